Background: an optimization exercise with open tools, aiming at small area, a short achievable clock period and few clock cycles. Do not read the settings as production practice. At most, simulation tests tie the RTL to the original design; equivalence was not proved. Runs are listed by start time; runs that overlapped did not see each other's results, and the first one shown may already differ from the original design. Not every run is shown, and edits may drop behaviour that the tests do not exercise. The RTL of runs 2 to 8, 11 to 15, 17 and 18 was laid out without a check of its function. Power is estimated from default activity; no workload was simulated.

--- flow/run.sh ---
#!/bin/bash
# synth_recipe.tcl (not shown) runs the flow's synth.tcl, then flattens the netlist and writes it again
# the make line also repeats each setting of config.mk as NAME=value (left out here)
make -C /OpenROAD-flow-scripts/flow DESIGN_CONFIG=/design/flow/config.mk WORK_HOME=/design/flow/orfs CLKGATE_MAP_FILE= SYNTH_SCRIPT=/design/flow/synth_recipe.tcl finish
--- flow/config.mk ---
export PLATFORM = sky130hd
export DESIGN_NAME = engine
export DESIGN_NICKNAME = engine
export VERILOG_FILES = /design/flow/design.v
export SDC_FILE = /design/flow/constraint.sdc
export NUM_CORES = 4
export LEC_CHECK = 0
export CAP_MARGIN = 20
export CORE_MARGIN = 2
export CORE_UTILIZATION = 40
export SLEW_MARGIN = 20
--- flow/constraint.sdc ---
create_clock -name core_clock -period 11.0 [get_ports {clk}]
set_input_delay 2.2000 -clock core_clock [delete_from_list [all_inputs] [get_ports {clk}]]
set_output_delay 2.2000 -clock core_clock [all_outputs]
set_load 0.01 [all_outputs]
--- flow/design.v ---
`timescale 1 ns / 1 ps
module generic_register_chain #(
   parameter                  DATA_WIDTH     = 32,
   parameter                  CHAIN_LENGTH   = 1
) (
   input                      clk,
   input                      rst,
   input    [DATA_WIDTH-1:0]  data_in,
   output   [DATA_WIDTH-1:0]  data_out
);
   wire  [DATA_WIDTH-1:0]     chain [0:CHAIN_LENGTH];
   assign chain[CHAIN_LENGTH] = data_in;
   genvar i;
   generate
      for (i = CHAIN_LENGTH-1; i >= 0; i = i - 1) begin : REGS
         generic_register #(
            .DATA_WIDTH       (DATA_WIDTH)
         ) REG_I (
            .clk              (clk),
            .rst              (rst),
            .data_in          (chain[i+1]),
            .data_out         (chain[i])
         );
      end
   endgenerate
   assign data_out = chain[0];
endmodule
module generic_register #(
   parameter                  DATA_WIDTH     = 32
) (
   input                      clk,
   input                      rst,
   input    [DATA_WIDTH-1:0]  data_in,
   output   [DATA_WIDTH-1:0]  data_out
);
   reg   [DATA_WIDTH-1:0]     data_s;
   always @(posedge clk)
   begin
      if (rst == 1'd1)
         data_s <= {DATA_WIDTH{1'b0}};
      else
         data_s <= data_in;
   end
   assign data_out = data_s;
endmodule
`timescale 1 ns / 1 ps
module generic_fifo #(
   parameter                  DATA_WIDTH  = 8,
   parameter                  DATA_DEPTH  = 32,
   parameter                  AFULL_POS   = 24
) (
   input                      clk,
   input                      rst,
   output                     afull_out,
   input                      write_en_in,
   input    [DATA_WIDTH-1:0]  data_in,
   output                     empty_out,
   input                      read_en_in,
   output   [DATA_WIDTH-1:0]  data_out
);
   localparam                 PW = $clog2(DATA_DEPTH);
   reg   [DATA_WIDTH-1:0]     memory_s [0:DATA_DEPTH-1];
   reg   [PW-1:0]             push_pointer_s;
   reg   [PW-1:0]             pop_pointer_s;
   wire                       empty_s;
   wire                       afull_s;
   always @(posedge clk)
   begin
      if (rst == 1'd1) begin
         push_pointer_s <= {PW{1'b0}};
      end else if (write_en_in == 1'd1) begin
         memory_s[push_pointer_s] <= data_in;
         if (push_pointer_s >= DATA_DEPTH-1)
            push_pointer_s <= {PW{1'b0}};
         else
            push_pointer_s <= push_pointer_s + 1'd1;
      end
   end
   always @(posedge clk)
   begin
      if (rst == 1'd1) begin
         pop_pointer_s <= {PW{1'b0}};
      end else if (read_en_in == 1'd1 && empty_s == 1'd0) begin
         if (pop_pointer_s >= DATA_DEPTH-1)
            pop_pointer_s <= {PW{1'b0}};
         else
            pop_pointer_s <= pop_pointer_s + 1'd1;
      end
   end
   assign empty_s = (push_pointer_s == pop_pointer_s);
   assign afull_s = ((push_pointer_s > pop_pointer_s) &&
                     ({1'b0, push_pointer_s} - {1'b0, pop_pointer_s} > AFULL_POS)) ||
                    ((push_pointer_s < pop_pointer_s) &&
                     (DATA_DEPTH - 1 - pop_pointer_s + push_pointer_s > AFULL_POS));
   assign empty_out  = empty_s;
   assign afull_out  = afull_s;
   assign data_out   = memory_s[pop_pointer_s];
endmodule
`timescale 1 ns / 1 ps
module fifo_64x512 (
   input                      clk,
   input                      rst,
   input    [63:0]            din,
   input                      wr_en,
   input                      rd_en,
   output   [63:0]            dout,
   output                     full,
   output                     empty,
   output                     prog_full
);
   localparam                 DEPTH       = 16;
   localparam                 PROG_FULL   = 12;
   reg   [63:0]               memory_s [0:DEPTH-1];
   reg   [3:0]                push_pointer_s;
   reg   [3:0]                pop_pointer_s;
   reg   [4:0]                count_s;
   wire                       push_s = wr_en && !full;
   wire                       pop_s  = rd_en && !empty;
   always @(posedge clk)
   begin
      if (push_s)
         memory_s[push_pointer_s] <= din;
   end
   always @(posedge clk)
   begin
      if (rst == 1'd1) begin
         push_pointer_s <= 4'd0;
         pop_pointer_s  <= 4'd0;
         count_s        <= 5'd0;
      end else begin
         if (push_s)
            push_pointer_s <= push_pointer_s + 4'd1;
         if (pop_s)
            pop_pointer_s  <= pop_pointer_s + 4'd1;
         count_s <= count_s + {4'd0, push_s} - {4'd0, pop_s};
      end
   end
   assign dout       = memory_s[pop_pointer_s];
   assign full       = (count_s == DEPTH);
   assign empty      = (count_s == 5'd0);
   assign prog_full  = (count_s >= PROG_FULL);
endmodule
`timescale 1 ns / 1 ps
module mul_48 (
   input                      clk,
   input    [47:0]            a,
   input    [47:0]            b,
   output   [47:0]            p
);
   reg   [47:0]               p_s;
   always @(posedge clk)
   begin
      p_s <= a * b;
   end
   assign p = p_s;
endmodule
`timescale 1 ns / 1 ps
module generic_counter (
   input                      clk,
   input                      rst,
   output                     done,
   input    [63:0]            start_in,
   input    [63:0]            end_in,
   input    [63:0]            step_in,
   input                      read_in,
   output   [63:0]            count_out
);
   reg   [63:0]               counter_s;
   always @(posedge clk)
   begin
      if (rst == 'd1)
         counter_s <= start_in;
      else if (read_in == 'd1)
         counter_s <= counter_s + step_in;
   end
   assign count_out = counter_s;
   assign done = counter_s >= end_in;
endmodule
`timescale 1 ns / 1 ps
module outstanding_requests (
   input                      clk,
   input                      rst,
   output                     done,
   input                      rq_vld_in,
   input                      rs_vld_in
);
   reg   [63:0]               rq_count_s;
   reg   [63:0]               rs_count_s;
   always @(posedge clk)
   begin
      if (rst == 1)              rq_count_s <= 64'd0;
      else if (rq_vld_in == 1)   rq_count_s <= rq_count_s + 64'd1;
      if (rst == 1)              rs_count_s <= 64'd0;
      else if (rs_vld_in == 1)   rs_count_s <= rs_count_s + 64'd1;
   end
   assign done = (rq_count_s == rs_count_s);
endmodule
`timescale 1 ns / 1 ps
module hash_function (
   input                      clk,
   input                      rst,
   input                      valid_in,
   input    [63:0]            data_in,
   output                     valid_out,
   output   [63:0]            data_out
);
   wire  [47:0]               prime_0_s = 48'h00001E698F65;
   wire  [47:0]               prime_1_s = 48'h000024820C8D;
   wire  [47:0]               data_in_0_s;
   wire  [47:0]               data_in_1_s;
   wire  [47:0]               mul_0_s;
   wire  [47:0]               mul_1_s;
   wire  [47:0]               add_s;
   reg                        valid_out_s;
   assign data_in_0_s = {16'd0, data_in[63:32]};
   assign data_in_1_s = {16'd0, data_in[31:0]};
   mul_48 MUL_0 (
      .clk                    (clk),
      .a                      (prime_0_s),
      .b                      (data_in_0_s),
      .p                      (mul_0_s)
   );
   mul_48 MUL_1 (
      .clk                    (clk),
      .a                      (prime_1_s),
      .b                      (data_in_1_s),
      .p                      (mul_1_s)
   );
   assign add_s = mul_0_s + mul_1_s;
   always @(posedge clk)
   begin
      if (rst == 1'd1) begin
         valid_out_s <= 1'd0;
      end else begin
         valid_out_s <= valid_in;
      end
   end
   assign valid_out  = valid_out_s;
   assign data_out   = {33'd0, add_s[30:0]};
endmodule
`timescale 1 ns / 1 ps
module sync_2_fifo (
   input                      clk,
   input                      rst,
   output   [1:0]             afull_out,
   input    [1:0]             write_en_in,
   input    [63:0]            data_1_in,
   input    [63:0]            data_0_in,
   output                     empty_out,
   input                      read_en_in,
   output   [63:0]            data_1_out,
   output   [63:0]            data_0_out
);
   wire  [1:0]                fifo_empty_s;
   fifo_64x512 FIFO_0 (
      .clk                    (clk),
      .rst                    (rst),
      .din                    (data_0_in),
      .wr_en                  (write_en_in[0]),
      .rd_en                  (read_en_in),
      .dout                   (data_0_out),
      .full                   (),
      .empty                  (fifo_empty_s[0]),
      .prog_full              (afull_out[0])
   );
   fifo_64x512 FIFO_1 (
      .clk                    (clk),
      .rst                    (rst),
      .din                    (data_1_in),
      .wr_en                  (write_en_in[1]),
      .rd_en                  (read_en_in),
      .dout                   (data_1_out),
      .full                   (),
      .empty                  (fifo_empty_s[1]),
      .prog_full              (afull_out[1])
   );
   assign empty_out = (fifo_empty_s != 2'd0);
endmodule
`timescale 1 ns / 1 ps
module stream_rows (
   input                clk,
   input                rst,
   output               done,
   input    [63:0]      num_rows_in,
   input    [63:0]      rows_size_in,   
   input    [63:0]      row_start_in,   
   input    [63:0]      row_skip_in,    
   output               output_empty_out,
   input                output_read_en_in,
   output   [63:0]      output_value_out,
   input                row_rq_stall_in,
   output               row_rq_vld_out,
   output   [47:0]      row_rq_vadr_out,
   output               row_rs_stall_out,
   input                row_rs_vld_in,
   input    [63:0]      row_rs_data_in
);
   wire                       curr_row_done_s;
   reg   [7:0]                curr_row_done_hold_s;
   wire                       curr_row_read_en_s;
   wire  [63:0]               curr_row_data_out_s;
   wire                       req_fifo_afull_s;
   wire                       req_fifo_empty_s;
   wire  [47:0]               row_base_address_s;
   wire                       mem_rq_vld_s;
   wire  [47:0]               mem_rq_addr_s;
   wire                       mem_rq_out_done_s;
   wire                       row_fifo_empty_s;
   generic_counter CURR_ROW (
      .clk                    (clk),
      .rst                    (rst),
      .done                   (curr_row_done_s),
      .start_in               (row_start_in),
      .end_in                 (num_rows_in),
      .step_in                (row_skip_in),
      .read_in                (curr_row_read_en_s),
      .count_out              (curr_row_data_out_s)
   );
   assign curr_row_read_en_s = !rst && !req_fifo_afull_s && !curr_row_done_s;
   always @(posedge clk)
   begin
      curr_row_done_hold_s <= {curr_row_done_hold_s[6:0], curr_row_done_s};
   end
   wire                       curr_row_read_en_reg;
   wire  [47:0]               curr_row_data_out_reg;
   wire  [47:0]               curr_row_size_out_reg;
   generic_register_chain #(
      .DATA_WIDTH             (1),
      .CHAIN_LENGTH           (6)
   ) RE_CHAIN (
      .clk                    (clk),
      .rst                    (rst),
      .data_in                (curr_row_read_en_s),
      .data_out               (curr_row_read_en_reg)
   );
   generic_register_chain #(
      .DATA_WIDTH             (48),
      .CHAIN_LENGTH           (5)
   ) DATA_CHAIN (
      .clk                    (clk),
      .rst                    (rst),
      .data_in                (curr_row_data_out_s[47:0]),
      .data_out               (curr_row_data_out_reg)
   );
   mul_48 ROW_BASE (
      .clk                    (clk),
      .a                      (curr_row_data_out_reg),
      .b                      (rows_size_in[47:0]),
      .p                      (row_base_address_s)
   );
   generic_fifo #(
      .DATA_WIDTH             (48),
      .DATA_DEPTH             (32),
      .AFULL_POS              (12)
   ) REQ_FIFO (
      .clk                    (clk),
      .rst                    (rst),
      .afull_out              (req_fifo_afull_s),
      .write_en_in            (curr_row_read_en_reg),
      .data_in                ({3'd0, row_base_address_s[47:3]}),
      .empty_out              (req_fifo_empty_s),
      .read_en_in             (mem_rq_vld_s),
      .data_out               (mem_rq_addr_s)
   );
   assign mem_rq_vld_s = !req_fifo_empty_s && !row_rq_stall_in;
   outstanding_requests MEM_RQ_OUT (
      .clk                    (clk),
      .rst                    (rst),
      .done                   (mem_rq_out_done_s),
      .rq_vld_in              (mem_rq_vld_s),
      .rs_vld_in              (row_rs_vld_in)
   );
   assign row_rq_vld_out      = mem_rq_vld_s;
   assign row_rq_vadr_out     = mem_rq_addr_s;
   generic_fifo #(
      .DATA_WIDTH             (64),
      .DATA_DEPTH             (32),
      .AFULL_POS              (24)
   ) ROW_FIFO (
      .clk                    (clk),
      .rst                    (rst),
      .afull_out              (row_rs_stall_out),
      .write_en_in            (row_rs_vld_in),
      .data_in                (row_rs_data_in),
      .empty_out              (row_fifo_empty_s),
      .read_en_in             (output_read_en_in),
      .data_out               (output_value_out)
   );
   assign output_empty_out = row_fifo_empty_s;
   assign done = (curr_row_done_hold_s == 8'hFF) && req_fifo_empty_s && 
                  mem_rq_out_done_s && row_fifo_empty_s;
endmodule
`timescale 1 ns / 1 ps
module build_phase(
   input                      clk,
   input                      rst,
   output                     done,
   input    [63:0]            row_start_in,
   input    [63:0]            row_skip_in,
   input    [63:0]            hash_table_mask,
   output                     row_afull_out,
   input                      row_write_en_in,
   input    [63:0]            row_value_in,
   input                      ll_afull_in,
   output                     ll_write_en_out,
   output   [47:0]            ll_address_out,
   output   [63:0]            ll_payload_out,
   input                      ht_rq_afull_in,
   output                     ht_rq_read_en_out, 
   output   [47:0]            ht_rq_address_out,
   output   [63:0]            ht_rq_data_out,
   output                     ht_rs_afull_out,
   input                      ht_rs_write_en_in,
   input    [63:0]            ht_rs_data_in,
   input                      ll_update_afull_in,
   output                     ll_update_write_en_out,
   output   [47:0]            ll_update_addr_out,
   output   [63:0]            ll_update_data_out,
   input                      ll_rs_write_en_in
);
   wire                       hash_valid_s;
   wire  [63:0]               hash_data_out_s;
   wire  [63:0]               hash_masked_value_s;
   wire  [1:0]                phase_1_fifo_afull_s;
   wire                       phase_1_fifo_empty_s;
   wire  [63:0]               phase_1_fifo_payload_s;
   wire  [63:0]               phase_1_fifo_hash_value_s;
   wire                       phase_1_fifo_read_en_s;
   hash_function HASH (
      .clk                    (clk),
      .rst                    (rst),
      .valid_in               (row_write_en_in),
      .data_in                ({32'd0, row_value_in[63:32]}),
      .valid_out              (hash_valid_s),
      .data_out               (hash_data_out_s)
   );
   assign hash_masked_value_s = hash_data_out_s & hash_table_mask;
   sync_2_fifo PHASE_1_FIFO (
      .clk                    (clk),
      .rst                    (rst),
      .afull_out              (phase_1_fifo_afull_s),
      .write_en_in            ({row_write_en_in, hash_valid_s}),
      .data_1_in              (row_value_in),
      .data_0_in              (hash_masked_value_s),
      .empty_out              (phase_1_fifo_empty_s),
      .read_en_in             (phase_1_fifo_read_en_s),
      .data_1_out             (phase_1_fifo_payload_s),
      .data_0_out             (phase_1_fifo_hash_value_s)
   );
   assign row_afull_out = (phase_1_fifo_afull_s != 2'd0);
   reg   [63:0]               phase_2_addr_count_s;
   wire                       outstanding_ht_rq_done_s;
   assign phase_1_fifo_read_en_s = !phase_1_fifo_empty_s && !ll_afull_in && !ht_rq_afull_in;
   always @(posedge clk)
   begin
      if (rst == 1'd1)
         phase_2_addr_count_s <= row_start_in;
      else if (phase_1_fifo_read_en_s)
         phase_2_addr_count_s <= phase_2_addr_count_s + row_skip_in;
   end
   assign ll_write_en_out     = phase_1_fifo_read_en_s;
   assign ll_address_out      = phase_2_addr_count_s[47:0] * 48'd2;
   assign ll_payload_out      = phase_1_fifo_payload_s;
   assign ht_rq_read_en_out   = phase_1_fifo_read_en_s;
   assign ht_rq_address_out   = phase_1_fifo_hash_value_s[47:0];
   assign ht_rq_data_out      = phase_2_addr_count_s;
   outstanding_requests OUTSTANDING_HT_REQ (
      .clk                    (clk),
      .rst                    (rst),
      .done                   (outstanding_ht_rq_done_s),
      .rq_vld_in              (phase_1_fifo_read_en_s),
      .rs_vld_in              (ht_rs_write_en_in)
   );
   wire                       phase_3_fifo_empty_s;
   wire                       phase_3_fifo_read_en_s;
   wire  [63:0]               phase_3_fifo_data_out_s;
   reg   [63:0]               phase_3_addr_count_s;
   wire                       outstanding_ll_rq_done_s;
   fifo_64x512 PHASE_3_FIFO (
      .clk                    (clk),
      .rst                    (rst),
      .din                    (ht_rs_data_in),
      .wr_en                  (ht_rs_write_en_in),
      .rd_en                  (phase_3_fifo_read_en_s),
      .dout                   (phase_3_fifo_data_out_s),
      .full                   (),
      .empty                  (phase_3_fifo_empty_s),
      .prog_full              (ht_rs_afull_out)
   );
   assign phase_3_fifo_read_en_s = !phase_3_fifo_empty_s && !ll_update_afull_in;
   always @(posedge clk)
   begin
      if (rst == 1'd1)
         phase_3_addr_count_s <= row_start_in;
      else if (phase_3_fifo_read_en_s)
         phase_3_addr_count_s <= phase_3_addr_count_s + row_skip_in;
   end
   assign ll_update_write_en_out = phase_3_fifo_read_en_s;
   assign ll_update_addr_out     = (phase_3_addr_count_s[47:0] * 48'd2) + 48'd1;
   assign ll_update_data_out     = phase_3_fifo_data_out_s;
   outstanding_requests OUTSTANDING_LL_REQ (
      .clk                    (clk),
      .rst                    (rst),
      .done                   (outstanding_ll_rq_done_s),
      .rq_vld_in              (phase_3_fifo_read_en_s),
      .rs_vld_in              (ll_rs_write_en_in)
   );
   assign done = phase_1_fifo_empty_s && !hash_valid_s && outstanding_ht_rq_done_s &&
                 phase_3_fifo_empty_s && outstanding_ll_rq_done_s;
endmodule 
`timescale 1 ns / 1 ps
module engine (
   input                      clk,
   input                      rst,
   output                     done,
   input    [63:0]            num_rows_in,
   input    [63:0]            rows_size_in,   
   input    [63:0]            row_start_in,   
   input    [63:0]            row_skip_in,    
   input    [63:0]            hash_table_mask,
   input                      row_rq_stall_in,
   output                     row_rq_vld_out,
   output   [47:0]            row_rq_vadr_out,
   output                     row_rs_stall_out,
   input                      row_rs_vld_in,
   input    [63:0]            row_rs_data_in,
   input                      ll_afull_in,
   output                     ll_write_en_out,
   output   [47:0]            ll_address_out,
   output   [63:0]            ll_payload_out,
   input                      ht_rq_afull_in,
   output                     ht_rq_read_en_out, 
   output   [47:0]            ht_rq_address_out,
   output   [63:0]            ht_rq_data_out,
   output                     ht_rs_afull_out,
   input                      ht_rs_write_en_in,
   input    [63:0]            ht_rs_data_in,
   input                      ll_update_afull_in,
   output                     ll_update_write_en_out,
   output   [47:0]            ll_update_addr_out,
   output   [63:0]            ll_update_data_out,
   input                      ll_rs_write_en_in
);
   wire                       rows_done_s;
   wire                       rows_output_empty_s;
   wire  [63:0]               rows_output_value_s;
   wire                       rows_read_en_s;
   wire                       build_done_s;
   wire                       build_row_afull_s;
   stream_rows ROWS (
      .clk                    (clk),
      .rst                    (rst),
      .done                   (rows_done_s),
      .num_rows_in            (num_rows_in),
      .rows_size_in           (rows_size_in),
      .row_start_in           (row_start_in),
      .row_skip_in            (row_skip_in),
      .output_empty_out       (rows_output_empty_s),
      .output_read_en_in      (rows_read_en_s),
      .output_value_out       (rows_output_value_s),
      .row_rq_stall_in        (row_rq_stall_in),
      .row_rq_vld_out         (row_rq_vld_out),
      .row_rq_vadr_out        (row_rq_vadr_out),
      .row_rs_stall_out       (row_rs_stall_out),
      .row_rs_vld_in          (row_rs_vld_in),
      .row_rs_data_in         (row_rs_data_in)
   );
   assign rows_read_en_s = !rows_output_empty_s && !build_row_afull_s;
   build_phase BUILD (
      .clk                    (clk),
      .rst                    (rst),
      .done                   (build_done_s),
      .row_start_in           (row_start_in),
      .row_skip_in            (row_skip_in),
      .hash_table_mask        (hash_table_mask),
      .row_afull_out          (build_row_afull_s),
      .row_write_en_in        (rows_read_en_s),
      .row_value_in           (rows_output_value_s),
      .ll_afull_in            (ll_afull_in),
      .ll_write_en_out        (ll_write_en_out),
      .ll_address_out         (ll_address_out),
      .ll_payload_out         (ll_payload_out),
      .ht_rq_afull_in         (ht_rq_afull_in),
      .ht_rq_read_en_out      (ht_rq_read_en_out), 
      .ht_rq_address_out      (ht_rq_address_out),
      .ht_rq_data_out         (ht_rq_data_out),
      .ht_rs_afull_out        (ht_rs_afull_out),
      .ht_rs_write_en_in      (ht_rs_write_en_in),
      .ht_rs_data_in          (ht_rs_data_in),
      .ll_update_afull_in     (ll_update_afull_in),
      .ll_update_write_en_out (ll_update_write_en_out),
      .ll_update_addr_out     (ll_update_addr_out),
      .ll_update_data_out     (ll_update_data_out),
      .ll_rs_write_en_in      (ll_rs_write_en_in)
   );
   assign done = rows_done_s && build_done_s;
endmodule
==> results of run 1 <==
power breakdown:
group	leakage, nW	switching, mW	total [mW]	internal, mW
clock network	11.1	10.5	23.8	13.3
logic	49.0	15.7	28.0	12.3
registers	63.1	1.12	32.4	31.2
cell type report:
class / instances / area, um^2 / share of cell area, %
diodes: 72 / 180.2 / 0.04962
clock buffers: 914 / 18920 / 5.212
clock inverters: 384 / 3965 / 1.092
inverters: 1611 / 6047 / 1.665
multi-input cells: 9277 / 107200 / 29.52
flip-flops and latches: 7003 / 202400 / 55.74
well taps: 10528 / 13170 / 3.628
repair buffers: 1166 / 11230 / 3.092
per-layer routing:
metal | vias up | routed length [um] | part of all wire, % | global-route usage (%)
met1 | 91310 | 373100 | 43 | 30.54
met5 | - | 216 | 0.025 | 0
met2 | 5830 | 418500 | 48 | 34.53
met3 | 1191 | 61590 | 7.0 | 3.545
li1 | 72299 | - | - | -
met4 | 32 | 23670 | 2.7 | 5.377
kinds of logic after synthesis:
logic type,Yosys count,share of synthesized area [%]
AO/OA/AOI/OAI,1279,2.517
buffers and inverters,2524,3.103
other,2,0.002358
AND/OR/NAND/NOR,3410,5.367
multiplexers,2015,13.74
flip-flops,7003,63.54
adder cells (fa/ha/maj),1778,9.591
XOR/XNOR,773,2.140
cells in the mapped netlist, types with 15 or more instances:
library cell | count | area [um^2]
nor2b_1 | 289 | 1808
a211oi_1 | 22 | 165.2
nand3b_1 | 15 | 112.6
dfxtp_1 | 796 | 15940
and3_1 | 75 | 469.2
nand3_1 | 172 | 860.8
buf_4 | 72 | 540.5
buf_1 | 118 | 442.9
fa_1 | 1105 | 22120
edfxtp_1 | 6207 | 186400
a221oi_1 | 36 | 315.3
clkbuf_1 | 655 | 2459
and2_1 | 694 | 4342
o22ai_1 | 49 | 306.5
nand4_1 | 143 | 894.6
mux2_2 | 96 | 1081
o21a_1 | 40 | 300.3
or3_1 | 91 | 569.3
a21oi_1 | 347 | 1737
o21bai_1 | 40 | 300.3
o31ai_1 | 24 | 180.2
xnor2_1 | 429 | 3757
xor2_1 | 340 | 2978
nor3_1 | 100 | 500.5
mux2i_1 | 43 | 430.4
buf_2 | 59 | 295.3
nand2b_1 | 49 | 306.5
o211ai_1 | 16 | 120.1
or2_2 | 15 | 93.84
nor4_1 | 53 | 331.6
ha_1 | 673 | 8421
inv_1 | 1608 | 6036
and4_1 | 34 | 297.8
nor2_1 | 659 | 2474
mux4_2 | 1876 | 42250
nand2_1 | 984 | 3694
o21ai_0 | 351 | 1757
a31oi_1 | 37 | 231.5
a21o_1 | 181 | 1359
through the flow:
step                power, mW  utilization (%)
floorplan               52.08                -
global placement        60.73            42.86
detailed placement      61.04            42.87
CTS                     84.86            45.75
global route            88.82            45.78
finish                  84.17            45.79
final timing paths:
path         cells after the start                                   end
max                             30         ROWS.ROW_BASE.p_s[47]$_DFF_P_
min                              0  ROWS.curr_row_done_hold_s[7]$_DFF_P_
max reg2reg                     25      BUILD.HASH.MUL_1.p_s[27]$_DFF_P_
min reg2reg                      0  ROWS.curr_row_done_hold_s[7]$_DFF_P_
critical path: cells and delay by family:
family | cells | cell delay [ps]
AO/OA/AOI/OAI | 6 | 1590
adder cells (fa/ha/maj) | 10 | 4390
XOR/XNOR | 1 | 140
buffers and inverters | 8 | 1350
AND/OR/NAND/NOR | 5 | 1020
state kept, by name, indices dropped and copies added (netlist names), 6 cells and up, named ones only:
name                                 count
BUILD.HASH.MUL_1.p_s                    31
BUILD.OUTSTANDING_HT_REQ.rq_count_s     64
BUILD.OUTSTANDING_HT_REQ.rs_count_s     64
BUILD.OUTSTANDING_LL_REQ.rq_count_s     64
BUILD.OUTSTANDING_LL_REQ.rs_count_s     64
BUILD.PHASE_1_FIFO.FIFO_0.memory_s     496
BUILD.PHASE_1_FIFO.FIFO_1.memory_s    1024
BUILD.PHASE_3_FIFO.memory_s           1024
BUILD.phase_2_addr_count_s              64
BUILD.phase_3_addr_count_s              47
ROWS.CURR_ROW.counter_s                 64
ROWS.DATA_CHAIN.REGS.REG_I.data_s      240
ROWS.MEM_RQ_OUT.rq_count_s              64
ROWS.MEM_RQ_OUT.rs_count_s              64
ROWS.REQ_FIFO.memory_s                1440
ROWS.RE_CHAIN.REGS.REG_I.data_s          6
ROWS.ROW_BASE.p_s                       45
ROWS.ROW_FIFO.memory_s                2048
ROWS.curr_row_done_hold_s                8
==> impl_metrics.env, run 1 <==
export IMPL_status="complete, no violations"
export IMPL_period_share_pct=88.90
export IMPL_grt_antenna_before_repair=110
export IMPL_setup_reg_to_reg_worst_slack_ps=1810
export IMPL_clock_tree_root_cell="clkbuf_16"
export IMPL_fin_cells=30955
export IMPL_detail_route_vias_per_cell=5.513
export IMPL_synthesis_area_mm2=0.3184
export IMPL_rsz0062_at_grt="false"
export IMPL_core_rowCount=327
export IMPL_fraction_of_final_layout_cells_sized_beyond_drive_strength_1_pct=17.54
export IMPL_hpwlAfterDp_mm=551.8
export IMPL_ant_nets=0
export IMPL_tritoncts_num_sinks=7003
export IMPL_critPathArrivalTime_ps=10730
export IMPL_stdcell_area_mm2=0.3631
export IMPL_grt_usage_pct=21.42
export IMPL_fillCellCount=67812
export IMPL_via_count_of_the_first_global_routing_pass=171924
export IMPL_cts_resized_gates=0
export IMPL_dr_first_iter_drc_count=18160
export IMPL_hold_ws_ps=353.6
export IMPL_largest_net_degree_at_the_start_of_global_routing=167
export IMPL_setup_tns_ps=0
export IMPL_detailedRoute_firstPassIterationCount=8
export IMPL_setup_repair_bufs_after_cts=0
export IMPL_max_freq_ghz=0.1023
export IMPL_critPathMaxFanout=18
export IMPL_critical_path_slowest_cell="clkdlybuf4s50_1"
export IMPL_synth_cell_types=92
export IMPL_max_stage_delay_ps=740
export IMPL_syn_instance_count=18784
export IMPL_floorplan_die_width_um=896.2
export IMPL_maxCapViolations=0
export IMPL_cp_startpoint="rows_size_in[5]"
export IMPL_drc_errors=0
export IMPL_floorplan_io_pins=848
export IMPL_source_of_the_worst_hold_timing_path="ROWS.curr_row_done_hold_s[6]$_DFF_P_"
export IMPL_number_of_failing_hold_endpoints_at_the_final_stage=0
export IMPL_ys_dominant_reg_cell="edfxtp_1"
export IMPL_syn_to_final_growth_pct=14.03
export IMPL_final_critical_path_setup_slack_ps=1221
export IMPL_critical_path_class="input pin to register"
export IMPL_timing_worst_slew_pin_value_ps=1193
export IMPL_synth_edff_count=6207
export IMPL_htree_num_levels=6
export IMPL_final_cell_mix="6207 x edfxtp_1, 1876 x mux4_2, 1607 x inv_1, 1105 x fa_1, 984 x nand2_1"
export IMPL_final_common_cell="edfxtp_1"
export IMPL_overflow=0
export IMPL_place_congestion=0.9497
export IMPL_clk_path_buf_depth=4
export IMPL_cts_reportedPaths_clkPinSlew_ps=60
export IMPL_place_inst=29577
export IMPL_drt_wl_total_mm=877.1
export IMPL_grt_pass1_wl_mm=1252
export IMPL_synth_avg_cell_area_um2=16.95
export IMPL_core_region_area_mm2=0.7929
export IMPL_numCtsBuffers=714
export IMPL_critPathRequiredTime_ps=11950
export IMPL_p_per_area_mw_per_mm2=231.8
export IMPL_hold_path_class="register to register"
export IMPL_fin_nets=22008
export IMPL_start_util_pct=40.16
export IMPL_setup_worst_path_start_class="input pin"
export IMPL_cellLeakagePower_nw=123.2
export IMPL_place_port_buffers=776
export IMPL_setup_viol=0
export IMPL_insertion_delay_ps=1170
export IMPL_synthArstFlopShare_pct=0
export IMPL_clock_skew_ps=106.5
export IMPL_detail_route_wl_per_cell_um=28.33
export IMPL_postSynthRegisterBits=7003
export IMPL_floorplan_die_height_um=896.2
export IMPL_route_vias_total=170662
export IMPL_postCtsHoldBufs=0
export IMPL_design_die_area_mm2=0.8032
export IMPL_synth_sequential_area_ratio_pct=63.54
export IMPL_max_slew_margin_rel_pct=20.25
export IMPL_dpl_cell_area_mm2=0.3399
export IMPL_final_period_minus_worst_setup_slack_ps=9779
export IMPL_critical_path_endpoint_type="register"
export IMPL_vdd_ir_drop_worst_v=0.002089
export IMPL_worst_slack_at_placement_ps=234.3
export IMPL_drv_slew=0
export IMPL_cts_tree="built"
export IMPL_worst_path_most_repeated_cell="fa_1"
export IMPL_synthesis_yosys_warnings=13
Testbench counts, summed over its fixed seeds: cycles 12,407.
==> run 2, diff against run 1 <==
==> flow/design.v (replaced) <==
`timescale 1 ns / 1 ps
module engine (
   input                      clk,
   input                      rst,
   output                     done,
   input    [63:0]            num_rows_in,
   input    [63:0]            rows_size_in,
   input    [63:0]            row_start_in,
   input    [63:0]            row_skip_in,
   input    [63:0]            hash_table_mask,
   input                      row_rq_stall_in,
   output                     row_rq_vld_out,
   output   [47:0]            row_rq_vadr_out,
   output                     row_rs_stall_out,
   input                      row_rs_vld_in,
   input    [63:0]            row_rs_data_in,
   input                      ll_afull_in,
   output                     ll_write_en_out,
   output   [47:0]            ll_address_out,
   output   [63:0]            ll_payload_out,
   input                      ht_rq_afull_in,
   output                     ht_rq_read_en_out,
   output   [47:0]            ht_rq_address_out,
   output   [63:0]            ht_rq_data_out,
   output                     ht_rs_afull_out,
   input                      ht_rs_write_en_in,
   input    [63:0]            ht_rs_data_in,
   input                      ll_update_afull_in,
   output                     ll_update_write_en_out,
   output   [47:0]            ll_update_addr_out,
   output   [63:0]            ll_update_data_out,
   input                      ll_rs_write_en_in
);
   wire  [47:0]               size_s = rows_size_in[47:0];
   wire  [47:0]               ss_s   = row_start_in[47:0] | row_skip_in[47:0];
   reg   [5:0]                msb_s;
   integer                    j;
   always @* begin
      msb_s = 6'd0;
      for (j = 0; j < 48; j = j + 1)
         if (ss_s[j]) msb_s = j[5:0];
   end
   reg   [63:0]               idx_a;       
   reg                        more_a;      
   reg   [47:0]               badr_a;      
   reg   [47:0]               step_a;      
   reg   [5:0]                bit_a;       
   reg                        init_a;      
   wire                       start_bit_s = row_start_in[bit_a];
   wire                       skip_bit_s  = row_skip_in[bit_a];
   wire                       rq_s        = init_a && more_a && !row_rq_stall_in;
   wire  [63:0]               idx_a_nx    = idx_a + row_skip_in;
   wire  [47:0]               badr_op_a   = init_a ? badr_a : {badr_a[46:0], 1'b0};
   wire  [47:0]               badr_op_b   = init_a ? step_a : (start_bit_s ? size_s : 48'd0);
   wire  [47:0]               badr_sum    = badr_op_a + badr_op_b;
   always @(posedge clk) begin
      if (rst) begin
         idx_a  <= row_start_in;
         more_a <= row_start_in < num_rows_in;
         badr_a <= row_start_in[msb_s] ? size_s : 48'd0;
         step_a <= row_skip_in[msb_s]  ? size_s : 48'd0;
         bit_a  <= msb_s - 6'd1;
         init_a <= (msb_s == 6'd0);
      end else begin
         if (!init_a) begin
            badr_a <= badr_sum;
            step_a <= {step_a[46:0], 1'b0} + (skip_bit_s ? size_s : 48'd0);
            bit_a  <= bit_a - 6'd1;
            init_a <= (bit_a == 6'd0);
         end else if (rq_s) begin
            badr_a <= badr_sum;
         end
         if (rq_s) begin
            idx_a  <= idx_a_nx;
            more_a <= idx_a_nx < num_rows_in;
         end
      end
   end
   assign row_rq_vld_out  = rq_s;
   assign row_rq_vadr_out = {3'd0, badr_a[47:3]};
   wire  [31:0]               key_s  = row_rs_data_in[63:32];
   wire  [31:0]               prod_s = 32'h24820C8D * key_s;
   wire  [30:0]               hash_s = prod_s[30:0];
   reg                        lv0, lv1;
   reg   [63:0]               ld0, ld1;
   wire                       ll_fire = lv0 && !ll_afull_in;
   reg                        hv0, hv1;
   reg   [30:0]               hd0, hd1;
   wire                       ht_fire = hv0 && !ht_rq_afull_in;
   wire                       push_s  = row_rs_vld_in;
   always @(posedge clk) begin
      if (ll_fire) begin
         ld0 <= lv1 ? ld1 : row_rs_data_in;
         if (lv1) ld1 <= row_rs_data_in;
      end else if (push_s) begin
         if (!lv0) ld0 <= row_rs_data_in;
         else      ld1 <= row_rs_data_in;
      end
      if (ht_fire) begin
         hd0 <= hv1 ? hd1 : hash_s;
         if (hv1) hd1 <= hash_s;
      end else if (push_s) begin
         if (!hv0) hd0 <= hash_s;
         else      hd1 <= hash_s;
      end
   end
   reg                        lv0_nx, lv1_nx, hv0_nx, hv1_nx;
   always @* begin
      if (ll_fire) begin
         lv0_nx = lv1 || push_s;
         lv1_nx = lv1 && push_s;
      end else begin
         lv0_nx = lv0 || push_s;
         lv1_nx = lv1 || (lv0 && push_s);
      end
      if (ht_fire) begin
         hv0_nx = hv1 || push_s;
         hv1_nx = hv1 && push_s;
      end else begin
         hv0_nx = hv0 || push_s;
         hv1_nx = hv1 || (hv0 && push_s);
      end
   end
   reg                        row_stall_r;
   always @(posedge clk) begin
      if (rst) begin
         lv0 <= 1'b0; lv1 <= 1'b0; hv0 <= 1'b0; hv1 <= 1'b0;
         row_stall_r <= 1'b0;
      end else begin
         lv0 <= lv0_nx; lv1 <= lv1_nx; hv0 <= hv0_nx; hv1 <= hv1_nx;
         row_stall_r <= lv1_nx || hv1_nx;
      end
   end
   assign row_rs_stall_out = row_stall_r;
   reg   [46:0]               idx_l;       
   reg   [63:0]               idx_h;       
   always @(posedge clk) begin
      if (rst) begin
         idx_l <= row_start_in[46:0];
         idx_h <= row_start_in;
      end else begin
         if (ll_fire) idx_l <= idx_l + row_skip_in[46:0];
         if (ht_fire) idx_h <= idx_h + row_skip_in;
      end
   end
   assign ll_write_en_out    = ll_fire;
   assign ll_address_out     = {idx_l, 1'b0};
   assign ll_payload_out     = ld0;
   assign ht_rq_read_en_out  = ht_fire;
   assign ht_rq_address_out  = {17'd0, hd0 & hash_table_mask[30:0]};
   assign ht_rq_data_out     = idx_h;
   reg                        uv0;
   reg   [63:0]               ud0;
   wire                       u_vld   = uv0 || ht_rs_write_en_in;
   wire                       u_fire  = u_vld && !ll_update_afull_in;
   reg   [46:0]               idx_u;
   reg                        ht_afull_r;
   wire                       uv0_nx  = u_vld && !u_fire;
   always @(posedge clk) begin
      if (!uv0) ud0 <= ht_rs_data_in;
      if (rst) begin
         uv0        <= 1'b0;
         ht_afull_r <= 1'b0;
         idx_u      <= row_start_in[46:0];
      end else begin
         uv0        <= uv0_nx;
         ht_afull_r <= uv0_nx;
         if (u_fire) idx_u <= idx_u + row_skip_in[46:0];
      end
   end
   assign ht_rs_afull_out        = ht_afull_r;
   assign ll_update_write_en_out = u_fire;
   assign ll_update_addr_out     = {idx_u, 1'b1};
   assign ll_update_data_out     = uv0 ? ud0 : ht_rs_data_in;
   reg   [15:0]               inflight;
   always @(posedge clk) begin
      if (rst)
         inflight <= 16'd0;
      else if (rq_s && !ll_rs_write_en_in)
         inflight <= inflight + 16'd1;
      else if (!rq_s && ll_rs_write_en_in)
         inflight <= inflight - 16'd1;
   end
   assign done = !more_a && (inflight == 16'd0 ||
                             (inflight == 16'd1 && ll_rs_write_en_in));
endmodule
==> impl_metrics.env, run 2 <==
export IMPL_vdd_ir_drop_worst_v=0.0002046
export IMPL_crit_chain="clkdlybuf4s50_1 > mux4_2 > mux4_2 > mux4_2 > nand2_1 > o21ai_0 > ha_1 > a211oi_1 > o2111ai_1 > nand4bb_1 > a31oi_1 > a21oi_1 > o21ai_1 > a211oi_1 > o31ai_1 > o31ai_1 > a311o_1 > a31oi_1 > mux2i_1 > a221o_1"
export IMPL_tritoncts_num_sinks=602
export IMPL_place_port_buffers=776
export IMPL_final_common_cell="clkdlybuf4s50_1"
export IMPL_critical_path_class="input pin to register"
export IMPL_critical_path_slowest_cell="o31ai_1"
export IMPL_final_core_util_pct=49.70
export IMPL_start_util_pct=40.21
export IMPL_cts_resized_gates=0
export IMPL_detail_route_wl_per_cell_um=23.21
export IMPL_met2_length_mm=80.38
export IMPL_power_clock_fraction_pct=19.3
export IMPL_cts_tree="built"
export IMPL_critical_path_endpoint_type="register"
export IMPL_area_share_of_the_leading_cell_type_in_the_synthesized_netlist_pct=30.24
export IMPL_drv_slew=0
export IMPL_core_region_area_mm2=0.1272
export IMPL_fin_cells=7658
export IMPL_synth_area_leader_cell="edfxtp_1"
export IMPL_synth_edff_count=515
export IMPL_leading_post_synthesis_cells_by_cell_area="edfxtp_1 30%, ha_1 15%, mux2_2 4.8%"
export IMPL_setup_viol=0
export IMPL_setup_worst_path_start_class="input pin"
export IMPL_largest_net_degree_at_the_start_of_global_routing=82
export IMPL_hold_path_class="register to register"
export IMPL_seq_power_share_pct=26.9
export IMPL_cp_buffers_inverters=1
export IMPL_number_of_failing_hold_endpoints_at_the_final_stage=0
export IMPL_syn_to_final_growth_pct=23.59
export IMPL_synth_avg_cell_area_um2=9.898
export IMPL_status="complete, no violations"
export IMPL_insertion_delay_ps=690
export IMPL_synthesis_area_mm2=0.05115
export IMPL_critPathMaxFanout=23
export IMPL_clk_path_buf_depth=3
export IMPL_drt_wl_total_mm=177.7
export IMPL_wl_met3_mm=15.07
export IMPL_max_slew_margin_rel_pct=26.17
export IMPL_core_rowCount=131
export IMPL_timing_worst_slew_pin_value_ps=1107
export IMPL_design_die_area_mm2=0.1307
export IMPL_final_period_minus_worst_setup_slack_ps=8744
export IMPL_maxCapViolations=0
export IMPL_cts_reportedPaths_clkPinSlew_ps=60
export IMPL_report_power_total_mw=13.42
export IMPL_floorplan_die_width_um=361.6
export IMPL_worst_path_most_repeated_cell="mux4_2"
export IMPL_grt_pass1_wl_mm=264.6
export IMPL_fin_nets=7084
export IMPL_maxUsedRoutingLayer="met5"
export IMPL_fraction_of_final_layout_cells_sized_beyond_drive_strength_1_pct=8.806
export IMPL_numCtsBuffers=78
export IMPL_max_stage_delay_ps=790
export IMPL_final_critical_path_setup_slack_ps=2256
export IMPL_synth_cell_types=88
export IMPL_met1_length_mm=76.32
export IMPL_clock_skew_ps=36.13
export IMPL_syn_instance_count=5167
export IMPL_clock_tree_root_cell="clkbuf_16"
export IMPL_synthesis_yosys_warnings=1
export IMPL_rsz0062_at_grt="false"
export IMPL_cellLeakagePower_nw=26.98
export IMPL_floorplan_io_pins=848
export IMPL_grt_usage_pct=26.49
export IMPL_critPathArrivalTime_ps=9160
export IMPL_route_vias_total=42950
export IMPL_max_freq_ghz=0.1144
export IMPL_setup_reg_to_reg_worst_slack_ps=3580
export IMPL_htree_num_levels=3
export IMPL_dr_first_iter_drc_count=3089
export IMPL_ys_dominant_reg_cell="edfxtp_1"
export IMPL_sw_frac_of_total_pct=38.46
export IMPL_worst_slack_at_placement_ps=1662
export IMPL_drc_errors=0
export IMPL_synth_commonest_cells="604 x ha_1, 515 x edfxtp_1, 423 x nand2_1"
export IMPL_detail_route_vias_per_cell=5.609
export IMPL_p_per_area_mw_per_mm2=212.3
export IMPL_grt_antenna_before_repair=65
export IMPL_synthArstFlopShare_pct=0
export IMPL_detailedRoute_firstPassIterationCount=6
export IMPL_floorplan_die_height_um=361.6
export IMPL_via_count_of_the_first_global_routing_pass=42511
export IMPL_place_inst=7494
export IMPL_ant_nets=0
export IMPL_critPathRequiredTime_ps=11420
export IMPL_postCtsHoldBufs=0
export IMPL_overflow=0
export IMPL_power_share_combinational_pct=53.8
export IMPL_crit_family="compound AO/OA/AOI/OAI gates"
export IMPL_setup_repair_bufs_after_cts=0
export IMPL_period_share_pct=79.49
export IMPL_setup_tns_ps=0
export IMPL_final_cell_mix="775 x clkdlybuf4s50_1, 604 x ha_1, 515 x edfxtp_1, 418 x nand2_1, 390 x inv_1"
export IMPL_place_congestion=0.9312
export IMPL_switching_power_mw=5.162
export IMPL_postSynthRegisterBits=602
export IMPL_hpwlAfterDp_mm=138.3
export IMPL_intPower_mw=8.258
export IMPL_yosysMostFrequentCell="ha_1"
export IMPL_synth_sequential_area_ratio_pct=33.64
==> run 2: cell types whose count changed after synthesis, moves of 561 or more <==
cell,previous run,this run
fa_1,1105,110
clkbuf_1,655,93
mux4_2,1876,42
dfxtp_1,796,87
and2_1,694,95
inv_1,1608,392
nand2_1,984,423
edfxtp_1,6207,515
==> run 2: metal layers <==
layer  up-vias  GRT usage, %
met3       309         7.371
met1     20729         34.65
li1      20466             -
met2      1372         42.43
met4        74         8.186
met5         -             0
==> run 2: layout make-up <==
type,instances,area [um^2]
diodes,23,57.56
clock buffers,97,2064
clock inverters,43,439.2
fillers,11779,63980
inverters,392,1476
multi-input cells,3993,31570
flip-flops and latches,602,17210
well taps,1662,2079
repair buffers,846,8310
==> run 2: power by group through the flow <==
stage | Clock (mW) | Sequential (mW) | Combinational [mW]
6_report | 2.59 | 3.61 | 7.22
5_1_grt | 2.72 | 3.67 | 8.07
4_1_cts | 2.66 | 3.61 | 7.23
3_5_place_dp | 0 | 3.65 | 7.17
3_3_place_gp | 0 | 3.65 | 7.05
2_1_floorplan | 0 | 3.59 | 5.22
==> run 2: cells by family after synthesis <==
logic type / synth area share, %
mux: 7.107
simple gates: 11.66
buf+inv: 4.981
compound gates: 17.73
fa+ha+maj: 19.08
xor+xnor: 5.788
other cells: 0.01468
flops: 33.64
==> run 2: path summary, 6_finish.rpt <==
| path | from | endpoint | depth (start not counted) |
|---|---|---|---|
| worst max register to register | bit_a[0]$_DFFE_PP_ | badr_a[47]$_DFFE_PP_ | 20 |
| worst max-delay path | row_start_in[47] | badr_a[47]$_DFFE_PP_ | 20 |
| worst min-delay path | ud0[46]$_DFF_P_ | ud0[46]$_DFF_P_ | 1 |
| worst min register to register | ud0[46]$_DFF_P_ | ud0[46]$_DFF_P_ | 1 |
==> run 2: per-stage QoR <==
step                      hold WS (ps)  area [um^2]
after global placement           453.5        60620
after detailed placement         457.3        60620
after floorplan                  467.2        51220
after CTS                        473.3        63120
final                            470.5        63210
after global routing             484.8        63180
==> run 3, diff against run 2 <==
--- a/flow/design.v
+++ b/flow/design.v
@@ -81,54 +81,38 @@
    wire  [31:0]               key_s  = row_rs_data_in[63:32];
    wire  [31:0]               prod_s = 32'h24820C8D * key_s;
    wire  [30:0]               hash_s = prod_s[30:0];
-   reg                        lv0, lv1;
-   reg   [63:0]               ld0, ld1;
-   wire                       ll_fire = lv0 && !ll_afull_in;
-   reg                        hv0, hv1;
-   reg   [30:0]               hd0, hd1;
+   wire                       push_s = row_rs_vld_in;
+   reg                        lv0;
+   reg   [63:0]               ld0;
+   wire                       ll_fire = (lv0 || push_s) && !ll_afull_in;
+   wire                       lv0_nx  = (lv0 || push_s) && !ll_fire;
+   always @(posedge clk)
+      if (!lv0) ld0 <= row_rs_data_in;
+   reg                        hv0, hv1, hv2;
+   reg   [30:0]               hd0, hd1, hd2;
    wire                       ht_fire = hv0 && !ht_rq_afull_in;
-   wire                       push_s  = row_rs_vld_in;
    always @(posedge clk) begin
-      if (ll_fire) begin
-         ld0 <= lv1 ? ld1 : row_rs_data_in;
-         if (lv1) ld1 <= row_rs_data_in;
-      end else if (push_s) begin
-         if (!lv0) ld0 <= row_rs_data_in;
-         else      ld1 <= row_rs_data_in;
-      end
       if (ht_fire) begin
          hd0 <= hv1 ? hd1 : hash_s;
-         if (hv1) hd1 <= hash_s;
+         hd1 <= hv2 ? hd2 : hash_s;
+         hd2 <= hash_s;
       end else if (push_s) begin
-         if (!hv0) hd0 <= hash_s;
-         else      hd1 <= hash_s;
+         if (!hv0)      hd0 <= hash_s;
+         else if (!hv1) hd1 <= hash_s;
+         else           hd2 <= hash_s;
       end
    end
-   reg                        lv0_nx, lv1_nx, hv0_nx, hv1_nx;
-   always @* begin
-      if (ll_fire) begin
-         lv0_nx = lv1 || push_s;
-         lv1_nx = lv1 && push_s;
-      end else begin
-         lv0_nx = lv0 || push_s;
-         lv1_nx = lv1 || (lv0 && push_s);
-      end
-      if (ht_fire) begin
-         hv0_nx = hv1 || push_s;
-         hv1_nx = hv1 && push_s;
-      end else begin
-         hv0_nx = hv0 || push_s;
-         hv1_nx = hv1 || (hv0 && push_s);
-      end
-   end
+   wire                       hv0_nx = ht_fire ? (hv1 || push_s) : (hv0 || push_s);
+   wire                       hv1_nx = ht_fire ? (hv2 || (hv1 && push_s)) : (hv1 || (hv0 && push_s));
+   wire                       hv2_nx = ht_fire ? (hv2 && push_s) : (hv2 || (hv1 && push_s));
    reg                        row_stall_r;
    always @(posedge clk) begin
       if (rst) begin
-         lv0 <= 1'b0; lv1 <= 1'b0; hv0 <= 1'b0; hv1 <= 1'b0;
+         lv0 <= 1'b0; hv0 <= 1'b0; hv1 <= 1'b0; hv2 <= 1'b0;
          row_stall_r <= 1'b0;
       end else begin
-         lv0 <= lv0_nx; lv1 <= lv1_nx; hv0 <= hv0_nx; hv1 <= hv1_nx;
-         row_stall_r <= lv1_nx || hv1_nx;
+         lv0 <= lv0_nx; hv0 <= hv0_nx; hv1 <= hv1_nx; hv2 <= hv2_nx;
+         row_stall_r <= lv0_nx || hv2_nx;
       end
    end
    assign row_rs_stall_out = row_stall_r;
@@ -145,7 +129,7 @@
    end
    assign ll_write_en_out    = ll_fire;
    assign ll_address_out     = {idx_l, 1'b0};
-   assign ll_payload_out     = ld0;
+   assign ll_payload_out     = lv0 ? ld0 : row_rs_data_in;
    assign ht_rq_read_en_out  = ht_fire;
    assign ht_rq_address_out  = {17'd0, hd0 & hash_table_mask[30:0]};
    assign ht_rq_data_out     = idx_h;
--- a/flow/config.mk
+++ b/flow/config.mk
@@ -5,7 +5,9 @@
 export SDC_FILE = /design/flow/constraint.sdc
 export NUM_CORES = 4
 export LEC_CHECK = 0
+export ABC_CLOCK_PERIOD_IN_PS = 5000
 export CAP_MARGIN = 20
 export CORE_MARGIN = 2
 export CORE_UTILIZATION = 40
+export SETUP_SLACK_MARGIN = 5
 export SLEW_MARGIN = 20
==> impl_metrics.env, run 3 <==
export IMPL_status="complete, no violations"
export IMPL_syn_instance_count=5397
export IMPL_dr_first_iter_drc_count=3947
export IMPL_route_vias_total=45692
export IMPL_synthesis_yosys_warnings=1
export IMPL_report_power_total_mw=16.83
export IMPL_clock_tree_root_cell="clkbuf_16"
export IMPL_synth_cell_types=112
export IMPL_hold_path_class="register to register"
export IMPL_place_inst=7664
export IMPL_synth_commonest_cells="604 x ha_1, 462 x nand2_1, 418 x edfxtp_1"
export IMPL_final_period_minus_worst_setup_slack_ps=7198
export IMPL_grt_antenna_before_repair=84
export IMPL_max_stage_delay_ps=580
export IMPL_critPathMaxFanout=7
export IMPL_timing_worst_slew_pin_value_ps=991.7
export IMPL_drt_wl_total_mm=196.9
export IMPL_critPathArrivalTime_ps=7610
export IMPL_detail_route_vias_per_cell=5.669
export IMPL_numCtsBuffers=76
export IMPL_switching_power_mw=7.012
export IMPL_final_cell_mix="623 x clkdlybuf4s50_1, 518 x ha_1, 437 x nand2_1, 418 x edfxtp_1, 347 x o21ai_0"
export IMPL_hpwlAfterDp_mm=149.0
export IMPL_yosysMostFrequentCell="ha_1"
export IMPL_synthesis_area_mm2=0.05070
export IMPL_dpl_cell_area_mm2=0.06062
export IMPL_largest_net_degree_at_the_start_of_global_routing=83
export IMPL_fillCellCount=11454
export IMPL_htree_num_levels=3
export IMPL_synth_edff_count=418
export IMPL_final_core_util_pct=53.09
export IMPL_cellLeakagePower_nw=28.36
export IMPL_area_share_of_the_leading_cell_type_in_the_synthesized_netlist_pct=24.76
export IMPL_drc_errors=0
export IMPL_period_share_pct=65.44
export IMPL_cts_reportedPaths_clkPinSlew_ps=50
export IMPL_final_common_cell="clkdlybuf4s50_1"
export IMPL_fin_nets=7461
export IMPL_final_critical_path_setup_slack_ps=3802
export IMPL_start_util_pct=40.33
export IMPL_rsz0062_at_grt="true"
export IMPL_critPathRequiredTime_ps=11410
export IMPL_leading_post_synthesis_cells_by_cell_area="edfxtp_1 25%, ha_1 15%, dfxtp_1 6.0%"
export IMPL_clk_path_buf_depth=3
export IMPL_seq_power_share_pct=21.8
export IMPL_setup_worst_path_start_class="input pin"
export IMPL_regToRegEndpoint="badr_a[35]$_DFFE_PP_"
export IMPL_worst_slack_at_placement_ps=2135
export IMPL_power_share_combinational_pct=62.9
export IMPL_setup_viol=0
export IMPL_critical_path_class="input pin to register"
export IMPL_p_per_area_mw_per_mm2=252.1
export IMPL_postCtsHoldBufs=0
export IMPL_floorplan_die_height_um=360.0
export IMPL_cell_count_of_the_worst_hold_path=1
export IMPL_place_port_buffers=776
export IMPL_via_count_of_the_first_global_routing_pass=44411
export IMPL_syn_to_final_growth_pct=31.64
export IMPL_tritoncts_num_sinks=569
export IMPL_core_rowCount=130
export IMPL_crit_chain="buf_6 > ha_4 > inv_2 > fa_2 > inv_2 > ha_4 > fa_1 > ha_4 > fa_1 > fa_1 > fa_1 > ha_4 > or3_4 > buf_6 > buf_6 > nand2b_4 > o211ai_1 > a41oi_2 > a21o_1 > a21oi_2 > xor2_2 > o21ai_1"
export IMPL_detailedRoute_firstPassIterationCount=7
export IMPL_max_slew_margin_rel_pct=33.89
export IMPL_ys_dominant_reg_cell="edfxtp_1"
export IMPL_postSynthRegisterBits=569
export IMPL_drv_slew=0
export IMPL_setup_tns_ps=0
export IMPL_sw_frac_of_total_pct=41.67
export IMPL_synth_sequential_area_ratio_pct=30.72
export IMPL_number_of_failing_hold_endpoints_at_the_final_stage=0
export IMPL_core_region_area_mm2=0.1257
export IMPL_max_freq_ghz=0.1389
export IMPL_r2r_start="bit_a[0]$_DFFE_PP_"
export IMPL_synth_area_leader_cell="edfxtp_1"
export IMPL_worstHoldEndpoint="ud0[15]$_DFF_P_"
export IMPL_vdd_ir_drop_worst_v=0.0003151
export IMPL_ant_nets=0
export IMPL_place_congestion=0.9406
export IMPL_cts_tree="built"
export IMPL_overflow=0
export IMPL_design_die_area_mm2=0.1296
export IMPL_source_of_the_worst_hold_timing_path="ud0[15]$_DFF_P_"
export IMPL_rr_worst_depth=21
export IMPL_stdcell_area_mm2=0.06675
export IMPL_fraction_of_final_layout_cells_sized_beyond_drive_strength_1_pct=19.15
export IMPL_critical_path_endpoint_type="register"
export IMPL_fin_cells=8060
export IMPL_detail_route_wl_per_cell_um=24.43
export IMPL_floorplan_die_width_um=360.0
export IMPL_clock_skew_ps=43.32
export IMPL_critical_path_slowest_cell="fa_1"
export IMPL_insertion_delay_ps=700
export IMPL_maxCapViolations=0
export IMPL_synth_avg_cell_area_um2=9.395
export IMPL_setup_reg_to_reg_worst_slack_ps=4470
export IMPL_floorplan_io_pins=848
export IMPL_synthArstFlopShare_pct=0
export IMPL_intPower_mw=9.816
export IMPL_hold_ws_ps=471.2
export IMPL_grt_usage_pct=29.15
export IMPL_power_clock_fraction_pct=15.3
export IMPL_grt_pass1_wl_mm=286.1
## run 3: cell count changes after synthesis, sizes merged, moves of 19 or more
cell and delta:
dfxtp +64, clkbuf +27, inv -25, nor2 +95, nand2 +40, edfxtp -97
o22ai -19, a21oi +31, mux2 -39, o21ai +49, mux2i +27
## run 3: final cells by class
| type | count | area, um^2 | share of cell area, % |
|---|---|---|---|
| antenna | 61 | 152.6 | 0.2287 |
| clock buffer | 101 | 2171 | 3.252 |
| clock inverter | 36 | 316.6 | 0.4743 |
| inverter | 368 | 1394 | 2.088 |
| multi-input combinational | 4248 | 35430 | 53.08 |
| sequential | 569 | 15590 | 23.35 |
| tap | 1650 | 2064 | 3.093 |
| timing repair buffer | 1027 | 9630 | 14.43 |
## run 3: kinds of logic (layout without fill, tap and decap cells)
logic type | Yosys count | in the layout | share of synthesized area [%]
compound gates | 1501 | 1501 | 19.01
simple gates | 1410 | 1410 | 13.36
fa+ha+maj | 714 | 714 | 19.25
buf+inv | 600 | 1532 | 5.066
flops | 569 | 569 | 30.72
xor+xnor | 328 | 328 | 5.666
mux | 273 | 273 | 6.924
other cells | 2 | 83 | 0.01481
## run 3: critical path, delay by kind of cell
family / cells / cell delay (ps)
XOR/XNOR: 1 / 300
AO/OA/AOI/OAI: 5 / 860
adder cells (fa/ha/maj): 9 / 3260
buffers and inverters: 5 / 490
AND/OR/NAND/NOR: 2 / 480
## run 3: worst max path at each step
stage                            start           endpoint  slack (ps)
finish              row_rs_data_in[40]  hd0[29]$_DFFE_PP_        3800
global placement    row_rs_data_in[34]  hd0[30]$_DFFE_PP_        2190
global route        row_rs_data_in[39]  hd0[29]$_DFFE_PP_        3710
CTS                 row_rs_data_in[39]  hd0[30]$_DFFE_PP_        3830
floorplan           row_rs_data_in[40]  hd0[30]$_DFFE_PP_        3690
detailed placement  row_rs_data_in[34]  hd0[30]$_DFFE_PP_        2140
## run 3: metal layers
layer  vias to the layer above  wire, um  global-route usage (%)  part of all wire [%]
met5                         -        59                       0                 0.030
met4                        10      8471                   13.31                   4.3
met3                       358     12550                   5.000                   6.4
met2                      1642     93960                   48.17                    48
met1                     22127     81900                   37.12                    42
li1                      21555         -                       -                     -
## run 3: repair_timing
item | in CTS | in global routing
resized for setup | 992 | 187
cloned | 6 | 1
pin swaps | 187 | 158
setup endpoints to repair | 235 | 153
buffers inserted | 136 | 55
## run 3: power by group through the flow
stage / Clock, mW / Combinational [mW] / Sequential, mW
final: 2.57 / 10.6 / 3.67
after global routing: 2.68 / 11.5 / 3.73
after CTS: 2.61 / 9.81 / 3.68
after detailed placement: 0 / 8.45 / 3.71
after global placement: 0 / 8.33 / 3.70
after floorplan: 0 / 6.10 / 3.60
==> run 4, diff against run 3 <==
--- a/flow/design.v
+++ b/flow/design.v
@@ -40,47 +40,56 @@
       for (j = 0; j < 48; j = j + 1)
          if (ss_s[j]) msb_s = j[5:0];
    end
-   reg   [63:0]               idx_a;       
-   reg                        more_a;      
+   reg   [5:0]                bit_a;       
+   reg                        took_a;      
+   reg                        last_a;      
+   reg                        sbit_a, kbit_a;
+   reg                        init_a;      
    reg   [47:0]               badr_a;      
    reg   [47:0]               step_a;      
-   reg   [5:0]                bit_a;       
-   reg                        init_a;      
-   wire                       start_bit_s = row_start_in[bit_a];
-   wire                       skip_bit_s  = row_skip_in[bit_a];
-   wire                       rq_s        = init_a && more_a && !row_rq_stall_in;
-   wire  [63:0]               idx_a_nx    = idx_a + row_skip_in;
-   wire  [47:0]               badr_op_a   = init_a ? badr_a : {badr_a[46:0], 1'b0};
-   wire  [47:0]               badr_op_b   = init_a ? step_a : (start_bit_s ? size_s : 48'd0);
-   wire  [47:0]               badr_sum    = badr_op_a + badr_op_b;
+   reg   [63:0]               idx_a;
+   reg                        more_a;
+   reg                        primed_a;
+   wire                       rq_s       = init_a && more_a && !row_rq_stall_in;
+   wire  [47:0]               badr_op_a  = init_a ? badr_a : {badr_a[46:0], 1'b0};
+   wire  [47:0]               badr_op_b  = init_a ? step_a : (sbit_a ? size_s : 48'd0);
+   wire  [47:0]               badr_sum   = badr_op_a + badr_op_b;
    always @(posedge clk) begin
       if (rst) begin
-         idx_a  <= row_start_in;
-         more_a <= row_start_in < num_rows_in;
-         badr_a <= row_start_in[msb_s] ? size_s : 48'd0;
-         step_a <= row_skip_in[msb_s]  ? size_s : 48'd0;
-         bit_a  <= msb_s - 6'd1;
-         init_a <= (msb_s == 6'd0);
-      end else begin
-         if (!init_a) begin
+         bit_a    <= msb_s;
+         took_a   <= 1'b0;
+         last_a   <= 1'b0;
+         init_a   <= 1'b0;
+         badr_a   <= 48'd0;
+         step_a   <= 48'd0;
+      end else if (!init_a) begin
+         sbit_a   <= row_start_in[bit_a];
+         kbit_a   <= row_skip_in[bit_a];
+         last_a   <= (bit_a == 6'd0);
+         bit_a    <= bit_a - 6'd1;
+         took_a   <= 1'b1;
+         if (took_a) begin
             badr_a <= badr_sum;
-            step_a <= {step_a[46:0], 1'b0} + (skip_bit_s ? size_s : 48'd0);
-            bit_a  <= bit_a - 6'd1;
-            init_a <= (bit_a == 6'd0);
-         end else if (rq_s) begin
-            badr_a <= badr_sum;
+            step_a <= {step_a[46:0], 1'b0} + (kbit_a ? size_s : 48'd0);
+            init_a <= last_a;
          end
-         if (rq_s) begin
-            idx_a  <= idx_a_nx;
-            more_a <= idx_a_nx < num_rows_in;
-         end
+      end else if (rq_s) begin
+         badr_a   <= badr_sum;
+      end
+   end
+   always @(posedge clk) begin
+      if (rst) begin
+         idx_a    <= row_start_in;
+         more_a   <= 1'b0;
+         primed_a <= 1'b0;
+      end else if (!primed_a || rq_s) begin
+         idx_a    <= idx_a + row_skip_in;
+         more_a   <= idx_a < num_rows_in;
+         primed_a <= 1'b1;
       end
    end
    assign row_rq_vld_out  = rq_s;
    assign row_rq_vadr_out = {3'd0, badr_a[47:3]};
-   wire  [31:0]               key_s  = row_rs_data_in[63:32];
-   wire  [31:0]               prod_s = 32'h24820C8D * key_s;
-   wire  [30:0]               hash_s = prod_s[30:0];
    wire                       push_s = row_rs_vld_in;
    reg                        lv0;
    reg   [63:0]               ld0;
@@ -88,6 +97,12 @@
    wire                       lv0_nx  = (lv0 || push_s) && !ll_fire;
    always @(posedge clk)
       if (!lv0) ld0 <= row_rs_data_in;
+   reg                        kv;
+   reg   [31:0]               kd;
+   always @(posedge clk)
+      if (push_s) kd <= row_rs_data_in[63:32];
+   wire  [31:0]               prod_s = 32'h24820C8D * kd;
+   wire  [30:0]               hash_s = prod_s[30:0] & hash_table_mask[30:0];
    reg                        hv0, hv1, hv2;
    reg   [30:0]               hd0, hd1, hd2;
    wire                       ht_fire = hv0 && !ht_rq_afull_in;
@@ -96,23 +111,23 @@
          hd0 <= hv1 ? hd1 : hash_s;
          hd1 <= hv2 ? hd2 : hash_s;
          hd2 <= hash_s;
-      end else if (push_s) begin
+      end else if (kv) begin
          if (!hv0)      hd0 <= hash_s;
          else if (!hv1) hd1 <= hash_s;
          else           hd2 <= hash_s;
       end
    end
-   wire                       hv0_nx = ht_fire ? (hv1 || push_s) : (hv0 || push_s);
-   wire                       hv1_nx = ht_fire ? (hv2 || (hv1 && push_s)) : (hv1 || (hv0 && push_s));
-   wire                       hv2_nx = ht_fire ? (hv2 && push_s) : (hv2 || (hv1 && push_s));
+   wire                       hv0_nx = ht_fire ? (hv1 || kv) : (hv0 || kv);
+   wire                       hv1_nx = ht_fire ? (hv2 || (hv1 && kv)) : (hv1 || (hv0 && kv));
+   wire                       hv2_nx = ht_fire ? (hv2 && kv) : (hv2 || (hv1 && kv));
    reg                        row_stall_r;
    always @(posedge clk) begin
       if (rst) begin
-         lv0 <= 1'b0; hv0 <= 1'b0; hv1 <= 1'b0; hv2 <= 1'b0;
+         lv0 <= 1'b0; kv <= 1'b0; hv0 <= 1'b0; hv1 <= 1'b0; hv2 <= 1'b0;
          row_stall_r <= 1'b0;
       end else begin
-         lv0 <= lv0_nx; hv0 <= hv0_nx; hv1 <= hv1_nx; hv2 <= hv2_nx;
-         row_stall_r <= lv0_nx || hv2_nx;
+         lv0 <= lv0_nx; kv <= push_s; hv0 <= hv0_nx; hv1 <= hv1_nx; hv2 <= hv2_nx;
+         row_stall_r <= lv0_nx || hv2_nx || (hv1_nx && push_s);
       end
    end
    assign row_rs_stall_out = row_stall_r;
@@ -131,15 +146,15 @@
    assign ll_address_out     = {idx_l, 1'b0};
    assign ll_payload_out     = lv0 ? ld0 : row_rs_data_in;
    assign ht_rq_read_en_out  = ht_fire;
-   assign ht_rq_address_out  = {17'd0, hd0 & hash_table_mask[30:0]};
+   assign ht_rq_address_out  = {17'd0, hd0};
    assign ht_rq_data_out     = idx_h;
    reg                        uv0;
    reg   [63:0]               ud0;
    wire                       u_vld   = uv0 || ht_rs_write_en_in;
    wire                       u_fire  = u_vld && !ll_update_afull_in;
+   wire                       uv0_nx  = u_vld && !u_fire;
    reg   [46:0]               idx_u;
    reg                        ht_afull_r;
-   wire                       uv0_nx  = u_vld && !u_fire;
    always @(posedge clk) begin
       if (!uv0) ud0 <= ht_rs_data_in;
       if (rst) begin
@@ -165,6 +180,6 @@
       else if (!rq_s && ll_rs_write_en_in)
          inflight <= inflight - 16'd1;
    end
-   assign done = !more_a && (inflight == 16'd0 ||
-                             (inflight == 16'd1 && ll_rs_write_en_in));
+   assign done = primed_a && !more_a &&
+                 (inflight == 16'd0 || (inflight == 16'd1 && ll_rs_write_en_in));
 endmodule
==> impl_metrics.env, run 4 <==
export IMPL_status="complete, no violations"
export IMPL_timing_worst_slew_pin_value_ps=1081
export IMPL_numCtsBuffers=78
export IMPL_synth_cell_types=96
export IMPL_setup_tns_ps=0
export IMPL_ys_dominant_reg_cell="edfxtp_1"
export IMPL_final_period_minus_worst_setup_slack_ps=5984
export IMPL_ant_nets=0
export IMPL_start_util_pct=40.34
export IMPL_detailedRoute_firstPassIterationCount=6
export IMPL_hold_ws_ps=467.9
export IMPL_synth_sequential_area_ratio_pct=31.39
export IMPL_area_share_of_the_leading_cell_type_in_the_synthesized_netlist_pct=21.29
export IMPL_tritoncts_num_sinks=606
export IMPL_synth_area_leader_cell="edfxtp_1"
export IMPL_yosysMostFrequentCell="ha_1"
export IMPL_synthesis_area_mm2=0.04993
export IMPL_final_critical_path_setup_slack_ps=5016
export IMPL_overflow=0
export IMPL_largest_net_degree_at_the_start_of_global_routing=150
export IMPL_critPathArrivalTime_ps=6420
export IMPL_critPathMaxFanout=7
export IMPL_fin_nets=7283
export IMPL_cts_tree="built"
export IMPL_setup_viol=0
export IMPL_place_port_buffers=776
export IMPL_syn_to_final_growth_pct=25.95
export IMPL_critical_path_class="input pin to register"
export IMPL_cellLeakagePower_nw=26.62
export IMPL_p_per_area_mw_per_mm2=264.8
export IMPL_syn_instance_count=5439
export IMPL_max_freq_ghz=0.1671
export IMPL_grt_pass1_wl_mm=270.4
export IMPL_clock_tree_root_cell="clkbuf_16"
export IMPL_dr_first_iter_drc_count=3637
export IMPL_htree_num_levels=3
export IMPL_route_vias_total=44552
export IMPL_hpwlAfterDp_mm=143.3
export IMPL_detail_route_vias_per_cell=5.647
export IMPL_design_die_area_mm2=0.1277
export IMPL_rsz0062_at_grt="true"
export IMPL_core_region_area_mm2=0.1238
export IMPL_leading_post_synthesis_cells_by_cell_area="edfxtp_1 21%, ha_1 14%, dfxtp_1 10%"
export IMPL_drt_wl_total_mm=183.3
export IMPL_grt_antenna_before_repair=41
export IMPL_setup_worst_path_start_class="input pin"
export IMPL_clk_path_buf_depth=3
export IMPL_via_count_of_the_first_global_routing_pass=43457
export IMPL_worst_slack_at_placement_ps=4127
export IMPL_floorplan_die_width_um=357.3
export IMPL_insertion_delay_ps=700
export IMPL_final_common_cell="clkdlybuf4s50_1"
export IMPL_drc_errors=0
export IMPL_synthArstFlopShare_pct=0
export IMPL_drv_slew=0
export IMPL_hold_path_class="register to register"
export IMPL_period_share_pct=54.40
export IMPL_synth_edff_count=354
export IMPL_critPathRequiredTime_ps=11440
export IMPL_postCtsHoldBufs=0
export IMPL_synth_commonest_cells="542 x ha_1, 484 x inv_1, 445 x nand2_1"
export IMPL_max_slew_margin_rel_pct=27.95
export IMPL_maxCapViolations=0
export IMPL_critical_path_endpoint_type="register"
export IMPL_floorplan_io_pins=848
export IMPL_grt_usage_pct=27.83
export IMPL_report_power_total_mw=16.65
export IMPL_final_core_util_pct=50.80
export IMPL_core_rowCount=129
export IMPL_place_congestion=0.9714
export IMPL_vdd_ir_drop_worst_v=0.0004603
export IMPL_detail_route_wl_per_cell_um=23.23
export IMPL_postSynthRegisterBits=606
export IMPL_clock_skew_ps=28.02
export IMPL_synthesis_yosys_warnings=1
export IMPL_number_of_failing_hold_endpoints_at_the_final_stage=0
export IMPL_fraction_of_final_layout_cells_sized_beyond_drive_strength_1_pct=10.40
export IMPL_synth_avg_cell_area_um2=9.181
export IMPL_cts_reportedPaths_clkPinSlew_ps=60
export IMPL_final_cell_mix="773 x clkdlybuf4s50_1, 511 x ha_1, 451 x inv_1, 441 x nand2_1, 421 x a21oi_1"
export IMPL_floorplan_die_height_um=357.3
run 4: metrics by stage:
step	instances	area [um^2]
finish	7890	62890
global route	7881	62870
CTS	7855	62320
detailed placement	7663	59000
global placement	7663	59000
floorplan	5459	50020
run 4: area by class of cell:
type                            instances  area [um^2]
Multi-Input combinational cell       4127        32160
Clock inverter                         37        324.1
Inverter                              484         1823
Antenna cell                           14        35.03
Clock buffer                          108         2265
Sequential cell                       606        15690
Timing Repair Buffer                  877         8544
Fill cell                           11476        60910
Tap cell                             1637         2048
run 4: metal layers:
metal	track usage, %	share of wire [%]	vias up
met3	6.617	8.2	337
met1	36.36	42	21383
li1	-	-	21225
met4	10.16	3.7	48
met5	0	0.16	-
met2	44.71	46	1559
run 4: where the power goes:
| part | switching (mW) | internal [mW] | total (mW) |
|---|---|---|---|
| clock | 1.11 | 1.52 | 2.63 |
| sequential | 0.307 | 3.15 | 3.45 |
| combinational | 5.66 | 4.91 | 10.6 |
run 4: critical path, stage by stage:
cell             delay, ps
clkdlybuf4s50_1        590
ha_1                   450
o21ai_0                140
o21ai_1                320
a311oi_2               230
a22oi_1                530
o21bai_1               210
o21ai_2                460
a311oi_1               300
o41ai_2                600
nor2_1                 110
a211o_1                260
run 4: kinds of logic (layout without fill, tap and decap cells):
| kind of cell | count (synthesis) | after routing | synth area share (%) |
|---|---|---|---|
| XOR/XNOR | 303 | 303 | 5.315 |
| AO/OA/AOI/OAI | 1613 | 1613 | 20.68 |
| adder cells (fa/ha/maj) | 652 | 652 | 17.99 |
| buffers and inverters | 726 | 1506 | 5.979 |
| multiplexers | 234 | 234 | 6.194 |
| AND/OR/NAND/NOR | 1303 | 1303 | 12.44 |
| other | 2 | 36 | 0.01504 |
| flip-flops | 606 | 606 | 31.39 |
run 4: path summary, 6_finish.rpt:
kind	startpoint	slack, ps	endpoint	depth (start not counted)
max	row_skip_in[2]	5020	idx_h[51]$_DFFE_PP_	12
min	badr_a[0]$_SDFFE_PP0P_	470	badr_a[0]$_SDFFE_PP0P_	2
min reg2reg	badr_a[0]$_SDFFE_PP0P_	470	badr_a[0]$_SDFFE_PP0P_	2
max reg2reg	kd[10]$_DFFE_PP_	5030	hd0[26]$_DFFE_PP_	25
run 4: timing repair:
item / 4_1_cts / 5_1_grt
resized for setup: 67 / 81
pin swaps: 64 / 74
endpoints found under the setup margin: 48 / 53
buffers inserted: 47 / 21
gates cloned: 0 / 0
endpoints found under the hold margin: 0 / 0
==> run 5, diff against run 4 <==
--- a/flow/design.v
+++ b/flow/design.v
@@ -41,12 +41,14 @@
          if (ss_s[j]) msb_s = j[5:0];
    end
    reg   [5:0]                bit_a;       
-   reg                        took_a;      
    reg                        last_a;      
    reg                        sbit_a, kbit_a;
    reg                        init_a;      
    reg   [47:0]               badr_a;      
    reg   [47:0]               step_a;      
+   wire  [5:0]                sel_a      = rst ? msb_s : bit_a;
+   wire                       sbit_s     = row_start_in[sel_a];
+   wire                       kbit_s     = row_skip_in[sel_a];
    reg   [63:0]               idx_a;
    reg                        more_a;
    reg                        primed_a;
@@ -55,24 +57,20 @@
    wire  [47:0]               badr_op_b  = init_a ? step_a : (sbit_a ? size_s : 48'd0);
    wire  [47:0]               badr_sum   = badr_op_a + badr_op_b;
    always @(posedge clk) begin
+      if (rst || !init_a) begin
+         sbit_a   <= sbit_s;
+         kbit_a   <= kbit_s;
+         last_a   <= (sel_a == 6'd0);
+         bit_a    <= sel_a - 6'd1;
+      end
       if (rst) begin
-         bit_a    <= msb_s;
-         took_a   <= 1'b0;
-         last_a   <= 1'b0;
          init_a   <= 1'b0;
          badr_a   <= 48'd0;
          step_a   <= 48'd0;
       end else if (!init_a) begin
-         sbit_a   <= row_start_in[bit_a];
-         kbit_a   <= row_skip_in[bit_a];
-         last_a   <= (bit_a == 6'd0);
-         bit_a    <= bit_a - 6'd1;
-         took_a   <= 1'b1;
-         if (took_a) begin
-            badr_a <= badr_sum;
-            step_a <= {step_a[46:0], 1'b0} + (kbit_a ? size_s : 48'd0);
-            init_a <= last_a;
-         end
+         badr_a   <= badr_sum;
+         step_a   <= {step_a[46:0], 1'b0} + (kbit_a ? size_s : 48'd0);
+         init_a   <= last_a;
       end else if (rq_s) begin
          badr_a   <= badr_sum;
       end
@@ -99,35 +97,34 @@
       if (!lv0) ld0 <= row_rs_data_in;
    reg                        kv;
    reg   [31:0]               kd;
+   reg                        hv0, hv1;
+   reg   [30:0]               hd0, hd1;
+   wire                       ht_fire = hv0 && !ht_rq_afull_in;
+   wire                       k_move  = kv && (!hv1 || ht_fire);
    always @(posedge clk)
       if (push_s) kd <= row_rs_data_in[63:32];
    wire  [31:0]               prod_s = 32'h24820C8D * kd;
    wire  [30:0]               hash_s = prod_s[30:0] & hash_table_mask[30:0];
-   reg                        hv0, hv1, hv2;
-   reg   [30:0]               hd0, hd1, hd2;
-   wire                       ht_fire = hv0 && !ht_rq_afull_in;
    always @(posedge clk) begin
       if (ht_fire) begin
          hd0 <= hv1 ? hd1 : hash_s;
-         hd1 <= hv2 ? hd2 : hash_s;
-         hd2 <= hash_s;
+         hd1 <= hash_s;
       end else if (kv) begin
          if (!hv0)      hd0 <= hash_s;
          else if (!hv1) hd1 <= hash_s;
-         else           hd2 <= hash_s;
       end
    end
    wire                       hv0_nx = ht_fire ? (hv1 || kv) : (hv0 || kv);
-   wire                       hv1_nx = ht_fire ? (hv2 || (hv1 && kv)) : (hv1 || (hv0 && kv));
-   wire                       hv2_nx = ht_fire ? (hv2 && kv) : (hv2 || (hv1 && kv));
+   wire                       hv1_nx = ht_fire ? (hv1 && kv) : (hv1 || (hv0 && kv));
+   wire                       kv_nx  = push_s || (kv && !k_move);
    reg                        row_stall_r;
    always @(posedge clk) begin
       if (rst) begin
-         lv0 <= 1'b0; kv <= 1'b0; hv0 <= 1'b0; hv1 <= 1'b0; hv2 <= 1'b0;
+         lv0 <= 1'b0; kv <= 1'b0; hv0 <= 1'b0; hv1 <= 1'b0;
          row_stall_r <= 1'b0;
       end else begin
-         lv0 <= lv0_nx; kv <= push_s; hv0 <= hv0_nx; hv1 <= hv1_nx; hv2 <= hv2_nx;
-         row_stall_r <= lv0_nx || hv2_nx || (hv1_nx && push_s);
+         lv0 <= lv0_nx; kv <= kv_nx; hv0 <= hv0_nx; hv1 <= hv1_nx;
+         row_stall_r <= lv0_nx || (kv_nx && hv1_nx);
       end
    end
    assign row_rs_stall_out = row_stall_r;
==> flow/flow/run.sh (new file) <==
#!/bin/bash
# Layout: the standard flow (standard.sh: the standard synthesis, then
# ORFS floorplan to finish at the design's clock and constraints), with two
# changes to how the layout is optimised:
#  - the port buffers that buffer_ports inserts are buf_1 cells;
#  - repair_timing works towards a larger setup margin.
# make's full output goes to standard_finish.log in this folder.
set -uo pipefail
bash standard.sh \
   "BUFFER_PORTS_ARGS=-buffer_cell sky130_fd_sc_hd__buf_1" \
   SETUP_SLACK_MARGIN=6.0 \
   finish > standard_finish.log 2>&1
status=$?
tail -5 standard_finish.log
exit $status
==> flow/standard.sh (new file) <==
#!/bin/bash
# synth_recipe.tcl (not shown) runs the flow's synth.tcl, then flattens the netlist and writes it again
# the make line also repeats each setting of config.mk as NAME=value (left out here)
make -C /OpenROAD-flow-scripts/flow DESIGN_CONFIG=/design/flow/config.mk WORK_HOME=/design/flow/orfs CLKGATE_MAP_FILE= SYNTH_SCRIPT=/design/flow/synth_recipe.tcl "${@:-finish}"
--- a/flow/config.mk
+++ b/flow/config.mk
@@ -9,5 +9,4 @@
 export CAP_MARGIN = 20
 export CORE_MARGIN = 2
 export CORE_UTILIZATION = 40
-export SETUP_SLACK_MARGIN = 5
 export SLEW_MARGIN = 20
removed: flow/run.sh
==> impl_metrics.env, run 5 <==
export IMPL_setup_tns_ps=0
export IMPL_tritoncts_num_sinks=573
export IMPL_final_common_cell="buf_1"
export IMPL_clock_tree_root_cell="clkbuf_16"
export IMPL_multiInputGateArea_mm2=0.03288
export IMPL_htree_num_levels=3
export IMPL_synth_area_leader_cell="edfxtp_1"
export IMPL_syn_instance_count=5277
export IMPL_grt_usage_pct=26.93
export IMPL_intPower_mw=8.990
export IMPL_p_per_area_mw_per_mm2=273.2
export IMPL_synth_commonest_cells="542 x ha_1, 478 x nand2_1, 461 x inv_1"
export IMPL_leading_post_synthesis_cells_by_cell_area="edfxtp_1 20%, ha_1 14%, dfxtp_1 10%"
export IMPL_postSynthRegisterBits=573
export IMPL_core_region_area_mm2=0.1182
export IMPL_core_rowCount=126
export IMPL_hpwlAfterDp_mm=132.7
export IMPL_synth_avg_cell_area_um2=9.057
export IMPL_synth_sequential_area_ratio_pct=30.79
export IMPL_setup_worst_path_start_class="register"
export IMPL_floorplan_die_height_um=349.7
export IMPL_synthArstFlopShare_pct=0
export IMPL_period_share_pct=55.58
export IMPL_critPathMaxFanout=4
export IMPL_place_port_buffers=776
export IMPL_fraction_of_final_layout_cells_sized_beyond_drive_strength_1_pct=14.61
export IMPL_sw_frac_of_total_pct=43.63
export IMPL_overflow=0
export IMPL_postCtsHoldBufs=0
export IMPL_start_util_pct=40.42
export IMPL_setup_viol=0
export IMPL_final_critical_path_setup_slack_ps=4886
export IMPL_cellLeakagePower_nw=24.70
export IMPL_via_count_of_the_first_global_routing_pass=41489
export IMPL_critical_path_class="register to register"
export IMPL_insertion_delay_ps=670
export IMPL_route_vias_total=43039
export IMPL_grt_pass1_wl_mm=252.9
export IMPL_drc_errors=0
export IMPL_drt_wl_total_mm=172.1
export IMPL_grt_antenna_before_repair=27
export IMPL_critical_path_slowest_cell="fa_1"
export IMPL_switching_power_mw=6.958
export IMPL_worst_slack_at_placement_ps=3873
export IMPL_synthesis_area_mm2=0.04779
export IMPL_hold_path_class="register to register"
export IMPL_floorplan_die_width_um=349.7
export IMPL_vdd_ir_drop_worst_v=0.0004844
export IMPL_cts_reportedPaths_clkPinSlew_ps=60
export IMPL_critical_path_endpoint_type="register"
export IMPL_maxCapViolations=0
export IMPL_clock_skew_ps=19.78
export IMPL_final_period_minus_worst_setup_slack_ps=6114
export IMPL_cts_tree="built"
export IMPL_final_cell_mix="723 x buf_1, 486 x ha_1, 467 x nand2_1, 426 x inv_1, 363 x o21ai_0"
export IMPL_detailedRoute_firstPassIterationCount=5
export IMPL_drv_slew=0
export IMPL_power_clock_fraction_pct=15.9
export IMPL_number_of_failing_hold_endpoints_at_the_final_stage=0
export IMPL_numCtsBuffers=74
export IMPL_max_slew_margin_rel_pct=32.34
export IMPL_detail_route_vias_per_cell=5.579
export IMPL_place_congestion=0.9454
export IMPL_power_share_combinational_pct=62.9
export IMPL_design_die_area_mm2=0.1223
export IMPL_dr_first_iter_drc_count=3065
export IMPL_largest_net_degree_at_the_start_of_global_routing=162
export IMPL_ys_dominant_reg_cell="edfxtp_1"
export IMPL_critPathRequiredTime_ps=11410
export IMPL_critPathArrivalTime_ps=6530
export IMPL_yosysMostFrequentCell="ha_1"
export IMPL_synth_edff_count=324
export IMPL_ant_nets=0
export IMPL_status="complete, no violations"
export IMPL_max_freq_ghz=0.1636
export IMPL_fillCellCount=11216
export IMPL_area_sequential_mm2=0.01472
export IMPL_synthesis_yosys_warnings=1
export IMPL_max_stage_delay_ps=560
export IMPL_detail_route_wl_per_cell_um=22.31
export IMPL_seq_power_share_pct=21.2
export IMPL_floorplan_io_pins=848
export IMPL_setup_reg_to_reg_worst_slack_ps=4890
export IMPL_syn_to_final_growth_pct=22.14
export IMPL_fin_nets=7215
export IMPL_timing_worst_slew_pin_value_ps=1015
export IMPL_worst_path_most_repeated_cell="inv_2"
export IMPL_rsz0062_at_grt="true"
export IMPL_clk_path_buf_depth=3
export IMPL_area_share_of_the_leading_cell_type_in_the_synthesized_netlist_pct=20.36
export IMPL_synth_cell_types=99
[run 5: changes by cell type in the layout (fill, tap and decap cells not counted), moves of 21 or more]
cell	delta
a211oi_1	-53
a21oi_1	-66
a31oi_1	-22
buf_1	+723
buf_2	+26
buf_4	+36
buf_6	+21
clkdlybuf4s50_1	-773
edfxtp_1	-30
ha_1	-25
inv_1	-25
mux2i_1	+38
mux4_2	-42
nand2_1	+26
[run 5: power by group through the flow]
stage               clock, mW  combinational [mW]  sequential [mW]
floorplan                   0                6.24             3.34
global placement            0                8.05             3.41
detailed placement          0                8.17             3.42
CTS                      2.59                9.13             3.37
global route             2.67                11.0             3.43
finish                   2.54                10.0             3.37
[run 5: worst paths after layout]
kind / startpoint / to / cells after the start
min: ld0[30]$_DFF_P_ / ld0[30]$_DFF_P_ / 1
max: kd[5]$_DFFE_PP_ / hd1[30]$_DFFE_PP_ / 27
min reg2reg: ld0[30]$_DFF_P_ / ld0[30]$_DFF_P_ / 1
max reg2reg: kd[5]$_DFFE_PP_ / hd1[30]$_DFFE_PP_ / 27
[run 5: what timing repair did]
| item | 4_1_cts | 5_1_grt |
|---|---|---|
| endpoints found under the setup margin | 197 | 105 |
| setup buffers | 70 | 62 |
| pin swaps | 116 | 158 |
| cloned | 3 | 1 |
| resized for setup | 262 | 233 |
[run 5: cells by family after synthesis]
logic type | after synthesis | share of synthesized area [%]
adders and majority gates | 652 | 18.80
xor gates and xnor gates | 321 | 5.883
DFF | 573 | 30.79
buffers and inverters | 673 | 5.843
and+or+nand+nor | 1322 | 13.15
muxes | 234 | 5.380
AOI/OAI and AO/OA | 1500 | 20.15
other | 2 | 0.01571
[run 5: critical path, delay by kind of cell (launching register included)]
kind,cells,cell delay [ps]
adders and majority gates,9,3030
DFF,1,550
xor gates and xnor gates,1,220
AOI/OAI and AO/OA,11,1710
buffers and inverters,6,350
[run 5: cell type report]
class	count	share of cell area, %
diodes	12	0.05144
clock buffers	91	3.385
clock inverters	45	0.8424
inverters	463	3.020
multi-input cells	4053	56.33
flip-flops and latches	573	25.22
well taps	1536	3.292
repair buffers	941	7.858
[run 5: metrics by stage]
stage | hold WS, ps | power [mW] | utilization (%) | cell area (um^2) | cells
5_1_grt | 480.5 | 17.13 | 49.34 | 58340 | 7703
3_5_place_dp | 456.9 | 11.59 | 44.33 | 52420 | 7426
6_report | 466.1 | 15.95 | 49.37 | 58370 | 7714
3_3_place_gp | 451.2 | 11.46 | 44.33 | 52420 | 7426
4_1_cts | 469.8 | 15.09 | 47.88 | 56610 | 7635
2_1_floorplan | 427.9 | 9.580 | - | 48340 | 5297
[run 5: per-layer routing]
layer  global-route usage, %  share of wire, %  vias to the layer above  routed length, um
met4                   10.49               4.0                       32               6811
met3                   6.309               7.3                      359              12640
met5                       0              0.12                        -                212
li1                        -                 -                    20665                  -
met1                   34.60                43                    20609              73490
met2                   43.70                46                     1374              78940
==> run 6, diff against run 5 <==
==> flow/run.sh (new file) <==
#!/bin/bash
# synth_recipe.tcl (not shown) runs the flow's synth.tcl, then flattens the netlist and writes it again
# the make line also repeats each setting of config.mk as NAME=value (left out here)
make -C /OpenROAD-flow-scripts/flow DESIGN_CONFIG=/design/flow/config.mk WORK_HOME=/design/flow/orfs CLKGATE_MAP_FILE= SYNTH_SCRIPT=/design/flow/synth_recipe.tcl finish
--- a/flow/config.mk
+++ b/flow/config.mk
@@ -9,4 +9,5 @@
 export CAP_MARGIN = 20
 export CORE_MARGIN = 2
 export CORE_UTILIZATION = 40
+export SETUP_SLACK_MARGIN = 5
 export SLEW_MARGIN = 20
removed: flow/flow/run.sh
removed: flow/standard.sh
==> impl_metrics.env, run 6 <==
export IMPL_timing_worst_slew_pin_value_ps=1034
export IMPL_overflow=0
export IMPL_detailedRoute_firstPassIterationCount=6
export IMPL_fin_nets=7122
export IMPL_critical_path_endpoint_type="register"
export IMPL_place_congestion=0.9425
export IMPL_hold_path_class="register to register"
export IMPL_cellLeakagePower_nw=25.86
export IMPL_ys_dominant_reg_cell="edfxtp_1"
export IMPL_vdd_ir_drop_worst_v=0.0003370
export IMPL_setup_viol=0
export IMPL_fraction_of_final_layout_cells_sized_beyond_drive_strength_1_pct=8.892
export IMPL_max_stage_delay_ps=580
export IMPL_critPathArrivalTime_ps=6680
export IMPL_design_die_area_mm2=0.1223
export IMPL_rr_worst_depth=27
export IMPL_insertion_delay_ps=680
export IMPL_dr_first_iter_drc_count=2909
export IMPL_crit_family="adder cells"
export IMPL_synth_avg_cell_area_um2=9.057
export IMPL_yosysMostFrequentCell="ha_1"
export IMPL_critPathMaxFanout=5
export IMPL_route_vias_total=42555
export IMPL_drt_wl_total_mm=173.3
export IMPL_htree_num_levels=3
export IMPL_leading_post_synthesis_cells_by_cell_area="edfxtp_1 20%, ha_1 14%, dfxtp_1 10%"
export IMPL_detail_route_wl_per_cell_um=22.75
export IMPL_start_util_pct=40.42
export IMPL_postSynthRegisterBits=573
export IMPL_synthesis_area_mm2=0.04779
export IMPL_number_of_failing_hold_endpoints_at_the_final_stage=0
export IMPL_area_share_of_the_leading_cell_type_in_the_synthesized_netlist_pct=20.36
export IMPL_setup_reg_to_reg_worst_slack_ps=4740
export IMPL_cp_buffers_inverters=6
export IMPL_clk_path_buf_depth=3
export IMPL_grt_antenna_before_repair=45
export IMPL_max_slew_margin_rel_pct=29.28
export IMPL_p_per_area_mw_per_mm2=255.6
export IMPL_place_port_buffers=776
export IMPL_clock_tree_root_cell="clkbuf_16"
export IMPL_rsz0062_at_grt="true"
export IMPL_tritoncts_num_sinks=573
export IMPL_maxCapViolations=0
export IMPL_synth_edff_count=324
export IMPL_grt_pass1_wl_mm=254.5
export IMPL_synthArstFlopShare_pct=0
export IMPL_critical_path_cell_count=27
export IMPL_setup_worst_path_start_class="register"
export IMPL_period_share_pct=56.93
export IMPL_drc_errors=0
export IMPL_cts_tree="built"
export IMPL_floorplan_die_width_um=349.7
export IMPL_critical_path_endpoint="hd1[30]$_DFFE_PP_"
export IMPL_status="complete, no violations"
export IMPL_detail_route_vias_per_cell=5.585
export IMPL_synth_area_leader_cell="edfxtp_1"
export IMPL_critical_path_slowest_cell="fa_1"
export IMPL_max_freq_ghz=0.1597
export IMPL_floorplan_die_height_um=349.7
export IMPL_syn_instance_count=5277
export IMPL_ant_nets=0
export IMPL_critPathRequiredTime_ps=11410
export IMPL_floorplan_io_pins=848
export IMPL_synth_sequential_area_ratio_pct=30.79
export IMPL_clock_skew_ps=37.01
export IMPL_regToRegEndpoint="hd1[30]$_DFFE_PP_"
export IMPL_r2r_start="kd[5]$_DFFE_PP_"
export IMPL_fillCellCount=11015
export IMPL_final_core_util_pct=50.96
export IMPL_final_cell_mix="765 x clkdlybuf4s50_1, 530 x ha_1, 473 x nand2_1, 441 x inv_1, 404 x o21ai_0"
export IMPL_numCtsBuffers=75
export IMPL_via_count_of_the_first_global_routing_pass=41211
export IMPL_cp_startpoint="kd[5]$_DFFE_PP_"
export IMPL_final_period_minus_worst_setup_slack_ps=6263
export IMPL_syn_to_final_growth_pct=26.08
export IMPL_largest_net_degree_at_the_start_of_global_routing=99
export IMPL_synthesis_yosys_warnings=1
export IMPL_hpwlAfterDp_mm=136.0
export IMPL_cts_reportedPaths_clkPinSlew_ps=60
export IMPL_drv_slew=0
export IMPL_critical_path_class="register to register"
export IMPL_core_rowCount=126
export IMPL_synth_commonest_cells="542 x ha_1, 478 x nand2_1, 461 x inv_1"
export IMPL_final_common_cell="clkdlybuf4s50_1"
export IMPL_core_region_area_mm2=0.1182
export IMPL_setup_tns_ps=0
export IMPL_grt_usage_pct=27.29
export IMPL_synth_cell_types=99
export IMPL_worst_path_most_repeated_cell="inv_2"
-- run 6: cell counts after synthesis --
No cell type changed its count.
-- run 6: routing by layer --
layer	vias up	routed length (um)	GRT usage (%)
met1	20287	72310	34.33
met5	-	374	0
met3	356	15230	7.867
met4	56	5823	8.893
met2	1403	79580	44.83
li1	20453	-	-
-- run 6: worst min-delay path, stage by stage, from the launching register on --
cell     delay, ps
dfxtp_1        320
nand2_1         60
a21oi_1         50
-- run 6: report_power, final --
group	switching (mW)	internal [mW]	total (mW)
Sequential	0.369	3.00	3.37
Clock	1.06	1.37	2.43
Combinational	5.16	4.45	9.60
Total	6.58	8.82	15.4
-- run 6: how the worst min path moves through the flow --
stage	cells after the start	slack [ps]	endpoint	from
after global placement	1	450	ld0[19]$_DFF_P_	ld0[19]$_DFF_P_
after CTS	1	470	ld0[11]$_DFF_P_	ld0[11]$_DFF_P_
after global routing	1	480	ld0[55]$_DFF_P_	ld0[55]$_DFF_P_
final	2	470	badr_a[0]$_SDFFE_PP0P_	badr_a[0]$_SDFFE_PP0P_
after floorplan	2	430	init_a$_SDFF_PP0_	last_a$_DFFE_PP_
after detailed placement	1	460	ud0[13]$_DFF_P_	ud0[13]$_DFF_P_
-- run 6: cell type report --
cell class,count,area (um^2),share of cell area (%)
repair buffers,847,8449,14.02
inverters,463,1744,2.895
flip-flops and latches,573,14720,24.43
well taps,1536,1922,3.189
clock inverters,26,239.0,0.3966
clock buffers,111,2125,3.526
multi-input cells,4053,31030,51.49
diodes,11,27.53,0.04568
-- run 6: repair_timing --
action / 4_1_cts / 5_1_grt
gates resized for setup: 92 / 68
endpoints found under the setup margin: 70 / 63
setup buffers: 31 / 11
cloned: 2 / 1
pin swaps: 59 / 44
hold buffers: 0 / 0
-- run 6: per-stage QoR --
step | total power [mW] | std cells | worst slack (ps) | hold slack [ps] | area (um^2)
2_1_floorplan | 9.307 | 5297 | 4993 | 427.9 | 47900
3_3_place_gp | 11.57 | 7423 | 3614 | 453.9 | 56810
3_5_place_dp | 11.70 | 7423 | 3682 | 457.3 | 56810
4_1_cts | 15.00 | 7593 | 4766 | 471.3 | 59780
5_1_grt | 16.56 | 7612 | 4557 | 483.1 | 60240
6_report | 15.40 | 7620 | 4737 | 468.1 | 60260
-- run 6: kinds of logic after synthesis --
family,share of synthesized area [%]
flops,30.79
fa+ha+maj,18.80
buf+inv,5.843
other cells,0.01571
compound gates,20.15
simple gates,13.15
xor+xnor,5.883
mux,5.380
==> run 7, diff against run 6 <==
--- a/flow/design.v
+++ b/flow/design.v
@@ -1,4 +1,314 @@
 `timescale 1 ns / 1 ps
+module bk_add #(
+   parameter                  W = 64
+) (
+   input    [W-1:0]           a,
+   input    [W-1:0]           b,
+   input                      ci,
+   output   [W-1:0]           s
+);
+   localparam                 L = $clog2(W);
+   reg   [W-1:0]              g, p, gg, pp;
+   integer                    i, k;
+   always @* begin
+      p  = a ^ b;
+      g  = a & b;
+      gg = g;
+      pp = p;
+      gg[0] = g[0] | (p[0] & ci);
+      for (k = 0; k < L; k = k + 1) begin
+         for (i = (2 << k) - 1; i < W; i = i + (2 << k)) begin
+            gg[i] = gg[i] | (pp[i] & gg[i - (1 << k)]);
+            pp[i] = pp[i] & pp[i - (1 << k)];
+         end
+      end
+      for (k = L - 2; k >= 0; k = k - 1) begin
+         for (i = (3 << k) - 1; i < W; i = i + (2 << k)) begin
+            gg[i] = gg[i] | (pp[i] & gg[i - (1 << k)]);
+            pp[i] = pp[i] & pp[i - (1 << k)];
+         end
+      end
+   end
+   assign s = p ^ {gg[W-2:0], ci};
+endmodule
+module bk_lt #(
+   parameter                  W = 64
+) (
+   input    [W-1:0]           a,
+   input    [W-1:0]           b,
+   output                     lt
+);
+   localparam                 L = $clog2(W);
+   reg   [W-1:0]              gg, pp;
+   integer                    i, k;
+   always @* begin
+      pp = a ^ ~b;
+      gg = a & ~b;
+      gg[0] = gg[0] | pp[0];
+      for (k = 0; k < L; k = k + 1) begin
+         for (i = (2 << k) - 1; i < W; i = i + (2 << k)) begin
+            gg[i] = gg[i] | (pp[i] & gg[i - (1 << k)]);
+            pp[i] = pp[i] & pp[i - (1 << k)];
+         end
+      end
+   end
+   assign lt = !gg[W-1];
+endmodule
+`timescale 1 ns / 1 ps
+module hash31 (
+   input    [31:0]            k,
+   output   [30:0]            h
+);
+   wire t1, t2, t3, t4, t5, t6, t7, t8, t9, t10, t11, t12, t13, t14, t15, t16, t17, t18, t19, t20, t21, t22, t23, t24, t25, t26, t27, t28, t29, t30, t31, t32, t33, t34, t35, t36, t37, t38, t39, t40, t41, t42, t43, t44, t45, t46, t47, t48, t49, t50, t51, t52, t53, t54, t55, t56, t57, t58, t59, t60, t61, t62, t63, t64, t65, t66, t67, t68, t69, t70, t71, t72, t73, t74, t75, t76, t77, t78, t79, t80, t81, t82, t83, t84, t85, t86, t87, t88, t89, t90, t91, t92, t93, t94, t95, t96, t97, t98, t99, t100, t101, t102, t103, t104, t105, t106, t107, t108, t109, t110, t111, t112, t113, t114, t115, t116, t117, t118, t119, t120, t121, t122, t123, t124, t125, t126, t127, t128, t129, t130, t131, t132, t133, t134, t135, t136, t137, t138, t139, t140, t141, t142, t143, t144, t145, t146, t147, t148, t149, t150, t151, t152, t153, t154, t155, t156, t157, t158, t159, t160, t161, t162, t163, t164, t165, t166, t167, t168, t169, t170, t171, t172, t173, t174, t175, t176, t177, t178, t179, t180, t181, t182, t183, t184, t185, t186, t187, t188, t189, t190, t191, t192, t193, t194, t195, t196, t197, t198, t199, t200, t201, t202, t203, t204, t205, t206, t207, t208, t209, t210, t211, t212, t213, t214, t215, t216, t217, t218, t219, t220, t221, t222, t223, t224, t225, t226, t227, t228, t229, t230, t231, t232, t233, t234, t235, t236, t237, t238, t239, t240, t241, t242, t243, t244;
+   assign t1 = k[29] ^ k[27];
+   assign t2 = k[29] & k[27];
+   assign t3 = k[30] ^ k[28] ^ k[27];
+   assign t4 = (k[30] & k[28]) | (k[30] & k[27]) | (k[28] & k[27]);
+   assign t5 = k[17] ^ k[15];
+   assign t6 = k[17] & k[15];
+   assign t7 = k[18] ^ k[16] ^ k[15];
+   assign t8 = (k[18] & k[16]) | (k[18] & k[15]) | (k[16] & k[15]);
+   assign t9 = k[19] ^ k[17] ^ k[16];
+   assign t10 = (k[19] & k[17]) | (k[19] & k[16]) | (k[17] & k[16]);
+   assign t11 = k[20] ^ k[18] ^ k[17];
+   assign t12 = (k[20] & k[18]) | (k[20] & k[17]) | (k[18] & k[17]);
+   assign t13 = k[21] ^ k[19] ^ k[18];
+   assign t14 = (k[21] & k[19]) | (k[21] & k[18]) | (k[19] & k[18]);
+   assign t15 = k[22] ^ k[20] ^ k[19];
+   assign t16 = (k[22] & k[20]) | (k[22] & k[19]) | (k[20] & k[19]);
+   assign t17 = k[23] ^ k[21] ^ k[20];
+   assign t18 = (k[23] & k[21]) | (k[23] & k[20]) | (k[21] & k[20]);
+   assign t19 = k[16] ^ k[13];
+   assign t20 = k[16] & k[13];
+   assign t21 = k[24] ^ k[22] ^ k[21];
+   assign t22 = (k[24] & k[22]) | (k[24] & k[21]) | (k[22] & k[21]);
+   assign t23 = k[17] ^ k[14] ^ k[13];
+   assign t24 = (k[17] & k[14]) | (k[17] & k[13]) | (k[14] & k[13]);
+   assign t25 = k[25] ^ k[23] ^ k[22];
+   assign t26 = (k[25] & k[23]) | (k[25] & k[22]) | (k[23] & k[22]);
+   assign t27 = k[18] ^ k[15] ^ k[14];
+   assign t28 = (k[18] & k[15]) | (k[18] & k[14]) | (k[15] & k[14]);
+   assign t29 = k[26] ^ k[24] ^ k[23];
+   assign t30 = (k[26] & k[24]) | (k[26] & k[23]) | (k[24] & k[23]);
+   assign t31 = k[19] ^ k[16] ^ k[15];
+   assign t32 = (k[19] & k[16]) | (k[19] & k[15]) | (k[16] & k[15]);
+   assign t33 = k[9] ^ k[3];
+   assign t34 = k[9] & k[3];
+   assign t35 = k[27] ^ k[25] ^ k[24];
+   assign t36 = (k[27] & k[25]) | (k[27] & k[24]) | (k[25] & k[24]);
+   assign t37 = k[20] ^ k[17] ^ k[16];
+   assign t38 = (k[20] & k[17]) | (k[20] & k[16]) | (k[17] & k[16]);
+   assign t39 = k[10] ^ k[4] ^ k[1];
+   assign t40 = (k[10] & k[4]) | (k[10] & k[1]) | (k[4] & k[1]);
+   assign t41 = k[28] ^ k[26] ^ k[25];
+   assign t42 = (k[28] & k[26]) | (k[28] & k[25]) | (k[26] & k[25]);
+   assign t43 = k[21] ^ k[18] ^ k[17];
+   assign t44 = (k[21] & k[18]) | (k[21] & k[17]) | (k[18] & k[17]);
+   assign t45 = k[11] ^ k[5] ^ k[2];
+   assign t46 = (k[11] & k[5]) | (k[11] & k[2]) | (k[5] & k[2]);
+   assign t47 = t1 ^ k[26] ^ k[22];
+   assign t48 = (t1 & k[26]) | (t1 & k[22]) | (k[26] & k[22]);
+   assign t49 = k[19] ^ k[18] ^ k[12];
+   assign t50 = (k[19] & k[18]) | (k[19] & k[12]) | (k[18] & k[12]);
+   assign t51 = k[6] ^ k[3] ^ k[0];
+   assign t52 = (k[6] & k[3]) | (k[6] & k[0]) | (k[3] & k[0]);
+   assign t53 = t2 ^ t3 ^ k[23];
+   assign t54 = (t2 & t3) | (t2 & k[23]) | (t3 & k[23]);
+   assign t55 = k[20] ^ k[19] ^ k[13];
+   assign t56 = (k[20] & k[19]) | (k[20] & k[13]) | (k[19] & k[13]);
+   assign t57 = k[7] ^ k[4] ^ k[1];
+   assign t58 = (k[7] & k[4]) | (k[7] & k[1]) | (k[4] & k[1]);
+   assign t59 = k[10] ^ k[8];
+   assign t60 = k[10] & k[8];
+   assign t61 = k[11] ^ k[9] ^ k[8];
+   assign t62 = (k[11] & k[9]) | (k[11] & k[8]) | (k[9] & k[8]);
+   assign t63 = k[4] ^ k[1];
+   assign t64 = k[4] & k[1];
+   assign t65 = k[12] ^ k[10] ^ k[9];
+   assign t66 = (k[12] & k[10]) | (k[12] & k[9]) | (k[10] & k[9]);
+   assign t67 = k[5] ^ k[2] ^ k[1];
+   assign t68 = (k[5] & k[2]) | (k[5] & k[1]) | (k[2] & k[1]);
+   assign t69 = k[13] ^ k[11] ^ k[10];
+   assign t70 = (k[13] & k[11]) | (k[13] & k[10]) | (k[11] & k[10]);
+   assign t71 = k[6] ^ k[3] ^ k[2];
+   assign t72 = (k[6] & k[3]) | (k[6] & k[2]) | (k[3] & k[2]);
+   assign t73 = k[14] ^ k[12] ^ k[11];
+   assign t74 = (k[14] & k[12]) | (k[14] & k[11]) | (k[12] & k[11]);
+   assign t75 = k[7] ^ k[4] ^ k[3];
+   assign t76 = (k[7] & k[4]) | (k[7] & k[3]) | (k[4] & k[3]);
+   assign t77 = k[15] ^ k[13] ^ k[12];
+   assign t78 = (k[15] & k[13]) | (k[15] & k[12]) | (k[13] & k[12]);
+   assign t79 = k[8] ^ k[5] ^ k[4];
+   assign t80 = (k[8] & k[5]) | (k[8] & k[4]) | (k[5] & k[4]);
+   assign t81 = k[16] ^ k[14] ^ k[13];
+   assign t82 = (k[16] & k[14]) | (k[16] & k[13]) | (k[14] & k[13]);
+   assign t83 = k[9] ^ k[6] ^ k[5];
+   assign t84 = (k[9] & k[6]) | (k[9] & k[5]) | (k[6] & k[5]);
+   assign t85 = t5 ^ k[14] ^ k[10];
+   assign t86 = (t5 & k[14]) | (t5 & k[10]) | (k[14] & k[10]);
+   assign t87 = k[7] ^ k[6] ^ k[0];
+   assign t88 = (k[7] & k[6]) | (k[7] & k[0]) | (k[6] & k[0]);
+   assign t89 = t6 ^ t7 ^ k[11];
+   assign t90 = (t6 & t7) | (t6 & k[11]) | (t7 & k[11]);
+   assign t91 = k[8] ^ k[7] ^ k[1];
+   assign t92 = (k[8] & k[7]) | (k[8] & k[1]) | (k[7] & k[1]);
+   assign t93 = t8 ^ t9 ^ k[12];
+   assign t94 = (t8 & t9) | (t8 & k[12]) | (t9 & k[12]);
+   assign t95 = k[9] ^ k[8] ^ k[2];
+   assign t96 = (k[9] & k[8]) | (k[9] & k[2]) | (k[8] & k[2]);
+   assign t97 = t10 ^ t11 ^ k[13];
+   assign t98 = (t10 & t11) | (t10 & k[13]) | (t11 & k[13]);
+   assign t99 = k[10] ^ k[9] ^ k[3];
+   assign t100 = (k[10] & k[9]) | (k[10] & k[3]) | (k[9] & k[3]);
+   assign t101 = t12 ^ t13 ^ k[14];
+   assign t102 = (t12 & t13) | (t12 & k[14]) | (t13 & k[14]);
+   assign t103 = k[11] ^ k[10] ^ k[4];
+   assign t104 = (k[11] & k[10]) | (k[11] & k[4]) | (k[10] & k[4]);
+   assign t105 = t14 ^ t15 ^ k[15];
+   assign t106 = (t14 & t15) | (t14 & k[15]) | (t15 & k[15]);
+   assign t107 = k[12] ^ k[11] ^ k[5];
+   assign t108 = (k[12] & k[11]) | (k[12] & k[5]) | (k[11] & k[5]);
+   assign t109 = t16 ^ t17 ^ t19;
+   assign t110 = (t16 & t17) | (t16 & t19) | (t17 & t19);
+   assign t111 = k[12] ^ k[6] ^ k[0];
+   assign t112 = (k[12] & k[6]) | (k[12] & k[0]) | (k[6] & k[0]);
+   assign t113 = t18 ^ t20 ^ t21;
+   assign t114 = (t18 & t20) | (t18 & t21) | (t20 & t21);
+   assign t115 = t23 ^ k[7] ^ k[1];
+   assign t116 = (t23 & k[7]) | (t23 & k[1]) | (k[7] & k[1]);
+   assign t117 = t22 ^ t24 ^ t25;
+   assign t118 = (t22 & t24) | (t22 & t25) | (t24 & t25);
+   assign t119 = t27 ^ k[8] ^ k[2];
+   assign t120 = (t27 & k[8]) | (t27 & k[2]) | (k[8] & k[2]);
+   assign t121 = t26 ^ t28 ^ t29;
+   assign t122 = (t26 & t28) | (t26 & t29) | (t28 & t29);
+   assign t123 = t31 ^ t33 ^ k[0];
+   assign t124 = (t31 & t33) | (t31 & k[0]) | (t33 & k[0]);
+   assign t125 = t30 ^ t32 ^ t34;
+   assign t126 = (t30 & t32) | (t30 & t34) | (t32 & t34);
+   assign t127 = t35 ^ t37 ^ t39;
+   assign t128 = (t35 & t37) | (t35 & t39) | (t37 & t39);
+   assign t129 = t36 ^ t38 ^ t40;
+   assign t130 = (t36 & t38) | (t36 & t40) | (t38 & t40);
+   assign t131 = t41 ^ t43 ^ t45;
+   assign t132 = (t41 & t43) | (t41 & t45) | (t43 & t45);
+   assign t133 = t42 ^ t44 ^ t46;
+   assign t134 = (t42 & t44) | (t42 & t46) | (t44 & t46);
+   assign t135 = t47 ^ t49 ^ t51;
+   assign t136 = (t47 & t49) | (t47 & t51) | (t49 & t51);
+   assign t137 = t48 ^ t50 ^ t52;
+   assign t138 = (t48 & t50) | (t48 & t52) | (t50 & t52);
+   assign t139 = t53 ^ t55 ^ t57;
+   assign t140 = (t53 & t55) | (t53 & t57) | (t55 & t57);
+   assign t141 = k[7] ^ k[5];
+   assign t142 = k[7] & k[5];
+   assign t143 = k[8] ^ k[6] ^ k[5];
+   assign t144 = (k[8] & k[6]) | (k[8] & k[5]) | (k[6] & k[5]);
+   assign t145 = k[9] ^ k[7] ^ k[6];
+   assign t146 = (k[9] & k[7]) | (k[9] & k[6]) | (k[7] & k[6]);
+   assign t147 = t59 ^ k[7] ^ k[3];
+   assign t148 = (t59 & k[7]) | (t59 & k[3]) | (k[7] & k[3]);
+   assign t149 = t60 ^ t61 ^ t63;
+   assign t150 = (t60 & t61) | (t60 & t63) | (t61 & t63);
+   assign t151 = t62 ^ t64 ^ t65;
+   assign t152 = (t62 & t64) | (t62 & t65) | (t64 & t65);
+   assign t153 = t66 ^ t68 ^ t69;
+   assign t154 = (t66 & t68) | (t66 & t69) | (t68 & t69);
+   assign t155 = t70 ^ t72 ^ t73;
+   assign t156 = (t70 & t72) | (t70 & t73) | (t72 & t73);
+   assign t157 = t74 ^ t76 ^ t77;
+   assign t158 = (t74 & t76) | (t74 & t77) | (t76 & t77);
+   assign t159 = t78 ^ t80 ^ t81;
+   assign t160 = (t78 & t80) | (t78 & t81) | (t80 & t81);
+   assign t161 = t82 ^ t84 ^ t85;
+   assign t162 = (t82 & t84) | (t82 & t85) | (t84 & t85);
+   assign t163 = t86 ^ t88 ^ t89;
+   assign t164 = (t86 & t88) | (t86 & t89) | (t88 & t89);
+   assign t165 = t90 ^ t92 ^ t93;
+   assign t166 = (t90 & t92) | (t90 & t93) | (t92 & t93);
+   assign t167 = t94 ^ t96 ^ t97;
+   assign t168 = (t94 & t96) | (t94 & t97) | (t96 & t97);
+   assign t169 = t98 ^ t100 ^ t101;
+   assign t170 = (t98 & t100) | (t98 & t101) | (t100 & t101);
+   assign t171 = t102 ^ t104 ^ t105;
+   assign t172 = (t102 & t104) | (t102 & t105) | (t104 & t105);
+   assign t173 = t106 ^ t108 ^ t109;
+   assign t174 = (t106 & t108) | (t106 & t109) | (t108 & t109);
+   assign t175 = t110 ^ t112 ^ t113;
+   assign t176 = (t110 & t112) | (t110 & t113) | (t112 & t113);
+   assign t177 = t114 ^ t116 ^ t117;
+   assign t178 = (t114 & t116) | (t114 & t117) | (t116 & t117);
+   assign t179 = t118 ^ t120 ^ t121;
+   assign t180 = (t118 & t120) | (t118 & t121) | (t120 & t121);
+   assign t181 = t122 ^ t124 ^ t125;
+   assign t182 = (t122 & t124) | (t122 & t125) | (t124 & t125);
+   assign t183 = t126 ^ t128 ^ t129;
+   assign t184 = (t126 & t128) | (t126 & t129) | (t128 & t129);
+   assign t185 = t130 ^ t132 ^ t133;
+   assign t186 = (t130 & t132) | (t130 & t133) | (t132 & t133);
+   assign t187 = t134 ^ t136 ^ t137;
+   assign t188 = (t134 & t136) | (t134 & t137) | (t136 & t137);
+   assign t189 = k[3] ^ k[1];
+   assign t190 = k[3] & k[1];
+   assign t191 = k[4] ^ k[2] ^ k[1];
+   assign t192 = (k[4] & k[2]) | (k[4] & k[1]) | (k[2] & k[1]);
+   assign t193 = k[5] ^ k[3] ^ k[2];
+   assign t194 = (k[5] & k[3]) | (k[5] & k[2]) | (k[3] & k[2]);
+   assign t195 = k[6] ^ k[4] ^ k[3];
+   assign t196 = (k[6] & k[4]) | (k[6] & k[3]) | (k[4] & k[3]);
+   assign t197 = t141 ^ k[4] ^ k[0];
+   assign t198 = (t141 & k[4]) | (t141 & k[0]) | (k[4] & k[0]);
+   assign t199 = t142 ^ t143 ^ k[1];
+   assign t200 = (t142 & t143) | (t142 & k[1]) | (t143 & k[1]);
+   assign t201 = t144 ^ t145 ^ k[2];
+   assign t202 = (t144 & t145) | (t144 & k[2]) | (t145 & k[2]);
+   assign t203 = t146 ^ t147 ^ k[0];
+   assign t204 = (t146 & t147) | (t146 & k[0]) | (t147 & k[0]);
+   assign t205 = t148 ^ t149 ^ k[0];
+   assign t206 = (t148 & t149) | (t148 & k[0]) | (t149 & k[0]);
+   assign t207 = t150 ^ t151 ^ t67;
+   assign t208 = (t150 & t151) | (t150 & t67) | (t151 & t67);
+   assign t209 = t152 ^ t153 ^ t71;
+   assign t210 = (t152 & t153) | (t152 & t71) | (t153 & t71);
+   assign t211 = t154 ^ t155 ^ t75;
+   assign t212 = (t154 & t155) | (t154 & t75) | (t155 & t75);
+   assign t213 = t156 ^ t157 ^ t79;
+   assign t214 = (t156 & t157) | (t156 & t79) | (t157 & t79);
+   assign t215 = t158 ^ t159 ^ t83;
+   assign t216 = (t158 & t159) | (t158 & t83) | (t159 & t83);
+   assign t217 = t160 ^ t161 ^ t87;
+   assign t218 = (t160 & t161) | (t160 & t87) | (t161 & t87);
+   assign t219 = t162 ^ t163 ^ t91;
+   assign t220 = (t162 & t163) | (t162 & t91) | (t163 & t91);
+   assign t221 = t164 ^ t165 ^ t95;
+   assign t222 = (t164 & t165) | (t164 & t95) | (t165 & t95);
+   assign t223 = t166 ^ t167 ^ t99;
+   assign t224 = (t166 & t167) | (t166 & t99) | (t167 & t99);
+   assign t225 = t168 ^ t169 ^ t103;
+   assign t226 = (t168 & t169) | (t168 & t103) | (t169 & t103);
+   assign t227 = t170 ^ t171 ^ t107;
+   assign t228 = (t170 & t171) | (t170 & t107) | (t171 & t107);
+   assign t229 = t172 ^ t173 ^ t111;
+   assign t230 = (t172 & t173) | (t172 & t111) | (t173 & t111);
+   assign t231 = t174 ^ t175 ^ t115;
+   assign t232 = (t174 & t175) | (t174 & t115) | (t175 & t115);
+   assign t233 = t176 ^ t177 ^ t119;
+   assign t234 = (t176 & t177) | (t176 & t119) | (t177 & t119);
+   assign t235 = t178 ^ t179 ^ t123;
+   assign t236 = (t178 & t179) | (t178 & t123) | (t179 & t123);
+   assign t237 = t180 ^ t181 ^ t127;
+   assign t238 = (t180 & t181) | (t180 & t127) | (t181 & t127);
+   assign t239 = t182 ^ t183 ^ t131;
+   assign t240 = (t182 & t183) | (t182 & t131) | (t183 & t131);
+   assign t241 = t184 ^ t185 ^ t135;
+   assign t242 = (t184 & t185) | (t184 & t135) | (t185 & t135);
+   assign t243 = t186 ^ t187 ^ t139;
+   assign t244 = (t186 & t187) | (t186 & t139) | (t187 & t139);
+   wire  [30:0]               ra = {t242, t240, t238, t236, t234, t232, t230, t228, t226, t224, t222, t220, t218, t216, t214, t212, t210, t208, t206, t204, t202, t200, t198, t196, t194, t192, t190, t189, k[2], k[1], k[0]};
+   wire  [30:0]               rb = {t243, t241, t239, t237, t235, t233, t231, t229, t227, t225, t223, t221, t219, t217, t215, t213, t211, t209, t207, t205, t203, t201, t199, t197, t195, t193, t191, k[0], k[0], 1'b0, 1'b0};
+   bk_add #(.W(31)) ADD (.a(ra), .b(rb), .ci(1'b0), .s(h));
+endmodule
+`timescale 1 ns / 1 ps
 module engine (
    input                      clk,
    input                      rst,
@@ -55,7 +365,11 @@
    wire                       rq_s       = init_a && more_a && !row_rq_stall_in;
    wire  [47:0]               badr_op_a  = init_a ? badr_a : {badr_a[46:0], 1'b0};
    wire  [47:0]               badr_op_b  = init_a ? step_a : (sbit_a ? size_s : 48'd0);
-   wire  [47:0]               badr_sum   = badr_op_a + badr_op_b;
+   wire  [47:0]               badr_sum;
+   wire  [47:0]               step_sum;
+   bk_add #(.W(48)) BADR_ADD (.a(badr_op_a), .b(badr_op_b), .ci(1'b0), .s(badr_sum));
+   bk_add #(.W(48)) STEP_ADD (.a({step_a[46:0], 1'b0}), .b(kbit_a ? size_s : 48'd0),
+                              .ci(1'b0), .s(step_sum));
    always @(posedge clk) begin
       if (rst || !init_a) begin
          sbit_a   <= sbit_s;
@@ -69,20 +383,24 @@
          step_a   <= 48'd0;
       end else if (!init_a) begin
          badr_a   <= badr_sum;
-         step_a   <= {step_a[46:0], 1'b0} + (kbit_a ? size_s : 48'd0);
+         step_a   <= step_sum;
          init_a   <= last_a;
       end else if (rq_s) begin
          badr_a   <= badr_sum;
       end
    end
+   wire  [63:0]               idx_a_sum;
+   wire                       idx_a_lt;
+   bk_add #(.W(64)) IDXA_ADD (.a(idx_a), .b(row_skip_in), .ci(1'b0), .s(idx_a_sum));
+   bk_lt  #(.W(64)) IDXA_LT  (.a(idx_a), .b(num_rows_in), .lt(idx_a_lt));
    always @(posedge clk) begin
       if (rst) begin
          idx_a    <= row_start_in;
          more_a   <= 1'b0;
          primed_a <= 1'b0;
       end else if (!primed_a || rq_s) begin
-         idx_a    <= idx_a + row_skip_in;
-         more_a   <= idx_a < num_rows_in;
+         idx_a    <= idx_a_sum;
+         more_a   <= idx_a_lt;
          primed_a <= 1'b1;
       end
    end
@@ -103,8 +421,9 @@
    wire                       k_move  = kv && (!hv1 || ht_fire);
    always @(posedge clk)
       if (push_s) kd <= row_rs_data_in[63:32];
-   wire  [31:0]               prod_s = 32'h24820C8D * kd;
-   wire  [30:0]               hash_s = prod_s[30:0] & hash_table_mask[30:0];
+   wire  [30:0]               prod_s;
+   hash31 HASH (.k(kd), .h(prod_s));
+   wire  [30:0]               hash_s = prod_s & hash_table_mask[30:0];
    always @(posedge clk) begin
       if (ht_fire) begin
          hd0 <= hv1 ? hd1 : hash_s;
@@ -130,13 +449,17 @@
    assign row_rs_stall_out = row_stall_r;
    reg   [46:0]               idx_l;       
    reg   [63:0]               idx_h;       
+   wire  [46:0]               idx_l_sum;
+   wire  [63:0]               idx_h_sum;
+   bk_add #(.W(47)) IDXL_ADD (.a(idx_l), .b(row_skip_in[46:0]), .ci(1'b0), .s(idx_l_sum));
+   bk_add #(.W(64)) IDXH_ADD (.a(idx_h), .b(row_skip_in), .ci(1'b0), .s(idx_h_sum));
    always @(posedge clk) begin
       if (rst) begin
          idx_l <= row_start_in[46:0];
          idx_h <= row_start_in;
       end else begin
-         if (ll_fire) idx_l <= idx_l + row_skip_in[46:0];
-         if (ht_fire) idx_h <= idx_h + row_skip_in;
+         if (ll_fire) idx_l <= idx_l_sum;
+         if (ht_fire) idx_h <= idx_h_sum;
       end
    end
    assign ll_write_en_out    = ll_fire;
@@ -152,6 +475,8 @@
    wire                       uv0_nx  = u_vld && !u_fire;
    reg   [46:0]               idx_u;
    reg                        ht_afull_r;
+   wire  [46:0]               idx_u_sum;
+   bk_add #(.W(47)) IDXU_ADD (.a(idx_u), .b(row_skip_in[46:0]), .ci(1'b0), .s(idx_u_sum));
    always @(posedge clk) begin
       if (!uv0) ud0 <= ht_rs_data_in;
       if (rst) begin
@@ -161,7 +486,7 @@
       end else begin
          uv0        <= uv0_nx;
          ht_afull_r <= uv0_nx;
-         if (u_fire) idx_u <= idx_u + row_skip_in[46:0];
+         if (u_fire) idx_u <= idx_u_sum;
       end
    end
    assign ht_rs_afull_out        = ht_afull_r;
==> impl_metrics.env, run 7 <==
export IMPL_status="complete, no violations"
export IMPL_grt_antenna_before_repair=52
export IMPL_tritoncts_num_sinks=573
export IMPL_area_sequential_mm2=0.01472
export IMPL_place_congestion=0.9061
export IMPL_drt_wl_total_mm=146.5
export IMPL_synthArstFlopShare_pct=0
export IMPL_period_share_pct=54.37
export IMPL_clock_tree_root_cell="clkbuf_16"
export IMPL_power_share_combinational_pct=47.8
export IMPL_worst_slack_at_placement_ps=2925
export IMPL_sw_frac_of_total_pct=37.57
export IMPL_synth_sequential_area_ratio_pct=33.86
export IMPL_floorplan_io_pins=848
export IMPL_setup_viol=0
export IMPL_timing_worst_slew_pin_value_ps=1092
export IMPL_largest_net_degree_at_the_start_of_global_routing=134
export IMPL_ys_dominant_reg_cell="edfxtp_1"
export IMPL_report_power_total_mw=11.24
export IMPL_route_vias_total=35272
export IMPL_detailedRoute_firstPassIterationCount=5
export IMPL_synth_edff_count=324
export IMPL_clk_path_buf_depth=3
export IMPL_detail_route_vias_per_cell=5.366
export IMPL_vdd_ir_drop_worst_v=0.0001366
export IMPL_insertion_delay_ps=670
export IMPL_syn_instance_count=4339
export IMPL_area_share_of_the_leading_cell_type_in_the_synthesized_netlist_pct=22.39
export IMPL_drv_slew=0
export IMPL_leading_post_synthesis_cells_by_cell_area="edfxtp_1 22%, fa_1 13%, ha_1 12%"
export IMPL_synth_area_leader_cell="edfxtp_1"
export IMPL_drc_errors=0
export IMPL_dr_first_iter_drc_count=2158
export IMPL_power_clock_fraction_pct=22.8
export IMPL_core_region_area_mm2=0.1074
export IMPL_intPower_mw=7.019
export IMPL_fin_cells=6573
export IMPL_grt_pass1_wl_mm=219.3
export IMPL_critPathMaxFanout=7
export IMPL_p_per_area_mw_per_mm2=200.6
export IMPL_numCtsBuffers=75
export IMPL_setup_tns_ps=0
export IMPL_critPathRequiredTime_ps=11370
export IMPL_cts_tree="built"
export IMPL_rsz0062_at_grt="true"
export IMPL_ant_nets=0
export IMPL_final_cell_mix="725 x clkdlybuf4s50_1, 419 x inv_1, 396 x ha_1, 324 x edfxtp_1, 305 x nand2_1"
export IMPL_postCtsHoldBufs=0
export IMPL_clock_skew_ps=24.67
export IMPL_design_die_area_mm2=0.1113
export IMPL_via_count_of_the_first_global_routing_pass=35428
export IMPL_hold_path_class="register to register"
export IMPL_max_freq_ghz=0.1672
export IMPL_grt_usage_pct=25.84
export IMPL_fin_nets=6238
export IMPL_final_critical_path_setup_slack_ps=5020
export IMPL_multiInputGateArea_mm2=0.02693
export IMPL_final_core_util_pct=52.21
export IMPL_core_rowCount=120
export IMPL_maxCapViolations=0
export IMPL_floorplan_die_height_um=333.6
export IMPL_critPathArrivalTime_ps=6350
export IMPL_syn_to_final_growth_pct=28.98
export IMPL_htree_num_levels=3
export IMPL_floorplan_die_width_um=333.6
export IMPL_synth_cell_types=86
export IMPL_number_of_failing_hold_endpoints_at_the_final_stage=0
export IMPL_synth_avg_cell_area_um2=10.01
export IMPL_seq_power_share_pct=29.4
export IMPL_setup_worst_path_start_class="input pin"
export IMPL_fraction_of_final_layout_cells_sized_beyond_drive_strength_1_pct=9.758
export IMPL_final_period_minus_worst_setup_slack_ps=5980
export IMPL_overflow=0
export IMPL_final_common_cell="clkdlybuf4s50_1"
export IMPL_start_util_pct=40.48
export IMPL_synthesis_yosys_warnings=6
export IMPL_postSynthRegisterBits=573
export IMPL_critical_path_endpoint_type="register"
export IMPL_max_slew_margin_rel_pct=27.18
export IMPL_detail_route_wl_per_cell_um=22.29
export IMPL_synth_commonest_cells="422 x inv_1, 408 x ha_1, 324 x edfxtp_1"
export IMPL_place_port_buffers=776
export IMPL_critical_path_class="input pin to register"
export IMPL_cellLeakagePower_nw=23.97
export IMPL_switching_power_mw=4.223
export IMPL_synthesis_area_mm2=0.04345
export IMPL_hpwlAfterDp_mm=113.7
export IMPL_place_inst=6364
export IMPL_fillCellCount=9757
export IMPL_cts_reportedPaths_clkPinSlew_ps=60
export IMPL_yosysMostFrequentCell="inv_1"
-- run 7: final timing paths --
path                          start                 endpoint  slack (ps)  cells after the start
setup / recovery    row_skip_in[37]      idx_h[63]$_DFFE_PP_        5020                     18
hold / removal     last_a$_DFFE_PP_        init_a$_SDFF_PP0_         460                      2
setup reg to reg  init_a$_SDFF_PP0_  badr_a[47]$_SDFFE_PP0P_        5360                     20
hold reg to reg    last_a$_DFFE_PP_        init_a$_SDFF_PP0_         460                      2
-- run 7: power groups by stage --
stage / sequential (mW) / combinational, mW / clock (mW)
floorplan: 3.27 / 3.64 / 0
global placement: 3.33 / 5.12 / 0
detailed placement: 3.34 / 5.22 / 0
CTS: 3.30 / 5.33 / 2.62
global route: 3.37 / 6.11 / 2.69
finish: 3.30 / 5.38 / 2.56
-- run 7: kinds of logic after synthesis --
logic type                 synth area share (%)
buffers and inverters                     6.081
DFF                                       33.86
AOI/OAI and AO/OA                         15.23
muxes                                     5.877
other                                   0.01728
xor gates and xnor gates                  4.112
adders and majority gates                 24.51
and+or+nand+nor                           10.31
-- run 7: through the flow --
| stage | hold WS, ps | area (um^2) |
|---|---|---|
| CTS | 461.1 | 55510 |
| global route | 482.1 | 56020 |
| global placement | 432.9 | 52360 |
| finish | 455.6 | 56050 |
| floorplan | 427.9 | 43540 |
| detailed placement | 446.1 | 52360 |
-- run 7: layout make-up --
| type | instances | area share [%] |
|---|---|---|
| antenna | 15 | 0.06697 |
| clock buffer | 116 | 4.029 |
| clock inverter | 20 | 0.5023 |
| inverter | 423 | 2.844 |
| multi-input combinational | 3157 | 48.05 |
| sequential | 573 | 26.27 |
| tap | 1403 | 3.132 |
| timing repair buffer | 866 | 15.11 |
-- run 7: repair_timing --
action                     4_1_cts  5_1_grt
resized for setup              129      102
hold endpoints to repair         0        0
setup buffers                   29       28
pin swaps                       28       48
setup endpoints to repair      102       27
cloned                           1        0
-- run 7: critical path: stages --
cell,delay (ps)
dlygate4sd2_1,510
ha_1,370
a21o_1,200
a21oi_1,140
nor2b_1,100
or4_1,500
a211oi_4,320
o221ai_2,180
o211ai_1,220
buf_4,170
a21oi_4,80
nor4_4,250
o31a_1,240
a21oi_2,90
fa_2,380
xor2_1,170
xnor2_1,130
o21ai_0,90
-- run 7: per-layer routing --
layer	vias up	global-route usage [%]	wire, um	part of all wire [%]
li1	16745	-	-	-
met1	17190	33.36	62360	43
met2	1030	42.53	68500	47
met3	253	6.576	11230	7.7
met4	54	7.789	4048	2.8
met5	-	0	363	0.25
==> run 8, diff against run 7 <==
==> flow/flow/run.sh (new file) <==
#!/bin/bash
# Layout: the standard flow (standard.sh: the standard synthesis, then
# ORFS floorplan to finish at the design's clock and constraints), with two
# changes to how the layout is optimised:
#  - the port buffers that buffer_ports inserts are buf_1 cells;
#  - repair_timing works towards a larger setup margin.
# make's full output goes to standard_finish.log in this folder.
set -uo pipefail
bash standard.sh \
   "BUFFER_PORTS_ARGS=-buffer_cell sky130_fd_sc_hd__buf_1" \
   SETUP_SLACK_MARGIN=5.5 \
   finish > standard_finish.log 2>&1
status=$?
tail -5 standard_finish.log
exit $status
==> flow/standard.sh (new file) <==
#!/bin/bash
# synth_recipe.tcl (not shown) runs the flow's synth.tcl, then flattens the netlist and writes it again
# the make line also repeats each setting of config.mk as NAME=value (left out here)
make -C /OpenROAD-flow-scripts/flow DESIGN_CONFIG=/design/flow/config.mk WORK_HOME=/design/flow/orfs CLKGATE_MAP_FILE= SYNTH_SCRIPT=/design/flow/synth_recipe.tcl "${@:-finish}"
--- a/flow/config.mk
+++ b/flow/config.mk
@@ -9,5 +9,4 @@
 export CAP_MARGIN = 20
 export CORE_MARGIN = 2
 export CORE_UTILIZATION = 40
-export SETUP_SLACK_MARGIN = 5
 export SLEW_MARGIN = 20
removed: flow/run.sh
==> impl_metrics.env, run 8 <==
export IMPL_synth_sequential_area_ratio_pct=33.86
export IMPL_via_count_of_the_first_global_routing_pass=34814
export IMPL_cellLeakagePower_nw=21.94
export IMPL_tritoncts_num_sinks=573
export IMPL_fraction_of_final_layout_cells_sized_beyond_drive_strength_1_pct=11.08
export IMPL_area_share_of_the_leading_cell_type_in_the_synthesized_netlist_pct=22.39
export IMPL_design_die_area_mm2=0.1113
export IMPL_max_slew_margin_rel_pct=28.42
export IMPL_final_period_minus_worst_setup_slack_ps=5608
export IMPL_drt_wl_total_mm=143.6
export IMPL_final_cell_mix="747 x buf_1, 407 x inv_1, 394 x ha_1, 324 x edfxtp_1, 305 x nand2_1"
export IMPL_ant_nets=0
export IMPL_grt_pass1_wl_mm=213.3
export IMPL_grt_usage_pct=25.18
export IMPL_final_common_cell="buf_1"
export IMPL_critical_path_class="input pin to register"
export IMPL_critPathArrivalTime_ps=5990
export IMPL_stdcell_area_mm2=0.05162
export IMPL_hpwlAfterDp_mm=112.4
export IMPL_setup_worst_path_start_class="input pin"
export IMPL_numCtsBuffers=74
export IMPL_period_share_pct=50.98
export IMPL_source_of_the_worst_hold_timing_path="last_a$_DFFE_PP_"
export IMPL_hold_path_class="register to register"
export IMPL_grt_antenna_before_repair=53
export IMPL_synthesis_yosys_warnings=6
export IMPL_final_critical_path_setup_slack_ps=5392
export IMPL_critPathRequiredTime_ps=11380
export IMPL_synthesis_area_mm2=0.04345
export IMPL_htree_num_levels=3
export IMPL_clock_skew_ps=33.09
export IMPL_route_vias_total=35265
export IMPL_postSynthRegisterBits=573
export IMPL_core_region_area_mm2=0.1074
export IMPL_setup_reg_to_reg_worst_slack_ps=5730
export IMPL_number_of_failing_hold_endpoints_at_the_final_stage=0
export IMPL_dr_first_iter_drc_count=2129
export IMPL_p_per_area_mw_per_mm2=211.1
export IMPL_rr_worst_depth=18
export IMPL_worstHoldEndpoint="init_a$_SDFF_PP0_"
export IMPL_detail_route_vias_per_cell=5.338
export IMPL_floorplan_die_width_um=333.6
export IMPL_core_rowCount=120
export IMPL_regToRegEndpoint="hd0[29]$_DFFE_PP_"
export IMPL_maxCapViolations=0
export IMPL_synth_cell_types=86
export IMPL_rsz0062_at_grt="true"
export IMPL_critPathMaxFanout=4
export IMPL_dpl_cell_area_mm2=0.04780
export IMPL_largest_net_degree_at_the_start_of_global_routing=127
export IMPL_timing_worst_slew_pin_value_ps=1074
export IMPL_syn_to_final_growth_pct=18.78
export IMPL_cts_tree="built"
export IMPL_synth_area_leader_cell="edfxtp_1"
export IMPL_place_congestion=0.9159
export IMPL_drc_errors=0
export IMPL_setup_tns_ps=0
export IMPL_r2r_start="kd[19]$_DFFE_PP_"
export IMPL_ys_dominant_reg_cell="edfxtp_1"
export IMPL_floorplan_die_height_um=333.6
export IMPL_synth_avg_cell_area_um2=10.01
export IMPL_insertion_delay_ps=670
export IMPL_place_port_buffers=776
export IMPL_clk_path_buf_depth=3
export IMPL_detailedRoute_firstPassIterationCount=5
export IMPL_overflow=0
export IMPL_synthArstFlopShare_pct=0
export IMPL_drv_slew=0
export IMPL_cell_count_of_the_worst_hold_path=2
export IMPL_synth_commonest_cells="422 x inv_1, 408 x ha_1, 324 x edfxtp_1"
export IMPL_status="complete, no violations"
export IMPL_vdd_ir_drop_worst_v=0.0002006
export IMPL_max_freq_ghz=0.1783
export IMPL_syn_instance_count=4339
export IMPL_cts_reportedPaths_clkPinSlew_ps=60
export IMPL_start_util_pct=40.48
export IMPL_yosysMostFrequentCell="inv_1"
export IMPL_critical_path_endpoint_type="register"
export IMPL_setup_viol=0
export IMPL_floorplan_io_pins=848
export IMPL_detail_route_wl_per_cell_um=21.73
export IMPL_worst_slack_at_placement_ps=3684
export IMPL_clock_tree_root_cell="clkbuf_16"
export IMPL_leading_post_synthesis_cells_by_cell_area="edfxtp_1 22%, fa_1 13%, ha_1 12%"
export IMPL_fin_nets=6269
export IMPL_synth_edff_count=324
run 8: cell counts after synthesis:
Identical to the previous run, type by type.
run 8: cells by family after synthesis:
| family | Yosys count | synth area share, % |
|---|---|---|
| compound gates | 1060 | 15.23 |
| simple gates | 950 | 10.31 |
| fa+ha+maj | 685 | 24.51 |
| buf+inv | 629 | 6.081 |
| flops | 573 | 33.86 |
| mux | 236 | 5.877 |
| xor+xnor | 204 | 4.112 |
| other cells | 2 | 0.01728 |
run 8: layout make-up:
cell class,count,area [um^2]
fillers,10279,55740
multi-input cells,3157,27110
flip-flops and latches,573,14720
repair buffers,898,4005
clock buffers,96,2047
well taps,1403,1755
inverters,423,1600
clock inverters,34,319.1
diodes,22,55.05
run 8: worst max-delay path by stage:
stage,from,endpoint,slack [ps]
floorplan,rows_size_in[2],step_a[47]$_SDFFE_PP0N_,5050
global placement,row_skip_in[1],idx_u[40]$_DFFE_PP_,3710
detailed placement,row_skip_in[0],idx_l[41]$_DFFE_PP_,3680
CTS,row_skip_in[0],idx_a[63]$_DFFE_PP_,5350
global route,row_skip_in[0],idx_h[63]$_DFFE_PP_,5200
finish,row_skip_in[0],idx_h[63]$_DFFE_PP_,5390
run 8: what timing repair did:
action | in CTS | in global routing
resized for setup | 101 | 77
endpoints found under the setup margin | 101 | 48
pin swaps | 55 | 74
hold buffers | 0 | 0
setup buffers | 54 | 27
run 8: worst max-delay path: stages:
cell,delay (ps)
buf_12,110
ha_4,150
inv_2,50
fa_2,290
nor2b_2,70
o31a_1,310
o21ai_4,220
a21o_1,230
a31oi_4,180
a211oi_2,330
o221ai_2,160
o211ai_1,210
buf_4,170
a21oi_4,70
nor4_4,160
o31a_1,210
a21oi_2,70
fa_2,360
xor2_2,180
xnor2_1,160
o21ai_1,70
run 8: routing by layer:
metal / global-route usage [%] / routed length [um]
met1: 32.41 / 60340
met3: 6.448 / 11580
met2: 41.35 / 67180
met5: 0 / 366
met4: 7.952 / 4097
run 8: where the power goes:
group | internal, mW | leakage, nW | switching, mW
clock network | 1.41 | 1.16 | 1.02
registers | 2.89 | 5.29 | 0.392
logic | 2.32 | 15.5 | 2.87
total | 6.62 | 21.9 | 4.28
run 8: through the flow:
step	util [%]	hold slack, ps	std cells	total power, mW
after floorplan	-	427.9	4359	6.951
after global placement	44.53	437.0	6372	8.118
after detailed placement	44.53	448.2	6372	8.246
after CTS	47.52	463.3	6556	10.85
after global routing	48.05	479.1	6592	11.82
final	48.08	457.4	6606	10.90
==> run 9, diff against run 8 <==
--- a/flow/design.v
+++ b/flow/design.v
@@ -341,6 +341,9 @@
    output   [63:0]            ll_update_data_out,
    input                      ll_rs_write_en_in
 );
+   reg   [63:0]               skip_r;
+   always @(posedge clk)
+      if (rst) skip_r <= row_skip_in;
    wire  [47:0]               size_s = rows_size_in[47:0];
    wire  [47:0]               ss_s   = row_start_in[47:0] | row_skip_in[47:0];
    reg   [5:0]                msb_s;
@@ -391,7 +394,7 @@
    end
    wire  [63:0]               idx_a_sum;
    wire                       idx_a_lt;
-   bk_add #(.W(64)) IDXA_ADD (.a(idx_a), .b(row_skip_in), .ci(1'b0), .s(idx_a_sum));
+   bk_add #(.W(64)) IDXA_ADD (.a(idx_a), .b(skip_r), .ci(1'b0), .s(idx_a_sum));
    bk_lt  #(.W(64)) IDXA_LT  (.a(idx_a), .b(num_rows_in), .lt(idx_a_lt));
    always @(posedge clk) begin
       if (rst) begin
@@ -451,8 +454,8 @@
    reg   [63:0]               idx_h;       
    wire  [46:0]               idx_l_sum;
    wire  [63:0]               idx_h_sum;
-   bk_add #(.W(47)) IDXL_ADD (.a(idx_l), .b(row_skip_in[46:0]), .ci(1'b0), .s(idx_l_sum));
-   bk_add #(.W(64)) IDXH_ADD (.a(idx_h), .b(row_skip_in), .ci(1'b0), .s(idx_h_sum));
+   bk_add #(.W(47)) IDXL_ADD (.a(idx_l), .b(skip_r[46:0]), .ci(1'b0), .s(idx_l_sum));
+   bk_add #(.W(64)) IDXH_ADD (.a(idx_h), .b(skip_r), .ci(1'b0), .s(idx_h_sum));
    always @(posedge clk) begin
       if (rst) begin
          idx_l <= row_start_in[46:0];
@@ -476,7 +479,7 @@
    reg   [46:0]               idx_u;
    reg                        ht_afull_r;
    wire  [46:0]               idx_u_sum;
-   bk_add #(.W(47)) IDXU_ADD (.a(idx_u), .b(row_skip_in[46:0]), .ci(1'b0), .s(idx_u_sum));
+   bk_add #(.W(47)) IDXU_ADD (.a(idx_u), .b(skip_r[46:0]), .ci(1'b0), .s(idx_u_sum));
    always @(posedge clk) begin
       if (!uv0) ud0 <= ht_rs_data_in;
       if (rst) begin
--- a/flow/flow/run.sh
+++ b/flow/flow/run.sh
@@ -8,7 +8,7 @@
 set -uo pipefail
 bash standard.sh \
    "BUFFER_PORTS_ARGS=-buffer_cell sky130_fd_sc_hd__buf_1" \
-   SETUP_SLACK_MARGIN=5.5 \
+   SETUP_SLACK_MARGIN=6.0 \
    finish > standard_finish.log 2>&1
 status=$?
 tail -5 standard_finish.log
==> impl_metrics.env, run 9 <==
export IMPL_status="complete, no violations"
export IMPL_critical_path_class="input pin to register"
export IMPL_crit_family="compound AO/OA/AOI/OAI gates"
export IMPL_max_stage_delay_ps=350
export IMPL_worstHoldEndpoint="init_a$_SDFF_PP0_"
export IMPL_critPathArrivalTime_ps=5930
export IMPL_setup_worst_path_start_class="input pin"
export IMPL_synth_commonest_cells="420 x inv_1, 408 x ha_1, 388 x edfxtp_1"
export IMPL_core_rowCount=123
export IMPL_synth_top_family_by_area="adder cells"
export IMPL_grt_usage_pct=24.74
export IMPL_period_share_pct=49.56
export IMPL_synthesis_yosys_warnings=6
export IMPL_final_period_minus_worst_setup_slack_ps=5451
export IMPL_hpwlAfterDp_mm=113.2
export IMPL_cell_count_of_the_worst_hold_path=2
export IMPL_detailedRoute_firstPassIterationCount=5
export IMPL_max_freq_ghz=0.1834
export IMPL_synthAdderAreaFrac_pct=23.45
export IMPL_regToRegEndpoint="badr_a[47]$_SDFFE_PP0P_"
export IMPL_numCtsBuffers=80
export IMPL_place_congestion=0.9433
export IMPL_multiInputGateArea_mm2=0.02719
export IMPL_clk_path_buf_depth=3
export IMPL_worst_slack_at_placement_ps=3996
export IMPL_critical_path_slowest_cell="fa_2"
export IMPL_via_count_of_the_first_global_routing_pass=36022
export IMPL_drv_slew=0
export IMPL_start_util_pct=40.37
export IMPL_grt_antenna_before_repair=58
export IMPL_detail_route_wl_per_cell_um=21.87
export IMPL_cp_buffers_inverters=2
export IMPL_maxCapViolations=0
export IMPL_drt_wl_total_mm=148.1
export IMPL_sw_frac_of_total_pct=38.47
export IMPL_grt_pass1_wl_mm=218.8
export IMPL_drc_errors=0
export IMPL_setup_viol=0
export IMPL_critPathMaxFanout=3
export IMPL_ys_dominant_reg_cell="edfxtp_1"
export IMPL_floorplan_io_pins=848
export IMPL_max_slew_margin_rel_pct=29.31
export IMPL_synth_sequential_area_ratio_pct=36.63
export IMPL_area_share_of_the_leading_cell_type_in_the_synthesized_netlist_pct=25.65
export IMPL_rr_worst_depth=20
export IMPL_synth_area_leader_cell="edfxtp_1"
export IMPL_clock_tree_root_cell="clkbuf_16"
export IMPL_syn_to_final_growth_pct=19.47
export IMPL_synth_xor_xnor_area_share_pct=3.953
export IMPL_power_share_combinational_pct=47.1
export IMPL_place_port_buffers=776
export IMPL_fraction_of_final_layout_cells_sized_beyond_drive_strength_1_pct=11.93
export IMPL_seq_power_share_pct=29.7
export IMPL_fillCellCount=10557
export IMPL_crit_chain="buf_6 > a22o_1 > ha_2 > inv_2 > fa_2 > nand2b_4 > a21oi_4 > o2111ai_2 > nand4_1 > a41o_1 > a41oi_2 > o21ai_2 > a41oi_2 > a21oi_2 > a31oi_2 > o21a_1 > fa_2 > xnor2_2 > nor2_1 > xnor2_1 > a211oi_1"
export IMPL_cts_tree="built"
export IMPL_source_of_the_worst_hold_timing_path="last_a$_DFFE_PP_"
export IMPL_setup_reg_to_reg_worst_slack_ps=5860
export IMPL_cts_reportedPaths_clkPinSlew_ps=60
export IMPL_switching_power_mw=4.802
export IMPL_critPathRequiredTime_ps=11480
export IMPL_synth_compound_gate_area_share_pct=14.88
export IMPL_ant_nets=0
export IMPL_final_cell_mix="756 x buf_1, 410 x inv_1, 390 x ha_1, 388 x edfxtp_1, 282 x a21oi_1"
export IMPL_power_clock_fraction_pct=23.1
export IMPL_intPower_mw=7.681
export IMPL_design_die_area_mm2=0.1163
export IMPL_synth_edff_count=388
export IMPL_cellLeakagePower_nw=22.79
export IMPL_number_of_failing_hold_endpoints_at_the_final_stage=0
export IMPL_route_vias_total=36377
export IMPL_final_critical_path_setup_slack_ps=5549
export IMPL_htree_num_levels=3
export IMPL_setup_tns_ps=0
export IMPL_synthSimpleGateAreaFrac_pct=9.469
export IMPL_synth_avg_cell_area_um2=10.40
export IMPL_p_per_area_mw_per_mm2=230.1
export IMPL_critical_path_endpoint_type="register"
export IMPL_syn_instance_count=4368
export IMPL_leading_post_synthesis_cells_by_cell_area="edfxtp_1 26%, fa_1 12%, ha_1 11%"
export IMPL_floorplan_die_width_um=341.0
export IMPL_detail_route_vias_per_cell=5.374
export IMPL_tritoncts_num_sinks=637
export IMPL_insertion_delay_ps=660
export IMPL_timing_worst_slew_pin_value_ps=1060
export IMPL_muxShareOfSynthArea_pct=5.780
export IMPL_largest_net_degree_at_the_start_of_global_routing=86
export IMPL_synthesis_area_mm2=0.04542
export IMPL_hold_path_class="register to register"
export IMPL_vdd_ir_drop_worst_v=0.0001784
export IMPL_final_common_cell="buf_1"
export IMPL_yosysMostFrequentCell="inv_1"
export IMPL_area_sequential_mm2=0.01664
export IMPL_rsz0062_at_grt="true"
export IMPL_postSynthRegisterBits=637
export IMPL_r2r_start="init_a$_SDFF_PP0_"
export IMPL_dr_first_iter_drc_count=2411
export IMPL_floorplan_die_height_um=341.0
export IMPL_fin_nets=6313
export IMPL_overflow=0
export IMPL_clock_skew_ps=30.28
export IMPL_core_region_area_mm2=0.1125
export IMPL_synthArstFlopShare_pct=0
export IMPL_synth_cell_types=91
-- run 9: cell types whose count changed after synthesis, moves of 14 or more --
cell and change:
o21ai_0 +21, clkbuf_1 -18, buf_1 +14, nand3_1 +26, a21o_1 +18, nand2_1 -40, edfxtp_1 +64
-- run 9: routing by layer --
| metal | GRT usage [%] | vias up | share of wire [%] |
|---|---|---|---|
| li1 | - | 17059 | - |
| met1 | 31.26 | 17761 | 41 |
| met2 | 41.17 | 1219 | 47 |
| met3 | 6.144 | 284 | 7.9 |
| met4 | 8.618 | 54 | 3.4 |
| met5 | 0 | - | 0.23 |
-- run 9: timing repair --
item | in CTS | in global routing
buffers inserted | 56 | 38
hold buffers | 0 | 0
endpoints found under the setup margin | 74 | 57
gates cloned | 4 | 0
resized for setup | 80 | 105
pin swaps | 51 | 61
hold endpoints to repair | 0 | 0
-- run 9: layout make-up --
cell class                 count  share of cell area [%]
antenna                       30                  0.1384
timing repair buffer         898                   7.390
sequential                   637                   30.68
tap                         1500                   3.459
clock buffer                 103                   4.194
multi-input combinational   3133                   50.11
clock inverter                47                   1.093
inverter                     421                   2.938
-- run 9: cell families (layout without fill, tap and decap cells) --
kind of cell	after synthesis	after routing
compound gates	1073	1073
xor+xnor	205	205
fa+ha+maj	685	685
buf+inv	621	1469
flops	637	637
mux	239	239
other cells	2	52
simple gates	906	909
-- run 9: how the worst max path moves through the flow --
stage,startpoint,slack [ps],cells after the start,end
floorplan,rows_size_in[17],5350,18,step_a[47]$_SDFFE_PP0N_
global placement,rst,4110,12,kbit_a$_DFFE_PP_
detailed placement,rst,4000,12,kbit_a$_DFFE_PP_
CTS,rows_size_in[0],5520,21,badr_a[47]$_SDFFE_PP0P_
global route,rows_size_in[0],5410,21,badr_a[47]$_SDFFE_PP0P_
finish,rows_size_in[0],5550,21,badr_a[47]$_SDFFE_PP0P_
-- run 9: through the flow --
stage / cell area [um^2] / hold WS (ps) / utilization, % / total power, mW / std cells
finish: 54260 / 458.3 / 48.23 / 12.48 / 6769
global route: 54240 / 478.2 / 48.21 / 13.50 / 6759
CTS: 53420 / 459.9 / 47.48 / 12.21 / 6701
detailed placement: 49750 / 446.8 / 44.22 / 9.059 / 6491
global placement: 49750 / 444.7 / 44.22 / 8.932 / 6491
floorplan: 45730 / 427.9 / - / 7.712 / 4388
-- run 9: power by group through the flow --
stage | clock network [mW] | logic [mW] | registers [mW]
after CTS | 2.96 | 5.53 | 3.72
after detailed placement | 0 | 5.29 | 3.77
after global placement | 0 | 5.17 | 3.77
after floorplan | 0 | 4.03 | 3.69
final | 2.89 | 5.88 | 3.71
after global routing | 3.04 | 6.67 | 3.79
-- run 9: worst min-delay path: stages, from the launching register on --
cell and delay (ps):
edfxtp_1 320, nor2_1 40, nor2_1 60
Testbench counts for the RTL of run 9, summed over its fixed seeds: cycles 12,034.
==> run 10, diff against run 9 <==
--- a/flow/config.mk
+++ b/flow/config.mk
@@ -9,4 +9,5 @@
 export CAP_MARGIN = 20
 export CORE_MARGIN = 2
 export CORE_UTILIZATION = 40
+export CTS_BUF_LIST = sky130_fd_sc_hd__clkbuf_4 sky130_fd_sc_hd__clkbuf_8
 export SLEW_MARGIN = 20
==> impl_metrics.env, run 10 <==
export IMPL_synthesis_area_mm2=0.04542
export IMPL_cts_reportedPaths_clkPinSlew_ps=60
export IMPL_overflow=0
export IMPL_yosysMostFrequentCell="inv_1"
export IMPL_syn_instance_count=4368
export IMPL_start_util_pct=40.37
export IMPL_power_clock_fraction_pct=22.1
export IMPL_dpl_cell_area_mm2=0.04975
export IMPL_final_common_cell="buf_1"
export IMPL_area_share_of_the_leading_cell_type_in_the_synthesized_netlist_pct=25.65
export IMPL_leading_post_synthesis_cells_by_cell_area="edfxtp_1 26%, fa_1 12%, ha_1 11%"
export IMPL_intPower_mw=7.369
export IMPL_synthesis_yosys_warnings=6
export IMPL_design_die_area_mm2=0.1163
export IMPL_report_power_total_mw=12.15
export IMPL_period_share_pct=47.97
export IMPL_area_sequential_mm2=0.01664
export IMPL_critPathRequiredTime_ps=11650
export IMPL_fraction_of_final_layout_cells_sized_beyond_drive_strength_1_pct=12.64
export IMPL_place_port_buffers=776
export IMPL_cts_tree="built"
export IMPL_number_of_failing_hold_endpoints_at_the_final_stage=0
export IMPL_multiInputGateArea_mm2=0.02701
export IMPL_insertion_delay_ps=820
export IMPL_drt_wl_total_mm=148.0
export IMPL_postSynthRegisterBits=637
export IMPL_setup_tns_ps=0
export IMPL_detail_route_vias_per_cell=5.349
export IMPL_place_congestion=0.9433
export IMPL_dr_first_iter_drc_count=2262
export IMPL_detailedRoute_firstPassIterationCount=6
export IMPL_floorplan_die_height_um=341.0
export IMPL_ant_nets=0
export IMPL_final_cell_mix="759 x buf_1, 411 x inv_1, 392 x ha_1, 388 x edfxtp_1, 284 x a21oi_1"
export IMPL_ys_dominant_reg_cell="edfxtp_1"
export IMPL_critPathMaxFanout=3
export IMPL_critical_path_class="input pin to register"
export IMPL_core_region_area_mm2=0.1125
export IMPL_vdd_ir_drop_worst_v=0.0001753
export IMPL_max_freq_ghz=0.1895
export IMPL_via_count_of_the_first_global_routing_pass=36470
export IMPL_grt_usage_pct=24.91
export IMPL_hold_ws_ps=456.8
export IMPL_critPathArrivalTime_ps=5930
export IMPL_htree_num_levels=4
export IMPL_critical_path_endpoint_type="register"
export IMPL_floorplan_die_width_um=341.0
export IMPL_final_critical_path_setup_slack_ps=5724
export IMPL_clock_skew_ps=45.62
export IMPL_grt_antenna_before_repair=58
export IMPL_status="complete, no violations"
export IMPL_synth_edff_count=388
export IMPL_fin_nets=6346
export IMPL_maxCapViolations=0
export IMPL_rsz0062_at_grt="true"
export IMPL_drv_slew=0
export IMPL_floorplan_io_pins=848
export IMPL_largest_net_degree_at_the_start_of_global_routing=86
export IMPL_timing_worst_slew_pin_value_ps=1064
export IMPL_hold_path_class="register to register"
export IMPL_worst_slack_at_placement_ps=3996
export IMPL_core_rowCount=123
export IMPL_tritoncts_num_sinks=637
export IMPL_syn_to_final_growth_pct=18.58
export IMPL_setup_reg_to_reg_worst_slack_ps=5890
export IMPL_cellLeakagePower_nw=22.72
export IMPL_synth_area_leader_cell="edfxtp_1"
export IMPL_stdcell_area_mm2=0.05385
export IMPL_drc_errors=0
export IMPL_sw_frac_of_total_pct=39.33
export IMPL_synth_commonest_cells="420 x inv_1, 408 x ha_1, 388 x edfxtp_1"
export IMPL_final_period_minus_worst_setup_slack_ps=5276
export IMPL_p_per_area_mw_per_mm2=225.5
export IMPL_numCtsBuffers=130
export IMPL_clock_tree_root_cell="clkbuf_8"
export IMPL_synthArstFlopShare_pct=0
export IMPL_switching_power_mw=4.777
export IMPL_power_share_combinational_pct=47.3
export IMPL_hpwlAfterDp_mm=113.2
export IMPL_setup_viol=0
export IMPL_synth_avg_cell_area_um2=10.40
export IMPL_synth_cell_types=91
export IMPL_synth_sequential_area_ratio_pct=36.63
export IMPL_setup_worst_path_start_class="input pin"
export IMPL_max_slew_margin_rel_pct=29.10
export IMPL_detail_route_wl_per_cell_um=21.61
export IMPL_fillCellCount=10675
export IMPL_route_vias_total=36649
export IMPL_seq_power_share_pct=30.6
export IMPL_grt_pass1_wl_mm=219.3
export IMPL_clk_path_buf_depth=3
run 10: cell counts after synthesis:
Identical to the previous run, type by type.
run 10: worst max-delay path, stage by stage:
cell	delay (ps)
buf_6	70
a22o_1	110
ha_2	170
inv_2	30
fa_2	340
nand2b_4	170
a21oi_4	220
o2111ai_2	150
nand4_1	180
a41o_1	270
a41oi_2	220
o21ai_2	230
a41oi_2	160
a21oi_2	220
a31oi_2	130
o21a_1	200
fa_2	360
xnor2_2	150
nor2_1	140
xnor2_1	130
a211oi_1	80
run 10: per-layer routing:
layer | track usage (%) | routed length, um | vias to the layer above
met4 | 9.581 | 5611 | 48
met1 | 31.34 | 59810 | 17754
li1 | - | - | 17189
met2 | 40.92 | 69590 | 1328
met3 | 6.523 | 12700 | 330
met5 | 0 | 316 | -
run 10: area by class of cell:
type	instances	area share [%]
Antenna cell	41	0.1905
Clock inverter	54	0.8875
Timing Repair Buffer	881	7.146
Tap cell	1500	3.485
Clock buffer	184	4.273
Inverter	421	2.951
Sequential cell	637	30.91
Multi-Input combinational cell	3133	50.16
run 10: worst paths after layout:
check,startpoint,end,cells past startpoint
worst min register to register,last_a$_DFFE_PP_,init_a$_SDFF_PP0_,2
worst min-delay path,last_a$_DFFE_PP_,init_a$_SDFF_PP0_,2
worst max register to register,kd[11]$_DFFE_PP_,hd0[29]$_DFFE_PP_,18
worst max-delay path,rows_size_in[0],badr_a[47]$_SDFFE_PP0P_,21
run 10: metrics by stage:
step / std cells / utilization (%)
finish: 6851 / 47.87
global route: 6835 / 47.84
CTS: 6790 / 47.38
detailed placement: 6491 / 44.22
global placement: 6491 / 44.22
floorplan: 4388 / -
run 10: what timing repair did:
action	CTS	global route
resized for setup	77	59
buffers inserted	57	20
hold buffers	0	0
pin swaps	47	40
gates cloned	4	0
endpoints found under the setup margin	70	50
run 10: logic make-up after synthesis:
group	count (synthesis)	share of synthesized area [%]
XOR/XNOR	205	3.953
adder cells (fa/ha/maj)	685	23.45
AO/OA/AOI/OAI	1073	14.88
flip-flops	637	36.63
multiplexers	239	5.780
other	2	0.01654
buffers and inverters	621	5.821
AND/OR/NAND/NOR	906	9.469
run 10: power groups by stage:
stage          clock, mW  combinational, mW  sequential [mW]
2_1_floorplan          0               4.03             3.69
3_3_place_gp           0               5.17             3.77
3_5_place_dp           0               5.29             3.77
4_1_cts             2.76               5.52             3.72
5_1_grt             2.86               6.54             3.78
6_report            2.69               5.75             3.71
==> run 11, diff against run 10 <==
--- a/flow/design.v
+++ b/flow/design.v
@@ -344,7 +344,6 @@
    reg   [63:0]               skip_r;
    always @(posedge clk)
       if (rst) skip_r <= row_skip_in;
-   wire  [47:0]               size_s = rows_size_in[47:0];
    wire  [47:0]               ss_s   = row_start_in[47:0] | row_skip_in[47:0];
    reg   [5:0]                msb_s;
    integer                    j;
@@ -354,40 +353,44 @@
          if (ss_s[j]) msb_s = j[5:0];
    end
    reg   [5:0]                bit_a;       
+   reg                        took_a;      
    reg                        last_a;      
    reg                        sbit_a, kbit_a;
    reg                        init_a;      
    reg   [47:0]               badr_a;      
    reg   [47:0]               step_a;      
-   wire  [5:0]                sel_a      = rst ? msb_s : bit_a;
-   wire                       sbit_s     = row_start_in[sel_a];
-   wire                       kbit_s     = row_skip_in[sel_a];
+   reg   [63:0]               idx_h;       
+   wire  [47:0]               size_r     = idx_h[47:0];
+   wire                       init_end   = !init_a && took_a && last_a;
    reg   [63:0]               idx_a;
    reg                        more_a;
    reg                        primed_a;
    wire                       rq_s       = init_a && more_a && !row_rq_stall_in;
    wire  [47:0]               badr_op_a  = init_a ? badr_a : {badr_a[46:0], 1'b0};
-   wire  [47:0]               badr_op_b  = init_a ? step_a : (sbit_a ? size_s : 48'd0);
+   wire  [47:0]               badr_op_b  = init_a ? step_a : (sbit_a ? size_r : 48'd0);
    wire  [47:0]               badr_sum;
    wire  [47:0]               step_sum;
    bk_add #(.W(48)) BADR_ADD (.a(badr_op_a), .b(badr_op_b), .ci(1'b0), .s(badr_sum));
-   bk_add #(.W(48)) STEP_ADD (.a({step_a[46:0], 1'b0}), .b(kbit_a ? size_s : 48'd0),
+   bk_add #(.W(48)) STEP_ADD (.a({step_a[46:0], 1'b0}), .b(kbit_a ? size_r : 48'd0),
                               .ci(1'b0), .s(step_sum));
    always @(posedge clk) begin
-      if (rst || !init_a) begin
-         sbit_a   <= sbit_s;
-         kbit_a   <= kbit_s;
-         last_a   <= (sel_a == 6'd0);
-         bit_a    <= sel_a - 6'd1;
-      end
       if (rst) begin
+         bit_a    <= msb_s;
+         took_a   <= 1'b0;
          init_a   <= 1'b0;
          badr_a   <= 48'd0;
          step_a   <= 48'd0;
       end else if (!init_a) begin
-         badr_a   <= badr_sum;
-         step_a   <= step_sum;
-         init_a   <= last_a;
+         sbit_a   <= row_start_in[bit_a];
+         kbit_a   <= skip_r[bit_a];
+         last_a   <= (bit_a == 6'd0);
+         bit_a    <= bit_a - 6'd1;
+         took_a   <= 1'b1;
+         if (took_a) begin
+            badr_a <= badr_sum;
+            step_a <= step_sum;
+            init_a <= last_a;
+         end
       end else if (rq_s) begin
          badr_a   <= badr_sum;
       end
@@ -451,7 +454,6 @@
    end
    assign row_rs_stall_out = row_stall_r;
    reg   [46:0]               idx_l;       
-   reg   [63:0]               idx_h;       
    wire  [46:0]               idx_l_sum;
    wire  [63:0]               idx_h_sum;
    bk_add #(.W(47)) IDXL_ADD (.a(idx_l), .b(skip_r[46:0]), .ci(1'b0), .s(idx_l_sum));
@@ -459,10 +461,11 @@
    always @(posedge clk) begin
       if (rst) begin
          idx_l <= row_start_in[46:0];
-         idx_h <= row_start_in;
+         idx_h <= {16'd0, rows_size_in[47:0]};
       end else begin
-         if (ll_fire) idx_l <= idx_l_sum;
-         if (ht_fire) idx_h <= idx_h_sum;
+         if (ll_fire)  idx_l <= idx_l_sum;
+         if (init_end) idx_h <= row_start_in;
+         else if (ht_fire) idx_h <= idx_h_sum;
       end
    end
    assign ll_write_en_out    = ll_fire;
--- a/flow/config.mk
+++ b/flow/config.mk
@@ -9,5 +9,4 @@
 export CAP_MARGIN = 20
 export CORE_MARGIN = 2
 export CORE_UTILIZATION = 40
-export CTS_BUF_LIST = sky130_fd_sc_hd__clkbuf_4 sky130_fd_sc_hd__clkbuf_8
 export SLEW_MARGIN = 20
==> impl_metrics.env, run 11 <==
export IMPL_synth_edff_count=372
export IMPL_dpl_cell_area_mm2=0.04966
export IMPL_htree_num_levels=3
export IMPL_p_per_area_mw_per_mm2=219.6
export IMPL_critPathArrivalTime_ps=2820
export IMPL_synth_avg_cell_area_um2=10.48
export IMPL_rr_worst_depth=14
export IMPL_synthesis_area_mm2=0.04550
export IMPL_worstHoldEndpoint="step_a[47]$_SDFFE_PP0P_"
export IMPL_synthArstFlopShare_pct=0
export IMPL_fillCellCount=10692
export IMPL_critPathRequiredTime_ps=8800
export IMPL_yosysMostFrequentCell="ha_1"
export IMPL_setup_viol=0
export IMPL_synth_commonest_cells="409 x ha_1, 377 x inv_1, 372 x edfxtp_1"
export IMPL_cell_count_of_the_worst_hold_path=2
export IMPL_synth_sequential_area_ratio_pct=36.25
export IMPL_detail_route_wl_per_cell_um=23.01
export IMPL_final_core_util_pct=47.38
export IMPL_critical_path_class="input pin to primary output"
export IMPL_number_of_failing_hold_endpoints_at_the_final_stage=0
export IMPL_largest_net_degree_at_the_start_of_global_routing=87
export IMPL_fin_cells=6698
export IMPL_area_sequential_mm2=0.01650
export IMPL_via_count_of_the_first_global_routing_pass=35177
export IMPL_detailedRoute_firstPassIterationCount=7
export IMPL_route_vias_total=36484
export IMPL_final_cell_mix="762 x buf_1, 402 x ha_1, 372 x edfxtp_1, 365 x inv_1, 357 x nand2_1"
export IMPL_syn_instance_count=4343
export IMPL_max_freq_ghz=0.1993
export IMPL_floorplan_die_width_um=341.3
export IMPL_syn_to_final_growth_pct=17.31
export IMPL_drc_errors=0
export IMPL_cts_tree="built"
export IMPL_fin_nets=6248
export IMPL_drt_wl_total_mm=154.1
export IMPL_hpwlAfterDp_mm=121.1
export IMPL_floorplan_die_height_um=341.3
export IMPL_source_of_the_worst_hold_timing_path="step_a[47]$_SDFFE_PP0P_"
export IMPL_drv_slew=0
export IMPL_setup_worst_path_start_class="input pin"
export IMPL_final_period_minus_worst_setup_slack_ps=5018
export IMPL_multiInputGateArea_mm2=0.02699
export IMPL_report_power_total_mw=11.72
export IMPL_design_die_area_mm2=0.1165
export IMPL_stdcell_area_mm2=0.05338
export IMPL_synthesis_yosys_warnings=6
export IMPL_postCtsHoldBufs=0
export IMPL_core_rowCount=123
export IMPL_start_util_pct=40.39
export IMPL_tritoncts_num_sinks=638
export IMPL_critPathMaxFanout=2
export IMPL_grt_antenna_before_repair=40
export IMPL_hold_path_class="register to register"
export IMPL_maxCapViolations=0
export IMPL_cts_reportedPaths_clkPinSlew_ps=60
export IMPL_place_congestion=0.9590
export IMPL_fraction_of_final_layout_cells_sized_beyond_drive_strength_1_pct=10.33
export IMPL_setup_reg_to_reg_worst_slack_ps=6030
export IMPL_ys_dominant_reg_cell="edfxtp_1"
export IMPL_timing_worst_slew_pin_value_ps=1066
export IMPL_clk_path_buf_depth=3
export IMPL_max_slew_margin_rel_pct=28.92
export IMPL_core_region_area_mm2=0.1127
export IMPL_insertion_delay_ps=680
export IMPL_place_port_buffers=776
export IMPL_clock_tree_root_cell="clkbuf_16"
export IMPL_dr_first_iter_drc_count=2960
export IMPL_regToRegEndpoint="hd0[29]$_DFFE_PP_"
export IMPL_setup_tns_ps=0
export IMPL_worst_slack_at_placement_ps=5050
export IMPL_period_share_pct=45.62
export IMPL_rsz0062_at_grt="true"
export IMPL_numCtsBuffers=79
export IMPL_clock_skew_ps=33.05
export IMPL_ant_nets=0
export IMPL_cellLeakagePower_nw=22.45
export IMPL_final_critical_path_setup_slack_ps=5982
export IMPL_place_inst=6461
export IMPL_final_common_cell="buf_1"
export IMPL_critical_path_endpoint_type="primary output"
export IMPL_grt_pass1_wl_mm=225.2
export IMPL_floorplan_io_pins=848
export IMPL_overflow=0
export IMPL_grt_usage_pct=25.77
export IMPL_r2r_start="kd[20]$_DFFE_PP_"
export IMPL_postSynthRegisterBits=638
export IMPL_vdd_ir_drop_worst_v=0.0001653
export IMPL_hold_ws_ps=451.2
export IMPL_status="complete, no violations"
export IMPL_area_share_of_the_leading_cell_type_in_the_synthesized_netlist_pct=24.55
export IMPL_synth_cell_types=76
export IMPL_synth_area_leader_cell="edfxtp_1"
export IMPL_leading_post_synthesis_cells_by_cell_area="edfxtp_1 25%, fa_1 12%, dfxtp_1 12%"
export IMPL_detail_route_vias_per_cell=5.447
## run 11: logic make-up after synthesis
kind of cell / after synthesis / share of synthesized area [%]
flip-flops: 638 / 36.25
AND/OR/NAND/NOR: 929 / 9.429
AO/OA/AOI/OAI: 1034 / 14.21
XOR/XNOR: 206 / 3.965
multiplexers: 258 / 7.265
buffers and inverters: 590 / 5.423
adder cells (fa/ha/maj): 686 / 23.43
other: 2 / 0.01651
## run 11: how the worst max path moves through the flow
stage	startpoint	endpoint	slack, ps	depth (start not counted)
floorplan	rst	idx_l[0]$_DFFE_PP_	5860	6
global placement	init_a$_SDFF_PP0_	badr_a[47]$_SDFFE_PP0P_	5090	21
detailed placement	init_a$_SDFF_PP0_	badr_a[47]$_SDFFE_PP0P_	5050	21
CTS	init_a$_SDFF_PP0_	badr_a[47]$_SDFFE_PP0P_	5960	21
global route	kd[19]$_DFFE_PP_	hd0[25]$_DFFE_PP_	5850	18
finish	row_rs_data_in[26]	ll_payload_out[26]	5980	3
## run 11: power breakdown
part / internal, mW / switching, mW / total [mW] / leakage (nW)
logic: 2.39 / 2.94 / 5.34 / 15.2
clock network: 1.64 / 1.16 / 2.80 / 1.34
registers: 3.12 / 0.469 / 3.59 / 5.90
total: 7.16 / 4.57 / 11.7 / 22.5
## run 11: timing repair
| item | CTS | global route |
|---|---|---|
| pin swaps | 14 | 30 |
| resized for setup | 50 | 51 |
| gates cloned | 1 | 0 |
| setup buffers | 40 | 21 |
| endpoints found under the setup margin | 51 | 32 |
## run 11: worst max-delay path: stages
cell and delay, ps:
buf_1 240, mux2_2 220, buf_1 160
## run 11: final cells by class
| cell class | instances | area share, % |
|---|---|---|
| multi-input cells | 3135 | 50.56 |
| clock buffers | 105 | 4.065 |
| inverters | 377 | 2.677 |
| clock inverters | 42 | 1.069 |
| flip-flops and latches | 638 | 30.92 |
| well taps | 1500 | 3.516 |
| repair buffers | 874 | 7.072 |
| diodes | 27 | 0.1266 |
## run 11: routing by layer
metal | track usage [%] | vias up | share of wire [%]
li1 | - | 16918 | -
met1 | 37.47 | 17868 | 45
met2 | 37.74 | 1427 | 43
met3 | 4.756 | 247 | 8.5
met4 | 10.32 | 24 | 3.7
met5 | 0 | - | 0.12
==> run 12, diff against run 11 <==
--- a/flow/design.v
+++ b/flow/design.v
@@ -355,44 +355,53 @@
    reg   [5:0]                bit_a;       
    reg                        took_a;      
    reg                        last_a;      
-   reg                        sbit_a, kbit_a;
+   reg                        mbit_a;
+   reg                        pass_a;      
    reg                        init_a;      
    reg   [47:0]               badr_a;      
    reg   [47:0]               step_a;      
    reg   [63:0]               idx_h;       
    wire  [47:0]               size_r     = idx_h[47:0];
-   wire                       init_end   = !init_a && took_a && last_a;
+   wire                       init_end   = !init_a && took_a && last_a && pass_a;
    reg   [63:0]               idx_a;
    reg                        more_a;
    reg                        primed_a;
    wire                       rq_s       = init_a && more_a && !row_rq_stall_in;
-   wire  [47:0]               badr_op_a  = init_a ? badr_a : {badr_a[46:0], 1'b0};
-   wire  [47:0]               badr_op_b  = init_a ? step_a : (sbit_a ? size_r : 48'd0);
-   wire  [47:0]               badr_sum;
-   wire  [47:0]               step_sum;
-   bk_add #(.W(48)) BADR_ADD (.a(badr_op_a), .b(badr_op_b), .ci(1'b0), .s(badr_sum));
-   bk_add #(.W(48)) STEP_ADD (.a({step_a[46:0], 1'b0}), .b(kbit_a ? size_r : 48'd0),
-                              .ci(1'b0), .s(step_sum));
+   wire  [47:0]               acc_s      = pass_a ? step_a : badr_a;
+   wire  [47:0]               add_op_a   = init_a ? badr_a : {acc_s[46:0], 1'b0};
+   wire  [47:0]               add_op_b   = init_a ? step_a : (mbit_a ? size_r : 48'd0);
+   wire  [47:0]               add_sum;
+   bk_add #(.W(48)) BADR_ADD (.a(add_op_a), .b(add_op_b), .ci(1'b0), .s(add_sum));
    always @(posedge clk) begin
       if (rst) begin
          bit_a    <= msb_s;
          took_a   <= 1'b0;
+         pass_a   <= 1'b0;
          init_a   <= 1'b0;
          badr_a   <= 48'd0;
          step_a   <= 48'd0;
       end else if (!init_a) begin
-         sbit_a   <= row_start_in[bit_a];
-         kbit_a   <= skip_r[bit_a];
+         mbit_a   <= pass_a ? skip_r[bit_a] : row_start_in[bit_a];
          last_a   <= (bit_a == 6'd0);
          bit_a    <= bit_a - 6'd1;
          took_a   <= 1'b1;
          if (took_a) begin
-            badr_a <= badr_sum;
-            step_a <= step_sum;
-            init_a <= last_a;
+            if (pass_a)
+               step_a <= add_sum;
+            else
+               badr_a <= add_sum;
+            if (last_a) begin
+               if (pass_a) begin
+                  init_a <= 1'b1;
+               end else begin
+                  pass_a <= 1'b1;
+                  bit_a  <= msb_s;
+                  took_a <= 1'b0;
+               end
+            end
          end
       end else if (rq_s) begin
-         badr_a   <= badr_sum;
+         badr_a   <= add_sum;
       end
    end
    wire  [63:0]               idx_a_sum;
==> impl_metrics.env, run 12 <==
export IMPL_status="complete, no violations"
export IMPL_leading_post_synthesis_cells_by_cell_area="edfxtp_1 25%, dfxtp_1 12%, fa_1 12%"
export IMPL_grt_antenna_before_repair=40
export IMPL_grt_usage_pct=25.96
export IMPL_synth_avg_cell_area_um2=10.44
export IMPL_yosysMostFrequentCell="nand2_1"
export IMPL_hpwlAfterDp_mm=114.3
export IMPL_insertion_delay_ps=680
export IMPL_max_stage_delay_ps=550
export IMPL_worst_slack_at_placement_ps=5313
export IMPL_drv_slew=0
export IMPL_drt_wl_total_mm=150.1
export IMPL_detailedRoute_firstPassIterationCount=5
export IMPL_htree_num_levels=3
export IMPL_synth_sequential_area_ratio_pct=37.68
export IMPL_clock_skew_ps=36.72
export IMPL_number_of_failing_hold_endpoints_at_the_final_stage=0
export IMPL_critical_path_slowest_cell="fa_1"
export IMPL_final_core_util_pct=46.82
export IMPL_detail_route_wl_per_cell_um=23.39
export IMPL_area_share_of_the_leading_cell_type_in_the_synthesized_netlist_pct=25.46
export IMPL_clock_tree_root_cell="clkbuf_16"
export IMPL_max_freq_ghz=0.1977
export IMPL_synth_edff_count=371
export IMPL_overflow=0
export IMPL_synth_commonest_cells="417 x nand2_1, 371 x edfxtp_1, 364 x ha_1"
export IMPL_synthesis_area_mm2=0.04376
export IMPL_final_critical_path_setup_slack_ps=5941
export IMPL_stdcell_area_mm2=0.05090
export IMPL_dpl_cell_area_mm2=0.04773
export IMPL_r2r_start="kd[20]$_DFFE_PP_"
export IMPL_ant_nets=0
export IMPL_critical_path_class="register to register"
export IMPL_p_per_area_mw_per_mm2=214.5
export IMPL_cts_reportedPaths_clkPinSlew_ps=60
export IMPL_cp_startpoint="kd[20]$_DFFE_PP_"
export IMPL_numCtsBuffers=78
export IMPL_setup_viol=0
export IMPL_period_share_pct=45.99
export IMPL_rsz0062_at_grt="true"
export IMPL_final_period_minus_worst_setup_slack_ps=5059
export IMPL_syn_to_final_growth_pct=16.32
export IMPL_final_common_cell="buf_1"
export IMPL_fillCellCount=10312
export IMPL_place_congestion=0.9351
export IMPL_fin_cells=6418
export IMPL_critPathArrivalTime_ps=5460
export IMPL_source_of_the_worst_hold_timing_path="badr_a[0]$_SDFFE_PP0P_"
export IMPL_timing_worst_slew_pin_value_ps=1152
export IMPL_grt_pass1_wl_mm=217.6
export IMPL_critical_path_endpoint_type="register"
export IMPL_cp_buffers_inverters=2
export IMPL_design_die_area_mm2=0.1121
export IMPL_detail_route_vias_per_cell=5.511
export IMPL_critPathRequiredTime_ps=11400
export IMPL_worst_path_most_repeated_cell="fa_1"
export IMPL_report_power_total_mw=10.92
export IMPL_core_rowCount=121
export IMPL_setup_tns_ps=0
export IMPL_floorplan_io_pins=848
export IMPL_via_count_of_the_first_global_routing_pass=33897
export IMPL_crit_family="adder cells"
export IMPL_crit_chain="fa_1 > inv_1 > fa_1 > fa_1 > inv_1 > fa_1 > ha_1 > a21o_1 > a21o_1 > a2111oi_4 > o21ai_2 > a41o_1 > fa_2 > xor2_2 > nand2_1 > o21ai_0"
export IMPL_cts_tree="built"
export IMPL_floorplan_die_width_um=334.7
export IMPL_synthArstFlopShare_pct=0
export IMPL_final_cell_mix="768 x buf_1, 416 x nand2_1, 371 x edfxtp_1, 360 x ha_1, 333 x o21ai_0"
export IMPL_setup_worst_path_start_class="register"
export IMPL_vdd_ir_drop_worst_v=0.0002066
export IMPL_fin_nets=5989
export IMPL_hold_path_class="register to register"
export IMPL_largest_net_degree_at_the_start_of_global_routing=156
export IMPL_start_util_pct=40.25
export IMPL_maxCapViolations=0
export IMPL_synth_cell_types=81
export IMPL_place_inst=6207
export IMPL_synth_area_leader_cell="edfxtp_1"
export IMPL_clk_path_buf_depth=3
export IMPL_synthesis_yosys_warnings=6
export IMPL_ys_dominant_reg_cell="edfxtp_1"
export IMPL_postSynthRegisterBits=638
export IMPL_cellLeakagePower_nw=20.85
export IMPL_setup_reg_to_reg_worst_slack_ps=5940
export IMPL_floorplan_die_height_um=334.7
export IMPL_hold_ws_ps=465.1
export IMPL_max_slew_margin_rel_pct=23.22
export IMPL_drc_errors=0
export IMPL_route_vias_total=35369
export IMPL_place_port_buffers=776
export IMPL_fraction_of_final_layout_cells_sized_beyond_drive_strength_1_pct=8.939
export IMPL_dr_first_iter_drc_count=2848
export IMPL_syn_instance_count=4191
export IMPL_tritoncts_num_sinks=638
export IMPL_postCtsHoldBufs=0
export IMPL_core_region_area_mm2=0.1087
export IMPL_critPathMaxFanout=5
-- run 12: final cells by class --
type | count | area, um^2 | area share, %
antenna | 26 | 65.06 | 0.1278
clock buffer | 109 | 2182 | 4.287
clock inverter | 35 | 299.0 | 0.5876
inverter | 322 | 1214 | 2.385
multi-input combinational | 3033 | 25310 | 49.72
sequential | 638 | 16500 | 32.41
tap | 1414 | 1769 | 3.476
timing repair buffer | 841 | 3565 | 7.004
-- run 12: final timing paths --
kind,to,depth (start not counted)
max,hd1[29]$_DFFE_PP_,16
min reg2reg,badr_a[0]$_SDFFE_PP0P_,2
max reg2reg,hd1[29]$_DFFE_PP_,16
min,badr_a[0]$_SDFFE_PP0P_,2
-- run 12: cells by family after synthesis --
family | after synthesis | synth area share (%)
and+or+nand+nor | 907 | 9.193
other | 2 | 0.01716
muxes | 258 | 7.495
DFF | 638 | 37.68
xor gates and xnor gates | 181 | 3.623
adders and majority gates | 618 | 22.03
AOI/OAI and AO/OA | 1046 | 14.66
buffers and inverters | 541 | 5.302
-- run 12: worst reg2reg max path: cells and delay by family, from the launching register on --
| kind | cells | cell delay [ps] |
|---|---|---|
| compound gates | 6 | 1130 |
| buf+inv | 2 | 100 |
| xor+xnor | 1 | 190 |
| flops | 1 | 540 |
| fa+ha+maj | 6 | 2770 |
| simple gates | 1 | 80 |
-- run 12: layer usage --
metal | routed length [um] | global-route usage (%) | up-vias
met5 | 155 | 0 | -
met4 | 5777 | 10.09 | 24
met3 | 11690 | 4.875 | 274
met2 | 66360 | 39.06 | 1426
met1 | 66110 | 36.92 | 17324
li1 | - | - | 16321
-- run 12: where the power goes --
part / total, mW / internal, mW / leakage (nW) / switching [mW]
Clock: 2.56 / 1.43 / 1.21 / 1.14
Combinational: 4.83 / 2.16 / 13.8 / 2.67
Sequential: 3.53 / 3.09 / 5.89 / 0.437
Total: 10.9 / 6.67 / 20.9 / 4.24
-- run 12: repair_timing --
item | in CTS | in global routing
cloned | 2 | 0
buffers inserted | 21 | 18
hold endpoints to repair | 0 | 0
setup endpoints to repair | 43 | 41
pin swaps | 13 | 11
gates resized for setup | 29 | 30
==> run 13, diff against run 12 <==
--- a/flow/config.mk
+++ b/flow/config.mk
@@ -5,6 +5,7 @@
 export SDC_FILE = /design/flow/constraint.sdc
 export NUM_CORES = 4
 export LEC_CHECK = 0
+export ABC_AREA = 1
 export ABC_CLOCK_PERIOD_IN_PS = 5000
 export CAP_MARGIN = 20
 export CORE_MARGIN = 2
==> impl_metrics.env, run 13 <==
export IMPL_grt_usage_pct=26.51
export IMPL_synth_top_family_by_area="adder cells"
export IMPL_vdd_ir_drop_worst_v=0.0002150
export IMPL_floorplan_die_height_um=333.2
export IMPL_stdcell_area_mm2=0.05167
export IMPL_critPathMaxFanout=2
export IMPL_synth_area_leader_cell="edfxtp_1"
export IMPL_numCtsBuffers=79
export IMPL_status="complete, no violations"
export IMPL_detail_route_vias_per_cell=5.313
export IMPL_dpl_cell_area_mm2=0.04730
export IMPL_muxShareOfSynthArea_pct=3.325
export IMPL_worst_path_most_repeated_cell="buf_1"
export IMPL_detailedRoute_firstPassIterationCount=5
export IMPL_postCtsHoldBufs=0
export IMPL_floorplan_die_width_um=333.2
export IMPL_timing_worst_slew_pin_value_ps=1120
export IMPL_max_freq_ghz=0.2002
export IMPL_fillCellCount=10318
export IMPL_drv_slew=0
export IMPL_synth_edff_count=371
export IMPL_period_share_pct=45.40
export IMPL_detail_route_wl_per_cell_um=21.92
export IMPL_setup_reg_to_reg_worst_slack_ps=6020
export IMPL_max_slew_margin_rel_pct=24.77
export IMPL_clk_path_buf_depth=3
export IMPL_htree_num_levels=3
export IMPL_hpwlAfterDp_mm=113.9
export IMPL_floorplan_io_pins=848
export IMPL_overflow=0
export IMPL_critPathArrivalTime_ps=2790
export IMPL_critical_path_class="input pin to primary output"
export IMPL_synthArstFlopShare_pct=0
export IMPL_leading_post_synthesis_cells_by_cell_area="edfxtp_1 26%, dfxtp_1 12%, fa_1 12%"
export IMPL_critPathRequiredTime_ps=8800
export IMPL_final_common_cell="buf_1"
export IMPL_largest_net_degree_at_the_start_of_global_routing=175
export IMPL_number_of_failing_hold_endpoints_at_the_final_stage=0
export IMPL_max_stage_delay_ps=220
export IMPL_critical_path_endpoint_type="primary output"
export IMPL_start_util_pct=40.43
export IMPL_drc_errors=0
export IMPL_synth_xor_xnor_area_share_pct=3.172
export IMPL_postSynthRegisterBits=638
export IMPL_clock_skew_ps=37.45
export IMPL_synthesis_yosys_warnings=6
export IMPL_place_congestion=0.9565
export IMPL_cp_startpoint="row_rs_data_in[63]"
export IMPL_synthAdderAreaFrac_pct=22.24
export IMPL_core_region_area_mm2=0.1072
export IMPL_syn_instance_count=4616
export IMPL_area_share_of_the_leading_cell_type_in_the_synthesized_netlist_pct=25.70
export IMPL_insertion_delay_ps=680
export IMPL_maxCapViolations=0
export IMPL_final_period_minus_worst_setup_slack_ps=4994
export IMPL_syn_to_final_growth_pct=19.21
export IMPL_design_die_area_mm2=0.1110
export IMPL_final_cell_mix="769 x buf_1, 768 x nand2_1, 452 x o21ai_0, 415 x inv_1, 371 x edfxtp_1"
export IMPL_ant_nets=0
export IMPL_grt_pass1_wl_mm=221.3
export IMPL_yosysMostFrequentCell="nand2_1"
export IMPL_route_vias_total=36727
export IMPL_cts_tree="built"
export IMPL_grt_antenna_before_repair=47
export IMPL_synth_commonest_cells="781 x nand2_1, 472 x o21ai_0, 425 x inv_1"
export IMPL_rsz0062_at_grt="true"
export IMPL_crit_chain="buf_1 > mux2_2 > buf_1"
export IMPL_synth_compound_gate_area_share_pct=13.27
export IMPL_synthSimpleGateAreaFrac_pct=13.50
export IMPL_p_per_area_mw_per_mm2=212.9
export IMPL_setup_tns_ps=0
export IMPL_drt_wl_total_mm=151.5
export IMPL_synth_sequential_area_ratio_pct=38.03
export IMPL_report_power_total_mw=11.00
export IMPL_dr_first_iter_drc_count=2925
export IMPL_tritoncts_num_sinks=638
export IMPL_place_port_buffers=776
export IMPL_setup_worst_path_start_class="input pin"
export IMPL_core_rowCount=120
export IMPL_clock_tree_root_cell="clkbuf_16"
export IMPL_setup_viol=0
export IMPL_via_count_of_the_first_global_routing_pass=34689
export IMPL_critical_path_slowest_cell="buf_1"
export IMPL_cellLeakagePower_nw=21.79
export IMPL_source_of_the_worst_hold_timing_path="step_a[2]$_SDFFE_PP0P_"
export IMPL_hold_path_class="register to register"
export IMPL_fin_nets=6491
export IMPL_r2r_start="kd[16]$_DFFE_PP_"
export IMPL_synthesis_area_mm2=0.04334
export IMPL_fraction_of_final_layout_cells_sized_beyond_drive_strength_1_pct=11.81
export IMPL_synth_avg_cell_area_um2=9.390
export IMPL_ys_dominant_reg_cell="edfxtp_1"
export IMPL_synth_cell_types=66
export IMPL_cts_reportedPaths_clkPinSlew_ps=50
[run 13: changes by cell type after synthesis, moves of 48 or more]
| cell | delta |
|---|---|
| a22o_1 | -48 |
| xnor2_1 | -60 |
| nand2_1 | +364 |
| nand2_2 | +49 |
| mux2i_1 | -79 |
| nand3_1 | +67 |
| o21ai_0 | +130 |
| nor2_1 | +130 |
| inv_1 | +105 |
| a21o_1 | -121 |
[run 13: where the power goes]
| part | leakage (nW) | switching, mW | internal, mW |
|---|---|---|---|
| clock | 1.26 | 1.14 | 1.51 |
| combinational | 14.6 | 2.80 | 2.11 |
| sequential | 5.91 | 0.375 | 3.07 |
[run 13: cell type report]
type                       instances  area (um^2)  area share, %
clock buffer                      97         2135          4.131
timing repair inverter             3        36.28        0.07022
clock inverter                    47        431.7         0.8354
timing repair buffer             940         4451          8.613
inverter                         432         1672          3.235
tap                             1403         1755          3.397
multi-input combinational       3322        24620          47.64
antenna                           31        77.57         0.1501
sequential                       638        16500          31.93
[run 13: timing repair]
| item | 4_1_cts | 5_1_grt |
|---|---|---|
| gates resized for setup | 62 | 80 |
| cloned | 5 | 5 |
| setup endpoints to repair | 57 | 51 |
| setup buffers | 57 | 64 |
| pin swaps | 37 | 65 |
[run 13: critical path, delay by kind of cell]
family | cells | cell delay [ps]
muxes | 1 | 210
buffers and inverters | 2 | 380
[run 13: path summary, 6_finish.rpt]
check / to / cells past startpoint
setup / recovery: ll_payload_out[63] / 3
hold / removal: step_a[2]$_SDFFE_PP0P_ / 2
setup reg to reg: hd1[28]$_DFFE_PP_ / 18
hold reg to reg: step_a[2]$_SDFFE_PP0P_ / 2
[run 13: per-stage QoR]
stage / hold slack [ps] / util [%] / cells / worst slack (ps)
CTS: 464.7 / 47.31 / 6813 / 5994
global placement: 450.3 / 44.12 / 6607 / 5185
finish: 465.9 / 48.20 / 6913 / 6006
detailed placement: 457.2 / 44.12 / 6607 / 5082
floorplan: 439.3 / - / 4636 / 5733
global route: 477.9 / 48.18 / 6907 / 5787
[run 13: cells by family after synthesis]
| kind of cell | count (synthesis) |
|---|---|
| and+or+nand+nor | 1389 |
| AOI/OAI and AO/OA | 1008 |
| buffers and inverters | 676 |
| DFF | 638 |
| adders and majority gates | 618 |
| xor gates and xnor gates | 157 |
| muxes | 128 |
| other | 2 |
[run 13: layer usage]
| layer | track usage (%) | vias to the layer above | wire length, um |
|---|---|---|---|
| li1 | - | 17288 | - |
| met1 | 37.91 | 17670 | 66820 |
| met2 | 39.61 | 1455 | 66030 |
| met3 | 5.012 | 286 | 12520 |
| met4 | 10.19 | 28 | 5983 |
| met5 | 0 | - | 161 |
==> run 14, diff against run 13 <==
--- a/flow/config.mk
+++ b/flow/config.mk
@@ -5,9 +5,10 @@
 export SDC_FILE = /design/flow/constraint.sdc
 export NUM_CORES = 4
 export LEC_CHECK = 0
-export ABC_AREA = 1
 export ABC_CLOCK_PERIOD_IN_PS = 5000
 export CAP_MARGIN = 20
 export CORE_MARGIN = 2
-export CORE_UTILIZATION = 40
+export CORE_UTILIZATION = 60
+export CTS_CLUSTER_DIAMETER = 150
+export CTS_CLUSTER_SIZE = 20
 export SLEW_MARGIN = 20
==> impl_metrics.env, run 14 <==
export IMPL_status="complete, no violations"
export IMPL_overflow=0
export IMPL_fillCellCount=5971
export IMPL_grt_pass1_wl_mm=212.0
export IMPL_place_port_buffers=776
export IMPL_grt_most_used_layer="met2"
export IMPL_drc_errors=0
export IMPL_maxCapViolations=0
export IMPL_crit_chain="buf_4 > fa_1 > inv_1 > fa_1 > fa_1 > inv_1 > fa_1 > ha_1 > a21o_1 > a21o_1 > a2111oi_4 > o21ai_2 > a41o_1 > fa_2 > xor2_1 > nand2_1 > o21ai_1"
export IMPL_largest_net_degree_at_the_start_of_global_routing=181
export IMPL_htree_num_levels=2
export IMPL_max_stage_delay_ps=540
export IMPL_place_congestion=1.084
export IMPL_power_clock_fraction_pct=15.6
export IMPL_critPathArrivalTime_ps=5430
export IMPL_syn_instance_count=4191
export IMPL_detailedRoute_firstPassIterationCount=6
export IMPL_synth_avg_cell_area_um2=10.44
export IMPL_final_common_cell="buf_1"
export IMPL_floorplan_die_width_um=274.1
export IMPL_clock_tree_root_cell="clkbuf_16"
export IMPL_worst_slack_at_placement_ps=5497
export IMPL_insertion_delay_ps=630
export IMPL_floorplan_io_pins=848
export IMPL_intPower_mw=5.806
export IMPL_sw_frac_of_total_pct=39.96
export IMPL_clock_skew_ps=50.18
export IMPL_switching_power_mw=3.865
export IMPL_numCtsBuffers=37
export IMPL_grt_util_met3_pct=8.827
export IMPL_synth_edff_count=371
export IMPL_final_cell_mix="756 x buf_1, 416 x nand2_1, 371 x edfxtp_1, 361 x ha_1, 330 x o21ai_0"
export IMPL_yosysMostFrequentCell="nand2_1"
export IMPL_cp_buffers_inverters=3
export IMPL_fraction_of_final_layout_cells_sized_beyond_drive_strength_1_pct=8.029
export IMPL_rsz0062_at_grt="true"
export IMPL_route_vias_total=35789
export IMPL_detail_route_wl_per_cell_um=24.80
export IMPL_floorplan_die_height_um=274.1
export IMPL_drt_wl_total_mm=146.6
export IMPL_max_slew_margin_rel_pct=30.46
export IMPL_ys_dominant_reg_cell="edfxtp_1"
export IMPL_hold_path_class="register to register"
export IMPL_global_route_usage_met1_pct=52.67
export IMPL_critical_path_slowest_cell="fa_1"
export IMPL_tritoncts_num_sinks=638
export IMPL_critical_path_class="register to register"
export IMPL_design_die_area_mm2=0.07510
export IMPL_synth_area_leader_cell="edfxtp_1"
export IMPL_vdd_ir_drop_worst_v=0.0002773
export IMPL_crit_family="adder cells"
export IMPL_core_rowCount=99
export IMPL_cts_reportedPaths_clkPinSlew_ps=90
export IMPL_period_share_pct=46.55
export IMPL_synthesis_area_mm2=0.04376
export IMPL_synthesis_yosys_warnings=6
export IMPL_core_region_area_mm2=0.07259
export IMPL_critPathRequiredTime_ps=11310
export IMPL_syn_to_final_growth_pct=11.98
export IMPL_leading_post_synthesis_cells_by_cell_area="edfxtp_1 25%, dfxtp_1 12%, fa_1 12%"
export IMPL_final_period_minus_worst_setup_slack_ps=5120
export IMPL_power_share_combinational_pct=48.2
export IMPL_clk_path_buf_depth=3
export IMPL_p_per_area_mw_per_mm2=197.4
export IMPL_worst_path_most_repeated_cell="fa_1"
export IMPL_setup_tns_ps=0
export IMPL_cellLeakagePower_nw=20.22
export IMPL_number_of_failing_hold_endpoints_at_the_final_stage=0
export IMPL_synth_sequential_area_ratio_pct=37.68
export IMPL_grt_usage_pct=38.07
export IMPL_drv_slew=0
export IMPL_area_sequential_mm2=0.01650
export IMPL_critPathMaxFanout=3
export IMPL_multiInputGateArea_mm2=0.02528
export IMPL_hpwlAfterDp_mm=115.0
export IMPL_report_power_total_mw=9.671
export IMPL_area_share_of_the_leading_cell_type_in_the_synthesized_netlist_pct=25.46
export IMPL_seq_power_share_pct=36.2
export IMPL_detail_route_vias_per_cell=6.053
export IMPL_final_critical_path_setup_slack_ps=5880
export IMPL_synthArstFlopShare_pct=0
export IMPL_fin_nets=5956
export IMPL_grt_antenna_before_repair=55
export IMPL_cts_tree="built"
export IMPL_ant_nets=0
export IMPL_start_util_pct=60.28
export IMPL_postSynthRegisterBits=638
export IMPL_timing_worst_slew_pin_value_ps=1043
export IMPL_setup_worst_path_start_class="register"
export IMPL_via_count_of_the_first_global_routing_pass=33831
export IMPL_dr_first_iter_drc_count=3652
export IMPL_synth_commonest_cells="417 x nand2_1, 371 x edfxtp_1, 364 x ha_1"
export IMPL_max_freq_ghz=0.1953
export IMPL_globalRouteMet2Util_pct=57.83
export IMPL_critical_path_endpoint_type="register"
export IMPL_setup_viol=0
export IMPL_synth_cell_types=81
run 14: cell types whose count changed in the layout (fill, tap and decap cells not counted), moves of 80 or more:
cell	change
inv_1	-99
o21ai_0	-122
a21o_1	+121
nand2_1	-352
nor2_1	-123
buf_4	-80
run 14: power by group through the flow:
stage / logic (mW) / registers (mW) / clock network [mW]
3_5_place_dp: 4.40 / 3.55 / 0
6_report: 4.66 / 3.50 / 1.51
4_1_cts: 4.49 / 3.49 / 1.52
2_1_floorplan: 3.23 / 3.46 / 0
5_1_grt: 5.25 / 3.54 / 1.59
3_3_place_gp: 4.28 / 3.54 / 0
run 14: layer usage:
layer,vias to the layer above,part of all wire (%)
met4,20,4.3
met5,-,0.080
met2,1785,45
met1,17481,41
met3,285,10
li1,16218,-
run 14: cells by family after synthesis:
logic type | Yosys count | share of synthesized area, %
adder cells (fa/ha/maj) | 618 | 22.03
AO/OA/AOI/OAI | 1046 | 14.66
other | 2 | 0.01716
buffers and inverters | 541 | 5.302
flip-flops | 638 | 37.68
XOR/XNOR | 181 | 3.623
multiplexers | 258 | 7.495
AND/OR/NAND/NOR | 907 | 9.193
run 14: metrics by stage:
step | hold WS [ps] | area [um^2] | util (%) | std cells
floorplan | 444.1 | 43850 | - | 4211
global placement | 452.8 | 47180 | 64.99 | 5755
detailed placement | 456.8 | 47180 | 64.99 | 5755
CTS | 476.2 | 48580 | 66.92 | 5840
global route | 486.1 | 48960 | 67.45 | 5896
finish | 475.4 | 49000 | 67.50 | 5913
run 14: area by class of cell:
cell class              instances  share of cell area [%]
diodes                         47                  0.2400
clock inverters                 3                 0.08427
well taps                     959                   2.449
multi-input cells            3032                   51.59
repair buffers                850                   7.397
inverters                     322                   2.469
flip-flops and latches        638                   33.67
clock buffers                  62                   2.102
run 14: what timing repair did:
item	in CTS	in global routing
pin swaps	5	22
resized for setup	43	32
gates cloned	1	0
buffers inserted	19	26
hold buffers	0	0
setup endpoints to repair	44	40
run 14: worst paths after layout:
path	startpoint	slack, ps	cells after the start	end
worst min-delay path	ud0[42]$_DFF_P_	480	1	ud0[42]$_DFF_P_
worst max-delay path	kd[17]$_DFFE_PP_	5880	17	hd0[29]$_DFFE_PP_
worst max register to register	kd[17]$_DFFE_PP_	5880	17	hd0[29]$_DFFE_PP_
worst min register to register	ud0[42]$_DFF_P_	480	1	ud0[42]$_DFF_P_
==> run 15, diff against run 14 <==
--- a/flow/design.v
+++ b/flow/design.v
@@ -376,14 +376,15 @@
       if (rst) begin
          bit_a    <= msb_s;
          took_a   <= 1'b0;
+         last_a   <= 1'b0;
          pass_a   <= 1'b0;
          init_a   <= 1'b0;
          badr_a   <= 48'd0;
          step_a   <= 48'd0;
       end else if (!init_a) begin
-         mbit_a   <= pass_a ? skip_r[bit_a] : row_start_in[bit_a];
+         mbit_a   <= (pass_a || (took_a && last_a)) ? skip_r[bit_a] : row_start_in[bit_a];
          last_a   <= (bit_a == 6'd0);
-         bit_a    <= bit_a - 6'd1;
+         bit_a    <= (bit_a == 6'd0) ? msb_s : bit_a - 6'd1;
          took_a   <= 1'b1;
          if (took_a) begin
             if (pass_a)
@@ -391,13 +392,8 @@
             else
                badr_a <= add_sum;
             if (last_a) begin
-               if (pass_a) begin
-                  init_a <= 1'b1;
-               end else begin
-                  pass_a <= 1'b1;
-                  bit_a  <= msb_s;
-                  took_a <= 1'b0;
-               end
+               pass_a <= 1'b1;
+               init_a <= pass_a;
             end
          end
       end else if (rq_s) begin
@@ -438,15 +434,15 @@
       if (push_s) kd <= row_rs_data_in[63:32];
    wire  [30:0]               prod_s;
    hash31 HASH (.k(kd), .h(prod_s));
-   wire  [30:0]               hash_s = prod_s & hash_table_mask[30:0];
+   reg                        hd_rd;
+   wire                       hd_wr = hv1 ? hd_rd : (hd_rd ^ hv0);   
    always @(posedge clk) begin
-      if (ht_fire) begin
-         hd0 <= hv1 ? hd1 : hash_s;
-         hd1 <= hash_s;
-      end else if (kv) begin
-         if (!hv0)      hd0 <= hash_s;
-         else if (!hv1) hd1 <= hash_s;
-      end
+      if (k_move && !hd_wr) hd0 <= prod_s;
+      if (k_move &&  hd_wr) hd1 <= prod_s;
+      if (rst)
+         hd_rd <= 1'b0;
+      else if (ht_fire)
+         hd_rd <= !hd_rd;
    end
    wire                       hv0_nx = ht_fire ? (hv1 || kv) : (hv0 || kv);
    wire                       hv1_nx = ht_fire ? (hv1 && kv) : (hv1 || (hv0 && kv));
@@ -481,7 +477,7 @@
    assign ll_address_out     = {idx_l, 1'b0};
    assign ll_payload_out     = lv0 ? ld0 : row_rs_data_in;
    assign ht_rq_read_en_out  = ht_fire;
-   assign ht_rq_address_out  = {17'd0, hd0};
+   assign ht_rq_address_out  = {17'd0, (hd_rd ? hd1 : hd0) & hash_table_mask[30:0]};
    assign ht_rq_data_out     = idx_h;
    reg                        uv0;
    reg   [63:0]               ud0;
==> impl_metrics.env, run 15 <==
export IMPL_route_vias_total=34921
export IMPL_report_power_total_mw=9.528
export IMPL_setup_tns_ps=0
export IMPL_drc_errors=0
export IMPL_postCtsHoldBufs=0
export IMPL_regToRegEndpoint="hd0[29]$_DFFE_PP_"
export IMPL_final_period_minus_worst_setup_slack_ps=5164
export IMPL_fin_cells=5870
export IMPL_floorplan_die_width_um=274.0
export IMPL_ys_dominant_reg_cell="edfxtp_1"
export IMPL_overflow=0
export IMPL_synth_avg_cell_area_um2=10.56
export IMPL_syn_to_final_growth_pct=12.82
export IMPL_multiInputGateArea_mm2=0.02527
export IMPL_synth_commonest_cells="370 x edfxtp_1, 364 x ha_1, 355 x inv_1"
export IMPL_rr_worst_depth=18
export IMPL_syn_instance_count=4142
export IMPL_tritoncts_num_sinks=639
export IMPL_synthArstFlopShare_pct=0
export IMPL_detail_route_wl_per_cell_um=24.00
export IMPL_postSynthRegisterBits=639
export IMPL_status="complete, no violations"
export IMPL_critical_path_class="register to register"
export IMPL_max_freq_ghz=0.1937
export IMPL_yosysMostFrequentCell="edfxtp_1"
export IMPL_setup_reg_to_reg_worst_slack_ps=5840
export IMPL_clk_path_buf_depth=3
export IMPL_period_share_pct=46.94
export IMPL_synthesis_area_mm2=0.04373
export IMPL_core_region_area_mm2=0.07185
export IMPL_htree_num_levels=2
export IMPL_place_congestion=0.9649
export IMPL_critPathArrivalTime_ps=5510
export IMPL_r2r_start="kd[16]$_DFFE_PP_"
export IMPL_design_die_area_mm2=0.07505
export IMPL_place_port_buffers=776
export IMPL_fin_nets=5940
export IMPL_drv_slew=0
export IMPL_rsz0062_at_grt="true"
export IMPL_dr_first_iter_drc_count=3051
export IMPL_grt_pass1_wl_mm=204.3
export IMPL_final_core_util_pct=68.65
export IMPL_synth_area_leader_cell="edfxtp_1"
export IMPL_final_common_cell="buf_1"
export IMPL_largest_net_degree_at_the_start_of_global_routing=181
export IMPL_numCtsBuffers=37
export IMPL_drt_wl_total_mm=140.9
export IMPL_clock_tree_root_cell="clkbuf_16"
export IMPL_hold_path_class="register to register"
export IMPL_synth_cell_types=78
export IMPL_ant_nets=0
export IMPL_cp_startpoint="kd[16]$_DFFE_PP_"
export IMPL_fraction_of_final_layout_cells_sized_beyond_drive_strength_1_pct=8.219
export IMPL_critPathMaxFanout=3
export IMPL_maxCapViolations=0
export IMPL_clock_skew_ps=25.41
export IMPL_worst_slack_at_placement_ps=5413
export IMPL_place_inst=5702
export IMPL_leading_post_synthesis_cells_by_cell_area="edfxtp_1 25%, dfxtp_1 12%, fa_1 12%"
export IMPL_synth_edff_count=370
export IMPL_timing_worst_slew_pin_value_ps=1101
export IMPL_floorplan_io_pins=848
export IMPL_cellLeakagePower_nw=20.73
export IMPL_start_util_pct=60.85
export IMPL_insertion_delay_ps=610
export IMPL_cts_tree="built"
export IMPL_synthesis_yosys_warnings=6
export IMPL_floorplan_die_height_um=274.0
export IMPL_fillCellCount=5861
export IMPL_dpl_cell_area_mm2=0.04718
export IMPL_max_slew_margin_rel_pct=26.57
export IMPL_grt_antenna_before_repair=35
export IMPL_grt_usage_pct=36.42
export IMPL_number_of_failing_hold_endpoints_at_the_final_stage=0
export IMPL_stdcell_area_mm2=0.04933
export IMPL_final_critical_path_setup_slack_ps=5836
export IMPL_detail_route_vias_per_cell=5.949
export IMPL_setup_viol=0
export IMPL_area_sequential_mm2=0.01651
export IMPL_area_share_of_the_leading_cell_type_in_the_synthesized_netlist_pct=25.41
export IMPL_critical_path_endpoint="hd0[29]$_DFFE_PP_"
export IMPL_final_cell_mix="762 x buf_1, 370 x edfxtp_1, 357 x ha_1, 348 x inv_1, 341 x nand2_1"
export IMPL_synth_sequential_area_ratio_pct=37.73
export IMPL_core_rowCount=98
export IMPL_critPathRequiredTime_ps=11340
export IMPL_setup_worst_path_start_class="register"
export IMPL_critical_path_endpoint_type="register"
export IMPL_hold_ws_ps=473.7
export IMPL_via_count_of_the_first_global_routing_pass=33237
export IMPL_detailedRoute_firstPassIterationCount=5
export IMPL_hpwlAfterDp_mm=108.8
export IMPL_vdd_ir_drop_worst_v=0.0002009
export IMPL_cts_reportedPaths_clkPinSlew_ps=80
export IMPL_p_per_area_mw_per_mm2=193.1
==> run 15: cell types whose count changed in the layout (fill, tap and decap cells not counted), sizes merged, moves of 10 or more <==
| cell | delta |
|---|---|
| diode | -18 |
| a21o | +43 |
| buf | +25 |
| a22oi | -10 |
| mux2i | +26 |
| nand2 | -75 |
| a21oi | -34 |
| inv | +36 |
| o21ai | -72 |
| nor2b | +31 |
| nor2 | +17 |
==> run 15: logic make-up after synthesis <==
| logic type | share of synthesized area, % |
|---|---|
| muxes | 7.863 |
| DFF | 37.73 |
| buffers and inverters | 5.480 |
| xor gates and xnor gates | 3.646 |
| and+or+nand+nor | 9.005 |
| other | 0.01718 |
| AOI/OAI and AO/OA | 14.22 |
| adders and majority gates | 22.04 |
==> run 15: report_power, final <==
part	switching [mW]	internal, mW
combinational	2.45	1.97
clock	0.847	0.669
sequential	0.409	3.18
==> run 15: cell type report <==
type	count	area share, %
multi-input cells	2953	51.22
flip-flops and latches	639	33.46
repair buffers	876	7.837
inverters	358	2.737
well taps	950	2.410
clock buffers	64	2.169
diodes	29	0.1471
clock inverters	1	0.01775
==> run 15: per-layer routing <==
layer | wire, um | share of wire, % | vias up | GRT usage, %
met5 | 104 | 0.074 | - | 0
met4 | 8158 | 5.8 | 16 | 18.94
met3 | 12390 | 8.8 | 335 | 6.515
met2 | 65970 | 47 | 1593 | 58.41
met1 | 54240 | 39 | 16904 | 47.40
li1 | - | - | 16073 | -
==> run 15: worst max-delay path: stages (launching register included) <==
cell      delay, ps
edfxtp_1        440
buf_4           180
fa_1            610
fa_1            450
fa_1            500
inv_1            50
fa_1            490
inv_1            70
ha_2            190
nor2_4          120
nand3b_1         80
a21o_1          170
a311o_1         320
a21o_1          180
a21oi_2         200
o21ai_2          90
or2_1           230
fa_2            340
xor2_1          190
==> run 15: how the worst min path moves through the flow <==
stage | startpoint | endpoint | slack [ps] | cells after the start
2_1_floorplan | badr_a[0]$_SDFFE_PP0P_ | badr_a[0]$_SDFFE_PP0P_ | 440 | 2
3_3_place_gp | ld0[37]$_DFF_P_ | ld0[37]$_DFF_P_ | 450 | 1
3_5_place_dp | ld0[62]$_DFF_P_ | ld0[62]$_DFF_P_ | 460 | 1
4_1_cts | step_a[30]$_SDFFE_PP0P_ | step_a[30]$_SDFFE_PP0P_ | 470 | 2
5_1_grt | ld0[44]$_DFF_P_ | ld0[44]$_DFF_P_ | 490 | 1
6_report | ld0[62]$_DFF_P_ | ld0[62]$_DFF_P_ | 470 | 1
==> run 15: timing repair <==
item	CTS	global route
endpoints found under the hold margin	0	0
gates resized for setup	47	45
cloned	1	1
endpoints found under the setup margin	51	33
buffers inserted	26	46
pin swaps	10	12
==> run 16, diff against run 15 <==
--- a/flow/design.v
+++ b/flow/design.v
@@ -54,6 +54,56 @@
    end
    assign lt = !gg[W-1];
 endmodule
+module blk_add #(
+   parameter                  W = 47
+) (
+   input    [W-1:0]           a,
+   input    [W-1:0]           b,
+   input                      ci,
+   output   [W-1:0]           s
+);
+   localparam                 B  = 4;
+   localparam                 NB = (W + B - 1) / B;
+   localparam                 L  = $clog2(NB);
+   reg   [W-1:0]              p, g;
+   reg   [NB-1:0]             bg, bp, gg, pp;
+   reg   [W:0]                c;
+   integer                    i, j, k;
+   always @* begin
+      p = a ^ b;
+      g = a & b;
+      for (j = 0; j < NB; j = j + 1) begin
+         bg[j] = 1'b0;
+         bp[j] = 1'b1;
+         for (i = j * B; i < j * B + B && i < W; i = i + 1) begin
+            bg[j] = g[i] | (p[i] & bg[j]);
+            bp[j] = bp[j] & p[i];
+         end
+      end
+      gg = bg;
+      pp = bp;
+      gg[0] = bg[0] | (bp[0] & ci);
+      for (k = 0; k < L; k = k + 1) begin
+         for (i = (2 << k) - 1; i < NB; i = i + (2 << k)) begin
+            gg[i] = gg[i] | (pp[i] & gg[i - (1 << k)]);
+            pp[i] = pp[i] & pp[i - (1 << k)];
+         end
+      end
+      for (k = L - 2; k >= 0; k = k - 1) begin
+         for (i = (3 << k) - 1; i < NB; i = i + (2 << k)) begin
+            gg[i] = gg[i] | (pp[i] & gg[i - (1 << k)]);
+            pp[i] = pp[i] & pp[i - (1 << k)];
+         end
+      end
+      c[0] = ci;
+      for (j = 0; j < NB; j = j + 1) begin
+         if (j > 0) c[j * B] = gg[j - 1];
+         for (i = j * B; i < j * B + B - 1 && i < W - 1; i = i + 1)
+            c[i + 1] = g[i] | (p[i] & c[i]);
+      end
+   end
+   assign s = p ^ c[W-1:0];
+endmodule
 `timescale 1 ns / 1 ps
 module hash31 (
    input    [31:0]            k,
@@ -461,7 +511,7 @@
    reg   [46:0]               idx_l;       
    wire  [46:0]               idx_l_sum;
    wire  [63:0]               idx_h_sum;
-   bk_add #(.W(47)) IDXL_ADD (.a(idx_l), .b(skip_r[46:0]), .ci(1'b0), .s(idx_l_sum));
+   blk_add #(.W(47)) IDXL_ADD (.a(idx_l), .b(skip_r[46:0]), .ci(1'b0), .s(idx_l_sum));
    bk_add #(.W(64)) IDXH_ADD (.a(idx_h), .b(skip_r), .ci(1'b0), .s(idx_h_sum));
    always @(posedge clk) begin
       if (rst) begin
@@ -487,7 +537,7 @@
    reg   [46:0]               idx_u;
    reg                        ht_afull_r;
    wire  [46:0]               idx_u_sum;
-   bk_add #(.W(47)) IDXU_ADD (.a(idx_u), .b(skip_r[46:0]), .ci(1'b0), .s(idx_u_sum));
+   blk_add #(.W(47)) IDXU_ADD (.a(idx_u), .b(skip_r[46:0]), .ci(1'b0), .s(idx_u_sum));
    always @(posedge clk) begin
       if (!uv0) ud0 <= ht_rs_data_in;
       if (rst) begin
==> impl_metrics.env, run 16 <==
export IMPL_place_port_buffers=776
export IMPL_leading_post_synthesis_cells_by_cell_area="edfxtp_1 26%, fa_1 13%, dfxtp_1 12%"
export IMPL_htree_num_levels=2
export IMPL_critPathMaxFanout=2
export IMPL_area_sequential_mm2=0.01651
export IMPL_cellLeakagePower_nw=20.59
export IMPL_critical_path_endpoint_type="primary output"
export IMPL_number_of_failing_hold_endpoints_at_the_final_stage=0
export IMPL_fin_nets=5851
export IMPL_rsz0062_at_grt="true"
export IMPL_floorplan_die_width_um=272.7
export IMPL_largest_net_degree_at_the_start_of_global_routing=179
export IMPL_critPathRequiredTime_ps=8800
export IMPL_synth_avg_cell_area_um2=10.74
export IMPL_overflow=0
export IMPL_yosysMostFrequentCell="inv_1"
export IMPL_clock_tree_root_cell="clkbuf_16"
export IMPL_critical_path_slowest_cell="nor2_4"
export IMPL_p_per_area_mw_per_mm2=191.3
export IMPL_core_rowCount=98
export IMPL_place_congestion=0.9737
export IMPL_detailedRoute_firstPassIterationCount=6
export IMPL_fraction_of_final_layout_cells_sized_beyond_drive_strength_1_pct=9.904
export IMPL_period_share_pct=46.69
export IMPL_status="complete, no violations"
export IMPL_ant_nets=0
export IMPL_dr_first_iter_drc_count=3167
export IMPL_hold_path_class="register to register"
export IMPL_route_vias_total=34157
export IMPL_floorplan_die_height_um=272.7
export IMPL_critical_path_class="input pin to primary output"
export IMPL_synth_compound_gate_area_share_pct=13.46
export IMPL_clk_path_buf_depth=3
export IMPL_maxCapViolations=0
export IMPL_numCtsBuffers=37
export IMPL_core_region_area_mm2=0.07149
export IMPL_grt_pass1_wl_mm=204.5
export IMPL_drt_wl_total_mm=140.7
export IMPL_synthArstFlopShare_pct=0
export IMPL_fin_cells=5775
export IMPL_synthesis_area_mm2=0.04331
export IMPL_grt_antenna_before_repair=44
export IMPL_setup_viol=0
export IMPL_final_common_cell="buf_1"
export IMPL_max_stage_delay_ps=210
export IMPL_fillCellCount=5706
export IMPL_setup_worst_path_start_class="input pin"
export IMPL_critPathArrivalTime_ps=2940
export IMPL_hold_ws_ps=474.3
export IMPL_final_cell_mix="762 x buf_1, 371 x inv_1, 370 x edfxtp_1, 351 x ha_1, 323 x nand2_1"
export IMPL_final_period_minus_worst_setup_slack_ps=5136
export IMPL_via_count_of_the_first_global_routing_pass=32649
export IMPL_grt_usage_pct=37.04
export IMPL_vdd_ir_drop_worst_v=0.0001678
export IMPL_synth_edff_count=370
export IMPL_drc_errors=0
export IMPL_place_inst=5598
export IMPL_report_power_total_mw=9.438
export IMPL_detail_route_wl_per_cell_um=24.37
export IMPL_max_slew_margin_rel_pct=28.48
export IMPL_syn_to_final_growth_pct=13.92
export IMPL_design_die_area_mm2=0.07435
export IMPL_synth_area_leader_cell="edfxtp_1"
export IMPL_drv_slew=0
export IMPL_area_share_of_the_leading_cell_type_in_the_synthesized_netlist_pct=25.65
export IMPL_cts_reportedPaths_clkPinSlew_ps=80
export IMPL_crit_family="simple AND/OR/NAND/NOR gates"
export IMPL_synth_top_family_by_area="adder cells"
export IMPL_multiInputGateArea_mm2=0.02507
export IMPL_crit_chain="buf_8 > o21ai_4 > nor2_4 > nand3_2 > nor3_2 > buf_2"
export IMPL_insertion_delay_ps=600
export IMPL_synth_commonest_cells="380 x inv_1, 370 x edfxtp_1, 356 x ha_1"
export IMPL_synthSimpleGateAreaFrac_pct=8.236
export IMPL_clock_skew_ps=24.48
export IMPL_max_freq_ghz=0.1947
export IMPL_synth_xor_xnor_area_share_pct=3.195
export IMPL_syn_instance_count=4032
export IMPL_setup_tns_ps=0
export IMPL_start_util_pct=60.59
export IMPL_detail_route_vias_per_cell=5.915
export IMPL_worst_slack_at_placement_ps=5005
export IMPL_cts_tree="built"
export IMPL_synth_sequential_area_ratio_pct=38.09
export IMPL_synthAdderAreaFrac_pct=23.13
export IMPL_hpwlAfterDp_mm=109.4
export IMPL_timing_worst_slew_pin_value_ps=1073
export IMPL_cp_buffers_inverters=2
export IMPL_synthesis_yosys_warnings=6
export IMPL_synth_cell_types=75
export IMPL_floorplan_io_pins=848
export IMPL_muxShareOfSynthArea_pct=8.120
export IMPL_tritoncts_num_sinks=639
export IMPL_postSynthRegisterBits=639
export IMPL_ys_dominant_reg_cell="edfxtp_1"
export IMPL_final_critical_path_setup_slack_ps=5864
==> run 16: cell count changes after synthesis, moves of 7 or more <==
cell / previous run / this run
a21oi_1: 262 / 219
a21o_1: 187 / 151
nand2_1: 342 / 324
nor2_1: 240 / 214
ha_1: 364 / 356
and3_1: 14 / 7
and4_1: 10 / 3
fa_1: 254 / 278
inv_1: 355 / 380
nand2b_1: 37 / 28
o21ai_0: 246 / 298
xnor2_1: 159 / 135
o21ai_1: 33 / 0
==> run 16: through the flow <==
stage	util, %	instance area [um^2]
after CTS	68.15	48720
final	69.02	49340
after detailed placement	65.55	46860
after global placement	65.55	46860
after floorplan	-	43450
after global routing	68.98	49310
==> run 16: cells by family after synthesis <==
family                     count (synthesis)
AOI/OAI and AO/OA                        928
buffers and inverters                    596
DFF                                      639
other                                      2
muxes                                    283
and+or+nand+nor                          792
adders and majority gates                634
xor gates and xnor gates                 158
==> run 16: path summary, 6_finish.rpt <==
path / from / endpoint / slack, ps / depth (start not counted)
setup / recovery: row_rq_stall_in / done / 5860 / 6
setup reg to reg: skip_r[0]$_DFFE_PP_ / idx_l[46]$_DFFE_PP_ / 5980 / 21
hold / removal: ud0[27]$_DFF_P_ / ud0[27]$_DFF_P_ / 470 / 1
hold reg to reg: ud0[27]$_DFF_P_ / ud0[27]$_DFF_P_ / 470 / 1
==> run 16: what timing repair did <==
action | CTS | global route
gates resized for setup | 111 | 56
buffers inserted | 37 | 32
setup endpoints to repair | 84 | 53
hold buffers | 0 | 0
gates cloned | 2 | 2
pin swaps | 52 | 30
==> run 16: power breakdown <==
| part | switching (mW) | internal, mW | total [mW] |
|---|---|---|---|
| combinational | 2.42 | 1.93 | 4.35 |
| sequential | 0.396 | 3.18 | 3.57 |
| clock | 0.843 | 0.669 | 1.51 |
| total | 3.65 | 5.78 | 9.44 |
==> run 16: layout make-up <==
type                    instances  share of cell area [%]
flip-flops and latches        639                   33.46
clock inverters                 1                 0.01775
inverters                     383                   2.947
repair inverters                1                 0.01775
multi-input cells            2817                   50.81
diodes                         39                  0.1978
repair buffers                881                   7.968
clock buffers                  64                   2.168
well taps                     950                   2.409
==> run 16: layer usage <==
layer | track usage (%) | part of all wire (%)
met3 | 8.145 | 9.0
met2 | 61.23 | 48
met4 | 20.50 | 6.4
met5 | 0 | 0.083
met1 | 45.17 | 36
Testbench counts for the RTL of run 16, summed over its fixed seeds: cycles 12,119.
==> run 17, diff against run 16 <==
==> flow/design.v (replaced) <==
`timescale 1 ns / 1 ps
module bk_add #(
   parameter                  W = 64
) (
   input    [W-1:0]           a,
   input    [W-1:0]           b,
   input                      ci,
   output   [W-1:0]           s
);
   localparam                 L = $clog2(W);
   reg   [W-1:0]              g, p, gg, pp;
   integer                    i, k;
   always @* begin
      p  = a ^ b;
      g  = a & b;
      gg = g;
      pp = p;
      gg[0] = g[0] | (p[0] & ci);
      for (k = 0; k < L; k = k + 1) begin
         for (i = (2 << k) - 1; i < W; i = i + (2 << k)) begin
            gg[i] = gg[i] | (pp[i] & gg[i - (1 << k)]);
            pp[i] = pp[i] & pp[i - (1 << k)];
         end
      end
      for (k = L - 2; k >= 0; k = k - 1) begin
         for (i = (3 << k) - 1; i < W; i = i + (2 << k)) begin
            gg[i] = gg[i] | (pp[i] & gg[i - (1 << k)]);
            pp[i] = pp[i] & pp[i - (1 << k)];
         end
      end
   end
   assign s = p ^ {gg[W-2:0], ci};
endmodule
module bk_lt #(
   parameter                  W = 64
) (
   input    [W-1:0]           a,
   input    [W-1:0]           b,
   output                     lt
);
   localparam                 L = $clog2(W);
   reg   [W-1:0]              gg, pp;
   integer                    i, k;
   always @* begin
      pp = a ^ ~b;
      gg = a & ~b;
      gg[0] = gg[0] | pp[0];
      for (k = 0; k < L; k = k + 1) begin
         for (i = (2 << k) - 1; i < W; i = i + (2 << k)) begin
            gg[i] = gg[i] | (pp[i] & gg[i - (1 << k)]);
            pp[i] = pp[i] & pp[i - (1 << k)];
         end
      end
   end
   assign lt = !gg[W-1];
endmodule
module blk_add #(
   parameter                  W = 47
) (
   input    [W-1:0]           a,
   input    [W-1:0]           b,
   input                      ci,
   output   [W-1:0]           s
);
   localparam                 B  = 4;
   localparam                 NB = (W + B - 1) / B;
   localparam                 L  = $clog2(NB);
   reg   [W-1:0]              p, g;
   reg   [NB-1:0]             bg, bp, gg, pp;
   reg   [W:0]                c;
   integer                    i, j, k;
   always @* begin
      p = a ^ b;
      g = a & b;
      for (j = 0; j < NB; j = j + 1) begin
         bg[j] = 1'b0;
         bp[j] = 1'b1;
         for (i = j * B; i < j * B + B && i < W; i = i + 1) begin
            bg[j] = g[i] | (p[i] & bg[j]);
            bp[j] = bp[j] & p[i];
         end
      end
      gg = bg;
      pp = bp;
      gg[0] = bg[0] | (bp[0] & ci);
      for (k = 0; k < L; k = k + 1) begin
         for (i = (2 << k) - 1; i < NB; i = i + (2 << k)) begin
            gg[i] = gg[i] | (pp[i] & gg[i - (1 << k)]);
            pp[i] = pp[i] & pp[i - (1 << k)];
         end
      end
      for (k = L - 2; k >= 0; k = k - 1) begin
         for (i = (3 << k) - 1; i < NB; i = i + (2 << k)) begin
            gg[i] = gg[i] | (pp[i] & gg[i - (1 << k)]);
            pp[i] = pp[i] & pp[i - (1 << k)];
         end
      end
      c[0] = ci;
      for (j = 0; j < NB; j = j + 1) begin
         if (j > 0) c[j * B] = gg[j - 1];
         for (i = j * B; i < j * B + B - 1 && i < W - 1; i = i + 1)
            c[i + 1] = g[i] | (p[i] & c[i]);
      end
   end
   assign s = p ^ c[W-1:0];
endmodule
`timescale 1 ns / 1 ps
module hash31 (
   input    [31:0]            k,
   input    [2:0]             e,       
   output   [30:0]            h
);
   wire t1, t2, t3, t4, t5, t6, t7, t8, t9, t10, t11, t12, t13, t14, t15, t16, t17, t18, t19, t20, t21, t22, t23, t24, t25, t26, t27, t28, t29, t30, t31, t32, t33, t34, t35, t36, t37, t38, t39, t40, t41, t42, t43, t44, t45, t46, t47, t48, t49, t50, t51, t52, t53, t54, t55, t56, t57, t58, t59, t60, t61, t62, t63, t64, t65, t66, t67, t68, t69, t70, t71, t72, t73, t74, t75, t76, t77, t78, t79, t80, t81, t82, t83, t84, t85, t86, t87, t88, t89, t90, t91, t92, t93, t94, t95, t96, t97, t98, t99, t100, t101, t102, t103, t104, t105, t106, t107, t108, t109, t110, t111, t112, t113, t114, t115, t116, t117, t118, t119, t120, t121, t122, t123, t124, t125, t126, t127, t128, t129, t130, t131, t132, t133, t134, t135, t136, t137, t138, t139, t140, t141, t142, t143, t144, t145, t146, t147, t148, t149, t150, t151, t152, t153, t154, t155, t156, t157, t158, t159, t160, t161, t162, t163, t164, t165, t166, t167, t168, t169, t170, t171, t172, t173, t174, t175, t176, t177, t178, t179, t180, t181, t182, t183, t184, t185, t186, t187, t188, t189, t190, t191, t192, t193, t194, t195, t196, t197, t198, t199, t200, t201, t202, t203, t204, t205, t206, t207, t208, t209, t210, t211, t212, t213, t214, t215, t216, t217, t218, t219, t220, t221, t222, t223, t224, t225, t226, t227, t228, t229, t230, t231, t232, t233, t234, t235, t236, t237, t238, t239, t240;
   assign t1 = k[17] ^ k[15];
   assign t2 = k[17] & k[15];
   assign t3 = k[18] ^ k[16] ^ k[15];
   assign t4 = (k[18] & k[16]) | (k[18] & k[15]) | (k[16] & k[15]);
   assign t5 = k[19] ^ k[17] ^ k[16];
   assign t6 = (k[19] & k[17]) | (k[19] & k[16]) | (k[17] & k[16]);
   assign t7 = k[20] ^ k[18] ^ k[17];
   assign t8 = (k[20] & k[18]) | (k[20] & k[17]) | (k[18] & k[17]);
   assign t9 = k[21] ^ k[19] ^ k[18];
   assign t10 = (k[21] & k[19]) | (k[21] & k[18]) | (k[19] & k[18]);
   assign t11 = k[22] ^ k[20] ^ k[19];
   assign t12 = (k[22] & k[20]) | (k[22] & k[19]) | (k[20] & k[19]);
   assign t13 = k[23] ^ k[21] ^ k[20];
   assign t14 = (k[23] & k[21]) | (k[23] & k[20]) | (k[21] & k[20]);
   assign t15 = k[16] ^ k[13];
   assign t16 = k[16] & k[13];
   assign t17 = k[24] ^ k[22] ^ k[21];
   assign t18 = (k[24] & k[22]) | (k[24] & k[21]) | (k[22] & k[21]);
   assign t19 = k[17] ^ k[14] ^ k[13];
   assign t20 = (k[17] & k[14]) | (k[17] & k[13]) | (k[14] & k[13]);
   assign t21 = k[25] ^ k[23] ^ k[22];
   assign t22 = (k[25] & k[23]) | (k[25] & k[22]) | (k[23] & k[22]);
   assign t23 = k[18] ^ k[15] ^ k[14];
   assign t24 = (k[18] & k[15]) | (k[18] & k[14]) | (k[15] & k[14]);
   assign t25 = k[26] ^ k[24] ^ k[23];
   assign t26 = (k[26] & k[24]) | (k[26] & k[23]) | (k[24] & k[23]);
   assign t27 = k[19] ^ k[16] ^ k[15];
   assign t28 = (k[19] & k[16]) | (k[19] & k[15]) | (k[16] & k[15]);
   assign t29 = k[9] ^ k[3];
   assign t30 = k[9] & k[3];
   assign t31 = k[27] ^ k[25] ^ k[24];
   assign t32 = (k[27] & k[25]) | (k[27] & k[24]) | (k[25] & k[24]);
   assign t33 = k[20] ^ k[17] ^ k[16];
   assign t34 = (k[20] & k[17]) | (k[20] & k[16]) | (k[17] & k[16]);
   assign t35 = k[10] ^ k[4] ^ k[1];
   assign t36 = (k[10] & k[4]) | (k[10] & k[1]) | (k[4] & k[1]);
   assign t37 = k[28] ^ k[26] ^ k[25];
   assign t38 = (k[28] & k[26]) | (k[28] & k[25]) | (k[26] & k[25]);
   assign t39 = k[21] ^ k[18] ^ k[17];
   assign t40 = (k[21] & k[18]) | (k[21] & k[17]) | (k[18] & k[17]);
   assign t41 = k[11] ^ k[5] ^ k[2];
   assign t42 = (k[11] & k[5]) | (k[11] & k[2]) | (k[5] & k[2]);
   assign t43 = k[26] ^ k[22] ^ k[19];
   assign t44 = (k[26] & k[22]) | (k[26] & k[19]) | (k[22] & k[19]);
   assign t45 = k[18] ^ k[12] ^ k[6];
   assign t46 = (k[18] & k[12]) | (k[18] & k[6]) | (k[12] & k[6]);
   assign t47 = k[3] ^ k[0] ^ e[0];
   assign t48 = (k[3] & k[0]) | (k[3] & e[0]) | (k[0] & e[0]);
   assign t49 = k[27] ^ k[20] ^ k[19];
   assign t50 = (k[27] & k[20]) | (k[27] & k[19]) | (k[20] & k[19]);
   assign t51 = k[13] ^ k[7] ^ k[4];
   assign t52 = (k[13] & k[7]) | (k[13] & k[4]) | (k[7] & k[4]);
   assign t53 = k[1] ^ e[1] ^ e[2];
   assign t54 = (k[1] & e[1]) | (k[1] & e[2]) | (e[1] & e[2]);
   assign t55 = k[10] ^ k[8];
   assign t56 = k[10] & k[8];
   assign t57 = k[11] ^ k[9] ^ k[8];
   assign t58 = (k[11] & k[9]) | (k[11] & k[8]) | (k[9] & k[8]);
   assign t59 = k[4] ^ k[1];
   assign t60 = k[4] & k[1];
   assign t61 = k[12] ^ k[10] ^ k[9];
   assign t62 = (k[12] & k[10]) | (k[12] & k[9]) | (k[10] & k[9]);
   assign t63 = k[5] ^ k[2] ^ k[1];
   assign t64 = (k[5] & k[2]) | (k[5] & k[1]) | (k[2] & k[1]);
   assign t65 = k[13] ^ k[11] ^ k[10];
   assign t66 = (k[13] & k[11]) | (k[13] & k[10]) | (k[11] & k[10]);
   assign t67 = k[6] ^ k[3] ^ k[2];
   assign t68 = (k[6] & k[3]) | (k[6] & k[2]) | (k[3] & k[2]);
   assign t69 = k[14] ^ k[12] ^ k[11];
   assign t70 = (k[14] & k[12]) | (k[14] & k[11]) | (k[12] & k[11]);
   assign t71 = k[7] ^ k[4] ^ k[3];
   assign t72 = (k[7] & k[4]) | (k[7] & k[3]) | (k[4] & k[3]);
   assign t73 = k[15] ^ k[13] ^ k[12];
   assign t74 = (k[15] & k[13]) | (k[15] & k[12]) | (k[13] & k[12]);
   assign t75 = k[8] ^ k[5] ^ k[4];
   assign t76 = (k[8] & k[5]) | (k[8] & k[4]) | (k[5] & k[4]);
   assign t77 = k[16] ^ k[14] ^ k[13];
   assign t78 = (k[16] & k[14]) | (k[16] & k[13]) | (k[14] & k[13]);
   assign t79 = k[9] ^ k[6] ^ k[5];
   assign t80 = (k[9] & k[6]) | (k[9] & k[5]) | (k[6] & k[5]);
   assign t81 = t1 ^ k[14] ^ k[10];
   assign t82 = (t1 & k[14]) | (t1 & k[10]) | (k[14] & k[10]);
   assign t83 = k[7] ^ k[6] ^ k[0];
   assign t84 = (k[7] & k[6]) | (k[7] & k[0]) | (k[6] & k[0]);
   assign t85 = t2 ^ t3 ^ k[11];
   assign t86 = (t2 & t3) | (t2 & k[11]) | (t3 & k[11]);
   assign t87 = k[8] ^ k[7] ^ k[1];
   assign t88 = (k[8] & k[7]) | (k[8] & k[1]) | (k[7] & k[1]);
   assign t89 = t4 ^ t5 ^ k[12];
   assign t90 = (t4 & t5) | (t4 & k[12]) | (t5 & k[12]);
   assign t91 = k[9] ^ k[8] ^ k[2];
   assign t92 = (k[9] & k[8]) | (k[9] & k[2]) | (k[8] & k[2]);
   assign t93 = t6 ^ t7 ^ k[13];
   assign t94 = (t6 & t7) | (t6 & k[13]) | (t7 & k[13]);
   assign t95 = k[10] ^ k[9] ^ k[3];
   assign t96 = (k[10] & k[9]) | (k[10] & k[3]) | (k[9] & k[3]);
   assign t97 = t8 ^ t9 ^ k[14];
   assign t98 = (t8 & t9) | (t8 & k[14]) | (t9 & k[14]);
   assign t99 = k[11] ^ k[10] ^ k[4];
   assign t100 = (k[11] & k[10]) | (k[11] & k[4]) | (k[10] & k[4]);
   assign t101 = t10 ^ t11 ^ k[15];
   assign t102 = (t10 & t11) | (t10 & k[15]) | (t11 & k[15]);
   assign t103 = k[12] ^ k[11] ^ k[5];
   assign t104 = (k[12] & k[11]) | (k[12] & k[5]) | (k[11] & k[5]);
   assign t105 = t12 ^ t13 ^ t15;
   assign t106 = (t12 & t13) | (t12 & t15) | (t13 & t15);
   assign t107 = k[12] ^ k[6] ^ k[0];
   assign t108 = (k[12] & k[6]) | (k[12] & k[0]) | (k[6] & k[0]);
   assign t109 = t14 ^ t16 ^ t17;
   assign t110 = (t14 & t16) | (t14 & t17) | (t16 & t17);
   assign t111 = t19 ^ k[7] ^ k[1];
   assign t112 = (t19 & k[7]) | (t19 & k[1]) | (k[7] & k[1]);
   assign t113 = t18 ^ t20 ^ t21;
   assign t114 = (t18 & t20) | (t18 & t21) | (t20 & t21);
   assign t115 = t23 ^ k[8] ^ k[2];
   assign t116 = (t23 & k[8]) | (t23 & k[2]) | (k[8] & k[2]);
   assign t117 = t22 ^ t24 ^ t25;
   assign t118 = (t22 & t24) | (t22 & t25) | (t24 & t25);
   assign t119 = t27 ^ t29 ^ k[0];
   assign t120 = (t27 & t29) | (t27 & k[0]) | (t29 & k[0]);
   assign t121 = t26 ^ t28 ^ t30;
   assign t122 = (t26 & t28) | (t26 & t30) | (t28 & t30);
   assign t123 = t31 ^ t33 ^ t35;
   assign t124 = (t31 & t33) | (t31 & t35) | (t33 & t35);
   assign t125 = t32 ^ t34 ^ t36;
   assign t126 = (t32 & t34) | (t32 & t36) | (t34 & t36);
   assign t127 = t37 ^ t39 ^ t41;
   assign t128 = (t37 & t39) | (t37 & t41) | (t39 & t41);
   assign t129 = t38 ^ t40 ^ t42;
   assign t130 = (t38 & t40) | (t38 & t42) | (t40 & t42);
   assign t131 = t43 ^ t45 ^ t47;
   assign t132 = (t43 & t45) | (t43 & t47) | (t45 & t47);
   assign t133 = t44 ^ t46 ^ t48;
   assign t134 = (t44 & t46) | (t44 & t48) | (t46 & t48);
   assign t135 = t49 ^ t51 ^ t53;
   assign t136 = (t49 & t51) | (t49 & t53) | (t51 & t53);
   assign t137 = k[7] ^ k[5];
   assign t138 = k[7] & k[5];
   assign t139 = k[8] ^ k[6] ^ k[5];
   assign t140 = (k[8] & k[6]) | (k[8] & k[5]) | (k[6] & k[5]);
   assign t141 = k[9] ^ k[7] ^ k[6];
   assign t142 = (k[9] & k[7]) | (k[9] & k[6]) | (k[7] & k[6]);
   assign t143 = t55 ^ k[7] ^ k[3];
   assign t144 = (t55 & k[7]) | (t55 & k[3]) | (k[7] & k[3]);
   assign t145 = t56 ^ t57 ^ t59;
   assign t146 = (t56 & t57) | (t56 & t59) | (t57 & t59);
   assign t147 = t58 ^ t60 ^ t61;
   assign t148 = (t58 & t60) | (t58 & t61) | (t60 & t61);
   assign t149 = t62 ^ t64 ^ t65;
   assign t150 = (t62 & t64) | (t62 & t65) | (t64 & t65);
   assign t151 = t66 ^ t68 ^ t69;
   assign t152 = (t66 & t68) | (t66 & t69) | (t68 & t69);
   assign t153 = t70 ^ t72 ^ t73;
   assign t154 = (t70 & t72) | (t70 & t73) | (t72 & t73);
   assign t155 = t74 ^ t76 ^ t77;
   assign t156 = (t74 & t76) | (t74 & t77) | (t76 & t77);
   assign t157 = t78 ^ t80 ^ t81;
   assign t158 = (t78 & t80) | (t78 & t81) | (t80 & t81);
   assign t159 = t82 ^ t84 ^ t85;
   assign t160 = (t82 & t84) | (t82 & t85) | (t84 & t85);
   assign t161 = t86 ^ t88 ^ t89;
   assign t162 = (t86 & t88) | (t86 & t89) | (t88 & t89);
   assign t163 = t90 ^ t92 ^ t93;
   assign t164 = (t90 & t92) | (t90 & t93) | (t92 & t93);
   assign t165 = t94 ^ t96 ^ t97;
   assign t166 = (t94 & t96) | (t94 & t97) | (t96 & t97);
   assign t167 = t98 ^ t100 ^ t101;
   assign t168 = (t98 & t100) | (t98 & t101) | (t100 & t101);
   assign t169 = t102 ^ t104 ^ t105;
   assign t170 = (t102 & t104) | (t102 & t105) | (t104 & t105);
   assign t171 = t106 ^ t108 ^ t109;
   assign t172 = (t106 & t108) | (t106 & t109) | (t108 & t109);
   assign t173 = t110 ^ t112 ^ t113;
   assign t174 = (t110 & t112) | (t110 & t113) | (t112 & t113);
   assign t175 = t114 ^ t116 ^ t117;
   assign t176 = (t114 & t116) | (t114 & t117) | (t116 & t117);
   assign t177 = t118 ^ t120 ^ t121;
   assign t178 = (t118 & t120) | (t118 & t121) | (t120 & t121);
   assign t179 = t122 ^ t124 ^ t125;
   assign t180 = (t122 & t124) | (t122 & t125) | (t124 & t125);
   assign t181 = t126 ^ t128 ^ t129;
   assign t182 = (t126 & t128) | (t126 & t129) | (t128 & t129);
   assign t183 = t130 ^ t132 ^ t133;
   assign t184 = (t130 & t132) | (t130 & t133) | (t132 & t133);
   assign t185 = k[3] ^ k[1];
   assign t186 = k[3] & k[1];
   assign t187 = k[4] ^ k[2] ^ k[1];
   assign t188 = (k[4] & k[2]) | (k[4] & k[1]) | (k[2] & k[1]);
   assign t189 = k[5] ^ k[3] ^ k[2];
   assign t190 = (k[5] & k[3]) | (k[5] & k[2]) | (k[3] & k[2]);
   assign t191 = k[6] ^ k[4] ^ k[3];
   assign t192 = (k[6] & k[4]) | (k[6] & k[3]) | (k[4] & k[3]);
   assign t193 = t137 ^ k[4] ^ k[0];
   assign t194 = (t137 & k[4]) | (t137 & k[0]) | (k[4] & k[0]);
   assign t195 = t138 ^ t139 ^ k[1];
   assign t196 = (t138 & t139) | (t138 & k[1]) | (t139 & k[1]);
   assign t197 = t140 ^ t141 ^ k[2];
   assign t198 = (t140 & t141) | (t140 & k[2]) | (t141 & k[2]);
   assign t199 = t142 ^ t143 ^ k[0];
   assign t200 = (t142 & t143) | (t142 & k[0]) | (t143 & k[0]);
   assign t201 = t144 ^ t145 ^ k[0];
   assign t202 = (t144 & t145) | (t144 & k[0]) | (t145 & k[0]);
   assign t203 = t146 ^ t147 ^ t63;
   assign t204 = (t146 & t147) | (t146 & t63) | (t147 & t63);
   assign t205 = t148 ^ t149 ^ t67;
   assign t206 = (t148 & t149) | (t148 & t67) | (t149 & t67);
   assign t207 = t150 ^ t151 ^ t71;
   assign t208 = (t150 & t151) | (t150 & t71) | (t151 & t71);
   assign t209 = t152 ^ t153 ^ t75;
   assign t210 = (t152 & t153) | (t152 & t75) | (t153 & t75);
   assign t211 = t154 ^ t155 ^ t79;
   assign t212 = (t154 & t155) | (t154 & t79) | (t155 & t79);
   assign t213 = t156 ^ t157 ^ t83;
   assign t214 = (t156 & t157) | (t156 & t83) | (t157 & t83);
   assign t215 = t158 ^ t159 ^ t87;
   assign t216 = (t158 & t159) | (t158 & t87) | (t159 & t87);
   assign t217 = t160 ^ t161 ^ t91;
   assign t218 = (t160 & t161) | (t160 & t91) | (t161 & t91);
   assign t219 = t162 ^ t163 ^ t95;
   assign t220 = (t162 & t163) | (t162 & t95) | (t163 & t95);
   assign t221 = t164 ^ t165 ^ t99;
   assign t222 = (t164 & t165) | (t164 & t99) | (t165 & t99);
   assign t223 = t166 ^ t167 ^ t103;
   assign t224 = (t166 & t167) | (t166 & t103) | (t167 & t103);
   assign t225 = t168 ^ t169 ^ t107;
   assign t226 = (t168 & t169) | (t168 & t107) | (t169 & t107);
   assign t227 = t170 ^ t171 ^ t111;
   assign t228 = (t170 & t171) | (t170 & t111) | (t171 & t111);
   assign t229 = t172 ^ t173 ^ t115;
   assign t230 = (t172 & t173) | (t172 & t115) | (t173 & t115);
   assign t231 = t174 ^ t175 ^ t119;
   assign t232 = (t174 & t175) | (t174 & t119) | (t175 & t119);
   assign t233 = t176 ^ t177 ^ t123;
   assign t234 = (t176 & t177) | (t176 & t123) | (t177 & t123);
   assign t235 = t178 ^ t179 ^ t127;
   assign t236 = (t178 & t179) | (t178 & t127) | (t179 & t127);
   assign t237 = t180 ^ t181 ^ t131;
   assign t238 = (t180 & t181) | (t180 & t131) | (t181 & t131);
   assign t239 = t182 ^ t183 ^ t135;
   assign t240 = (t182 & t183) | (t182 & t135) | (t183 & t135);
   wire  [30:0]               ra = {t238, t236, t234, t232, t230, t228, t226, t224, t222, t220, t218, t216, t214, t212, t210, t208, t206, t204, t202, t200, t198, t196, t194, t192, t190, t188, t186, t185, k[2], k[1], k[0]};
   wire  [30:0]               rb = {t239, t237, t235, t233, t231, t229, t227, t225, t223, t221, t219, t217, t215, t213, t211, t209, t207, t205, t203, t201, t199, t197, t195, t193, t191, t189, t187, k[0], k[0], 1'b0, 1'b0};
   bk_add #(.W(31)) ADD (.a(ra), .b(rb), .ci(1'b0), .s(h));
endmodule
module hash_pre (
   input    [31:0]            k,
   output   [2:0]             e
);
   assign e = {k[30] ^ k[28] ^ k[23], k[29] & k[27], k[29] ^ k[27]};
endmodule
`timescale 1 ns / 1 ps
module engine (
   input                      clk,
   input                      rst,
   output                     done,
   input    [63:0]            num_rows_in,
   input    [63:0]            rows_size_in,
   input    [63:0]            row_start_in,
   input    [63:0]            row_skip_in,
   input    [63:0]            hash_table_mask,
   input                      row_rq_stall_in,
   output                     row_rq_vld_out,
   output   [47:0]            row_rq_vadr_out,
   output                     row_rs_stall_out,
   input                      row_rs_vld_in,
   input    [63:0]            row_rs_data_in,
   input                      ll_afull_in,
   output                     ll_write_en_out,
   output   [47:0]            ll_address_out,
   output   [63:0]            ll_payload_out,
   input                      ht_rq_afull_in,
   output                     ht_rq_read_en_out,
   output   [47:0]            ht_rq_address_out,
   output   [63:0]            ht_rq_data_out,
   output                     ht_rs_afull_out,
   input                      ht_rs_write_en_in,
   input    [63:0]            ht_rs_data_in,
   input                      ll_update_afull_in,
   output                     ll_update_write_en_out,
   output   [47:0]            ll_update_addr_out,
   output   [63:0]            ll_update_data_out,
   input                      ll_rs_write_en_in
);
   reg   [63:0]               skip_r;
   always @(posedge clk)
      if (rst) skip_r <= row_skip_in;
   wire  [47:0]               ss_s   = row_start_in[47:0] | row_skip_in[47:0];
   reg   [5:0]                msb_s;
   integer                    j;
   always @* begin
      msb_s = 6'd0;
      for (j = 0; j < 48; j = j + 1)
         if (ss_s[j]) msb_s = j[5:0];
   end
   reg   [5:0]                bit_a;       
   reg                        took_a;      
   reg                        last_a;      
   reg                        mbit_a;
   reg                        pass_a;      
   reg                        init_a;      
   reg   [47:0]               badr_a;      
   reg   [47:0]               step_a;      
   reg   [63:0]               idx_h;       
   wire  [47:0]               size_r     = idx_h[47:0];
   wire                       init_end   = !init_a && took_a && last_a && pass_a;
   reg   [63:0]               idx_a;
   reg                        more_a;
   reg                        primed_a;
   wire                       rq_s       = init_a && more_a && !row_rq_stall_in;
   wire  [47:0]               acc_s      = pass_a ? step_a : badr_a;
   wire  [47:0]               add_op_a   = init_a ? badr_a : {acc_s[46:0], 1'b0};
   wire  [47:0]               add_op_b   = init_a ? step_a : (mbit_a ? size_r : 48'd0);
   wire  [47:0]               add_sum;
   bk_add #(.W(48)) BADR_ADD (.a(add_op_a), .b(add_op_b), .ci(1'b0), .s(add_sum));
   always @(posedge clk) begin
      if (rst) begin
         bit_a    <= msb_s;
         took_a   <= 1'b0;
         last_a   <= 1'b0;
         pass_a   <= 1'b0;
         init_a   <= 1'b0;
         badr_a   <= 48'd0;
         step_a   <= 48'd0;
      end else if (!init_a) begin
         mbit_a   <= (pass_a || (took_a && last_a)) ? skip_r[bit_a] : row_start_in[bit_a];
         last_a   <= (bit_a == 6'd0);
         bit_a    <= (bit_a == 6'd0) ? msb_s : bit_a - 6'd1;
         took_a   <= 1'b1;
         if (took_a) begin
            if (pass_a)
               step_a <= add_sum;
            else
               badr_a <= add_sum;
            if (last_a) begin
               pass_a <= 1'b1;
               init_a <= pass_a;
            end
         end
      end else if (rq_s) begin
         badr_a   <= add_sum;
      end
   end
   wire  [63:0]               idx_a_sum;
   wire                       idx_a_lt;
   bk_add #(.W(64)) IDXA_ADD (.a(idx_a), .b(skip_r), .ci(1'b0), .s(idx_a_sum));
   bk_lt  #(.W(64)) IDXA_LT  (.a(idx_a), .b(num_rows_in), .lt(idx_a_lt));
   always @(posedge clk) begin
      if (rst) begin
         idx_a    <= row_start_in;
         more_a   <= 1'b0;
         primed_a <= 1'b0;
      end else if (!primed_a || rq_s) begin
         idx_a    <= idx_a_sum;
         more_a   <= idx_a_lt;
         primed_a <= 1'b1;
      end
   end
   assign row_rq_vld_out  = rq_s;
   assign row_rq_vadr_out = {3'd0, badr_a[47:3]};
   wire                       push_s = row_rs_vld_in;
   reg                        lv0;
   reg   [63:0]               ld0;
   wire                       ll_fire = (lv0 || push_s) && !ll_afull_in;
   wire                       lv0_nx  = (lv0 || push_s) && !ll_fire;
   always @(posedge clk)
      if (!lv0) ld0 <= row_rs_data_in;
   reg                        kv;
   reg   [31:0]               kd;
   reg                        hv0, hv1;
   reg   [30:0]               hd0, hd1;
   wire                       ht_fire = hv0 && !ht_rq_afull_in;
   wire                       k_move  = kv && (!hv1 || ht_fire);
   reg   [2:0]                ke;
   wire  [2:0]                ke_s;
   hash_pre HASH_PRE (.k(row_rs_data_in[63:32]), .e(ke_s));
   always @(posedge clk)
      if (push_s) begin
         kd <= row_rs_data_in[63:32];
         ke <= ke_s;
      end
   wire  [30:0]               prod_s;
   hash31 HASH (.k(kd), .e(ke), .h(prod_s));
   reg                        hd_rd;
   wire                       hd_wr = hv1 ? hd_rd : (hd_rd ^ hv0);   
   always @(posedge clk) begin
      if (k_move && !hd_wr) hd0 <= prod_s;
      if (k_move &&  hd_wr) hd1 <= prod_s;
      if (rst)
         hd_rd <= 1'b0;
      else if (ht_fire)
         hd_rd <= !hd_rd;
   end
   wire                       hv0_nx = ht_fire ? (hv1 || kv) : (hv0 || kv);
   wire                       hv1_nx = ht_fire ? (hv1 && kv) : (hv1 || (hv0 && kv));
   wire                       kv_nx  = push_s || (kv && !k_move);
   reg                        row_stall_r;
   always @(posedge clk) begin
      if (rst) begin
         lv0 <= 1'b0; kv <= 1'b0; hv0 <= 1'b0; hv1 <= 1'b0;
         row_stall_r <= 1'b0;
      end else begin
         lv0 <= lv0_nx; kv <= kv_nx; hv0 <= hv0_nx; hv1 <= hv1_nx;
         row_stall_r <= lv0_nx || (kv_nx && hv1_nx);
      end
   end
   assign row_rs_stall_out = row_stall_r;
   reg   [46:0]               idx_l;       
   wire  [46:0]               idx_l_sum;
   wire  [63:0]               idx_h_sum;
   blk_add #(.W(47)) IDXL_ADD (.a(idx_l), .b(skip_r[46:0]), .ci(1'b0), .s(idx_l_sum));
   bk_add #(.W(64)) IDXH_ADD (.a(idx_h), .b(skip_r), .ci(1'b0), .s(idx_h_sum));
   always @(posedge clk) begin
      if (rst) begin
         idx_l <= row_start_in[46:0];
         idx_h <= {16'd0, rows_size_in[47:0]};
      end else begin
         if (ll_fire)  idx_l <= idx_l_sum;
         if (init_end) idx_h <= row_start_in;
         else if (ht_fire) idx_h <= idx_h_sum;
      end
   end
   assign ll_write_en_out    = ll_fire;
   assign ll_address_out     = {idx_l, 1'b0};
   assign ll_payload_out     = lv0 ? ld0 : row_rs_data_in;
   assign ht_rq_read_en_out  = ht_fire;
   assign ht_rq_address_out  = {17'd0, (hd_rd ? hd1 : hd0) & hash_table_mask[30:0]};
   assign ht_rq_data_out     = idx_h;
   reg                        uv0;
   reg   [63:0]               ud0;
   wire                       u_vld   = uv0 || ht_rs_write_en_in;
   wire                       u_fire  = u_vld && !ll_update_afull_in;
   wire                       uv0_nx  = u_vld && !u_fire;
   reg   [46:0]               idx_u;
   reg                        ht_afull_r;
   wire  [46:0]               idx_u_sum;
   blk_add #(.W(47)) IDXU_ADD (.a(idx_u), .b(skip_r[46:0]), .ci(1'b0), .s(idx_u_sum));
   always @(posedge clk) begin
      if (!uv0) ud0 <= ht_rs_data_in;
      if (rst) begin
         uv0        <= 1'b0;
         ht_afull_r <= 1'b0;
         idx_u      <= row_start_in[46:0];
      end else begin
         uv0        <= uv0_nx;
         ht_afull_r <= uv0_nx;
         if (u_fire) idx_u <= idx_u_sum;
      end
   end
   assign ht_rs_afull_out        = ht_afull_r;
   assign ll_update_write_en_out = u_fire;
   assign ll_update_addr_out     = {idx_u, 1'b1};
   assign ll_update_data_out     = uv0 ? ud0 : ht_rs_data_in;
   reg   [15:0]               inflight;
   always @(posedge clk) begin
      if (rst)
         inflight <= 16'd0;
      else if (rq_s && !ll_rs_write_en_in)
         inflight <= inflight + 16'd1;
      else if (!rq_s && ll_rs_write_en_in)
         inflight <= inflight - 16'd1;
   end
   assign done = primed_a && !more_a &&
                 (inflight == 16'd0 || (inflight == 16'd1 && ll_rs_write_en_in));
endmodule
==> impl_metrics.env, run 17 <==
export IMPL_status="complete, no violations"
export IMPL_syn_instance_count=4076
export IMPL_worst_slack_at_placement_ps=5029
export IMPL_cts_reportedPaths_clkPinSlew_ps=90
export IMPL_synth_area_leader_cell="edfxtp_1"
export IMPL_number_of_failing_hold_endpoints_at_the_final_stage=0
export IMPL_synthesis_area_mm2=0.04347
export IMPL_synth_cell_types=75
export IMPL_rsz0062_at_grt="true"
export IMPL_critical_path_slowest_cell="fa_1"
export IMPL_detail_route_vias_per_cell=5.948
export IMPL_postCtsHoldBufs=0
export IMPL_clk_path_buf_depth=3
export IMPL_drv_slew=0
export IMPL_grt_pass1_wl_mm=207.5
export IMPL_critical_path_class="register to register"
export IMPL_setup_tns_ps=0
export IMPL_floorplan_die_height_um=273.2
export IMPL_rr_worst_depth=16
export IMPL_detail_route_wl_per_cell_um=24.78
export IMPL_leading_post_synthesis_cells_by_cell_area="edfxtp_1 26%, fa_1 13%, dfxtp_1 12%"
export IMPL_synth_edff_count=371
export IMPL_cell_count_of_the_worst_hold_path=2
export IMPL_critical_path_endpoint_type="register"
export IMPL_detailedRoute_firstPassIterationCount=5
export IMPL_cts_tree="built"
export IMPL_place_congestion=0.9752
export IMPL_synth_avg_cell_area_um2=10.66
export IMPL_period_share_pct=45.87
export IMPL_drt_wl_total_mm=143.7
export IMPL_place_port_buffers=776
export IMPL_syn_to_final_growth_pct=13.40
export IMPL_start_util_pct=60.70
export IMPL_dr_first_iter_drc_count=3075
export IMPL_max_freq_ghz=0.1982
export IMPL_final_period_minus_worst_setup_slack_ps=5046
export IMPL_hold_path_class="register to register"
export IMPL_synth_sequential_area_ratio_pct=38.02
export IMPL_grt_antenna_before_repair=49
export IMPL_grt_usage_pct=37.69
export IMPL_fin_nets=5873
export IMPL_p_per_area_mw_per_mm2=203.1
export IMPL_overflow=0
export IMPL_report_power_total_mw=10.01
export IMPL_clock_skew_ps=36.41
export IMPL_synthArstFlopShare_pct=0
export IMPL_max_slew_margin_rel_pct=27.69
export IMPL_largest_net_degree_at_the_start_of_global_routing=96
export IMPL_floorplan_io_pins=848
export IMPL_critPathRequiredTime_ps=11320
export IMPL_worst_path_most_repeated_cell="fa_1"
export IMPL_drc_errors=0
export IMPL_ant_nets=0
export IMPL_clock_tree_root_cell="clkbuf_16"
export IMPL_critPathArrivalTime_ps=5370
export IMPL_core_region_area_mm2=0.07161
export IMPL_hpwlAfterDp_mm=110.8
export IMPL_area_share_of_the_leading_cell_type_in_the_synthesized_netlist_pct=25.63
export IMPL_core_rowCount=98
export IMPL_tritoncts_num_sinks=640
export IMPL_final_common_cell="buf_1"
export IMPL_synth_commonest_cells="371 x edfxtp_1, 371 x nand2_1, 365 x inv_1"
export IMPL_cellLeakagePower_nw=20.43
export IMPL_final_cell_mix="757 x buf_1, 371 x edfxtp_1, 363 x nand2_1, 355 x inv_1, 346 x ha_1"
export IMPL_critPathMaxFanout=2
export IMPL_fraction_of_final_layout_cells_sized_beyond_drive_strength_1_pct=9.977
export IMPL_crit_chain="buf_4 > fa_1 > inv_1 > fa_1 > inv_1 > fa_1 > inv_1 > fa_1 > inv_2 > ha_2 > o21a_1 > o21ai_1 > or4_4 > buf_6 > nand3b_1 > fa_2"
export IMPL_fillCellCount=5752
export IMPL_ys_dominant_reg_cell="edfxtp_1"
export IMPL_setup_viol=0
export IMPL_final_critical_path_setup_slack_ps=5954
export IMPL_htree_num_levels=2
export IMPL_via_count_of_the_first_global_routing_pass=33428
export IMPL_insertion_delay_ps=620
export IMPL_vdd_ir_drop_worst_v=0.0002235
export IMPL_max_stage_delay_ps=580
export IMPL_design_die_area_mm2=0.07462
export IMPL_setup_worst_path_start_class="register"
export IMPL_postSynthRegisterBits=640
export IMPL_synthesis_yosys_warnings=6
export IMPL_numCtsBuffers=37
export IMPL_maxCapViolations=0
export IMPL_route_vias_total=34497
export IMPL_timing_worst_slew_pin_value_ps=1085
export IMPL_floorplan_die_width_um=273.2
run 17: cell type report:
class | count | area (um^2) | area share (%)
Timing Repair inverter | 1 | 8.758 | 0.01777
Multi-Input combinational cell | 2877 | 25280 | 51.29
Sequential cell | 640 | 16540 | 33.55
Tap cell | 950 | 1189 | 2.411
Clock buffer | 64 | 1049 | 2.127
Inverter | 368 | 1394 | 2.828
Antenna cell | 39 | 97.59 | 0.1980
Timing Repair Buffer | 859 | 3700 | 7.506
Clock inverter | 2 | 36.28 | 0.07361
run 17: cells by family (layout without fill, tap and decap cells):
family,Yosys count,count (layout),synth area share (%)
fa+ha+maj,632,632,22.99
buf+inv,579,1294,5.578
mux,284,284,8.114
xor+xnor,160,160,3.224
flops,640,640,38.02
other cells,2,61,0.01728
compound gates,918,918,13.09
simple gates,861,861,8.964
run 17: report_power, final:
part / switching (mW) / total [mW] / internal, mW
Sequential: 0.403 / 3.59 / 3.19
Combinational: 2.71 / 4.90 / 2.18
Clock: 0.863 / 1.53 / 0.662
Total: 3.98 / 10.0 / 6.03
run 17: what timing repair did:
item                                    CTS  global route
endpoints found under the setup margin  114            80
cloned                                    2             0
setup buffers                            34            22
pin swaps                                34            58
endpoints found under the hold margin     0             0
gates resized for setup                 100            88
run 17: worst max-delay path, delay by kind of cell, from the launching register on:
| kind | cells | cell delay, ps |
|---|---|---|
| DFF | 1 | 490 |
| buffers and inverters | 6 | 550 |
| adders and majority gates | 6 | 2860 |
| and+or+nand+nor | 2 | 650 |
| AOI/OAI and AO/OA | 2 | 220 |
run 17: metrics by stage:
step / util (%) / cell area (um^2) / hold slack, ps / instances
2_1_floorplan: - / 43560 / 444.1 / 4096
3_3_place_gp: 65.54 / 46930 / 453.3 / 5637
3_5_place_dp: 65.54 / 46930 / 456.8 / 5637
4_1_cts: 67.96 / 48660 / 475.6 / 5739
5_1_grt: 68.78 / 49250 / 481.5 / 5784
6_report: 68.84 / 49290 / 472.0 / 5800
run 17: layer usage:
metal	GRT usage, %	share of wire (%)	wire (um)	vias up
met3	9.560	9.9	14200	368
li1	-	-	-	15743
met5	0	0.077	110	-
met1	46.25	37	53160	16801
met4	22.52	6.6	9536	20
met2	60.21	46	66710	1565
run 17: final timing paths:
kind / endpoint / slack (ps) / startpoint
max: hd0[26]$_DFFE_PP_ / 5950 / kd[20]$_DFFE_PP_
min: badr_a[0]$_SDFFE_PP0P_ / 470 / badr_a[0]$_SDFFE_PP0P_
min reg2reg: badr_a[0]$_SDFFE_PP0P_ / 470 / badr_a[0]$_SDFFE_PP0P_
max reg2reg: hd0[26]$_DFFE_PP_ / 5950 / kd[20]$_DFFE_PP_
==> run 18, diff against run 17 <==
--- a/flow/design.v
+++ b/flow/design.v
@@ -564,14 +564,25 @@
    assign ll_update_addr_out     = {idx_u, 1'b1};
    assign ll_update_data_out     = uv0 ? ud0 : ht_rs_data_in;
    reg   [15:0]               inflight;
+   reg                        in_z0, in_z1;
+   reg   [15:0]               inflight_nx;
+   always @* begin
+      inflight_nx = inflight;
+      if (rq_s && !ll_rs_write_en_in)
+         inflight_nx = inflight + 16'd1;
+      else if (!rq_s && ll_rs_write_en_in)
+         inflight_nx = inflight - 16'd1;
+   end
    always @(posedge clk) begin
-      if (rst)
+      if (rst) begin
          inflight <= 16'd0;
-      else if (rq_s && !ll_rs_write_en_in)
-         inflight <= inflight + 16'd1;
-      else if (!rq_s && ll_rs_write_en_in)
-         inflight <= inflight - 16'd1;
+         in_z0    <= 1'b1;
+         in_z1    <= 1'b0;
+      end else begin
+         inflight <= inflight_nx;
+         in_z0    <= (inflight_nx == 16'd0);
+         in_z1    <= (inflight_nx == 16'd1);
+      end
    end
-   assign done = primed_a && !more_a &&
-                 (inflight == 16'd0 || (inflight == 16'd1 && ll_rs_write_en_in));
+   assign done = primed_a && !more_a && (in_z0 || (in_z1 && ll_rs_write_en_in));
 endmodule
==> impl_metrics.env, run 18 <==
export IMPL_detail_route_wl_per_cell_um=24.17
export IMPL_design_die_area_mm2=0.07468
export IMPL_core_rowCount=98
export IMPL_overflow=0
export IMPL_insertion_delay_ps=620
export IMPL_floorplan_io_pins=848
export IMPL_p_per_area_mw_per_mm2=190.9
export IMPL_fraction_of_final_layout_cells_sized_beyond_drive_strength_1_pct=9.973
export IMPL_critical_path_class="register to register"
export IMPL_rsz0062_at_grt="true"
export IMPL_worstHoldEndpoint="ud0[26]$_DFF_P_"
export IMPL_final_core_util_pct=68.90
export IMPL_setup_worst_path_start_class="register"
export IMPL_clock_tree_root_cell="clkbuf_16"
export IMPL_vdd_ir_drop_worst_v=0.0001443
export IMPL_worst_path_most_repeated_cell="fa_2"
export IMPL_clk_path_buf_depth=3
export IMPL_cell_count_of_the_worst_hold_path=1
export IMPL_synth_cell_types=80
export IMPL_cts_tree="built"
export IMPL_synth_avg_cell_area_um2=10.68
export IMPL_critical_path_slowest_cell="a311o_1"
export IMPL_cts_reportedPaths_clkPinSlew_ps=100
export IMPL_seq_power_share_pct=38.0
export IMPL_setup_tns_ps=0
export IMPL_route_vias_total=34101
export IMPL_core_region_area_mm2=0.07161
export IMPL_place_congestion=0.9980
export IMPL_r2r_start="skip_r[0]$_DFFE_PP_"
export IMPL_critPathRequiredTime_ps=11360
export IMPL_crit_chain="ha_2 > inv_2 > fa_2 > inv_2 > fa_2 > fa_2 > a211oi_2 > o21ai_1 > a311o_1 > a31oi_4 > o2111ai_2 > o211a_4 > a2111oi_4 > o21bai_2 > fa_2 > fa_2 > fa_2 > xnor2_1 > a21oi_1"
export IMPL_tritoncts_num_sinks=642
export IMPL_synthArstFlopShare_pct=0
export IMPL_source_of_the_worst_hold_timing_path="ud0[26]$_DFF_P_"
export IMPL_numCtsBuffers=38
export IMPL_ant_nets=0
export IMPL_critPathArrivalTime_ps=5580
export IMPL_synth_edff_count=371
export IMPL_max_freq_ghz=0.1916
export IMPL_largest_net_degree_at_the_start_of_global_routing=196
export IMPL_drc_errors=0
export IMPL_synthesis_area_mm2=0.04351
export IMPL_ys_dominant_reg_cell="edfxtp_1"
export IMPL_critPathMaxFanout=4
export IMPL_setup_reg_to_reg_worst_slack_ps=5780
export IMPL_dpl_cell_area_mm2=0.04698
export IMPL_final_period_minus_worst_setup_slack_ps=5218
export IMPL_grt_pass1_wl_mm=204.0
export IMPL_final_cell_mix="746 x buf_1, 371 x inv_1, 371 x edfxtp_1, 370 x nand2_1, 348 x ha_1"
export IMPL_hold_path_class="register to register"
export IMPL_power_clock_fraction_pct=16.4
export IMPL_power_share_combinational_pct=45.7
export IMPL_drv_slew=0
export IMPL_area_share_of_the_leading_cell_type_in_the_synthesized_netlist_pct=25.61
export IMPL_postCtsHoldBufs=0
export IMPL_synth_sequential_area_ratio_pct=38.08
export IMPL_critical_path_endpoint_type="register"
export IMPL_yosysMostFrequentCell="inv_1"
export IMPL_fin_nets=5872
export IMPL_place_port_buffers=776
export IMPL_maxCapViolations=0
export IMPL_synth_area_leader_cell="edfxtp_1"
export IMPL_syn_to_final_growth_pct=13.40
export IMPL_leading_post_synthesis_cells_by_cell_area="edfxtp_1 26%, fa_1 13%, dfxtp_1 12%"
export IMPL_max_slew_margin_rel_pct=26.04
export IMPL_stdcell_area_mm2=0.04934
export IMPL_period_share_pct=47.44
export IMPL_htree_num_levels=2
export IMPL_via_count_of_the_first_global_routing_pass=33339
export IMPL_synth_commonest_cells="381 x inv_1, 374 x nand2_1, 371 x edfxtp_1"
export IMPL_regToRegEndpoint="idx_l[43]$_DFFE_PP_"
export IMPL_rr_worst_depth=19
export IMPL_syn_instance_count=4075
export IMPL_report_power_total_mw=9.420
export IMPL_sw_frac_of_total_pct=39.07
export IMPL_floorplan_die_width_um=273.3
export IMPL_max_stage_delay_ps=460
export IMPL_intPower_mw=5.740
export IMPL_final_common_cell="buf_1"
export IMPL_switching_power_mw=3.680
export IMPL_floorplan_die_height_um=273.3
export IMPL_postSynthRegisterBits=642
export IMPL_hpwlAfterDp_mm=108.4
export IMPL_cellLeakagePower_nw=20.44
export IMPL_status="complete, no violations"
export IMPL_clock_skew_ps=27.62
export IMPL_detailedRoute_firstPassIterationCount=8
export IMPL_synthesis_yosys_warnings=6
export IMPL_number_of_failing_hold_endpoints_at_the_final_stage=0
export IMPL_detail_route_vias_per_cell=5.886
export IMPL_dr_first_iter_drc_count=2870
export IMPL_setup_viol=0
export IMPL_timing_worst_slew_pin_value_ps=1098
export IMPL_grt_usage_pct=36.79
export IMPL_drt_wl_total_mm=140.0
export IMPL_start_util_pct=60.75
export IMPL_grt_antenna_before_repair=39
-- run 18: power groups by stage --
stage | Clock (mW) | Sequential, mW | Combinational (mW)
after floorplan | 0 | 3.55 | 2.95
after global placement | 0 | 3.63 | 3.92
after detailed placement | 0 | 3.64 | 4.04
after CTS | 1.55 | 3.57 | 4.15
after global routing | 1.63 | 3.63 | 4.87
final | 1.54 | 3.58 | 4.30
-- run 18: cells by family after synthesis --
kind of cell / Yosys count / share of synthesized area, %
simple gates: 850 / 8.775
buf+inv: 592 / 5.709
mux: 285 / 8.162
compound gates: 911 / 13.07
fa+ha+maj: 629 / 22.89
xor+xnor: 164 / 3.302
flops: 642 / 38.08
other cells: 2 / 0.01726
-- run 18: critical path, delay by kind of cell, from the launching register on --
kind / cells / cell delay, ps
adder cells (fa/ha/maj): 7 / 2310
buffers and inverters: 2 / 90
XOR/XNOR: 1 / 140
AO/OA/AOI/OAI: 9 / 1980
flip-flops: 1 / 430
-- run 18: metrics by stage --
step           hold WS, ps  worst slack [ps]  instances
5_1_grt              485.6              5617       5787
3_5_place_dp         457.2              4811       5637
4_1_cts              476.9              5683       5743
3_3_place_gp         452.9              4835       5637
6_report             473.6              5782       5794
2_1_floorplan        444.1              6006       4095
-- run 18: how the worst max path moves through the flow --
| stage | cells past startpoint | start | end |
|---|---|---|---|
| floorplan | 19 | idx_l[0]$_DFFE_PP_ | idx_l[43]$_DFFE_PP_ |
| global placement | 21 | skip_r[0]$_DFFE_PP_ | idx_u[43]$_DFFE_PP_ |
| detailed placement | 21 | skip_r[0]$_DFFE_PP_ | idx_u[43]$_DFFE_PP_ |
| CTS | 19 | skip_r[0]$_DFFE_PP_ | idx_l[43]$_DFFE_PP_ |
| global route | 19 | skip_r[0]$_DFFE_PP_ | idx_l[43]$_DFFE_PP_ |
| finish | 19 | skip_r[0]$_DFFE_PP_ | idx_l[43]$_DFFE_PP_ |
-- run 18: timing repair --
item | CTS | global route
resized for setup | 95 | 95
hold endpoints to repair | 0 | 0
gates cloned | 2 | 0
setup buffers | 37 | 19
setup endpoints to repair | 124 | 97
pin swaps | 34 | 54
-- run 18: cell type report --
type / count / area (um^2)
multi-input combinational: 2861 / 25140
fill: 5791 / 22270
sequential: 642 / 16580
timing repair buffer: 858 / 3794
inverter: 384 / 1449
tap: 950 / 1189
clock buffer: 65 / 1074
antenna: 31 / 77.57
clock inverter: 2 / 28.78
timing repair inverter: 1 / 6.256
-- run 18: per-layer routing --
layer	up-vias	part of all wire [%]	routed length [um]	track usage (%)
met2	1394	47	66160	59.79
met1	16610	37	51930	45.06
met5	-	0.071	99	0
li1	15753	-	-	-
met3	326	8.5	11840	7.868
met4	18	7.1	9992	22.46
==> run 19, diff against run 18 <==
--- a/flow/design.v
+++ b/flow/design.v
@@ -54,56 +54,6 @@
    end
    assign lt = !gg[W-1];
 endmodule
-module blk_add #(
-   parameter                  W = 47
-) (
-   input    [W-1:0]           a,
-   input    [W-1:0]           b,
-   input                      ci,
-   output   [W-1:0]           s
-);
-   localparam                 B  = 4;
-   localparam                 NB = (W + B - 1) / B;
-   localparam                 L  = $clog2(NB);
-   reg   [W-1:0]              p, g;
-   reg   [NB-1:0]             bg, bp, gg, pp;
-   reg   [W:0]                c;
-   integer                    i, j, k;
-   always @* begin
-      p = a ^ b;
-      g = a & b;
-      for (j = 0; j < NB; j = j + 1) begin
-         bg[j] = 1'b0;
-         bp[j] = 1'b1;
-         for (i = j * B; i < j * B + B && i < W; i = i + 1) begin
-            bg[j] = g[i] | (p[i] & bg[j]);
-            bp[j] = bp[j] & p[i];
-         end
-      end
-      gg = bg;
-      pp = bp;
-      gg[0] = bg[0] | (bp[0] & ci);
-      for (k = 0; k < L; k = k + 1) begin
-         for (i = (2 << k) - 1; i < NB; i = i + (2 << k)) begin
-            gg[i] = gg[i] | (pp[i] & gg[i - (1 << k)]);
-            pp[i] = pp[i] & pp[i - (1 << k)];
-         end
-      end
-      for (k = L - 2; k >= 0; k = k - 1) begin
-         for (i = (3 << k) - 1; i < NB; i = i + (2 << k)) begin
-            gg[i] = gg[i] | (pp[i] & gg[i - (1 << k)]);
-            pp[i] = pp[i] & pp[i - (1 << k)];
-         end
-      end
-      c[0] = ci;
-      for (j = 0; j < NB; j = j + 1) begin
-         if (j > 0) c[j * B] = gg[j - 1];
-         for (i = j * B; i < j * B + B - 1 && i < W - 1; i = i + 1)
-            c[i + 1] = g[i] | (p[i] & c[i]);
-      end
-   end
-   assign s = p ^ c[W-1:0];
-endmodule
 `timescale 1 ns / 1 ps
 module hash31 (
    input    [31:0]            k,
@@ -520,7 +470,7 @@
    reg   [46:0]               idx_l;       
    wire  [46:0]               idx_l_sum;
    wire  [63:0]               idx_h_sum;
-   blk_add #(.W(47)) IDXL_ADD (.a(idx_l), .b(skip_r[46:0]), .ci(1'b0), .s(idx_l_sum));
+   bk_add #(.W(47)) IDXL_ADD (.a(idx_l), .b(skip_r[46:0]), .ci(1'b0), .s(idx_l_sum));
    bk_add #(.W(64)) IDXH_ADD (.a(idx_h), .b(skip_r), .ci(1'b0), .s(idx_h_sum));
    always @(posedge clk) begin
       if (rst) begin
@@ -546,7 +496,7 @@
    reg   [46:0]               idx_u;
    reg                        ht_afull_r;
    wire  [46:0]               idx_u_sum;
-   blk_add #(.W(47)) IDXU_ADD (.a(idx_u), .b(skip_r[46:0]), .ci(1'b0), .s(idx_u_sum));
+   bk_add #(.W(47)) IDXU_ADD (.a(idx_u), .b(skip_r[46:0]), .ci(1'b0), .s(idx_u_sum));
    always @(posedge clk) begin
       if (!uv0) ud0 <= ht_rs_data_in;
       if (rst) begin
--- a/flow/flow/run.sh
+++ b/flow/flow/run.sh
@@ -8,7 +8,7 @@
 set -uo pipefail
 bash standard.sh \
    "BUFFER_PORTS_ARGS=-buffer_cell sky130_fd_sc_hd__buf_1" \
-   SETUP_SLACK_MARGIN=6.0 \
+   SETUP_SLACK_MARGIN=6.3 \
    finish > standard_finish.log 2>&1
 status=$?
 tail -5 standard_finish.log
==> impl_metrics.env, run 19 <==
export IMPL_p_per_area_mw_per_mm2=195.4
export IMPL_floorplan_die_height_um=274.5
export IMPL_synth_sequential_area_ratio_pct=37.73
export IMPL_hpwlAfterDp_mm=112.5
export IMPL_wl_met3_mm=14.78
export IMPL_final_period_minus_worst_setup_slack_ps=4981
export IMPL_place_congestion=0.9881
export IMPL_switching_power_mw=3.944
export IMPL_synth_commonest_cells="371 x edfxtp_1, 361 x nand2_1, 360 x inv_1"
export IMPL_design_die_area_mm2=0.07535
export IMPL_grt_antenna_before_repair=50
export IMPL_rr_worst_depth=17
export IMPL_regToRegEndpoint="hd0[25]$_DFFE_PP_"
export IMPL_r2r_start="kd[10]$_DFFE_PP_"
export IMPL_insertion_delay_ps=610
export IMPL_final_common_cell="buf_1"
export IMPL_maxUsedRoutingLayer="met5"
export IMPL_syn_instance_count=4152
export IMPL_dr_first_iter_drc_count=3325
export IMPL_detailedRoute_firstPassIterationCount=6
export IMPL_sw_frac_of_total_pct=39.50
export IMPL_detail_route_wl_per_cell_um=24.69
export IMPL_status="complete, no violations"
export IMPL_synthArstFlopShare_pct=0
export IMPL_max_freq_ghz=0.2007
export IMPL_place_port_buffers=776
export IMPL_met1_length_mm=55.51
export IMPL_drt_wl_total_mm=146.4
export IMPL_clock_tree_root_cell="clkbuf_16"
export IMPL_synthesis_yosys_warnings=6
export IMPL_setup_worst_path_start_class="input pin"
export IMPL_power_clock_fraction_pct=15.5
export IMPL_max_slew_margin_rel_pct=24.35
export IMPL_clock_skew_ps=31.20
export IMPL_postSynthRegisterBits=642
export IMPL_timing_worst_slew_pin_value_ps=1135
export IMPL_synth_cell_types=85
export IMPL_hold_path_class="register to register"
export IMPL_setup_tns_ps=0
export IMPL_postCtsHoldBufs=0
export IMPL_core_rowCount=99
export IMPL_maxCapViolations=0
export IMPL_intPower_mw=6.041
export IMPL_numCtsBuffers=38
export IMPL_rsz0062_at_grt="true"
export IMPL_ys_dominant_reg_cell="edfxtp_1"
export IMPL_setup_reg_to_reg_worst_slack_ps=6160
export IMPL_overflow=0
export IMPL_floorplan_io_pins=848
export IMPL_critPathRequiredTime_ps=8800
export IMPL_grt_pass1_wl_mm=211.4
export IMPL_drc_errors=0
export IMPL_htree_num_levels=2
export IMPL_critical_path_endpoint_type="primary output"
export IMPL_critPathArrivalTime_ps=2780
export IMPL_largest_net_degree_at_the_start_of_global_routing=213
export IMPL_cts_tree="built"
export IMPL_synth_edff_count=371
export IMPL_critical_path_class="input pin to primary output"
export IMPL_met2_length_mm=67.93
export IMPL_cp_startpoint="row_rs_data_in[0]"
export IMPL_syn_to_final_growth_pct=16.36
export IMPL_area_share_of_the_leading_cell_type_in_the_synthesized_netlist_pct=25.37
export IMPL_vdd_ir_drop_worst_v=0.0001735
export IMPL_critical_path_endpoint="ll_payload_out[0]"
export IMPL_number_of_failing_hold_endpoints_at_the_final_stage=0
export IMPL_hold_ws_ps=478.6
export IMPL_core_region_area_mm2=0.07271
export IMPL_floorplan_die_width_um=274.5
export IMPL_critPathMaxFanout=2
export IMPL_drv_slew=0
export IMPL_ant_nets=0
export IMPL_period_share_pct=45.29
export IMPL_tritoncts_num_sinks=642
export IMPL_start_util_pct=60.38
export IMPL_fin_nets=5964
export IMPL_route_vias_total=35397
export IMPL_clk_path_buf_depth=3
export IMPL_synth_area_leader_cell="edfxtp_1"
export IMPL_via_count_of_the_first_global_routing_pass=34435
export IMPL_synthesis_area_mm2=0.04390
export IMPL_setup_viol=0
export IMPL_power_share_combinational_pct=48.7
export IMPL_seq_power_share_pct=35.8
export IMPL_detail_route_vias_per_cell=5.970
export IMPL_leading_post_synthesis_cells_by_cell_area="edfxtp_1 25%, dfxtp_1 12%, fa_1 12%"
export IMPL_fraction_of_final_layout_cells_sized_beyond_drive_strength_1_pct=13.41
export IMPL_final_cell_mix="592 x buf_1, 371 x edfxtp_1, 359 x nand2_1, 349 x ha_1, 342 x inv_1"
export IMPL_yosysMostFrequentCell="edfxtp_1"
export IMPL_synth_avg_cell_area_um2=10.57
export IMPL_cellLeakagePower_nw=21.83
export IMPL_cts_reportedPaths_clkPinSlew_ps=80
export IMPL_grt_usage_pct=37.75
==> run 19: power groups by stage <==
| stage | registers (mW) | logic [mW] | clock network, mW |
|---|---|---|---|
| floorplan | 3.54 | 3.05 | 0 |
| global placement | 3.62 | 4.08 | 0 |
| detailed placement | 3.63 | 4.21 | 0 |
| CTS | 3.56 | 4.62 | 1.56 |
| global route | 3.62 | 5.44 | 1.63 |
| finish | 3.57 | 4.86 | 1.55 |
==> run 19: cell families after synthesis <==
kind of cell / Yosys count / synth area share [%]
muxes: 284 / 8.065
other: 2 / 0.01711
buffers and inverters: 573 / 5.512
adders and majority gates: 613 / 21.81
AOI/OAI and AO/OA: 953 / 13.78
and+or+nand+nor: 899 / 9.370
DFF: 642 / 37.73
xor gates and xnor gates: 186 / 3.710
==> run 19: worst min path at each step <==
| stage | depth (start not counted) | startpoint | slack [ps] | end |
|---|---|---|---|---|
| final | 1 | ld0[35]$_DFF_P_ | 480 | ld0[35]$_DFF_P_ |
| after global routing | 2 | badr_a[0]$_SDFFE_PP0P_ | 490 | badr_a[0]$_SDFFE_PP0P_ |
| after CTS | 1 | ud0[51]$_DFF_P_ | 480 | ud0[51]$_DFF_P_ |
| after detailed placement | 1 | ud0[51]$_DFF_P_ | 460 | ud0[51]$_DFF_P_ |
| after global placement | 1 | ld0[53]$_DFF_P_ | 450 | ld0[53]$_DFF_P_ |
| after floorplan | 2 | badr_a[0]$_SDFFE_PP0P_ | 440 | badr_a[0]$_SDFFE_PP0P_ |
==> run 19: cell type report <==
class | instances | area [um^2]
multi-input cells | 2957 | 25720
fillers | 5635 | 21620
flip-flops and latches | 642 | 16580
repair buffers | 890 | 4971
inverters | 364 | 1386
well taps | 959 | 1200
clock buffers | 65 | 1052
diodes | 47 | 117.6
clock inverters | 4 | 53.80
repair inverters | 1 | 8.758
==> run 19: stage by stage <==
stage | instances | cell area, um^2 | utilization, % | power (mW) | setup WS, ps
floorplan | 4172 | 44040 | - | 6.593 | 5856
global placement | 5726 | 47400 | 65.19 | 7.704 | 5308
detailed placement | 5726 | 47400 | 65.19 | 7.846 | 5293
CTS | 5853 | 50250 | 69.11 | 9.748 | 6033
global route | 5915 | 51050 | 70.21 | 10.68 | 6023
finish | 5929 | 51090 | 70.26 | 9.985 | 6019
==> run 19: critical path, cell delays in order <==
cell    delay [ps]
buf_4          150
mux2_2         290
buf_6          140
==> run 19: timing repair <==
action	in CTS	in global routing
gates resized for setup	424	145
setup buffers	57	26
endpoints found under the setup margin	230	198
cloned	1	3
endpoints found under the hold margin	0	0
pin swaps	24	25
==> run 19: metal layers <==
layer | vias to the layer above | global-route usage [%]
met5 | - | 0
met4 | 16 | 18.28
met3 | 322 | 8.862
met2 | 1634 | 60.10
met1 | 17259 | 48.72
li1 | 16166 | -
Testbench counts for the RTL of run 19, summed over its fixed seeds: cycles 12,119.
==> run 20, diff against run 19 <==
--- a/flow/flow/run.sh
+++ b/flow/flow/run.sh
@@ -8,7 +8,7 @@
 set -uo pipefail
 bash standard.sh \
    "BUFFER_PORTS_ARGS=-buffer_cell sky130_fd_sc_hd__buf_1" \
-   SETUP_SLACK_MARGIN=6.3 \
+   SETUP_SLACK_MARGIN=6.0 \
    finish > standard_finish.log 2>&1
 status=$?
 tail -5 standard_finish.log
==> impl_metrics.env, run 20 <==
export IMPL_source_of_the_worst_hold_timing_path="badr_a[0]$_SDFFE_PP0P_"
export IMPL_overflow=0
export IMPL_hpwlAfterDp_mm=111.4
export IMPL_insertion_delay_ps=620
export IMPL_cts_tree="built"
export IMPL_area_share_of_the_leading_cell_type_in_the_synthesized_netlist_pct=25.37
export IMPL_setup_tns_ps=0
export IMPL_start_util_pct=60.38
export IMPL_numCtsBuffers=38
export IMPL_floorplan_io_pins=848
export IMPL_cp_buffers_inverters=2
export IMPL_p_per_area_mw_per_mm2=191.6
export IMPL_max_stage_delay_ps=280
export IMPL_rr_worst_depth=16
export IMPL_critical_path_class="input pin to primary output"
export IMPL_final_core_util_pct=67.72
export IMPL_design_die_area_mm2=0.07535
export IMPL_vdd_ir_drop_worst_v=0.0001768
export IMPL_critPathArrivalTime_ps=2800
export IMPL_critical_path_slowest_cell="mux2_2"
export IMPL_drv_slew=0
export IMPL_synth_cell_types=85
export IMPL_synth_commonest_cells="371 x edfxtp_1, 361 x nand2_1, 360 x inv_1"
export IMPL_regToRegEndpoint="hd0[25]$_DFFE_PP_"
export IMPL_power_share_combinational_pct=45.8
export IMPL_setup_worst_path_start_class="input pin"
export IMPL_rsz0062_at_grt="true"
export IMPL_cellLeakagePower_nw=20.64
export IMPL_synthesis_area_mm2=0.04390
export IMPL_syn_to_final_growth_pct=12.15
export IMPL_htree_num_levels=2
export IMPL_sw_frac_of_total_pct=39.20
export IMPL_grt_usage_pct=36.48
export IMPL_final_period_minus_worst_setup_slack_ps=4997
export IMPL_tritoncts_num_sinks=642
export IMPL_synth_avg_cell_area_um2=10.57
export IMPL_syn_instance_count=4152
export IMPL_route_vias_total=34966
export IMPL_floorplan_die_width_um=274.5
export IMPL_status="complete, no violations"
export IMPL_fin_nets=5926
export IMPL_detail_route_vias_per_cell=5.947
export IMPL_clock_tree_root_cell="clkbuf_16"
export IMPL_seq_power_share_pct=37.9
export IMPL_synth_sequential_area_ratio_pct=37.73
export IMPL_timing_worst_slew_pin_value_ps=1030
export IMPL_clock_skew_ps=32.04
export IMPL_synthesis_yosys_warnings=6
export IMPL_yosysMostFrequentCell="edfxtp_1"
export IMPL_hold_path_class="register to register"
export IMPL_fillCellCount=5978
export IMPL_final_common_cell="buf_1"
export IMPL_setup_viol=0
export IMPL_cp_startpoint="row_rs_data_in[16]"
export IMPL_clk_path_buf_depth=3
export IMPL_drt_wl_total_mm=141.1
export IMPL_dr_first_iter_drc_count=3511
export IMPL_place_port_buffers=776
export IMPL_ys_dominant_reg_cell="edfxtp_1"
export IMPL_via_count_of_the_first_global_routing_pass=33260
export IMPL_crit_chain="buf_2 > mux2_2 > buf_1"
export IMPL_grt_antenna_before_repair=43
export IMPL_postCtsHoldBufs=0
export IMPL_synth_area_leader_cell="edfxtp_1"
export IMPL_ant_nets=0
export IMPL_r2r_start="kd[11]$_DFFE_PP_"
export IMPL_cts_reportedPaths_clkPinSlew_ps=90
export IMPL_final_cell_mix="759 x buf_1, 371 x edfxtp_1, 360 x nand2_1, 359 x ha_1, 356 x inv_1"
export IMPL_cell_count_of_the_worst_hold_path=2
export IMPL_core_rowCount=99
export IMPL_fraction_of_final_layout_cells_sized_beyond_drive_strength_1_pct=8.048
export IMPL_drc_errors=0
export IMPL_period_share_pct=45.42
export IMPL_place_inst=5727
export IMPL_synth_edff_count=371
export IMPL_critical_path_endpoint_type="primary output"
export IMPL_leading_post_synthesis_cells_by_cell_area="edfxtp_1 25%, dfxtp_1 12%, fa_1 12%"
export IMPL_synthArstFlopShare_pct=0
export IMPL_power_clock_fraction_pct=16.3
export IMPL_number_of_failing_hold_endpoints_at_the_final_stage=0
export IMPL_largest_net_degree_at_the_start_of_global_routing=209
export IMPL_max_freq_ghz=0.2001
export IMPL_floorplan_die_height_um=274.5
export IMPL_critPathMaxFanout=2
export IMPL_core_region_area_mm2=0.07271
export IMPL_fin_cells=5880
export IMPL_grt_pass1_wl_mm=204.3
export IMPL_place_congestion=0.9917
export IMPL_maxCapViolations=0
export IMPL_detail_route_wl_per_cell_um=23.99
export IMPL_max_slew_margin_rel_pct=31.32
export IMPL_switching_power_mw=3.698
export IMPL_worstHoldEndpoint="badr_a[0]$_SDFFE_PP0P_"
export IMPL_postSynthRegisterBits=642
export IMPL_critPathRequiredTime_ps=8800
export IMPL_detailedRoute_firstPassIterationCount=6
export IMPL_setup_reg_to_reg_worst_slack_ps=6160
export IMPL_crit_family="buffers and inverters"
export IMPL_intPower_mw=5.736
-- run 20: cells by family after synthesis --
| family | after synthesis | synth area share [%] |
|---|---|---|
| other | 2 | 0.01711 |
| buffers and inverters | 573 | 5.512 |
| AND/OR/NAND/NOR | 899 | 9.370 |
| AO/OA/AOI/OAI | 953 | 13.78 |
| XOR/XNOR | 186 | 3.710 |
| adder cells (fa/ha/maj) | 613 | 21.81 |
| multiplexers | 284 | 8.065 |
| flip-flops | 642 | 37.73 |
-- run 20: metrics by stage --
stage | hold slack (ps) | worst slack, ps | total power, mW | cell area (um^2)
final | 472.5 | 6003 | 9.435 | 49240
after global routing | 484.1 | 5960 | 10.14 | 49210
after CTS | 474.8 | 5853 | 9.394 | 48830
after detailed placement | 458.0 | 5376 | 7.821 | 47380
after global placement | 453.3 | 5384 | 7.701 | 47380
after floorplan | 444.1 | 5856 | 6.589 | 43990
-- run 20: area by class of cell --
type / count / area (um^2) / area share, %
multi-input cells: 2957 / 25210 / 51.19
inverters: 364 / 1371 / 2.785
clock buffers: 65 / 1074 / 2.180
clock inverters: 2 / 28.78 / 0.05844
well taps: 959 / 1200 / 2.437
flip-flops and latches: 642 / 16580 / 33.67
repair buffers: 853 / 3687 / 7.488
diodes: 38 / 95.09 / 0.1931
-- run 20: worst register-to-register path: stages (launching register included) --
cell and delay (ps):
edfxtp_1 350, inv_1 80, fa_1 540, inv_1 50
fa_1 470, inv_1 50, fa_1 500, inv_1 70
ha_1 210, or4_1 530, a211o_1 290, a21oi_2 180
o31a_2 210, a21oi_1 70, or3_1 370, fa_1 410
xor2_2 180
-- run 20: layer usage --
layer / share of wire, % / global-route usage (%)
met1: 38 / 47.46
met2: 46 / 57.81
met3: 10 / 8.880
met4: 5.2 / 16.78
met5: 0.082 / 0
-- run 20: repair_timing --
item / CTS / global route
endpoints found under the setup margin: 53 / 29
setup buffers: 26 / 19
pin swaps: 3 / 3
cloned: 1 / 2
gates resized for setup: 35 / 30
-- run 20: worst max-delay path by stage --
stage | endpoint | depth (start not counted)
6_report | ll_payload_out[16] | 3
5_1_grt | done | 4
4_1_cts | ll_write_en_out | 5
3_5_place_dp | more_a$_SDFFE_PP0P_ | 12
3_3_place_gp | more_a$_SDFFE_PP0P_ | 12
2_1_floorplan | idx_l[0]$_DFFE_PP_ | 6
-- run 20: power groups by stage --
| stage | clock network [mW] | registers [mW] | logic, mW |
|---|---|---|---|
| 2_1_floorplan | 0 | 3.54 | 3.05 |
| 3_3_place_gp | 0 | 3.63 | 4.07 |
| 3_5_place_dp | 0 | 3.64 | 4.18 |
| 4_1_cts | 1.55 | 3.57 | 4.27 |
| 5_1_grt | 1.63 | 3.62 | 4.89 |
| 6_report | 1.54 | 3.58 | 4.32 |
==> run 21, diff against run 20 <==
--- a/flow/config.mk
+++ b/flow/config.mk
@@ -8,7 +8,8 @@
 export ABC_CLOCK_PERIOD_IN_PS = 5000
 export CAP_MARGIN = 20
 export CORE_MARGIN = 2
-export CORE_UTILIZATION = 60
+export CORE_UTILIZATION = 70
 export CTS_CLUSTER_DIAMETER = 150
 export CTS_CLUSTER_SIZE = 20
+export PLACE_DENSITY = 0.72
 export SLEW_MARGIN = 20
==> impl_metrics.env, run 21 <==
export IMPL_drc_errors=0
export IMPL_hold_ws_ps=476.5
export IMPL_setup_viol=0
export IMPL_floorplan_io_pins=848
export IMPL_critical_path_endpoint_type="primary output"
export IMPL_status="complete, no violations"
export IMPL_max_slew_margin_rel_pct=34.20
export IMPL_critPathMaxFanout=2
export IMPL_postCtsHoldBufs=0
export IMPL_critical_path_class="input pin to primary output"
export IMPL_stdcell_area_mm2=0.04911
export IMPL_core_rowCount=91
export IMPL_area_share_of_the_leading_cell_type_in_the_synthesized_netlist_pct=25.37
export IMPL_syn_instance_count=4152
export IMPL_final_period_minus_worst_setup_slack_ps=4997
export IMPL_cts_reportedPaths_clkPinSlew_ps=80
export IMPL_largest_net_degree_at_the_start_of_global_routing=182
export IMPL_detailedRoute_firstPassIterationCount=7
export IMPL_hold_path_class="register to register"
export IMPL_floorplan_die_height_um=254.4
export IMPL_dpl_cell_area_mm2=0.04723
export IMPL_r2r_start="kd[13]$_DFFE_PP_"
export IMPL_drt_wl_total_mm=144.7
export IMPL_drv_slew=0
export IMPL_via_count_of_the_first_global_routing_pass=34950
export IMPL_final_common_cell="buf_1"
export IMPL_critPathRequiredTime_ps=8800
export IMPL_number_of_failing_hold_endpoints_at_the_final_stage=0
export IMPL_synth_commonest_cells="371 x edfxtp_1, 361 x nand2_1, 360 x inv_1"
export IMPL_synth_avg_cell_area_um2=10.57
export IMPL_vdd_ir_drop_worst_v=0.0001913
export IMPL_grt_antenna_before_repair=56
export IMPL_critPathArrivalTime_ps=2800
export IMPL_cts_tree="built"
export IMPL_numCtsBuffers=38
export IMPL_start_util_pct=71.01
export IMPL_cp_startpoint="ht_rq_afull_in"
export IMPL_floorplan_die_width_um=254.4
export IMPL_place_port_buffers=776
export IMPL_setup_tns_ps=0
export IMPL_detail_route_wl_per_cell_um=25.17
export IMPL_setup_worst_path_start_class="input pin"
export IMPL_worst_slack_at_placement_ps=5342
export IMPL_report_power_total_mw=9.615
export IMPL_timing_worst_slew_pin_value_ps=983.3
export IMPL_synth_sequential_area_ratio_pct=37.73
export IMPL_p_per_area_mw_per_mm2=195.8
export IMPL_core_region_area_mm2=0.06183
export IMPL_maxCapViolations=0
export IMPL_synthArstFlopShare_pct=0
export IMPL_final_cell_mix="753 x buf_1, 371 x edfxtp_1, 360 x nand2_1, 358 x ha_1, 355 x inv_1"
export IMPL_synthesis_area_mm2=0.04390
export IMPL_max_freq_ghz=0.2001
export IMPL_syn_to_final_growth_pct=11.85
export IMPL_fin_cells=5748
export IMPL_postSynthRegisterBits=642
export IMPL_htree_num_levels=2
export IMPL_detail_route_vias_per_cell=6.275
export IMPL_final_critical_path_setup_slack_ps=6003
export IMPL_fin_nets=5912
export IMPL_synthesis_yosys_warnings=6
export IMPL_tritoncts_num_sinks=642
export IMPL_yosysMostFrequentCell="edfxtp_1"
export IMPL_insertion_delay_ps=600
export IMPL_regToRegEndpoint="hd1[29]$_DFFE_PP_"
export IMPL_final_core_util_pct=79.43
export IMPL_critical_path_endpoint="ht_rq_read_en_out"
export IMPL_clock_tree_root_cell="clkbuf_16"
export IMPL_leading_post_synthesis_cells_by_cell_area="edfxtp_1 25%, dfxtp_1 12%, fa_1 12%"
export IMPL_grt_pass1_wl_mm=208.0
export IMPL_place_inst=5604
export IMPL_cellLeakagePower_nw=20.64
export IMPL_grt_usage_pct=43.71
export IMPL_ant_nets=0
export IMPL_fraction_of_final_layout_cells_sized_beyond_drive_strength_1_pct=7.966
export IMPL_route_vias_total=36070
export IMPL_clk_path_buf_depth=3
export IMPL_synth_edff_count=371
export IMPL_clock_skew_ps=28.48
export IMPL_dr_first_iter_drc_count=4173
export IMPL_hpwlAfterDp_mm=113.4
export IMPL_rr_worst_depth=17
export IMPL_synth_cell_types=85
export IMPL_place_congestion=0.9925
export IMPL_overflow=0
export IMPL_ys_dominant_reg_cell="edfxtp_1"
export IMPL_synth_area_leader_cell="edfxtp_1"
export IMPL_rsz0062_at_grt="true"
export IMPL_design_die_area_mm2=0.06474
export IMPL_setup_reg_to_reg_worst_slack_ps=6090
export IMPL_period_share_pct=45.43
[run 21: cell counts after synthesis]
Identical to the previous run, type by type.
[run 21: layer usage]
| layer | GRT usage [%] | part of all wire, % |
|---|---|---|
| met5 | 0 | 0.12 |
| met1 | 52.84 | 35 |
| met3 | 14.42 | 12 |
| met2 | 66.86 | 45 |
| met4 | 29.51 | 7.8 |
[run 21: worst min-delay path by stage]
| stage | startpoint | to | slack [ps] | depth (start not counted) |
|---|---|---|---|---|
| after floorplan | badr_a[0]$_SDFFE_PP0P_ | badr_a[0]$_SDFFE_PP0P_ | 440 | 2 |
| after global placement | ud0[8]$_DFF_P_ | ud0[8]$_DFF_P_ | 450 | 1 |
| after detailed placement | ud0[8]$_DFF_P_ | ud0[8]$_DFF_P_ | 460 | 1 |
| after CTS | step_a[6]$_SDFFE_PP0P_ | step_a[6]$_SDFFE_PP0P_ | 480 | 2 |
| after global routing | ud0[14]$_DFF_P_ | ud0[14]$_DFF_P_ | 490 | 1 |
| final | ud0[15]$_DFF_P_ | ud0[15]$_DFF_P_ | 480 | 1 |
[run 21: timing repair]
| item | in CTS | in global routing |
|---|---|---|
| cloned | 1 | 2 |
| pin swaps | 2 | 5 |
| resized for setup | 59 | 34 |
| setup endpoints to repair | 63 | 41 |
| buffers inserted | 26 | 6 |
[run 21: where the power goes]
group / switching [mW] / leakage [nW] / total [mW] / internal [mW]
Combinational: 2.58 / 14.2 / 4.47 / 1.90
Sequential: 0.388 / 5.90 / 3.58 / 3.20
Clock: 0.853 / 0.547 / 1.56 / 0.706
Total: 3.82 / 20.6 / 9.62 / 5.80
[run 21: area by class of cell]
type,count,area (um^2)
timing repair buffer,839,3643
fill,4225,12720
multi-input combinational,2957,25210
inverter,364,1386
antenna,40,100.1
sequential,642,16580
tap,837,1047
clock buffer,68,1127
clock inverter,1,20.02
[run 21: logic make-up after synthesis]
family	count (synthesis)	share of synthesized area, %
adders and majority gates	613	21.81
muxes	284	8.065
and+or+nand+nor	899	9.370
DFF	642	37.73
xor gates and xnor gates	186	3.710
other	2	0.01711
AOI/OAI and AO/OA	953	13.78
buffers and inverters	573	5.512
[run 21: worst max-delay path, stage by stage]
cell      delay [ps]
buf_6             90
nand2b_4         130
buf_8            130
clkinv_8          40
buf_12           100
buf_6            100

-- port drivers added, routing unchanged --
No port has a modelled driver above. Below, the same layouts with a new extraction and two added sets of constraints.
Step 1 sets driving cells, clkbuf_16 on the clock port and buf_2 on the other inputs (assumed; they add their load-dependent delay and slew).
Step 2 also shifts input and output timing later by t, the mid clock arrival at the registers, as if the neighbouring blocks saw the same clock.
Slacks: no drivers / after step 1 / after step 2; pairs: no drivers / after step 1.
| run | t (ns) | setup slack, ns | worst setup path at the end | worst slew at a driven data input, ns |
|---|---|---|---|---|
| run 1 | 1.250 | 1.221 / 1.340 / 0.090 | input to register | 0.39 |
| run 2 | 0.750 | 2.256 / 2.261 / 1.511 | input to register | 0.18 |
| run 3 | 0.763 | 3.802 / 3.828 / 3.065 | input to register | 0.19 |
| run 4 | 0.760 | 5.016 / 5.031 / 4.308 | input to register | 0.17 |
| run 5 | 0.742 | 4.886 / 4.886 / 4.886 | register to register | 0.17 |
| run 6 | 0.740 | 4.737 / 4.737 / 4.329 | input to register | 0.18 |
| run 7 | 0.732 | 5.020 / 5.048 / 4.316 | input to register | 0.17 |
| run 8 | 0.720 | 5.392 / 5.388 / 4.669 | input to register | 0.19 |
| run 9 | 0.724 | 5.549 / 5.524 / 4.800 | input to register | 0.18 |
| run 10 | 0.883 | 5.724 / 5.690 / 4.807 | input to register | 0.19 |
| run 11 | 0.742 | 5.982 / 5.944 / 5.651 | input to register | 0.17 |
| run 12 | 0.732 | 5.941 / 5.939 / 5.663 | input to register | 0.18 |
| run 13 | 0.738 | 6.006 / 5.949 / 5.656 | input to register | 0.20 |
| run 14 | 0.677 | 5.880 / 5.880 / 5.539 | input to register | 0.22 |
| run 15 | 0.663 | 5.836 / 5.836 / 5.500 | input to register | 0.21 |
| run 16 | 0.658 | 5.864 / 5.813 / 5.813 | input to output | 0.22 |
| run 17 | 0.670 | 5.954 / 5.926 / 5.653 | input to register | 0.25 |
| run 18 | 0.666 | 5.782 / 5.782 / 5.503 | input to register | 0.21 |
| run 19 | 0.668 | 6.019 / 5.848 / 5.720 | input to register | 0.30 |
| run 20 | 0.667 | 6.003 / 5.825 / 5.449 | input to register | 0.42 |
| run 21 | 0.659 | 6.003 / 5.805 / 5.423 | input to register | 0.30 |
After both steps every run listed still meets setup and hold. The setup slack of run 1, which loses most, moves by +0.119 ns with the drivers and by -1.131 ns with both steps.
